Context: an optimization exercise on an open-source flow, tuned for a short achievable clock period and few clock cycles. The choices shown serve that exercise and are no tape-out recipe.
RTL that was checked went through simulation tests only; none was proved equivalent to the original.
Order is by start time. A run may have started before the one above it ended, and the first run may already hold edits.
Some runs may be left out. An edit can pass the tests and still lose a function that they never use.
Function not checked in runs 3, 4, 12, 15 and 16: the RTL went through the layout flow alone.
In runs 7 to 10 and 12 to 20 the design's own scripts or RTL, not TritonCTS, make the clock network.
No driver is modelled on the clock port, so clock power and skew are understated where the tree is cut down; a real chip needs a root buffer or a tree.

==> flow/design.v <==
`timescale 1ns / 1ps
module register (
    input wire clk,
    input wire rst,
    input wire load,
    input wire inr,  
    input wire dcr,  
    input wire [7:0] data_in,
    output wire [7:0] out
);
    reg [7:0] store;
    always @(posedge clk or posedge rst) begin
        if (rst) begin
            store <= 8'b0;
        end else if (load) begin
            store <= data_in;
        end else if (inr) begin
            store <= store + 1;
        end else if (dcr) begin
            store <= store - 1;
        end
    end
    assign out = store;
endmodule
`timescale 1ns / 1ps
module program_counter (
    input wire clk,
    input wire rst,
    input wire inr,
    input wire load,
    input wire [15:0] data_in,
    output wire [15:0] out
);
    reg [15:0] pc;
    always @(posedge clk, posedge rst) begin
        if (rst) begin
            pc <= 16'b0;
        end else if (load) begin
            pc <= data_in;
        end else if (inr) begin
            pc <= pc + 1;
        end
    end
    assign out = pc;
endmodule
`timescale 1ns / 1ps
module alu (
    input wire [7:0] A,
    input wire [7:0] B,
    input wire cin,
    input wire [3:0] op,
    output wire [7:0] out,
    output wire cout
);
    reg [8:0] result;
    always @(*) begin
        case (op)
            4'b0000: result = A + B + cin;  
            4'b0001: result = A - B - cin;  
            4'b0010: result = {1'b0, A & B};  
            4'b0011: result = {1'b0, A | B};  
            4'b0100: result = {1'b0, A ^ B};  
            4'b0101: result = {1'b0, ~A};  
            4'b0110: result = A + 1;  
            4'b0111: result = A - 1;  
            4'b1000: result = {A[7], A[6:0], cin};  
            4'b1001: result = {A[0], cin, A[7:1]};  
            4'b1010: result = {1'b0, A};  
            4'b1011: result = {1'b0, B};  
            default: result = 9'b0;
        endcase
    end
    assign out  = result[7:0];
    assign cout = result[8];
endmodule
`timescale 1ns / 1ps
module flag_register(
    input wire clk,
    input wire rst,
    input wire load,
    input wire [7:0] data_in,
    input wire carry_in,
    output reg Z,
    output reg S,
    output reg CY
);
    always @(posedge clk or posedge rst) begin
        if (rst) begin
            Z <= 1'b0;
            S <= 1'b0;
            CY <= 1'b0;
        end else if (load) begin
            Z <= (data_in == 8'b0);
            S <= data_in[7];
            CY <= carry_in;
        end
    end
endmodule
`timescale 1ns / 1ps
module memory(
    input wire clk,
    input wire rst,
    input wire [15:0] data_in,    
    output wire [15:0] out,       
    input wire mar_load,          
    input wire mdr_load_bus,      
    input wire mdr_load_low,      
    input wire mdr_load_high,     
    input wire ram_write,         
    output wire [15:0] ram_addr,
    input wire [7:0] ram_rdata,
    output wire [7:0] ram_wdata,
    output wire ram_we
);
    reg [15:0] mar;
    reg [15:0] mdr;
    assign out = mdr;
    assign ram_addr  = mar;
    assign ram_wdata = mdr[7:0];
    assign ram_we    = ram_write;
    always @(posedge clk or posedge rst) begin
        if (rst) begin
            mar <= 16'b0;
            mdr <= 16'b0;
        end else begin
            if (mar_load)
                mar <= data_in;
            if (mdr_load_bus)
                mdr <= data_in;
            if (mdr_load_low)
                mdr[7:0] <= ram_rdata;
            if (mdr_load_high)
                mdr[15:8] <= ram_rdata;
        end
    end
endmodule
 module control_unit (
    input wire clk,
    input wire rst,
    input wire [7:0] opcode,
    input wire Z,
    input wire S,
    output wire [45:0] out
);
    localparam SIG_END        = 46;
    localparam SIG_HLT        = 45;
    localparam SIG_PC_EN      = 44;
    localparam SIG_MDR_EN     = 43;
    localparam SIG_A_EN       = 42;
    localparam SIG_B_EN       = 41;
    localparam SIG_C_EN       = 40;
    localparam SIG_TMP_EN     = 39;
    localparam SIG_ALU_EN     = 38;
    localparam SIG_SP_EN      = 37;
    localparam SIG_IO_EN      = 36;
    localparam SIG_PC_LOAD    = 35;
    localparam SIG_PC_INR     = 34;
    localparam SIG_IR_LOAD    = 33;
    localparam SIG_A_LOAD     = 32;
    localparam SIG_A_INR      = 31;
    localparam SIG_A_DCR      = 30;
    localparam SIG_B_LOAD     = 29;
    localparam SIG_B_INR      = 28;
    localparam SIG_B_DCR      = 27;
    localparam SIG_C_LOAD     = 26;
    localparam SIG_C_INR      = 25;
    localparam SIG_C_DCR      = 24;
    localparam SIG_TMP_LOAD   = 23;
    localparam SIG_TMP_INR    = 22;
    localparam SIG_TMP_DCR    = 21;
    localparam SIG_OUT_LOAD   = 20;
    localparam SIG_SP_LOAD    = 19;
    localparam SIG_SP_INR     = 18;
    localparam SIG_SP_DCR     = 17;
    localparam SIG_MAR_LOAD   = 16;
    localparam SIG_MDR_LOADB  = 15;
    localparam SIG_MDR_LOADL  = 14;
    localparam SIG_MDR_LOADH  = 13;
    localparam SIG_RAM_WRITE  = 12;
    localparam SIG_ALU_OP3    = 11;
    localparam SIG_ALU_OP2    = 10;
    localparam SIG_ALU_OP1    = 9;
    localparam SIG_ALU_OP0    = 8;
    localparam SIG_FLAG_LOAD  = 7;
    localparam SIG_IO_LOAD    = 6;
    localparam SIG_UNUSED5    = 5;
    localparam SIG_UNUSED4    = 4;
    localparam SIG_UNUSED3    = 3;
    localparam SIG_UNUSED2    = 2;
    localparam SIG_UNUSED1    = 1;
    localparam SIG_UNUSED0    = 0;
    reg [3:0] stage;
    reg [7:0] opcode_reg;
    reg [46:0] ctrl_word;
    reg [46:0] ctrl_rom [0:4095];
    initial $readmemb("ctrl_rom.mem", ctrl_rom);
    always @(negedge clk or posedge rst) begin
        if (rst)
            stage <= 0;
        else if (ctrl_word[SIG_HLT])
            stage <= stage;  
        else if (ctrl_word[SIG_END])
            stage <= 0;
        else
            stage <= stage + 1;
    end
    always @(*) begin
        ctrl_word = ctrl_rom[{opcode, stage}];
        if ((opcode == 8'hCA && stage == 4 && !Z) ||    
            (opcode == 8'hC2 && stage == 4 && Z)  ||    
            (opcode == 8'hFA && stage == 4 && !S))      
        begin
            ctrl_word = {1'b1, 46'b0};  
        end
    end
    assign out = ctrl_word[45:0];
endmodule
`timescale 1ns / 1ps
module cpu_top (
    input wire clk,
    input wire rst,
    output wire [15:0] mem_addr,
    input wire [7:0] mem_rdata,
    output wire [7:0] mem_wdata,
    output wire mem_we,
    output wire [7:0] out_value,
    output wire halted
);
    wire hlt;
    assign halted = hlt;
    reg [15:0] bus;
    always @(*) begin
        case (1'b1)
            pc_en:   bus = pc_out;
            mdr_en:  bus = mdr_out;
            a_en:    bus = {8'b0, a_out};
            b_en:    bus = {8'b0, b_out};
            c_en:    bus = {8'b0, c_out};
            tmp_en:  bus = {8'b0, tmp_out};
            alu_en:  bus = {8'b0, alu_out};
            default: bus = 16'b0;  
        endcase
    end
    wire pc_inr;
    wire pc_load;
    wire pc_en;
    wire [15:0] pc_out;
    program_counter pc (
        .clk(clk),
        .rst(rst),
        .inr(pc_inr),
        .load(pc_load),
        .data_in(bus),
        .out(pc_out)
    );
    wire ir_load;
    wire [7:0] ir_out;
    register ir (
        .clk(clk),
        .rst(rst),
        .load(ir_load),
        .inr(1'b0),
        .dcr(1'b0),
        .data_in(bus[7:0]),  
        .out(ir_out)
    );
    wire mar_load;
    wire mdr_load_bus;
    wire mdr_load_low;
    wire mdr_load_high;
    wire mdr_en;
    wire ram_write;
    wire [15:0] mdr_out;
    memory mem (
        .clk(clk),
        .rst(rst),
        .data_in(bus),
        .out(mdr_out),
        .mar_load(mar_load),
        .mdr_load_bus(mdr_load_bus),
        .mdr_load_low(mdr_load_low),
        .mdr_load_high(mdr_load_high),
        .ram_write(ram_write),
        .ram_addr(mem_addr),
        .ram_rdata(mem_rdata),
        .ram_wdata(mem_wdata),
        .ram_we(mem_we)
    );
    wire a_load;
    wire a_inr;
    wire a_dcr;
    wire a_en;
    wire [7:0] a_out;
    register a (
        .clk(clk),
        .rst(rst),
        .load(a_load),
        .inr(a_inr),
        .dcr(a_dcr),
        .data_in(bus[7:0]),
        .out(a_out)
    );
    wire tmp_load;
    wire tmp_inr;
    wire tmp_dcr;
    wire tmp_en;
    wire [7:0] tmp_out;
    register tmp (
        .clk(clk),
        .rst(rst),
        .load(tmp_load),
        .inr(tmp_inr),
        .dcr(tmp_dcr),
        .data_in(bus[7:0]),
        .out(tmp_out)
    );
    wire b_load;
    wire b_inr;
    wire b_dcr;
    wire b_en;
    wire [7:0] b_out;
    register b (
        .clk(clk),
        .rst(rst),
        .load(b_load),
        .inr(b_inr),
        .dcr(b_dcr),
        .data_in(bus[7:0]),
        .out(b_out)
    );
    wire c_load;
    wire c_inr;
    wire c_dcr;
    wire c_en;
    wire [7:0] c_out;
    register c (
        .clk(clk),
        .rst(rst),
        .load(c_load),
        .inr(c_inr),
        .dcr(c_dcr),
        .data_in(bus[7:0]),
        .out(c_out)
    );
    wire [3:0] alu_op;
    wire alu_en;
    wire [7:0] alu_out;
    wire alu_cout;
    alu alu (
        .A(a_out),
        .B(tmp_out),
        .cin(1'b0),
        .op(alu_op),
        .out(alu_out),
        .cout(alu_cout)
    );
    wire flag_load;
    wire Z;
    wire S;
    wire CY;
    flag_register flag (
        .clk(clk),
        .rst(rst),
        .load(flag_load),
        .data_in(alu_out),
        .carry_in(alu_cout),
        .Z(Z),
        .S(S),
        .CY(CY)
    );
    wire out_load;
    wire [7:0] out_out;
    register out (
        .clk(clk),
        .rst(rst),
        .load(out_load),
        .inr(1'b0),
        .dcr(1'b0),
        .data_in(bus[7:0]),
        .out(out_out)
    );
    wire [45:0] cu_out;
    control_unit cu(
        .clk(clk),
        .rst(rst),
        .opcode(ir_out),
        .Z(Z),
        .S(S),
        .out(cu_out)
    );
    assign hlt       = cu_out[45];
    assign pc_en     = cu_out[44];
    assign mdr_en    = cu_out[43];
    assign a_en      = cu_out[42];
    assign b_en      = cu_out[41];
    assign c_en      = cu_out[40];
    assign tmp_en    = cu_out[39];
    assign alu_en    = cu_out[38];
    assign sp_en     = cu_out[37];
    assign io_en     = cu_out[36];
    assign pc_load   = cu_out[35];
    assign pc_inr    = cu_out[34];
    assign ir_load   = cu_out[33];
    assign a_load    = cu_out[32];
    assign a_inr     = cu_out[31];
    assign a_dcr     = cu_out[30];
    assign b_load    = cu_out[29];
    assign b_inr     = cu_out[28];
    assign b_dcr     = cu_out[27];
    assign c_load    = cu_out[26];
    assign c_inr     = cu_out[25];
    assign c_dcr     = cu_out[24];
    assign tmp_load  = cu_out[23];
    assign tmp_inr   = cu_out[22];
    assign tmp_dcr   = cu_out[21];
    assign out_load  = cu_out[20];
    assign sp_load   = cu_out[19];
    assign sp_inr    = cu_out[18];
    assign sp_dcr    = cu_out[17];
    assign mar_load  = cu_out[16];
    assign mdr_load_bus = cu_out[15];
    assign mdr_load_low = cu_out[14];
    assign mdr_load_high = cu_out[13];
    assign ram_write = cu_out[12];
    assign alu_op    = cu_out[11:8];
    assign flag_load = cu_out[7];
    assign io_load   = cu_out[6];
    assign unused5   = cu_out[5];
    assign unused4   = cu_out[4];
    assign unused3   = cu_out[3];
    assign unused2   = cu_out[2];
    assign unused1   = cu_out[1];
    assign unused0   = cu_out[0];
    assign out_value = out_out;
endmodule
==> flow/ctrl_rom.mem <==
00100000000000000000000000000010000000000000000
00000000000000000000000000000000100000000000000
10010000000011000000000000000000000000000000000
10000000000000000000000000000000000000000000000
10000000000000000000000000000000000000000000000
10000000000000000000000000000000000000000000000
10000000000000000000000000000000000000000000000
10000000000000000000000000000000000000000000000
10000000000000000000000000000000000000000000000
10000000000000000000000000000000000000000000000
10000000000000000000000000000000000000000000000
10000000000000000000000000000000000000000000000
10000000000000000000000000000000000000000000000
10000000000000000000000000000000000000000000000
10000000000000000000000000000000000000000000000
10000000000000000000000000000000000000000000000
00000000000000000000000000000000000000000000000
00000000000000000000000000000000000000000000000
00000000000000000000000000000000000000000000000
00000000000000000000000000000000000000000000000
00000000000000000000000000000000000000000000000
00000000000000000000000000000000000000000000000
00000000000000000000000000000000000000000000000
00000000000000000000000000000000000000000000000
00000000000000000000000000000000000000000000000
00000000000000000000000000000000000000000000000
00000000000000000000000000000000000000000000000
00000000000000000000000000000000000000000000000
00000000000000000000000000000000000000000000000
00000000000000000000000000000000000000000000000
00000000000000000000000000000000000000000000000
00000000000000000000000000000000000000000000000
00000000000000000000000000000000000000000000000
00000000000000000000000000000000000000000000000
00000000000000000000000000000000000000000000000
00000000000000000000000000000000000000000000000
00000000000000000000000000000000000000000000000
00000000000000000000000000000000000000000000000
00000000000000000000000000000000000000000000000
00000000000000000000000000000000000000000000000
00000000000000000000000000000000000000000000000
00000000000000000000000000000000000000000000000
00000000000000000000000000000000000000000000000
00000000000000000000000000000000000000000000000
00000000000000000000000000000000000000000000000
00000000000000000000000000000000000000000000000
00000000000000000000000000000000000000000000000
00000000000000000000000000000000000000000000000
00000000000000000000000000000000000000000000000
00000000000000000000000000000000000000000000000
00000000000000000000000000000000000000000000000
00000000000000000000000000000000000000000000000
00000000000000000000000000000000000000000000000
00000000000000000000000000000000000000000000000
00000000000000000000000000000000000000000000000
00000000000000000000000000000000000000000000000
00000000000000000000000000000000000000000000000
00000000000000000000000000000000000000000000000
00000000000000000000000000000000000000000000000
00000000000000000000000000000000000000000000000
00000000000000000000000000000000000000000000000
00000000000000000000000000000000000000000000000
00000000000000000000000000000000000000000000000
00000000000000000000000000000000000000000000000
00100000000000000000000000000010000000000000000
00000000000000000000000000000000100000000000000
00010000000011000000000000000000000000000000000
00000000000000000010000000000000000000000000000
10000100000000000000000000100000000000000000000
10000000000000000000000000000000000000000000000
10000000000000000000000000000000000000000000000
10000000000000000000000000000000000000000000000
10000000000000000000000000000000000000000000000
10000000000000000000000000000000000000000000000
10000000000000000000000000000000000000000000000
10000000000000000000000000000000000000000000000
10000000000000000000000000000000000000000000000
10000000000000000000000000000000000000000000000
10000000000000000000000000000000000000000000000
10000000000000000000000000000000000000000000000
00100000000000000000000000000010000000000000000
00000000000000000000000000000000100000000000000
00010000000011000000000000000000000000000000000
10000000000000000001000000000000000000000000000
10000000000000000000000000000000000000000000000
10000000000000000000000000000000000000000000000
10000000000000000000000000000000000000000000000
10000000000000000000000000000000000000000000000
10000000000000000000000000000000000000000000000
10000000000000000000000000000000000000000000000
10000000000000000000000000000000000000000000000
10000000000000000000000000000000000000000000000
10000000000000000000000000000000000000000000000
10000000000000000000000000000000000000000000000
10000000000000000000000000000000000000000000000
10000000000000000000000000000000000000000000000
00100000000000000000000000000010000000000000000
00000000000000000000000000000000100000000000000
00010000000011000000000000000000000000000000000
00100000000000000000000000000010000000000000000
00000000000000000000000000000000100000000000000
10010000000010000100000000000000000000000000000
10000000000000000000000000000000000000000000000
10000000000000000000000000000000000000000000000
10000000000000000000000000000000000000000000000
10000000000000000000000000000000000000000000000
10000000000000000000000000000000000000000000000
10000000000000000000000000000000000000000000000
10000000000000000000000000000000000000000000000
10000000000000000000000000000000000000000000000
10000000000000000000000000000000000000000000000
10000000000000000000000000000000000000000000000
00000000000000000000000000000000000000000000000
00000000000000000000000000000000000000000000000
00000000000000000000000000000000000000000000000
00000000000000000000000000000000000000000000000
00000000000000000000000000000000000000000000000
00000000000000000000000000000000000000000000000
00000000000000000000000000000000000000000000000
00000000000000000000000000000000000000000000000
00000000000000000000000000000000000000000000000
00000000000000000000000000000000000000000000000
00000000000000000000000000000000000000000000000
00000000000000000000000000000000000000000000000
00000000000000000000000000000000000000000000000
00000000000000000000000000000000000000000000000
00000000000000000000000000000000000000000000000
00000000000000000000000000000000000000000000000
00000000000000000000000000000000000000000000000
00000000000000000000000000000000000000000000000
00000000000000000000000000000000000000000000000
00000000000000000000000000000000000000000000000
00000000000000000000000000000000000000000000000
00000000000000000000000000000000000000000000000
00000000000000000000000000000000000000000000000
00000000000000000000000000000000000000000000000
00000000000000000000000000000000000000000000000
00000000000000000000000000000000000000000000000
00000000000000000000000000000000000000000000000
00000000000000000000000000000000000000000000000
00000000000000000000000000000000000000000000000
00000000000000000000000000000000000000000000000
00000000000000000000000000000000000000000000000
00000000000000000000000000000000000000000000000
00000000000000000000000000000000000000000000000
00000000000000000000000000000000000000000000000
00000000000000000000000000000000000000000000000
00000000000000000000000000000000000000000000000
00000000000000000000000000000000000000000000000
00000000000000000000000000000000000000000000000
00000000000000000000000000000000000000000000000
00000000000000000000000000000000000000000000000
00000000000000000000000000000000000000000000000
00000000000000000000000000000000000000000000000
00000000000000000000000000000000000000000000000
00000000000000000000000000000000000000000000000
00000000000000000000000000000000000000000000000
00000000000000000000000000000000000000000000000
00000000000000000000000000000000000000000000000
00000000000000000000000000000000000000000000000
00000000000000000000000000000000000000000000000
00000000000000000000000000000000000000000000000
00000000000000000000000000000000000000000000000
00000000000000000000000000000000000000000000000
00000000000000000000000000000000000000000000000
00000000000000000000000000000000000000000000000
00000000000000000000000000000000000000000000000
00000000000000000000000000000000000000000000000
00000000000000000000000000000000000000000000000
00000000000000000000000000000000000000000000000
00000000000000000000000000000000000000000000000
00000000000000000000000000000000000000000000000
00000000000000000000000000000000000000000000000
00000000000000000000000000000000000000000000000
00000000000000000000000000000000000000000000000
00000000000000000000000000000000000000000000000
00000000000000000000000000000000000000000000000
00000000000000000000000000000000000000000000000
00000000000000000000000000000000000000000000000
00000000000000000000000000000000000000000000000
00000000000000000000000000000000000000000000000
00000000000000000000000000000000000000000000000
00000000000000000000000000000000000000000000000
00000000000000000000000000000000000000000000000
00000000000000000000000000000000000000000000000
00000000000000000000000000000000000000000000000
00000000000000000000000000000000000000000000000
00000000000000000000000000000000000000000000000
00000000000000000000000000000000000000000000000
00000000000000000000000000000000000000000000000
00000000000000000000000000000000000000000000000
00000000000000000000000000000000000000000000000
00100000000000000000000000000010000000000000000
00000000000000000000000000000000100000000000000
00010000000011000000000000000000000000000000000
10000000000000000000010000000000000000000000000
10000000000000000000000000000000000000000000000
10000000000000000000000000000000000000000000000
10000000000000000000000000000000000000000000000
10000000000000000000000000000000000000000000000
10000000000000000000000000000000000000000000000
10000000000000000000000000000000000000000000000
10000000000000000000000000000000000000000000000
10000000000000000000000000000000000000000000000
10000000000000000000000000000000000000000000000
10000000000000000000000000000000000000000000000
10000000000000000000000000000000000000000000000
10000000000000000000000000000000000000000000000
00100000000000000000000000000010000000000000000
00000000000000000000000000000000100000000000000
00010000000011000000000000000000000000000000000
10000000000000000000001000000000000000000000000
10000000000000000000000000000000000000000000000
10000000000000000000000000000000000000000000000
10000000000000000000000000000000000000000000000
10000000000000000000000000000000000000000000000
10000000000000000000000000000000000000000000000
10000000000000000000000000000000000000000000000
10000000000000000000000000000000000000000000000
10000000000000000000000000000000000000000000000
10000000000000000000000000000000000000000000000
10000000000000000000000000000000000000000000000
10000000000000000000000000000000000000000000000
10000000000000000000000000000000000000000000000
00100000000000000000000000000010000000000000000
00000000000000000000000000000000100000000000000
00010000000011000000000000000000000000000000000
00100000000000000000000000000010000000000000000
00000000000000000000000000000000100000000000000
10010000000010000000100000000000000000000000000
10000000000000000000000000000000000000000000000
10000000000000000000000000000000000000000000000
10000000000000000000000000000000000000000000000
10000000000000000000000000000000000000000000000
10000000000000000000000000000000000000000000000
10000000000000000000000000000000000000000000000
10000000000000000000000000000000000000000000000
10000000000000000000000000000000000000000000000
10000000000000000000000000000000000000000000000
10000000000000000000000000000000000000000000000
00000000000000000000000000000000000000000000000
00000000000000000000000000000000000000000000000
00000000000000000000000000000000000000000000000
00000000000000000000000000000000000000000000000
00000000000000000000000000000000000000000000000
00000000000000000000000000000000000000000000000
00000000000000000000000000000000000000000000000
00000000000000000000000000000000000000000000000
00000000000000000000000000000000000000000000000
00000000000000000000000000000000000000000000000
00000000000000000000000000000000000000000000000
00000000000000000000000000000000000000000000000
00000000000000000000000000000000000000000000000
00000000000000000000000000000000000000000000000
00000000000000000000000000000000000000000000000
00000000000000000000000000000000000000000000000
00000000000000000000000000000000000000000000000
00000000000000000000000000000000000000000000000
00000000000000000000000000000000000000000000000
00000000000000000000000000000000000000000000000
00000000000000000000000000000000000000000000000
00000000000000000000000000000000000000000000000
00000000000000000000000000000000000000000000000
00000000000000000000000000000000000000000000000
00000000000000000000000000000000000000000000000
00000000000000000000000000000000000000000000000
00000000000000000000000000000000000000000000000
00000000000000000000000000000000000000000000000
00000000000000000000000000000000000000000000000
00000000000000000000000000000000000000000000000
00000000000000000000000000000000000000000000000
00000000000000000000000000000000000000000000000
00000000000000000000000000000000000000000000000
00000000000000000000000000000000000000000000000
00000000000000000000000000000000000000000000000
00000000000000000000000000000000000000000000000
00000000000000000000000000000000000000000000000
00000000000000000000000000000000000000000000000
00000000000000000000000000000000000000000000000
00000000000000000000000000000000000000000000000
00000000000000000000000000000000000000000000000
00000000000000000000000000000000000000000000000
00000000000000000000000000000000000000000000000
00000000000000000000000000000000000000000000000
00000000000000000000000000000000000000000000000
00000000000000000000000000000000000000000000000
00000000000000000000000000000000000000000000000
00000000000000000000000000000000000000000000000
00000000000000000000000000000000000000000000000
00000000000000000000000000000000000000000000000
00000000000000000000000000000000000000000000000
00000000000000000000000000000000000000000000000
00000000000000000000000000000000000000000000000
00000000000000000000000000000000000000000000000
00000000000000000000000000000000000000000000000
00000000000000000000000000000000000000000000000
00000000000000000000000000000000000000000000000
00000000000000000000000000000000000000000000000
00000000000000000000000000000000000000000000000
00000000000000000000000000000000000000000000000
00000000000000000000000000000000000000000000000
00000000000000000000000000000000000000000000000
00000000000000000000000000000000000000000000000
00000000000000000000000000000000000000000000000
00000000000000000000000000000000000000000000000
00000000000000000000000000000000000000000000000
00000000000000000000000000000000000000000000000
00000000000000000000000000000000000000000000000
00000000000000000000000000000000000000000000000
00000000000000000000000000000000000000000000000
00000000000000000000000000000000000000000000000
00000000000000000000000000000000000000000000000
00000000000000000000000000000000000000000000000
00000000000000000000000000000000000000000000000
00000000000000000000000000000000000000000000000
00000000000000000000000000000000000000000000000
00000000000000000000000000000000000000000000000
00000000000000000000000000000000000000000000000
00000000000000000000000000000000000000000000000
00000000000000000000000000000000000000000000000
00000000000000000000000000000000000000000000000
00000000000000000000000000000000000000000000000
00000000000000000000000000000000000000000000000
00000000000000000000000000000000000000000000000
00000000000000000000000000000000000000000000000
00000000000000000000000000000000000000000000000
00000000000000000000000000000000000000000000000
00000000000000000000000000000000000000000000000
00000000000000000000000000000000000000000000000
00000000000000000000000000000000000000000000000
00000000000000000000000000000000000000000000000
00000000000000000000000000000000000000000000000
00000000000000000000000000000000000000000000000
00000000000000000000000000000000000000000000000
00000000000000000000000000000000000000000000000
00000000000000000000000000000000000000000000000
00000000000000000000000000000000000000000000000
00000000000000000000000000000000000000000000000
00000000000000000000000000000000000000000000000
00000000000000000000000000000000000000000000000
00000000000000000000000000000000000000000000000
00000000000000000000000000000000000000000000000
00000000000000000000000000000000000000000000000
00000000000000000000000000000000000000000000000
00000000000000000000000000000000000000000000000
00000000000000000000000000000000000000000000000
00000000000000000000000000000000000000000000000
00000000000000000000000000000000000000000000000
00000000000000000000000000000000000000000000000
00000000000000000000000000000000000000000000000
00000000000000000000000000000000000000000000000
00000000000000000000000000000000000000000000000
00000000000000000000000000000000000000000000000
00000000000000000000000000000000000000000000000
00000000000000000000000000000000000000000000000
00000000000000000000000000000000000000000000000
00000000000000000000000000000000000000000000000
00000000000000000000000000000000000000000000000
00000000000000000000000000000000000000000000000
00000000000000000000000000000000000000000000000
00000000000000000000000000000000000000000000000
00000000000000000000000000000000000000000000000
00000000000000000000000000000000000000000000000
00000000000000000000000000000000000000000000000
00000000000000000000000000000000000000000000000
00000000000000000000000000000000000000000000000
00000000000000000000000000000000000000000000000
00000000000000000000000000000000000000000000000
00100000000000000000000000000010000000000000000
00000000000000000000000000000000100000000000000
00010000000011000000000000000000000000000000000
10000000100000100000000000000000000100000000000
10000000000000000000000000000000000000000000000
10000000000000000000000000000000000000000000000
10000000000000000000000000000000000000000000000
10000000000000000000000000000000000000000000000
10000000000000000000000000000000000000000000000
10000000000000000000000000000000000000000000000
10000000000000000000000000000000000000000000000
10000000000000000000000000000000000000000000000
10000000000000000000000000000000000000000000000
10000000000000000000000000000000000000000000000
10000000000000000000000000000000000000000000000
10000000000000000000000000000000000000000000000
00000000000000000000000000000000000000000000000
00000000000000000000000000000000000000000000000
00000000000000000000000000000000000000000000000
00000000000000000000000000000000000000000000000
00000000000000000000000000000000000000000000000
00000000000000000000000000000000000000000000000
00000000000000000000000000000000000000000000000
00000000000000000000000000000000000000000000000
00000000000000000000000000000000000000000000000
00000000000000000000000000000000000000000000000
00000000000000000000000000000000000000000000000
00000000000000000000000000000000000000000000000
00000000000000000000000000000000000000000000000
00000000000000000000000000000000000000000000000
00000000000000000000000000000000000000000000000
00000000000000000000000000000000000000000000000
00000000000000000000000000000000000000000000000
00000000000000000000000000000000000000000000000
00000000000000000000000000000000000000000000000
00000000000000000000000000000000000000000000000
00000000000000000000000000000000000000000000000
00000000000000000000000000000000000000000000000
00000000000000000000000000000000000000000000000
00000000000000000000000000000000000000000000000
00000000000000000000000000000000000000000000000
00000000000000000000000000000000000000000000000
00000000000000000000000000000000000000000000000
00000000000000000000000000000000000000000000000
00000000000000000000000000000000000000000000000
00000000000000000000000000000000000000000000000
00000000000000000000000000000000000000000000000
00000000000000000000000000000000000000000000000
00000000000000000000000000000000000000000000000
00000000000000000000000000000000000000000000000
00000000000000000000000000000000000000000000000
00000000000000000000000000000000000000000000000
00000000000000000000000000000000000000000000000
00000000000000000000000000000000000000000000000
00000000000000000000000000000000000000000000000
00000000000000000000000000000000000000000000000
00000000000000000000000000000000000000000000000
00000000000000000000000000000000000000000000000
00000000000000000000000000000000000000000000000
00000000000000000000000000000000000000000000000
00000000000000000000000000000000000000000000000
00000000000000000000000000000000000000000000000
00000000000000000000000000000000000000000000000
00000000000000000000000000000000000000000000000
00000000000000000000000000000000000000000000000
00000000000000000000000000000000000000000000000
00000000000000000000000000000000000000000000000
00000000000000000000000000000000000000000000000
00000000000000000000000000000000000000000000000
00000000000000000000000000000000000000000000000
00000000000000000000000000000000000000000000000
00000000000000000000000000000000000000000000000
00000000000000000000000000000000000000000000000
00000000000000000000000000000000000000000000000
00000000000000000000000000000000000000000000000
00000000000000000000000000000000000000000000000
00000000000000000000000000000000000000000000000
00000000000000000000000000000000000000000000000
00000000000000000000000000000000000000000000000
00000000000000000000000000000000000000000000000
00000000000000000000000000000000000000000000000
00000000000000000000000000000000000000000000000
00000000000000000000000000000000000000000000000
00000000000000000000000000000000000000000000000
00000000000000000000000000000000000000000000000
00000000000000000000000000000000000000000000000
00000000000000000000000000000000000000000000000
00000000000000000000000000000000000000000000000
00000000000000000000000000000000000000000000000
00000000000000000000000000000000000000000000000
00000000000000000000000000000000000000000000000
00000000000000000000000000000000000000000000000
00000000000000000000000000000000000000000000000
00000000000000000000000000000000000000000000000
00000000000000000000000000000000000000000000000
00000000000000000000000000000000000000000000000
00000000000000000000000000000000000000000000000
00000000000000000000000000000000000000000000000
00000000000000000000000000000000000000000000000
00000000000000000000000000000000000000000000000
00000000000000000000000000000000000000000000000
00000000000000000000000000000000000000000000000
00000000000000000000000000000000000000000000000
00000000000000000000000000000000000000000000000
00000000000000000000000000000000000000000000000
00000000000000000000000000000000000000000000000
00000000000000000000000000000000000000000000000
00000000000000000000000000000000000000000000000
00000000000000000000000000000000000000000000000
00000000000000000000000000000000000000000000000
00000000000000000000000000000000000000000000000
00000000000000000000000000000000000000000000000
00000000000000000000000000000000000000000000000
00000000000000000000000000000000000000000000000
00000000000000000000000000000000000000000000000
00000000000000000000000000000000000000000000000
00000000000000000000000000000000000000000000000
00000000000000000000000000000000000000000000000
00000000000000000000000000000000000000000000000
00000000000000000000000000000000000000000000000
00000000000000000000000000000000000000000000000
00000000000000000000000000000000000000000000000
00000000000000000000000000000000000000000000000
00000000000000000000000000000000000000000000000
00000000000000000000000000000000000000000000000
00000000000000000000000000000000000000000000000
00000000000000000000000000000000000000000000000
00000000000000000000000000000000000000000000000
00100000000000000000000000000010000000000000000
00000000000000000000000000000000100000000000000
00010000000011000000000000000000000000000000000
10000000100000100000000000000000000100100000000
10000000000000000000000000000000000000000000000
10000000000000000000000000000000000000000000000
10000000000000000000000000000000000000000000000
10000000000000000000000000000000000000000000000
10000000000000000000000000000000000000000000000
10000000000000000000000000000000000000000000000
10000000000000000000000000000000000000000000000
10000000000000000000000000000000000000000000000
10000000000000000000000000000000000000000000000
10000000000000000000000000000000000000000000000
10000000000000000000000000000000000000000000000
10000000000000000000000000000000000000000000000
00000000000000000000000000000000000000000000000
00000000000000000000000000000000000000000000000
00000000000000000000000000000000000000000000000
00000000000000000000000000000000000000000000000
00000000000000000000000000000000000000000000000
00000000000000000000000000000000000000000000000
00000000000000000000000000000000000000000000000
00000000000000000000000000000000000000000000000
00000000000000000000000000000000000000000000000
00000000000000000000000000000000000000000000000
00000000000000000000000000000000000000000000000
00000000000000000000000000000000000000000000000
00000000000000000000000000000000000000000000000
00000000000000000000000000000000000000000000000
00000000000000000000000000000000000000000000000
00000000000000000000000000000000000000000000000
00000000000000000000000000000000000000000000000
00000000000000000000000000000000000000000000000
00000000000000000000000000000000000000000000000
00000000000000000000000000000000000000000000000
00000000000000000000000000000000000000000000000
00000000000000000000000000000000000000000000000
00000000000000000000000000000000000000000000000
00000000000000000000000000000000000000000000000
00000000000000000000000000000000000000000000000
00000000000000000000000000000000000000000000000
00000000000000000000000000000000000000000000000
00000000000000000000000000000000000000000000000
00000000000000000000000000000000000000000000000
00000000000000000000000000000000000000000000000
00000000000000000000000000000000000000000000000
00000000000000000000000000000000000000000000000
00000000000000000000000000000000000000000000000
00000000000000000000000000000000000000000000000
00000000000000000000000000000000000000000000000
00000000000000000000000000000000000000000000000
00000000000000000000000000000000000000000000000
00000000000000000000000000000000000000000000000
00000000000000000000000000000000000000000000000
00000000000000000000000000000000000000000000000
00000000000000000000000000000000000000000000000
00000000000000000000000000000000000000000000000
00000000000000000000000000000000000000000000000
00000000000000000000000000000000000000000000000
00000000000000000000000000000000000000000000000
00000000000000000000000000000000000000000000000
00000000000000000000000000000000000000000000000
00000000000000000000000000000000000000000000000
00000000000000000000000000000000000000000000000
00000000000000000000000000000000000000000000000
00000000000000000000000000000000000000000000000
00000000000000000000000000000000000000000000000
00000000000000000000000000000000000000000000000
00000000000000000000000000000000000000000000000
00000000000000000000000000000000000000000000000
00000000000000000000000000000000000000000000000
00000000000000000000000000000000000000000000000
00000000000000000000000000000000000000000000000
00000000000000000000000000000000000000000000000
00000000000000000000000000000000000000000000000
00000000000000000000000000000000000000000000000
00000000000000000000000000000000000000000000000
00000000000000000000000000000000000000000000000
00000000000000000000000000000000000000000000000
00000000000000000000000000000000000000000000000
00000000000000000000000000000000000000000000000
00000000000000000000000000000000000000000000000
00000000000000000000000000000000000000000000000
00000000000000000000000000000000000000000000000
00000000000000000000000000000000000000000000000
00000000000000000000000000000000000000000000000
00000000000000000000000000000000000000000000000
00000000000000000000000000000000000000000000000
00000000000000000000000000000000000000000000000
00000000000000000000000000000000000000000000000
00000000000000000000000000000000000000000000000
00000000000000000000000000000000000000000000000
00000000000000000000000000000000000000000000000
00000000000000000000000000000000000000000000000
00000000000000000000000000000000000000000000000
00000000000000000000000000000000000000000000000
00000000000000000000000000000000000000000000000
00000000000000000000000000000000000000000000000
00000000000000000000000000000000000000000000000
00000000000000000000000000000000000000000000000
00000000000000000000000000000000000000000000000
00000000000000000000000000000000000000000000000
00000000000000000000000000000000000000000000000
00000000000000000000000000000000000000000000000
00000000000000000000000000000000000000000000000
00000000000000000000000000000000000000000000000
00000000000000000000000000000000000000000000000
00000000000000000000000000000000000000000000000
00000000000000000000000000000000000000000000000
00000000000000000000000000000000000000000000000
00000000000000000000000000000000000000000000000
00000000000000000000000000000000000000000000000
00000000000000000000000000000000000000000000000
00000000000000000000000000000000000000000000000
00000000000000000000000000000000000000000000000
00000000000000000000000000000000000000000000000
00000000000000000000000000000000000000000000000
00000000000000000000000000000000000000000000000
00000000000000000000000000000000000000000000000
00000000000000000000000000000000000000000000000
00000000000000000000000000000000000000000000000
00000000000000000000000000000000000000000000000
00000000000000000000000000000000000000000000000
00000000000000000000000000000000000000000000000
00000000000000000000000000000000000000000000000
00000000000000000000000000000000000000000000000
00000000000000000000000000000000000000000000000
00000000000000000000000000000000000000000000000
00000000000000000000000000000000000000000000000
00000000000000000000000000000000000000000000000
00000000000000000000000000000000000000000000000
00000000000000000000000000000000000000000000000
00000000000000000000000000000000000000000000000
00000000000000000000000000000000000000000000000
00000000000000000000000000000000000000000000000
00000000000000000000000000000000000000000000000
00000000000000000000000000000000000000000000000
00000000000000000000000000000000000000000000000
00000000000000000000000000000000000000000000000
00000000000000000000000000000000000000000000000
00000000000000000000000000000000000000000000000
00000000000000000000000000000000000000000000000
00000000000000000000000000000000000000000000000
00000000000000000000000000000000000000000000000
00000000000000000000000000000000000000000000000
00000000000000000000000000000000000000000000000
00000000000000000000000000000000000000000000000
00000000000000000000000000000000000000000000000
00000000000000000000000000000000000000000000000
00000000000000000000000000000000000000000000000
00000000000000000000000000000000000000000000000
00000000000000000000000000000000000000000000000
00000000000000000000000000000000000000000000000
00000000000000000000000000000000000000000000000
00000000000000000000000000000000000000000000000
00000000000000000000000000000000000000000000000
00000000000000000000000000000000000000000000000
00000000000000000000000000000000000000000000000
00000000000000000000000000000000000000000000000
00000000000000000000000000000000000000000000000
00000000000000000000000000000000000000000000000
00000000000000000000000000000000000000000000000
00000000000000000000000000000000000000000000000
00000000000000000000000000000000000000000000000
00000000000000000000000000000000000000000000000
00000000000000000000000000000000000000000000000
00000000000000000000000000000000000000000000000
00000000000000000000000000000000000000000000000
00000000000000000000000000000000000000000000000
00000000000000000000000000000000000000000000000
00000000000000000000000000000000000000000000000
00000000000000000000000000000000000000000000000
00000000000000000000000000000000000000000000000
00000000000000000000000000000000000000000000000
00000000000000000000000000000000000000000000000
00000000000000000000000000000000000000000000000
00000000000000000000000000000000000000000000000
00000000000000000000000000000000000000000000000
00000000000000000000000000000000000000000000000
00000000000000000000000000000000000000000000000
00000000000000000000000000000000000000000000000
00000000000000000000000000000000000000000000000
00000000000000000000000000000000000000000000000
00000000000000000000000000000000000000000000000
00000000000000000000000000000000000000000000000
00000000000000000000000000000000000000000000000
00000000000000000000000000000000000000000000000
00000000000000000000000000000000000000000000000
00000000000000000000000000000000000000000000000
00000000000000000000000000000000000000000000000
00000000000000000000000000000000000000000000000
00000000000000000000000000000000000000000000000
00000000000000000000000000000000000000000000000
00000000000000000000000000000000000000000000000
00000000000000000000000000000000000000000000000
00000000000000000000000000000000000000000000000
00000000000000000000000000000000000000000000000
00000000000000000000000000000000000000000000000
00000000000000000000000000000000000000000000000
00000000000000000000000000000000000000000000000
00000000000000000000000000000000000000000000000
00000000000000000000000000000000000000000000000
00000000000000000000000000000000000000000000000
00000000000000000000000000000000000000000000000
00000000000000000000000000000000000000000000000
00000000000000000000000000000000000000000000000
00000000000000000000000000000000000000000000000
00000000000000000000000000000000000000000000000
00000000000000000000000000000000000000000000000
00000000000000000000000000000000000000000000000
00000000000000000000000000000000000000000000000
00000000000000000000000000000000000000000000000
00000000000000000000000000000000000000000000000
00000000000000000000000000000000000000000000000
00000000000000000000000000000000000000000000000
00000000000000000000000000000000000000000000000
00000000000000000000000000000000000000000000000
00000000000000000000000000000000000000000000000
00000000000000000000000000000000000000000000000
00000000000000000000000000000000000000000000000
00000000000000000000000000000000000000000000000
00000000000000000000000000000000000000000000000
00000000000000000000000000000000000000000000000
00000000000000000000000000000000000000000000000
00000000000000000000000000000000000000000000000
00000000000000000000000000000000000000000000000
00000000000000000000000000000000000000000000000
00000000000000000000000000000000000000000000000
00000000000000000000000000000000000000000000000
00000000000000000000000000000000000000000000000
00000000000000000000000000000000000000000000000
00000000000000000000000000000000000000000000000
00000000000000000000000000000000000000000000000
00000000000000000000000000000000000000000000000
00000000000000000000000000000000000000000000000
00000000000000000000000000000000000000000000000
00000000000000000000000000000000000000000000000
00000000000000000000000000000000000000000000000
00000000000000000000000000000000000000000000000
00000000000000000000000000000000000000000000000
00000000000000000000000000000000000000000000000
00000000000000000000000000000000000000000000000
00000000000000000000000000000000000000000000000
00000000000000000000000000000000000000000000000
00000000000000000000000000000000000000000000000
00000000000000000000000000000000000000000000000
00000000000000000000000000000000000000000000000
00000000000000000000000000000000000000000000000
00000000000000000000000000000000000000000000000
00000000000000000000000000000000000000000000000
00000000000000000000000000000000000000000000000
00000000000000000000000000000000000000000000000
00000000000000000000000000000000000000000000000
00000000000000000000000000000000000000000000000
00000000000000000000000000000000000000000000000
00100000000000000000000000000010000000000000000
00000000000000000000000000000000100000000000000
00010000000011000000000000000000000000000000000
10000000100000100000000000000000000010100000000
10000000000000000000000000000000000000000000000
10000000000000000000000000000000000000000000000
10000000000000000000000000000000000000000000000
10000000000000000000000000000000000000000000000
10000000000000000000000000000000000000000000000
10000000000000000000000000000000000000000000000
10000000000000000000000000000000000000000000000
10000000000000000000000000000000000000000000000
10000000000000000000000000000000000000000000000
10000000000000000000000000000000000000000000000
10000000000000000000000000000000000000000000000
10000000000000000000000000000000000000000000000
00000000000000000000000000000000000000000000000
00000000000000000000000000000000000000000000000
00000000000000000000000000000000000000000000000
00000000000000000000000000000000000000000000000
00000000000000000000000000000000000000000000000
00000000000000000000000000000000000000000000000
00000000000000000000000000000000000000000000000
00000000000000000000000000000000000000000000000
00000000000000000000000000000000000000000000000
00000000000000000000000000000000000000000000000
00000000000000000000000000000000000000000000000
00000000000000000000000000000000000000000000000
00000000000000000000000000000000000000000000000
00000000000000000000000000000000000000000000000
00000000000000000000000000000000000000000000000
00000000000000000000000000000000000000000000000
00000000000000000000000000000000000000000000000
00000000000000000000000000000000000000000000000
00000000000000000000000000000000000000000000000
00000000000000000000000000000000000000000000000
00000000000000000000000000000000000000000000000
00000000000000000000000000000000000000000000000
00000000000000000000000000000000000000000000000
00000000000000000000000000000000000000000000000
00000000000000000000000000000000000000000000000
00000000000000000000000000000000000000000000000
00000000000000000000000000000000000000000000000
00000000000000000000000000000000000000000000000
00000000000000000000000000000000000000000000000
00000000000000000000000000000000000000000000000
00000000000000000000000000000000000000000000000
00000000000000000000000000000000000000000000000
00100000000000000000000000000010000000000000000
00000000000000000000000000000000100000000000000
00010000000011000000000000000000000000000000000
00100000000000000000000000000010000000000000000
00000000000000000000000000000000010000000000000
00000000000010000000000000000000000000000000000
00100000000000000000000000000010000000000000000
00000000000000000000000000000000100000000000000
00000000000010000000000000000000000000000000000
00010000000000000000000000000010000000000000000
00001000000000000000000000000001000000000000000
10000000000000000000000000000000001000000000000
10000000000000000000000000000000000000000000000
10000000000000000000000000000000000000000000000
10000000000000000000000000000000000000000000000
10000000000000000000000000000000000000000000000
00000000000000000000000000000000000000000000000
00000000000000000000000000000000000000000000000
00000000000000000000000000000000000000000000000
00000000000000000000000000000000000000000000000
00000000000000000000000000000000000000000000000
00000000000000000000000000000000000000000000000
00000000000000000000000000000000000000000000000
00000000000000000000000000000000000000000000000
00000000000000000000000000000000000000000000000
00000000000000000000000000000000000000000000000
00000000000000000000000000000000000000000000000
00000000000000000000000000000000000000000000000
00000000000000000000000000000000000000000000000
00000000000000000000000000000000000000000000000
00000000000000000000000000000000000000000000000
00000000000000000000000000000000000000000000000
00000000000000000000000000000000000000000000000
00000000000000000000000000000000000000000000000
00000000000000000000000000000000000000000000000
00000000000000000000000000000000000000000000000
00000000000000000000000000000000000000000000000
00000000000000000000000000000000000000000000000
00000000000000000000000000000000000000000000000
00000000000000000000000000000000000000000000000
00000000000000000000000000000000000000000000000
00000000000000000000000000000000000000000000000
00000000000000000000000000000000000000000000000
00000000000000000000000000000000000000000000000
00000000000000000000000000000000000000000000000
00000000000000000000000000000000000000000000000
00000000000000000000000000000000000000000000000
00000000000000000000000000000000000000000000000
00000000000000000000000000000000000000000000000
00000000000000000000000000000000000000000000000
00000000000000000000000000000000000000000000000
00000000000000000000000000000000000000000000000
00000000000000000000000000000000000000000000000
00000000000000000000000000000000000000000000000
00000000000000000000000000000000000000000000000
00000000000000000000000000000000000000000000000
00000000000000000000000000000000000000000000000
00000000000000000000000000000000000000000000000
00000000000000000000000000000000000000000000000
00000000000000000000000000000000000000000000000
00000000000000000000000000000000000000000000000
00000000000000000000000000000000000000000000000
00000000000000000000000000000000000000000000000
00000000000000000000000000000000000000000000000
00000000000000000000000000000000000000000000000
00000000000000000000000000000000000000000000000
00000000000000000000000000000000000000000000000
00000000000000000000000000000000000000000000000
00000000000000000000000000000000000000000000000
00000000000000000000000000000000000000000000000
00000000000000000000000000000000000000000000000
00000000000000000000000000000000000000000000000
00000000000000000000000000000000000000000000000
00000000000000000000000000000000000000000000000
00000000000000000000000000000000000000000000000
00000000000000000000000000000000000000000000000
00000000000000000000000000000000000000000000000
00000000000000000000000000000000000000000000000
00000000000000000000000000000000000000000000000
00000000000000000000000000000000000000000000000
00000000000000000000000000000000000000000000000
00000000000000000000000000000000000000000000000
00000000000000000000000000000000000000000000000
00000000000000000000000000000000000000000000000
00000000000000000000000000000000000000000000000
00000000000000000000000000000000000000000000000
00000000000000000000000000000000000000000000000
00000000000000000000000000000000000000000000000
00000000000000000000000000000000000000000000000
00000000000000000000000000000000000000000000000
00000000000000000000000000000000000000000000000
00000000000000000000000000000000000000000000000
00000000000000000000000000000000000000000000000
00000000000000000000000000000000000000000000000
00000000000000000000000000000000000000000000000
00000000000000000000000000000000000000000000000
00000000000000000000000000000000000000000000000
00000000000000000000000000000000000000000000000
00000000000000000000000000000000000000000000000
00000000000000000000000000000000000000000000000
00000000000000000000000000000000000000000000000
00000000000000000000000000000000000000000000000
00000000000000000000000000000000000000000000000
00000000000000000000000000000000000000000000000
00000000000000000000000000000000000000000000000
00000000000000000000000000000000000000000000000
00000000000000000000000000000000000000000000000
00000000000000000000000000000000000000000000000
00000000000000000000000000000000000000000000000
00000000000000000000000000000000000000000000000
00000000000000000000000000000000000000000000000
00000000000000000000000000000000000000000000000
00000000000000000000000000000000000000000000000
00000000000000000000000000000000000000000000000
00000000000000000000000000000000000000000000000
00000000000000000000000000000000000000000000000
00000000000000000000000000000000000000000000000
00000000000000000000000000000000000000000000000
00000000000000000000000000000000000000000000000
00000000000000000000000000000000000000000000000
00000000000000000000000000000000000000000000000
00000000000000000000000000000000000000000000000
00000000000000000000000000000000000000000000000
00000000000000000000000000000000000000000000000
00000000000000000000000000000000000000000000000
00000000000000000000000000000000000000000000000
00000000000000000000000000000000000000000000000
00000000000000000000000000000000000000000000000
00100000000000000000000000000010000000000000000
00000000000000000000000000000000100000000000000
00010000000011000000000000000000000000000000000
00100000000000000000000000000010000000000000000
00000000000000000000000000000000010000000000000
00000000000010000000000000000000000000000000000
00100000000000000000000000000010000000000000000
00000000000000000000000000000000100000000000000
00000000000010000000000000000000000000000000000
00010000000000000000000000000010000000000000000
00000000000000000000000000000000110000000000000
10010000000000100000000000000000000000000000000
10000000000000000000000000000000000000000000000
10000000000000000000000000000000000000000000000
10000000000000000000000000000000000000000000000
10000000000000000000000000000000000000000000000
00000000000000000000000000000000000000000000000
00000000000000000000000000000000000000000000000
00000000000000000000000000000000000000000000000
00000000000000000000000000000000000000000000000
00000000000000000000000000000000000000000000000
00000000000000000000000000000000000000000000000
00000000000000000000000000000000000000000000000
00000000000000000000000000000000000000000000000
00000000000000000000000000000000000000000000000
00000000000000000000000000000000000000000000000
00000000000000000000000000000000000000000000000
00000000000000000000000000000000000000000000000
00000000000000000000000000000000000000000000000
00000000000000000000000000000000000000000000000
00000000000000000000000000000000000000000000000
00000000000000000000000000000000000000000000000
00100000000000000000000000000010000000000000000
00000000000000000000000000000000100000000000000
00010000000011000000000000000000000000000000000
10000000000000010000000000000000000000000000000
10000000000000000000000000000000000000000000000
10000000000000000000000000000000000000000000000
10000000000000000000000000000000000000000000000
10000000000000000000000000000000000000000000000
10000000000000000000000000000000000000000000000
10000000000000000000000000000000000000000000000
10000000000000000000000000000000000000000000000
10000000000000000000000000000000000000000000000
10000000000000000000000000000000000000000000000
10000000000000000000000000000000000000000000000
10000000000000000000000000000000000000000000000
10000000000000000000000000000000000000000000000
00100000000000000000000000000010000000000000000
00000000000000000000000000000000100000000000000
00010000000011000000000000000000000000000000000
10000000000000001000000000000000000000000000000
10000000000000000000000000000000000000000000000
10000000000000000000000000000000000000000000000
10000000000000000000000000000000000000000000000
10000000000000000000000000000000000000000000000
10000000000000000000000000000000000000000000000
10000000000000000000000000000000000000000000000
10000000000000000000000000000000000000000000000
10000000000000000000000000000000000000000000000
10000000000000000000000000000000000000000000000
10000000000000000000000000000000000000000000000
10000000000000000000000000000000000000000000000
10000000000000000000000000000000000000000000000
00100000000000000000000000000010000000000000000
00000000000000000000000000000000100000000000000
00010000000011000000000000000000000000000000000
00100000000000000000000000000010000000000000000
00000000000000000000000000000000100000000000000
10010000000010100000000000000000000000000000000
10000000000000000000000000000000000000000000000
10000000000000000000000000000000000000000000000
10000000000000000000000000000000000000000000000
10000000000000000000000000000000000000000000000
10000000000000000000000000000000000000000000000
10000000000000000000000000000000000000000000000
10000000000000000000000000000000000000000000000
10000000000000000000000000000000000000000000000
10000000000000000000000000000000000000000000000
10000000000000000000000000000000000000000000000
00000000000000000000000000000000000000000000000
00000000000000000000000000000000000000000000000
00000000000000000000000000000000000000000000000
00000000000000000000000000000000000000000000000
00000000000000000000000000000000000000000000000
00000000000000000000000000000000000000000000000
00000000000000000000000000000000000000000000000
00000000000000000000000000000000000000000000000
00000000000000000000000000000000000000000000000
00000000000000000000000000000000000000000000000
00000000000000000000000000000000000000000000000
00000000000000000000000000000000000000000000000
00000000000000000000000000000000000000000000000
00000000000000000000000000000000000000000000000
00000000000000000000000000000000000000000000000
00000000000000000000000000000000000000000000000
00000000000000000000000000000000000000000000000
00000000000000000000000000000000000000000000000
00000000000000000000000000000000000000000000000
00000000000000000000000000000000000000000000000
00000000000000000000000000000000000000000000000
00000000000000000000000000000000000000000000000
00000000000000000000000000000000000000000000000
00000000000000000000000000000000000000000000000
00000000000000000000000000000000000000000000000
00000000000000000000000000000000000000000000000
00000000000000000000000000000000000000000000000
00000000000000000000000000000000000000000000000
00000000000000000000000000000000000000000000000
00000000000000000000000000000000000000000000000
00000000000000000000000000000000000000000000000
00000000000000000000000000000000000000000000000
00100000000000000000000000000010000000000000000
00000000000000000000000000000000100000000000000
00010000000011000000000000000000000000000000000
10000010000000000100000000000000000000000000000
10000000000000000000000000000000000000000000000
10000000000000000000000000000000000000000000000
10000000000000000000000000000000000000000000000
10000000000000000000000000000000000000000000000
10000000000000000000000000000000000000000000000
10000000000000000000000000000000000000000000000
10000000000000000000000000000000000000000000000
10000000000000000000000000000000000000000000000
10000000000000000000000000000000000000000000000
10000000000000000000000000000000000000000000000
10000000000000000000000000000000000000000000000
10000000000000000000000000000000000000000000000
00000000000000000000000000000000000000000000000
00000000000000000000000000000000000000000000000
00000000000000000000000000000000000000000000000
00000000000000000000000000000000000000000000000
00000000000000000000000000000000000000000000000
00000000000000000000000000000000000000000000000
00000000000000000000000000000000000000000000000
00000000000000000000000000000000000000000000000
00000000000000000000000000000000000000000000000
00000000000000000000000000000000000000000000000
00000000000000000000000000000000000000000000000
00000000000000000000000000000000000000000000000
00000000000000000000000000000000000000000000000
00000000000000000000000000000000000000000000000
00000000000000000000000000000000000000000000000
00000000000000000000000000000000000000000000000
00000000000000000000000000000000000000000000000
00000000000000000000000000000000000000000000000
00000000000000000000000000000000000000000000000
00000000000000000000000000000000000000000000000
00000000000000000000000000000000000000000000000
00000000000000000000000000000000000000000000000
00000000000000000000000000000000000000000000000
00000000000000000000000000000000000000000000000
00000000000000000000000000000000000000000000000
00000000000000000000000000000000000000000000000
00000000000000000000000000000000000000000000000
00000000000000000000000000000000000000000000000
00000000000000000000000000000000000000000000000
00000000000000000000000000000000000000000000000
00000000000000000000000000000000000000000000000
00000000000000000000000000000000000000000000000
00000000000000000000000000000000000000000000000
00000000000000000000000000000000000000000000000
00000000000000000000000000000000000000000000000
00000000000000000000000000000000000000000000000
00000000000000000000000000000000000000000000000
00000000000000000000000000000000000000000000000
00000000000000000000000000000000000000000000000
00000000000000000000000000000000000000000000000
00000000000000000000000000000000000000000000000
00000000000000000000000000000000000000000000000
00000000000000000000000000000000000000000000000
00000000000000000000000000000000000000000000000
00000000000000000000000000000000000000000000000
00000000000000000000000000000000000000000000000
00000000000000000000000000000000000000000000000
00000000000000000000000000000000000000000000000
00000000000000000000000000000000000000000000000
00000000000000000000000000000000000000000000000
00000000000000000000000000000000000000000000000
00000000000000000000000000000000000000000000000
00000000000000000000000000000000000000000000000
00000000000000000000000000000000000000000000000
00000000000000000000000000000000000000000000000
00000000000000000000000000000000000000000000000
00000000000000000000000000000000000000000000000
00000000000000000000000000000000000000000000000
00000000000000000000000000000000000000000000000
00000000000000000000000000000000000000000000000
00000000000000000000000000000000000000000000000
00000000000000000000000000000000000000000000000
00000000000000000000000000000000000000000000000
00000000000000000000000000000000000000000000000
00000000000000000000000000000000000000000000000
00000000000000000000000000000000000000000000000
00000000000000000000000000000000000000000000000
00000000000000000000000000000000000000000000000
00000000000000000000000000000000000000000000000
00000000000000000000000000000000000000000000000
00000000000000000000000000000000000000000000000
00000000000000000000000000000000000000000000000
00000000000000000000000000000000000000000000000
00000000000000000000000000000000000000000000000
00000000000000000000000000000000000000000000000
00000000000000000000000000000000000000000000000
00000000000000000000000000000000000000000000000
00000000000000000000000000000000000000000000000
00000000000000000000000000000000000000000000000
00000000000000000000000000000000000000000000000
00100000000000000000000000000010000000000000000
00000000000000000000000000000000100000000000000
00010000000011000000000000000000000000000000000
10001000000000000100000000000000000000000000000
10000000000000000000000000000000000000000000000
10000000000000000000000000000000000000000000000
10000000000000000000000000000000000000000000000
10000000000000000000000000000000000000000000000
10000000000000000000000000000000000000000000000
10000000000000000000000000000000000000000000000
10000000000000000000000000000000000000000000000
10000000000000000000000000000000000000000000000
10000000000000000000000000000000000000000000000
10000000000000000000000000000000000000000000000
10000000000000000000000000000000000000000000000
10000000000000000000000000000000000000000000000
00100000000000000000000000000010000000000000000
00000000000000000000000000000000100000000000000
00010000000011000000000000000000000000000000000
10000100000000000000100000000000000000000000000
10000000000000000000000000000000000000000000000
10000000000000000000000000000000000000000000000
10000000000000000000000000000000000000000000000
10000000000000000000000000000000000000000000000
10000000000000000000000000000000000000000000000
10000000000000000000000000000000000000000000000
10000000000000000000000000000000000000000000000
10000000000000000000000000000000000000000000000
10000000000000000000000000000000000000000000000
10000000000000000000000000000000000000000000000
10000000000000000000000000000000000000000000000
10000000000000000000000000000000000000000000000
00000000000000000000000000000000000000000000000
00000000000000000000000000000000000000000000000
00000000000000000000000000000000000000000000000
00000000000000000000000000000000000000000000000
00000000000000000000000000000000000000000000000
00000000000000000000000000000000000000000000000
00000000000000000000000000000000000000000000000
00000000000000000000000000000000000000000000000
00000000000000000000000000000000000000000000000
00000000000000000000000000000000000000000000000
00000000000000000000000000000000000000000000000
00000000000000000000000000000000000000000000000
00000000000000000000000000000000000000000000000
00000000000000000000000000000000000000000000000
00000000000000000000000000000000000000000000000
00000000000000000000000000000000000000000000000
00000000000000000000000000000000000000000000000
00000000000000000000000000000000000000000000000
00000000000000000000000000000000000000000000000
00000000000000000000000000000000000000000000000
00000000000000000000000000000000000000000000000
00000000000000000000000000000000000000000000000
00000000000000000000000000000000000000000000000
00000000000000000000000000000000000000000000000
00000000000000000000000000000000000000000000000
00000000000000000000000000000000000000000000000
00000000000000000000000000000000000000000000000
00000000000000000000000000000000000000000000000
00000000000000000000000000000000000000000000000
00000000000000000000000000000000000000000000000
00000000000000000000000000000000000000000000000
00000000000000000000000000000000000000000000000
00000000000000000000000000000000000000000000000
00000000000000000000000000000000000000000000000
00000000000000000000000000000000000000000000000
00000000000000000000000000000000000000000000000
00000000000000000000000000000000000000000000000
00000000000000000000000000000000000000000000000
00000000000000000000000000000000000000000000000
00000000000000000000000000000000000000000000000
00000000000000000000000000000000000000000000000
00000000000000000000000000000000000000000000000
00000000000000000000000000000000000000000000000
00000000000000000000000000000000000000000000000
00000000000000000000000000000000000000000000000
00000000000000000000000000000000000000000000000
00000000000000000000000000000000000000000000000
00000000000000000000000000000000000000000000000
00000000000000000000000000000000000000000000000
00000000000000000000000000000000000000000000000
00000000000000000000000000000000000000000000000
00000000000000000000000000000000000000000000000
00000000000000000000000000000000000000000000000
00000000000000000000000000000000000000000000000
00000000000000000000000000000000000000000000000
00000000000000000000000000000000000000000000000
00000000000000000000000000000000000000000000000
00000000000000000000000000000000000000000000000
00000000000000000000000000000000000000000000000
00000000000000000000000000000000000000000000000
00000000000000000000000000000000000000000000000
00000000000000000000000000000000000000000000000
00000000000000000000000000000000000000000000000
00000000000000000000000000000000000000000000000
00000000000000000000000000000000000000000000000
00000000000000000000000000000000000000000000000
00000000000000000000000000000000000000000000000
00000000000000000000000000000000000000000000000
00000000000000000000000000000000000000000000000
00000000000000000000000000000000000000000000000
00000000000000000000000000000000000000000000000
00000000000000000000000000000000000000000000000
00000000000000000000000000000000000000000000000
00000000000000000000000000000000000000000000000
00000000000000000000000000000000000000000000000
00000000000000000000000000000000000000000000000
00000000000000000000000000000000000000000000000
00000000000000000000000000000000000000000000000
00000000000000000000000000000000000000000000000
00000000000000000000000000000000000000000000000
00000000000000000000000000000000000000000000000
00000000000000000000000000000000000000000000000
00000000000000000000000000000000000000000000000
00000000000000000000000000000000000000000000000
00000000000000000000000000000000000000000000000
00000000000000000000000000000000000000000000000
00000000000000000000000000000000000000000000000
00000000000000000000000000000000000000000000000
00000000000000000000000000000000000000000000000
00000000000000000000000000000000000000000000000
00000000000000000000000000000000000000000000000
00000000000000000000000000000000000000000000000
00000000000000000000000000000000000000000000000
00000000000000000000000000000000000000000000000
00000000000000000000000000000000000000000000000
00000000000000000000000000000000000000000000000
00100000000000000000000000000010000000000000000
00000000000000000000000000000000100000000000000
00010000000011000000000000000000000000000000000
10001000000000000000100000000000000000000000000
10000000000000000000000000000000000000000000000
10000000000000000000000000000000000000000000000
10000000000000000000000000000000000000000000000
10000000000000000000000000000000000000000000000
10000000000000000000000000000000000000000000000
10000000000000000000000000000000000000000000000
10000000000000000000000000000000000000000000000
10000000000000000000000000000000000000000000000
10000000000000000000000000000000000000000000000
10000000000000000000000000000000000000000000000
10000000000000000000000000000000000000000000000
10000000000000000000000000000000000000000000000
00000000000000000000000000000000000000000000000
00000000000000000000000000000000000000000000000
00000000000000000000000000000000000000000000000
00000000000000000000000000000000000000000000000
00000000000000000000000000000000000000000000000
00000000000000000000000000000000000000000000000
00000000000000000000000000000000000000000000000
00000000000000000000000000000000000000000000000
00000000000000000000000000000000000000000000000
00000000000000000000000000000000000000000000000
00000000000000000000000000000000000000000000000
00000000000000000000000000000000000000000000000
00000000000000000000000000000000000000000000000
00000000000000000000000000000000000000000000000
00000000000000000000000000000000000000000000000
00000000000000000000000000000000000000000000000
00000000000000000000000000000000000000000000000
00000000000000000000000000000000000000000000000
00000000000000000000000000000000000000000000000
00000000000000000000000000000000000000000000000
00000000000000000000000000000000000000000000000
00000000000000000000000000000000000000000000000
00000000000000000000000000000000000000000000000
00000000000000000000000000000000000000000000000
00000000000000000000000000000000000000000000000
00000000000000000000000000000000000000000000000
00000000000000000000000000000000000000000000000
00000000000000000000000000000000000000000000000
00000000000000000000000000000000000000000000000
00000000000000000000000000000000000000000000000
00000000000000000000000000000000000000000000000
00000000000000000000000000000000000000000000000
00000000000000000000000000000000000000000000000
00000000000000000000000000000000000000000000000
00000000000000000000000000000000000000000000000
00000000000000000000000000000000000000000000000
00000000000000000000000000000000000000000000000
00000000000000000000000000000000000000000000000
00000000000000000000000000000000000000000000000
00000000000000000000000000000000000000000000000
00000000000000000000000000000000000000000000000
00000000000000000000000000000000000000000000000
00000000000000000000000000000000000000000000000
00000000000000000000000000000000000000000000000
00000000000000000000000000000000000000000000000
00000000000000000000000000000000000000000000000
00000000000000000000000000000000000000000000000
00000000000000000000000000000000000000000000000
00000000000000000000000000000000000000000000000
00000000000000000000000000000000000000000000000
00000000000000000000000000000000000000000000000
00000000000000000000000000000000000000000000000
00000000000000000000000000000000000000000000000
00000000000000000000000000000000000000000000000
00000000000000000000000000000000000000000000000
00000000000000000000000000000000000000000000000
00000000000000000000000000000000000000000000000
00000000000000000000000000000000000000000000000
00000000000000000000000000000000000000000000000
00000000000000000000000000000000000000000000000
00000000000000000000000000000000000000000000000
00000000000000000000000000000000000000000000000
00000000000000000000000000000000000000000000000
00000000000000000000000000000000000000000000000
00000000000000000000000000000000000000000000000
00000000000000000000000000000000000000000000000
00000000000000000000000000000000000000000000000
00000000000000000000000000000000000000000000000
00000000000000000000000000000000000000000000000
00000000000000000000000000000000000000000000000
00000000000000000000000000000000000000000000000
00000000000000000000000000000000000000000000000
00000000000000000000000000000000000000000000000
00000000000000000000000000000000000000000000000
00000000000000000000000000000000000000000000000
00000000000000000000000000000000000000000000000
00000000000000000000000000000000000000000000000
00000000000000000000000000000000000000000000000
00000000000000000000000000000000000000000000000
00000000000000000000000000000000000000000000000
00000000000000000000000000000000000000000000000
00000000000000000000000000000000000000000000000
00000000000000000000000000000000000000000000000
00000000000000000000000000000000000000000000000
00000000000000000000000000000000000000000000000
00000000000000000000000000000000000000000000000
00000000000000000000000000000000000000000000000
00000000000000000000000000000000000000000000000
00000000000000000000000000000000000000000000000
00000000000000000000000000000000000000000000000
00000000000000000000000000000000000000000000000
00000000000000000000000000000000000000000000000
00000000000000000000000000000000000000000000000
00000000000000000000000000000000000000000000000
00000000000000000000000000000000000000000000000
00000000000000000000000000000000000000000000000
00000000000000000000000000000000000000000000000
00000000000000000000000000000000000000000000000
00000000000000000000000000000000000000000000000
00000000000000000000000000000000000000000000000
00000000000000000000000000000000000000000000000
00000000000000000000000000000000000000000000000
00000000000000000000000000000000000000000000000
00000000000000000000000000000000000000000000000
00000000000000000000000000000000000000000000000
00000000000000000000000000000000000000000000000
00000000000000000000000000000000000000000000000
00000000000000000000000000000000000000000000000
00000000000000000000000000000000000000000000000
00000000000000000000000000000000000000000000000
00000000000000000000000000000000000000000000000
00000000000000000000000000000000000000000000000
00000000000000000000000000000000000000000000000
00000000000000000000000000000000000000000000000
00000000000000000000000000000000000000000000000
00000000000000000000000000000000000000000000000
00000000000000000000000000000000000000000000000
00000000000000000000000000000000000000000000000
00000000000000000000000000000000000000000000000
00000000000000000000000000000000000000000000000
00000000000000000000000000000000000000000000000
00000000000000000000000000000000000000000000000
00000000000000000000000000000000000000000000000
00000000000000000000000000000000000000000000000
00000000000000000000000000000000000000000000000
00000000000000000000000000000000000000000000000
00000000000000000000000000000000000000000000000
00000000000000000000000000000000000000000000000
00000000000000000000000000000000000000000000000
00000000000000000000000000000000000000000000000
00000000000000000000000000000000000000000000000
00000000000000000000000000000000000000000000000
00000000000000000000000000000000000000000000000
00000000000000000000000000000000000000000000000
00000000000000000000000000000000000000000000000
00000000000000000000000000000000000000000000000
00000000000000000000000000000000000000000000000
00000000000000000000000000000000000000000000000
00000000000000000000000000000000000000000000000
00000000000000000000000000000000000000000000000
00000000000000000000000000000000000000000000000
00000000000000000000000000000000000000000000000
00000000000000000000000000000000000000000000000
00000000000000000000000000000000000000000000000
00000000000000000000000000000000000000000000000
00000000000000000000000000000000000000000000000
00000000000000000000000000000000000000000000000
00000000000000000000000000000000000000000000000
00000000000000000000000000000000000000000000000
00000000000000000000000000000000000000000000000
00000000000000000000000000000000000000000000000
00000000000000000000000000000000000000000000000
00000000000000000000000000000000000000000000000
00000000000000000000000000000000000000000000000
00000000000000000000000000000000000000000000000
00000000000000000000000000000000000000000000000
00000000000000000000000000000000000000000000000
00000000000000000000000000000000000000000000000
00000000000000000000000000000000000000000000000
00000000000000000000000000000000000000000000000
00000000000000000000000000000000000000000000000
00000000000000000000000000000000000000000000000
00000000000000000000000000000000000000000000000
00000000000000000000000000000000000000000000000
00000000000000000000000000000000000000000000000
00000000000000000000000000000000000000000000000
00000000000000000000000000000000000000000000000
00000000000000000000000000000000000000000000000
00000000000000000000000000000000000000000000000
00000000000000000000000000000000000000000000000
00000000000000000000000000000000000000000000000
00000000000000000000000000000000000000000000000
00000000000000000000000000000000000000000000000
00000000000000000000000000000000000000000000000
00000000000000000000000000000000000000000000000
00000000000000000000000000000000000000000000000
00000000000000000000000000000000000000000000000
00000000000000000000000000000000000000000000000
00000000000000000000000000000000000000000000000
00000000000000000000000000000000000000000000000
00000000000000000000000000000000000000000000000
00000000000000000000000000000000000000000000000
00000000000000000000000000000000000000000000000
00000000000000000000000000000000000000000000000
00000000000000000000000000000000000000000000000
00000000000000000000000000000000000000000000000
00000000000000000000000000000000000000000000000
00000000000000000000000000000000000000000000000
00000000000000000000000000000000000000000000000
00000000000000000000000000000000000000000000000
00000000000000000000000000000000000000000000000
00000000000000000000000000000000000000000000000
00000000000000000000000000000000000000000000000
00000000000000000000000000000000000000000000000
00000000000000000000000000000000000000000000000
00000000000000000000000000000000000000000000000
00000000000000000000000000000000000000000000000
00000000000000000000000000000000000000000000000
00000000000000000000000000000000000000000000000
00000000000000000000000000000000000000000000000
00000000000000000000000000000000000000000000000
00000000000000000000000000000000000000000000000
00000000000000000000000000000000000000000000000
00000000000000000000000000000000000000000000000
00000000000000000000000000000000000000000000000
00000000000000000000000000000000000000000000000
00000000000000000000000000000000000000000000000
00000000000000000000000000000000000000000000000
00000000000000000000000000000000000000000000000
00000000000000000000000000000000000000000000000
00000000000000000000000000000000000000000000000
00000000000000000000000000000000000000000000000
00000000000000000000000000000000000000000000000
00000000000000000000000000000000000000000000000
00000000000000000000000000000000000000000000000
00000000000000000000000000000000000000000000000
00000000000000000000000000000000000000000000000
00000000000000000000000000000000000000000000000
00000000000000000000000000000000000000000000000
00000000000000000000000000000000000000000000000
00000000000000000000000000000000000000000000000
00000000000000000000000000000000000000000000000
00000000000000000000000000000000000000000000000
00000000000000000000000000000000000000000000000
00000000000000000000000000000000000000000000000
00000000000000000000000000000000000000000000000
00000000000000000000000000000000000000000000000
00000000000000000000000000000000000000000000000
00000000000000000000000000000000000000000000000
00000000000000000000000000000000000000000000000
00000000000000000000000000000000000000000000000
00000000000000000000000000000000000000000000000
00000000000000000000000000000000000000000000000
00000000000000000000000000000000000000000000000
00000000000000000000000000000000000000000000000
00000000000000000000000000000000000000000000000
00000000000000000000000000000000000000000000000
00000000000000000000000000000000000000000000000
00000000000000000000000000000000000000000000000
00000000000000000000000000000000000000000000000
00000000000000000000000000000000000000000000000
00000000000000000000000000000000000000000000000
00000000000000000000000000000000000000000000000
00000000000000000000000000000000000000000000000
00000000000000000000000000000000000000000000000
00000000000000000000000000000000000000000000000
00000000000000000000000000000000000000000000000
00000000000000000000000000000000000000000000000
00000000000000000000000000000000000000000000000
00000000000000000000000000000000000000000000000
00000000000000000000000000000000000000000000000
00000000000000000000000000000000000000000000000
00000000000000000000000000000000000000000000000
00000000000000000000000000000000000000000000000
00000000000000000000000000000000000000000000000
00000000000000000000000000000000000000000000000
00000000000000000000000000000000000000000000000
00000000000000000000000000000000000000000000000
00000000000000000000000000000000000000000000000
00000000000000000000000000000000000000000000000
00000000000000000000000000000000000000000000000
00000000000000000000000000000000000000000000000
00000000000000000000000000000000000000000000000
00000000000000000000000000000000000000000000000
00000000000000000000000000000000000000000000000
00000000000000000000000000000000000000000000000
00000000000000000000000000000000000000000000000
00000000000000000000000000000000000000000000000
00000000000000000000000000000000000000000000000
00000000000000000000000000000000000000000000000
00000000000000000000000000000000000000000000000
00000000000000000000000000000000000000000000000
00000000000000000000000000000000000000000000000
00000000000000000000000000000000000000000000000
00000000000000000000000000000000000000000000000
00000000000000000000000000000000000000000000000
00000000000000000000000000000000000000000000000
00000000000000000000000000000000000000000000000
00000000000000000000000000000000000000000000000
00000000000000000000000000000000000000000000000
00000000000000000000000000000000000000000000000
00000000000000000000000000000000000000000000000
00000000000000000000000000000000000000000000000
00000000000000000000000000000000000000000000000
00000000000000000000000000000000000000000000000
00000000000000000000000000000000000000000000000
00000000000000000000000000000000000000000000000
00000000000000000000000000000000000000000000000
00000000000000000000000000000000000000000000000
00000000000000000000000000000000000000000000000
00000000000000000000000000000000000000000000000
00000000000000000000000000000000000000000000000
00000000000000000000000000000000000000000000000
00000000000000000000000000000000000000000000000
00000000000000000000000000000000000000000000000
00000000000000000000000000000000000000000000000
00000000000000000000000000000000000000000000000
00000000000000000000000000000000000000000000000
00000000000000000000000000000000000000000000000
00000000000000000000000000000000000000000000000
00000000000000000000000000000000000000000000000
00000000000000000000000000000000000000000000000
00000000000000000000000000000000000000000000000
00000000000000000000000000000000000000000000000
00000000000000000000000000000000000000000000000
00000000000000000000000000000000000000000000000
00000000000000000000000000000000000000000000000
00000000000000000000000000000000000000000000000
00000000000000000000000000000000000000000000000
00000000000000000000000000000000000000000000000
00000000000000000000000000000000000000000000000
00000000000000000000000000000000000000000000000
00000000000000000000000000000000000000000000000
00000000000000000000000000000000000000000000000
00000000000000000000000000000000000000000000000
00000000000000000000000000000000000000000000000
00000000000000000000000000000000000000000000000
00000000000000000000000000000000000000000000000
00000000000000000000000000000000000000000000000
00000000000000000000000000000000000000000000000
00000000000000000000000000000000000000000000000
00000000000000000000000000000000000000000000000
00000000000000000000000000000000000000000000000
00000000000000000000000000000000000000000000000
00000000000000000000000000000000000000000000000
00000000000000000000000000000000000000000000000
00000000000000000000000000000000000000000000000
00000000000000000000000000000000000000000000000
00000000000000000000000000000000000000000000000
00000000000000000000000000000000000000000000000
00000000000000000000000000000000000000000000000
00000000000000000000000000000000000000000000000
00000000000000000000000000000000000000000000000
00000000000000000000000000000000000000000000000
00000000000000000000000000000000000000000000000
00000000000000000000000000000000000000000000000
00000000000000000000000000000000000000000000000
00000000000000000000000000000000000000000000000
00000000000000000000000000000000000000000000000
00000000000000000000000000000000000000000000000
00000000000000000000000000000000000000000000000
00000000000000000000000000000000000000000000000
00000000000000000000000000000000000000000000000
00000000000000000000000000000000000000000000000
00000000000000000000000000000000000000000000000
00000000000000000000000000000000000000000000000
00000000000000000000000000000000000000000000000
00000000000000000000000000000000000000000000000
00000000000000000000000000000000000000000000000
00000000000000000000000000000000000000000000000
00000000000000000000000000000000000000000000000
00000000000000000000000000000000000000000000000
00000000000000000000000000000000000000000000000
00000000000000000000000000000000000000000000000
00000000000000000000000000000000000000000000000
00000000000000000000000000000000000000000000000
00000000000000000000000000000000000000000000000
00000000000000000000000000000000000000000000000
00000000000000000000000000000000000000000000000
00000000000000000000000000000000000000000000000
00000000000000000000000000000000000000000000000
00000000000000000000000000000000000000000000000
00000000000000000000000000000000000000000000000
00000000000000000000000000000000000000000000000
00000000000000000000000000000000000000000000000
00000000000000000000000000000000000000000000000
00000000000000000000000000000000000000000000000
00000000000000000000000000000000000000000000000
00000000000000000000000000000000000000000000000
00000000000000000000000000000000000000000000000
00000000000000000000000000000000000000000000000
00000000000000000000000000000000000000000000000
00000000000000000000000000000000000000000000000
00000000000000000000000000000000000000000000000
00000000000000000000000000000000000000000000000
00000000000000000000000000000000000000000000000
00000000000000000000000000000000000000000000000
00000000000000000000000000000000000000000000000
00000000000000000000000000000000000000000000000
00000000000000000000000000000000000000000000000
00000000000000000000000000000000000000000000000
00000000000000000000000000000000000000000000000
00000000000000000000000000000000000000000000000
00000000000000000000000000000000000000000000000
00000000000000000000000000000000000000000000000
00000000000000000000000000000000000000000000000
00000000000000000000000000000000000000000000000
00000000000000000000000000000000000000000000000
00000000000000000000000000000000000000000000000
00000000000000000000000000000000000000000000000
00000000000000000000000000000000000000000000000
00000000000000000000000000000000000000000000000
00000000000000000000000000000000000000000000000
00000000000000000000000000000000000000000000000
00000000000000000000000000000000000000000000000
00000000000000000000000000000000000000000000000
00000000000000000000000000000000000000000000000
00000000000000000000000000000000000000000000000
00000000000000000000000000000000000000000000000
00000000000000000000000000000000000000000000000
00000000000000000000000000000000000000000000000
00000000000000000000000000000000000000000000000
00000000000000000000000000000000000000000000000
00000000000000000000000000000000000000000000000
00000000000000000000000000000000000000000000000
00000000000000000000000000000000000000000000000
00000000000000000000000000000000000000000000000
00000000000000000000000000000000000000000000000
00000000000000000000000000000000000000000000000
00000000000000000000000000000000000000000000000
00000000000000000000000000000000000000000000000
00000000000000000000000000000000000000000000000
00000000000000000000000000000000000000000000000
00000000000000000000000000000000000000000000000
00000000000000000000000000000000000000000000000
00000000000000000000000000000000000000000000000
00000000000000000000000000000000000000000000000
00000000000000000000000000000000000000000000000
00000000000000000000000000000000000000000000000
00000000000000000000000000000000000000000000000
00000000000000000000000000000000000000000000000
00000000000000000000000000000000000000000000000
00000000000000000000000000000000000000000000000
00000000000000000000000000000000000000000000000
00000000000000000000000000000000000000000000000
00000000000000000000000000000000000000000000000
00000000000000000000000000000000000000000000000
00000000000000000000000000000000000000000000000
00000000000000000000000000000000000000000000000
00000000000000000000000000000000000000000000000
00000000000000000000000000000000000000000000000
00000000000000000000000000000000000000000000000
00000000000000000000000000000000000000000000000
00000000000000000000000000000000000000000000000
00000000000000000000000000000000000000000000000
00000000000000000000000000000000000000000000000
00000000000000000000000000000000000000000000000
00000000000000000000000000000000000000000000000
00000000000000000000000000000000000000000000000
00000000000000000000000000000000000000000000000
00000000000000000000000000000000000000000000000
00000000000000000000000000000000000000000000000
00000000000000000000000000000000000000000000000
00000000000000000000000000000000000000000000000
00000000000000000000000000000000000000000000000
00000000000000000000000000000000000000000000000
00000000000000000000000000000000000000000000000
00000000000000000000000000000000000000000000000
00000000000000000000000000000000000000000000000
00000000000000000000000000000000000000000000000
00000000000000000000000000000000000000000000000
00000000000000000000000000000000000000000000000
00000000000000000000000000000000000000000000000
00000000000000000000000000000000000000000000000
00000000000000000000000000000000000000000000000
00000000000000000000000000000000000000000000000
00000000000000000000000000000000000000000000000
00000000000000000000000000000000000000000000000
00000000000000000000000000000000000000000000000
00000000000000000000000000000000000000000000000
00000000000000000000000000000000000000000000000
00000000000000000000000000000000000000000000000
00000000000000000000000000000000000000000000000
00000000000000000000000000000000000000000000000
00000000000000000000000000000000000000000000000
00000000000000000000000000000000000000000000000
00000000000000000000000000000000000000000000000
00000000000000000000000000000000000000000000000
00000000000000000000000000000000000000000000000
00000000000000000000000000000000000000000000000
00000000000000000000000000000000000000000000000
00000000000000000000000000000000000000000000000
00000000000000000000000000000000000000000000000
00000000000000000000000000000000000000000000000
00000000000000000000000000000000000000000000000
00000000000000000000000000000000000000000000000
00000000000000000000000000000000000000000000000
00000000000000000000000000000000000000000000000
00000000000000000000000000000000000000000000000
00000000000000000000000000000000000000000000000
00000000000000000000000000000000000000000000000
00000000000000000000000000000000000000000000000
00000000000000000000000000000000000000000000000
00000000000000000000000000000000000000000000000
00000000000000000000000000000000000000000000000
00000000000000000000000000000000000000000000000
00000000000000000000000000000000000000000000000
00000000000000000000000000000000000000000000000
00000000000000000000000000000000000000000000000
00000000000000000000000000000000000000000000000
00000000000000000000000000000000000000000000000
00000000000000000000000000000000000000000000000
00000000000000000000000000000000000000000000000
00000000000000000000000000000000000000000000000
00000000000000000000000000000000000000000000000
00000000000000000000000000000000000000000000000
00000000000000000000000000000000000000000000000
00000000000000000000000000000000000000000000000
00000000000000000000000000000000000000000000000
00000000000000000000000000000000000000000000000
00000000000000000000000000000000000000000000000
00000000000000000000000000000000000000000000000
00000000000000000000000000000000000000000000000
00000000000000000000000000000000000000000000000
00000000000000000000000000000000000000000000000
00000000000000000000000000000000000000000000000
00000000000000000000000000000000000000000000000
00000000000000000000000000000000000000000000000
00000000000000000000000000000000000000000000000
00000000000000000000000000000000000000000000000
00000000000000000000000000000000000000000000000
00000000000000000000000000000000000000000000000
00000000000000000000000000000000000000000000000
00000000000000000000000000000000000000000000000
00000000000000000000000000000000000000000000000
00000000000000000000000000000000000000000000000
00000000000000000000000000000000000000000000000
00000000000000000000000000000000000000000000000
00000000000000000000000000000000000000000000000
00000000000000000000000000000000000000000000000
00000000000000000000000000000000000000000000000
00000000000000000000000000000000000000000000000
00000000000000000000000000000000000000000000000
00000000000000000000000000000000000000000000000
00000000000000000000000000000000000000000000000
00000000000000000000000000000000000000000000000
00000000000000000000000000000000000000000000000
00000000000000000000000000000000000000000000000
00000000000000000000000000000000000000000000000
00000000000000000000000000000000000000000000000
00000000000000000000000000000000000000000000000
00000000000000000000000000000000000000000000000
00000000000000000000000000000000000000000000000
00000000000000000000000000000000000000000000000
00000000000000000000000000000000000000000000000
00000000000000000000000000000000000000000000000
00000000000000000000000000000000000000000000000
00000000000000000000000000000000000000000000000
00000000000000000000000000000000000000000000000
00000000000000000000000000000000000000000000000
00000000000000000000000000000000000000000000000
00000000000000000000000000000000000000000000000
00000000000000000000000000000000000000000000000
00000000000000000000000000000000000000000000000
00000000000000000000000000000000000000000000000
00000000000000000000000000000000000000000000000
00000000000000000000000000000000000000000000000
00000000000000000000000000000000000000000000000
00000000000000000000000000000000000000000000000
00000000000000000000000000000000000000000000000
00000000000000000000000000000000000000000000000
00000000000000000000000000000000000000000000000
00000000000000000000000000000000000000000000000
00000000000000000000000000000000000000000000000
00000000000000000000000000000000000000000000000
00000000000000000000000000000000000000000000000
00000000000000000000000000000000000000000000000
00000000000000000000000000000000000000000000000
00000000000000000000000000000000000000000000000
00000000000000000000000000000000000000000000000
00000000000000000000000000000000000000000000000
00000000000000000000000000000000000000000000000
00000000000000000000000000000000000000000000000
00000000000000000000000000000000000000000000000
00000000000000000000000000000000000000000000000
00000000000000000000000000000000000000000000000
00000000000000000000000000000000000000000000000
00000000000000000000000000000000000000000000000
00000000000000000000000000000000000000000000000
00000000000000000000000000000000000000000000000
00000000000000000000000000000000000000000000000
00000000000000000000000000000000000000000000000
00000000000000000000000000000000000000000000000
00000000000000000000000000000000000000000000000
00000000000000000000000000000000000000000000000
00000000000000000000000000000000000000000000000
00000000000000000000000000000000000000000000000
00000000000000000000000000000000000000000000000
00000000000000000000000000000000000000000000000
00000000000000000000000000000000000000000000000
00000000000000000000000000000000000000000000000
00000000000000000000000000000000000000000000000
00000000000000000000000000000000000000000000000
00000000000000000000000000000000000000000000000
00000000000000000000000000000000000000000000000
00000000000000000000000000000000000000000000000
00000000000000000000000000000000000000000000000
00000000000000000000000000000000000000000000000
00000000000000000000000000000000000000000000000
00000000000000000000000000000000000000000000000
00000000000000000000000000000000000000000000000
00000000000000000000000000000000000000000000000
00000000000000000000000000000000000000000000000
00000000000000000000000000000000000000000000000
00000000000000000000000000000000000000000000000
00000000000000000000000000000000000000000000000
00000000000000000000000000000000000000000000000
00000000000000000000000000000000000000000000000
00000000000000000000000000000000000000000000000
00000000000000000000000000000000000000000000000
00000000000000000000000000000000000000000000000
00000000000000000000000000000000000000000000000
00000000000000000000000000000000000000000000000
00000000000000000000000000000000000000000000000
00000000000000000000000000000000000000000000000
00000000000000000000000000000000000000000000000
00000000000000000000000000000000000000000000000
00000000000000000000000000000000000000000000000
00100000000000000000000000000010000000000000000
00000000000000000000000000000000100000000000000
00010000000011000000000000000000000000000000000
11000000000000000000000000000000000000000000000
10000000000000000000000000000000000000000000000
10000000000000000000000000000000000000000000000
10000000000000000000000000000000000000000000000
10000000000000000000000000000000000000000000000
10000000000000000000000000000000000000000000000
10000000000000000000000000000000000000000000000
10000000000000000000000000000000000000000000000
10000000000000000000000000000000000000000000000
10000000000000000000000000000000000000000000000
10000000000000000000000000000000000000000000000
10000000000000000000000000000000000000000000000
10000000000000000000000000000000000000000000000
00000000000000000000000000000000000000000000000
00000000000000000000000000000000000000000000000
00000000000000000000000000000000000000000000000
00000000000000000000000000000000000000000000000
00000000000000000000000000000000000000000000000
00000000000000000000000000000000000000000000000
00000000000000000000000000000000000000000000000
00000000000000000000000000000000000000000000000
00000000000000000000000000000000000000000000000
00000000000000000000000000000000000000000000000
00000000000000000000000000000000000000000000000
00000000000000000000000000000000000000000000000
00000000000000000000000000000000000000000000000
00000000000000000000000000000000000000000000000
00000000000000000000000000000000000000000000000
00000000000000000000000000000000000000000000000
00100000000000000000000000000010000000000000000
00000000000000000000000000000000100000000000000
00010000000011000000000000000000000000000000000
10000100000000100000000000000000000000000000000
10000000000000000000000000000000000000000000000
10000000000000000000000000000000000000000000000
10000000000000000000000000000000000000000000000
10000000000000000000000000000000000000000000000
10000000000000000000000000000000000000000000000
10000000000000000000000000000000000000000000000
10000000000000000000000000000000000000000000000
10000000000000000000000000000000000000000000000
10000000000000000000000000000000000000000000000
10000000000000000000000000000000000000000000000
10000000000000000000000000000000000000000000000
10000000000000000000000000000000000000000000000
00100000000000000000000000000010000000000000000
00000000000000000000000000000000100000000000000
00010000000011000000000000000000000000000000000
10000010000000100000000000000000000000000000000
10000000000000000000000000000000000000000000000
10000000000000000000000000000000000000000000000
10000000000000000000000000000000000000000000000
10000000000000000000000000000000000000000000000
10000000000000000000000000000000000000000000000
10000000000000000000000000000000000000000000000
10000000000000000000000000000000000000000000000
10000000000000000000000000000000000000000000000
10000000000000000000000000000000000000000000000
10000000000000000000000000000000000000000000000
10000000000000000000000000000000000000000000000
10000000000000000000000000000000000000000000000
00000000000000000000000000000000000000000000000
00000000000000000000000000000000000000000000000
00000000000000000000000000000000000000000000000
00000000000000000000000000000000000000000000000
00000000000000000000000000000000000000000000000
00000000000000000000000000000000000000000000000
00000000000000000000000000000000000000000000000
00000000000000000000000000000000000000000000000
00000000000000000000000000000000000000000000000
00000000000000000000000000000000000000000000000
00000000000000000000000000000000000000000000000
00000000000000000000000000000000000000000000000
00000000000000000000000000000000000000000000000
00000000000000000000000000000000000000000000000
00000000000000000000000000000000000000000000000
00000000000000000000000000000000000000000000000
00000000000000000000000000000000000000000000000
00000000000000000000000000000000000000000000000
00000000000000000000000000000000000000000000000
00000000000000000000000000000000000000000000000
00000000000000000000000000000000000000000000000
00000000000000000000000000000000000000000000000
00000000000000000000000000000000000000000000000
00000000000000000000000000000000000000000000000
00000000000000000000000000000000000000000000000
00000000000000000000000000000000000000000000000
00000000000000000000000000000000000000000000000
00000000000000000000000000000000000000000000000
00000000000000000000000000000000000000000000000
00000000000000000000000000000000000000000000000
00000000000000000000000000000000000000000000000
00000000000000000000000000000000000000000000000
00000000000000000000000000000000000000000000000
00000000000000000000000000000000000000000000000
00000000000000000000000000000000000000000000000
00000000000000000000000000000000000000000000000
00000000000000000000000000000000000000000000000
00000000000000000000000000000000000000000000000
00000000000000000000000000000000000000000000000
00000000000000000000000000000000000000000000000
00000000000000000000000000000000000000000000000
00000000000000000000000000000000000000000000000
00000000000000000000000000000000000000000000000
00000000000000000000000000000000000000000000000
00000000000000000000000000000000000000000000000
00000000000000000000000000000000000000000000000
00000000000000000000000000000000000000000000000
00000000000000000000000000000000000000000000000
00000000000000000000000000000000000000000000000
00000000000000000000000000000000000000000000000
00000000000000000000000000000000000000000000000
00000000000000000000000000000000000000000000000
00000000000000000000000000000000000000000000000
00000000000000000000000000000000000000000000000
00000000000000000000000000000000000000000000000
00000000000000000000000000000000000000000000000
00000000000000000000000000000000000000000000000
00000000000000000000000000000000000000000000000
00000000000000000000000000000000000000000000000
00000000000000000000000000000000000000000000000
00000000000000000000000000000000000000000000000
00000000000000000000000000000000000000000000000
00000000000000000000000000000000000000000000000
00000000000000000000000000000000000000000000000
00000000000000000000000000000000000000000000000
00000000000000000000000000000000000000000000000
00000000000000000000000000000000000000000000000
00000000000000000000000000000000000000000000000
00000000000000000000000000000000000000000000000
00000000000000000000000000000000000000000000000
00000000000000000000000000000000000000000000000
00000000000000000000000000000000000000000000000
00000000000000000000000000000000000000000000000
00000000000000000000000000000000000000000000000
00000000000000000000000000000000000000000000000
00000000000000000000000000000000000000000000000
00000000000000000000000000000000000000000000000
00000000000000000000000000000000000000000000000
00000000000000000000000000000000000000000000000
00000000000000000000000000000000000000000000000
00000000000000000000000000000000000000000000000
00000000000000000000000000000000000000000000000
00000000000000000000000000000000000000000000000
00000000000000000000000000000000000000000000000
00000000000000000000000000000000000000000000000
00000000000000000000000000000000000000000000000
00000000000000000000000000000000000000000000000
00000000000000000000000000000000000000000000000
00000000000000000000000000000000000000000000000
00000000000000000000000000000000000000000000000
00000000000000000000000000000000000000000000000
00000000000000000000000000000000000000000000000
00000000000000000000000000000000000000000000000
00000000000000000000000000000000000000000000000
00000000000000000000000000000000000000000000000
00000000000000000000000000000000000000000000000
00100000000000000000000000000010000000000000000
00000000000000000000000000000000100000000000000
00010000000011000000000000000000000000000000000
00000100000000000000000100000000000000000000000
10000000100000100000000000000000000000010000000
10000000000000000000000000000000000000000000000
10000000000000000000000000000000000000000000000
10000000000000000000000000000000000000000000000
10000000000000000000000000000000000000000000000
10000000000000000000000000000000000000000000000
10000000000000000000000000000000000000000000000
10000000000000000000000000000000000000000000000
10000000000000000000000000000000000000000000000
10000000000000000000000000000000000000000000000
10000000000000000000000000000000000000000000000
10000000000000000000000000000000000000000000000
00100000000000000000000000000010000000000000000
00000000000000000000000000000000100000000000000
00010000000011000000000000000000000000000000000
00000010000000000000000100000000000000000000000
10000000100000100000000000000000000000010000000
10000000000000000000000000000000000000000000000
10000000000000000000000000000000000000000000000
10000000000000000000000000000000000000000000000
10000000000000000000000000000000000000000000000
10000000000000000000000000000000000000000000000
10000000000000000000000000000000000000000000000
10000000000000000000000000000000000000000000000
10000000000000000000000000000000000000000000000
10000000000000000000000000000000000000000000000
10000000000000000000000000000000000000000000000
10000000000000000000000000000000000000000000000
00000000000000000000000000000000000000000000000
00000000000000000000000000000000000000000000000
00000000000000000000000000000000000000000000000
00000000000000000000000000000000000000000000000
00000000000000000000000000000000000000000000000
00000000000000000000000000000000000000000000000
00000000000000000000000000000000000000000000000
00000000000000000000000000000000000000000000000
00000000000000000000000000000000000000000000000
00000000000000000000000000000000000000000000000
00000000000000000000000000000000000000000000000
00000000000000000000000000000000000000000000000
00000000000000000000000000000000000000000000000
00000000000000000000000000000000000000000000000
00000000000000000000000000000000000000000000000
00000000000000000000000000000000000000000000000
00000000000000000000000000000000000000000000000
00000000000000000000000000000000000000000000000
00000000000000000000000000000000000000000000000
00000000000000000000000000000000000000000000000
00000000000000000000000000000000000000000000000
00000000000000000000000000000000000000000000000
00000000000000000000000000000000000000000000000
00000000000000000000000000000000000000000000000
00000000000000000000000000000000000000000000000
00000000000000000000000000000000000000000000000
00000000000000000000000000000000000000000000000
00000000000000000000000000000000000000000000000
00000000000000000000000000000000000000000000000
00000000000000000000000000000000000000000000000
00000000000000000000000000000000000000000000000
00000000000000000000000000000000000000000000000
00000000000000000000000000000000000000000000000
00000000000000000000000000000000000000000000000
00000000000000000000000000000000000000000000000
00000000000000000000000000000000000000000000000
00000000000000000000000000000000000000000000000
00000000000000000000000000000000000000000000000
00000000000000000000000000000000000000000000000
00000000000000000000000000000000000000000000000
00000000000000000000000000000000000000000000000
00000000000000000000000000000000000000000000000
00000000000000000000000000000000000000000000000
00000000000000000000000000000000000000000000000
00000000000000000000000000000000000000000000000
00000000000000000000000000000000000000000000000
00000000000000000000000000000000000000000000000
00000000000000000000000000000000000000000000000
00000000000000000000000000000000000000000000000
00000000000000000000000000000000000000000000000
00000000000000000000000000000000000000000000000
00000000000000000000000000000000000000000000000
00000000000000000000000000000000000000000000000
00000000000000000000000000000000000000000000000
00000000000000000000000000000000000000000000000
00000000000000000000000000000000000000000000000
00000000000000000000000000000000000000000000000
00000000000000000000000000000000000000000000000
00000000000000000000000000000000000000000000000
00000000000000000000000000000000000000000000000
00000000000000000000000000000000000000000000000
00000000000000000000000000000000000000000000000
00000000000000000000000000000000000000000000000
00000000000000000000000000000000000000000000000
00000000000000000000000000000000000000000000000
00000000000000000000000000000000000000000000000
00000000000000000000000000000000000000000000000
00000000000000000000000000000000000000000000000
00000000000000000000000000000000000000000000000
00000000000000000000000000000000000000000000000
00000000000000000000000000000000000000000000000
00000000000000000000000000000000000000000000000
00000000000000000000000000000000000000000000000
00000000000000000000000000000000000000000000000
00000000000000000000000000000000000000000000000
00000000000000000000000000000000000000000000000
00000000000000000000000000000000000000000000000
00000000000000000000000000000000000000000000000
00000000000000000000000000000000000000000000000
00000000000000000000000000000000000000000000000
00000000000000000000000000000000000000000000000
00000000000000000000000000000000000000000000000
00000000000000000000000000000000000000000000000
00000000000000000000000000000000000000000000000
00000000000000000000000000000000000000000000000
00000000000000000000000000000000000000000000000
00000000000000000000000000000000000000000000000
00000000000000000000000000000000000000000000000
00000000000000000000000000000000000000000000000
00000000000000000000000000000000000000000000000
00000000000000000000000000000000000000000000000
00000000000000000000000000000000000000000000000
00000000000000000000000000000000000000000000000
00000000000000000000000000000000000000000000000
00000000000000000000000000000000000000000000000
00000000000000000000000000000000000000000000000
00000000000000000000000000000000000000000000000
00000000000000000000000000000000000000000000000
00000000000000000000000000000000000000000000000
00000000000000000000000000000000000000000000000
00000000000000000000000000000000000000000000000
00000000000000000000000000000000000000000000000
00000000000000000000000000000000000000000000000
00000000000000000000000000000000000000000000000
00000000000000000000000000000000000000000000000
00000000000000000000000000000000000000000000000
00000000000000000000000000000000000000000000000
00000000000000000000000000000000000000000000000
00000000000000000000000000000000000000000000000
00000000000000000000000000000000000000000000000
00000000000000000000000000000000000000000000000
00000000000000000000000000000000000000000000000
00000000000000000000000000000000000000000000000
00000000000000000000000000000000000000000000000
00000000000000000000000000000000000000000000000
00000000000000000000000000000000000000000000000
00000000000000000000000000000000000000000000000
00000000000000000000000000000000000000000000000
00000000000000000000000000000000000000000000000
00000000000000000000000000000000000000000000000
00000000000000000000000000000000000000000000000
00000000000000000000000000000000000000000000000
00000000000000000000000000000000000000000000000
00000000000000000000000000000000000000000000000
00000000000000000000000000000000000000000000000
00000000000000000000000000000000000000000000000
00000000000000000000000000000000000000000000000
00000000000000000000000000000000000000000000000
00000000000000000000000000000000000000000000000
00000000000000000000000000000000000000000000000
00000000000000000000000000000000000000000000000
00000000000000000000000000000000000000000000000
00000000000000000000000000000000000000000000000
00000000000000000000000000000000000000000000000
00000000000000000000000000000000000000000000000
00000000000000000000000000000000000000000000000
00000000000000000000000000000000000000000000000
00000000000000000000000000000000000000000000000
00000000000000000000000000000000000000000000000
00000000000000000000000000000000000000000000000
00000000000000000000000000000000000000000000000
00000000000000000000000000000000000000000000000
00000000000000000000000000000000000000000000000
00000000000000000000000000000000000000000000000
00000000000000000000000000000000000000000000000
00000000000000000000000000000000000000000000000
00000000000000000000000000000000000000000000000
00000000000000000000000000000000000000000000000
00000000000000000000000000000000000000000000000
00000000000000000000000000000000000000000000000
00000000000000000000000000000000000000000000000
00000000000000000000000000000000000000000000000
00000000000000000000000000000000000000000000000
00000000000000000000000000000000000000000000000
00000000000000000000000000000000000000000000000
00000000000000000000000000000000000000000000000
00000000000000000000000000000000000000000000000
00000000000000000000000000000000000000000000000
00000000000000000000000000000000000000000000000
00000000000000000000000000000000000000000000000
00000000000000000000000000000000000000000000000
00000000000000000000000000000000000000000000000
00000000000000000000000000000000000000000000000
00000000000000000000000000000000000000000000000
00000000000000000000000000000000000000000000000
00000000000000000000000000000000000000000000000
00000000000000000000000000000000000000000000000
00000000000000000000000000000000000000000000000
00000000000000000000000000000000000000000000000
00000000000000000000000000000000000000000000000
00000000000000000000000000000000000000000000000
00000000000000000000000000000000000000000000000
00000000000000000000000000000000000000000000000
00000000000000000000000000000000000000000000000
00000000000000000000000000000000000000000000000
00000000000000000000000000000000000000000000000
00000000000000000000000000000000000000000000000
00000000000000000000000000000000000000000000000
00000000000000000000000000000000000000000000000
00000000000000000000000000000000000000000000000
00000000000000000000000000000000000000000000000
00000000000000000000000000000000000000000000000
00000000000000000000000000000000000000000000000
00000000000000000000000000000000000000000000000
00000000000000000000000000000000000000000000000
00000000000000000000000000000000000000000000000
00000000000000000000000000000000000000000000000
00000000000000000000000000000000000000000000000
00000000000000000000000000000000000000000000000
00000000000000000000000000000000000000000000000
00000000000000000000000000000000000000000000000
00000000000000000000000000000000000000000000000
00000000000000000000000000000000000000000000000
00000000000000000000000000000000000000000000000
00000000000000000000000000000000000000000000000
00000000000000000000000000000000000000000000000
00000000000000000000000000000000000000000000000
00000000000000000000000000000000000000000000000
00000000000000000000000000000000000000000000000
00000000000000000000000000000000000000000000000
00000000000000000000000000000000000000000000000
00000000000000000000000000000000000000000000000
00000000000000000000000000000000000000000000000
00000000000000000000000000000000000000000000000
00000000000000000000000000000000000000000000000
00000000000000000000000000000000000000000000000
00000000000000000000000000000000000000000000000
00000000000000000000000000000000000000000000000
00000000000000000000000000000000000000000000000
00000000000000000000000000000000000000000000000
00000000000000000000000000000000000000000000000
00000000000000000000000000000000000000000000000
00000000000000000000000000000000000000000000000
00000000000000000000000000000000000000000000000
00000000000000000000000000000000000000000000000
00000000000000000000000000000000000000000000000
00000000000000000000000000000000000000000000000
00000000000000000000000000000000000000000000000
00000000000000000000000000000000000000000000000
00000000000000000000000000000000000000000000000
00000000000000000000000000000000000000000000000
00000000000000000000000000000000000000000000000
00000000000000000000000000000000000000000000000
00000000000000000000000000000000000000000000000
00100000000000000000000000000010000000000000000
00000000000000000000000000000000100000000000000
00010000000011000000000000000000000000000000000
00000100000000000000000100000000000000000000000
10000000100000100000000000000000000000110000000
10000000000000000000000000000000000000000000000
10000000000000000000000000000000000000000000000
10000000000000000000000000000000000000000000000
10000000000000000000000000000000000000000000000
10000000000000000000000000000000000000000000000
10000000000000000000000000000000000000000000000
10000000000000000000000000000000000000000000000
10000000000000000000000000000000000000000000000
10000000000000000000000000000000000000000000000
10000000000000000000000000000000000000000000000
10000000000000000000000000000000000000000000000
00100000000000000000000000000010000000000000000
00000000000000000000000000000000100000000000000
00010000000011000000000000000000000000000000000
00000010000000000000000100000000000000000000000
10000000100000100000000000000000000000110000000
10000000000000000000000000000000000000000000000
10000000000000000000000000000000000000000000000
10000000000000000000000000000000000000000000000
10000000000000000000000000000000000000000000000
10000000000000000000000000000000000000000000000
10000000000000000000000000000000000000000000000
10000000000000000000000000000000000000000000000
10000000000000000000000000000000000000000000000
10000000000000000000000000000000000000000000000
10000000000000000000000000000000000000000000000
10000000000000000000000000000000000000000000000
00000000000000000000000000000000000000000000000
00000000000000000000000000000000000000000000000
00000000000000000000000000000000000000000000000
00000000000000000000000000000000000000000000000
00000000000000000000000000000000000000000000000
00000000000000000000000000000000000000000000000
00000000000000000000000000000000000000000000000
00000000000000000000000000000000000000000000000
00000000000000000000000000000000000000000000000
00000000000000000000000000000000000000000000000
00000000000000000000000000000000000000000000000
00000000000000000000000000000000000000000000000
00000000000000000000000000000000000000000000000
00000000000000000000000000000000000000000000000
00000000000000000000000000000000000000000000000
00000000000000000000000000000000000000000000000
00000000000000000000000000000000000000000000000
00000000000000000000000000000000000000000000000
00000000000000000000000000000000000000000000000
00000000000000000000000000000000000000000000000
00000000000000000000000000000000000000000000000
00000000000000000000000000000000000000000000000
00000000000000000000000000000000000000000000000
00000000000000000000000000000000000000000000000
00000000000000000000000000000000000000000000000
00000000000000000000000000000000000000000000000
00000000000000000000000000000000000000000000000
00000000000000000000000000000000000000000000000
00000000000000000000000000000000000000000000000
00000000000000000000000000000000000000000000000
00000000000000000000000000000000000000000000000
00000000000000000000000000000000000000000000000
00000000000000000000000000000000000000000000000
00000000000000000000000000000000000000000000000
00000000000000000000000000000000000000000000000
00000000000000000000000000000000000000000000000
00000000000000000000000000000000000000000000000
00000000000000000000000000000000000000000000000
00000000000000000000000000000000000000000000000
00000000000000000000000000000000000000000000000
00000000000000000000000000000000000000000000000
00000000000000000000000000000000000000000000000
00000000000000000000000000000000000000000000000
00000000000000000000000000000000000000000000000
00000000000000000000000000000000000000000000000
00000000000000000000000000000000000000000000000
00000000000000000000000000000000000000000000000
00000000000000000000000000000000000000000000000
00000000000000000000000000000000000000000000000
00000000000000000000000000000000000000000000000
00000000000000000000000000000000000000000000000
00000000000000000000000000000000000000000000000
00000000000000000000000000000000000000000000000
00000000000000000000000000000000000000000000000
00000000000000000000000000000000000000000000000
00000000000000000000000000000000000000000000000
00000000000000000000000000000000000000000000000
00000000000000000000000000000000000000000000000
00000000000000000000000000000000000000000000000
00000000000000000000000000000000000000000000000
00000000000000000000000000000000000000000000000
00000000000000000000000000000000000000000000000
00000000000000000000000000000000000000000000000
00000000000000000000000000000000000000000000000
00000000000000000000000000000000000000000000000
00000000000000000000000000000000000000000000000
00000000000000000000000000000000000000000000000
00000000000000000000000000000000000000000000000
00000000000000000000000000000000000000000000000
00000000000000000000000000000000000000000000000
00000000000000000000000000000000000000000000000
00000000000000000000000000000000000000000000000
00000000000000000000000000000000000000000000000
00000000000000000000000000000000000000000000000
00000000000000000000000000000000000000000000000
00000000000000000000000000000000000000000000000
00000000000000000000000000000000000000000000000
00000000000000000000000000000000000000000000000
00000000000000000000000000000000000000000000000
00000000000000000000000000000000000000000000000
00000000000000000000000000000000000000000000000
00000000000000000000000000000000000000000000000
00000000000000000000000000000000000000000000000
00000000000000000000000000000000000000000000000
00000000000000000000000000000000000000000000000
00000000000000000000000000000000000000000000000
00000000000000000000000000000000000000000000000
00000000000000000000000000000000000000000000000
00000000000000000000000000000000000000000000000
00000000000000000000000000000000000000000000000
00000000000000000000000000000000000000000000000
00000000000000000000000000000000000000000000000
00000000000000000000000000000000000000000000000
00000000000000000000000000000000000000000000000
00000000000000000000000000000000000000000000000
00000000000000000000000000000000000000000000000
00000000000000000000000000000000000000000000000
00000000000000000000000000000000000000000000000
00000000000000000000000000000000000000000000000
00000000000000000000000000000000000000000000000
00000000000000000000000000000000000000000000000
00000000000000000000000000000000000000000000000
00000000000000000000000000000000000000000000000
00000000000000000000000000000000000000000000000
00000000000000000000000000000000000000000000000
00000000000000000000000000000000000000000000000
00000000000000000000000000000000000000000000000
00000000000000000000000000000000000000000000000
00000000000000000000000000000000000000000000000
00000000000000000000000000000000000000000000000
00000000000000000000000000000000000000000000000
00000000000000000000000000000000000000000000000
00000000000000000000000000000000000000000000000
00000000000000000000000000000000000000000000000
00000000000000000000000000000000000000000000000
00000000000000000000000000000000000000000000000
00000000000000000000000000000000000000000000000
00000000000000000000000000000000000000000000000
00000000000000000000000000000000000000000000000
00000000000000000000000000000000000000000000000
00000000000000000000000000000000000000000000000
00000000000000000000000000000000000000000000000
00000000000000000000000000000000000000000000000
00000000000000000000000000000000000000000000000
00000000000000000000000000000000000000000000000
00000000000000000000000000000000000000000000000
00000000000000000000000000000000000000000000000
00000000000000000000000000000000000000000000000
00000000000000000000000000000000000000000000000
00000000000000000000000000000000000000000000000
00000000000000000000000000000000000000000000000
00000000000000000000000000000000000000000000000
00000000000000000000000000000000000000000000000
00000000000000000000000000000000000000000000000
00000000000000000000000000000000000000000000000
00000000000000000000000000000000000000000000000
00000000000000000000000000000000000000000000000
00000000000000000000000000000000000000000000000
00000000000000000000000000000000000000000000000
00000000000000000000000000000000000000000000000
00000000000000000000000000000000000000000000000
00000000000000000000000000000000000000000000000
00000000000000000000000000000000000000000000000
00000000000000000000000000000000000000000000000
00000000000000000000000000000000000000000000000
00000000000000000000000000000000000000000000000
00000000000000000000000000000000000000000000000
00000000000000000000000000000000000000000000000
00000000000000000000000000000000000000000000000
00000000000000000000000000000000000000000000000
00000000000000000000000000000000000000000000000
00000000000000000000000000000000000000000000000
00000000000000000000000000000000000000000000000
00000000000000000000000000000000000000000000000
00000000000000000000000000000000000000000000000
00000000000000000000000000000000000000000000000
00000000000000000000000000000000000000000000000
00000000000000000000000000000000000000000000000
00000000000000000000000000000000000000000000000
00000000000000000000000000000000000000000000000
00000000000000000000000000000000000000000000000
00000000000000000000000000000000000000000000000
00000000000000000000000000000000000000000000000
00000000000000000000000000000000000000000000000
00000000000000000000000000000000000000000000000
00000000000000000000000000000000000000000000000
00000000000000000000000000000000000000000000000
00000000000000000000000000000000000000000000000
00000000000000000000000000000000000000000000000
00000000000000000000000000000000000000000000000
00000000000000000000000000000000000000000000000
00000000000000000000000000000000000000000000000
00000000000000000000000000000000000000000000000
00000000000000000000000000000000000000000000000
00000000000000000000000000000000000000000000000
00000000000000000000000000000000000000000000000
00000000000000000000000000000000000000000000000
00000000000000000000000000000000000000000000000
00000000000000000000000000000000000000000000000
00000000000000000000000000000000000000000000000
00000000000000000000000000000000000000000000000
00000000000000000000000000000000000000000000000
00000000000000000000000000000000000000000000000
00000000000000000000000000000000000000000000000
00000000000000000000000000000000000000000000000
00000000000000000000000000000000000000000000000
00000000000000000000000000000000000000000000000
00000000000000000000000000000000000000000000000
00000000000000000000000000000000000000000000000
00000000000000000000000000000000000000000000000
00000000000000000000000000000000000000000000000
00000000000000000000000000000000000000000000000
00000000000000000000000000000000000000000000000
00000000000000000000000000000000000000000000000
00000000000000000000000000000000000000000000000
00000000000000000000000000000000000000000000000
00000000000000000000000000000000000000000000000
00000000000000000000000000000000000000000000000
00000000000000000000000000000000000000000000000
00000000000000000000000000000000000000000000000
00000000000000000000000000000000000000000000000
00000000000000000000000000000000000000000000000
00000000000000000000000000000000000000000000000
00000000000000000000000000000000000000000000000
00000000000000000000000000000000000000000000000
00000000000000000000000000000000000000000000000
00000000000000000000000000000000000000000000000
00000000000000000000000000000000000000000000000
00000000000000000000000000000000000000000000000
00000000000000000000000000000000000000000000000
00000000000000000000000000000000000000000000000
00000000000000000000000000000000000000000000000
00000000000000000000000000000000000000000000000
00000000000000000000000000000000000000000000000
00000000000000000000000000000000000000000000000
00000000000000000000000000000000000000000000000
00000000000000000000000000000000000000000000000
00000000000000000000000000000000000000000000000
00000000000000000000000000000000000000000000000
00000000000000000000000000000000000000000000000
00000000000000000000000000000000000000000000000
00000000000000000000000000000000000000000000000
00000000000000000000000000000000000000000000000
00000000000000000000000000000000000000000000000
00100000000000000000000000000010000000000000000
00000000000000000000000000000000100000000000000
00010000000011000000000000000000000000000000000
00000100000000000000000100000000000000000000000
10000000100000100000000000000000000001010000000
10000000000000000000000000000000000000000000000
10000000000000000000000000000000000000000000000
10000000000000000000000000000000000000000000000
10000000000000000000000000000000000000000000000
10000000000000000000000000000000000000000000000
10000000000000000000000000000000000000000000000
10000000000000000000000000000000000000000000000
10000000000000000000000000000000000000000000000
10000000000000000000000000000000000000000000000
10000000000000000000000000000000000000000000000
10000000000000000000000000000000000000000000000
00100000000000000000000000000010000000000000000
00000000000000000000000000000000100000000000000
00010000000011000000000000000000000000000000000
00000010000000000000000100000000000000000000000
10000000100000100000000000000000000001010000000
10000000000000000000000000000000000000000000000
10000000000000000000000000000000000000000000000
10000000000000000000000000000000000000000000000
10000000000000000000000000000000000000000000000
10000000000000000000000000000000000000000000000
10000000000000000000000000000000000000000000000
10000000000000000000000000000000000000000000000
10000000000000000000000000000000000000000000000
10000000000000000000000000000000000000000000000
10000000000000000000000000000000000000000000000
10000000000000000000000000000000000000000000000
00000000000000000000000000000000000000000000000
00000000000000000000000000000000000000000000000
00000000000000000000000000000000000000000000000
00000000000000000000000000000000000000000000000
00000000000000000000000000000000000000000000000
00000000000000000000000000000000000000000000000
00000000000000000000000000000000000000000000000
00000000000000000000000000000000000000000000000
00000000000000000000000000000000000000000000000
00000000000000000000000000000000000000000000000
00000000000000000000000000000000000000000000000
00000000000000000000000000000000000000000000000
00000000000000000000000000000000000000000000000
00000000000000000000000000000000000000000000000
00000000000000000000000000000000000000000000000
00000000000000000000000000000000000000000000000
00000000000000000000000000000000000000000000000
00000000000000000000000000000000000000000000000
00000000000000000000000000000000000000000000000
00000000000000000000000000000000000000000000000
00000000000000000000000000000000000000000000000
00000000000000000000000000000000000000000000000
00000000000000000000000000000000000000000000000
00000000000000000000000000000000000000000000000
00000000000000000000000000000000000000000000000
00000000000000000000000000000000000000000000000
00000000000000000000000000000000000000000000000
00000000000000000000000000000000000000000000000
00000000000000000000000000000000000000000000000
00000000000000000000000000000000000000000000000
00000000000000000000000000000000000000000000000
00000000000000000000000000000000000000000000000
00000000000000000000000000000000000000000000000
00000000000000000000000000000000000000000000000
00000000000000000000000000000000000000000000000
00000000000000000000000000000000000000000000000
00000000000000000000000000000000000000000000000
00000000000000000000000000000000000000000000000
00000000000000000000000000000000000000000000000
00000000000000000000000000000000000000000000000
00000000000000000000000000000000000000000000000
00000000000000000000000000000000000000000000000
00000000000000000000000000000000000000000000000
00000000000000000000000000000000000000000000000
00000000000000000000000000000000000000000000000
00000000000000000000000000000000000000000000000
00000000000000000000000000000000000000000000000
00000000000000000000000000000000000000000000000
00000000000000000000000000000000000000000000000
00000000000000000000000000000000000000000000000
00000000000000000000000000000000000000000000000
00000000000000000000000000000000000000000000000
00000000000000000000000000000000000000000000000
00000000000000000000000000000000000000000000000
00000000000000000000000000000000000000000000000
00000000000000000000000000000000000000000000000
00000000000000000000000000000000000000000000000
00000000000000000000000000000000000000000000000
00000000000000000000000000000000000000000000000
00000000000000000000000000000000000000000000000
00000000000000000000000000000000000000000000000
00000000000000000000000000000000000000000000000
00000000000000000000000000000000000000000000000
00000000000000000000000000000000000000000000000
00000000000000000000000000000000000000000000000
00000000000000000000000000000000000000000000000
00000000000000000000000000000000000000000000000
00000000000000000000000000000000000000000000000
00000000000000000000000000000000000000000000000
00000000000000000000000000000000000000000000000
00000000000000000000000000000000000000000000000
00000000000000000000000000000000000000000000000
00000000000000000000000000000000000000000000000
00000000000000000000000000000000000000000000000
00000000000000000000000000000000000000000000000
00000000000000000000000000000000000000000000000
00000000000000000000000000000000000000000000000
00000000000000000000000000000000000000000000000
00000000000000000000000000000000000000000000000
00000000000000000000000000000000000000000000000
00000000000000000000000000000000000000000000000
00000000000000000000000000000000000000000000000
00000000000000000000000000000000000000000000000
00000000000000000000000000000000000000000000000
00000000000000000000000000000000000000000000000
00000000000000000000000000000000000000000000000
00000000000000000000000000000000000000000000000
00000000000000000000000000000000000000000000000
00000000000000000000000000000000000000000000000
00000000000000000000000000000000000000000000000
00000000000000000000000000000000000000000000000
00000000000000000000000000000000000000000000000
00000000000000000000000000000000000000000000000
00000000000000000000000000000000000000000000000
00000000000000000000000000000000000000000000000
00000000000000000000000000000000000000000000000
00100000000000000000000000000010000000000000000
00000000000000000000000000000000100000000000000
00010000000011000000000000000000000000000000000
00000100000000000000000100000000000000000000000
10000000100000100000000000000000000010010000000
10000000000000000000000000000000000000000000000
10000000000000000000000000000000000000000000000
10000000000000000000000000000000000000000000000
10000000000000000000000000000000000000000000000
10000000000000000000000000000000000000000000000
10000000000000000000000000000000000000000000000
10000000000000000000000000000000000000000000000
10000000000000000000000000000000000000000000000
10000000000000000000000000000000000000000000000
10000000000000000000000000000000000000000000000
10000000000000000000000000000000000000000000000
00100000000000000000000000000010000000000000000
00000000000000000000000000000000100000000000000
00010000000011000000000000000000000000000000000
00000010000000000000000100000000000000000000000
10000000100000100000000000000000000010010000000
10000000000000000000000000000000000000000000000
10000000000000000000000000000000000000000000000
10000000000000000000000000000000000000000000000
10000000000000000000000000000000000000000000000
10000000000000000000000000000000000000000000000
10000000000000000000000000000000000000000000000
10000000000000000000000000000000000000000000000
10000000000000000000000000000000000000000000000
10000000000000000000000000000000000000000000000
10000000000000000000000000000000000000000000000
10000000000000000000000000000000000000000000000
00000000000000000000000000000000000000000000000
00000000000000000000000000000000000000000000000
00000000000000000000000000000000000000000000000
00000000000000000000000000000000000000000000000
00000000000000000000000000000000000000000000000
00000000000000000000000000000000000000000000000
00000000000000000000000000000000000000000000000
00000000000000000000000000000000000000000000000
00000000000000000000000000000000000000000000000
00000000000000000000000000000000000000000000000
00000000000000000000000000000000000000000000000
00000000000000000000000000000000000000000000000
00000000000000000000000000000000000000000000000
00000000000000000000000000000000000000000000000
00000000000000000000000000000000000000000000000
00000000000000000000000000000000000000000000000
00000000000000000000000000000000000000000000000
00000000000000000000000000000000000000000000000
00000000000000000000000000000000000000000000000
00000000000000000000000000000000000000000000000
00000000000000000000000000000000000000000000000
00000000000000000000000000000000000000000000000
00000000000000000000000000000000000000000000000
00000000000000000000000000000000000000000000000
00000000000000000000000000000000000000000000000
00000000000000000000000000000000000000000000000
00000000000000000000000000000000000000000000000
00000000000000000000000000000000000000000000000
00000000000000000000000000000000000000000000000
00000000000000000000000000000000000000000000000
00000000000000000000000000000000000000000000000
00000000000000000000000000000000000000000000000
00000000000000000000000000000000000000000000000
00000000000000000000000000000000000000000000000
00000000000000000000000000000000000000000000000
00000000000000000000000000000000000000000000000
00000000000000000000000000000000000000000000000
00000000000000000000000000000000000000000000000
00000000000000000000000000000000000000000000000
00000000000000000000000000000000000000000000000
00000000000000000000000000000000000000000000000
00000000000000000000000000000000000000000000000
00000000000000000000000000000000000000000000000
00000000000000000000000000000000000000000000000
00000000000000000000000000000000000000000000000
00000000000000000000000000000000000000000000000
00000000000000000000000000000000000000000000000
00000000000000000000000000000000000000000000000
00000000000000000000000000000000000000000000000
00000000000000000000000000000000000000000000000
00000000000000000000000000000000000000000000000
00000000000000000000000000000000000000000000000
00000000000000000000000000000000000000000000000
00000000000000000000000000000000000000000000000
00000000000000000000000000000000000000000000000
00000000000000000000000000000000000000000000000
00000000000000000000000000000000000000000000000
00000000000000000000000000000000000000000000000
00000000000000000000000000000000000000000000000
00000000000000000000000000000000000000000000000
00000000000000000000000000000000000000000000000
00000000000000000000000000000000000000000000000
00000000000000000000000000000000000000000000000
00000000000000000000000000000000000000000000000
00000000000000000000000000000000000000000000000
00000000000000000000000000000000000000000000000
00000000000000000000000000000000000000000000000
00000000000000000000000000000000000000000000000
00000000000000000000000000000000000000000000000
00000000000000000000000000000000000000000000000
00000000000000000000000000000000000000000000000
00000000000000000000000000000000000000000000000
00000000000000000000000000000000000000000000000
00000000000000000000000000000000000000000000000
00000000000000000000000000000000000000000000000
00000000000000000000000000000000000000000000000
00000000000000000000000000000000000000000000000
00000000000000000000000000000000000000000000000
00000000000000000000000000000000000000000000000
00000000000000000000000000000000000000000000000
00000000000000000000000000000000000000000000000
00000000000000000000000000000000000000000000000
00000000000000000000000000000000000000000000000
00000000000000000000000000000000000000000000000
00000000000000000000000000000000000000000000000
00000000000000000000000000000000000000000000000
00000000000000000000000000000000000000000000000
00000000000000000000000000000000000000000000000
00000000000000000000000000000000000000000000000
00000000000000000000000000000000000000000000000
00000000000000000000000000000000000000000000000
00000000000000000000000000000000000000000000000
00000000000000000000000000000000000000000000000
00000000000000000000000000000000000000000000000
00000000000000000000000000000000000000000000000
00000000000000000000000000000000000000000000000
00100000000000000000000000000010000000000000000
00000000000000000000000000000000100000000000000
00010000000011000000000000000000000000000000000
00000100000000000000000100000000000000000000000
10000000100000100000000000000000000001110000000
10000000000000000000000000000000000000000000000
10000000000000000000000000000000000000000000000
10000000000000000000000000000000000000000000000
10000000000000000000000000000000000000000000000
10000000000000000000000000000000000000000000000
10000000000000000000000000000000000000000000000
10000000000000000000000000000000000000000000000
10000000000000000000000000000000000000000000000
10000000000000000000000000000000000000000000000
10000000000000000000000000000000000000000000000
10000000000000000000000000000000000000000000000
00100000000000000000000000000010000000000000000
00000000000000000000000000000000100000000000000
00010000000011000000000000000000000000000000000
00000010000000000000000100000000000000000000000
10000000100000100000000000000000000001110000000
10000000000000000000000000000000000000000000000
10000000000000000000000000000000000000000000000
10000000000000000000000000000000000000000000000
10000000000000000000000000000000000000000000000
10000000000000000000000000000000000000000000000
10000000000000000000000000000000000000000000000
10000000000000000000000000000000000000000000000
10000000000000000000000000000000000000000000000
10000000000000000000000000000000000000000000000
10000000000000000000000000000000000000000000000
10000000000000000000000000000000000000000000000
00000000000000000000000000000000000000000000000
00000000000000000000000000000000000000000000000
00000000000000000000000000000000000000000000000
00000000000000000000000000000000000000000000000
00000000000000000000000000000000000000000000000
00000000000000000000000000000000000000000000000
00000000000000000000000000000000000000000000000
00000000000000000000000000000000000000000000000
00000000000000000000000000000000000000000000000
00000000000000000000000000000000000000000000000
00000000000000000000000000000000000000000000000
00000000000000000000000000000000000000000000000
00000000000000000000000000000000000000000000000
00000000000000000000000000000000000000000000000
00000000000000000000000000000000000000000000000
00000000000000000000000000000000000000000000000
00000000000000000000000000000000000000000000000
00000000000000000000000000000000000000000000000
00000000000000000000000000000000000000000000000
00000000000000000000000000000000000000000000000
00000000000000000000000000000000000000000000000
00000000000000000000000000000000000000000000000
00000000000000000000000000000000000000000000000
00000000000000000000000000000000000000000000000
00000000000000000000000000000000000000000000000
00000000000000000000000000000000000000000000000
00000000000000000000000000000000000000000000000
00000000000000000000000000000000000000000000000
00000000000000000000000000000000000000000000000
00000000000000000000000000000000000000000000000
00000000000000000000000000000000000000000000000
00000000000000000000000000000000000000000000000
00000000000000000000000000000000000000000000000
00000000000000000000000000000000000000000000000
00000000000000000000000000000000000000000000000
00000000000000000000000000000000000000000000000
00000000000000000000000000000000000000000000000
00000000000000000000000000000000000000000000000
00000000000000000000000000000000000000000000000
00000000000000000000000000000000000000000000000
00000000000000000000000000000000000000000000000
00000000000000000000000000000000000000000000000
00000000000000000000000000000000000000000000000
00000000000000000000000000000000000000000000000
00000000000000000000000000000000000000000000000
00000000000000000000000000000000000000000000000
00000000000000000000000000000000000000000000000
00000000000000000000000000000000000000000000000
00000000000000000000000000000000000000000000000
00000000000000000000000000000000000000000000000
00000000000000000000000000000000000000000000000
00000000000000000000000000000000000000000000000
00000000000000000000000000000000000000000000000
00000000000000000000000000000000000000000000000
00000000000000000000000000000000000000000000000
00000000000000000000000000000000000000000000000
00000000000000000000000000000000000000000000000
00000000000000000000000000000000000000000000000
00000000000000000000000000000000000000000000000
00000000000000000000000000000000000000000000000
00000000000000000000000000000000000000000000000
00000000000000000000000000000000000000000000000
00000000000000000000000000000000000000000000000
00000000000000000000000000000000000000000000000
00000000000000000000000000000000000000000000000
00000000000000000000000000000000000000000000000
00000000000000000000000000000000000000000000000
00000000000000000000000000000000000000000000000
00000000000000000000000000000000000000000000000
00000000000000000000000000000000000000000000000
00000000000000000000000000000000000000000000000
00000000000000000000000000000000000000000000000
00000000000000000000000000000000000000000000000
00000000000000000000000000000000000000000000000
00000000000000000000000000000000000000000000000
00000000000000000000000000000000000000000000000
00000000000000000000000000000000000000000000000
00000000000000000000000000000000000000000000000
00000000000000000000000000000000000000000000000
00000000000000000000000000000000000000000000000
00000000000000000000000000000000000000000000000
00000000000000000000000000000000000000000000000
00000000000000000000000000000000000000000000000
00000000000000000000000000000000000000000000000
00000000000000000000000000000000000000000000000
00000000000000000000000000000000000000000000000
00000000000000000000000000000000000000000000000
00000000000000000000000000000000000000000000000
00000000000000000000000000000000000000000000000
00000000000000000000000000000000000000000000000
00000000000000000000000000000000000000000000000
00000000000000000000000000000000000000000000000
00000000000000000000000000000000000000000000000
00000000000000000000000000000000000000000000000
00000000000000000000000000000000000000000000000
00000000000000000000000000000000000000000000000
00000000000000000000000000000000000000000000000
00000000000000000000000000000000000000000000000
00000000000000000000000000000000000000000000000
00000000000000000000000000000000000000000000000
00000000000000000000000000000000000000000000000
00000000000000000000000000000000000000000000000
00000000000000000000000000000000000000000000000
00000000000000000000000000000000000000000000000
00000000000000000000000000000000000000000000000
00000000000000000000000000000000000000000000000
00000000000000000000000000000000000000000000000
00000000000000000000000000000000000000000000000
00000000000000000000000000000000000000000000000
00000000000000000000000000000000000000000000000
00000000000000000000000000000000000000000000000
00000000000000000000000000000000000000000000000
00000000000000000000000000000000000000000000000
00000000000000000000000000000000000000000000000
00000000000000000000000000000000000000000000000
00000000000000000000000000000000000000000000000
00000000000000000000000000000000000000000000000
00000000000000000000000000000000000000000000000
00000000000000000000000000000000000000000000000
00000000000000000000000000000000000000000000000
00000000000000000000000000000000000000000000000
00000000000000000000000000000000000000000000000
00000000000000000000000000000000000000000000000
00000000000000000000000000000000000000000000000
00000000000000000000000000000000000000000000000
00000000000000000000000000000000000000000000000
00000000000000000000000000000000000000000000000
00000000000000000000000000000000000000000000000
00000000000000000000000000000000000000000000000
00000000000000000000000000000000000000000000000
00000000000000000000000000000000000000000000000
00000000000000000000000000000000000000000000000
00000000000000000000000000000000000000000000000
00000000000000000000000000000000000000000000000
00000000000000000000000000000000000000000000000
00000000000000000000000000000000000000000000000
00000000000000000000000000000000000000000000000
00000000000000000000000000000000000000000000000
00000000000000000000000000000000000000000000000
00000000000000000000000000000000000000000000000
00000000000000000000000000000000000000000000000
00000000000000000000000000000000000000000000000
00000000000000000000000000000000000000000000000
00000000000000000000000000000000000000000000000
00000000000000000000000000000000000000000000000
00000000000000000000000000000000000000000000000
00000000000000000000000000000000000000000000000
00000000000000000000000000000000000000000000000
00000000000000000000000000000000000000000000000
00000000000000000000000000000000000000000000000
00000000000000000000000000000000000000000000000
00000000000000000000000000000000000000000000000
00000000000000000000000000000000000000000000000
00000000000000000000000000000000000000000000000
00000000000000000000000000000000000000000000000
00000000000000000000000000000000000000000000000
00000000000000000000000000000000000000000000000
00000000000000000000000000000000000000000000000
00000000000000000000000000000000000000000000000
00000000000000000000000000000000000000000000000
00000000000000000000000000000000000000000000000
00000000000000000000000000000000000000000000000
00000000000000000000000000000000000000000000000
00000000000000000000000000000000000000000000000
00000000000000000000000000000000000000000000000
00000000000000000000000000000000000000000000000
00000000000000000000000000000000000000000000000
00000000000000000000000000000000000000000000000
00000000000000000000000000000000000000000000000
00000000000000000000000000000000000000000000000
00000000000000000000000000000000000000000000000
00000000000000000000000000000000000000000000000
00000000000000000000000000000000000000000000000
00000000000000000000000000000000000000000000000
00000000000000000000000000000000000000000000000
00000000000000000000000000000000000000000000000
00000000000000000000000000000000000000000000000
00000000000000000000000000000000000000000000000
00000000000000000000000000000000000000000000000
00000000000000000000000000000000000000000000000
00000000000000000000000000000000000000000000000
00000000000000000000000000000000000000000000000
00000000000000000000000000000000000000000000000
00000000000000000000000000000000000000000000000
00000000000000000000000000000000000000000000000
00000000000000000000000000000000000000000000000
00000000000000000000000000000000000000000000000
00000000000000000000000000000000000000000000000
00000000000000000000000000000000000000000000000
00000000000000000000000000000000000000000000000
00000000000000000000000000000000000000000000000
00000000000000000000000000000000000000000000000
00000000000000000000000000000000000000000000000
00000000000000000000000000000000000000000000000
00000000000000000000000000000000000000000000000
00000000000000000000000000000000000000000000000
00000000000000000000000000000000000000000000000
00000000000000000000000000000000000000000000000
00000000000000000000000000000000000000000000000
00000000000000000000000000000000000000000000000
00000000000000000000000000000000000000000000000
00000000000000000000000000000000000000000000000
00000000000000000000000000000000000000000000000
00000000000000000000000000000000000000000000000
00000000000000000000000000000000000000000000000
00000000000000000000000000000000000000000000000
00000000000000000000000000000000000000000000000
00000000000000000000000000000000000000000000000
00000000000000000000000000000000000000000000000
00000000000000000000000000000000000000000000000
00000000000000000000000000000000000000000000000
00000000000000000000000000000000000000000000000
00000000000000000000000000000000000000000000000
00000000000000000000000000000000000000000000000
00000000000000000000000000000000000000000000000
00000000000000000000000000000000000000000000000
00000000000000000000000000000000000000000000000
00000000000000000000000000000000000000000000000
00000000000000000000000000000000000000000000000
00000000000000000000000000000000000000000000000
00000000000000000000000000000000000000000000000
00000000000000000000000000000000000000000000000
00000000000000000000000000000000000000000000000
00000000000000000000000000000000000000000000000
00000000000000000000000000000000000000000000000
00000000000000000000000000000000000000000000000
00000000000000000000000000000000000000000000000
00000000000000000000000000000000000000000000000
00000000000000000000000000000000000000000000000
00000000000000000000000000000000000000000000000
00000000000000000000000000000000000000000000000
00000000000000000000000000000000000000000000000
00000000000000000000000000000000000000000000000
00000000000000000000000000000000000000000000000
00000000000000000000000000000000000000000000000
00000000000000000000000000000000000000000000000
00000000000000000000000000000000000000000000000
00000000000000000000000000000000000000000000000
00000000000000000000000000000000000000000000000
00000000000000000000000000000000000000000000000
00000000000000000000000000000000000000000000000
00000000000000000000000000000000000000000000000
00000000000000000000000000000000000000000000000
00000000000000000000000000000000000000000000000
00000000000000000000000000000000000000000000000
00000000000000000000000000000000000000000000000
00000000000000000000000000000000000000000000000
00000000000000000000000000000000000000000000000
00000000000000000000000000000000000000000000000
00000000000000000000000000000000000000000000000
00000000000000000000000000000000000000000000000
00000000000000000000000000000000000000000000000
00000000000000000000000000000000000000000000000
00000000000000000000000000000000000000000000000
00000000000000000000000000000000000000000000000
00000000000000000000000000000000000000000000000
00100000000000000000000000000010000000000000000
00000000000000000000000000000000100000000000000
00010000000011000000000000000000000000000000000
10000000000000000000000000000000000000000000000
10000000000000000000000000000000000000000000000
10000000000000000000000000000000000000000000000
10000000000000000000000000000000000000000000000
10000000000000000000000000000000000000000000000
10000000000000000000000000000000000000000000000
10000000000000000000000000000000000000000000000
10000000000000000000000000000000000000000000000
10000000000000000000000000000000000000000000000
10000000000000000000000000000000000000000000000
10000000000000000000000000000000000000000000000
10000000000000000000000000000000000000000000000
10000000000000000000000000000000000000000000000
00100000000000000000000000000010000000000000000
00000000000000000000000000000000100000000000000
00010000000011000000000000000000000000000000000
00100000000000000000000000000010000000000000000
00000000000000000000000000000000010000000000000
00010000000010000000000000000000000000000000000
00000000000000000000000000000010000000000000000
00000000000000000000000000000000100000000000000
10010000000100000000000000000000000000000000000
10000000000000000000000000000000000000000000000
10000000000000000000000000000000000000000000000
10000000000000000000000000000000000000000000000
10000000000000000000000000000000000000000000000
10000000000000000000000000000000000000000000000
10000000000000000000000000000000000000000000000
10000000000000000000000000000000000000000000000
00000000000000000000000000000000000000000000000
00000000000000000000000000000000000000000000000
00000000000000000000000000000000000000000000000
00000000000000000000000000000000000000000000000
00000000000000000000000000000000000000000000000
00000000000000000000000000000000000000000000000
00000000000000000000000000000000000000000000000
00000000000000000000000000000000000000000000000
00000000000000000000000000000000000000000000000
00000000000000000000000000000000000000000000000
00000000000000000000000000000000000000000000000
00000000000000000000000000000000000000000000000
00000000000000000000000000000000000000000000000
00000000000000000000000000000000000000000000000
00000000000000000000000000000000000000000000000
00000000000000000000000000000000000000000000000
00000000000000000000000000000000000000000000000
00000000000000000000000000000000000000000000000
00000000000000000000000000000000000000000000000
00000000000000000000000000000000000000000000000
00000000000000000000000000000000000000000000000
00000000000000000000000000000000000000000000000
00000000000000000000000000000000000000000000000
00000000000000000000000000000000000000000000000
00000000000000000000000000000000000000000000000
00000000000000000000000000000000000000000000000
00000000000000000000000000000000000000000000000
00000000000000000000000000000000000000000000000
00000000000000000000000000000000000000000000000
00000000000000000000000000000000000000000000000
00000000000000000000000000000000000000000000000
00000000000000000000000000000000000000000000000
00000000000000000000000000000000000000000000000
00000000000000000000000000000000000000000000000
00000000000000000000000000000000000000000000000
00000000000000000000000000000000000000000000000
00000000000000000000000000000000000000000000000
00000000000000000000000000000000000000000000000
00000000000000000000000000000000000000000000000
00000000000000000000000000000000000000000000000
00000000000000000000000000000000000000000000000
00000000000000000000000000000000000000000000000
00000000000000000000000000000000000000000000000
00000000000000000000000000000000000000000000000
00000000000000000000000000000000000000000000000
00000000000000000000000000000000000000000000000
00000000000000000000000000000000000000000000000
00000000000000000000000000000000000000000000000
00000000000000000000000000000000000000000000000
00000000000000000000000000000000000000000000000
00000000000000000000000000000000000000000000000
00000000000000000000000000000000000000000000000
00000000000000000000000000000000000000000000000
00000000000000000000000000000000000000000000000
00000000000000000000000000000000000000000000000
00000000000000000000000000000000000000000000000
00000000000000000000000000000000000000000000000
00000000000000000000000000000000000000000000000
00000000000000000000000000000000000000000000000
00000000000000000000000000000000000000000000000
00000000000000000000000000000000000000000000000
00000000000000000000000000000000000000000000000
00000000000000000000000000000000000000000000000
00000000000000000000000000000000000000000000000
00000000000000000000000000000000000000000000000
00000000000000000000000000000000000000000000000
00000000000000000000000000000000000000000000000
00000000000000000000000000000000000000000000000
00000000000000000000000000000000000000000000000
00000000000000000000000000000000000000000000000
00000000000000000000000000000000000000000000000
00000000000000000000000000000000000000000000000
00000000000000000000000000000000000000000000000
00000000000000000000000000000000000000000000000
00000000000000000000000000000000000000000000000
00000000000000000000000000000000000000000000000
00000000000000000000000000000000000000000000000
00000000000000000000000000000000000000000000000
00000000000000000000000000000000000000000000000
00000000000000000000000000000000000000000000000
00100000000000000000000000000010000000000000000
00000000000000000000000000000000100000000000000
00010000000011000000000000000000000000000000000
10000000000000000000000000000000000000000000000
10000000000000000000000000000000000000000000000
10000000000000000000000000000000000000000000000
10000000000000000000000000000000000000000000000
10000000000000000000000000000000000000000000000
10000000000000000000000000000000000000000000000
10000000000000000000000000000000000000000000000
10000000000000000000000000000000000000000000000
10000000000000000000000000000000000000000000000
10000000000000000000000000000000000000000000000
10000000000000000000000000000000000000000000000
10000000000000000000000000000000000000000000000
10000000000000000000000000000000000000000000000
00100000000000000000000000000010000000000000000
00000000000000000000000000000000100000000000000
00010000000011000000000000000000000000000000000
10000000000000000000000000000000000000000000000
10000000000000000000000000000000000000000000000
10000000000000000000000000000000000000000000000
10000000000000000000000000000000000000000000000
10000000000000000000000000000000000000000000000
10000000000000000000000000000000000000000000000
10000000000000000000000000000000000000000000000
10000000000000000000000000000000000000000000000
10000000000000000000000000000000000000000000000
10000000000000000000000000000000000000000000000
10000000000000000000000000000000000000000000000
10000000000000000000000000000000000000000000000
10000000000000000000000000000000000000000000000
00000000000000000000000000000000000000000000000
00000000000000000000000000000000000000000000000
00000000000000000000000000000000000000000000000
00000000000000000000000000000000000000000000000
00000000000000000000000000000000000000000000000
00000000000000000000000000000000000000000000000
00000000000000000000000000000000000000000000000
00000000000000000000000000000000000000000000000
00000000000000000000000000000000000000000000000
00000000000000000000000000000000000000000000000
00000000000000000000000000000000000000000000000
00000000000000000000000000000000000000000000000
00000000000000000000000000000000000000000000000
00000000000000000000000000000000000000000000000
00000000000000000000000000000000000000000000000
00000000000000000000000000000000000000000000000
00000000000000000000000000000000000000000000000
00000000000000000000000000000000000000000000000
00000000000000000000000000000000000000000000000
00000000000000000000000000000000000000000000000
00000000000000000000000000000000000000000000000
00000000000000000000000000000000000000000000000
00000000000000000000000000000000000000000000000
00000000000000000000000000000000000000000000000
00000000000000000000000000000000000000000000000
00000000000000000000000000000000000000000000000
00000000000000000000000000000000000000000000000
00000000000000000000000000000000000000000000000
00000000000000000000000000000000000000000000000
00000000000000000000000000000000000000000000000
00000000000000000000000000000000000000000000000
00000000000000000000000000000000000000000000000
00100000000000000000000000000010000000000000000
00000000000000000000000000000000100000000000000
00010000000011000000000000000000000000000000000
10000000000000000000000000000000000000000000000
10000000000000000000000000000000000000000000000
10000000000000000000000000000000000000000000000
10000000000000000000000000000000000000000000000
10000000000000000000000000000000000000000000000
10000000000000000000000000000000000000000000000
10000000000000000000000000000000000000000000000
10000000000000000000000000000000000000000000000
10000000000000000000000000000000000000000000000
10000000000000000000000000000000000000000000000
10000000000000000000000000000000000000000000000
10000000000000000000000000000000000000000000000
10000000000000000000000000000000000000000000000
00000000000000000000000000000000000000000000000
00000000000000000000000000000000000000000000000
00000000000000000000000000000000000000000000000
00000000000000000000000000000000000000000000000
00000000000000000000000000000000000000000000000
00000000000000000000000000000000000000000000000
00000000000000000000000000000000000000000000000
00000000000000000000000000000000000000000000000
00000000000000000000000000000000000000000000000
00000000000000000000000000000000000000000000000
00000000000000000000000000000000000000000000000
00000000000000000000000000000000000000000000000
00000000000000000000000000000000000000000000000
00000000000000000000000000000000000000000000000
00000000000000000000000000000000000000000000000
00000000000000000000000000000000000000000000000
00000000000000000000000000000000000000000000000
00000000000000000000000000000000000000000000000
00000000000000000000000000000000000000000000000
00000000000000000000000000000000000000000000000
00000000000000000000000000000000000000000000000
00000000000000000000000000000000000000000000000
00000000000000000000000000000000000000000000000
00000000000000000000000000000000000000000000000
00000000000000000000000000000000000000000000000
00000000000000000000000000000000000000000000000
00000000000000000000000000000000000000000000000
00000000000000000000000000000000000000000000000
00000000000000000000000000000000000000000000000
00000000000000000000000000000000000000000000000
00000000000000000000000000000000000000000000000
00000000000000000000000000000000000000000000000
00000000000000000000000000000000000000000000000
00000000000000000000000000000000000000000000000
00000000000000000000000000000000000000000000000
00000000000000000000000000000000000000000000000
00000000000000000000000000000000000000000000000
00000000000000000000000000000000000000000000000
00000000000000000000000000000000000000000000000
00000000000000000000000000000000000000000000000
00000000000000000000000000000000000000000000000
00000000000000000000000000000000000000000000000
00000000000000000000000000000000000000000000000
00000000000000000000000000000000000000000000000
00000000000000000000000000000000000000000000000
00000000000000000000000000000000000000000000000
00000000000000000000000000000000000000000000000
00000000000000000000000000000000000000000000000
00000000000000000000000000000000000000000000000
00000000000000000000000000000000000000000000000
00000000000000000000000000000000000000000000000
00000000000000000000000000000000000000000000000
00000000000000000000000000000000000000000000000
00000000000000000000000000000000000000000000000
00000000000000000000000000000000000000000000000
00000000000000000000000000000000000000000000000
00000000000000000000000000000000000000000000000
00000000000000000000000000000000000000000000000
00000000000000000000000000000000000000000000000
00000000000000000000000000000000000000000000000
00000000000000000000000000000000000000000000000
00000000000000000000000000000000000000000000000
00000000000000000000000000000000000000000000000
00000000000000000000000000000000000000000000000
00000000000000000000000000000000000000000000000
00000000000000000000000000000000000000000000000
00000000000000000000000000000000000000000000000
00000000000000000000000000000000000000000000000
00000000000000000000000000000000000000000000000
00000000000000000000000000000000000000000000000
00000000000000000000000000000000000000000000000
00000000000000000000000000000000000000000000000
00000000000000000000000000000000000000000000000
00000000000000000000000000000000000000000000000
00000000000000000000000000000000000000000000000
00000000000000000000000000000000000000000000000
00000000000000000000000000000000000000000000000
00000000000000000000000000000000000000000000000
00000000000000000000000000000000000000000000000
00000000000000000000000000000000000000000000000
00100000000000000000000000000010000000000000000
00000000000000000000000000000000100000000000000
00010000000011000000000000000000000000000000000
10000000000000000000000000000000000000000000000
10000000000000000000000000000000000000000000000
10000000000000000000000000000000000000000000000
10000000000000000000000000000000000000000000000
10000000000000000000000000000000000000000000000
10000000000000000000000000000000000000000000000
10000000000000000000000000000000000000000000000
10000000000000000000000000000000000000000000000
10000000000000000000000000000000000000000000000
10000000000000000000000000000000000000000000000
10000000000000000000000000000000000000000000000
10000000000000000000000000000000000000000000000
10000000000000000000000000000000000000000000000
00000000000000000000000000000000000000000000000
00000000000000000000000000000000000000000000000
00000000000000000000000000000000000000000000000
00000000000000000000000000000000000000000000000
00000000000000000000000000000000000000000000000
00000000000000000000000000000000000000000000000
00000000000000000000000000000000000000000000000
00000000000000000000000000000000000000000000000
00000000000000000000000000000000000000000000000
00000000000000000000000000000000000000000000000
00000000000000000000000000000000000000000000000
00000000000000000000000000000000000000000000000
00000000000000000000000000000000000000000000000
00000000000000000000000000000000000000000000000
00000000000000000000000000000000000000000000000
00000000000000000000000000000000000000000000000
00000000000000000000000000000000000000000000000
00000000000000000000000000000000000000000000000
00000000000000000000000000000000000000000000000
00000000000000000000000000000000000000000000000
00000000000000000000000000000000000000000000000
00000000000000000000000000000000000000000000000
00000000000000000000000000000000000000000000000
00000000000000000000000000000000000000000000000
00000000000000000000000000000000000000000000000
00000000000000000000000000000000000000000000000
00000000000000000000000000000000000000000000000
00000000000000000000000000000000000000000000000
00000000000000000000000000000000000000000000000
00000000000000000000000000000000000000000000000
00000000000000000000000000000000000000000000000
00000000000000000000000000000000000000000000000
00000000000000000000000000000000000000000000000
00000000000000000000000000000000000000000000000
00000000000000000000000000000000000000000000000
00000000000000000000000000000000000000000000000
00000000000000000000000000000000000000000000000
00000000000000000000000000000000000000000000000
00000000000000000000000000000000000000000000000
00000000000000000000000000000000000000000000000
00000000000000000000000000000000000000000000000
00000000000000000000000000000000000000000000000
00000000000000000000000000000000000000000000000
00000000000000000000000000000000000000000000000
00000000000000000000000000000000000000000000000
00000000000000000000000000000000000000000000000
00000000000000000000000000000000000000000000000
00000000000000000000000000000000000000000000000
00000000000000000000000000000000000000000000000
00000000000000000000000000000000000000000000000
00000000000000000000000000000000000000000000000
00000000000000000000000000000000000000000000000
00000000000000000000000000000000000000000000000
00000000000000000000000000000000000000000000000
00000000000000000000000000000000000000000000000
00000000000000000000000000000000000000000000000
00000000000000000000000000000000000000000000000
00000000000000000000000000000000000000000000000
00000000000000000000000000000000000000000000000
00000000000000000000000000000000000000000000000
00000000000000000000000000000000000000000000000
00000000000000000000000000000000000000000000000
00000000000000000000000000000000000000000000000
00000000000000000000000000000000000000000000000
00000000000000000000000000000000000000000000000
00000000000000000000000000000000000000000000000
00000000000000000000000000000000000000000000000
00000000000000000000000000000000000000000000000
00000000000000000000000000000000000000000000000
00000000000000000000000000000000000000000000000
00000000000000000000000000000000000000000000000
00000000000000000000000000000000000000000000000
00000000000000000000000000000000000000000000000
00000000000000000000000000000000000000000000000
00000000000000000000000000000000000000000000000
00000000000000000000000000000000000000000000000
00000000000000000000000000000000000000000000000
00000000000000000000000000000000000000000000000
00000000000000000000000000000000000000000000000
00000000000000000000000000000000000000000000000
00000000000000000000000000000000000000000000000
00000000000000000000000000000000000000000000000
00000000000000000000000000000000000000000000000
00000000000000000000000000000000000000000000000
00000000000000000000000000000000000000000000000
00000000000000000000000000000000000000000000000
00000000000000000000000000000000000000000000000
00000000000000000000000000000000000000000000000
00000000000000000000000000000000000000000000000
00000000000000000000000000000000000000000000000
00000000000000000000000000000000000000000000000
00000000000000000000000000000000000000000000000
00000000000000000000000000000000000000000000000
00000000000000000000000000000000000000000000000
00000000000000000000000000000000000000000000000
00000000000000000000000000000000000000000000000
00000000000000000000000000000000000000000000000
00000000000000000000000000000000000000000000000
00000000000000000000000000000000000000000000000
00000000000000000000000000000000000000000000000
00000000000000000000000000000000000000000000000
00000000000000000000000000000000000000000000000
00000000000000000000000000000000000000000000000
00000000000000000000000000000000000000000000000
00000000000000000000000000000000000000000000000
00000000000000000000000000000000000000000000000
00000000000000000000000000000000000000000000000
00000000000000000000000000000000000000000000000
00000000000000000000000000000000000000000000000
00000000000000000000000000000000000000000000000
00000000000000000000000000000000000000000000000
00000000000000000000000000000000000000000000000
00100000000000000000000000000010000000000000000
00000000000000000000000000000000100000000000000
00010000000011000000000000000000000000000000000
10000000000000000000000000000000000000000000000
10000000000000000000000000000000000000000000000
10000000000000000000000000000000000000000000000
10000000000000000000000000000000000000000000000
10000000000000000000000000000000000000000000000
10000000000000000000000000000000000000000000000
10000000000000000000000000000000000000000000000
10000000000000000000000000000000000000000000000
10000000000000000000000000000000000000000000000
10000000000000000000000000000000000000000000000
10000000000000000000000000000000000000000000000
10000000000000000000000000000000000000000000000
10000000000000000000000000000000000000000000000
00000000000000000000000000000000000000000000000
00000000000000000000000000000000000000000000000
00000000000000000000000000000000000000000000000
00000000000000000000000000000000000000000000000
00000000000000000000000000000000000000000000000
00000000000000000000000000000000000000000000000
00000000000000000000000000000000000000000000000
00000000000000000000000000000000000000000000000
00000000000000000000000000000000000000000000000
00000000000000000000000000000000000000000000000
00000000000000000000000000000000000000000000000
00000000000000000000000000000000000000000000000
00000000000000000000000000000000000000000000000
00000000000000000000000000000000000000000000000
00000000000000000000000000000000000000000000000
00000000000000000000000000000000000000000000000
00000000000000000000000000000000000000000000000
00000000000000000000000000000000000000000000000
00000000000000000000000000000000000000000000000
00000000000000000000000000000000000000000000000
00000000000000000000000000000000000000000000000
00000000000000000000000000000000000000000000000
00000000000000000000000000000000000000000000000
00000000000000000000000000000000000000000000000
00000000000000000000000000000000000000000000000
00000000000000000000000000000000000000000000000
00000000000000000000000000000000000000000000000
00000000000000000000000000000000000000000000000
00000000000000000000000000000000000000000000000
00000000000000000000000000000000000000000000000
00000000000000000000000000000000000000000000000
00000000000000000000000000000000000000000000000
00000000000000000000000000000000000000000000000
00000000000000000000000000000000000000000000000
00000000000000000000000000000000000000000000000
00000000000000000000000000000000000000000000000
00000000000000000000000000000000000000000000000
00000000000000000000000000000000000000000000000
00000000000000000000000000000000000000000000000
00000000000000000000000000000000000000000000000
00000000000000000000000000000000000000000000000
00000000000000000000000000000000000000000000000
00000000000000000000000000000000000000000000000
00000000000000000000000000000000000000000000000
00000000000000000000000000000000000000000000000
00000000000000000000000000000000000000000000000
00000000000000000000000000000000000000000000000
00000000000000000000000000000000000000000000000
00000000000000000000000000000000000000000000000
00000000000000000000000000000000000000000000000
00000000000000000000000000000000000000000000000
00000000000000000000000000000000000000000000000
00000000000000000000000000000000000000000000000
00000000000000000000000000000000000000000000000
00000000000000000000000000000000000000000000000
00000000000000000000000000000000000000000000000
00000000000000000000000000000000000000000000000
00000000000000000000000000000000000000000000000
00000000000000000000000000000000000000000000000
00000000000000000000000000000000000000000000000
00000000000000000000000000000000000000000000000
00000000000000000000000000000000000000000000000
00000000000000000000000000000000000000000000000
00000000000000000000000000000000000000000000000
00000000000000000000000000000000000000000000000
00000000000000000000000000000000000000000000000
00000000000000000000000000000000000000000000000
00000000000000000000000000000000000000000000000
00000000000000000000000000000000000000000000000
00000000000000000000000000000000000000000000000
00000000000000000000000000000000000000000000000
00000000000000000000000000000000000000000000000
00000000000000000000000000000000000000000000000
00000000000000000000000000000000000000000000000
00000000000000000000000000000000000000000000000
00000000000000000000000000000000000000000000000
00000000000000000000000000000000000000000000000
00000000000000000000000000000000000000000000000
00000000000000000000000000000000000000000000000
00000000000000000000000000000000000000000000000
00000000000000000000000000000000000000000000000
00000000000000000000000000000000000000000000000
00000000000000000000000000000000000000000000000
00000000000000000000000000000000000000000000000
00000000000000000000000000000000000000000000000
00000000000000000000000000000000000000000000000
00000000000000000000000000000000000000000000000
00000000000000000000000000000000000000000000000
00000000000000000000000000000000000000000000000
00000000000000000000000000000000000000000000000
00000000000000000000000000000000000000000000000
00000000000000000000000000000000000000000000000
00000000000000000000000000000000000000000000000
00000000000000000000000000000000000000000000000
00000000000000000000000000000000000000000000000
00000000000000000000000000000000000000000000000
00000000000000000000000000000000000000000000000
00000000000000000000000000000000000000000000000
00000000000000000000000000000000000000000000000
00000000000000000000000000000000000000000000000
00000000000000000000000000000000000000000000000
00000000000000000000000000000000000000000000000
00000000000000000000000000000000000000000000000
00000000000000000000000000000000000000000000000
00000000000000000000000000000000000000000000000
00000000000000000000000000000000000000000000000
00000000000000000000000000000000000000000000000
00000000000000000000000000000000000000000000000
00000000000000000000000000000000000000000000000
00000000000000000000000000000000000000000000000
00000000000000000000000000000000000000000000000
00000000000000000000000000000000000000000000000
00000000000000000000000000000000000000000000000
00000000000000000000000000000000000000000000000
00000000000000000000000000000000000000000000000
00000000000000000000000000000000000000000000000
00000000000000000000000000000000000000000000000
00000000000000000000000000000000000000000000000
00000000000000000000000000000000000000000000000
00000000000000000000000000000000000000000000000
00000000000000000000000000000000000000000000000
00000000000000000000000000000000000000000000000
00000000000000000000000000000000000000000000000
00000000000000000000000000000000000000000000000
00000000000000000000000000000000000000000000000
00000000000000000000000000000000000000000000000
00000000000000000000000000000000000000000000000
00000000000000000000000000000000000000000000000
00000000000000000000000000000000000000000000000
00000000000000000000000000000000000000000000000
00000000000000000000000000000000000000000000000
00000000000000000000000000000000000000000000000
00000000000000000000000000000000000000000000000
00000000000000000000000000000000000000000000000
00000000000000000000000000000000000000000000000
00000000000000000000000000000000000000000000000
00000000000000000000000000000000000000000000000
00000000000000000000000000000000000000000000000
00000000000000000000000000000000000000000000000
00000000000000000000000000000000000000000000000
00000000000000000000000000000000000000000000000
00000000000000000000000000000000000000000000000
00000000000000000000000000000000000000000000000
00000000000000000000000000000000000000000000000
00000000000000000000000000000000000000000000000
00000000000000000000000000000000000000000000000
00000000000000000000000000000000000000000000000
00000000000000000000000000000000000000000000000
00000000000000000000000000000000000000000000000
00000000000000000000000000000000000000000000000
00000000000000000000000000000000000000000000000
00000000000000000000000000000000000000000000000
00000000000000000000000000000000000000000000000
00000000000000000000000000000000000000000000000
00000000000000000000000000000000000000000000000
00000000000000000000000000000000000000000000000
00000000000000000000000000000000000000000000000
00000000000000000000000000000000000000000000000
00000000000000000000000000000000000000000000000
00000000000000000000000000000000000000000000000
00100000000000000000000000000010000000000000000
00000000000000000000000000000000100000000000000
00010000000011000000000000000000000000000000000
10000000000000000000000000000000000000000000000
10000000000000000000000000000000000000000000000
10000000000000000000000000000000000000000000000
10000000000000000000000000000000000000000000000
10000000000000000000000000000000000000000000000
10000000000000000000000000000000000000000000000
10000000000000000000000000000000000000000000000
10000000000000000000000000000000000000000000000
10000000000000000000000000000000000000000000000
10000000000000000000000000000000000000000000000
10000000000000000000000000000000000000000000000
10000000000000000000000000000000000000000000000
10000000000000000000000000000000000000000000000
00000000000000000000000000000000000000000000000
00000000000000000000000000000000000000000000000
00000000000000000000000000000000000000000000000
00000000000000000000000000000000000000000000000
00000000000000000000000000000000000000000000000
00000000000000000000000000000000000000000000000
00000000000000000000000000000000000000000000000
00000000000000000000000000000000000000000000000
00000000000000000000000000000000000000000000000
00000000000000000000000000000000000000000000000
00000000000000000000000000000000000000000000000
00000000000000000000000000000000000000000000000
00000000000000000000000000000000000000000000000
00000000000000000000000000000000000000000000000
00000000000000000000000000000000000000000000000
00000000000000000000000000000000000000000000000
00000000000000000000000000000000000000000000000
00000000000000000000000000000000000000000000000
00000000000000000000000000000000000000000000000
00000000000000000000000000000000000000000000000
00000000000000000000000000000000000000000000000
00000000000000000000000000000000000000000000000
00000000000000000000000000000000000000000000000
00000000000000000000000000000000000000000000000
00000000000000000000000000000000000000000000000
00000000000000000000000000000000000000000000000
00000000000000000000000000000000000000000000000
00000000000000000000000000000000000000000000000
00000000000000000000000000000000000000000000000
00000000000000000000000000000000000000000000000
00000000000000000000000000000000000000000000000
00000000000000000000000000000000000000000000000
00000000000000000000000000000000000000000000000
00000000000000000000000000000000000000000000000
00000000000000000000000000000000000000000000000
00000000000000000000000000000000000000000000000
00000000000000000000000000000000000000000000000
00000000000000000000000000000000000000000000000
00000000000000000000000000000000000000000000000
00000000000000000000000000000000000000000000000
00000000000000000000000000000000000000000000000
00000000000000000000000000000000000000000000000
00000000000000000000000000000000000000000000000
00000000000000000000000000000000000000000000000
00000000000000000000000000000000000000000000000
00000000000000000000000000000000000000000000000
00000000000000000000000000000000000000000000000
00000000000000000000000000000000000000000000000
00000000000000000000000000000000000000000000000
00000000000000000000000000000000000000000000000
00000000000000000000000000000000000000000000000
00000000000000000000000000000000000000000000000
00000000000000000000000000000000000000000000000
00000000000000000000000000000000000000000000000
00000000000000000000000000000000000000000000000
00000000000000000000000000000000000000000000000
00000000000000000000000000000000000000000000000
00000000000000000000000000000000000000000000000
00000000000000000000000000000000000000000000000
00000000000000000000000000000000000000000000000
00000000000000000000000000000000000000000000000
00000000000000000000000000000000000000000000000
00000000000000000000000000000000000000000000000
00000000000000000000000000000000000000000000000
00000000000000000000000000000000000000000000000
00000000000000000000000000000000000000000000000
00000000000000000000000000000000000000000000000
00000000000000000000000000000000000000000000000
00000000000000000000000000000000000000000000000
00000000000000000000000000000000000000000000000
00000000000000000000000000000000000000000000000
00000000000000000000000000000000000000000000000
00000000000000000000000000000000000000000000000
00000000000000000000000000000000000000000000000
00000000000000000000000000000000000000000000000
00000000000000000000000000000000000000000000000
00000000000000000000000000000000000000000000000
00000000000000000000000000000000000000000000000
00000000000000000000000000000000000000000000000
00000000000000000000000000000000000000000000000
00000000000000000000000000000000000000000000000
00000000000000000000000000000000000000000000000
00000000000000000000000000000000000000000000000
00000000000000000000000000000000000000000000000
00000000000000000000000000000000000000000000000
00000000000000000000000000000000000000000000000
00000000000000000000000000000000000000000000000
00000000000000000000000000000000000000000000000
00000000000000000000000000000000000000000000000
00000000000000000000000000000000000000000000000
00000000000000000000000000000000000000000000000
00000000000000000000000000000000000000000000000
00000000000000000000000000000000000000000000000
00000000000000000000000000000000000000000000000
00000000000000000000000000000000000000000000000
00000000000000000000000000000000000000000000000
00000000000000000000000000000000000000000000000
00000000000000000000000000000000000000000000000
00000000000000000000000000000000000000000000000
00000000000000000000000000000000000000000000000
00000000000000000000000000000000000000000000000
00000000000000000000000000000000000000000000000
00000000000000000000000000000000000000000000000
00000000000000000000000000000000000000000000000
00000000000000000000000000000000000000000000000
00000000000000000000000000000000000000000000000
00000000000000000000000000000000000000000000000
00000000000000000000000000000000000000000000000
00000000000000000000000000000000000000000000000
00000000000000000000000000000000000000000000000
00000000000000000000000000000000000000000000000
00000000000000000000000000000000000000000000000
00100000000000000000000000000010000000000000000
00000000000000000000000000000000100000000000000
00010000000011000000000000000000000000000000000
10000000000000000000000000000000000000000000000
10000000000000000000000000000000000000000000000
10000000000000000000000000000000000000000000000
10000000000000000000000000000000000000000000000
10000000000000000000000000000000000000000000000
10000000000000000000000000000000000000000000000
10000000000000000000000000000000000000000000000
10000000000000000000000000000000000000000000000
10000000000000000000000000000000000000000000000
10000000000000000000000000000000000000000000000
10000000000000000000000000000000000000000000000
10000000000000000000000000000000000000000000000
10000000000000000000000000000000000000000000000
00000000000000000000000000000000000000000000000
00000000000000000000000000000000000000000000000
00000000000000000000000000000000000000000000000
00000000000000000000000000000000000000000000000
00000000000000000000000000000000000000000000000
00000000000000000000000000000000000000000000000
00000000000000000000000000000000000000000000000
00000000000000000000000000000000000000000000000
00000000000000000000000000000000000000000000000
00000000000000000000000000000000000000000000000
00000000000000000000000000000000000000000000000
00000000000000000000000000000000000000000000000
00000000000000000000000000000000000000000000000
00000000000000000000000000000000000000000000000
00000000000000000000000000000000000000000000000
00000000000000000000000000000000000000000000000
00000000000000000000000000000000000000000000000
00000000000000000000000000000000000000000000000
00000000000000000000000000000000000000000000000
00000000000000000000000000000000000000000000000
00000000000000000000000000000000000000000000000
00000000000000000000000000000000000000000000000
00000000000000000000000000000000000000000000000
00000000000000000000000000000000000000000000000
00000000000000000000000000000000000000000000000
00000000000000000000000000000000000000000000000
00000000000000000000000000000000000000000000000
00000000000000000000000000000000000000000000000
00000000000000000000000000000000000000000000000
00000000000000000000000000000000000000000000000
00000000000000000000000000000000000000000000000
00000000000000000000000000000000000000000000000
00000000000000000000000000000000000000000000000
00000000000000000000000000000000000000000000000
00000000000000000000000000000000000000000000000
00000000000000000000000000000000000000000000000
00000000000000000000000000000000000000000000000
00000000000000000000000000000000000000000000000
00000000000000000000000000000000000000000000000
00000000000000000000000000000000000000000000000
00000000000000000000000000000000000000000000000
00000000000000000000000000000000000000000000000
00000000000000000000000000000000000000000000000
00000000000000000000000000000000000000000000000
00000000000000000000000000000000000000000000000
00000000000000000000000000000000000000000000000
00000000000000000000000000000000000000000000000
00000000000000000000000000000000000000000000000
00000000000000000000000000000000000000000000000
00000000000000000000000000000000000000000000000
00000000000000000000000000000000000000000000000
00000000000000000000000000000000000000000000000
00000000000000000000000000000000000000000000000
00000000000000000000000000000000000000000000000
00000000000000000000000000000000000000000000000
00000000000000000000000000000000000000000000000
00000000000000000000000000000000000000000000000
00000000000000000000000000000000000000000000000
00000000000000000000000000000000000000000000000
00000000000000000000000000000000000000000000000
00000000000000000000000000000000000000000000000
00000000000000000000000000000000000000000000000
00000000000000000000000000000000000000000000000
00000000000000000000000000000000000000000000000
00000000000000000000000000000000000000000000000
00000000000000000000000000000000000000000000000
00000000000000000000000000000000000000000000000
00000000000000000000000000000000000000000000000
00000000000000000000000000000000000000000000000
00000000000000000000000000000000000000000000000
00000000000000000000000000000000000000000000000
00000000000000000000000000000000000000000000000
00000000000000000000000000000000000000000000000
00000000000000000000000000000000000000000000000
00000000000000000000000000000000000000000000000
00000000000000000000000000000000000000000000000
00000000000000000000000000000000000000000000000
00000000000000000000000000000000000000000000000
00000000000000000000000000000000000000000000000
00000000000000000000000000000000000000000000000
00000000000000000000000000000000000000000000000
00000000000000000000000000000000000000000000000
00000000000000000000000000000000000000000000000
00000000000000000000000000000000000000000000000
00000000000000000000000000000000000000000000000
00000000000000000000000000000000000000000000000
00000000000000000000000000000000000000000000000
00000000000000000000000000000000000000000000000
00000000000000000000000000000000000000000000000
00000000000000000000000000000000000000000000000
00000000000000000000000000000000000000000000000
00000000000000000000000000000000000000000000000
00000000000000000000000000000000000000000000000
00000000000000000000000000000000000000000000000
00000000000000000000000000000000000000000000000
00000000000000000000000000000000000000000000000
00000000000000000000000000000000000000000000000
00000000000000000000000000000000000000000000000
00000000000000000000000000000000000000000000000
00000000000000000000000000000000000000000000000
00000000000000000000000000000000000000000000000
00000000000000000000000000000000000000000000000
00000000000000000000000000000000000000000000000
00000000000000000000000000000000000000000000000
00000000000000000000000000000000000000000000000
00000000000000000000000000000000000000000000000
00000000000000000000000000000000000000000000000
00000000000000000000000000000000000000000000000
00000000000000000000000000000000000000000000000
00000000000000000000000000000000000000000000000
00000000000000000000000000000000000000000000000
00000000000000000000000000000000000000000000000
00100000000000000000000000000010000000000000000
00000000000000000000000000000000100000000000000
00010000000011000000000000000000000000000000000
10000000000000000000000000000000000000000000000
10000000000000000000000000000000000000000000000
10000000000000000000000000000000000000000000000
10000000000000000000000000000000000000000000000
10000000000000000000000000000000000000000000000
10000000000000000000000000000000000000000000000
10000000000000000000000000000000000000000000000
10000000000000000000000000000000000000000000000
10000000000000000000000000000000000000000000000
10000000000000000000000000000000000000000000000
10000000000000000000000000000000000000000000000
10000000000000000000000000000000000000000000000
10000000000000000000000000000000000000000000000
00000000000000000000000000000000000000000000000
00000000000000000000000000000000000000000000000
00000000000000000000000000000000000000000000000
00000000000000000000000000000000000000000000000
00000000000000000000000000000000000000000000000
00000000000000000000000000000000000000000000000
00000000000000000000000000000000000000000000000
00000000000000000000000000000000000000000000000
00000000000000000000000000000000000000000000000
00000000000000000000000000000000000000000000000
00000000000000000000000000000000000000000000000
00000000000000000000000000000000000000000000000
00000000000000000000000000000000000000000000000
00000000000000000000000000000000000000000000000
00000000000000000000000000000000000000000000000
00000000000000000000000000000000000000000000000
00000000000000000000000000000000000000000000000
00000000000000000000000000000000000000000000000
00000000000000000000000000000000000000000000000
00000000000000000000000000000000000000000000000
00000000000000000000000000000000000000000000000
00000000000000000000000000000000000000000000000
00000000000000000000000000000000000000000000000
00000000000000000000000000000000000000000000000
00000000000000000000000000000000000000000000000
00000000000000000000000000000000000000000000000
00000000000000000000000000000000000000000000000
00000000000000000000000000000000000000000000000
00000000000000000000000000000000000000000000000
00000000000000000000000000000000000000000000000
00000000000000000000000000000000000000000000000
00000000000000000000000000000000000000000000000
00000000000000000000000000000000000000000000000
00000000000000000000000000000000000000000000000
00000000000000000000000000000000000000000000000
00000000000000000000000000000000000000000000000
00000000000000000000000000000000000000000000000
00000000000000000000000000000000000000000000000
00000000000000000000000000000000000000000000000
00000000000000000000000000000000000000000000000
00000000000000000000000000000000000000000000000
00000000000000000000000000000000000000000000000
00000000000000000000000000000000000000000000000
00000000000000000000000000000000000000000000000
00000000000000000000000000000000000000000000000
00000000000000000000000000000000000000000000000
00000000000000000000000000000000000000000000000
00000000000000000000000000000000000000000000000
00100000000000000000000000000010000000000000000
00000000000000000000000000000000100000000000000
00010000000011000000000000000000000000000000000
10000000000000000000000000000000000000000000000
10000000000000000000000000000000000000000000000
10000000000000000000000000000000000000000000000
10000000000000000000000000000000000000000000000
10000000000000000000000000000000000000000000000
10000000000000000000000000000000000000000000000
10000000000000000000000000000000000000000000000
10000000000000000000000000000000000000000000000
10000000000000000000000000000000000000000000000
10000000000000000000000000000000000000000000000
10000000000000000000000000000000000000000000000
10000000000000000000000000000000000000000000000
10000000000000000000000000000000000000000000000
00000000000000000000000000000000000000000000000
00000000000000000000000000000000000000000000000
00000000000000000000000000000000000000000000000
00000000000000000000000000000000000000000000000
00000000000000000000000000000000000000000000000
00000000000000000000000000000000000000000000000
00000000000000000000000000000000000000000000000
00000000000000000000000000000000000000000000000
00000000000000000000000000000000000000000000000
00000000000000000000000000000000000000000000000
00000000000000000000000000000000000000000000000
00000000000000000000000000000000000000000000000
00000000000000000000000000000000000000000000000
00000000000000000000000000000000000000000000000
00000000000000000000000000000000000000000000000
00000000000000000000000000000000000000000000000
00000000000000000000000000000000000000000000000
00000000000000000000000000000000000000000000000
00000000000000000000000000000000000000000000000
00000000000000000000000000000000000000000000000
00000000000000000000000000000000000000000000000
00000000000000000000000000000000000000000000000
00000000000000000000000000000000000000000000000
00000000000000000000000000000000000000000000000
00000000000000000000000000000000000000000000000
00000000000000000000000000000000000000000000000
00000000000000000000000000000000000000000000000
00000000000000000000000000000000000000000000000
00000000000000000000000000000000000000000000000
00000000000000000000000000000000000000000000000
00000000000000000000000000000000000000000000000
00000000000000000000000000000000000000000000000
00000000000000000000000000000000000000000000000
00000000000000000000000000000000000000000000000
00000000000000000000000000000000000000000000000
00000000000000000000000000000000000000000000000
00000000000000000000000000000000000000000000000
00000000000000000000000000000000000000000000000
00000000000000000000000000000000000000000000000
00000000000000000000000000000000000000000000000
00000000000000000000000000000000000000000000000
00000000000000000000000000000000000000000000000
00000000000000000000000000000000000000000000000
00000000000000000000000000000000000000000000000
00000000000000000000000000000000000000000000000
00000000000000000000000000000000000000000000000
00000000000000000000000000000000000000000000000
00000000000000000000000000000000000000000000000
00000000000000000000000000000000000000000000000
00000000000000000000000000000000000000000000000
00000000000000000000000000000000000000000000000
00000000000000000000000000000000000000000000000
00000000000000000000000000000000000000000000000
00000000000000000000000000000000000000000000000
00000000000000000000000000000000000000000000000
00000000000000000000000000000000000000000000000
00000000000000000000000000000000000000000000000
00000000000000000000000000000000000000000000000
00000000000000000000000000000000000000000000000
00000000000000000000000000000000000000000000000
00000000000000000000000000000000000000000000000
00000000000000000000000000000000000000000000000
00000000000000000000000000000000000000000000000
00000000000000000000000000000000000000000000000
00000000000000000000000000000000000000000000000
00000000000000000000000000000000000000000000000
00000000000000000000000000000000000000000000000
00000000000000000000000000000000000000000000000
00000000000000000000000000000000000000000000000
00000000000000000000000000000000000000000000000
00000000000000000000000000000000000000000000000
00000000000000000000000000000000000000000000000
00000000000000000000000000000000000000000000000
00000000000000000000000000000000000000000000000
00000000000000000000000000000000000000000000000
00000000000000000000000000000000000000000000000
00000000000000000000000000000000000000000000000
00000000000000000000000000000000000000000000000
00000000000000000000000000000000000000000000000
00000000000000000000000000000000000000000000000
==> flow/run.sh <==
#!/bin/bash
# synth_recipe.tcl (not shown) runs the flow's synth.tcl, then flattens the netlist and writes it again
# the make line also repeats each setting of config.mk as NAME=value (left out here)
make -C /OpenROAD-flow-scripts/flow DESIGN_CONFIG=/design/flow/config.mk WORK_HOME=/design/flow/orfs CLKGATE_MAP_FILE= SYNTH_SCRIPT=/design/flow/synth_recipe.tcl finish
==> flow/config.mk <==
export PLATFORM = sky130hd
export DESIGN_NAME = cpu_top
export DESIGN_NICKNAME = cpu_top
export VERILOG_FILES = /design/flow/design.v
export SDC_FILE = /design/flow/constraint.sdc
export NUM_CORES = 4
export LEC_CHECK = 0
export CAP_MARGIN = 20
export CORE_MARGIN = 2
export CORE_UTILIZATION = 40
export SLEW_MARGIN = 20
export SYNTH_MEMORY_MAX_BITS = 262144
==> flow/constraint.sdc <==
create_clock -name core_clock -period 11.0 [get_ports {clk}]
set_input_delay 2.2000 -clock core_clock [delete_from_list [all_inputs] [get_ports {clk}]]
set_output_delay 2.2000 -clock core_clock [all_outputs]
set_load 0.01 [all_outputs]
==> results of run 1 <==
worst max-delay path by stage:
stage / to / slack, ns / cells past startpoint
3_5_place_dp: a.store[3]$_DFFE_PP0P_ / 0.57 / 18
5_1_grt: a.store[3]$_DFFE_PP0P_ / 0.15 / 18
4_1_cts: a.store[3]$_DFFE_PP0P_ / 0.54 / 18
6_report: a.store[3]$_DFFE_PP0P_ / 0.40 / 18
2_1_floorplan: cu.stage[0]$_DFFE_NP0N_ / 0.75 / 1
3_3_place_gp: a.store[3]$_DFFE_PP0P_ / 0.60 / 19
through the flow:
stage | setup slack [ns] | hold WS (ns) | utilization [%] | area [sq um] | std cells
floorplan | 0.754 | 0.472 | - | 8600 | 1055
global placement | 0.596 | 0.467 | 43.9 | 9250 | 1323
detailed placement | 0.565 | 0.470 | 43.9 | 9250 | 1323
CTS | 0.539 | 0.488 | 45.3 | 9560 | 1339
global route | 0.153 | 0.515 | 45.4 | 9560 | 1340
finish | 0.401 | 0.481 | 45.4 | 9560 | 1340
cell usage in the layout, fill, tap and decap left out, types with 10 or more instances in the layout:
| master | instances |
|---|---|
| nor3_1 | 21 |
| xnor2_1 | 20 |
| buf_4 | 28 |
| nand2_1 | 82 |
| xor2_1 | 14 |
| mux2i_1 | 23 |
| nor3b_1 | 11 |
| clkdlybuf4s50_1 | 43 |
| ha_1 | 46 |
| inv_1 | 46 |
| o21ai_0 | 80 |
| nand3_1 | 28 |
| dfrtp_1 | 98 |
| and3_1 | 15 |
| a211oi_1 | 12 |
| nor2_1 | 76 |
| a31oi_1 | 12 |
| nor2b_1 | 22 |
| nand4_1 | 23 |
| nor4_1 | 10 |
| a21oi_1 | 81 |
| o221ai_1 | 10 |
| a21o_1 | 12 |
| a22oi_1 | 28 |
| o211ai_1 | 12 |
sequential cells by signal, indices dropped and copies added (netlist names), 8 cells and up:
signal     count
a.store        8
b.store        8
tmp.store      8
pc.pc         16
out.store      8
mem.mar       16
ir.store       8
c.store        8
mem.mdr       16
worst max-delay path, cell delays in order, from the launching register on:
cell      delay, ns
dfrtn_1        0.42
inv_1          0.14
ha_1           0.42
nand2b_1       0.20
or2_2          0.45
o211a_1        0.36
o21ai_0        0.22
nor2_1         0.08
a21o_1         0.19
inv_1          0.06
ha_1           0.21
nor2b_1        0.14
o21a_1         0.17
or3_1          0.33
a31oi_1        0.19
o21ai_0        0.25
a211oi_1       0.42
o21a_1         0.50
o221ai_1       0.20
cell families (layout without fill, tap and decap cells):
group / Yosys count / in the layout / share of synthesized area (%)
adders and majority gates: 49 / 49 / 7.39
AOI/OAI and AO/OA: 354 / 354 / 27.3
xor gates and xnor gates: 34 / 34 / 3.46
DFF: 102 / 102 / 29.7
buffers and inverters: 125 / 135 / 6.27
and+or+nand+nor: 365 / 365 / 22.8
muxes: 26 / 26 / 3.07
layout make-up:
type	count	area, sq um
fillers	2126	11500
multi-input cells	828	5530
flip-flops and latches	102	2550
repair buffers	72	646
well taps	275	344
clock buffers	10	229
inverters	47	179
clock inverters	6	80.1
routing by layer:
metal  routed length, um  global-route usage (%)  part of all wire [%]  vias up
met5                   0                       0                     0        -
met4                 870                    9.44                   3.0        0
met3                2690                    4.94                   9.2       69
met2               12500                    38.7                    43      432
met1               13200                    38.0                    45     4058
li1                    -                       -                     -     3951
==> impl_metrics.csv, run 1 <==
group,metric,value,unit
floorplanning,core,0.0211,sq mm
route,detail_route.iter0.violations,906,
flow_run,timing.max_cap.violations,0,
setup_path,reg2reg_to,"a.store[3]$_DFFE_PP0P_",
synthesis,post-synth-top-area-cell,"dfrtp_1",
cells_and_area,areaGrowthSynthToFinish,11.2,%
synthesis,netlist_top_cells_count,"dfrtp_1 (98), nand2_1 (82), a21oi_1 (81)",
synthesis,post_synth_num_cell_types,81,
cells_and_area,fraction_of_layout_cells_with_a_size_suffix_above_1,7.04,%
cells_and_area,nNetsFinal,1119,
sta,hold_violations,0,
synthesis,synth_edf_count,0,
hold_path,min_to,"mem.mar[10]$_DFFE_PP0P_",
global_routing,grt-ovfl-total,0,
clock_network,cts.reportedPaths.clkPinSlew,0.08,ns
sta,finalSetupTns,0,ns
clock_network,number_of_buffers_on_the_longest_clock_path,2,
floorplanning,height_of_the_die,151,um
synthesis,synthesis.area_per_instance,8.15,sq um
synthesis,ys_seq_elements,102,
setup_path,worst-setup-path-type,"reg2reg",
synthesis,synth_seq_area_share,29.7,%
clock_network,root_buffer,"clkbuf_16",
run_status,outcome,"complete, no violations",
route,vias_per_cell,6.35,
synthesis,synth-warning-count,19,
floorplanning,num_rows,53,
synthesis,syn-num-nets,1114,
synthesis,synth_top_flop_cell,"dfrtp_1",
sta,fin_worst_skew,0.0110,ns
setup_path,cp_data_required_time,11.21,ns
sta,setup-violations-final,0,
global_routing,antenna_found_initial,0,
route,drt_wl_total,29.2,mm
route,firstDrtPassIters,8,
route,via_count,8510,
clock_network,post-cts-setup-buffers,0,
setup_path,launching_point_of_the_worst_reg2reg_path,"cu.stage[0]$_DFFE_NP0N_",
setup_path,critPathMaxFanout,12,
synthesis,syn_inst,1055,
cells_and_area,diodes,0,
clock_network,cts-htree-levels,3,
setup_path,setup.worst_path.start_class,"flop",
setup_path,worstRegToRegCells,18,
clock_network,number_of_clock_buffers_inserted_by_tritoncts,9,
clock_network,clkLatencyLatePin,0.36,ns
setup_path,worst-r2r-setup-slack,0.40,ns
place,dp_hpwl,21.1,mm
global_routing,number_of_global_route_vias_before_repair,8012,
sta,tightest_slew,0.994,ns
clock_network,total_of_hold_buffers_inserted_after_clock_tree_synthesis,0,
floorplanning,top_level_ports,44,
synthesis,synth_area_leaders,"dfrtp_1 (29%), ha_1 (6.7%), a21oi_1 (4.7%)",
global_routing,grt_start_max_net_pins,68,
sta,report.final.slew_viol_count,0,
route,detail_route.drc_violations,0,
hold_path,hold-path-cell-count,2,
sta,relSlewSlack,33.2,%
hold_path,hold_class,"reg2reg",
global_routing,grt_pass1_wl,46.2,mm
floorplanning,die_area,0.0227,sq mm
floorplanning,effective_utilization_at_floorplan,40.8,%
hold_path,hp-start,"mem.mar[10]$_DFFE_PP0P_",
global_routing,track_usage,26.2,%
sta,grt_setup_unrepaired,"no",
synthesis,async_set_or_reset_register_ratio_after_synthesis,100,%
synthesis,fraction_of_post_synthesis_cell_area_in_the_top_cell_type_by_area,28.5,%
synthesis,synthesis.area,0.00860,sq mm
place,gp_congestion,1.00,
setup_path,arrival,10.81,ns
clock_network,cts-resized-gates,0,
route,wl_per_cell,21.8,um
route,ant_nets,0,
place,input_output_buffers,43,
clock_network,tritoncts,"built",
setup_path,timing.critical_path.to_type,"flop",
floorplanning,die_width,151,um
synthesis,synth_most_common_cell,"dfrtp_1",
setup_path,worst_setup_path_startpoint,"cu.stage[0]$_DFFE_NP0N_",
clock_network,clock-sinks,102,
Testbench counts, summed over its fixed seeds: cycles 150,794.
Power of run 1 is not shown: the default activity estimate is doubtful for this run.
==> run 2, diff against run 1 <==
==> flow/design.v (replaced) <==
`timescale 1ns / 1ps
module cpu_top (
    input wire clk,
    input wire rst,
    output wire [15:0] mem_addr,
    input wire [7:0] mem_rdata,
    output wire [7:0] mem_wdata,
    output wire mem_we,
    output wire [7:0] out_value,
    output wire halted
);
    reg [15:0] ma;        
    reg [15:0] ret;       
    reg [7:0]  ir;
    reg [7:0]  hi;
    reg [7:0]  m0;
    reg [7:0]  a, b, c, outr;
    reg        we;
    reg        hlt;
    reg        first;
    reg        st_op, st_aft, st_lo, st_data;
    assign mem_addr  = ma;
    assign mem_wdata = a;
    assign mem_we    = we;
    assign out_value = outr;
    assign halted    = hlt;
    wire [7:0] d = mem_rdata;
    wire ir_mvi_a = ir == 8'h3E;
    wire ir_mvi_b = ir == 8'h06;
    wire ir_mvi_c = ir == 8'h0E;
    wire ir_lda   = ir == 8'h3A;
    wire ir_sta   = ir == 8'h32;
    wire ir_jmp   = ir == 8'hC3;
    wire ir_multi = ir_mvi_a | ir_mvi_b | ir_mvi_c | ir_lda | ir_sta | ir_jmp;
    wire byte_op = st_op | (st_aft & ~ir_multi);    
    wire exec1   = st_aft & ~ir_multi;              
    wire opnd1   = st_aft & ir_multi;               
    reg [7:0] a_n, b_n, c_n;
    reg a_w, b_w, c_w, o_w;
    always @(*) begin
        a_n = 8'h00; b_n = 8'h00; c_n = 8'h00;
        a_w = 1'b0;  b_w = 1'b0;  c_w = 1'b0; o_w = 1'b0;
        case (ir)
            8'h78: begin a_w = 1'b1; a_n = b; end
            8'h79: begin a_w = 1'b1; a_n = c; end
            8'h47: begin b_w = 1'b1; b_n = a; end
            8'h4F: begin c_w = 1'b1; c_n = a; end
            8'h41: begin b_w = 1'b1; b_n = c; end
            8'h48: begin c_w = 1'b1; c_n = b; end
            8'h3C: begin a_w = 1'b1; a_n = a + 8'd1; end
            8'h3D: begin a_w = 1'b1; a_n = a - 8'd1; end
            8'h04: begin b_w = 1'b1; b_n = b + 8'd1; o_w = 1'b1; end
            8'h05: begin b_w = 1'b1; b_n = b - 8'd1; end
            8'h0C: begin c_w = 1'b1; c_n = c + 8'd1; end
            8'h0D: begin c_w = 1'b1; c_n = c - 8'd1; end
            8'h80: begin a_w = 1'b1; a_n = a + b; end
            8'h81: begin a_w = 1'b1; a_n = a + c; end
            8'h90: begin a_w = 1'b1; a_n = a - b; end
            8'h91: begin a_w = 1'b1; a_n = a - c; end
            8'hA0: begin a_w = 1'b1; a_n = a & b; end
            8'hA1: begin a_w = 1'b1; a_n = a & c; end
            8'hA8: begin a_w = 1'b1; a_n = a ^ b; end
            8'hA9: begin a_w = 1'b1; a_n = a ^ c; end
            8'hB0: begin a_w = 1'b1; a_n = a | b; end
            8'hB1: begin a_w = 1'b1; a_n = a | c; end
            8'h2F: begin a_w = 1'b1; a_n = ~a; end
            8'h17: begin a_w = 1'b1; a_n = {a[6:0], 1'b0}; end
            8'h1F: begin a_w = 1'b1; a_n = {1'b0, a[7:1]}; end
            default: ;
        endcase
    end
    wire [15:0] ma_inc = ma + 16'd1;
    always @(posedge clk or posedge rst) begin
        if (rst) begin
            ma <= 16'h0000; ret <= 16'h0000;
            ir <= 8'h00; hi <= 8'h00; m0 <= 8'h00;
            a <= 8'h00; b <= 8'h00; c <= 8'h00; outr <= 8'h00;
            we <= 1'b0; hlt <= 1'b0; first <= 1'b1;
            st_op <= 1'b1; st_aft <= 1'b0; st_lo <= 1'b0; st_data <= 1'b0;
        end else if (!hlt) begin
            first <= 1'b0;
            if (first) m0 <= d;
            if (exec1 && a_w) a <= a_n;
            else if ((opnd1 && ir_mvi_a) || (st_data && ir_lda)) a <= d;
            if (exec1 && b_w) b <= b_n;
            else if (opnd1 && ir_mvi_b) b <= d;
            if (exec1 && c_w) c <= c_n;
            else if (opnd1 && ir_mvi_c) c <= d;
            if (exec1 && o_w) outr <= b_n;
            if (byte_op) begin
                ir <= d;
                hlt <= d == 8'h76;
            end
            if (opnd1) hi <= d;
            we <= st_lo & ir_sta;
            if (st_lo) ret <= ma_inc;
            if (opnd1 && ir_jmp) ma <= {d, m0};
            else if (st_lo) ma <= {hi, d};
            else if (st_data) ma <= ret;
            else ma <= ma_inc;
            st_op   <= (opnd1 & ~(ir_lda | ir_sta)) | st_data;
            st_aft  <= byte_op;
            st_lo   <= opnd1 & (ir_lda | ir_sta);
            st_data <= st_lo;
        end
    end
endmodule
removed: flow/ctrl_rom.mem
==> run 2 against run 1 <==
  * Register-to-register slack improved by 6.4 ns
  * Non-clock buffer count down 26
  * Final cell count fell by 23%
  * Worst setup slack improved by 6.4 ns
  * Largest cell class unchanged
  * Highest routed layer unchanged
==> impl_metrics.csv, run 2 <==
group,metric,value,unit
sta,period_minus_slack,4.15,ns
global_routing,antenna_found_initial,0,
clock_network,post-cts-setup-buffers,0,
synthesis,post_synth_num_cell_types,73,
sta,report.final.slew_viol_count,0,
setup_path,worst-setup-path-type,"reg2reg",
setup_path,setup.worst_path.start_class,"flop",
cells_and_area,post-route-util,45.3,%
sta,hold_violations,0,
synthesis,synthesis.area,0.00710,sq mm
run_status,outcome,"complete, no violations",
setup_path,cp_data_required_time,11.24,ns
floorplanning,core,0.0173,sq mm
synthesis,async_set_or_reset_register_ratio_after_synthesis,100,%
setup_path,worst-r2r-setup-slack,6.85,ns
hold_path,hold_class,"reg2reg",
global_routing,number_of_global_route_vias_before_repair,5893,
clock_network,clkLatencyLatePin,0.36,ns
cells_and_area,reg.largest.list,"ma x16, ret x16",
clock_network,cts-resized-gates,0,
route,detail_route.drc_violations,0,
setup_path,worstRegToRegCells,12,
synthesis,netlist_top_cells_count,"dfrtp_1 (93), nand2_1 (90), nor2_1 (79)",
cells_and_area,mostFrequentLayoutCell,"dfrtp_1",
setup_path,crit_chain,"nor4b_1 > nand2_1 > o21ai_0 > inv_1 > ha_1 > nor2b_1 > o21ai_0 > a21oi_1 > o41ai_1 > xnor3_1 > nand2_1 > a22oi_2",
sta,grt_setup_unrepaired,"no",
synthesis,synth-warning-count,1,
setup_path,crit_path_top_delay_cell,"dfrtp_1",
cells_and_area,diodes,0,
global_routing,grt_start_max_net_pins,53,
synthesis,synth_area_leaders,"dfrtp_1 (33%), o21ai_0 (4.9%), nand2_1 (4.8%)",
clock_network,cts.reportedPaths.clkPinSlew,0.08,ns
synthesis,syn-num-nets,851,
route,drt_wl_total,20.0,mm
clock_network,number_of_clock_buffers_inserted_by_tritoncts,9,
place,gp_congestion,0.941,
sta,relSlewSlack,37.1,%
sta,layout_worst_path_cycle_share,37.7,%
route,detail_route.iter0.violations,594,
cells_and_area,layout.cells.most_common_list,"dfrtp_1 (93), nand2_1 (90), nor2_1 (79), o21ai_0 (70), a21oi_1 (45)",
cells_and_area,stdcell_count,1038,
flow_run,timing.max_cap.violations,0,
cells_and_area,nNetsFinal,845,
clock_network,root_buffer,"clkbuf_16",
hold_path,hold-path-cell-count,2,
route,vias_per_cell,5.93,
synthesis,synth_seq_area_share,33.5,%
route,firstDrtPassIters,5,
setup_path,max_stage_delay,0.92,ns
floorplanning,num_rows,48,
synthesis,post-synth-top-area-cell,"dfrtp_1",
place,place.detailed.instances,1023,
synthesis,ys_seq_elements,95,
setup_path,timing.critical_path.to_type,"flop",
synthesis,fraction_of_post_synthesis_cell_area_in_the_top_cell_type_by_area,32.8,%
setup_path,critPathMaxFanout,20,
global_routing,grt_pass1_wl,32.4,mm
synthesis,syn_inst,815,
place,placedInstanceArea,0.00752,sq mm
cells_and_area,fin_area,0.00784,sq mm
sta,finalSetupTns,0,ns
synthesis,synth_top_flop_cell,"dfrtp_1",
synthesis,synth_most_common_cell,"dfrtp_1",
place,input_output_buffers,43,
cells_and_area,fraction_of_layout_cells_with_a_size_suffix_above_1,8.86,%
route,via_count,6160,
place,dp_hpwl,13.7,mm
floorplanning,effective_utilization_at_floorplan,41.0,%
clock_network,tritoncts,"built",
sta,fin_worst_skew,0.0144,ns
route,wl_per_cell,19.3,um
sta,setup-violations-final,0,
clock_network,clock-sinks,95,
clock_network,number_of_buffers_on_the_longest_clock_path,2,
setup_path,arrival,4.39,ns
synthesis,synth_edf_count,0,
route,ant_nets,0,
floorplanning,top_level_ports,44,
global_routing,grt-ovfl-total,0,
clock_network,cts-htree-levels,3,
synthesis,synthesis.area_per_instance,8.71,sq um
sta,tightest_slew,0.937,ns
cells_and_area,areaGrowthSynthToFinish,10.5,%
sta,fmax,241,MHz
floorplanning,height_of_the_die,137,um
floorplanning,die_area,0.0188,sq mm
global_routing,track_usage,22.2,%
clock_network,total_of_hold_buffers_inserted_after_clock_tree_synthesis,0,
floorplanning,die_width,137,um
==> run 2: changes by cell type in the layout (fill, tap and decap cells not counted), sizes merged, moves of 10 or more <==
cell	change
a22oi	-21
a21oi	-37
and3	-13
nor2b	-15
mux2	+26
nand3	-19
nand4	-21
ha	-23
buf	-26
nor3b	-10
inv	-23
xnor2	+16
o21ai	-13
==> run 2: layer usage <==
metal	share of wire [%]	wire (um)	GRT usage, %
met5	0	0	0
met1	48	9590	32.7
met2	43	8690	33.0
met3	6.8	1360	4.05
met4	1.8	351	6.47
==> run 2: metrics by stage <==
stage	setup slack (ns)	hold WS (ns)
after floorplan	6.33	0.444
after global placement	7.02	0.463
after detailed placement	6.88	0.471
after CTS	6.85	0.489
after global routing	6.42	0.504
final	6.85	0.482
==> run 2: worst max-delay path: cells and delay by family (launching register included) <==
kind	cells	cell delay, ns
AND/OR/NAND/NOR	4	1.22
AO/OA/AOI/OAI	5	1.17
flip-flops	1	0.92
XOR/XNOR	1	0.38
adder cells (fa/ha/maj)	1	0.27
buffers and inverters	1	0.09
==> run 2: path summary, 6_finish.rpt <==
path	start	endpoint
max in group asynchronous	rst	b[6]$_DFFE_PP0P_
min	ret[4]$_DFFE_PP0P_	ret[4]$_DFFE_PP0P_
max	ir[0]$_DFFE_PP0P_	a[7]$_DFFE_PP0P_
max reg2reg	ir[0]$_DFFE_PP0P_	a[7]$_DFFE_PP0P_
min in group asynchronous	rst	a[7]$_DFFE_PP0P_
min reg2reg	ret[4]$_DFFE_PP0P_	ret[4]$_DFFE_PP0P_
==> run 2: layout make-up <==
class                   instances  area [sq um]
well taps                     225           282
flip-flops and latches         95          2380
clock inverters                 4          77.6
clock buffers                  11           243
multi-input cells             631          4310
repair buffers                 46           453
inverters                      26           100
fillers                      1712          9460
==> run 2: logic make-up after synthesis <==
kind of cell / synth area share [%]
buffers and inverters: 5.85
xor gates and xnor gates: 5.99
adders and majority gates: 4.90
muxes: 6.57
AOI/OAI and AO/OA: 24.5
DFF: 33.5
and+or+nand+nor: 18.7
Testbench counts for the RTL of run 2, summed over its fixed seeds: cycles 42,268.
Power of run 2 is not shown: the default activity estimate is doubtful for this run.
==> run 3, diff against run 2 <==
==> flow/design.v (replaced) <==
`timescale 1ns / 1ps
module cpu_top (
    input wire clk,
    input wire rst,
    output wire [15:0] mem_addr,
    input wire [7:0] mem_rdata,
    output wire [7:0] mem_wdata,
    output wire mem_we,
    output wire [7:0] out_value,
    output wire halted
);
    reg [15:0] ma;        
    reg [15:0] ret;       
    reg [7:0]  ir;
    reg [7:0]  hi;
    reg [7:0]  m0;
    reg [7:0]  a, b, c, outr;
    reg        we;
    reg        hlt, hlt_p;
    reg        first;
    reg        st_op, st_aft, st_lo, st_data;
    reg sel_c;                                    
    reg a_add, a_and, a_xor, a_or, a_mov, a_cma, a_shl, a_shr;
    reg y_x, y_inv, y_cin;                        
    reg b_inc, b_dec, b_fa, b_fc;
    reg c_inc, c_dec, c_fa, c_fb;
    assign mem_addr  = ma;
    assign mem_wdata = a;
    assign mem_we    = we;
    assign out_value = outr;
    assign halted    = hlt;
    wire [7:0] d = mem_rdata;
    wire ir_mvi_a = ir == 8'h3E;
    wire ir_mvi_b = ir == 8'h06;
    wire ir_mvi_c = ir == 8'h0E;
    wire ir_lda   = ir == 8'h3A;
    wire ir_sta   = ir == 8'h32;
    wire ir_jmp   = ir == 8'hC3;
    wire ir_multi = ir_mvi_a | ir_mvi_b | ir_mvi_c | ir_lda | ir_sta | ir_jmp;
    wire run     = ~hlt_p;
    wire byte_op = st_op | (st_aft & ~ir_multi);    
    wire dec1    = st_aft & ~ir_multi;              
    wire opnd1   = st_aft & ir_multi;               
    wire [7:0] x   = sel_c ? c : b;
    wire [7:0] y   = (x & {8{y_x}}) ^ {8{y_inv}};
    wire [7:0] sum = a + y + {7'b0, y_cin};
    wire [7:0] a_n = ({8{a_add}} & sum)
                   | ({8{a_and}} & (a & x))
                   | ({8{a_xor}} & (a ^ x))
                   | ({8{a_or}}  & (a | x))
                   | ({8{a_mov}} & x)
                   | ({8{a_cma}} & ~a)
                   | ({8{a_shl}} & {a[6:0], 1'b0})
                   | ({8{a_shr}} & {1'b0, a[7:1]});
    wire a_w = a_add | a_and | a_xor | a_or | a_mov | a_cma | a_shl | a_shr;
    wire [7:0] b_id = b + (b_inc ? 8'h01 : 8'hFF);
    wire [7:0] c_id = c + (c_inc ? 8'h01 : 8'hFF);
    wire [7:0] b_n = (b_inc | b_dec) ? b_id : (b_fa ? a : c);
    wire [7:0] c_n = (c_inc | c_dec) ? c_id : (c_fa ? a : b);
    wire b_w = b_inc | b_dec | b_fa | b_fc;
    wire c_w = c_inc | c_dec | c_fa | c_fb;
    wire [15:0] ma_inc = ma + 16'd1;
    always @(posedge clk or posedge rst) begin
        if (rst) begin
            a <= 8'h00; b <= 8'h00; c <= 8'h00; outr <= 8'h00;
            {sel_c, a_add, a_and, a_xor, a_or, a_mov, a_cma, a_shl, a_shr} <= 9'b0;
            {y_x, y_inv, y_cin} <= 3'b0;
            {b_inc, b_dec, b_fa, b_fc, c_inc, c_dec, c_fa, c_fb} <= 8'b0;
        end else begin
            if (run && ((opnd1 && ir_mvi_a) || (st_data && ir_lda))) a <= d;
            else if (a_w) a <= a_n;
            if (run && opnd1 && ir_mvi_b) b <= d;
            else if (b_w) b <= b_n;
            if (run && opnd1 && ir_mvi_c) c <= d;
            else if (c_w) c <= c_n;
            if (b_inc) outr <= b_id;
            sel_c <= ir[0] | (ir == 8'h48);
            a_add <= run && dec1 && (ir == 8'h80 || ir == 8'h81 || ir == 8'h90 || ir == 8'h91 ||
                                     ir == 8'h3C || ir == 8'h3D);
            y_x   <= ir[7];
            y_inv <= (ir[7] & ir[4]) | (ir == 8'h3D);
            y_cin <= (ir[7] & ir[4]) | (ir == 8'h3C);
            a_and <= run && dec1 && (ir == 8'hA0 || ir == 8'hA1);
            a_xor <= run && dec1 && (ir == 8'hA8 || ir == 8'hA9);
            a_or  <= run && dec1 && (ir == 8'hB0 || ir == 8'hB1);
            a_mov <= run && dec1 && (ir == 8'h78 || ir == 8'h79);
            a_cma <= run && dec1 && (ir == 8'h2F);
            a_shl <= run && dec1 && (ir == 8'h17);
            a_shr <= run && dec1 && (ir == 8'h1F);
            b_inc <= run && dec1 && (ir == 8'h04);
            b_dec <= run && dec1 && (ir == 8'h05);
            b_fa  <= run && dec1 && (ir == 8'h47);
            b_fc  <= run && dec1 && (ir == 8'h41);
            c_inc <= run && dec1 && (ir == 8'h0C);
            c_dec <= run && dec1 && (ir == 8'h0D);
            c_fa  <= run && dec1 && (ir == 8'h4F);
            c_fb  <= run && dec1 && (ir == 8'h48);
        end
    end
    always @(posedge clk or posedge rst) begin
        if (rst) begin
            ma <= 16'h0000; ret <= 16'h0000;
            ir <= 8'h00; hi <= 8'h00; m0 <= 8'h00;
            we <= 1'b0; hlt <= 1'b0; hlt_p <= 1'b0; first <= 1'b1;
            st_op <= 1'b1; st_aft <= 1'b0; st_lo <= 1'b0; st_data <= 1'b0;
        end else begin
            hlt <= hlt_p;
            if (run) begin
                first <= 1'b0;
                if (first) m0 <= d;
                if (byte_op) begin
                    ir <= d;
                    hlt_p <= d == 8'h76;
                end
                if (opnd1) hi <= d;
                we <= st_lo & ir_sta;
                if (st_lo) ret <= ma_inc;
                if (opnd1 && ir_jmp) ma <= {d, m0};
                else if (st_lo) ma <= {hi, d};
                else if (st_data) ma <= ret;
                else ma <= ma_inc;
                st_op   <= (opnd1 & ~(ir_lda | ir_sta)) | st_data;
                st_aft  <= byte_op;
                st_lo   <= opnd1 & (ir_lda | ir_sta);
                st_data <= st_lo;
            end
        end
    end
endmodule
==> flow/flow/run.sh (new file) <==
#!/bin/bash
set -euo pipefail
MARGIN=$(cat flow/margin.txt)
bash standard.sh synth > synth.log 2>&1
bash standard.sh SETUP_SLACK_MARGIN=$MARGIN finish > layout.log 2>&1
==> flow/flow/margin.txt (new file) <==
8.0
==> flow/standard.sh (new file) <==
#!/bin/bash
# synth_recipe.tcl (not shown) runs the flow's synth.tcl, then flattens the netlist and writes it again
# the make line also repeats each setting of config.mk as NAME=value (left out here)
make -C /OpenROAD-flow-scripts/flow DESIGN_CONFIG=/design/flow/config.mk WORK_HOME=/design/flow/orfs CLKGATE_MAP_FILE= SYNTH_SCRIPT=/design/flow/synth_recipe.tcl "${@:-finish}"
--- a/flow/config.mk
+++ b/flow/config.mk
@@ -6,4 +6,5 @@
 export NUM_CORES = 4
 export LEC_CHECK = 0
+export ABC_CLOCK_PERIOD_IN_PS = 3000
 export CAP_MARGIN = 20
 export CORE_MARGIN = 2
removed: flow/run.sh
==> run 3 against run 2 <==
  * Critical endpoint is now mem_addr[0]
  * Still clean on timing, DRC and antenna
  * Fmax rose by 30%
  * Largest cell class unchanged
  * Sequential share of layout area rose by 2.0 points
  * Global-route usage fell by 0.53 points
  * Flip-flop and latch count rose by 21
  * Critical path type is now reg2out
==> impl_metrics.csv, run 3 <==
group,metric,value,unit
sta,fin_worst_skew,0.00903,ns
synthesis,netlist_top_cells_count,"dfrtp_1 (114), nand2_1 (105), o21ai_0 (54)",
floorplanning,num_rows,50,
route,detail_route.iter0.violations,383,
place,gp_congestion,0.824,
synthesis,syn_inst,829,
place,placedInstanceArea,0.00817,sq mm
synthesis,synth_most_common_cell,"dfrtp_1",
cells_and_area,mostFrequentLayoutCell,"nand2_1",
synthesis,post-synth-top-area-cell,"dfrtp_1",
floorplanning,height_of_the_die,142,um
setup_path,worst_path_dominant_cell_family,"flip-flops",
route,via_count,6443,
setup_path,critPathMaxFanout,2,
route,detail_route.drc_violations,0,
place,input_output_buffers,43,
synthesis,ys_seq_elements,116,
clock_network,root_buffer,"clkbuf_16",
clock_network,number_of_clock_buffers_inserted_by_tritoncts,17,
synthesis,synth_top_flop_cell,"dfrtp_1",
synthesis,synth-warning-count,1,
floorplanning,top_level_ports,44,
route,wl_per_cell,18.5,um
clock_network,cts.reportedPaths.clkPinSlew,0.05,ns
synthesis,synth_seq_area_share,38.2,%
sta,setup-violations-final,0,
setup_path,crit_chain,"buf_6",
synthesis,synthesis.area,0.00761,sq mm
cells_and_area,areaGrowthSynthToFinish,18.9,%
sta,relSlewSlack,27.8,%
global_routing,grt_start_max_net_pins,63,
global_routing,grt_pass1_wl,34.0,mm
sta,finalSetupTns,0,ns
global_routing,antenna_found_initial,0,
sta,hold_violations,0,
synthesis,async_set_or_reset_register_ratio_after_synthesis,100,%
cells_and_area,fraction_of_layout_cells_with_a_size_suffix_above_1,21.2,%
setup_path,worst_path_buf_inv,1,
clock_network,cts-htree-levels,4,
flow_run,timing.max_cap.violations,0,
floorplanning,effective_utilization_at_floorplan,40.7,%
global_routing,grt-ovfl-total,0,
clock_network,clkLatencyLatePin,0.42,ns
sta,tightest_slew,1.08,ns
setup_path,crit_path_top_delay_cell,"dfrtp_2",
synthesis,syn-num-nets,878,
synthesis,synth_area_leaders,"dfrtp_1 (37%), ha_1 (5.8%), mux2_2 (5.5%)",
cells_and_area,layout.cells.most_common_list,"nand2_1 (105), dfrtp_1 (95), o21ai_0 (53), nor2_1 (48), buf_4 (40)",
cells_and_area,reg.largest.list,"ma x16, ret x16",
route,ant_nets,0,
global_routing,gr-usage-met2,36.1,%
sta,period_minus_slack,3.19,ns
route,firstDrtPassIters,6,
cells_and_area,fin_area,0.00905,sq mm
global_routing,globalRouteMet1Util,29.0,%
global_routing,track_usage,21.6,%
cells_and_area,diodes,0,
setup_path,max_stage_delay,0.44,ns
hold_path,hold_class,"reg2reg",
sta,report.final.slew_viol_count,0,
floorplanning,core,0.0187,sq mm
floorplanning,die_width,142,um
clock_network,clock-sinks,116,
route,drt_wl_total,20.9,mm
place,dp_hpwl,13.9,mm
sta,final.hold.worst_slack,0.472,ns
sta,fmax,314,MHz
clock_network,tritoncts,"built",
cells_and_area,nNetsFinal,931,
run_status,outcome,"complete, no violations",
floorplanning,die_area,0.0202,sq mm
route,vias_per_cell,5.71,
sta,layout_worst_path_cycle_share,29.0,%
sta,grt_setup_unrepaired,"yes",
clock_network,total_of_hold_buffers_inserted_after_clock_tree_synthesis,0,
synthesis,fraction_of_post_synthesis_cell_area_in_the_top_cell_type_by_area,37.5,%
setup_path,worst-r2r-setup-slack,8.19,ns
synthesis,post_synth_num_cell_types,78,
global_routing,groute.layer.met3.usage,3.87,%
global_routing,number_of_global_route_vias_before_repair,6314,
global_routing,grt_busiest_layer,"met2",
setup_path,setup.worst_path.start_class,"flop",
setup_path,timing.critical_path.to_type,"output port",
setup_path,arrival,0.99,ns
setup_path,cp_data_required_time,8.80,ns
setup_path,worst-setup-path-type,"reg2out",
clock_network,number_of_buffers_on_the_longest_clock_path,2,
synthesis,synthesis.area_per_instance,9.19,sq um
synthesis,synth_edf_count,0,
run 3: cell count changes in the layout (fill, tap and decap cells not counted), sizes merged, moves of 15 or more:
cell           change
nor2              -33
nand2             +15
xnor2             -15
a21oi             -15
dfrtp             +21
buf               +73
clkdlybuf4s50     -42
o21ai             -21
run 3: cell families (layout without fill, tap and decap cells):
| logic type | count (synthesis) | in the layout | share of synthesized area (%) |
|---|---|---|---|
| mux | 65 | 65 | 9.22 |
| xor+xnor | 33 | 33 | 3.80 |
| buf+inv | 90 | 156 | 4.67 |
| flops | 116 | 116 | 38.2 |
| compound gates | 205 | 205 | 18.8 |
| simple gates | 281 | 281 | 18.6 |
| fa+ha+maj | 39 | 39 | 6.80 |
run 3: timing repair:
action | 4_1_cts | 5_1_grt
setup buffers | 27 | 10
resized for setup | 182 | 13
setup endpoints to repair | 122 | 102
run 3: final timing paths:
check                                           end                from  depth (start not counted)
worst min-delay path             ret[0]$_DFFE_PP0P_  ret[0]$_DFFE_PP0P_                          2
worst min register to register   ret[0]$_DFFE_PP0P_  ret[0]$_DFFE_PP0P_                          2
worst max-delay path                    mem_addr[0]   ma[0]$_DFFE_PP0N_                          1
worst max register to register     a[6]$_DFFE_PP0P_    b[0]$_DFFE_PP0P_                         11
max in group asynchronous         st_op$_DFFE_PP1N_                 rst                          4
min in group asynchronous       outr[6]$_DFFE_PP0P_                 rst                          3
run 3: final cells by class:
type	instances	area, sq um
Timing Repair Buffer	85	692
Sequential cell	116	2930
Fill cell	1788	9650
Tap cell	234	293
Clock inverter	9	151
Multi-Input combinational cell	623	4370
Clock buffer	23	468
Inverter	39	150
run 3: metal layers:
| layer | wire length, um | vias up |
|---|---|---|
| met4 | 369 | 0 |
| li1 | - | 3118 |
| met5 | 0 | - |
| met2 | 10400 | 118 |
| met3 | 680 | 25 |
| met1 | 9500 | 3182 |
run 3: stage by stage:
| step | utilization [%] | std cells | worst slack [ns] |
|---|---|---|---|
| final | 48.4 | 1129 | 7.81 |
| after global routing | 48.4 | 1129 | 7.79 |
| after CTS | 47.8 | 1119 | 7.80 |
| after detailed placement | 43.7 | 1060 | 6.84 |
| after global placement | 43.7 | 1060 | 6.83 |
| after floorplan | - | 829 | 7.39 |
Power of run 3 is not shown: the default activity estimate is doubtful for this run.
==> run 4, diff against run 3 <==
==> flow/run.sh (new file) <==
#!/bin/bash
# synth_recipe.tcl (not shown) runs the flow's synth.tcl, then flattens the netlist and writes it again
# the make line also repeats each setting of config.mk as NAME=value (left out here)
make -C /OpenROAD-flow-scripts/flow DESIGN_CONFIG=/design/flow/config.mk WORK_HOME=/design/flow/orfs CLKGATE_MAP_FILE= SYNTH_SCRIPT=/design/flow/synth_recipe.tcl finish
--- a/flow/config.mk
+++ b/flow/config.mk
@@ -10,4 +10,5 @@
 export CORE_MARGIN = 2
 export CORE_UTILIZATION = 40
+export SETUP_SLACK_MARGIN = 5
 export SLEW_MARGIN = 20
 export SYNTH_MEMORY_MAX_BITS = 262144
removed: flow/flow/run.sh
removed: flow/flow/margin.txt
removed: flow/standard.sh
==> run 4 against run 3 <==
  * Worst setup slack got worse by 0.62 ns
  * Die area unchanged
  * Largest cell class unchanged
  * First-iteration DRC count increased by 53%
  * Final cell count decreased by 3.3%
  * Synthesized cell count unchanged
  * Design area decreased by 3.3%
  * Hold slack improved by 0.0069 ns
==> impl_metrics.csv, run 4 <==
group,metric,value,unit
setup_path,crit_chain,"clkdlybuf4s50_1",
cells_and_area,fraction_of_layout_cells_with_a_size_suffix_above_1,11.4,%
floorplanning,num_rows,50,
setup_path,worst_path_dominant_cell_family,"buffers and inverters",
synthesis,synth_top_family_by_area,"compound AO/OA/AOI/OAI gates",
floorplanning,height_of_the_die,142,um
sta,period_minus_slack,3.81,ns
global_routing,number_of_global_route_vias_before_repair,6029,
sta,finalSetupTns,0,ns
cells_and_area,mostFrequentLayoutCell,"dfrtp_1",
cells_and_area,diodes,0,
sta,layout_worst_path_cycle_share,34.6,%
sta,tightest_slew,1.04,ns
floorplanning,die_width,142,um
sta,fmax,262,MHz
clock_network,cts-resized-gates,0,
synthesis,synth-warning-count,1,
global_routing,grt-ovfl-total,0,
route,wl_per_cell,18.7,um
route,drt_wl_total,20.4,mm
clock_network,cts-htree-levels,4,
place,dp_hpwl,14.1,mm
clock_network,cts.reportedPaths.clkPinSlew,0.05,ns
clock_network,total_of_hold_buffers_inserted_after_clock_tree_synthesis,0,
sta,setup-violations-final,0,
floorplanning,core,0.0187,sq mm
synthesis,synthesis.area_per_instance,9.19,sq um
setup_path,worst_path_buf_inv,1,
global_routing,grt_pass1_wl,33.2,mm
cells_and_area,nNetsFinal,894,
place,gp_congestion,0.882,
clock_network,post-cts-setup-buffers,0,
clock_network,tritoncts,"built",
setup_path,cp_data_required_time,8.80,ns
global_routing,antenna_found_initial,0,
setup_path,crit_path_top_delay_cell,"clkdlybuf4s50_1",
synthesis,synth_area_leaders,"dfrtp_1 (37%), ha_1 (5.8%), mux2_2 (5.5%)",
synthesis,synth_most_common_cell,"dfrtp_1",
hold_path,hold_class,"reg2reg",
flow_run,timing.max_cap.violations,0,
setup_path,arrival,1.61,ns
cells_and_area,areaGrowthSynthToFinish,15.0,%
sta,fin_worst_skew,0.00836,ns
synthesis,post_synth_num_cell_types,78,
route,detail_route.iter0.violations,587,
clock_network,clkLatencyLatePin,0.42,ns
synthesis,synth_top_flop_cell,"dfrtp_1",
route,firstDrtPassIters,5,
clock_network,root_buffer,"clkbuf_16",
setup_path,launching_point_of_the_worst_reg2reg_path,"sel_c$_DFF_PP0_",
synthesis,synth_seq_area_share,38.2,%
clock_network,number_of_clock_buffers_inserted_by_tritoncts,17,
synthesis,share_of_synthesized_cell_area_in_and_or_nand_and_nor_gates,18.6,%
synthesis,synthesis.area,0.00761,sq mm
synthesis,synthXorXnorAreaFrac,3.80,%
synthesis,yosys-mux-area-fraction,9.22,%
setup_path,timing.critical_path.to_type,"output port",
synthesis,synth_edf_count,0,
route,vias_per_cell,5.73,
setup_path,setup.worst_path.start_class,"flop",
floorplanning,effective_utilization_at_floorplan,40.7,%
clock_network,clock-sinks,116,
run_status,outcome,"complete, no violations",
synthesis,ys_seq_elements,116,
cells_and_area,fillerInstances,1819,
sta,relSlewSlack,30.2,%
sta,report.final.slew_viol_count,0,
setup_path,max_stage_delay,0.62,ns
route,via_count,6255,
route,detail_route.drc_violations,0,
sta,hold_violations,0,
synthesis,fraction_of_post_synthesis_cell_area_in_the_top_cell_type_by_area,37.5,%
floorplanning,top_level_ports,44,
clock_network,number_of_buffers_on_the_longest_clock_path,2,
cells_and_area,reg.largest.list,"ma x16, ret x16",
global_routing,track_usage,21.1,%
route,ant_nets,0,
global_routing,grt_start_max_net_pins,67,
synthesis,syn-num-nets,878,
synthesis,fraction_of_the_mapped_netlist_area_in_adder_cells,6.80,%
synthesis,async_set_or_reset_register_ratio_after_synthesis,100,%
cells_and_area,layout.cells.most_common_list,"dfrtp_1 (114), nand2_1 (105), o21ai_0 (54), nor2_1 (48), clkdlybuf4s50_1 (43)",
setup_path,worst_setup_path_startpoint,"a[1]$_DFFE_PP0P_",
setup_path,critPathMaxFanout,10,
floorplanning,die_area,0.0202,sq mm
synthesis,synthesized_area_fraction_occupied_by_ao_oa_aoi_and_oai_cells,18.8,%
hold_path,hp-start,"ret[15]$_DFFE_PP0P_",
sta,grt_setup_unrepaired,"no",
synthesis,netlist_top_cells_count,"dfrtp_1 (114), nand2_1 (105), o21ai_0 (54)",
synthesis,syn_inst,829,
setup_path,worst-setup-path-type,"reg2out",
place,input_output_buffers,43,
synthesis,post-synth-top-area-cell,"dfrtp_1",
[run 4: layout make-up]
type	count	area, sq um	share of cell area [%]
Multi-Input combinational cell	623	4350	49.7
Sequential cell	116	2910	33.2
Timing Repair Buffer	48	468	5.34
Clock buffer	19	453	5.17
Tap cell	234	293	3.34
Inverter	39	149	1.70
Clock inverter	13	134	1.53
[run 4: logic make-up after synthesis]
logic type	count (synthesis)
multiplexers	65
flip-flops	116
adder cells (fa/ha/maj)	39
AO/OA/AOI/OAI	205
AND/OR/NAND/NOR	281
XOR/XNOR	33
buffers and inverters	90
[run 4: path summary, 6_finish.rpt]
check	cells after the start	slack, ns	to
setup reg to reg	11	7.80	a[6]$_DFFE_PP0P_
hold / removal	2	0.48	ret[15]$_DFFE_PP0P_
setup / recovery	1	7.19	mem_wdata[1]
max in group asynchronous	3	7.48	a_shr$_DFF_PP0_
hold reg to reg	2	0.48	ret[15]$_DFFE_PP0P_
min in group asynchronous	2	2.24	outr[3]$_DFFE_PP0P_
[run 4: stage by stage]
stage / area (sq um) / util [%] / setup WS [ns] / hold WS (ns) / cells
CTS: 8760 / 46.8 / 7.17 / 0.484 / 1092
detailed placement: 8170 / 43.7 / 6.94 / 0.471 / 1060
floorplan: 7610 / - / 5.73 / 0.445 / 829
global placement: 8170 / 43.7 / 6.94 / 0.461 / 1060
global route: 8760 / 46.8 / 7.13 / 0.503 / 1092
finish: 8760 / 46.8 / 7.19 / 0.479 / 1092
[run 4: worst reg2reg max path: stages (launching register included)]
cell and delay, ns:
dfrtp_1 0.59, mux2_2 0.44, nand2_1 0.10, xor2_1 0.08
fa_1 0.41, inv_1 0.08, fa_1 0.20, a21oi_1 0.09
o21ai_0 0.35, mux2i_1 0.23, a41oi_1 0.19, mux2_2 0.33
[run 4: per-layer routing]
metal | vias up | wire length (um) | part of all wire, % | track usage, %
li1 | 3046 | - | - | -
met1 | 3065 | 9480 | 46 | 29.3
met2 | 128 | 9860 | 48 | 34.5
met3 | 16 | 820 | 4.0 | 3.63
met4 | 0 | 260 | 1.3 | 5.47
met5 | - | 0 | 0 | 0
Power of run 4 is not shown: the default activity estimate is doubtful for this run.
==> run 5, diff against run 4 <==
==> flow/design.v (replaced) <==
`timescale 1ns / 1ps
module cpu_top (
    input wire clk,
    input wire rst,
    output wire [15:0] mem_addr,
    input wire [7:0] mem_rdata,
    output wire [7:0] mem_wdata,
    output wire mem_we,
    output wire [7:0] out_value,
    output wire halted
);
    reg [15:0] ma;        
    reg [15:0] ret;       
    reg [7:0]  dr;        
    reg [7:0]  m0;
    reg [7:0]  a, b, c;
    reg [7:0]  outr;
    reg        we;
    reg        hlt, hlt_p;
    reg        first;
    reg        st_boot, st_op, st_aft, st_lo, st_data;
    reg        k_lda, k_sta;              
    reg        w_a, w_b, w_c;             
    reg sel_c;                                    
    reg a_add, a_and, a_xor, a_or, a_mov, a_cma, a_shl, a_shr;
    reg y_x, y_inv, y_cin;                        
    reg b_inc, b_dec, b_fa, b_fc;
    reg c_inc, c_dec, c_fa, c_fb;
    assign mem_addr  = ma;
    assign mem_wdata = a;
    assign mem_we    = we;
    assign out_value = outr;
    assign halted    = hlt;
    wire [7:0] d = mem_rdata;
    wire dr_mvi_a = dr == 8'h3E;
    wire dr_mvi_b = dr == 8'h06;
    wire dr_mvi_c = dr == 8'h0E;
    wire dr_lda   = dr == 8'h3A;
    wire dr_sta   = dr == 8'h32;
    wire dr_jmp   = dr == 8'hC3;
    wire dr_multi = dr_mvi_a | dr_mvi_b | dr_mvi_c | dr_lda | dr_sta | dr_jmp;
    wire run     = ~hlt_p & ~hlt;
    wire byte_op = st_op | (st_aft & ~dr_multi);    
    wire dec1    = st_aft & ~dr_multi;              
    wire opnd1   = st_aft & dr_multi;               
    wire is_hlt  = run & byte_op & (d == 8'h76);
    wire [7:0] x   = sel_c ? c : b;
    wire [7:0] y   = (x & {8{y_x}}) ^ {8{y_inv}};
    wire [7:0] sum = a + y + {7'b0, y_cin};
    wire [7:0] a_n = ({8{a_add}} & sum)
                   | ({8{a_and}} & (a & x))
                   | ({8{a_xor}} & (a ^ x))
                   | ({8{a_or}}  & (a | x))
                   | ({8{a_mov}} & x)
                   | ({8{a_cma}} & ~a)
                   | ({8{a_shl}} & {a[6:0], 1'b0})
                   | ({8{a_shr}} & {1'b0, a[7:1]});
    wire a_w = a_add | a_and | a_xor | a_or | a_mov | a_cma | a_shl | a_shr;
    wire [7:0] b_id = b + (b_inc ? 8'h01 : 8'hFF);
    wire [7:0] c_id = c + (c_inc ? 8'h01 : 8'hFF);
    wire [7:0] b_n = (b_inc | b_dec) ? b_id : (b_fa ? a : c);
    wire [7:0] c_n = (c_inc | c_dec) ? c_id : (c_fa ? a : b);
    wire b_w = b_inc | b_dec | b_fa | b_fc;
    wire c_w = c_inc | c_dec | c_fa | c_fb;
    wire [15:0] ma_inc = ma + 16'd1;
    always @(posedge clk) begin
        if (st_boot) begin
            a <= 8'h00; b <= 8'h00; c <= 8'h00;
        end else begin
            if (w_a) a <= dr;
            else if (a_w) a <= a_n;
            if (w_b) b <= dr;
            else if (b_w) b <= b_n;
            if (w_c) c <= dr;
            else if (c_w) c <= c_n;
        end
        if (st_boot) ma <= 16'h0000;
        else if (run) begin
            if (opnd1 && dr_jmp) ma <= {d, m0};
            else if (st_lo) ma <= {dr, d};
            else if (st_data) ma <= ret;
            else ma <= ma_inc;
        end
        if (run && st_lo) ret <= ma_inc;
        if (run) dr <= d;
        if (first) m0 <= d;
    end
    always @(posedge clk or posedge rst) begin
        if (rst) begin
            outr <= 8'h00;
            {sel_c, a_add, a_and, a_xor, a_or, a_mov, a_cma, a_shl, a_shr} <= 9'b0;
            {y_x, y_inv, y_cin} <= 3'b0;
            {b_inc, b_dec, b_fa, b_fc, c_inc, c_dec, c_fa, c_fb} <= 8'b0;
            we <= 1'b0; hlt <= 1'b0; hlt_p <= 1'b0; first <= 1'b0;
            st_boot <= 1'b1; st_op <= 1'b0; st_aft <= 1'b0; st_lo <= 1'b0; st_data <= 1'b0;
            k_lda <= 1'b0; k_sta <= 1'b0;
            w_a <= 1'b0; w_b <= 1'b0; w_c <= 1'b0;
        end else begin
            if (b_inc) outr <= b_id;
            sel_c <= dr[0] | (dr == 8'h48);
            a_add <= run && dec1 && (dr == 8'h80 || dr == 8'h81 || dr == 8'h90 || dr == 8'h91 ||
                                     dr == 8'h3C || dr == 8'h3D);
            y_x   <= dr[7];
            y_inv <= (dr[7] & dr[4]) | (dr == 8'h3D);
            y_cin <= (dr[7] & dr[4]) | (dr == 8'h3C);
            a_and <= run && dec1 && (dr == 8'hA0 || dr == 8'hA1);
            a_xor <= run && dec1 && (dr == 8'hA8 || dr == 8'hA9);
            a_or  <= run && dec1 && (dr == 8'hB0 || dr == 8'hB1);
            a_mov <= run && dec1 && (dr == 8'h78 || dr == 8'h79);
            a_cma <= run && dec1 && (dr == 8'h2F);
            a_shl <= run && dec1 && (dr == 8'h17);
            a_shr <= run && dec1 && (dr == 8'h1F);
            b_inc <= run && dec1 && (dr == 8'h04);
            b_dec <= run && dec1 && (dr == 8'h05);
            b_fa  <= run && dec1 && (dr == 8'h47);
            b_fc  <= run && dec1 && (dr == 8'h41);
            c_inc <= run && dec1 && (dr == 8'h0C);
            c_dec <= run && dec1 && (dr == 8'h0D);
            c_fa  <= run && dec1 && (dr == 8'h4F);
            c_fb  <= run && dec1 && (dr == 8'h48);
            first <= st_boot;
            hlt_p <= is_hlt;
            hlt   <= hlt | hlt_p | (is_hlt & ~(st_aft & dr == 8'h04));
            if (run) begin
                we <= st_lo & k_sta;
                if (opnd1) begin
                    k_lda <= dr_lda;
                    k_sta <= dr_sta;
                end
                w_a <= (opnd1 & dr_mvi_a) | (st_data & k_lda);
                w_b <= opnd1 & dr_mvi_b;
                w_c <= opnd1 & dr_mvi_c;
                st_boot <= 1'b0;
                st_op   <= st_boot | (opnd1 & ~(dr_lda | dr_sta)) | st_data;
                st_aft  <= byte_op;
                st_lo   <= opnd1 & (dr_lda | dr_sta);
                st_data <= st_lo;
            end else begin
                we <= 1'b0;
                w_a <= 1'b0; w_b <= 1'b0; w_c <= 1'b0;
            end
        end
    end
endmodule
==> flow/flow/run.sh (new file) <==
#!/bin/bash
set -euo pipefail
MARGIN=$(cat flow/margin.txt)
bash standard.sh synth > synth.log 2>&1
bash standard.sh SETUP_SLACK_MARGIN=$MARGIN finish > layout.log 2>&1
==> flow/flow/margin.txt (new file) <==
8.4
==> flow/standard.sh (new file) <==
#!/bin/bash
# synth_recipe.tcl (not shown) runs the flow's synth.tcl, then flattens the netlist and writes it again
# the make line also repeats each setting of config.mk as NAME=value (left out here)
make -C /OpenROAD-flow-scripts/flow DESIGN_CONFIG=/design/flow/config.mk WORK_HOME=/design/flow/orfs CLKGATE_MAP_FILE= SYNTH_SCRIPT=/design/flow/synth_recipe.tcl "${@:-finish}"
--- a/flow/config.mk
+++ b/flow/config.mk
@@ -6,9 +6,8 @@
 export NUM_CORES = 4
 export LEC_CHECK = 0
-export ABC_CLOCK_PERIOD_IN_PS = 3000
+export ABC_CLOCK_PERIOD_IN_PS = 2500
 export CAP_MARGIN = 20
 export CORE_MARGIN = 2
 export CORE_UTILIZATION = 40
-export SETUP_SLACK_MARGIN = 5
 export SLEW_MARGIN = 20
 export SYNTH_MEMORY_MAX_BITS = 262144
removed: flow/run.sh
==> run 5 against run 4 <==
  * Fmax is 20% higher
  * Register-to-register slack better by 0.59 ns
  * Via count is 6.4% higher
  * Hold slack worse by 0.0073 ns
  * Sequential share of layout area is 0.69 points lower
  * Clock-buffer cell count is 2 lower
  * Wire length is 9.2% higher
  * Final cell count is 1.1% higher
  * Highest routed layer unchanged
  * Area after synthesis is 4.6% lower
  * Worst setup slack better by 0.65 ns
==> impl_metrics.csv, run 5 <==
group,metric,value,unit
run_status,outcome,"complete, no violations",
floorplanning,die_width,139,um
clock_network,cts-htree-levels,4,
synthesis,synthesis.area,0.00727,sq mm
route,detail_route.iter0.violations,579,
setup_path,worst_path_dominant_cell_family,"flip-flops",
setup_path,max_stage_delay,0.39,ns
sta,period_minus_slack,3.16,ns
synthesis,syn-num-nets,855,
synthesis,synth_edf_count,32,
sta,hold_violations,0,
cells_and_area,nNetsFinal,911,
floorplanning,effective_utilization_at_floorplan,40.6,%
clock_network,cts.reportedPaths.clkPinSlew,0.06,ns
route,wl_per_cell,20.2,um
sta,setup-violations-final,0,
place,gp_congestion,0.881,
clock_network,number_of_buffers_on_the_longest_clock_path,2,
synthesis,synthesized_area_fraction_occupied_by_ao_oa_aoi_and_oai_cells,21.7,%
setup_path,arrival,0.96,ns
clock_network,clock-sinks,114,
setup_path,setup.worst_path.start_class,"flop",
setup_path,worst_path_buf_inv,1,
clock_network,number_of_clock_buffers_inserted_by_tritoncts,17,
global_routing,grt_start_max_net_pins,29,
cells_and_area,fraction_of_layout_cells_with_a_size_suffix_above_1,23.8,%
sta,tightest_slew,0.960,ns
route,firstDrtPassIters,7,
cells_and_area,areaGrowthSynthToFinish,22.9,%
sta,finalSetupTns,0,ns
route,detail_route.drc_violations,0,
route,drt_wl_total,22.3,mm
place,input_output_buffers,43,
setup_path,crit_chain,"buf_2",
cells_and_area,mostFrequentLayoutCell,"nand2_1",
route,ant_nets,0,
sta,layout_worst_path_cycle_share,28.7,%
floorplanning,die_area,0.0193,sq mm
synthesis,netlist_top_cells_count,"nand2_1 (66), nor2_1 (64), clkbuf_1 (46)",
synthesis,synth_most_common_cell,"nand2_1",
global_routing,grt_pass1_wl,35.8,mm
synthesis,synth_area_leaders,"dfrtp_1 (14%), edfxtp_1 (13%), dfxtp_1 (11%)",
synthesis,fraction_of_the_mapped_netlist_area_in_adder_cells,7.13,%
synthesis,fraction_of_post_synthesis_cell_area_in_the_top_cell_type_by_area,14.1,%
synthesis,synthXorXnorAreaFrac,3.37,%
clock_network,clkLatencyLatePin,0.43,ns
flow_run,timing.max_cap.violations,0,
synthesis,synth_top_family_by_area,"compound AO/OA/AOI/OAI gates",
cells_and_area,reg.largest.list,"ma x16, ret x16",
synthesis,share_of_synthesized_cell_area_in_and_or_nand_and_nor_gates,18.8,%
synthesis,synth_seq_area_share,38.7,%
global_routing,number_of_global_route_vias_before_repair,6484,
synthesis,synthesis.area_per_instance,9.02,sq um
setup_path,timing.critical_path.to_type,"output port",
clock_network,root_buffer,"clkbuf_16",
setup_path,crit_path_top_delay_cell,"dfrtp_1",
sta,report.final.slew_viol_count,0,
cells_and_area,diodes,0,
place,place.detailed.instances,1027,
setup_path,cp_data_required_time,8.80,ns
floorplanning,top_level_ports,44,
global_routing,grt-ovfl-total,0,
cells_and_area,stdcell_count,1104,
sta,grt_setup_unrepaired,"yes",
global_routing,track_usage,23.5,%
synthesis,post_synth_num_cell_types,82,
sta,relSlewSlack,35.7,%
floorplanning,core,0.0179,sq mm
floorplanning,height_of_the_die,139,um
setup_path,critPathMaxFanout,2,
synthesis,async_set_or_reset_register_ratio_after_synthesis,36.8,%
clock_network,total_of_hold_buffers_inserted_after_clock_tree_synthesis,0,
synthesis,yosys-mux-area-fraction,5.10,%
sta,fmax,316,MHz
synthesis,post-synth-top-area-cell,"dfrtp_1",
clock_network,tritoncts,"built",
hold_path,hold_class,"reg2reg",
route,via_count,6654,
synthesis,synth-warning-count,1,
cells_and_area,layout.cells.most_common_list,"nand2_1 (63), nor2_1 (62), buf_4 (42), a21oi_1 (41)",
floorplanning,num_rows,49,
synthesis,ys_seq_elements,114,
sta,fin_worst_skew,0.0121,ns
global_routing,antenna_found_initial,0,
setup_path,worst-setup-path-type,"reg2out",
cells_and_area,fillerInstances,1689,
place,dp_hpwl,14.5,mm
synthesis,synth_top_flop_cell,"dfrtp_1",
synthesis,syn_inst,806,
route,vias_per_cell,6.03,
## run 5: cell count changes after synthesis, sizes merged, moves of 7 or more
cell	before	now
dfrtp	114	41
dfxtp	0	40
nand2	105	66
edfxtp	0	32
mux2	38	16
nor2	48	65
o21ai	55	40
a22oi	8	20
a21oi	31	42
nand3	12	23
mux2i	27	19
clkbuf	39	46
## run 5: worst paths after layout
path                                        to            start  depth (start not counted)  slack, ns
max                                     halted    hlt$_DFF_PP0_                          1       7.84
min                         ma[3]$_SDFFE_PP0P_  m0[3]$_DFFE_PP_                          2       0.47
max reg2reg                  a[4]$_SDFFE_PP0P_  sel_c$_DFF_PP0_                         12       8.39
min reg2reg                 ma[3]$_SDFFE_PP0P_  m0[3]$_DFFE_PP_                          2       0.47
max in group asynchronous  st_boot$_DFFE_PP1P_              rst                          2       8.25
min in group asynchronous       b_fc$_DFF_PP0_              rst                          2       2.40
## run 5: kinds of logic after synthesis
group | after synthesis
AND/OR/NAND/NOR | 266
AO/OA/AOI/OAI | 226
flip-flops | 114
buffers and inverters | 98
adder cells (fa/ha/maj) | 39
multiplexers | 35
XOR/XNOR | 28
## run 5: tightest hold or removal path: cells and delay by family, from the launching register on
family,cells,cell delay [ns]
DFF,1,0.33
AOI/OAI and AO/OA,2,0.12
## run 5: layout make-up
class / count / area (sq um) / area share (%)
Inverter: 45 / 173 / 1.93
Timing Repair inverter: 4 / 30.0 / 0.336
Sequential cell: 114 / 2900 / 32.5
Clock buffer: 17 / 425 / 4.76
Timing Repair Buffer: 86 / 763 / 8.55
Tap cell: 229 / 287 / 3.21
Multi-Input combinational cell: 594 / 4200 / 47.1
Clock inverter: 15 / 148 / 1.65
## run 5: layer usage
layer | global-route usage, % | wire (um)
met2 | 37.0 | 10300
met1 | 31.8 | 9670
met3 | 4.28 | 1540
met4 | 10.3 | 770
met5 | 0 | 0
## run 5: per-stage QoR
stage	setup WS [ns]	util, %	area, sq um	hold slack (ns)
2_1_floorplan	8.16	-	7320	0.376
3_3_place_gp	7.44	43.8	7850	0.451
3_5_place_dp	7.41	43.8	7850	0.457
4_1_cts	7.81	49.1	8780	0.470
5_1_grt	7.80	49.9	8930	0.508
6_report	7.84	49.9	8930	0.472
## run 5: what timing repair did
| item | in CTS | in global routing |
|---|---|---|
| endpoints found under the setup margin | 123 | 76 |
| endpoints found under the hold margin | 0 | 0 |
| gates resized for setup | 241 | 17 |
| pin swaps | 8 | 6 |
| setup buffers | 32 | 9 |
| gates cloned | 2 | 2 |
Testbench counts for the RTL of run 5, summed over its fixed seeds: cycles 42,401.
Power of run 5 is not shown: the default activity estimate is doubtful for this run.
==> run 6, diff against run 5 <==
--- a/flow/config.mk
+++ b/flow/config.mk
@@ -10,4 +10,6 @@
 export CORE_MARGIN = 2
 export CORE_UTILIZATION = 40
+export CTS_CLUSTER_DIAMETER = 100
+export CTS_CLUSTER_SIZE = 40
 export SLEW_MARGIN = 20
 export SYNTH_MEMORY_MAX_BITS = 262144
==> run 6 against run 5 <==
  * Still clean
  * Hold slack stayed put
  * Critical path depth stayed put
  * Non-clock buffer count stayed put
  * Fmax stayed put
  * Clock-buffer cell count stayed put
  * Wire length stayed put
  * Utilization stayed put
  * Sequential share of layout area stayed put
  * Largest cell class unchanged
==> impl_metrics.csv, run 6 <==
group,metric,value,unit
clock_network,cts-htree-levels,4,
cells_and_area,layout.cells.most_common_list,"nand2_1 (63), nor2_1 (62), buf_4 (42), a21oi_1 (41)",
setup_path,worst_setup_path_startpoint,"hlt$_DFF_PP0_",
floorplanning,die_area,0.0193,sq mm
clock_network,root_buffer,"clkbuf_16",
route,via_count,6654,
sta,relSlewSlack,35.7,%
route,drt_wl_total,22.3,mm
setup_path,worstRegToRegCells,12,
sta,grt_setup_unrepaired,"yes",
sta,report.final.slew_viol_count,0,
global_routing,antenna_found_initial,0,
setup_path,worst_path_dominant_cell_family,"flip-flops",
setup_path,worst-setup-path-type,"reg2out",
floorplanning,core,0.0179,sq mm
cells_and_area,nNetsFinal,911,
cells_and_area,fillerInstances,1689,
sta,fmax,316,MHz
synthesis,synthesis.area_per_instance,9.02,sq um
setup_path,max_stage_delay,0.39,ns
synthesis,netlist_top_cells_count,"nand2_1 (66), nor2_1 (64), clkbuf_1 (46)",
hold_path,min_to,"ma[3]$_SDFFE_PP0P_",
route,ant_nets,0,
sta,fin_worst_skew,0.0121,ns
synthesis,synth_area_leaders,"dfrtp_1 (14%), edfxtp_1 (13%), dfxtp_1 (11%)",
cells_and_area,fraction_of_layout_cells_with_a_size_suffix_above_1,23.8,%
synthesis,post-synth-top-area-cell,"dfrtp_1",
cells_and_area,post-route-util,49.9,%
clock_network,clock-sinks,114,
floorplanning,height_of_the_die,139,um
sta,hold_violations,0,
route,detail_route.iter0.violations,579,
setup_path,worst_path_buf_inv,1,
hold_path,hold_class,"reg2reg",
clock_network,number_of_clock_buffers_inserted_by_tritoncts,17,
synthesis,async_set_or_reset_register_ratio_after_synthesis,36.8,%
route,firstDrtPassIters,7,
synthesis,post_synth_num_cell_types,82,
setup_path,cp_data_required_time,8.80,ns
route,vias_per_cell,6.03,
clock_network,cts.reportedPaths.clkPinSlew,0.06,ns
clock_network,tritoncts,"built",
floorplanning,die_width,139,um
sta,tightest_slew,0.960,ns
synthesis,syn_inst,806,
setup_path,crit_path_top_delay_cell,"dfrtp_1",
sta,layout_worst_path_cycle_share,28.7,%
clock_network,total_of_hold_buffers_inserted_after_clock_tree_synthesis,0,
sta,setup-violations-final,0,
cells_and_area,reg.largest.list,"ma x16, ret x16",
global_routing,grt_start_max_net_pins,29,
cells_and_area,mostFrequentLayoutCell,"nand2_1",
clock_network,number_of_buffers_on_the_longest_clock_path,2,
global_routing,track_usage,23.5,%
setup_path,launching_point_of_the_worst_reg2reg_path,"sel_c$_DFF_PP0_",
setup_path,critPathMaxFanout,2,
floorplanning,num_rows,49,
synthesis,synth_top_flop_cell,"dfrtp_1",
setup_path,timing.critical_path.to_type,"output port",
run_status,outcome,"complete, no violations",
setup_path,setup.worst_path.start_class,"flop",
route,detail_route.drc_violations,0,
route,wl_per_cell,20.2,um
synthesis,syn-num-nets,855,
sta,finalSetupTns,0,ns
setup_path,reg2reg_to,"a[4]$_SDFFE_PP0P_",
setup_path,crit_chain,"buf_2",
floorplanning,top_level_ports,44,
synthesis,ys_seq_elements,114,
synthesis,synthesis.area,0.00727,sq mm
place,gp_congestion,0.881,
synthesis,synth_seq_area_share,38.7,%
global_routing,number_of_global_route_vias_before_repair,6484,
cells_and_area,areaGrowthSynthToFinish,22.9,%
setup_path,arrival,0.96,ns
global_routing,grt-ovfl-total,0,
synthesis,synth-warning-count,1,
synthesis,fraction_of_post_synthesis_cell_area_in_the_top_cell_type_by_area,14.1,%
cells_and_area,diodes,0,
flow_run,timing.max_cap.violations,0,
synthesis,synth_edf_count,32,
setup_path,worst-r2r-setup-slack,8.39,ns
hold_path,hp-start,"m0[3]$_DFFE_PP_",
place,dp_hpwl,14.5,mm
synthesis,synth_most_common_cell,"nand2_1",
sta,period_minus_slack,3.16,ns
clock_network,clkLatencyLatePin,0.43,ns
floorplanning,effective_utilization_at_floorplan,40.6,%
global_routing,grt_pass1_wl,35.8,mm
hold_path,hold-path-cell-count,2,
place,input_output_buffers,43,
## run 6: cell counts after synthesis
No cell type changed its count.
## run 6: cells by family (layout without fill, tap and decap cells)
logic type / Yosys count / after routing / synth area share, %
fa+ha+maj: 39 / 39 / 7.13
simple gates: 266 / 266 / 18.8
mux: 35 / 35 / 5.10
buf+inv: 98 / 167 / 5.15
compound gates: 226 / 226 / 21.7
flops: 114 / 114 / 38.7
xor+xnor: 28 / 28 / 3.37
## run 6: per-layer routing
metal	track usage, %	up-vias	routed length (um)
li1	-	3110	-
met1	31.8	3196	9670
met2	37.0	293	10300
met3	4.28	55	1540
met4	10.3	0	770
met5	0	-	0
## run 6: layout make-up
type | instances | area, sq um | area share, %
sequential | 114 | 2900 | 32.5
clock buffer | 17 | 425 | 4.76
timing repair buffer | 86 | 763 | 8.55
multi-input combinational | 594 | 4200 | 47.1
tap | 229 | 287 | 3.21
inverter | 45 | 173 | 1.93
timing repair inverter | 4 | 30.0 | 0.336
clock inverter | 15 | 148 | 1.65
## run 6: metrics by stage
step	cells	setup slack (ns)	area, sq um	hold WS, ns
finish	1104	7.84	8930	0.472
global route	1104	7.80	8930	0.508
CTS	1093	7.81	8780	0.470
detailed placement	1027	7.41	7850	0.457
global placement	1027	7.44	7850	0.451
floorplan	806	8.16	7320	0.376
## run 6: how the worst max path moves through the flow
stage	to	depth (start not counted)
after detailed placement	hlt$_DFF_PP0_	4
after floorplan	hlt$_DFF_PP0_	3
after global placement	hlt$_DFF_PP0_	4
final	halted	1
after global routing	halted	1
after CTS	halted	1
## run 6: timing repair
item,CTS,global route
gates cloned,2,2
setup endpoints to repair,123,76
pin swaps,8,6
gates resized for setup,241,17
buffers inserted,32,9
## run 6: worst min-delay path, cell delays in order, from the launching register on
cell and delay [ns]:
edfxtp_1 0.33, a22oi_1 0.06, o21ai_0 0.06
Power of run 6 is not shown: the default activity estimate is doubtful for this run.
==> run 7, diff against run 6 <==
==> flow/flow/run.sh (replaced) <==
#!/bin/bash
set -euo pipefail
source flow/settings.sh
bash standard.sh synth > synth.log 2>&1
bash standard.sh SETUP_SLACK_MARGIN=$MARGIN place > place.log 2>&1
bash standard.sh SETUP_SLACK_MARGIN=$MARGIN CLK_NBUF=$CLK_NBUF CLK_BUFCELL=$CLK_BUFCELL \
  RUN_SCRIPT=$PWD/flow/cts.tcl RUN_LOG_NAME_STEM=4_1_cts run > cts.log 2>&1
bash standard.sh SETUP_SLACK_MARGIN=$MARGIN do-4_cts do-route > route.log 2>&1
bash standard.sh SETUP_SLACK_MARGIN=$MARGIN finish > finish.log 2>&1
==> flow/flow/cts.tcl (new file) <==
# Clock tree of one level: the clock port drives NBUF clock buffers, each
# placed at the middle of a balanced group of the registers it clocks. Then
# the usual post-CTS legalisation and timing repair, as ORFS's cts.tcl does.
utl::set_metrics_stage "cts__{}"
source $::env(SCRIPTS_DIR)/load.tcl
erase_non_stage_variables cts
load_design 3_place.odb 3_place.sdc

set nbuf $::env(CLK_NBUF)
set bufcell $::env(CLK_BUFCELL)
set block [ord::get_db_block]
set clknet [$block findNet clk]

# clock sinks with their locations
set sinks {}
foreach it [$clknet getITerms] {
  set inst [$it getInst]
  set bb [$inst getBBox]
  set x [expr {([$bb xMin] + [$bb xMax]) / 2}]
  set y [expr {([$bb yMin] + [$bb yMax]) / 2}]
  lappend sinks [list $x $y [$inst getName] [[$it getMTerm] getName]]
}
puts "clock sinks: [llength $sinks]"

# split into nbuf groups of equal size: by x into columns, then by y
proc split_groups {items n axis} {
  if {$n <= 1} { return [list $items] }
  set s [lsort -integer -index $axis $items]
  set n1 [expr {$n / 2}]
  set k [expr {([llength $s] * $n1 + $n / 2) / $n}]
  set na [expr {1 - $axis}]
  return [concat [split_groups [lrange $s 0 [expr {$k - 1}]] $n1 $na] \
                 [split_groups [lrange $s $k end] [expr {$n - $n1}] $na]]
}
set groups [split_groups $sinks $nbuf 0]

set i 0
foreach g $groups {
  set sx 0; set sy 0
  foreach s $g { incr sx [lindex $s 0]; incr sy [lindex $s 1] }
  set cx [expr {$sx / [llength $g]}]
  set cy [expr {$sy / [llength $g]}]
  set bname "clkbuf_one_$i"
  set nname "clknet_one_$i"
  set master [[ord::get_db] findMaster $bufcell]
  set inst [odb::dbInst_create $block $master $bname]
  set net [odb::dbNet_create $block $nname]
  $net setSigType CLOCK
  [$inst findITerm A] connect $clknet
  [$inst findITerm X] connect $net
  foreach s $g {
    set it [[$block findInst [lindex $s 2]] findITerm [lindex $s 3]]
    $it disconnect
    $it connect $net
  }
  $inst setLocation $cx $cy
  $inst setPlacementStatus PLACED
  puts "group $i: [llength $g] sinks, buffer at $cx $cy"
  incr i
}
$clknet setSigType CLOCK

set_propagated_clock [all_clocks]
log_cmd estimate_parasitics -placement

set_placement_padding -global \
  -left $::env(CELL_PAD_IN_SITES_DETAIL_PLACEMENT) \
  -right $::env(CELL_PAD_IN_SITES_DETAIL_PLACEMENT)
detailed_placement
log_cmd estimate_parasitics -placement
report_clock_latency
set_dont_use $::env(DONT_USE_CELLS)

repair_timing_helper
detailed_placement
check_placement -verbose
report_clock_latency
report_worst_slack -max
report_worst_slack -min

report_metrics 4 "cts final"
orfs_write_db $::env(RESULTS_DIR)/4_1_cts.odb
orfs_write_sdc $::env(RESULTS_DIR)/4_cts.sdc
==> flow/flow/settings.sh (new file) <==
MARGIN=8.4
CLK_NBUF=4
CLK_BUFCELL=sky130_fd_sc_hd__clkbuf_16
--- a/flow/config.mk
+++ b/flow/config.mk
@@ -10,6 +10,4 @@
 export CORE_MARGIN = 2
 export CORE_UTILIZATION = 40
-export CTS_CLUSTER_DIAMETER = 100
-export CTS_CLUSTER_SIZE = 40
 export SLEW_MARGIN = 20
 export SYNTH_MEMORY_MAX_BITS = 262144
removed: flow/flow/margin.txt
==> run 7 against run 6 <==
  * Still clean
  * Wire length decreased by 1.4%
  * Hold slack improved by 0.012 ns
  * First-iteration DRC count decreased by 2.8%
  * Via count decreased by 2.7%
  * Final cell count decreased by 2.1%
  * Critical path depth unchanged
  * Die area unchanged
  * Area after synthesis unchanged
  * Sequential share of layout area increased by 1.7 points
  * Design area decreased by 4.9%
  * Clock skew increased by 0.0054 ns
==> impl_metrics.csv, run 7 <==
group,metric,value,unit
cells_and_area,stdcell_count,1081,
floorplanning,core,0.0179,sq mm
floorplanning,top_level_ports,44,
cells_and_area,fraction_of_layout_cells_with_a_size_suffix_above_1,22.2,%
place,place.detailed.instances,1027,
route,firstDrtPassIters,7,
synthesis,synth_most_common_cell,"nand2_1",
sta,fin_worst_skew,0.0175,ns
setup_path,max_stage_delay,0.41,ns
synthesis,synth_seq_area_share,38.7,%
setup_path,worst_setup_path_startpoint,"hlt$_DFF_PP0_",
cells_and_area,reg.largest.list,"ma x16, ret x16",
sta,period_minus_slack,2.92,ns
floorplanning,die_width,139,um
setup_path,worstRegToRegCells,12,
synthesis,synthesis.area_per_instance,9.02,sq um
cells_and_area,fillerInstances,1726,
route,detail_route.iter0.violations,563,
synthesis,fraction_of_the_mapped_netlist_area_in_adder_cells,7.13,%
synthesis,synth_top_flop_cell,"dfrtp_1",
clock_network,total_of_hold_buffers_inserted_after_clock_tree_synthesis,0,
route,ant_nets,0,
sta,report.final.slew_viol_count,0,
synthesis,syn_inst,806,
floorplanning,die_area,0.0193,sq mm
synthesis,synthesized_area_fraction_occupied_by_ao_oa_aoi_and_oai_cells,21.7,%
cells_and_area,areaGrowthSynthToFinish,16.8,%
synthesis,synthXorXnorAreaFrac,3.37,%
floorplanning,num_rows,49,
setup_path,critical_path_cell_count,1,
clock_network,clkLatencyLatePin,0.18,ns
synthesis,syn-num-nets,855,
route,via_count,6475,
sta,grt_setup_unrepaired,"yes",
cells_and_area,mostFrequentLayoutCell,"nand2_1",
setup_path,worst_path_dominant_cell_family,"flip-flops",
sta,worst_slack,8.08,ns
global_routing,grt_pass1_wl,35.2,mm
global_routing,grt-ovfl-total,0,
setup_path,worst_path_buf_inv,1,
run_status,outcome,"complete, no violations",
setup_path,crit_path_top_delay_cell,"dfrtp_1",
route,vias_per_cell,5.99,
route,wl_per_cell,20.3,um
global_routing,number_of_global_route_vias_before_repair,6269,
cells_and_area,nNetsFinal,903,
setup_path,worst-setup-path-type,"reg2out",
route,detail_route.drc_violations,0,
synthesis,netlist_top_cells_count,"nand2_1 (66), nor2_1 (64), clkbuf_1 (46)",
setup_path,worst_setup_path_endpoint,"halted",
setup_path,critPathMaxFanout,2,
setup_path,worst-r2r-setup-slack,8.35,ns
sta,final.hold.worst_slack,0.483,ns
place,dp_hpwl,14.5,mm
sta,fmax,342,MHz
route,drt_wl_total,22.0,mm
setup_path,cp_data_required_time,8.80,ns
synthesis,synth_area_leaders,"dfrtp_1 (14%), edfxtp_1 (13%), dfxtp_1 (11%)",
global_routing,antenna_found_initial,0,
clock_network,cts.reportedPaths.clkPinSlew,0.11,ns
sta,hold_violations,0,
synthesis,fraction_of_post_synthesis_cell_area_in_the_top_cell_type_by_area,14.1,%
synthesis,synth_edf_count,32,
global_routing,track_usage,22.3,%
global_routing,grt_start_max_net_pins,30,
sta,tightest_slew,0.920,ns
sta,setup-violations-final,0,
synthesis,post_synth_num_cell_types,82,
sta,finalSetupTns,0,ns
synthesis,synth-warning-count,1,
synthesis,share_of_synthesized_cell_area_in_and_or_nand_and_nor_gates,18.8,%
floorplanning,height_of_the_die,139,um
floorplanning,effective_utilization_at_floorplan,40.6,%
sta,relSlewSlack,38.4,%
synthesis,synthesis.area,0.00727,sq mm
setup_path,crit_chain,"buf_2",
cells_and_area,diodes,0,
place,gp_congestion,0.881,
setup_path,launching_point_of_the_worst_reg2reg_path,"sel_c$_DFF_PP0_",
synthesis,yosys-mux-area-fraction,5.10,%
synthesis,ys_seq_elements,114,
setup_path,reg2reg_to,"a[4]$_SDFFE_PP0P_",
place,place_ws,7.41,ns
synthesis,synth_top_family_by_area,"compound AO/OA/AOI/OAI gates",
flow_run,timing.max_cap.violations,0,
synthesis,post-synth-top-area-cell,"dfrtp_1",
setup_path,timing.critical_path.to_type,"output port",
sta,layout_worst_path_cycle_share,26.6,%
hold_path,hold_class,"reg2reg",
setup_path,arrival,0.72,ns
place,input_output_buffers,43,
setup_path,setup.worst_path.start_class,"flop",
synthesis,async_set_or_reset_register_ratio_after_synthesis,36.8,%
cells_and_area,layout.cells.most_common_list,"nand2_1 (63), nor2_1 (62), buf_4 (46), a21oi_1 (41)",
[run 7: layout make-up]
class	instances	area (sq um)	area share, %
multi-input combinational	594	4200	49.5
tap	229	287	3.37
inverter	45	173	2.03
timing repair buffer	92	803	9.46
buffer	4	100	1.18
timing repair inverter	3	22.5	0.265
sequential	114	2900	34.2
[run 7: worst min-delay path by stage]
stage / start / endpoint / slack [ns] / cells past startpoint
final: m0[4]$_DFFE_PP_ / ma[4]$_SDFFE_PP0P_ / 0.48 / 2
after global routing: m0[3]$_DFFE_PP_ / ma[3]$_SDFFE_PP0P_ / 0.52 / 2
after CTS: m0[4]$_DFFE_PP_ / ma[4]$_SDFFE_PP0P_ / 0.48 / 2
after detailed placement: m0[4]$_DFFE_PP_ / ma[4]$_SDFFE_PP0P_ / 0.46 / 2
after global placement: m0[3]$_DFFE_PP_ / ma[3]$_SDFFE_PP0P_ / 0.45 / 2
after floorplan: dr[7]$_DFFE_PP_ / y_x$_DFF_PP0_ / 0.38 / 0
[run 7: layer usage]
layer	part of all wire (%)	track usage, %
met4	3.5	6.96
met5	0	0
met1	45	32.2
met3	5.3	1.73
met2	46	35.7
[run 7: logic make-up after synthesis]
kind of cell    after synthesis
compound gates              226
xor+xnor                     28
fa+ha+maj                    39
buf+inv                      98
flops                       114
mux                          35
simple gates                266
[run 7: worst min-delay path, cell delays in order (launching register included)]
cell	delay, ns
edfxtp_1	0.34
a22oi_1	0.06
o21ai_0	0.06
[run 7: timing repair]
item / CTS / global route
gates cloned: 3 / 0
gates resized for setup: 259 / 9
endpoints found under the setup margin: 133 / 61
pin swaps: 13 / 6
buffers inserted: 40 / 7
[run 7: stage by stage]
stage	area [sq um]	utilization, %
2_1_floorplan	7320	-
3_3_place_gp	7850	43.8
3_5_place_dp	7850	43.8
5_1_grt	8490	47.4
6_report	8490	47.4
Power of run 7 is not shown: the default activity estimate is doubtful for this run.
==> run 8, diff against run 7 <==
==> flow/flow/run.sh (replaced) <==
#!/bin/bash
set -euo pipefail
source flow/settings.sh
bash standard.sh synth > synth.log 2>&1
bash standard.sh SETUP_SLACK_MARGIN=$MARGIN place > place.log 2>&1
bash standard.sh SETUP_SLACK_MARGIN=$MARGIN CLK_NBUF=$CLK_NBUF CLK_BUFCELL=$CLK_BUFCELL CLK_INV1=${CLK_INV1:-} CLK_INV2=${CLK_INV2:-} \
  RUN_SCRIPT=$PWD/flow/cts.tcl RUN_LOG_NAME_STEM=4_1_cts run > cts.log 2>&1
bash standard.sh SETUP_SLACK_MARGIN=$MARGIN do-4_cts do-route > route.log 2>&1
bash standard.sh SETUP_SLACK_MARGIN=$MARGIN finish > finish.log 2>&1
--- a/flow/flow/cts.tcl
+++ b/flow/flow/cts.tcl
@@ -1,4 +1,5 @@
-# Clock tree of one level: the clock port drives NBUF clock buffers, each
-# placed at the middle of a balanced group of the registers it clocks. Then
+# Clock tree of one level: the clock port drives NBUF clock buffers (or
+# pairs of inverters), each placed at the middle of a balanced group of the
+# registers it clocks. Then
 # the usual post-CTS legalisation and timing repair, as ORFS's cts.tcl does.
 utl::set_metrics_stage "cts__{}"
@@ -43,10 +44,24 @@
   set bname "clkbuf_one_$i"
   set nname "clknet_one_$i"
-  set master [[ord::get_db] findMaster $bufcell]
-  set inst [odb::dbInst_create $block $master $bname]
   set net [odb::dbNet_create $block $nname]
   $net setSigType CLOCK
-  [$inst findITerm A] connect $clknet
-  [$inst findITerm X] connect $net
+  if {$bufcell eq "inv"} {
+    # two inverters in a row: a small one at the port's side, a big one
+    # driving the group
+    set i1 [odb::dbInst_create $block [[ord::get_db] findMaster $::env(CLK_INV1)] "clkinv_one_a$i"]
+    set i2 [odb::dbInst_create $block [[ord::get_db] findMaster $::env(CLK_INV2)] "clkinv_one_b$i"]
+    set mid [odb::dbNet_create $block "clknet_mid_$i"]
+    $mid setSigType CLOCK
+    [$i1 findITerm A] connect $clknet
+    [$i1 findITerm Y] connect $mid
+    [$i2 findITerm A] connect $mid
+    [$i2 findITerm Y] connect $net
+    set placed [list $i1 $i2]
+  } else {
+    set inst [odb::dbInst_create $block [[ord::get_db] findMaster $bufcell] $bname]
+    [$inst findITerm A] connect $clknet
+    [$inst findITerm X] connect $net
+    set placed [list $inst]
+  }
   foreach s $g {
     set it [[$block findInst [lindex $s 2]] findITerm [lindex $s 3]]
@@ -54,6 +69,8 @@
     $it connect $net
   }
-  $inst setLocation $cx $cy
-  $inst setPlacementStatus PLACED
+  foreach inst $placed {
+    $inst setLocation $cx $cy
+    $inst setPlacementStatus PLACED
+  }
   puts "group $i: [llength $g] sinks, buffer at $cx $cy"
   incr i
==> flow/flow/settings.sh (replaced) <==
MARGIN=8.4
CLK_NBUF=4
CLK_BUFCELL=inv
CLK_INV1=sky130_fd_sc_hd__clkinv_8
CLK_INV2=sky130_fd_sc_hd__clkinv_16
==> run 8 against run 7 <==
  * Critical path type unchanged
  * Register-to-register slack improved by 0.04 ns
  * Die area unchanged
  * Still clean
  * Wire length is 0.28% lower
  * Fmax decreased by 1.4%
==> impl_metrics.csv, run 8 <==
group,metric,value,unit
cells_and_area,nNetsFinal,903,
global_routing,grt_start_max_net_pins,30,
synthesis,post-synth-top-area-cell,"dfrtp_1",
global_routing,grt_pass1_wl,35.1,mm
synthesis,synth_most_common_cell,"nand2_1",
synthesis,synth_area_leaders,"dfrtp_1 (14%), edfxtp_1 (13%), dfxtp_1 (11%)",
synthesis,synth_top_flop_cell,"dfrtp_1",
global_routing,track_usage,22.2,%
setup_path,launching_point_of_the_worst_reg2reg_path,"sel_c$_DFF_PP0_",
sta,layout_worst_path_cycle_share,27.0,%
cells_and_area,fillerInstances,1736,
synthesis,synthXorXnorAreaFrac,3.37,%
setup_path,worst-setup-path-type,"reg2out",
setup_path,critical_path_cell_count,1,
sta,fmax,337,MHz
route,vias_per_cell,6.04,
cells_and_area,reg.largest.list,"ma x16, ret x16",
run_status,outcome,"complete, no violations",
synthesis,post_synth_num_cell_types,82,
floorplanning,die_area,0.0193,sq mm
synthesis,synth_top_family_by_area,"compound AO/OA/AOI/OAI gates",
route,firstDrtPassIters,7,
route,via_count,6534,
setup_path,reg2reg_to,"a[4]$_SDFFE_PP0P_",
cells_and_area,fraction_of_layout_cells_with_a_size_suffix_above_1,22.5,%
synthesis,netlist_top_cells_count,"nand2_1 (66), nor2_1 (64), clkbuf_1 (46)",
synthesis,async_set_or_reset_register_ratio_after_synthesis,36.8,%
synthesis,yosys-mux-area-fraction,5.10,%
hold_path,hold_class,"reg2reg",
sta,period_minus_slack,2.96,ns
sta,hold_violations,0,
place,input_output_buffers,43,
clock_network,total_of_hold_buffers_inserted_after_clock_tree_synthesis,0,
sta,setup-violations-final,0,
setup_path,worstRegToRegCells,12,
setup_path,worst_setup_path_startpoint,"ma[5]$_SDFFE_PP0P_",
setup_path,worst_path_dominant_cell_family,"flip-flops",
cells_and_area,layout.cells.most_common_list,"nand2_1 (63), nor2_1 (60), buf_4 (43), a21oi_1 (41)",
route,ant_nets,0,
setup_path,max_stage_delay,0.39,ns
setup_path,timing.critical_path.to_type,"output port",
synthesis,syn-num-nets,855,
sta,fin_worst_skew,0.0132,ns
floorplanning,effective_utilization_at_floorplan,40.6,%
sta,relSlewSlack,35.9,%
clock_network,cts.reportedPaths.clkPinSlew,0.07,ns
setup_path,worst-r2r-setup-slack,8.39,ns
route,detail_route.iter0.violations,516,
setup_path,crit_path_top_delay_cell,"dfxtp_2",
setup_path,crit_chain,"clkdlybuf4s15_2",
setup_path,arrival,0.76,ns
cells_and_area,areaGrowthSynthToFinish,17.8,%
place,dp_hpwl,14.5,mm
sta,tightest_slew,0.958,ns
synthesis,synthesis.area_per_instance,9.02,sq um
route,drt_wl_total,21.9,mm
clock_network,clkLatencyLatePin,0.14,ns
route,detail_route.drc_violations,0,
global_routing,antenna_found_initial,0,
setup_path,critPathMaxFanout,6,
synthesis,synthesis.area,0.00727,sq mm
synthesis,synthesized_area_fraction_occupied_by_ao_oa_aoi_and_oai_cells,21.7,%
synthesis,fraction_of_post_synthesis_cell_area_in_the_top_cell_type_by_area,14.1,%
setup_path,setup.worst_path.start_class,"flop",
flow_run,timing.max_cap.violations,0,
global_routing,number_of_global_route_vias_before_repair,6288,
synthesis,fraction_of_the_mapped_netlist_area_in_adder_cells,7.13,%
synthesis,syn_inst,806,
cells_and_area,mostFrequentLayoutCell,"nand2_1",
setup_path,worst_path_buf_inv,1,
synthesis,share_of_synthesized_cell_area_in_and_or_nand_and_nor_gates,18.8,%
floorplanning,num_rows,49,
floorplanning,height_of_the_die,139,um
floorplanning,top_level_ports,44,
synthesis,synth_edf_count,32,
sta,grt_setup_unrepaired,"yes",
synthesis,synth_seq_area_share,38.7,%
floorplanning,die_width,139,um
global_routing,grt-ovfl-total,0,
sta,finalSetupTns,0,ns
sta,report.final.slew_viol_count,0,
synthesis,ys_seq_elements,114,
setup_path,cp_data_required_time,8.80,ns
cells_and_area,diodes,0,
synthesis,synth-warning-count,1,
setup_path,worst_setup_path_endpoint,"mem_addr[5]",
place,gp_congestion,0.881,
floorplanning,core,0.0179,sq mm
route,wl_per_cell,20.3,um
[run 8: cell counts after synthesis]
No cell type changed its count.
[run 8: worst min path at each step]
stage                     from                 end  slack [ns]  depth (start not counted)
3_3_place_gp   m0[3]$_DFFE_PP_  ma[3]$_SDFFE_PP0P_        0.45                          2
3_5_place_dp   m0[4]$_DFFE_PP_  ma[4]$_SDFFE_PP0P_        0.46                          2
2_1_floorplan  dr[7]$_DFFE_PP_       y_x$_DFF_PP0_        0.38                          0
6_report       m0[3]$_DFFE_PP_  ma[3]$_SDFFE_PP0P_        0.47                          2
5_1_grt        m0[3]$_DFFE_PP_  ma[3]$_SDFFE_PP0P_        0.51                          2
4_1_cts        m0[4]$_DFFE_PP_  ma[4]$_SDFFE_PP0P_        0.47                          2
[run 8: through the flow]
stage | hold slack (ns) | util [%] | setup slack, ns | std cells | cell area, sq um
after global routing | 0.510 | 47.8 | 7.99 | 1081 | 8560
after global placement | 0.451 | 43.8 | 7.44 | 1027 | 7850
final | 0.471 | 47.8 | 8.04 | 1081 | 8560
after floorplan | 0.376 | - | 8.16 | 806 | 7320
after detailed placement | 0.457 | 43.8 | 7.41 | 1027 | 7850
[run 8: what timing repair did]
| item | 4_1_cts | 5_1_grt |
|---|---|---|
| cloned | 3 | 1 |
| endpoints found under the setup margin | 133 | 63 |
| resized for setup | 257 | 13 |
| pin swaps | 16 | 10 |
| setup buffers | 35 | 7 |
[run 8: area by class of cell]
cell class              instances  area (sq um)  area share (%)
inverters                      53           358            4.18
multi-input cells             594          4220            49.2
flip-flops and latches        114          2900            33.8
well taps                     229           287            3.35
repair buffers                 87           776            9.06
repair inverters                4          27.5           0.322
[run 8: per-layer routing]
metal / vias to the layer above / track usage (%) / part of all wire [%]
met5: - / 0 / 0
met3: 41 / 1.90 / 5.7
li1: 3065 / - / -
met1: 3186 / 32.1 / 44
met2: 242 / 35.9 / 47
met4: 0 / 6.33 / 2.9
[run 8: kinds of logic after synthesis]
kind of cell,Yosys count
simple gates,266
compound gates,226
flops,114
buf+inv,98
fa+ha+maj,39
mux,35
xor+xnor,28
Power of run 8 is not shown: the default activity estimate is doubtful for this run.
==> run 9, diff against run 8 <==
--- a/flow/design.v
+++ b/flow/design.v
@@ -11,5 +11,6 @@
 );
     reg [15:0] ma;        
-    reg [15:0] ret;       
+    reg [15:0] pc;        
+    reg [7:0]  wd;        
     reg [7:0]  dr;        
     reg [7:0]  m0;
@@ -17,5 +18,6 @@
     reg [7:0]  outr;
     reg        we;
-    reg        hlt, hlt_p;
+    reg        hlt;        
+    reg        frz;        
     reg        first;
     reg        st_boot, st_op, st_aft, st_lo, st_data;
@@ -28,5 +30,5 @@
     reg c_inc, c_dec, c_fa, c_fb;
     assign mem_addr  = ma;
-    assign mem_wdata = a;
+    assign mem_wdata = wd;
     assign mem_we    = we;
     assign out_value = outr;
@@ -40,9 +42,9 @@
     wire dr_jmp   = dr == 8'hC3;
     wire dr_multi = dr_mvi_a | dr_mvi_b | dr_mvi_c | dr_lda | dr_sta | dr_jmp;
-    wire run     = ~hlt_p & ~hlt;
+    wire run     = ~frz;
     wire byte_op = st_op | (st_aft & ~dr_multi);    
     wire dec1    = st_aft & ~dr_multi;              
     wire opnd1   = st_aft & dr_multi;               
-    wire is_hlt  = run & byte_op & (d == 8'h76);
+    wire is_hlt  = st_aft & (dr == 8'h76);          
     wire [7:0] x   = sel_c ? c : b;
     wire [7:0] y   = (x & {8{y_x}}) ^ {8{y_inv}};
@@ -63,5 +65,5 @@
     wire b_w = b_inc | b_dec | b_fa | b_fc;
     wire c_w = c_inc | c_dec | c_fa | c_fb;
-    wire [15:0] ma_inc = ma + 16'd1;
+    wire [15:0] pc_inc = pc + 16'd1;
     always @(posedge clk) begin
         if (st_boot) begin
@@ -79,8 +81,13 @@
             if (opnd1 && dr_jmp) ma <= {d, m0};
             else if (st_lo) ma <= {dr, d};
-            else if (st_data) ma <= ret;
-            else ma <= ma_inc;
+            else if (st_data) ma <= pc;
+            else ma <= pc_inc;
         end
-        if (run && st_lo) ret <= ma_inc;
+        if (st_boot) pc <= 16'h0000;
+        else if (run) begin
+            if (opnd1 && dr_jmp) pc <= {d, m0};
+            else if (!st_data) pc <= pc_inc;
+        end
+        wd <= a;
         if (run) dr <= d;
         if (first) m0 <= d;
@@ -92,5 +99,5 @@
             {y_x, y_inv, y_cin} <= 3'b0;
             {b_inc, b_dec, b_fa, b_fc, c_inc, c_dec, c_fa, c_fb} <= 8'b0;
-            we <= 1'b0; hlt <= 1'b0; hlt_p <= 1'b0; first <= 1'b0;
+            we <= 1'b0; hlt <= 1'b0; frz <= 1'b0; first <= 1'b0;
             st_boot <= 1'b1; st_op <= 1'b0; st_aft <= 1'b0; st_lo <= 1'b0; st_data <= 1'b0;
             k_lda <= 1'b0; k_sta <= 1'b0;
@@ -120,6 +127,6 @@
             c_fb  <= run && dec1 && (dr == 8'h48);
             first <= st_boot;
-            hlt_p <= is_hlt;
-            hlt   <= hlt | hlt_p | (is_hlt & ~(st_aft & dr == 8'h04));
+            frz <= frz | is_hlt;
+            hlt <= hlt | is_hlt;
             if (run) begin
                 we <= st_lo & k_sta;
==> run 9 against run 8 <==
  * Still clean
  * Flip-flop and latch count up 8
  * Via count shrank 1.3%
  * Clock skew decreased by 0.0037 ns
  * Synthesized cell count increased by 7.2%
  * Global-route usage down 1.7 points
  * Final cell count grew 3.4%
  * Critical path depth did not move
  * Utilization shrank 0.47 points
  * Register-to-register slack worse by 0.17 ns
  * Die area increased by 2.5%
  * Wire length fell by 5.3%
  * Critical endpoint is now out_value[2]
  * Highest routed layer unchanged
==> impl_metrics.csv, run 9 <==
group,metric,value,unit
sta,worst_slack,8.13,ns
global_routing,gr-usage-met2,34.1,%
setup_path,timing.critical_path.to_type,"output port",
synthesis,netlist_top_cells_count,"nand2_1 (95), nor2_1 (87), a21oi_1 (74)",
global_routing,grt-ovfl-total,0,
cells_and_area,diodes,0,
setup_path,worst_path_buf_inv,1,
synthesis,synth_most_common_cell,"nand2_1",
place,gp_congestion,0.845,
global_routing,globalRouteMet1Util,30.1,%
cells_and_area,mostFrequentLayoutCell,"nor2_1",
setup_path,max_stage_delay,0.40,ns
cells_and_area,reg.largest.list,"ma x16, pc x16",
synthesis,async_set_or_reset_register_ratio_after_synthesis,34.4,%
route,via_count,6450,
sta,period_minus_slack,2.87,ns
synthesis,synthesis.area,0.00746,sq mm
sta,fin_worst_skew,0.00945,ns
synthesis,fraction_of_post_synthesis_cell_area_in_the_top_cell_type_by_area,17.2,%
synthesis,post-synth-top-area-cell,"dfxtp_1",
cells_and_area,fraction_of_layout_cells_with_a_size_suffix_above_1,19.8,%
setup_path,worst_path_dominant_cell_family,"flip-flops",
route,ant_nets,0,
floorplanning,num_rows,49,
clock_network,total_of_hold_buffers_inserted_after_clock_tree_synthesis,0,
synthesis,synth_edf_count,16,
cells_and_area,areaGrowthSynthToFinish,15.2,%
sta,fmax,349,MHz
hold_path,hp-start,"hlt$_DFF_PP0_",
synthesis,synth_top_flop_cell,"dfxtp_1",
cells_and_area,layout.cells.most_common_list,"nor2_1 (87), nand2_1 (82), a21oi_1 (67), dfxtp_1 (46), inv_1 (40)",
floorplanning,core,0.0181,sq mm
setup_path,cp_data_required_time,8.80,ns
global_routing,track_usage,20.6,%
sta,finalSetupTns,0,ns
run_status,outcome,"complete, no violations",
synthesis,synth-warning-count,1,
cells_and_area,nNetsFinal,940,
global_routing,grt_pass1_wl,33.3,mm
setup_path,critPathMaxFanout,2,
setup_path,worst_setup_path_startpoint,"outr[2]$_DFFE_PP0P_",
global_routing,antenna_found_initial,0,
setup_path,crit_chain,"buf_2",
sta,relSlewSlack,47.1,%
synthesis,ys_seq_elements,122,
place,place_ws,7.59,ns
setup_path,launching_point_of_the_worst_reg2reg_path,"sel_c$_DFF_PP0_",
route,wl_per_cell,18.6,um
synthesis,synth_seq_area_share,37.7,%
route,detail_route.iter0.violations,640,
sta,tightest_slew,0.788,ns
synthesis,syn-num-nets,913,
place,dp_hpwl,13.8,mm
global_routing,groute.layer.met3.usage,0.991,%
hold_path,hold_class,"reg2reg",
synthesis,post_synth_num_cell_types,73,
sta,layout_worst_path_cycle_share,26.1,%
synthesis,synth_area_leaders,"dfxtp_1 (17%), dfrtp_1 (14%), edfxtp_1 (6.4%)",
global_routing,number_of_global_route_vias_before_repair,6080,
floorplanning,die_area,0.0198,sq mm
setup_path,worst-setup-path-type,"reg2out",
sta,grt_setup_unrepaired,"yes",
route,vias_per_cell,5.77,
route,detail_route.drc_violations,0,
clock_network,clkLatencyLatePin,0.14,ns
floorplanning,height_of_the_die,141,um
route,drt_wl_total,20.8,mm
synthesis,syn_inst,864,
floorplanning,top_level_ports,44,
clock_network,cts.reportedPaths.clkPinSlew,0.07,ns
sta,setup-violations-final,0,
floorplanning,effective_utilization_at_floorplan,41.1,%
floorplanning,die_width,141,um
route,firstDrtPassIters,7,
setup_path,arrival,0.67,ns
setup_path,crit_path_top_delay_cell,"dfrtp_1",
global_routing,grt_busiest_layer,"met2",
sta,report.final.slew_viol_count,0,
synthesis,synthesis.area_per_instance,8.63,sq um
global_routing,grt_start_max_net_pins,61,
setup_path,setup.worst_path.start_class,"flop",
sta,hold_violations,0,
place,input_output_buffers,43,
flow_run,timing.max_cap.violations,0,
[run 9: changes by cell type in the layout (fill, tap and decap cells not counted), sizes merged, moves of 8 or more]
cell	delta
a21oi	+32
nand2	+29
dfxtp	+24
nor2	+22
nand3	-17
edfxtp	-16
buf	-11
nor3	-9
a22oi	-8
o21ai	+8
[run 9: routing by layer]
layer | up-vias | routed length (um)
met5 | - | 0
met2 | 177 | 9790
met1 | 3099 | 9810
met4 | 0 | 347
met3 | 22 | 816
li1 | 3152 | -
[run 9: logic make-up after synthesis]
kind of cell	count (synthesis)	synth area share, %
xor+xnor	34	4.09
simple gates	290	19.4
flops	122	37.7
mux	34	4.85
fa+ha+maj	39	6.95
compound gates	242	21.4
buf+inv	103	5.62
[run 9: final timing paths]
path	endpoint	slack, ns	cells after the start
setup / recovery	out_value[2]	8.13	1
hold / removal	hlt$_DFF_PP0_	0.47	1
setup reg to reg	a[4]$_SDFFE_PP0P_	8.22	12
hold reg to reg	hlt$_DFF_PP0_	0.47	1
max in group asynchronous	st_boot$_DFFE_PP1N_	8.48	3
min in group asynchronous	b_fa$_DFF_PP0_	2.25	2
[run 9: layout make-up]
class	count	area [sq um]
fillers	1774	9560
repair buffers	74	674
inverters	51	354
repair inverters	3	22.5
flip-flops and latches	122	2840
well taps	229	287
multi-input cells	639	4410
[run 9: repair_timing]
action	4_1_cts	5_1_grt
endpoints found under the setup margin	125	59
endpoints found under the hold margin	0	0
buffers inserted	11	14
pin swaps	18	17
resized for setup	245	31
cloned	3	0
[run 9: per-stage QoR]
| step | cells | cell area [sq um] | util (%) | hold slack [ns] |
|---|---|---|---|---|
| 2_1_floorplan | 864 | 7530 | - | 0.404 |
| 3_3_place_gp | 1082 | 8030 | 44.2 | 0.461 |
| 3_5_place_dp | 1082 | 8030 | 44.2 | 0.455 |
| 5_1_grt | 1118 | 8590 | 47.3 | 0.500 |
| 6_report | 1118 | 8590 | 47.3 | 0.471 |
Testbench counts for the RTL of run 9, summed over its fixed seeds: cycles 42,524.
Power of run 9 is not shown: the default activity estimate is doubtful for this run.
==> run 10, diff against run 9 <==
--- a/flow/design.v
+++ b/flow/design.v
@@ -46,5 +46,5 @@
     wire dec1    = st_aft & ~dr_multi;              
     wire opnd1   = st_aft & dr_multi;               
-    wire is_hlt  = st_aft & (dr == 8'h76);          
+    wire is_hlt  = run & byte_op & (d == 8'h76);    
     wire [7:0] x   = sel_c ? c : b;
     wire [7:0] y   = (x & {8{y_x}}) ^ {8{y_inv}};
@@ -128,5 +128,5 @@
             first <= st_boot;
             frz <= frz | is_hlt;
-            hlt <= hlt | is_hlt;
+            hlt <= frz | (is_hlt & ~(st_aft & dr == 8'h04));
             if (run) begin
                 we <= st_lo & k_sta;
==> run 10 against run 9 <==
  * Fmax is 0.33% lower
  * Sequential share of layout area hardly changed
  * Design area hardly changed
  * Utilization is 0.61 points higher
  * Critical path type unchanged
==> impl_metrics.csv, run 10 <==
group,metric,value,unit
sta,hold_violations,0,
floorplanning,num_rows,49,
cells_and_area,multi_input_gate_area_in_the_final_layout,0.00432,sq mm
floorplanning,die_area,0.0193,sq mm
global_routing,grt_start_max_net_pins,62,
sta,layout_worst_path_cycle_share,26.2,%
flow_run,timing.max_cap.violations,0,
route,wl_per_cell,17.7,um
global_routing,antenna_found_initial,0,
setup_path,setup.worst_path.start_class,"flop",
synthesis,synth_edf_count,16,
sta,fin_worst_skew,0.0166,ns
setup_path,critPathMaxFanout,1,
synthesis,synth_most_common_cell,"nor2_1",
cells_and_area,mostFrequentLayoutCell,"nor2_1",
hold_path,hold_class,"reg2reg",
route,ant_nets,0,
clock_network,clkLatencyLatePin,0.14,ns
global_routing,grt_pass1_wl,31.6,mm
setup_path,worstRegToRegCells,13,
run_status,outcome,"complete, no violations",
synthesis,post-synth-top-area-cell,"dfxtp_1",
clock_network,cts.reportedPaths.clkPinSlew,0.07,ns
synthesis,fraction_of_post_synthesis_cell_area_in_the_top_cell_type_by_area,17.6,%
sta,final.hold.worst_slack,0.474,ns
setup_path,launching_point_of_the_worst_reg2reg_path,"sel_c$_DFF_PP0_",
setup_path,timing.critical_path.to_type,"output port",
synthesis,synth_area_leaders,"dfxtp_1 (18%), dfrtp_1 (14%), edfxtp_1 (6.6%)",
synthesis,synth_top_flop_cell,"dfxtp_1",
synthesis,synthesis.area_per_instance,8.57,sq um
synthesis,syn_inst,848,
route,detail_route.iter0.violations,415,
cells_and_area,fillerInstances,1785,
cells_and_area,reg.largest.list,"ma x16, pc x16",
sta,period_minus_slack,2.88,ns
setup_path,worst_setup_path_startpoint,"hlt$_DFF_PP0_",
floorplanning,core,0.0179,sq mm
synthesis,netlist_top_cells_count,"nor2_1 (90), a21oi_1 (86), nand2_1 (85)",
global_routing,track_usage,19.6,%
sta,grt_setup_unrepaired,"yes",
floorplanning,effective_utilization_at_floorplan,40.6,%
floorplanning,top_level_ports,44,
setup_path,arrival,0.68,ns
route,drt_wl_total,19.5,mm
synthesis,synth-warning-count,1,
sta,report.final.slew_viol_count,0,
synthesis,synth_seq_area_share,38.7,%
synthesis,async_set_or_reset_register_ratio_after_synthesis,34.4,%
route,vias_per_cell,5.72,
synthesis,post_synth_num_cell_types,69,
cells_and_area,areaGrowthSynthToFinish,18.1,%
cells_and_area,diodes,0,
setup_path,cp_data_required_time,8.80,ns
setup_path,crit_path_top_delay_cell,"dfrtp_1",
synthesis,syn-num-nets,897,
floorplanning,die_width,139,um
sta,tightest_slew,1.07,ns
sta,fmax,347,MHz
route,via_count,6312,
hold_path,hp-start,"ma[7]$_SDFFE_PP0N_",
place,gp_congestion,0.848,
synthesis,ys_seq_elements,122,
setup_path,crit_chain,"buf_6",
cells_and_area,fraction_of_layout_cells_with_a_size_suffix_above_1,22.7,%
setup_path,critical_path_cell_count,1,
setup_path,worst-setup-path-type,"reg2out",
sta,setup-violations-final,0,
global_routing,number_of_global_route_vias_before_repair,6019,
cells_and_area,layout.cells.most_common_list,"nor2_1 (89), a21oi_1 (75), nand2_1 (73), dfxtp_1 (46), inv_1 (43)",
synthesis,synthesis.area,0.00727,sq mm
route,firstDrtPassIters,5,
setup_path,max_stage_delay,0.41,ns
place,dp_hpwl,13.1,mm
route,detail_route.drc_violations,0,
place,input_output_buffers,43,
cells_and_area,ff_latch_area,0.00284,sq mm
global_routing,grt-ovfl-total,0,
setup_path,worst_path_buf_inv,1,
sta,relSlewSlack,28.4,%
clock_network,total_of_hold_buffers_inserted_after_clock_tree_synthesis,0,
setup_path,worst_path_dominant_cell_family,"flip-flops",
sta,finalSetupTns,0,ns
hold_path,hold-path-cell-count,2,
floorplanning,height_of_the_die,139,um
cells_and_area,nNetsFinal,926,
## run 10: through the flow
stage / area, sq um / utilization (%) / std cells / setup WS (ns)
after global routing: 8590 / 48.0 / 1104 / 8.08
after global placement: 7850 / 43.8 / 1066 / 7.52
final: 8590 / 48.0 / 1104 / 8.12
after floorplan: 7370 / - / 848 / 8.28
after detailed placement: 7850 / 43.8 / 1066 / 7.48
## run 10: cells by family after synthesis
family          synth area share (%)
fa+ha+maj                       7.13
xor+xnor                        4.82
flops                           38.7
buf+inv                         6.09
mux                             4.37
compound gates                  20.4
simple gates                    18.5
## run 10: worst min-delay path, stage by stage, from the launching register on
cell and delay (ns):
dfxtp_2 0.33, inv_1 0.06, a221oi_2 0.05
## run 10: worst paths after layout
check / endpoint / slack [ns]
min in group asynchronous: a_xor$_DFF_PP0_ / 2.25
max in group asynchronous: st_boot$_DFFE_PP1N_ / 8.47
min reg2reg: ma[7]$_SDFFE_PP0N_ / 0.47
max: halted / 8.12
min: ma[7]$_SDFFE_PP0N_ / 0.47
max reg2reg: a[6]$_SDFFE_PP0P_ / 8.27
## run 10: layout make-up
class / count / area share [%]
repair buffers: 74 / 8.39
repair inverters: 3 / 0.262
inverters: 57 / 4.53
well taps: 229 / 3.34
multi-input cells: 619 / 50.4
flip-flops and latches: 122 / 33.1
## run 10: per-layer routing
metal,vias to the layer above,GRT usage [%],part of all wire (%)
li1,3073,-,-
met1,3100,26.6,45
met2,107,34.9,50
met3,32,1.17,3.1
met4,0,3.67,2.1
met5,-,0,0
## run 10: timing repair
action / 4_1_cts / 5_1_grt
gates cloned: 3 / 0
buffers inserted: 16 / 11
gates resized for setup: 272 / 40
setup endpoints to repair: 127 / 79
pin swaps: 28 / 28
Testbench counts for the RTL of run 10, summed over its fixed seeds: cycles 42,401.
Power of run 10 is not shown: the default activity estimate is doubtful for this run.
==> run 11, diff against run 10 <==
--- a/flow/flow/cts.tcl
+++ b/flow/flow/cts.tcl
@@ -78,4 +78,21 @@
 $clknet setSigType CLOCK
 
+# Move each output port's buffer next to the register that drives it, so the
+# register drives a short wire and the buffer drives the long one to the pin.
+foreach port [get_ports -filter "direction==output"] {
+  set pname [get_full_name $port]
+  set drv [get_pins -of_objects [get_nets $pname] -filter "direction==output"]
+  if {[llength $drv] != 1} { continue }
+  set buf [get_cells -of_objects $drv]
+  set in [get_pins -of_objects $buf -filter "direction==input"]
+  set src [get_pins -of_objects [get_nets -of_objects $in] -filter "direction==output"]
+  if {[llength $src] != 1} { continue }
+  set ff [$block findInst [get_full_name [get_cells -of_objects $src]]]
+  set bi [$block findInst [get_full_name $buf]]
+  set loc [$ff getLocation]
+  $bi setLocation [lindex $loc 0] [lindex $loc 1]
+  puts "moved [$bi getName] next to [$ff getName] for $pname"
+}
+
 set_propagated_clock [all_clocks]
 log_cmd estimate_parasitics -placement
==> run 11 against run 10 <==
  * The flow now stops in 4_1_cts
  * Area after synthesis unchanged
  * Synthesized cell count did not move
==> impl_metrics.csv, run 11 <==
group,metric,value,unit
place,place.detailed.instances,1066,
synthesis,ys_seq_elements,122,
synthesis,share_of_synthesized_cell_area_in_and_or_nand_and_nor_gates,18.5,%
synthesis,synth_top_family_by_area,"compound AO/OA/AOI/OAI gates",
synthesis,synth_seq_area_share,38.7,%
synthesis,fraction_of_the_mapped_netlist_area_in_adder_cells,7.13,%
synthesis,post_synth_num_cell_types,69,
synthesis,netlist_top_cells_count,"nor2_1 (90), a21oi_1 (86), nand2_1 (85)",
floorplanning,num_rows,49,
place,place_ws,7.48,ns
floorplanning,top_level_ports,44,
synthesis,yosys-mux-area-fraction,4.37,%
synthesis,post-synth-top-area-cell,"dfxtp_1",
synthesis,fraction_of_post_synthesis_cell_area_in_the_top_cell_type_by_area,17.6,%
place,dp_hpwl,13.1,mm
synthesis,synthesis.area,0.00727,sq mm
synthesis,synth_area_leaders,"dfxtp_1 (18%), dfrtp_1 (14%), edfxtp_1 (6.6%)",
synthesis,syn_inst,848,
synthesis,syn-num-nets,897,
place,input_output_buffers,43,
floorplanning,effective_utilization_at_floorplan,40.6,%
place,gp_congestion,0.848,
synthesis,synthesis.area_per_instance,8.57,sq um
synthesis,synth-warning-count,1,
synthesis,synth_most_common_cell,"nor2_1",
floorplanning,die_width,139,um
run_status,failed_stage,"4_1_cts",
synthesis,synth_edf_count,16,
synthesis,synthesized_area_fraction_occupied_by_ao_oa_aoi_and_oai_cells,20.4,%
synthesis,synthXorXnorAreaFrac,4.82,%
synthesis,async_set_or_reset_register_ratio_after_synthesis,34.4,%
run_status,error_message,"Error: cts.tcl, 95 invalid command name \"NULL\"",
floorplanning,height_of_the_die,139,um
synthesis,synth_top_flop_cell,"dfxtp_1",
run_status,outcome,"did not finish",
[run 11: worst min-delay path by stage]
stage                            start                 end  slack (ns)  cells after the start
floorplan              dr[7]$_DFFE_PN_       y_x$_DFF_PP0_        0.38                      0
global placement    ma[6]$_SDFFE_PP0N_  ma[6]$_SDFFE_PP0N_        0.46                      2
detailed placement  ma[5]$_SDFFE_PP0N_  ma[5]$_SDFFE_PP0N_        0.47                      2
[run 11: kinds of logic after synthesis]
logic type	Yosys count
muxes	30
buffers and inverters	107
and+or+nand+nor	275
DFF	122
xor gates and xnor gates	40
AOI/OAI and AO/OA	235
adders and majority gates	39
[run 11: through the flow]
| step | hold WS [ns] | area (sq um) |
|---|---|---|
| floorplan | 0.377 | 7370 |
| global placement | 0.465 | 7850 |
| detailed placement | 0.468 | 7850 |
==> run 12, diff against run 11 <==
--- a/flow/design.v
+++ b/flow/design.v
@@ -66,4 +66,21 @@
     wire c_w = c_inc | c_dec | c_fa | c_fb;
     wire [15:0] pc_inc = pc + 16'd1;
+    wire jmp  = opnd1 & dr_jmp;
+    wire keep = st_data | st_boot;                  
+    wire [7:0] ma_lo_o = jmp ? m0 : (keep ? pc[7:0] : pc_inc[7:0]);
+    wire [7:0] ma_hi_o = st_lo ? dr : (keep ? pc[15:8] : pc_inc[15:8]);
+    wire [7:0] pc_lo_n = jmp ? m0 : (keep ? pc[7:0] : pc_inc[7:0]);
+    wire [7:0] pc_hi_o = keep ? pc[15:8] : pc_inc[15:8];
+    always @(posedge clk or posedge rst) begin
+        if (rst) begin
+            ma <= 16'h0000;
+            pc <= 16'h0000;
+        end else begin
+            ma[7:0]  <= st_lo ? d : ma_lo_o;
+            ma[15:8] <= jmp ? d : ma_hi_o;
+            pc[7:0]  <= pc_lo_n;
+            pc[15:8] <= jmp ? d : pc_hi_o;
+        end
+    end
     always @(posedge clk) begin
         if (st_boot) begin
@@ -77,18 +94,6 @@
             else if (c_w) c <= c_n;
         end
-        if (st_boot) ma <= 16'h0000;
-        else if (run) begin
-            if (opnd1 && dr_jmp) ma <= {d, m0};
-            else if (st_lo) ma <= {dr, d};
-            else if (st_data) ma <= pc;
-            else ma <= pc_inc;
-        end
-        if (st_boot) pc <= 16'h0000;
-        else if (run) begin
-            if (opnd1 && dr_jmp) pc <= {d, m0};
-            else if (!st_data) pc <= pc_inc;
-        end
         wd <= a;
-        if (run) dr <= d;
+        dr <= d;
         if (first) m0 <= d;
     end
--- a/flow/flow/cts.tcl
+++ b/flow/flow/cts.tcl
@@ -88,6 +88,6 @@
   set src [get_pins -of_objects [get_nets -of_objects $in] -filter "direction==output"]
   if {[llength $src] != 1} { continue }
-  set ff [$block findInst [get_full_name [get_cells -of_objects $src]]]
-  set bi [$block findInst [get_full_name $buf]]
+  set ff [sta::sta_to_db_inst [get_cells -of_objects $src]]
+  set bi [sta::sta_to_db_inst $buf]
   set loc [$ff getLocation]
   $bi setLocation [lindex $loc 0] [lindex $loc 1]
==> run 12 against run 11 <==
  * Now clean on timing, DRC and antenna
  * Synthesized cell count shrank 14%
  * Area after synthesis shrank 5.3%
==> impl_metrics.csv, run 12 <==
group,metric,value,unit
sta,report.final.slew_viol_count,0,
synthesis,synth_edf_count,8,
synthesis,synth_area_leaders,"dfrtp_1 (27%), dfxtp_1 (12%), ha_1 (6.4%)",
sta,grt_setup_unrepaired,"yes",
synthesis,synthXorXnorAreaFrac,4.46,%
cells_and_area,fin_area,0.00808,sq mm
hold_path,hold_class,"reg2reg",
place,gp_congestion,0.862,
sta,finalSetupTns,0,ns
setup_path,setup.worst_path.start_class,"input pin",
cells_and_area,diodes,0,
cells_and_area,fillerInstances,1580,
run_status,outcome,"complete, no violations",
cells_and_area,layout.cells.most_common_list,"dfrtp_1 (71), nor2_1 (63), nand2_1 (50), a21oi_1 (49), inv_1 (36)",
synthesis,ys_seq_elements,122,
sta,fmax,308,MHz
setup_path,crit_chain,"buf_8 > nand4b_1 > or4_4 > o21bai_1 > o21bai_1",
synthesis,syn_inst,731,
place,dp_hpwl,12.8,mm
cells_and_area,stdcell_count,982,
sta,final.hold.worst_slack,0.458,ns
synthesis,synth-warning-count,1,
sta,fin_worst_skew,0.0238,ns
sta,setup-violations-final,0,
global_routing,grt_start_max_net_pins,41,
global_routing,antenna_found_initial,0,
synthesis,netlist_top_cells_count,"dfrtp_1 (73), nor2_1 (67), a21oi_1 (52)",
cells_and_area,mostFrequentLayoutCell,"dfrtp_1",
floorplanning,height_of_the_die,135,um
setup_path,cp_data_required_time,11.04,ns
cells_and_area,areaGrowthSynthToFinish,17.4,%
clock_network,clkLatencyLatePin,0.15,ns
setup_path,worst_path_buf_inv,1,
floorplanning,core,0.0167,sq mm
place,input_output_buffers,43,
sta,period_minus_slack,3.25,ns
sta,layout_worst_path_cycle_share,29.5,%
global_routing,grt_pass1_wl,31.2,mm
clock_network,total_of_hold_buffers_inserted_after_clock_tree_synthesis,0,
route,firstDrtPassIters,8,
sta,tightest_slew,0.810,ns
global_routing,number_of_global_route_vias_before_repair,5832,
cells_and_area,nNetsFinal,813,
clock_network,cts.reportedPaths.clkPinSlew,0.08,ns
synthesis,syn-num-nets,780,
floorplanning,effective_utilization_at_floorplan,41.2,%
sta,hold_violations,0,
route,drt_wl_total,19.2,mm
synthesis,share_of_synthesized_cell_area_in_and_or_nand_and_nor_gates,16.4,%
synthesis,synth_most_common_cell,"dfrtp_1",
route,detail_route.iter0.violations,489,
floorplanning,top_level_ports,44,
synthesis,post_synth_num_cell_types,73,
cells_and_area,reg.largest.list,"ma x16, pc x16",
flow_run,timing.max_cap.violations,0,
setup_path,critPathMaxFanout,2,
route,ant_nets,0,
global_routing,grt-ovfl-total,0,
route,wl_per_cell,19.6,um
global_routing,track_usage,21.0,%
setup_path,arrival,3.29,ns
synthesis,synth_top_flop_cell,"dfrtp_1",
synthesis,synth_top_family_by_area,"compound AO/OA/AOI/OAI gates",
setup_path,crit_path_top_delay_cell,"or4_4",
synthesis,post-synth-top-area-cell,"dfrtp_1",
setup_path,max_stage_delay,0.45,ns
setup_path,worst_path_dominant_cell_family,"simple AND/OR/NAND/NOR gates",
floorplanning,die_width,135,um
route,detail_route.drc_violations,0,
setup_path,worst-setup-path-type,"in2reg",
cells_and_area,fraction_of_layout_cells_with_a_size_suffix_above_1,20.2,%
floorplanning,num_rows,47,
synthesis,synthesized_area_fraction_occupied_by_ao_oa_aoi_and_oai_cells,18.8,%
synthesis,synth_seq_area_share,42.1,%
setup_path,critPathMostFrequentCell,"o21bai_1",
synthesis,fraction_of_post_synthesis_cell_area_in_the_top_cell_type_by_area,26.6,%
sta,relSlewSlack,45.9,%
synthesis,synthesis.area,0.00688,sq mm
setup_path,timing.critical_path.to_type,"flop",
floorplanning,die_area,0.0183,sq mm
place,placedInstanceArea,0.00744,sq mm
route,via_count,5836,
synthesis,synthesis.area_per_instance,9.41,sq um
synthesis,yosys-mux-area-fraction,5.95,%
synthesis,fraction_of_the_mapped_netlist_area_in_adder_cells,7.53,%
place,place.detailed.instances,953,
route,vias_per_cell,5.94,
synthesis,async_set_or_reset_register_ratio_after_synthesis,60.7,%
## run 12: changes by cell type after synthesis, moves of 5 or more
cell,before,now
and3_1,7,2
nor4_1,6,12
inv_1,49,38
o21ai_0,47,24
clkbuf_1,43,31
mux2_2,14,23
dfrtp_1,41,73
nor2_1,90,67
dfxtp_1,64,40
nand2_1,85,51
edfxtp_1,16,8
a311oi_1,8,1
a21oi_1,86,52
nand4_1,4,13
## run 12: final cells by class
class	instances	area, sq um	area share (%)
multi-input cells	526	3820	47.3
repair buffers	66	729	9.03
flip-flops and latches	122	2910	36.0
inverters	48	342	4.23
well taps	220	275	3.41
## run 12: path summary, 6_finish.rpt
check                                          to  slack (ns)         startpoint  depth (start not counted)
worst max register to register  a[6]$_SDFFE_PP0P_        8.35    sel_c$_DFF_PP0_                         11
max in group asynchronous         pc[5]$_DFF_PP0_        8.39                rst                          4
worst max-delay path                hlt$_DFF_PP0_        7.75       mem_rdata[3]                          5
worst min register to register      wd[6]$_DFF_P_        0.46  a[6]$_SDFFE_PP0P_                          0
worst min-delay path                wd[6]$_DFF_P_        0.46  a[6]$_SDFFE_PP0P_                          0
min in group asynchronous          b_fc$_DFF_PP0_        2.34                rst                          4
## run 12: cells by family after synthesis
group,count (synthesis)
AO/OA/AOI/OAI,188
XOR/XNOR,35
adder cells (fa/ha/maj),39
buffers and inverters,83
flip-flops,122
multiplexers,38
AND/OR/NAND/NOR,226
## run 12: repair_timing
action                                  CTS  global route
buffers inserted                         11             3
pin swaps                                11            14
endpoints found under the setup margin  165            65
cloned                                    7             0
gates resized for setup                 213            45
## run 12: layer usage
layer | track usage (%) | wire [um] | up-vias
met1 | 29.6 | 8580 | 2882
met4 | 5.38 | 439 | 0
met5 | 0 | 0 | -
met2 | 35.0 | 9290 | 192
met3 | 1.80 | 933 | 27
li1 | - | - | 2735
## run 12: worst reg2reg max path: stages, from the launching register on
cell and delay, ns:
dfrtp_2 0.44, buf_4 0.16, mux2_2 0.27, nand2_1 0.10
xnor2_2 0.17, buf_4 0.15, fa_2 0.37, a21o_1 0.19
a21oi_2 0.20, nor2b_2 0.09, nor4b_4 0.13, o31a_1 0.28
## run 12: stage by stage
| step | utilization, % | setup WS (ns) |
|---|---|---|
| 2_1_floorplan | - | 7.92 |
| 3_3_place_gp | 44.6 | 7.22 |
| 3_5_place_dp | 44.6 | 7.16 |
| 5_1_grt | 48.4 | 7.76 |
| 6_report | 48.4 | 7.75 |
Power of run 12 is not shown: the default activity estimate is doubtful for this run.
==> run 13, diff against run 12 <==
--- a/flow/design.v
+++ b/flow/design.v
@@ -66,21 +66,4 @@
     wire c_w = c_inc | c_dec | c_fa | c_fb;
     wire [15:0] pc_inc = pc + 16'd1;
-    wire jmp  = opnd1 & dr_jmp;
-    wire keep = st_data | st_boot;                  
-    wire [7:0] ma_lo_o = jmp ? m0 : (keep ? pc[7:0] : pc_inc[7:0]);
-    wire [7:0] ma_hi_o = st_lo ? dr : (keep ? pc[15:8] : pc_inc[15:8]);
-    wire [7:0] pc_lo_n = jmp ? m0 : (keep ? pc[7:0] : pc_inc[7:0]);
-    wire [7:0] pc_hi_o = keep ? pc[15:8] : pc_inc[15:8];
-    always @(posedge clk or posedge rst) begin
-        if (rst) begin
-            ma <= 16'h0000;
-            pc <= 16'h0000;
-        end else begin
-            ma[7:0]  <= st_lo ? d : ma_lo_o;
-            ma[15:8] <= jmp ? d : ma_hi_o;
-            pc[7:0]  <= pc_lo_n;
-            pc[15:8] <= jmp ? d : pc_hi_o;
-        end
-    end
     always @(posedge clk) begin
         if (st_boot) begin
@@ -94,6 +77,18 @@
             else if (c_w) c <= c_n;
         end
+        if (st_boot) ma <= 16'h0000;
+        else if (run) begin
+            if (opnd1 && dr_jmp) ma <= {d, m0};
+            else if (st_lo) ma <= {dr, d};
+            else if (st_data) ma <= pc;
+            else ma <= pc_inc;
+        end
+        if (st_boot) pc <= 16'h0000;
+        else if (run) begin
+            if (opnd1 && dr_jmp) pc <= {d, m0};
+            else if (!st_data) pc <= pc_inc;
+        end
         wd <= a;
-        dr <= d;
+        if (run) dr <= d;
         if (first) m0 <= d;
     end
==> run 13 against run 12 <==
  * Utilization decreased by 0.20 points
  * Synthesized cell count rose by 16%
  * Clock skew fell by 0.0071 ns
  * Die area is 5.5% higher
  * Design area grew 6.8%
  * Flip-flop and latch count did not move
==> impl_metrics.csv, run 13 <==
group,metric,value,unit
setup_path,arrival,0.67,ns
synthesis,post_synth_num_cell_types,69,
route,detail_route.iter0.violations,397,
synthesis,netlist_top_cells_count,"nor2_1 (90), a21oi_1 (86), nand2_1 (85)",
sta,period_minus_slack,2.87,ns
clock_network,total_of_hold_buffers_inserted_after_clock_tree_synthesis,0,
run_status,outcome,"complete, no violations",
synthesis,syn-num-nets,897,
sta,grt_setup_unrepaired,"yes",
synthesis,fraction_of_post_synthesis_cell_area_in_the_top_cell_type_by_area,17.6,%
route,firstDrtPassIters,5,
setup_path,crit_path_top_delay_cell,"dfrtp_1",
sta,layout_worst_path_cycle_share,26.1,%
cells_and_area,fraction_of_layout_cells_with_a_size_suffix_above_1,23.1,%
setup_path,cp_data_required_time,8.80,ns
sta,final.hold.worst_slack,0.483,ns
synthesis,synthesis.area_per_instance,8.57,sq um
place,gp_congestion,0.848,
place,dp_hpwl,13.1,mm
floorplanning,die_width,139,um
setup_path,worst_path_dominant_cell_family,"flip-flops",
route,via_count,6294,
route,wl_per_cell,18.1,um
sta,tightest_slew,1.06,ns
clock_network,clkLatencyLatePin,0.14,ns
setup_path,max_stage_delay,0.38,ns
floorplanning,effective_utilization_at_floorplan,40.6,%
floorplanning,die_area,0.0193,sq mm
clock_network,cts.reportedPaths.clkPinSlew,0.08,ns
synthesis,synth_top_flop_cell,"dfxtp_1",
floorplanning,top_level_ports,44,
cells_and_area,fillerInstances,1763,
sta,hold_violations,0,
synthesis,syn_inst,848,
global_routing,grt_start_max_net_pins,62,
route,detail_route.drc_violations,0,
sta,report.final.slew_viol_count,0,
cells_and_area,reg.largest.list,"ma x16, pc x16",
cells_and_area,nNetsFinal,923,
sta,fmax,349,MHz
synthesis,ys_seq_elements,122,
cells_and_area,mostFrequentLayoutCell,"nor2_1",
hold_path,hold_class,"reg2reg",
sta,finalSetupTns,0,ns
setup_path,crit_chain,"buf_2",
route,ant_nets,0,
synthesis,post-synth-top-area-cell,"dfxtp_1",
sta,setup-violations-final,0,
cells_and_area,layout.cells.most_common_list,"nor2_1 (89), a21oi_1 (74), nand2_1 (73), inv_1 (43), dfxtp_1 (40)",
route,vias_per_cell,5.72,
global_routing,grt-ovfl-total,0,
sta,relSlewSlack,28.6,%
sta,fin_worst_skew,0.0167,ns
synthesis,synth_area_leaders,"dfxtp_1 (18%), dfrtp_1 (14%), edfxtp_1 (6.6%)",
cells_and_area,diodes,0,
synthesis,synth_edf_count,16,
floorplanning,core,0.0179,sq mm
setup_path,timing.critical_path.to_type,"output port",
place,input_output_buffers,43,
setup_path,worst_path_buf_inv,1,
flow_run,timing.max_cap.violations,0,
floorplanning,height_of_the_die,139,um
setup_path,critPathMaxFanout,2,
synthesis,synth-warning-count,1,
setup_path,setup.worst_path.start_class,"flop",
synthesis,synth_seq_area_share,38.7,%
synthesis,synth_most_common_cell,"nor2_1",
route,drt_wl_total,19.9,mm
global_routing,antenna_found_initial,0,
global_routing,number_of_global_route_vias_before_repair,6041,
setup_path,worst-setup-path-type,"reg2out",
place,placedInstanceArea,0.00785,sq mm
cells_and_area,areaGrowthSynthToFinish,18.7,%
floorplanning,num_rows,49,
cells_and_area,fin_area,0.00862,sq mm
global_routing,track_usage,20.1,%
synthesis,synthesis.area,0.00727,sq mm
synthesis,async_set_or_reset_register_ratio_after_synthesis,34.4,%
global_routing,grt_pass1_wl,32.4,mm
## run 13: cell count changes in the layout (fill, tap and decap cells not counted), sizes merged, moves of 8 or more
cell and delta:
a21oi +34, and3 +8, dfrtp -32, dfxtp +24, edfxtp +8, mux2 -9
nand2 +35, nand4 -9, nor2 +24, o21ai +24
## run 13: area by class of cell
class / count / area [sq um] / area share, %
flip-flops and latches: 122 / 2850 / 33.0
multi-input cells: 619 / 4310 / 50.0
well taps: 229 / 287 / 3.32
inverters: 57 / 384 / 4.45
repair buffers: 71 / 773 / 8.97
repair inverters: 3 / 22.5 / 0.261
## run 13: metal layers
layer,GRT usage (%),wire [um],up-vias
met5,0,0,-
met1,27.5,9000,3084
met3,1.59,627,22
met4,3.19,300,0
li1,-,-,3061
met2,35.7,10000,127
## run 13: final timing paths
kind	slack, ns	cells after the start	startpoint	end
min	0.48	2	ma[6]$_SDFFE_PP0N_	ma[6]$_SDFFE_PP0N_
max	8.13	1	outr[7]$_DFFE_PP0P_	out_value[7]
min in group asynchronous	2.25	2	rst	w_c$_DFF_PP0_
max reg2reg	8.29	13	sel_c$_DFF_PP0_	a[6]$_SDFFE_PP0P_
min reg2reg	0.48	2	ma[6]$_SDFFE_PP0N_	ma[6]$_SDFFE_PP0N_
max in group asynchronous	8.47	3	rst	st_boot$_DFFE_PP1N_
## run 13: per-stage QoR
stage | util, % | setup slack [ns] | instances
3_3_place_gp | 43.8 | 7.52 | 1066
2_1_floorplan | - | 8.28 | 848
6_report | 48.2 | 8.13 | 1101
3_5_place_dp | 43.8 | 7.48 | 1066
5_1_grt | 48.2 | 8.10 | 1101
## run 13: cells by family after synthesis
| kind of cell | after synthesis | synth area share (%) |
|---|---|---|
| xor gates and xnor gates | 40 | 4.82 |
| AOI/OAI and AO/OA | 235 | 20.4 |
| adders and majority gates | 39 | 7.13 |
| buffers and inverters | 107 | 6.09 |
| and+or+nand+nor | 275 | 18.5 |
| muxes | 30 | 4.37 |
| DFF | 122 | 38.7 |
## run 13: repair_timing
action	CTS	global route
gates resized for setup	280	49
setup buffers	14	10
endpoints found under the setup margin	127	79
cloned	3	0
pin swaps	28	27
## run 13: worst register-to-register path: cells and delay by family (launching register included)
family / cells / cell delay (ns)
compound gates: 5 / 0.81
xor+xnor: 2 / 0.29
fa+ha+maj: 2 / 0.54
buf+inv: 1 / 0.04
flops: 1 / 0.44
mux: 1 / 0.34
simple gates: 2 / 0.16
Testbench counts for the RTL of run 13, summed over its fixed seeds: cycles 42,401.
Power of run 13 is not shown: the default activity estimate is doubtful for this run.
==> run 14, diff against run 13 <==
--- a/flow/flow/run.sh
+++ b/flow/flow/run.sh
@@ -6,4 +6,4 @@
 bash standard.sh SETUP_SLACK_MARGIN=$MARGIN CLK_NBUF=$CLK_NBUF CLK_BUFCELL=$CLK_BUFCELL CLK_INV1=${CLK_INV1:-} CLK_INV2=${CLK_INV2:-} \
   RUN_SCRIPT=$PWD/flow/cts.tcl RUN_LOG_NAME_STEM=4_1_cts run > cts.log 2>&1
-bash standard.sh SETUP_SLACK_MARGIN=$MARGIN do-4_cts do-route > route.log 2>&1
+bash standard.sh SETUP_SLACK_MARGIN=$MARGIN POST_GLOBAL_ROUTE_TCL=$PWD/flow/size.tcl do-4_cts do-route > route.log 2>&1
 bash standard.sh SETUP_SLACK_MARGIN=$MARGIN finish > finish.log 2>&1
==> flow/flow/size.tcl (new file) <==
# After global routing: for each output port, try the drive strengths of the
# port's buffer and of the register behind it, and keep the pair that gives
# the port the most slack without lowering the worst slack; then legalise,
# update the global routes and rewrite the route guides.
log_cmd estimate_parasitics -global_routing

proc sizes_of {cell} {
  if {[regexp {^(sky130_fd_sc_hd__(?:buf|dfxtp|dfrtp))_\d+$} $cell -> base]} {
    if {[string match *buf $base]} { return [list ${base}_1 ${base}_2 ${base}_4 ${base}_6 ${base}_8] }
    return [list ${base}_1 ${base}_2 ${base}_4]
  }
  return [list $cell]
}

foreach port [get_ports -filter "direction==output"] {
  set pname [get_full_name $port]
  set drv [get_pins -of_objects [get_nets $pname] -filter "direction==output"]
  if {[llength $drv] != 1} { continue }
  set buf [get_cells -of_objects $drv]
  set in [get_pins -of_objects $buf -filter "direction==input"]
  set src [get_pins -of_objects [get_nets -of_objects $in] -filter "direction==output"]
  if {[llength $src] != 1} { continue }
  set ff [get_cells -of_objects $src]
  set b0 [get_property $buf ref_name]
  set f0 [get_property $ff ref_name]
  set ws0 [sta::worst_slack_cmd max]
  set best_ps [get_property $port slack_max]
  set best [list $b0 $f0]
  foreach bc [sizes_of $b0] {
    foreach fc [sizes_of $f0] {
      replace_cell $buf $bc
      replace_cell $ff $fc
      set ws [sta::worst_slack_cmd max]
      set ps [get_property $port slack_max]
      if {$ws >= [expr {min($ws0, $ps) - 1e-13}] && $ps > $best_ps + 0.002} {
        set best_ps $ps
        set best [list $bc $fc]
      }
    }
  }
  replace_cell $buf [lindex $best 0]
  replace_cell $ff [lindex $best 1]
  if {$best ne [list $b0 $f0]} {
    puts "size $pname: $b0 $f0 -> $best, slack [format %.3f $best_ps]"
  }
}

log_cmd global_route -start_incremental
log_cmd detailed_placement
log_cmd global_route -end_incremental
log_cmd estimate_parasitics -global_routing
puts "worst slack after sizing: [sta::worst_slack_cmd max]"
write_guides $::env(RESULTS_DIR)/route.guide
==> run 14 against run 13 <==
  * Critical path type unchanged
  * Fmax is essentially flat
  * Worst setup slack gained 0.0015 ns
  * Still clean on timing, DRC and antenna
  * Hold slack gained 0.00067 ns
==> impl_metrics.csv, run 14 <==
group,metric,value,unit
cells_and_area,reg.largest.list,"ma x16, pc x16",
sta,report.final.slew_viol_count,0,
setup_path,cp_data_required_time,8.80,ns
synthesis,async_set_or_reset_register_ratio_after_synthesis,34.4,%
synthesis,share_of_synthesized_cell_area_in_and_or_nand_and_nor_gates,18.5,%
route,wl_per_cell,18.2,um
synthesis,fraction_of_post_synthesis_cell_area_in_the_top_cell_type_by_area,17.6,%
setup_path,worst_path_dominant_cell_family,"flip-flops",
synthesis,synthXorXnorAreaFrac,4.82,%
clock_network,clkLatencyLatePin,0.14,ns
clock_network,post-cts-setup-buffers,14,
setup_path,crit_path_top_delay_cell,"dfrtp_1",
setup_path,arrival,0.66,ns
synthesis,ys_seq_elements,122,
setup_path,reg2reg_to,"a[6]$_SDFFE_PP0P_",
global_routing,grt-ovfl-total,0,
synthesis,synth_edf_count,16,
floorplanning,die_width,139,um
global_routing,number_of_global_route_vias_before_repair,6041,
clock_network,total_of_hold_buffers_inserted_after_clock_tree_synthesis,0,
sta,final.hold.worst_slack,0.483,ns
setup_path,worst-r2r-setup-slack,8.28,ns
sta,period_minus_slack,2.86,ns
setup_path,worst_setup_path_startpoint,"outr[7]$_DFFE_PP0P_",
floorplanning,height_of_the_die,139,um
floorplanning,num_rows,49,
route,vias_per_cell,5.71,
global_routing,antenna_found_initial,0,
setup_path,launching_point_of_the_worst_reg2reg_path,"sel_c$_DFF_PP0_",
synthesis,synth-warning-count,1,
global_routing,grt_start_max_net_pins,62,
clock_network,cts-resized-gates,280,
route,drt_wl_total,20.0,mm
synthesis,synth_top_flop_cell,"dfxtp_1",
place,input_output_buffers,43,
setup_path,timing.critical_path.to_type,"output port",
synthesis,netlist_top_cells_count,"nor2_1 (90), a21oi_1 (86), nand2_1 (85)",
sta,fmax,349,MHz
synthesis,synth_top_family_by_area,"compound AO/OA/AOI/OAI gates",
synthesis,synth_seq_area_share,38.7,%
synthesis,synth_most_common_cell,"nor2_1",
global_routing,track_usage,20.1,%
sta,setup-violations-final,0,
route,detail_route.drc_violations,0,
sta,tightest_slew,1.08,ns
sta,layout_worst_path_cycle_share,26.0,%
place,dp_hpwl,13.1,mm
floorplanning,die_area,0.0193,sq mm
hold_path,hold_class,"reg2reg",
setup_path,max_stage_delay,0.36,ns
synthesis,post-synth-top-area-cell,"dfxtp_1",
floorplanning,top_level_ports,44,
cells_and_area,areaGrowthSynthToFinish,18.2,%
clock_network,cts.reportedPaths.clkPinSlew,0.08,ns
floorplanning,core,0.0179,sq mm
route,via_count,6283,
setup_path,worstRegToRegCells,13,
sta,fin_worst_skew,0.0167,ns
run_status,outcome,"complete, no violations",
setup_path,worst_setup_path_endpoint,"out_value[7]",
cells_and_area,nNetsFinal,923,
sta,hold_violations,0,
floorplanning,effective_utilization_at_floorplan,40.6,%
route,ant_nets,0,
synthesis,syn-num-nets,897,
sta,relSlewSlack,27.6,%
place,gp_congestion,0.848,
route,detail_route.iter0.violations,424,
cells_and_area,layout.cells.most_common_list,"nor2_1 (89), a21oi_1 (74), nand2_1 (73), dfxtp_1 (46), inv_1 (43)",
flow_run,timing.max_cap.violations,0,
route,firstDrtPassIters,5,
synthesis,synthesis.area_per_instance,8.57,sq um
setup_path,worst-setup-path-type,"reg2out",
synthesis,syn_inst,848,
synthesis,synthesized_area_fraction_occupied_by_ao_oa_aoi_and_oai_cells,20.4,%
setup_path,worst_path_buf_inv,1,
cells_and_area,diodes,0,
synthesis,post_synth_num_cell_types,69,
sta,finalSetupTns,0,ns
synthesis,synth_area_leaders,"dfxtp_1 (18%), dfrtp_1 (14%), edfxtp_1 (6.6%)",
synthesis,synthesis.area,0.00727,sq mm
cells_and_area,fraction_of_layout_cells_with_a_size_suffix_above_1,21.7,%
global_routing,grt_pass1_wl,32.4,mm
setup_path,critical_path_cell_count,1,
setup_path,setup.worst_path.start_class,"flop",
cells_and_area,mostFrequentLayoutCell,"nor2_1",
synthesis,fraction_of_the_mapped_netlist_area_in_adder_cells,7.13,%
synthesis,yosys-mux-area-fraction,4.37,%
setup_path,crit_chain,"buf_1",
setup_path,critPathMaxFanout,2,
cells_and_area,fillerInstances,1772,
[run 14: worst reg2reg max path, cell delays in order, from the launching register on]
cell and delay [ns]:
dfrtp_2 0.44, mux2_4 0.34, nand2_4 0.07, xor2_2 0.15, fa_2 0.21, inv_2 0.04, fa_2 0.33, a21o_1 0.17
a21oi_2 0.17, o21ai_1 0.10, a21oi_2 0.14, xnor2_1 0.15, nand2_1 0.09, a221oi_2 0.23
[run 14: final cells by class]
type                            instances  area (sq um)  area share [%]
Sequential cell                       122          2840            33.1
Timing Repair inverter                  3          22.5           0.262
Inverter                               57           384            4.47
Timing Repair Buffer                   71           747            8.70
Multi-Input combinational cell        619          4310            50.2
Tap cell                              229           287            3.34
[run 14: worst min path at each step]
stage	slack (ns)	endpoint	from	depth (start not counted)
floorplan	0.38	y_x$_DFF_PP0_	dr[7]$_DFFE_PN_	0
global placement	0.46	ma[6]$_SDFFE_PP0N_	ma[6]$_SDFFE_PP0N_	2
detailed placement	0.47	ma[5]$_SDFFE_PP0N_	ma[5]$_SDFFE_PP0N_	2
CTS	0.48	ma[6]$_SDFFE_PP0N_	ma[6]$_SDFFE_PP0N_	2
finish	0.48	ma[13]$_SDFFE_PP0N_	ma[13]$_SDFFE_PP0N_	2
[run 14: per-layer routing]
layer  vias to the layer above  routed length [um]  GRT usage [%]
li1                       3062                   -              -
met1                      3076                8980           27.5
met2                       119               10000           35.7
met3                        26                 670           1.59
met4                         0                 320           3.19
met5                         -                   0              0
[run 14: cell families (layout without fill, tap and decap cells)]
kind of cell / after synthesis / in the layout
and+or+nand+nor: 275 / 275
muxes: 30 / 30
buffers and inverters: 107 / 131
adders and majority gates: 39 / 39
xor gates and xnor gates: 40 / 40
DFF: 122 / 122
AOI/OAI and AO/OA: 235 / 235
[run 14: per-stage QoR]
stage | setup WS, ns | std cells | cell area (sq um) | util, %
final | 8.14 | 1101 | 8590 | 48.0
after detailed placement | 7.48 | 1066 | 7850 | 43.8
after global placement | 7.52 | 1066 | 7850 | 43.8
after floorplan | 8.28 | 848 | 7370 | -
Power of run 14 is not shown: the default activity estimate is doubtful for this run.
==> run 15, diff against run 14 <==
==> flow/design.v (replaced) <==
`timescale 1ns / 1ps
module cpu_top (
    input wire clk,
    input wire rst,
    output wire [15:0] mem_addr,
    input wire [7:0] mem_rdata,
    output wire [7:0] mem_wdata,
    output wire mem_we,
    output wire [7:0] out_value,
    output wire halted
);
    reg [15:0] ma;        
    reg [15:0] pc;        
    reg [15:0] pa;        
    reg [7:0]  wd;        
    reg [7:0]  dr;        
    reg [7:0]  m0;
    reg [7:0]  a, b, c;
    reg [7:0]  outr;
    reg        we;
    reg        hlt;        
    reg        frz;        
    reg        first;
    reg        st_boot, st_op, st_aft, st_lo, st_data, bub;
    reg        pend;                      
    reg        k_sta;                     
    reg        w_b, w_c, w_a;             
    reg sel_c;                                    
    reg a_add, a_and, a_xor, a_or, a_mov, a_cma, a_shl, a_shr;
    reg y_x, y_inv, y_cin;                        
    reg b_inc, b_dec, b_fa, b_fc;
    reg c_inc, c_dec, c_fa, c_fb;
    assign mem_addr  = ma;
    assign mem_wdata = wd;
    assign mem_we    = we;
    assign out_value = outr;
    assign halted    = hlt;
    wire [7:0] d = mem_rdata;
    wire dr_mvi_a = dr == 8'h3E;
    wire dr_mvi_b = dr == 8'h06;
    wire dr_mvi_c = dr == 8'h0E;
    wire dr_lda   = dr == 8'h3A;
    wire dr_sta   = dr == 8'h32;
    wire dr_jmp   = dr == 8'hC3;
    wire dr_multi = dr_mvi_a | dr_mvi_b | dr_mvi_c | dr_lda | dr_sta | dr_jmp;
    wire dr_rd_a  = dr == 8'h80 || dr == 8'h81 || dr == 8'h90 || dr == 8'h91 ||
                    dr == 8'hA0 || dr == 8'hA1 || dr == 8'hA8 || dr == 8'hA9 ||
                    dr == 8'hB0 || dr == 8'hB1 || dr == 8'h47 || dr == 8'h4F ||
                    dr == 8'h3C || dr == 8'h3D || dr == 8'h2F || dr == 8'h17 ||
                    dr == 8'h1F;
    wire dr_wr_a  = dr == 8'h78 || dr == 8'h79;   
    wire run     = ~frz;
    wire adv     = run & ~bub;                      
    wire byte_op = st_op | (st_aft & ~dr_multi);    
    wire dec1    = st_aft & ~dr_multi;              
    wire opnd1   = st_aft & dr_multi;               
    wire is_hlt  = adv & byte_op & (d == 8'h76);    
    wire ld_lo   = st_lo & ~k_sta;                  
    wire resolve = adv & pend & ((dec1 & dr_rd_a) | (opnd1 & dr_sta));
    wire ex = ~bub;
    wire [7:0] x   = sel_c ? c : b;
    wire [7:0] y   = (x & {8{y_x}}) ^ {8{y_inv}};
    wire [7:0] sum = a + y + {7'b0, y_cin};
    wire [7:0] a_n = ({8{a_add}} & sum)
                   | ({8{a_and}} & (a & x))
                   | ({8{a_xor}} & (a ^ x))
                   | ({8{a_or}}  & (a | x))
                   | ({8{a_mov}} & x)
                   | ({8{a_cma}} & ~a)
                   | ({8{a_shl}} & {a[6:0], 1'b0})
                   | ({8{a_shr}} & {1'b0, a[7:1]});
    wire a_w = ex & (a_add | a_and | a_xor | a_or | a_mov | a_cma | a_shl | a_shr);
    wire [7:0] b_id = b + (b_inc ? 8'h01 : 8'hFF);
    wire [7:0] c_id = c + (c_inc ? 8'h01 : 8'hFF);
    wire [7:0] b_n = (b_inc | b_dec) ? b_id : (b_fa ? a : c);
    wire [7:0] c_n = (c_inc | c_dec) ? c_id : (c_fa ? a : b);
    wire b_w = ex & (b_inc | b_dec | b_fa | b_fc);
    wire c_w = ex & (c_inc | c_dec | c_fa | c_fb);
    wire [15:0] pc_inc = pc + 16'd1;
    always @(posedge clk) begin
        if (st_boot) begin
            a <= 8'h00; b <= 8'h00; c <= 8'h00;
        end else begin
            if (bub) a <= d;
            else if (w_a) a <= dr;
            else if (a_w) a <= a_n;
            if (w_b) b <= dr;
            else if (b_w) b <= b_n;
            if (w_c) c <= dr;
            else if (c_w) c <= c_n;
        end
        if (st_boot) ma <= 16'h0000;
        else if (bub) ma <= pc;
        else if (run) begin
            if (resolve) ma <= pa;
            else if (opnd1 && dr_jmp) ma <= {d, m0};
            else if (st_lo && k_sta) ma <= {dr, d};
            else if (st_data) ma <= pc;
            else ma <= pc_inc;
        end
        if (st_boot) pc <= 16'h0000;
        else if (adv) begin
            if (opnd1 && dr_jmp) pc <= {d, m0};
            else if (!st_data) pc <= pc_inc;
        end
        if (adv && ld_lo) pa <= {dr, d};
        wd <= a;
        if (adv) dr <= d;
        if (first) m0 <= d;
    end
    always @(posedge clk or posedge rst) begin
        if (rst) begin
            outr <= 8'h00;
            {sel_c, a_add, a_and, a_xor, a_or, a_mov, a_cma, a_shl, a_shr} <= 9'b0;
            {y_x, y_inv, y_cin} <= 3'b0;
            {b_inc, b_dec, b_fa, b_fc, c_inc, c_dec, c_fa, c_fb} <= 8'b0;
            we <= 1'b0; hlt <= 1'b0; frz <= 1'b0; first <= 1'b0;
            st_boot <= 1'b1; st_op <= 1'b0; st_aft <= 1'b0; st_lo <= 1'b0; st_data <= 1'b0;
            bub <= 1'b0; pend <= 1'b0; k_sta <= 1'b0;
            w_a <= 1'b0; w_b <= 1'b0; w_c <= 1'b0;
        end else begin
            if (ex && b_inc) outr <= b_id;
            if (!bub) begin
                sel_c <= dr[0] | (dr == 8'h48);
                a_add <= run && dec1 && (dr == 8'h80 || dr == 8'h81 || dr == 8'h90 || dr == 8'h91 ||
                                         dr == 8'h3C || dr == 8'h3D);
                y_x   <= dr[7];
                y_inv <= (dr[7] & dr[4]) | (dr == 8'h3D);
                y_cin <= (dr[7] & dr[4]) | (dr == 8'h3C);
                a_and <= run && dec1 && (dr == 8'hA0 || dr == 8'hA1);
                a_xor <= run && dec1 && (dr == 8'hA8 || dr == 8'hA9);
                a_or  <= run && dec1 && (dr == 8'hB0 || dr == 8'hB1);
                a_mov <= run && dec1 && (dr == 8'h78 || dr == 8'h79);
                a_cma <= run && dec1 && (dr == 8'h2F);
                a_shl <= run && dec1 && (dr == 8'h17);
                a_shr <= run && dec1 && (dr == 8'h1F);
                b_inc <= run && dec1 && (dr == 8'h04);
                b_dec <= run && dec1 && (dr == 8'h05);
                b_fa  <= run && dec1 && (dr == 8'h47);
                b_fc  <= run && dec1 && (dr == 8'h41);
                c_inc <= run && dec1 && (dr == 8'h0C);
                c_dec <= run && dec1 && (dr == 8'h0D);
                c_fa  <= run && dec1 && (dr == 8'h4F);
                c_fb  <= run && dec1 && (dr == 8'h48);
            end
            if (bub) pend <= 1'b0;
            else if (adv) begin
                if (ld_lo) pend <= 1'b1;
                else if ((dec1 & dr_wr_a) | (opnd1 & dr_mvi_a)) pend <= 1'b0;
            end
            bub <= resolve;
            first <= st_boot;
            frz <= frz | is_hlt;
            hlt <= frz | (is_hlt & ~(st_aft & dr == 8'h04));
            if (adv) begin
                we <= st_lo & k_sta;
                if (opnd1) k_sta <= dr_sta;
                w_a <= opnd1 & dr_mvi_a;
                w_b <= opnd1 & dr_mvi_b;
                w_c <= opnd1 & dr_mvi_c;
                st_boot <= 1'b0;
                st_op   <= st_boot | (opnd1 & ~(dr_lda | dr_sta)) | st_data | ld_lo;
                st_aft  <= byte_op;
                st_lo   <= opnd1 & (dr_lda | dr_sta);
                st_data <= st_lo & k_sta;
            end else begin
                we <= 1'b0;
                w_a <= 1'b0; w_b <= 1'b0; w_c <= 1'b0;
            end
        end
    end
endmodule
==> flow/flow/run.sh (replaced) <==
#!/bin/bash
set -euo pipefail
source flow/settings.sh
bash standard.sh synth > synth.log 2>&1
bash standard.sh SETUP_SLACK_MARGIN=$MARGIN place > place.log 2>&1
bash standard.sh SETUP_SLACK_MARGIN=$MARGIN CLK_NBUF=$CLK_NBUF CLK_BUFCELL=$CLK_BUFCELL CLK_INV1=${CLK_INV1:-} CLK_INV2=${CLK_INV2:-} \
  RUN_SCRIPT=$PWD/flow/cts.tcl RUN_LOG_NAME_STEM=4_1_cts run > cts.log 2>&1
bash standard.sh SETUP_SLACK_MARGIN=$MARGIN do-4_cts do-route > route.log 2>&1
bash standard.sh SETUP_SLACK_MARGIN=$MARGIN finish > finish.log 2>&1
removed: flow/flow/size.tcl
==> run 15 against run 14 <==
  * Final cell count increased by 16%
  * Fmax decreased by 2.4%
  * Area after synthesis increased by 15%
  * Via count increased by 23%
  * Synthesized cell count increased by 14%
  * Worst setup slack got worse by 0.071 ns
  * Critical path depth increased by 5
  * Wire length increased by 35%
  * Hold slack improved by 0.0047 ns
  * First-iteration DRC count increased by 65%
  * Critical path type is now in2reg
  * Critical endpoint is now a[7]$_SDFFE_PP0P_
  * Highest routed layer unchanged
==> impl_metrics.csv, run 15 <==
group,metric,value,unit
place,input_output_buffers,43,
synthesis,synthesis.area,0.00835,sq mm
sta,hold_violations,0,
setup_path,critPathMostFrequentCell,"nor2b_1",
sta,period_minus_slack,2.94,ns
synthesis,netlist_top_cells_count,"nor2_1 (102), nand2_1 (94), a21oi_1 (93)",
place,gp_congestion,0.878,
sta,fmax,341,MHz
route,detail_route.iter0.violations,701,
hold_path,hold_class,"reg2reg",
setup_path,max_stage_delay,0.42,ns
hold_path,min_to,"outr[0]$_DFFE_PP0P_",
setup_path,timing.critical_path.to_type,"flop",
cells_and_area,fin_area,0.0101,sq mm
place,dp_hpwl,16.7,mm
cells_and_area,mostFrequentLayoutCell,"nor2_1",
global_routing,grt_start_max_net_pins,63,
floorplanning,top_level_ports,44,
global_routing,grt_pass1_wl,42.6,mm
setup_path,worst-r2r-setup-slack,8.15,ns
synthesis,synth-warning-count,1,
sta,report.final.slew_viol_count,0,
cells_and_area,areaGrowthSynthToFinish,20.9,%
cells_and_area,ff_latch_area,0.00335,sq mm
global_routing,number_of_global_route_vias_before_repair,7281,
route,vias_per_cell,6.05,
sta,setup-violations-final,0,
hold_path,hp-start,"outr[0]$_DFFE_PP0P_",
synthesis,post_synth_num_cell_types,74,
setup_path,crit_path_top_delay_cell,"or4_1",
synthesis,async_set_or_reset_register_ratio_after_synthesis,30.9,%
sta,layout_worst_path_cycle_share,26.7,%
synthesis,ys_seq_elements,139,
sta,fin_worst_skew,0.0138,ns
setup_path,setup.worst_path.start_class,"input pin",
floorplanning,effective_utilization_at_floorplan,41.0,%
cells_and_area,fraction_of_layout_cells_with_a_size_suffix_above_1,22.9,%
sta,relSlewSlack,49.9,%
floorplanning,die_width,148,um
setup_path,worstRegToRegCells,12,
setup_path,cp_data_required_time,11.09,ns
cells_and_area,diodes,0,
synthesis,post-synth-top-area-cell,"dfxtp_1",
clock_network,total_of_hold_buffers_inserted_after_clock_tree_synthesis,0,
sta,tightest_slew,0.752,ns
setup_path,worst-setup-path-type,"in2reg",
run_status,outcome,"complete, no violations",
floorplanning,height_of_the_die,148,um
place,placedInstanceArea,0.00899,sq mm
clock_network,cts.reportedPaths.clkPinSlew,0.09,ns
floorplanning,die_area,0.0221,sq mm
sta,grt_setup_unrepaired,"yes",
setup_path,crit_chain,"buf_12 > nor2b_1 > or4_1 > nor2b_1 > mux2i_1 > nand2_1",
setup_path,launching_point_of_the_worst_reg2reg_path,"sel_c$_DFFE_PP0N_",
setup_path,arrival,3.03,ns
synthesis,synth_seq_area_share,39.7,%
route,via_count,7714,
flow_run,timing.max_cap.violations,0,
route,detail_route.drc_violations,0,
synthesis,synth_most_common_cell,"nor2_1",
floorplanning,num_rows,52,
cells_and_area,layout.cells.most_common_list,"nor2_1 (99), nand2_1 (89), a21oi_1 (80), buf_6 (45), o21ai_0 (42)",
global_routing,track_usage,24.0,%
synthesis,synth_top_flop_cell,"dfxtp_1",
synthesis,syn-num-nets,1015,
hold_path,hold-path-cell-count,2,
route,ant_nets,0,
setup_path,critPathMaxFanout,4,
synthesis,syn_inst,966,
sta,finalSetupTns,0,ns
clock_network,clkLatencyLatePin,0.14,ns
synthesis,fraction_of_post_synthesis_cell_area_in_the_top_cell_type_by_area,15.3,%
route,firstDrtPassIters,7,
cells_and_area,multi_input_gate_area_in_the_final_layout,0.00492,sq mm
setup_path,worst_setup_path_startpoint,"mem_rdata[7]",
setup_path,reg2reg_to,"a[1]$_SDFFE_PP0P_",
synthesis,synth_edf_count,32,
floorplanning,core,0.0204,sq mm
route,drt_wl_total,26.9,mm
cells_and_area,reg.largest.list,"ma x16, pa x16, pc x16",
cells_and_area,nNetsFinal,1057,
global_routing,antenna_found_initial,0,
route,wl_per_cell,21.1,um
global_routing,grt-ovfl-total,0,
synthesis,synth_area_leaders,"dfxtp_1 (15%), dfrtp_1 (13%), edfxtp_1 (12%)",
cells_and_area,fillerInstances,1905,
synthesis,synthesis.area_per_instance,8.65,sq um
## run 15: changes by cell type after synthesis, moves of 8 or more
cell / previous run / this run
o21ai_0: 47 / 65
clkbuf_1: 43 / 56
nand2b_1: 0 / 8
nor2_1: 90 / 102
edfxtp_1: 16 / 32
inv_1: 49 / 40
a41oi_1: 0 / 8
nand2_1: 85 / 94
nand4_1: 4 / 13
## run 15: repair_timing
action	CTS	global route
cloned	4	0
gates resized for setup	294	67
pin swaps	23	34
setup endpoints to repair	141	88
setup buffers	27	23
## run 15: area by class of cell
type | count | share of cell area, %
timing repair buffer | 102 | 10.9
multi-input combinational | 713 | 48.8
tap | 270 | 3.34
timing repair inverter | 3 | 0.223
inverter | 49 | 3.59
sequential | 139 | 33.2
## run 15: stage by stage
stage | util, % | hold slack (ns) | instances | setup slack, ns
2_1_floorplan | - | 0.403 | 966 | 8.06
3_3_place_gp | 44.1 | 0.466 | 1214 | 7.15
3_5_place_dp | 44.1 | 0.478 | 1214 | 7.09
5_1_grt | 49.6 | 0.525 | 1276 | 8.04
6_report | 49.6 | 0.488 | 1276 | 8.06
## run 15: routing by layer
| metal | GRT usage [%] | part of all wire, % |
|---|---|---|
| met4 | 5.86 | 2.3 |
| met1 | 36.1 | 46 |
| met2 | 36.6 | 45 |
| met5 | 0 | 0 |
| met3 | 3.19 | 7.2 |
## run 15: worst max-delay path, delay by kind of cell
kind | cells | cell delay, ns
simple gates | 4 | 0.65
buf+inv | 1 | 0.10
mux | 1 | 0.07
## run 15: worst max path at each step
stage,end,cells after the start
after CTS,a[7]$_SDFFE_PP0P_,6
after detailed placement,hlt$_DFF_PP0_,6
final,a[7]$_SDFFE_PP0P_,6
after global placement,hlt$_DFF_PP0_,6
after floorplan,a[7]$_SDFFE_PP0P_,5
after global routing,a[7]$_SDFFE_PP0P_,6
## run 15: cells by family (layout without fill, tap and decap cells)
logic type / after synthesis / after routing / synth area share, %
buffers and inverters: 115 / 154 / 5.53
XOR/XNOR: 39 / 39 / 4.09
multiplexers: 35 / 35 / 4.39
AND/OR/NAND/NOR: 311 / 311 / 17.4
adder cells (fa/ha/maj): 39 / 39 / 6.20
AO/OA/AOI/OAI: 288 / 289 / 22.6
flip-flops: 139 / 139 / 39.7
Power of run 15 is not shown: the default activity estimate is doubtful for this run.
==> run 16, diff against run 15 <==
==> flow/design.v (replaced) <==
`timescale 1ns / 1ps
module cpu_top (
    input wire clk,
    input wire rst,
    output wire [15:0] mem_addr,
    input wire [7:0] mem_rdata,
    output wire [7:0] mem_wdata,
    output wire mem_we,
    output wire [7:0] out_value,
    output wire halted
);
    reg [15:0] ma;        
    reg [15:0] pc;        
    reg [15:0] pa;        
    reg [7:0]  wd;        
    reg [7:0]  dr;        
    reg [7:0]  dh;        
    reg [7:0]  m0;
    reg [7:0]  a, b, c;
    reg [7:0]  outr;
    reg        we;
    reg        hlt;        
    reg        frz;        
    reg        first;
    reg        st_boot, st_op, st_aft, st_lo, st_data, bub, pb;    
    reg        pend;                      
    reg        k_sta;                     
    reg        w_b, w_c, w_a;             
    reg sel_c;                                    
    reg a_add, a_and, a_xor, a_or, a_mov, a_cma, a_shl, a_shr;
    reg y_x, y_inv, y_cin;                        
    reg b_inc, b_dec, b_fa, b_fc;
    reg c_inc, c_dec, c_fa, c_fb;
    assign mem_addr  = ma;
    assign mem_wdata = wd;
    assign mem_we    = we;
    assign out_value = outr;
    assign halted    = hlt;
    wire [7:0] d = mem_rdata;
    wire [7:0] drx = pb ? dh : dr;
    wire dr_mvi_a = drx == 8'h3E;
    wire dr_mvi_b = drx == 8'h06;
    wire dr_mvi_c = drx == 8'h0E;
    wire dr_lda   = drx == 8'h3A;
    wire dr_sta   = drx == 8'h32;
    wire dr_jmp   = drx == 8'hC3;
    wire dr_multi = dr_mvi_a | dr_mvi_b | dr_mvi_c | dr_lda | dr_sta | dr_jmp;
    wire dr_rd_a  = drx == 8'h80 || drx == 8'h81 || drx == 8'h90 || drx == 8'h91 ||
                    drx == 8'hA0 || drx == 8'hA1 || drx == 8'hA8 || drx == 8'hA9 ||
                    drx == 8'hB0 || drx == 8'hB1 || drx == 8'h47 || drx == 8'h4F ||
                    drx == 8'h3C || drx == 8'h3D || drx == 8'h2F || drx == 8'h17 ||
                    drx == 8'h1F;
    wire dr_wr_a  = drx == 8'h78 || drx == 8'h79;   
    wire run     = ~frz;
    wire adv     = run & ~bub;                      
    wire byte_op = st_op | (st_aft & ~dr_multi);    
    wire dec1    = st_aft & ~dr_multi;              
    wire opnd1   = st_aft & dr_multi;               
    wire is_hlt  = adv & byte_op & (d == 8'h76);    
    wire ld_lo   = st_lo & ~k_sta;                  
    wire resolve = adv & pend & ((dec1 & dr_rd_a) | (opnd1 & dr_sta));
    wire ex = ~bub;
    wire [7:0] ao  = pb ? dr : a;                   
    wire [7:0] x   = sel_c ? c : b;
    wire [7:0] y   = (x & {8{y_x}}) ^ {8{y_inv}};
    wire [7:0] sum = ao + y + {7'b0, y_cin};
    wire [7:0] a_n = ({8{a_add}} & sum)
                   | ({8{a_and}} & (ao & x))
                   | ({8{a_xor}} & (ao ^ x))
                   | ({8{a_or}}  & (ao | x))
                   | ({8{a_mov}} & x)
                   | ({8{a_cma}} & ~ao)
                   | ({8{a_shl}} & {ao[6:0], 1'b0})
                   | ({8{a_shr}} & {1'b0, ao[7:1]});
    wire a_w = ex & (a_add | a_and | a_xor | a_or | a_mov | a_cma | a_shl | a_shr);
    wire [7:0] b_id = b + (b_inc ? 8'h01 : 8'hFF);
    wire [7:0] c_id = c + (c_inc ? 8'h01 : 8'hFF);
    wire [7:0] b_n = (b_inc | b_dec) ? b_id : (b_fa ? ao : c);
    wire [7:0] c_n = (c_inc | c_dec) ? c_id : (c_fa ? ao : b);
    wire b_w = ex & (b_inc | b_dec | b_fa | b_fc);
    wire c_w = ex & (c_inc | c_dec | c_fa | c_fb);
    wire [15:0] pc_inc = pc + 16'd1;
    always @(posedge clk) begin
        if (st_boot) begin
            a <= 8'h00; b <= 8'h00; c <= 8'h00;
        end else begin
            if (a_w) a <= a_n;
            else if (w_a | pb) a <= dr;
            if (w_b) b <= dr;
            else if (b_w) b <= b_n;
            if (w_c) c <= dr;
            else if (c_w) c <= c_n;
        end
        if (st_boot) ma <= 16'h0000;
        else if (bub) ma <= pc;
        else if (run) begin
            if (resolve) ma <= pa;
            else if (opnd1 && dr_jmp) ma <= {d, m0};
            else if (st_lo && k_sta) ma <= {drx, d};
            else if (st_data) ma <= pc;
            else ma <= pc_inc;
        end
        if (st_boot) pc <= 16'h0000;
        else if (adv) begin
            if (opnd1 && dr_jmp) pc <= {d, m0};
            else if (!st_data) pc <= pc_inc;
        end
        if (adv && ld_lo) pa <= {drx, d};
        wd <= ao;
        dr <= d;
        if (bub) dh <= dr;
        if (first) m0 <= d;
    end
    always @(posedge clk or posedge rst) begin
        if (rst) begin
            outr <= 8'h00;
            {sel_c, a_add, a_and, a_xor, a_or, a_mov, a_cma, a_shl, a_shr} <= 9'b0;
            {y_x, y_inv, y_cin} <= 3'b0;
            {b_inc, b_dec, b_fa, b_fc, c_inc, c_dec, c_fa, c_fb} <= 8'b0;
            we <= 1'b0; hlt <= 1'b0; frz <= 1'b0; first <= 1'b0;
            st_boot <= 1'b1; st_op <= 1'b0; st_aft <= 1'b0; st_lo <= 1'b0; st_data <= 1'b0;
            bub <= 1'b0; pb <= 1'b0; pend <= 1'b0; k_sta <= 1'b0;
            w_a <= 1'b0; w_b <= 1'b0; w_c <= 1'b0;
        end else begin
            if (ex && b_inc) outr <= b_id;
            if (!bub) begin
                sel_c <= drx[0] | (drx == 8'h48);
                a_add <= run && dec1 && (drx == 8'h80 || drx == 8'h81 || drx == 8'h90 || drx == 8'h91 ||
                                         drx == 8'h3C || drx == 8'h3D);
                y_x   <= drx[7];
                y_inv <= (drx[7] & drx[4]) | (drx == 8'h3D);
                y_cin <= (drx[7] & drx[4]) | (drx == 8'h3C);
                a_and <= run && dec1 && (drx == 8'hA0 || drx == 8'hA1);
                a_xor <= run && dec1 && (drx == 8'hA8 || drx == 8'hA9);
                a_or  <= run && dec1 && (drx == 8'hB0 || drx == 8'hB1);
                a_mov <= run && dec1 && (drx == 8'h78 || drx == 8'h79);
                a_cma <= run && dec1 && (drx == 8'h2F);
                a_shl <= run && dec1 && (drx == 8'h17);
                a_shr <= run && dec1 && (drx == 8'h1F);
                b_inc <= run && dec1 && (drx == 8'h04);
                b_dec <= run && dec1 && (drx == 8'h05);
                b_fa  <= run && dec1 && (drx == 8'h47);
                b_fc  <= run && dec1 && (drx == 8'h41);
                c_inc <= run && dec1 && (drx == 8'h0C);
                c_dec <= run && dec1 && (drx == 8'h0D);
                c_fa  <= run && dec1 && (drx == 8'h4F);
                c_fb  <= run && dec1 && (drx == 8'h48);
            end
            if (bub) pend <= 1'b0;
            else if (adv) begin
                if (ld_lo) pend <= 1'b1;
                else if ((dec1 & dr_wr_a) | (opnd1 & dr_mvi_a)) pend <= 1'b0;
            end
            bub <= resolve;
            pb  <= bub;
            first <= st_boot;
            frz <= frz | is_hlt;
            hlt <= frz | (is_hlt & ~(st_aft & drx == 8'h04));
            if (adv) begin
                we <= st_lo & k_sta;
                if (opnd1) k_sta <= dr_sta;
                w_a <= opnd1 & dr_mvi_a;
                w_b <= opnd1 & dr_mvi_b;
                w_c <= opnd1 & dr_mvi_c;
                st_boot <= 1'b0;
                st_op   <= st_boot | (opnd1 & ~(dr_lda | dr_sta)) | st_data | ld_lo;
                st_aft  <= byte_op;
                st_lo   <= opnd1 & (dr_lda | dr_sta);
                st_data <= st_lo & k_sta;
            end else begin
                we <= 1'b0;
                w_a <= 1'b0; w_b <= 1'b0; w_c <= 1'b0;
            end
        end
    end
endmodule
==> run 16 against run 15 <==
  * Area after synthesis up 6.6%
  * Design area up 5.3%
  * Hold slack better by 0.00070 ns
  * Global-route usage down 1.6 points
  * Utilization down 0.87 points
  * Clock skew up 0.0045 ns
  * Flip-flop and latch count up 9
  * Critical path depth up 1
  * Critical path type unchanged
  * Fmax down 2.6%
  * First-iteration DRC count down 22%
  * Critical endpoint is now ma[0]$_SDFFE_PP0P_
  * Worst setup slack worse by 0.078 ns
==> impl_metrics.csv, run 16 <==
group,metric,value,unit
floorplanning,top_level_ports,44,
place,place.detailed.instances,1266,
setup_path,reg2reg_to,"ma[3]$_SDFFE_PP0P_",
setup_path,crit_chain,"buf_12 > nor2_4 > a21oi_1 > mux2_4 > mux2i_1 > o21ai_1 > a22o_1",
route,wl_per_cell,20.7,um
run_status,outcome,"complete, no violations",
synthesis,syn_inst,1006,
cells_and_area,areaGrowthSynthToFinish,19.4,%
sta,layout_worst_path_cycle_share,27.4,%
global_routing,grt_start_max_net_pins,72,
synthesis,netlist_top_cells_count,"nand2_1 (104), nor2_1 (100), a21oi_1 (92)",
synthesis,fraction_of_post_synthesis_cell_area_in_the_top_cell_type_by_area,16.2,%
clock_network,total_of_hold_buffers_inserted_after_clock_tree_synthesis,0,
place,dp_hpwl,17.2,mm
cells_and_area,diodes,0,
hold_path,hold-path-cell-count,2,
setup_path,cp_data_required_time,11.04,ns
sta,finalSetupTns,0,ns
global_routing,antenna_found_initial,0,
cells_and_area,layout.cells.most_common_list,"nand2_1 (95), nor2_1 (95), a21oi_1 (83), inv_1 (50), dfxtp_1 (46)",
sta,tightest_slew,0.870,ns
setup_path,worstRegToRegCells,9,
route,detail_route.drc_violations,0,
sta,worst_slack,7.99,ns
sta,grt_setup_unrepaired,"yes",
setup_path,worst-setup-path-type,"in2reg",
cells_and_area,stdcell_count,1319,
route,ant_nets,0,
synthesis,syn-num-nets,1055,
synthesis,post_synth_num_cell_types,85,
synthesis,yosys-mux-area-fraction,4.17,%
route,detail_route.iter0.violations,544,
floorplanning,height_of_the_die,153,um
cells_and_area,fraction_of_layout_cells_with_a_size_suffix_above_1,23.8,%
sta,setup-violations-final,0,
sta,report.final.slew_viol_count,0,
flow_run,timing.max_cap.violations,0,
route,firstDrtPassIters,5,
synthesis,synthesized_area_fraction_occupied_by_ao_oa_aoi_and_oai_cells,24.3,%
clock_network,clkLatencyLatePin,0.15,ns
setup_path,timing.critical_path.to_type,"flop",
synthesis,synth_top_flop_cell,"dfxtp_1",
global_routing,grt_pass1_wl,43.1,mm
sta,relSlewSlack,42.0,%
sta,fmax,332,MHz
setup_path,worst-r2r-setup-slack,8.21,ns
cells_and_area,nNetsFinal,1090,
setup_path,setup.worst_path.start_class,"input pin",
floorplanning,die_area,0.0235,sq mm
place,gp_congestion,0.876,
setup_path,arrival,3.05,ns
place,place_ws,7.27,ns
synthesis,synthesis.area_per_instance,8.85,sq um
global_routing,number_of_global_route_vias_before_repair,7604,
synthesis,synthXorXnorAreaFrac,3.74,%
clock_network,cts.reportedPaths.clkPinSlew,0.09,ns
sta,fin_worst_skew,0.0183,ns
synthesis,synthesis.area,0.00890,sq mm
sta,period_minus_slack,3.01,ns
synthesis,fraction_of_the_mapped_netlist_area_in_adder_cells,5.82,%
setup_path,crit_path_top_delay_cell,"mux2_4",
route,drt_wl_total,27.3,mm
hold_path,min_to,"outr[0]$_DFFE_PP0P_",
synthesis,async_set_or_reset_register_ratio_after_synthesis,29.7,%
route,via_count,7853,
floorplanning,effective_utilization_at_floorplan,40.8,%
sta,final.hold.worst_slack,0.489,ns
setup_path,max_stage_delay,0.27,ns
global_routing,track_usage,22.4,%
synthesis,synth_top_family_by_area,"compound AO/OA/AOI/OAI gates",
synthesis,ys_seq_elements,148,
synthesis,synth_area_leaders,"dfxtp_1 (16%), dfrtp_1 (12%), edfxtp_1 (11%)",
setup_path,critPathMaxFanout,3,
floorplanning,num_rows,54,
global_routing,grt-ovfl-total,0,
setup_path,launching_point_of_the_worst_reg2reg_path,"pb$_DFF_PP0_",
hold_path,hold_class,"reg2reg",
route,vias_per_cell,5.95,
floorplanning,die_width,153,um
hold_path,hp-start,"outr[0]$_DFFE_PP0P_",
floorplanning,core,0.0218,sq mm
synthesis,post-synth-top-area-cell,"dfxtp_1",
synthesis,synth_most_common_cell,"nand2_1",
synthesis,synth_seq_area_share,39.4,%
synthesis,share_of_synthesized_cell_area_in_and_or_nand_and_nor_gates,16.6,%
sta,hold_violations,0,
synthesis,synth-warning-count,1,
synthesis,synth_edf_count,32,
place,input_output_buffers,43,
cells_and_area,reg.largest.list,"ma x16, pa x16, pc x16",
==> run 16: repair_timing <==
item / in CTS / in global routing
cloned: 3 / 1
resized for setup: 306 / 58
endpoints found under the setup margin: 164 / 107
buffers inserted: 26 / 15
pin swaps: 28 / 33
==> run 16: worst max-delay path: cells and delay by family <==
family                 cells  cell delay (ns)
muxes                      2             0.40
AOI/OAI and AO/OA          3             0.29
and+or+nand+nor            1             0.06
buffers and inverters      1             0.11
==> run 16: layout make-up <==
class / instances / area, sq um
Timing Repair Buffer: 94 / 1000
Timing Repair inverter: 3 / 22.5
Tap cell: 280 / 350
Sequential cell: 148 / 3540
Fill cell: 2070 / 11200
Multi-Input combinational cell: 730 / 5310
Inverter: 64 / 408
==> run 16: worst max path at each step <==
stage	start	to	slack [ns]	depth (start not counted)
after floorplan	mem_rdata[0]	ma[0]$_SDFFE_PP0P_	7.96	6
after global placement	mem_rdata[0]	ma[0]$_SDFFE_PP0P_	7.25	7
after detailed placement	mem_rdata[0]	ma[0]$_SDFFE_PP0P_	7.27	7
after CTS	mem_rdata[0]	ma[0]$_SDFFE_PP0P_	7.99	7
after global routing	mem_rdata[0]	ma[0]$_SDFFE_PP0P_	7.92	7
final	mem_rdata[0]	ma[0]$_SDFFE_PP0P_	7.99	7
==> run 16: per-layer routing <==
metal	GRT usage, %	wire length, um	up-vias
met3	2.27	1380	54
met2	37.1	13000	236
met1	31.2	12000	3830
met5	0	0	-
met4	6.75	914	0
li1	-	-	3733
==> run 16: logic make-up after synthesis <==
kind of cell               Yosys count
AOI/OAI and AO/OA                  302
DFF                                148
xor gates and xnor gates            38
muxes                               34
adders and majority gates           39
buffers and inverters              128
and+or+nand+nor                    317
==> run 16: stage by stage <==
step	utilization [%]	area, sq um
detailed placement	43.9	9580
floorplan	-	9080
finish	48.7	10600
global route	48.7	10600
global placement	43.9	9580
Power of run 16 is not shown: the default activity estimate is doubtful for this run.
==> run 17, diff against run 16 <==
--- a/flow/design.v
+++ b/flow/design.v
@@ -81,4 +81,20 @@
     wire c_w = ex & (c_inc | c_dec | c_fa | c_fb);
     wire [15:0] pc_inc = pc + 16'd1;
+    wire jmp   = adv & opnd1 & dr_jmp;
+    wire sta_a = adv & st_lo & k_sta;               
+    wire hold  = st_boot | st_data | bub;           
+    wire [15:0] ma_o = resolve ? pa :
+                       hold    ? pc : pc_inc;
+    always @(posedge clk or posedge rst) begin
+        if (rst) begin
+            ma <= 16'h0000;
+            pc <= 16'h0000;
+        end else begin
+            ma[7:0]  <= sta_a ? d : (jmp ? m0 : ma_o[7:0]);
+            ma[15:8] <= jmp ? d : (sta_a ? drx : ma_o[15:8]);
+            pc[7:0]  <= jmp ? m0 : ((hold | ~adv) ? pc[7:0] : pc_inc[7:0]);
+            pc[15:8] <= jmp ? d : ((hold | ~adv) ? pc[15:8] : pc_inc[15:8]);
+        end
+    end
     always @(posedge clk) begin
         if (st_boot) begin
@@ -91,18 +107,4 @@
             if (w_c) c <= dr;
             else if (c_w) c <= c_n;
-        end
-        if (st_boot) ma <= 16'h0000;
-        else if (bub) ma <= pc;
-        else if (run) begin
-            if (resolve) ma <= pa;
-            else if (opnd1 && dr_jmp) ma <= {d, m0};
-            else if (st_lo && k_sta) ma <= {drx, d};
-            else if (st_data) ma <= pc;
-            else ma <= pc_inc;
-        end
-        if (st_boot) pc <= 16'h0000;
-        else if (adv) begin
-            if (opnd1 && dr_jmp) pc <= {d, m0};
-            else if (!st_data) pc <= pc_inc;
         end
         if (adv && ld_lo) pa <= {drx, d};
==> run 17 against run 16 <==
  * Still clean
  * Flip-flop and latch count is the same
  * Design area shrank 4.0%
  * Clock skew fell by 0.0031 ns
  * Sequential share of layout area grew 2.7 points
  * Worst setup slack better by 0.13 ns
  * Via count down 10%
  * Register-to-register slack better by 0.11 ns
  * Critical endpoint is now mem_addr[9]
  * Highest routed layer unchanged
==> impl_metrics.csv, run 17 <==
group,metric,value,unit
global_routing,grt-ovfl-total,0,
global_routing,number_of_global_route_vias_before_repair,6523,
sta,fin_worst_skew,0.0152,ns
cells_and_area,nNetsFinal,995,
place,dp_hpwl,16.1,mm
synthesis,synth_most_common_cell,"nand2_1",
synthesis,yosys-mux-area-fraction,6.25,%
sta,layout_worst_path_cycle_share,26.2,%
cells_and_area,multi_input_gate_area_in_the_final_layout,0.00487,sq mm
synthesis,post-synth-top-area-cell,"dfrtp_1",
sta,fmax,347,MHz
global_routing,antenna_found_initial,0,
run_status,outcome,"complete, no violations",
synthesis,ys_seq_elements,148,
sta,relSlewSlack,32.0,%
route,detail_route.drc_violations,0,
global_routing,grt_pass1_wl,38.5,mm
place,placedInstanceArea,0.00918,sq mm
sta,finalSetupTns,0,ns
global_routing,track_usage,21.6,%
flow_run,timing.max_cap.violations,0,
clock_network,cts.reportedPaths.clkPinSlew,0.08,ns
synthesis,synth_top_family_by_area,"compound AO/OA/AOI/OAI gates",
setup_path,critical_path_cell_count,1,
cells_and_area,fin_area,0.0102,sq mm
synthesis,fraction_of_the_mapped_netlist_area_in_adder_cells,6.09,%
global_routing,grt_start_max_net_pins,43,
setup_path,crit_chain,"buf_6",
setup_path,max_stage_delay,0.40,ns
clock_network,clkLatencyLatePin,0.15,ns
place,gp_congestion,0.882,
hold_path,hold_class,"reg2reg",
setup_path,worst_path_dominant_cell_family,"flip-flops",
sta,setup-violations-final,0,
setup_path,critPathMaxFanout,1,
sta,grt_setup_unrepaired,"yes",
synthesis,netlist_top_cells_count,"nand2_1 (124), dfrtp_1 (75), nor2_1 (72)",
cells_and_area,ff_latch_area,0.00368,sq mm
synthesis,synth_top_flop_cell,"dfrtp_1",
synthesis,synthesized_area_fraction_occupied_by_ao_oa_aoi_and_oai_cells,18.0,%
setup_path,worst_setup_path_startpoint,"ma[9]$_DFF_PP0_",
cells_and_area,layout.cells.most_common_list,"nand2_1 (119), dfrtp_1 (70), nor2_1 (64), a21oi_1 (51), o21ai_0 (37)",
route,firstDrtPassIters,7,
synthesis,synth_seq_area_share,43.1,%
floorplanning,core,0.0210,sq mm
route,wl_per_cell,20.7,um
synthesis,syn-num-nets,953,
cells_and_area,mostFrequentLayoutCell,"nand2_1",
cells_and_area,diodes,0,
sta,report.final.slew_viol_count,0,
route,drt_wl_total,25.2,mm
setup_path,crit_path_top_delay_cell,"dfrtp_1",
floorplanning,top_level_ports,44,
synthesis,share_of_synthesized_cell_area_in_and_or_nand_and_nor_gates,16.2,%
route,ant_nets,0,
cells_and_area,fillerInstances,1981,
route,detail_route.iter0.violations,715,
cells_and_area,fraction_of_layout_cells_with_a_size_suffix_above_1,21.6,%
cells_and_area,areaGrowthSynthToFinish,20.0,%
floorplanning,die_width,150,um
synthesis,post_synth_num_cell_types,72,
sta,tightest_slew,1.02,ns
place,input_output_buffers,43,
floorplanning,num_rows,53,
cells_and_area,reg.largest.list,"ma x16, pa x16, pc x16",
sta,final.hold.worst_slack,0.485,ns
floorplanning,die_area,0.0225,sq mm
synthesis,fraction_of_post_synthesis_cell_area_in_the_top_cell_type_by_area,22.1,%
setup_path,worst_setup_path_endpoint,"mem_addr[9]",
sta,period_minus_slack,2.88,ns
setup_path,launching_point_of_the_worst_reg2reg_path,"sel_c$_DFFE_PP0N_",
sta,hold_violations,0,
floorplanning,effective_utilization_at_floorplan,40.6,%
synthesis,synth-warning-count,1,
synthesis,synthesis.area_per_instance,9.41,sq um
synthesis,synth_edf_count,32,
synthesis,async_set_or_reset_register_ratio_after_synthesis,51.4,%
route,via_count,7053,
setup_path,worstRegToRegCells,13,
synthesis,synthXorXnorAreaFrac,5.76,%
synthesis,syn_inst,904,
setup_path,arrival,0.68,ns
synthesis,synthesis.area,0.00851,sq mm
synthesis,synth_area_leaders,"dfrtp_1 (22%), edfxtp_1 (11%), dfxtp_1 (9.4%)",
setup_path,worst-setup-path-type,"reg2out",
setup_path,timing.critical_path.to_type,"output port",
route,vias_per_cell,5.79,
floorplanning,height_of_the_die,150,um
setup_path,worst-r2r-setup-slack,8.32,ns
setup_path,cp_data_required_time,8.80,ns
clock_network,total_of_hold_buffers_inserted_after_clock_tree_synthesis,0,
setup_path,setup.worst_path.start_class,"flop",
setup_path,worst_path_buf_inv,1,
setup_path,reg2reg_to,"a[6]$_SDFFE_PP0P_",
## run 17: worst min path at each step
stage,end,cells after the start,startpoint
3_5_place_dp,pc[3]$_DFFE_PP0P_,2,m0[3]$_DFFE_PP_
3_3_place_gp,outr[5]$_DFFE_PP0P_,2,outr[5]$_DFFE_PP0P_
4_1_cts,pc[3]$_DFFE_PP0P_,2,m0[3]$_DFFE_PP_
5_1_grt,a[3]$_SDFFE_PP0P_,2,a[3]$_SDFFE_PP0P_
6_report,pc[6]$_DFFE_PP0P_,2,m0[6]$_DFFE_PP_
2_1_floorplan,first$_DFF_PP0_,0,st_boot$_DFFE_PP1P_
## run 17: what timing repair did
action,in CTS,in global routing
pin swaps,17,17
endpoints found under the setup margin,189,126
gates cloned,4,4
setup buffers,13,15
gates resized for setup,266,56
## run 17: worst min-delay path: cells and delay by family (launching register included)
family / cells / cell delay [ns]
AOI/OAI and AO/OA: 1 / 0.06
and+or+nand+nor: 1 / 0.06
DFF: 1 / 0.33
## run 17: final cells by class
class,count,share of cell area [%]
Inverter,45,3.27
Multi-Input combinational cell,667,47.7
Sequential cell,148,36.1
Tap cell,275,3.37
Timing Repair Buffer,84,9.61
## run 17: cells by family (layout without fill, tap and decap cells)
logic type      Yosys count  count (layout)
mux                      50              50
buf+inv                  89             129
simple gates            298             298
flops                   148             148
compound gates          224             224
xor+xnor                 56              56
fa+ha+maj                39              39
## run 17: layer usage
layer / wire [um] / GRT usage (%) / part of all wire, % / up-vias
met4: 604 / 4.48 / 2.4 / 0
li1: - / - / - / 3343
met2: 11100 / 32.8 / 44 / 260
met3: 1580 / 1.65 / 6.2 / 35
met5: 0 / 0 / 0 / -
met1: 11900 / 33.7 / 47 / 3415
## run 17: metrics by stage
step                setup WS [ns]  instances  util (%)
floorplan                    7.95        904         -
global placement             7.30       1175      43.8
detailed placement           7.30       1175      43.8
global route                 8.08       1219      48.7
finish                       8.12       1219      48.7
Testbench counts for the RTL of run 17, summed over its fixed seeds: cycles 41,727.
Power of run 17 is not shown: the default activity estimate is doubtful for this run.
==> run 18, diff against run 17 <==
==> flow/flow/run.sh (replaced) <==
#!/bin/bash
set -euo pipefail
source flow/settings.sh
bash standard.sh synth > synth.log 2>&1
bash standard.sh SETUP_SLACK_MARGIN=$MARGIN place > place.log 2>&1
bash standard.sh SETUP_SLACK_MARGIN=$MARGIN CLK_NBUF=$CLK_NBUF CLK_BUFCELL=$CLK_BUFCELL CLK_INV1=${CLK_INV1:-} CLK_INV2=${CLK_INV2:-} CLK_FAN=${CLK_FAN:-1} \
  RUN_SCRIPT=$PWD/flow/cts.tcl RUN_LOG_NAME_STEM=4_1_cts run > cts.log 2>&1
bash standard.sh SETUP_SLACK_MARGIN=$MARGIN do-4_cts do-route > route.log 2>&1
bash standard.sh SETUP_SLACK_MARGIN=$MARGIN finish > finish.log 2>&1
--- a/flow/flow/cts.tcl
+++ b/flow/flow/cts.tcl
@@ -1,5 +1,5 @@
-# Clock tree of one level: the clock port drives NBUF clock buffers (or
-# pairs of inverters), each placed at the middle of a balanced group of the
-# registers it clocks. Then
+# Clock tree: the clock port drives NBUF clock buffers, or NBUF inverters
+# that each drive CLK_FAN inverters; the last cell of each branch sits at the
+# middle of a balanced group of the registers it clocks. Then
 # the usual post-CTS legalisation and timing repair, as ORFS's cts.tcl does.
 utl::set_metrics_stage "cts__{}"
@@ -34,34 +34,19 @@
                  [split_groups [lrange $s $k end] [expr {$n - $n1}] $na]]
 }
-set groups [split_groups $sinks $nbuf 0]
-
-set i 0
-foreach g $groups {
+proc centroid {g} {
   set sx 0; set sy 0
   foreach s $g { incr sx [lindex $s 0]; incr sy [lindex $s 1] }
-  set cx [expr {$sx / [llength $g]}]
-  set cy [expr {$sy / [llength $g]}]
-  set bname "clkbuf_one_$i"
-  set nname "clknet_one_$i"
-  set net [odb::dbNet_create $block $nname]
+  return [list [expr {$sx / [llength $g]}] [expr {$sy / [llength $g]}]]
+}
+proc place_at {inst xy} {
+  $inst setLocation [lindex $xy 0] [lindex $xy 1]
+  $inst setPlacementStatus PLACED
+}
+proc clock_net {block name} {
+  set net [odb::dbNet_create $block $name]
   $net setSigType CLOCK
-  if {$bufcell eq "inv"} {
-    # two inverters in a row: a small one at the port's side, a big one
-    # driving the group
-    set i1 [odb::dbInst_create $block [[ord::get_db] findMaster $::env(CLK_INV1)] "clkinv_one_a$i"]
-    set i2 [odb::dbInst_create $block [[ord::get_db] findMaster $::env(CLK_INV2)] "clkinv_one_b$i"]
-    set mid [odb::dbNet_create $block "clknet_mid_$i"]
-    $mid setSigType CLOCK
-    [$i1 findITerm A] connect $clknet
-    [$i1 findITerm Y] connect $mid
-    [$i2 findITerm A] connect $mid
-    [$i2 findITerm Y] connect $net
-    set placed [list $i1 $i2]
-  } else {
-    set inst [odb::dbInst_create $block [[ord::get_db] findMaster $bufcell] $bname]
-    [$inst findITerm A] connect $clknet
-    [$inst findITerm X] connect $net
-    set placed [list $inst]
-  }
+  return $net
+}
+proc hook_sinks {block g net} {
   foreach s $g {
     set it [[$block findInst [lindex $s 2]] findITerm [lindex $s 3]]
@@ -69,10 +54,46 @@
     $it connect $net
   }
-  foreach inst $placed {
-    $inst setLocation $cx $cy
-    $inst setPlacementStatus PLACED
+}
+
+if {$bufcell eq "inv"} {
+  # the port drives nbuf small inverters; each drives fan big inverters,
+  # each of which drives one group of registers
+  set fan $::env(CLK_FAN)
+  set groups [split_groups $sinks [expr {$nbuf * $fan}] 0]
+  for {set i 0} {$i < $nbuf} {incr i} {
+    set kids [lrange $groups [expr {$i * $fan}] [expr {$i * $fan + $fan - 1}]]
+    set i1 [odb::dbInst_create $block [[ord::get_db] findMaster $::env(CLK_INV1)] "clkinv_one_a$i"]
+    set mid [clock_net $block "clknet_mid_$i"]
+    [$i1 findITerm A] connect $clknet
+    [$i1 findITerm Y] connect $mid
+    set sx 0; set sy 0
+    set k 0
+    foreach g $kids {
+      set xy [centroid $g]
+      incr sx [lindex $xy 0]; incr sy [lindex $xy 1]
+      set i2 [odb::dbInst_create $block [[ord::get_db] findMaster $::env(CLK_INV2)] "clkinv_one_b${i}_$k"]
+      set net [clock_net $block "clknet_one_${i}_$k"]
+      [$i2 findITerm A] connect $mid
+      [$i2 findITerm Y] connect $net
+      hook_sinks $block $g $net
+      place_at $i2 $xy
+      puts "group $i/$k: [llength $g] sinks, inverter at $xy"
+      incr k
+    }
+    place_at $i1 [list [expr {$sx / $fan}] [expr {$sy / $fan}]]
   }
-  puts "group $i: [llength $g] sinks, buffer at $cx $cy"
-  incr i
+} else {
+  set groups [split_groups $sinks $nbuf 0]
+  set i 0
+  foreach g $groups {
+    set inst [odb::dbInst_create $block [[ord::get_db] findMaster $bufcell] "clkbuf_one_$i"]
+    set net [clock_net $block "clknet_one_$i"]
+    [$inst findITerm A] connect $clknet
+    [$inst findITerm X] connect $net
+    hook_sinks $block $g $net
+    place_at $inst [centroid $g]
+    puts "group $i: [llength $g] sinks, buffer at [centroid $g]"
+    incr i
+  }
 }
 $clknet setSigType CLOCK
==> flow/flow/settings.sh (replaced) <==
MARGIN=8.4
CLK_NBUF=4
CLK_BUFCELL=inv
CLK_FAN=2
CLK_INV1=sky130_fd_sc_hd__clkinv_16
CLK_INV2=sky130_fd_sc_hd__clkinv_16
==> run 18 against run 17 <==
  * Final cell count up 0.82%
  * Still clean on timing, DRC and antenna
  * Synthesized cell count did not move
  * Flip-flop and latch count unchanged
  * Worst setup slack got worse by 0.053 ns
  * Global-route usage grew 0.60 points
  * Utilization increased by 1.2 points
  * Largest cell class unchanged
  * Die area is the same
  * Wire length up 3.8%
  * Design area increased by 2.4%
==> impl_metrics.csv, run 18 <==
group,metric,value,unit
synthesis,fraction_of_the_mapped_netlist_area_in_adder_cells,6.09,%
global_routing,antenna_found_initial,0,
setup_path,arrival,3.01,ns
synthesis,synth_top_family_by_area,"compound AO/OA/AOI/OAI gates",
route,wl_per_cell,21.3,um
global_routing,number_of_global_route_vias_before_repair,6661,
cells_and_area,fraction_of_layout_cells_with_a_size_suffix_above_1,22.1,%
synthesis,syn-num-nets,953,
global_routing,grt_pass1_wl,39.5,mm
route,vias_per_cell,5.84,
sta,fmax,341,MHz
setup_path,critPathMaxFanout,2,
setup_path,worst-r2r-setup-slack,8.31,ns
cells_and_area,mostFrequentLayoutCell,"nand2_1",
floorplanning,top_level_ports,44,
run_status,outcome,"complete, no violations",
hold_path,min_to,"outr[6]$_DFFE_PP0P_",
cells_and_area,diodes,0,
setup_path,worstRegToRegCells,13,
sta,report.final.slew_viol_count,0,
global_routing,grt-ovfl-total,0,
setup_path,cp_data_required_time,11.08,ns
clock_network,cts.reportedPaths.clkPinSlew,0.05,ns
synthesis,synthesis.area_per_instance,9.41,sq um
setup_path,launching_point_of_the_worst_reg2reg_path,"sel_c$_DFFE_PP0N_",
route,detail_route.iter0.violations,658,
synthesis,synth_area_leaders,"dfrtp_1 (22%), edfxtp_1 (11%), dfxtp_1 (9.4%)",
sta,fin_worst_skew,0.00916,ns
floorplanning,core,0.0210,sq mm
synthesis,syn_inst,904,
synthesis,synthesized_area_fraction_occupied_by_ao_oa_aoi_and_oai_cells,18.0,%
setup_path,timing.critical_path.to_type,"flop",
cells_and_area,nNetsFinal,1005,
cells_and_area,reg.largest.list,"ma x16, pa x16, pc x16",
sta,finalSetupTns,0,ns
synthesis,ys_seq_elements,148,
cells_and_area,layout.cells.most_common_list,"nand2_1 (119), dfrtp_1 (70), nor2_1 (65), a21oi_1 (51)",
synthesis,synthXorXnorAreaFrac,5.76,%
clock_network,total_of_hold_buffers_inserted_after_clock_tree_synthesis,0,
route,via_count,7182,
route,firstDrtPassIters,5,
cells_and_area,ff_latch_area,0.00368,sq mm
floorplanning,die_width,150,um
synthesis,share_of_synthesized_cell_area_in_and_or_nand_and_nor_gates,16.2,%
synthesis,synth_edf_count,32,
flow_run,timing.max_cap.violations,0,
hold_path,hold-path-cell-count,2,
synthesis,synth_most_common_cell,"nand2_1",
synthesis,synth_seq_area_share,43.1,%
hold_path,hold_class,"reg2reg",
hold_path,hp-start,"outr[6]$_DFFE_PP0P_",
synthesis,synth-warning-count,1,
floorplanning,num_rows,53,
sta,period_minus_slack,2.93,ns
setup_path,setup.worst_path.start_class,"input pin",
route,ant_nets,0,
floorplanning,height_of_the_die,150,um
floorplanning,effective_utilization_at_floorplan,40.6,%
setup_path,reg2reg_to,"a[6]$_SDFFE_PP0P_",
global_routing,track_usage,22.2,%
route,detail_route.drc_violations,0,
synthesis,fraction_of_post_synthesis_cell_area_in_the_top_cell_type_by_area,22.1,%
synthesis,post-synth-top-area-cell,"dfrtp_1",
synthesis,synth_top_flop_cell,"dfrtp_1",
synthesis,yosys-mux-area-fraction,6.25,%
route,drt_wl_total,26.2,mm
setup_path,worst-setup-path-type,"in2reg",
place,input_output_buffers,43,
sta,grt_setup_unrepaired,"yes",
cells_and_area,multi_input_gate_area_in_the_final_layout,0.00482,sq mm
synthesis,netlist_top_cells_count,"nand2_1 (124), dfrtp_1 (75), nor2_1 (72)",
sta,setup-violations-final,0,
sta,layout_worst_path_cycle_share,26.7,%
floorplanning,die_area,0.0225,sq mm
place,gp_congestion,0.882,
cells_and_area,areaGrowthSynthToFinish,22.9,%
synthesis,post_synth_num_cell_types,72,
sta,tightest_slew,1.00,ns
synthesis,synthesis.area,0.00851,sq mm
global_routing,grt_start_max_net_pins,43,
sta,hold_violations,0,
synthesis,async_set_or_reset_register_ratio_after_synthesis,51.4,%
cells_and_area,fillerInstances,1928,
clock_network,clkLatencyLatePin,0.14,ns
sta,relSlewSlack,33.0,%
place,dp_hpwl,16.1,mm
run 18: cell types whose count changed in the layout (fill, tap and decap cells not counted), sizes merged:
cell and delta:
clkbuf +3, buf +3, clkinv +4, dlygate4sd2 -1, clkinvlp +1
run 18: routing by layer:
layer,track usage [%],up-vias,wire length (um)
met3,2.16,39,1840
met1,33.7,3502,12000
met5,0,-,0
li1,-,3342,-
met4,4.39,0,575
met2,34.5,299,11700
run 18: cell families after synthesis:
family                   count (synthesis)
AND/OR/NAND/NOR                        298
AO/OA/AOI/OAI                          224
flip-flops                             148
buffers and inverters                   89
XOR/XNOR                                56
multiplexers                            50
adder cells (fa/ha/maj)                 39
run 18: critical path, cell delays in order:
cell and delay, ns:
buf_12 0.10, and4b_1 0.23, nand4_1 0.13, o21bai_1 0.21, and2_1 0.15
run 18: worst max-delay path by stage:
stage                             end                start  depth (start not counted)
finish                  hlt$_DFF_PP0_         mem_rdata[3]                          5
global placement         pb$_DFF_PP0_                  rst                          3
CTS                      out_value[2]  outr[2]$_DFFE_PP0P_                          1
detailed placement       pb$_DFF_PP0_                  rst                          3
floorplan           a_add$_DFFE_PP0N_                  rst                          1
global route            hlt$_DFF_PP0_         mem_rdata[3]                          5
run 18: per-stage QoR:
stage | setup WS (ns) | hold slack, ns | std cells | utilization (%) | cell area, sq um
after global routing | 8.02 | 0.503 | 1229 | 49.9 | 10500
after floorplan | 7.95 | 0.388 | 904 | - | 8620
after detailed placement | 7.30 | 0.472 | 1175 | 43.8 | 9180
after global placement | 7.30 | 0.463 | 1175 | 43.8 | 9180
final | 8.07 | 0.475 | 1229 | 49.9 | 10500
run 18: area by class of cell:
type	count	area share (%)
inverters	49	4.87
multi-input cells	667	46.1
flip-flops and latches	148	35.2
well taps	275	3.29
repair buffers	89	10.4
repair inverters	1	0.0718
run 18: timing repair:
item                       4_1_cts  5_1_grt
cloned                           6        6
resized for setup              268       48
setup endpoints to repair      186       99
setup buffers                   16       14
pin swaps                       18       21
Power of run 18 is not shown: the default activity estimate is doubtful for this run.
==> run 19, diff against run 18 <==
==> flow/flow/run.sh (replaced) <==
#!/bin/bash
set -euo pipefail
source flow/settings.sh
bash standard.sh synth > synth.log 2>&1
bash standard.sh SETUP_SLACK_MARGIN=$MARGIN place > place.log 2>&1
bash standard.sh SETUP_SLACK_MARGIN=$MARGIN CLK_NBUF=$CLK_NBUF CLK_BUFCELL=$CLK_BUFCELL CLK_INV1=${CLK_INV1:-} CLK_INV2=${CLK_INV2:-} \
  RUN_SCRIPT=$PWD/flow/cts.tcl RUN_LOG_NAME_STEM=4_1_cts run > cts.log 2>&1
bash standard.sh SETUP_SLACK_MARGIN=$MARGIN do-4_cts do-route > route.log 2>&1
bash standard.sh SETUP_SLACK_MARGIN=$MARGIN finish > finish.log 2>&1
==> flow/flow/cts.tcl: back to that of run 12 <==
==> flow/flow/settings.sh (replaced) <==
MARGIN=8.4
CLK_NBUF=4
CLK_BUFCELL=inv
CLK_INV1=sky130_fd_sc_hd__clkinv_8
CLK_INV2=sky130_fd_sc_hd__clkinv_16
--- a/flow/config.mk
+++ b/flow/config.mk
@@ -9,5 +9,5 @@
 export CAP_MARGIN = 20
 export CORE_MARGIN = 2
-export CORE_UTILIZATION = 40
+export CORE_UTILIZATION = 60
 export SLEW_MARGIN = 20
 export SYNTH_MEMORY_MAX_BITS = 262144
==> run 19 against run 18 <==
  * Still clean on timing, DRC and antenna
  * Hold slack improved by 0.017 ns
  * Area after synthesis is the same
  * Via count is 3.6% higher
  * Fmax rose by 2.0%
  * Critical path depth decreased by 4
  * Utilization increased by 22 points
  * Synthesized cell count stayed put
  * Final cell count decreased by 8.4%
  * First-iteration DRC count up 35%
  * Die area is 33% lower
  * Design area down 4.0%
  * Critical endpoint is now mem_addr[11]
==> impl_metrics.csv, run 19 <==
group,metric,value,unit
synthesis,synth-warning-count,1,
floorplanning,core,0.0139,sq mm
setup_path,worst_path_buf_inv,1,
setup_path,crit_chain,"buf_6",
synthesis,synth_seq_area_share,43.1,%
setup_path,cp_data_required_time,8.80,ns
sta,grt_setup_unrepaired,"yes",
synthesis,synth_area_leaders,"dfrtp_1 (22%), edfxtp_1 (11%), dfxtp_1 (9.4%)",
cells_and_area,reg.largest.list,"ma x16, pa x16, pc x16",
sta,setup-violations-final,0,
sta,tightest_slew,1.09,ns
floorplanning,num_rows,43,
global_routing,antenna_found_initial,0,
run_status,outcome,"complete, no violations",
sta,period_minus_slack,2.88,ns
floorplanning,die_area,0.0151,sq mm
route,firstDrtPassIters,5,
floorplanning,effective_utilization_at_floorplan,61.3,%
place,dp_hpwl,16.5,mm
hold_path,hold_class,"reg2reg",
synthesis,syn-num-nets,953,
sta,hold_violations,0,
place,input_output_buffers,43,
synthesis,post_synth_num_cell_types,72,
setup_path,worst-setup-path-type,"reg2out",
synthesis,ys_seq_elements,148,
route,via_count,7442,
setup_path,crit_path_top_delay_cell,"dfrtp_1",
route,vias_per_cell,6.61,
sta,finalSetupTns,0,ns
cells_and_area,multi_input_gate_area_in_the_final_layout,0.00484,sq mm
global_routing,grt_start_max_net_pins,43,
global_routing,grt-ovfl-total,0,
setup_path,timing.critical_path.to_type,"output port",
cells_and_area,diodes,0,
cells_and_area,fraction_of_layout_cells_with_a_size_suffix_above_1,21.5,%
synthesis,syn_inst,904,
global_routing,grt_pass1_wl,38.7,mm
route,detail_route.drc_violations,0,
sta,fmax,348,MHz
route,detail_route.iter0.violations,886,
synthesis,synth_edf_count,32,
route,ant_nets,0,
setup_path,worst_path_dominant_cell_family,"flip-flops",
synthesis,synth_most_common_cell,"nand2_1",
global_routing,track_usage,32.8,%
cells_and_area,fillerInstances,1018,
floorplanning,die_width,123,um
sta,report.final.slew_viol_count,0,
floorplanning,top_level_ports,44,
sta,relSlewSlack,27.2,%
synthesis,fraction_of_post_synthesis_cell_area_in_the_top_cell_type_by_area,22.1,%
cells_and_area,mostFrequentLayoutCell,"nand2_1",
sta,fin_worst_skew,0.0131,ns
setup_path,arrival,0.68,ns
setup_path,max_stage_delay,0.40,ns
global_routing,number_of_global_route_vias_before_repair,7009,
place,gp_congestion,0.906,
synthesis,post-synth-top-area-cell,"dfrtp_1",
cells_and_area,ff_latch_area,0.00368,sq mm
setup_path,critPathMaxFanout,1,
floorplanning,height_of_the_die,123,um
setup_path,setup.worst_path.start_class,"flop",
cells_and_area,nNetsFinal,997,
cells_and_area,layout.cells.most_common_list,"nand2_1 (121), dfrtp_1 (70), nor2_1 (65), a21oi_1 (53), o21ai_0 (38)",
synthesis,async_set_or_reset_register_ratio_after_synthesis,51.4,%
clock_network,cts.reportedPaths.clkPinSlew,0.08,ns
cells_and_area,areaGrowthSynthToFinish,18.0,%
clock_network,clkLatencyLatePin,0.15,ns
synthesis,synthesis.area_per_instance,9.41,sq um
synthesis,netlist_top_cells_count,"nand2_1 (124), dfrtp_1 (75), nor2_1 (72)",
route,wl_per_cell,22.8,um
route,drt_wl_total,25.7,mm
sta,layout_worst_path_cycle_share,26.1,%
synthesis,synthesis.area,0.00851,sq mm
synthesis,synth_top_flop_cell,"dfrtp_1",
flow_run,timing.max_cap.violations,0,
==> run 19: cell counts after synthesis <==
No cell type changed its count.
==> run 19: kinds of logic after synthesis <==
kind of cell / count (synthesis) / synth area share [%]
muxes: 50 / 6.25
AOI/OAI and AO/OA: 224 / 18.0
and+or+nand+nor: 298 / 16.2
DFF: 148 / 43.1
buffers and inverters: 89 / 4.57
adders and majority gates: 39 / 6.09
xor gates and xnor gates: 56 / 5.76
==> run 19: layer usage <==
metal | vias up | part of all wire, % | wire (um) | GRT usage [%]
li1 | 3336 | - | - | -
met1 | 3601 | 42 | 10900 | 48.2
met2 | 456 | 44 | 11400 | 49.4
met3 | 49 | 11 | 2860 | 7.47
met4 | 0 | 2.2 | 554 | 7.67
met5 | - | 0 | 0 | 0
==> run 19: cell type report <==
class	instances	area share, %
repair inverters	1	0.0748
multi-input cells	668	48.2
well taps	180	2.24
inverters	45	3.33
flip-flops and latches	148	36.7
repair buffers	84	9.40
==> run 19: timing repair <==
item,CTS,global route
endpoints found under the setup margin,197,79
hold buffers,0,0
pin swaps,17,20
gates cloned,5,6
buffers inserted,15,13
gates resized for setup,245,59
==> run 19: through the flow <==
stage               instance area [sq um]  util [%]  setup WS (ns)  hold WS (ns)  cells
floorplan                            8620         -           7.95         0.388    904
global placement                     9050      65.2           7.42         0.458   1079
detailed placement                   9050      65.2           7.41         0.467   1079
global route                        10000      72.3           8.08         0.518   1126
finish                              10000      72.3           8.12         0.492   1126
==> run 19: path summary, 6_finish.rpt <==
path | startpoint | end | slack (ns) | cells past startpoint
worst max register to register | sel_c$_DFFE_PP0N_ | a[6]$_SDFFE_PP0P_ | 8.22 | 13
min in group asynchronous | rst | ma[13]$_DFF_PP0_ | 2.20 | 3
worst min-delay path | outr[5]$_DFFE_PP0P_ | outr[5]$_DFFE_PP0P_ | 0.49 | 2
worst min register to register | outr[5]$_DFFE_PP0P_ | outr[5]$_DFFE_PP0P_ | 0.49 | 2
max in group asynchronous | rst | st_boot$_DFFE_PP1P_ | 8.51 | 4
worst max-delay path | ma[11]$_DFF_PP0_ | mem_addr[11] | 8.12 | 1
Power of run 19 is not shown: the default activity estimate is doubtful for this run.
==> run 20, diff against run 19 <==
--- a/flow/flow/cts.tcl
+++ b/flow/flow/cts.tcl
@@ -12,4 +12,27 @@
 set block [ord::get_db_block]
 set clknet [$block findNet clk]
+
+# Move each output port's buffer, and the register that drives it, next to
+# the port's pin, so that both the register and the buffer drive short wires.
+set core [$block getCoreArea]
+foreach port [get_ports -filter "direction==output"] {
+  set pname [get_full_name $port]
+  set drv [get_pins -of_objects [get_nets $pname] -filter "direction==output"]
+  if {[llength $drv] != 1} { continue }
+  set buf [get_cells -of_objects $drv]
+  set in [get_pins -of_objects $buf -filter "direction==input"]
+  set src [get_pins -of_objects [get_nets -of_objects $in] -filter "direction==output"]
+  if {[llength $src] != 1} { continue }
+  set ff [sta::sta_to_db_inst [get_cells -of_objects $src]]
+  set bi [sta::sta_to_db_inst $buf]
+  set bb [[$block findBTerm $pname] getBBox]
+  set px [expr {([$bb xMin] + [$bb xMax]) / 2}]
+  set py [expr {([$bb yMin] + [$bb yMax]) / 2}]
+  set px [expr {max([$core xMin], min([$core xMax] - 5000, $px))}]
+  set py [expr {max([$core yMin], min([$core yMax] - 3000, $py))}]
+  $bi setLocation $px $py
+  $ff setLocation $px $py
+  puts "moved [$ff getName] and [$bi getName] next to the pin of $pname"
+}
 
 # clock sinks with their locations
@@ -78,20 +101,4 @@
 $clknet setSigType CLOCK
 
-# Move each output port's buffer next to the register that drives it, so the
-# register drives a short wire and the buffer drives the long one to the pin.
-foreach port [get_ports -filter "direction==output"] {
-  set pname [get_full_name $port]
-  set drv [get_pins -of_objects [get_nets $pname] -filter "direction==output"]
-  if {[llength $drv] != 1} { continue }
-  set buf [get_cells -of_objects $drv]
-  set in [get_pins -of_objects $buf -filter "direction==input"]
-  set src [get_pins -of_objects [get_nets -of_objects $in] -filter "direction==output"]
-  if {[llength $src] != 1} { continue }
-  set ff [sta::sta_to_db_inst [get_cells -of_objects $src]]
-  set bi [sta::sta_to_db_inst $buf]
-  set loc [$ff getLocation]
-  $bi setLocation [lindex $loc 0] [lindex $loc 1]
-  puts "moved [$bi getName] next to [$ff getName] for $pname"
-}
 
 set_propagated_clock [all_clocks]
--- a/flow/config.mk
+++ b/flow/config.mk
@@ -9,5 +9,5 @@
 export CAP_MARGIN = 20
 export CORE_MARGIN = 2
-export CORE_UTILIZATION = 60
+export CORE_UTILIZATION = 40
 export SLEW_MARGIN = 20
 export SYNTH_MEMORY_MAX_BITS = 262144
==> run 20 against run 19 <==
  * Still clean on timing, DRC and antenna
  * Via count is 3.2% lower
  * First-iteration DRC count is 22% lower
  * Clock skew is 0.0022 ns higher
  * Fmax is 1.2% lower
  * Critical path depth is 4 higher
  * Hold slack better by 0.00062 ns
  * Global-route usage is 11 points lower
  * Area after synthesis stayed put
  * Sequential share of layout area is 1.4 points lower
  * Die area is 48% higher
  * Largest cell class unchanged
==> impl_metrics.csv, run 20 <==
group,metric,value,unit
sta,report.final.slew_viol_count,0,
cells_and_area,multi_input_gate_area_in_the_final_layout,0.00494,sq mm
synthesis,synth_area_leaders,"dfrtp_1 (22%), edfxtp_1 (11%), dfxtp_1 (9.4%)",
synthesis,post_synth_num_cell_types,72,
floorplanning,height_of_the_die,150,um
place,input_output_buffers,43,
sta,setup-violations-final,0,
cells_and_area,diodes,0,
clock_network,clkLatencyLatePin,0.15,ns
sta,relSlewSlack,35.4,%
synthesis,post-synth-top-area-cell,"dfrtp_1",
synthesis,fraction_of_post_synthesis_cell_area_in_the_top_cell_type_by_area,22.1,%
setup_path,timing.critical_path.to_type,"flop",
setup_path,crit_chain,"buf_12 > and4b_1 > nand4_1 > o21bai_1 > and2_4",
synthesis,synthesis.area,0.00851,sq mm
synthesis,synth_most_common_cell,"nand2_1",
sta,grt_setup_unrepaired,"yes",
route,ant_nets,0,
global_routing,grt_start_max_net_pins,39,
setup_path,critPathMaxFanout,3,
setup_path,worst-setup-path-type,"in2reg",
clock_network,cts.reportedPaths.clkPinSlew,0.08,ns
synthesis,synth_edf_count,32,
sta,fmax,344,MHz
sta,layout_worst_path_cycle_share,26.4,%
floorplanning,core,0.0210,sq mm
sta,finalSetupTns,0,ns
global_routing,antenna_found_initial,0,
synthesis,async_set_or_reset_register_ratio_after_synthesis,51.4,%
route,via_count,7202,
setup_path,cp_data_required_time,11.08,ns
global_routing,grt-ovfl-total,0,
cells_and_area,mostFrequentLayoutCell,"nand2_1",
synthesis,ys_seq_elements,148,
synthesis,netlist_top_cells_count,"nand2_1 (124), dfrtp_1 (75), nor2_1 (72)",
floorplanning,num_rows,53,
sta,tightest_slew,0.968,ns
sta,fin_worst_skew,0.0153,ns
run_status,outcome,"complete, no violations",
sta,hold_violations,0,
cells_and_area,fillerInstances,1951,
global_routing,track_usage,21.7,%
cells_and_area,layout.cells.most_common_list,"nand2_1 (117), dfrtp_1 (70), nor2_1 (65), a21oi_1 (51), buf_4 (49)",
clock_network,total_of_hold_buffers_inserted_after_clock_tree_synthesis,0,
sta,final.hold.worst_slack,0.493,ns
setup_path,max_stage_delay,0.23,ns
cells_and_area,ff_latch_area,0.00368,sq mm
route,vias_per_cell,5.76,
hold_path,hold_class,"reg2reg",
route,drt_wl_total,25.4,mm
route,detail_route.iter0.violations,695,
setup_path,crit_path_top_delay_cell,"and4b_1",
cells_and_area,fraction_of_layout_cells_with_a_size_suffix_above_1,25.5,%
place,gp_congestion,0.882,
global_routing,grt_pass1_wl,38.6,mm
floorplanning,die_area,0.0225,sq mm
floorplanning,effective_utilization_at_floorplan,40.6,%
route,detail_route.drc_violations,0,
synthesis,syn-num-nets,953,
sta,period_minus_slack,2.91,ns
synthesis,synthesis.area_per_instance,9.41,sq um
setup_path,arrival,2.99,ns
global_routing,number_of_global_route_vias_before_repair,6552,
setup_path,worst_setup_path_startpoint,"mem_rdata[3]",
floorplanning,die_width,150,um
route,wl_per_cell,20.3,um
setup_path,setup.worst_path.start_class,"input pin",
setup_path,launching_point_of_the_worst_reg2reg_path,"pb$_DFF_PP0_",
synthesis,synth-warning-count,1,
flow_run,timing.max_cap.violations,0,
route,firstDrtPassIters,5,
hold_path,hp-start,"m0[5]$_DFFE_PP_",
synthesis,synth_top_flop_cell,"dfrtp_1",
floorplanning,top_level_ports,44,
synthesis,synth_seq_area_share,43.1,%
place,dp_hpwl,16.1,mm
synthesis,syn_inst,904,
cells_and_area,areaGrowthSynthToFinish,22.8,%
cells_and_area,nNetsFinal,1026,
cells_and_area,reg.largest.list,"ma x16, pa x16, pc x16",
-- run 20: cell count changes in the layout (fill, tap and decap cells not counted), sizes merged --
| cell | change |
|---|---|
| nor2 | -1 |
| bufbuf | -1 |
| buf | +33 |
| clkbuf | -3 |
| clkdlybuf4s15 | +1 |
-- run 20: cell type report --
type                            instances  share of cell area, %
Tap cell                              275                   3.29
Inverter                               45                   3.20
Sequential cell                       148                   35.3
Multi-Input combinational cell        667                   47.3
Timing Repair Buffer                  114                   10.9
Timing Repair inverter                  1                 0.0719
-- run 20: worst paths after layout --
check                                      end  slack (ns)  cells past startpoint
setup / recovery                 hlt$_DFF_PP0_        8.09                      5
hold / removal               pc[5]$_DFFE_PP0P_        0.49                      2
setup reg to reg              ma[12]$_DFF_PP0_        8.25                     11
hold reg to reg              pc[5]$_DFFE_PP0P_        0.49                      2
max in group asynchronous  st_boot$_DFFE_PP1P_        8.42                      4
min in group asynchronous    c_inc$_DFFE_PP0N_        2.28                      3
-- run 20: cell families after synthesis --
logic type,Yosys count,share of synthesized area [%]
and+or+nand+nor,298,16.2
xor gates and xnor gates,56,5.76
AOI/OAI and AO/OA,224,18.0
buffers and inverters,89,4.57
DFF,148,43.1
adders and majority gates,39,6.09
muxes,50,6.25
-- run 20: stage by stage --
step | instance area (sq um) | worst slack [ns] | std cells | util [%]
6_report | 10400 | 8.09 | 1250 | 49.9
3_5_place_dp | 9180 | 7.30 | 1175 | 43.8
3_3_place_gp | 9180 | 7.30 | 1175 | 43.8
2_1_floorplan | 8620 | 7.95 | 904 | -
5_1_grt | 10400 | 8.05 | 1250 | 49.9
-- run 20: worst max-delay path: cells and delay by family --
| kind | cells | cell delay (ns) |
|---|---|---|
| and+or+nand+nor | 3 | 0.51 |
| AOI/OAI and AO/OA | 1 | 0.18 |
| buffers and inverters | 1 | 0.10 |
-- run 20: routing by layer --
layer	GRT usage (%)	up-vias	routed length [um]
li1	-	3394	-
met1	32.8	3520	11900
met2	33.6	252	11300
met3	2.29	36	1610
met4	4.20	0	563
met5	0	-	0
-- run 20: repair_timing --
| item | in CTS | in global routing |
|---|---|---|
| endpoints found under the setup margin | 187 | 75 |
| resized for setup | 272 | 62 |
| setup buffers | 25 | 34 |
| cloned | 5 | 3 |
| pin swaps | 23 | 26 |
Power of run 20 is not shown: the default activity estimate is doubtful for this run.

-- what the ideal ports hide --
The results above use ideal ports. As a check the final layouts listed here were re-extracted and re-timed, cells and wires unchanged. Step 1 sets driving cells, clkbuf_16 on the clock port and buf_2 on the other inputs (assumed; they add their load-dependent delay and slew). Step 2 moves the port delays by t, midway between the first and last clock arrival at a register: inputs arrive t later, outputs are due t later. That takes back most of the time a late clock gives input paths. Three values: ideal ports, drivers, drivers and shift; two values: the first two.
| run | t (ns) | slack for setup (ns) | hold WS [ns] | pins driven straight from the clock port |
|---|---|---|---|---|
| run 2 | 0.395 | 6.850 / 6.850 / 6.850 | 0.482 / 0.482 / 0.482 | 1 |
| run 3 | 0.458 | 7.814 / 7.771 / 7.623 | 0.472 / 0.472 / 0.472 | 1 |
| run 4 | 0.456 | 7.190 / 7.146 / 7.045 | 0.479 / 0.479 / 0.479 | 1 |
| run 5 | 0.465 | 7.838 / 7.795 / 7.811 | 0.472 / 0.472 / 0.472 | 1 |
| run 6 | 0.465 | 7.838 / 7.795 / 7.811 | 0.472 / 0.472 / 0.472 | 1 |
| run 7 | 0.257 | 8.076 / 7.991 / 7.903 | 0.483 / 0.483 / 0.483 | 4 |
| run 8 | 0.272 | 8.035 / 7.892 / 7.877 | 0.471 / 0.472 / 0.472 | 4 |
| run 9 | 0.278 | 8.131 / 7.985 / 8.082 | 0.471 / 0.471 / 0.471 | 4 |
| run 10 | 0.278 | 8.122 / 7.975 / 8.038 | 0.474 / 0.475 / 0.475 | 4 |
| run 12 | 0.283 | 7.754 / 7.862 / 7.579 | 0.458 / 0.458 / 0.458 | 4 |
| run 13 | 0.278 | 8.134 / 7.987 / 8.034 | 0.483 / 0.483 / 0.483 | 4 |
| run 14 | 0.279 | 8.135 / 7.988 / 8.035 | 0.483 / 0.483 / 0.483 | 4 |
| run 15 | 0.288 | 8.064 / 7.979 / 7.865 | 0.488 / 0.488 / 0.488 | 4 |
| run 16 | 0.296 | 7.986 / 7.969 / 7.794 | 0.489 / 0.489 / 0.489 | 4 |
| run 17 | 0.293 | 8.121 / 7.967 / 7.967 | 0.485 / 0.486 / 0.486 | 4 |
| run 18 | 0.354 | 8.067 / 7.912 / 7.883 | 0.475 / 0.476 / 0.476 | 4 |
| run 19 | 0.286 | 8.125 / 7.977 / 7.966 | 0.492 / 0.492 / 0.492 | 4 |
| run 20 | 0.294 | 8.091 / 7.963 / 7.900 | 0.493 / 0.493 / 0.493 | 4 |
After both steps every run listed still meets setup and hold. The setup slack of run 15, which loses most, moves by -0.085 ns with the drivers and by -0.199 ns with both steps. The worst setup slack also covers recovery checks on asynchronous resets.
